Source: an optimization exercise on an open RTL-to-GDS flow (aim: small area and a short achievable clock period). Production flows keep margins and buffers that such runs may drop. Where RTL was checked, it was by simulation tests only, not by an equivalence proof against the original. Runs are listed by start time; runs that overlapped did not see each other's results, and the first one shown may already differ from the original design. The series may have gaps, and a smaller design here may also do less where the tests do not look. Function not checked in runs 2 to 13, 15, 20, 22, 25, 32, 34, 35 and 40 to 42: the RTL went through the layout flow alone. Power and IR drop assume default switching activity.

==> design.v <==
module kernel_rom (
    input [1:0] kernel_size,
    input [5:0] addr,   
    output reg signed [7:0] kernel_val
);
    always @(*) begin
        case (kernel_size)
            2'b00: begin  
                case (addr)
                    0, 6: kernel_val = 1;
                    1, 7: kernel_val = 0;
                    2, 8: kernel_val = -1;
                    3, 5: kernel_val = 2;
                    4: kernel_val = 0;
                    default: kernel_val = -2;
                endcase
            end
            2'b01: begin  
                case (addr)
                    0, 4, 20, 24: kernel_val = 1;
                    1, 3, 21, 23: kernel_val = 2;
                    2, 22: kernel_val = 4;
                    5, 15: kernel_val = 3;
                    10, 14: kernel_val = 6;
                    6, 18: kernel_val = -1;
                    7, 17: kernel_val = -2;
                    8, 16: kernel_val = -4;
                    default: kernel_val = 0;
                endcase
            end
            2'b10: begin  
                kernel_val = (addr[0] == 1'b0) ? 1 : -1;
            end
            default: kernel_val = 0;
        endcase
    end
endmodule
module pe (
    input clk,
    input reset,
    input signed [7:0] pixel,
    input signed [7:0] weight,
    input signed [15:0] partial_sum_in,
    output reg signed [15:0] partial_sum_out
);
    always @(posedge clk or posedge reset) begin
        if (reset)
            partial_sum_out <= 0;
        else
            partial_sum_out <= partial_sum_in + (pixel * weight);
    end
endmodule
module systolic_array (
    input clk,
    input reset,
    input [1:0] kernel_size,
    input [7:0] pixel_in,
    output reg signed [15:0] conv_result
);
    reg [5:0] index;
    wire signed [7:0] kernel_val;
    reg signed [15:0] partial_sum;
    wire signed [15:0] pe_sum;
    kernel_rom kr (
        .kernel_size(kernel_size),
        .addr(index),
        .kernel_val(kernel_val)
    );
    pe pe_inst (
        .clk(clk),
        .reset(reset),
        .pixel(pixel_in),
        .weight(kernel_val),
        .partial_sum_in(partial_sum),
        .partial_sum_out(pe_sum)
    );
    always @(posedge clk or posedge reset) begin
        if (reset) begin
            index <= 0;
            partial_sum <= 0;
            conv_result <= 0;
        end else begin
            if ((kernel_size == 2'b00 && index < 9) ||
                (kernel_size == 2'b01 && index < 25) ||
                (kernel_size == 2'b10 && index < 49)) begin
                partial_sum <= pe_sum;
                index <= index + 1;
            end else begin
                conv_result <= partial_sum;
                index <= 0;
                partial_sum <= 0;
            end
        end
    end
endmodule
module cnn_accelerator (
    input clk,
    input reset,
    input [7:0] pixel_in,
    input [1:0] kernel_size,
    output reg detected
);
    wire signed [15:0] conv_result;
    systolic_array sa (
        .clk(clk),
        .reset(reset),
        .kernel_size(kernel_size),
        .pixel_in(pixel_in),
        .conv_result(conv_result)
    );
    always @(posedge clk or posedge reset) begin
        if (reset)
            detected <= 0;
        else begin
            case (kernel_size)
                2'b00: detected <= (conv_result > 16'sd200);
                2'b01: detected <= (conv_result > 16'sd500);
                2'b10: detected <= (conv_result > 16'sd1000);
                default: detected <= 0;
            endcase
        end
    end
endmodule
==> run.sh <==
#!/bin/bash
# synth_recipe.tcl (not shown) runs the flow's synth.tcl, then flattens the netlist and writes it again
# the make line also repeats each setting of config.mk as NAME=value (left out here)
make -C /OpenROAD-flow-scripts/flow DESIGN_CONFIG=/design/flow/config.mk WORK_HOME=/design/flow/orfs CLKGATE_MAP_FILE= SYNTH_SCRIPT=/design/flow/synth_recipe.tcl finish
==> config.mk <==
export PLATFORM = sky130hd
export DESIGN_NAME = cnn_accelerator
export DESIGN_NICKNAME = cnn_accelerator
export VERILOG_FILES = /design/flow/design.v
export SDC_FILE = /design/flow/constraint.sdc
export NUM_CORES = 4
export LEC_CHECK = 0
export CAP_MARGIN = 20
export CORE_MARGIN = 2
export CORE_UTILIZATION = 40
export SLEW_MARGIN = 20
==> constraint.sdc <==
create_clock -name core_clock -period 6.0 [get_ports {clk}]
set_input_delay 1.2000 -clock core_clock [delete_from_list [all_inputs] [get_ports {clk}]]
set_output_delay 1.2000 -clock core_clock [all_outputs]
set_load 0.01 [all_outputs]
==> notes.md, run 1 <==
CTS max path bufs 2; Overflow after GRT 0; Clock Sinks 55; Final ANT Viol Nets 0; synth warn 4; EDFF count, synth 0; Final Max Slew Viols 0; Synth cell types 55; Avg Cell Area, Syn 11.4 um^2; vias per inst 5.14; final worst path period need around 5.8 ns; Crit Path Class input pin to flip-flop; register area share after synthesis ~28%; CP Data Arrival Time between 6 and 7 ns; fmax around 170 MHz; Post-synth top flop dfrtp_1; CTS buffer count 5; total track usage 17.8%; asr flop ratio synth 100%; ant diodes 0; Starting Density 41.1%; clock latency (worst-skew pair) roughly 0.30 ns; #FFs+latches synth 55; slew margin rel. a little over half; HP Class flip-flop to flip-flop; Worst Skew 0.00494 ns; initial antenna violation count 0; # nets final 622; final setup vio count 0; Boundary Pins 13; vias in the first global route 3650; Port Buf Inserts 12; Area growth, synth to finish 23.2%; filler instances 1052; CTS tree done; Req. time, crit path 6.20 ns; area of the core approximately 0.012 mm^2; crit end category flip-flop; Chip Height around 120 um; Post-Syn Area approximately 0.005 mm^2; result of the run finished clean; final worst-path cycle share approximately 97%; worst-path fanout max 7; DRT Wirelength 10.5 mm; Die X-Extent 115 um; DP HPWL around 8.3 mm; Slew @ Worst Pin 0.710 ns; Post-Synthesis Cells around 430; DRT iter0 DRCs around 200; DR vias approximately 3.3k; layout cells sized above 1 between 20% and 30%; Finished Cell Area 0.00608 mm^2; DP Area 0.00563 mm^2; first-pass GRT wire length about 18 mm; RePlAce Congestion about 0.85; clk slew on worst S/H paths approximately 0.080 ns; clock root buffer clkbuf_16; Fin. Hold Viols 0; H-Tree Depth 2; Std-Cell Rows 40; critical path startpoint category input pin; Syn Nets between 500 and 600; Routed WL per cell around 16 um; die area between 0.01 and 0.015 mm^2; max-cap viol count 0; largest net degree at the start of global routing 56; flop2flop setup slack around 0.3 ns; DRC viols 0; drt pass-1 iters 5
[stage by stage]
stage	hold WS [ns]	instances	setup WS (ns)	util, %	TNS (ns)
detailed placement	0.419	626	-0.792	46.9	-3.72
floorplan	0.398	434	0.0211	-	0
global placement	0.408	626	-0.731	46.9	-3.23
CTS	0.429	641	-0.00127	49.2	-0.00127
finish	0.428	648	0.193	50.6	0
global route	0.460	648	-0.00454	50.6	-0.00454
[worst max-delay path: stages]
cell and delay [ns]:
buf_6 0.11, nor3b_2 0.16, a21boi_4 0.17, o31ai_4 0.35, clkinvlp_4 0.22, buf_4 0.16
and2_4 0.12, ha_1 0.26, inv_1 0.04, fa_1 0.50, inv_2 0.04, fa_1 0.53
fa_1 0.44, fa_1 0.55, ha_4 0.23, a21oi_4 0.13, o21bai_2 0.11, a2111oi_4 0.34
nor2_2 0.08, o311ai_1 0.26
[kinds of logic after synthesis]
logic type / share of synthesized area [%]
adder cells (fa/ha/maj): 37.9
multiplexers: 3.83
AO/OA/AOI/OAI: 8.29
XOR/XNOR: 3.73
flip-flops: 27.9
buffers and inverters: 5.20
AND/OR/NAND/NOR: 13.1
[layer usage]
layer  part of all wire (%)  up-vias  GRT usage [%]
met5                      0        -              0
met4                    2.5        0           5.70
met3                    2.9       21           3.16
met2                     50       49           30.2
met1                     45     1684           23.4
li1                       -     1574              -
[timing repair]
action / CTS / global route
cloned: 1 / 0
resized for setup: 31 / 21
buffers inserted: 6 / 6
pin swaps: 22 / 27
endpoints found under the setup margin: 6 / 5
hold buffers: 0 / 0
[cell usage in the layout, fill, tap and decap left out, drive strengths merged, types with 4 or more instances in the layout]
cell and instances:
nand2b 14, o21ai 5, a21oi 11, nor2b 4, nand2 20, fa 66, a21o 4, xnor2 15
and2 17, and3 20, xor2 6, inv 46, dfrtp 55, clkbuf 6, mux2 15, buf 64
nor2 24, nand3 4, ha 44, a31oi 5, clkdlybuf4s50 10
[state kept, by name (all words and copies together), names as in the netlist]
| name | flops |
|---|---|
| sa.pe_inst.partial_sum_out | 16 |
| sa.partial_sum | 16 |
| sa.index | 6 |
| sa.conv_result | 16 |
| detected | 1 |
[synthesized netlist by cell type, types with 3 or more instances]
cell type | number | share of area, %
xnor2_1 | 15 | 2.7
nor3_1 | 3 | 0.30
o21ai_0 | 5 | 0.51
a21o_1 | 4 | 0.61
and3_1 | 20 | 2.5
nor2_1 | 24 | 1.8
dfrtp_1 | 55 | 28
nand2_1 | 19 | 1.4
nor2b_1 | 4 | 0.51
and2_1 | 17 | 2.2
mux2_2 | 5 | 1.1
clkbuf_1 | 4 | 0.30
o31a_1 | 3 | 0.53
inv_2 | 4 | 0.30
inv_1 | 41 | 3.1
mux2_1 | 10 | 2.3
a211oi_1 | 3 | 0.46
a31oi_1 | 4 | 0.51
nand3_1 | 4 | 0.41
nand2b_1 | 13 | 1.6
fa_1 | 66 | 27
ha_1 | 44 | 11
xor2_1 | 6 | 1.1
buf_2 | 10 | 1.0
a21oi_1 | 11 | 1.1
[final cells by class]
class / instances / area (um^2) / area share (%)
Clock buffer: 6 / 139 / 2.28
Clock inverter: 2 / 20.0 / 0.329
Inverter: 45 / 169 / 2.78
Multi-Input combinational cell: 318 / 3570 / 58.8
Sequential cell: 55 / 1380 / 22.7
Tap cell: 147 / 184 / 3.03
Timing Repair Buffer: 74 / 608 / 10.0
Timing Repair inverter: 1 / 7.51 / 0.123
[path summary, 6_finish.rpt]
| kind | start | endpoint | cells past startpoint |
|---|---|---|---|
| min in group asynchronous | reset | sa.index[1] | 3 |
| hold / removal | sa.conv_result[15] | detected | 1 |
| setup reg to reg | sa.index[0] | sa.pe_inst.partial_sum_out[14] | 24 |
| max in group asynchronous | reset | sa.conv_result[7] | 3 |
| hold reg to reg | sa.conv_result[15] | detected | 1 |
| setup / recovery | kernel_size[0] | sa.pe_inst.partial_sum_out[14] | 20 |
Power of run 1 is not shown: default switching activity piles up to over one toggle a cycle in this logic, so the estimate is an artifact.
==> run 2: changes to the inputs <==
==> design.v (replaced) <==
module kernel_rom (
    input [1:0] kernel_size,
    input [5:0] addr,
    output reg [3:0] wcode
);
    localparam [3:0] W0  = 4'b0011,
                     WP1 = 4'b0000, WN1 = 4'b0100,
                     WP2 = 4'b0001, WN2 = 4'b0101,
                     WP4 = 4'b0010, WN4 = 4'b0110,
                     WP3 = 4'b1000, WP6 = 4'b1001;
    always @(*) begin
        case (kernel_size)
            2'b00: begin  
                case (addr)
                    0, 6: wcode = WP1;
                    1, 7: wcode = W0;
                    2, 8: wcode = WN1;
                    3, 5: wcode = WP2;
                    4: wcode = W0;
                    default: wcode = WN2;
                endcase
            end
            2'b01: begin  
                case (addr)
                    0, 4, 20, 24: wcode = WP1;
                    1, 3, 21, 23: wcode = WP2;
                    2, 22: wcode = WP4;
                    5, 15: wcode = WP3;
                    10, 14: wcode = WP6;
                    6, 18: wcode = WN1;
                    7, 17: wcode = WN2;
                    8, 16: wcode = WN4;
                    default: wcode = W0;
                endcase
            end
            2'b10: wcode = addr[0] ? WN1 : WP1;  
            default: wcode = W0;
        endcase
    end
endmodule
module pe (
    input signed [15:0] acc,
    input signed [10:0] term,
    input dbl,
    input neg,
    output signed [15:0] sum_out
);
    wire signed [15:0] t1 = term;
    wire signed [15:0] t2 = dbl ? (t1 <<< 1) : 16'sd0;
    assign sum_out = acc + t1 + t2 + {15'd0, neg};
endmodule
module systolic_array (
    input clk,
    input reset,
    input [1:0] kernel_size,
    input [7:0] pixel_in,
    output reg [2:0] cmp_q
);
    reg [5:0] index;
    reg wr_q;
    reg [9:0] term_q;
    reg neg_q, dbl_q;
    reg signed [15:0] ps_q, ps_d;
    wire [3:0] wcode;
    kernel_rom kr (.kernel_size(kernel_size), .addr(index), .wcode(wcode));
    wire run = (kernel_size == 2'b00 && index < 9) ||
               (kernel_size == 2'b01 && index < 25) ||
               (kernel_size == 2'b10 && index < 49);
    wire signed [9:0] px = {{2{pixel_in[7]}}, pixel_in};
    reg signed [9:0] sh;
    always @(*) begin
        case (wcode[1:0])
            2'd0: sh = px;
            2'd1: sh = px <<< 1;
            2'd2: sh = px <<< 2;
            default: sh = 10'sd0;
        endcase
    end
    wire [9:0] term_d = wcode[2] ? ~sh : sh;
    wire signed [15:0] partial_sum = wr_q ? 16'sd0 : ps_q;
    wire signed [15:0] pe_sum;
    pe pe_inst (.acc(ps_d), .term({term_q[9], term_q}), .dbl(dbl_q), .neg(neg_q),
                .sum_out(pe_sum));
    always @(posedge clk or posedge reset) begin
        if (reset) begin
            index <= 0;
            wr_q <= 0;
            term_q <= 0;
            neg_q <= 0;
            dbl_q <= 0;
            ps_q <= 0;
            ps_d <= 0;
            cmp_q <= 0;
        end else begin
            term_q <= term_d;
            neg_q <= wcode[2];
            dbl_q <= wcode[3];
            ps_q <= pe_sum;
            ps_d <= partial_sum;
            wr_q <= !run;
            if (run) begin
                index <= index + 1;
            end else begin
                index <= 0;
                cmp_q <= {partial_sum > 16'sd1000, partial_sum > 16'sd500,
                          partial_sum > 16'sd200};
            end
        end
    end
endmodule
module cnn_accelerator (
    input clk,
    input reset,
    input [7:0] pixel_in,
    input [1:0] kernel_size,
    output reg detected
);
    wire [2:0] cmp;
    systolic_array sa (
        .clk(clk),
        .reset(reset),
        .kernel_size(kernel_size),
        .pixel_in(pixel_in),
        .cmp_q(cmp)
    );
    always @(posedge clk or posedge reset) begin
        if (reset)
            detected <= 0;
        else begin
            case (kernel_size)
                2'b00: detected <= cmp[0];
                2'b01: detected <= cmp[1];
                2'b10: detected <= cmp[2];
                default: detected <= 0;
            endcase
        end
    end
endmodule
==> notes.md, run 2 <==
result of the run finished clean (unchanged); total track usage 15.5% (was 17.8%); Std-Cell Rows 35 (was 40); end of the worst register-to-register path sa.ps_q[13] (was sa.pe_inst.partial_sum_out[14]); max-cap viol count 0 (unchanged); top cells by count, synth 55 x dfrtp_1, 29 x inv_1, 23 x a21oi_1 (was 66 x fa_1, 55 x dfrtp_1, 44 x ha_1); vias per inst 5.38 (was 5.14); DR vias 2582 (was 3328); Overflow after GRT 0 (unchanged); Pwr Density approximately 520 mW/mm^2; Routed WL per cell 15.1 um (was 16.2 um); Area growth, synth to finish 6.40% (was 23.2%); area of the core 0.00915 mm^2 (was 0.0120 mm^2); Avg Cell Area, Syn 10.3 um^2 (was 11.4 um^2); asr flop ratio synth 100% (unchanged); clock latency (worst-skew pair) 0.30 ns (about the same); Port Buf Inserts 12 (unchanged); first-pass GRT wire length 12.7 mm (was 18.2 mm); met3 Resource Use GR 2.08% (was 3.16%); Final ANT Viol Nets 0 (unchanged); final worst-path cycle share 57.0% (was 96.8%); hold path cells 2 (was 1); worst-path fanout max 16 (was 7); Logic pwr share a little under three fifths; top flop regs sa.ps_d x16, sa.ps_q x16, sa.term_q x10 (was sa.conv_result x16, sa.partial_sum x16, sa.pe_inst.partial_sum_out x16); CTS tree done (unchanged); Max VDD drop 0.166 mV; cells taking the most area after synthesis dfrtp_1 37%, fa_1 8.6%, ha_1 6.7%, xnor2_1 4.5%, a21oi_1 3.1% (was dfrtp_1 28%, fa_1 27%, ha_1 11%, inv_1 3.1%, xnor2_1 2.7%); CTS buffer count 5 (unchanged); Worst Skew 0.0113 ns (was 0.00494 ns); peak per-stage delay on the critical path 0.61 ns (was 0.55 ns); Final WS setup 2.58 ns (was 0.193 ns); # nets final 417 (was 622); total negative slack 0 ns (unchanged); die area 0.0101 mm^2 (was 0.0132 mm^2); crit end category flip-flop (unchanged); Synth cell types 69 (was 55); initial antenna violation count 0 (unchanged); H-Tree Depth 2 (unchanged); P_sw 877 uW; CP Data Arrival Time 3.63 ns (was 6.01 ns); drt pass-1 iters 4 (was 5); final setup vio count 0 (unchanged); DRC viols 0 (unchanged); largest net degree at the start of global routing 56 (unchanged); filler instances 880 (was 1052); met2 Use GR 25.0% (was 30.2%); Final Max Slew Viols 0 (unchanged); reg2reg path depth 12 (was 24); RR Startpoint sa.dbl_q (was sa.index[0]); Seq pwr share roughly 34%; worst-path cell chain clkdlybuf4s50_1 -> or4_4 -> a21oi_1 -> o31a_2 -> o21ai_0 -> o221ai_1 (was buf_6 -> nor3b_2 -> a21boi_4 -> o31ai_4 -> clkinvlp_4 -> buf_4 -> and2_4 -> ha_1 -> inv_1 -> fa_1 -> inv_2 -> fa_1 -> fa_1 -> fa_1 -> ha_4 -> a21oi_4 -> o21bai_2 -> a2111oi_4 -> nor2_2 -> o311ai_1); DRT iter0 DRCs 99 (was 198); DP HPWL 5.49 mm (was 8.33 mm); unrepaired setup endpoints after global routing no; Multi-input gate area 0.00213 mm^2 (was 0.00357 mm^2); RePlAce Congestion 0.804 (was 0.851); flop2flop setup slack 2.71 ns (was 0.30 ns); fmax 292 MHz (was 172 MHz); Post-synth top flop dfrtp_1 (unchanged); DRT Wirelength 7.26 mm (was 10.5 mm); Slew @ Worst Pin 0.861 ns (was 0.710 ns); Yosys top cell area share 36.9% (was 27.9%); Static Leak 0.00173 uW; HP Class flip-flop to flip-flop (unchanged); Clock power frac between 10% and 20%; Fin. Hold Viols 0 (unchanged); register area share after synthesis 36.9% (was 27.9%); final worst path period need 3.42 ns (was 5.81 ns); GR peak layer met2 (unchanged); Synth area leader dfrtp_1 (unchanged); Hold Path Sink detected (unchanged); EDFF count, synth 0 (unchanged); PostCTS Resize Cnt 0 (was 31); most frequent cell after synthesis dfrtp_1 (was fa_1); pre-CTS WS 2.31 ns (was -0.792 ns); slowest CP cell or4_4 (was fa_1); buffers inserted by post-CTS timing repair 0 (was 6); clock root buffer clkbuf_8 (was clkbuf_16); Finished Core Util 43.4% (was 50.6%); Clock Sinks 55 (unchanged); commonest non-fill, non-tap cells in the layout 55 x dfrtp_1, 28 x inv_1, 23 x a21oi_1, 21 x nor2_1, 20 x ha_1 (was 64 x fa_1, 60 x buf_4, 53 x dfrtp_1, 39 x inv_1, 36 x ha_1); slew margin rel. 42.0% (was 52.7%); Req. time, crit path 6.21 ns (was 6.20 ns); layout cells sized above 1 11.1% (was 25.7%); internal power roughly 1200 uW; met1 Track Usage GR 22.4% (was 23.4%); Boundary Pins 13 (unchanged); Hold Crit Start sa.cmp_q[2] (was sa.conv_result[15]); Net Sw Frac 42.7%; Crit Path Class input pin to flip-flop (unchanged); #FFs+latches synth 55 (unchanged); synth warn 3 (was 4); ant diodes 0 (unchanged); clk slew on worst S/H paths 0.09 ns (was 0.08 ns); Reg area 0.00138 mm^2 (about the same); most common cell after layout, fill and taps aside dfrtp_1 (was fa_1); CTS max path bufs 2 (unchanged); CTS Hold Bufs 0 (unchanged); Syn Nets 411 (was 556); Chip Height 101 um (was 115 um); vias in the first global route 2603 (was 3650); critical path startpoint category input pin (unchanged); Die X-Extent 101 um (was 115 um); Starting Density 40.8% (was 41.1%); Post-Syn Area 0.00373 mm^2 (was 0.00493 mm^2); Post-Synthesis Cells 363 (was 434)
## run 2: changes by cell type after synthesis, sizes merged, moves of 5 or more
cell    previous run  this run
ha                44        20
and3              20         3
nand4              1         6
fa                66        16
a31o               0         6
inv               45        29
a21oi             11        23
nand2b            14         4
nand2             20        14
mux2              15         2
nor2b              4        17
o21ai              5        16
o221ai             0         6
nand3              4         9
## run 2: stage by stage
step / hold slack, ns / instances / power, uW / cell area, um^2
2_1_floorplan: 0.444 / 363 / 1640 / 3730
4_1_cts: 0.516 / 480 / 2080 / 3970
3_3_place_gp: 0.490 / 473 / 1830 / 3880
5_1_grt: 0.548 / 480 / 2270 / 3970
3_5_place_dp: 0.501 / 473 / 1860 / 3880
6_report: 0.513 / 480 / 2060 / 3970
## run 2: layout make-up
class | instances | area share, %
timing repair buffer | 13 | 3.21
inverter | 29 | 2.74
multi-input combinational | 265 | 53.7
clock buffer | 6 | 2.08
clock inverter | 1 | 0.126
tap | 111 | 3.50
sequential | 55 | 34.6
## run 2: routing by layer
layer  share of wire (%)  vias up
met5                   0        -
met4                 1.1        0
met3                 2.0        6
met2                  47       33
met1                  50     1268
li1                    -     1275
## run 2: worst max path at each step
stage / start / endpoint / cells past startpoint
finish: kernel_size[0] / sa.term_q[5] / 6
CTS: kernel_size[0] / sa.term_q[5] / 6
global placement: kernel_size[0] / sa.term_q[7] / 6
detailed placement: kernel_size[0] / sa.term_q[5] / 6
floorplan: kernel_size[0] / sa.term_q[6] / 9
global route: kernel_size[0] / sa.term_q[5] / 6
## run 2: logic make-up after synthesis
kind of cell	synth area share (%)
simple gates	17.8
fa+ha+maj	15.3
buf+inv	6.00
flops	36.9
mux	1.41
xor+xnor	5.40
compound gates	17.2
## run 2: power by group through the flow
stage               Sequential, uW  Clock, uW  Combinational [uW]
global placement               698          0                1130
detailed placement             701          0                1160
CTS                            693        217                1170
global route                   720        230                1320
floorplan                      634          0                1000
finish                         689        207                1160
## run 2: worst max-delay path: cells and delay by family
kind                   cells  cell delay [ns]
AND/OR/NAND/NOR            1             0.61
buffers and inverters      1             0.58
AO/OA/AOI/OAI              4             1.23
==> run 3: changes to the inputs <==
--- a/config.mk
+++ b/config.mk
@@ -7,2 +7,3 @@
 export LEC_CHECK = 0
+export ABC_CLOCK_PERIOD_IN_PS = 2500
 export CAP_MARGIN = 20
@@ -10,2 +11,3 @@
 export CORE_UTILIZATION = 40
+export SETUP_SLACK_MARGIN = 3.5
 export SLEW_MARGIN = 20
==> notes.md, run 3 <==
Post-Syn Area 0.00373 mm^2 (unchanged); Worst Skew 0.0122 ns (was 0.0113 ns); pre-CTS WS 2.48 ns (was 2.31 ns); #FFs+latches synth 55 (unchanged); Multi-input gate area 0.00238 mm^2 (was 0.00213 mm^2); Max VDD drop 0.155 mV (was 0.166 mV); result of the run finished clean (unchanged); # nets final 435 (was 417); CTS tree done (unchanged); CP Data Arrival Time 3.03 ns (was 3.63 ns); DRT iter0 DRCs 97 (was 99); largest net degree at the start of global routing 56 (unchanged); worst-path cell chain and2_1 -> fa_1 -> ha_4 -> nor2b_2 -> o211ai_1 -> a31oi_2 -> a221o_1 -> o41ai_2 -> xnor2_1 (was clkdlybuf4s50_1 -> or4_4 -> a21oi_1 -> o31a_2 -> o21ai_0 -> o221ai_1); most common cell after layout, fill and taps aside dfrtp_1 (unchanged); DRC viols 0 (unchanged); RePlAce Congestion 0.825 (was 0.804); Starting Density 40.8% (unchanged); worst-path fanout max 7 (was 16); Overflow after GRT 0 (unchanged); Reg area 0.00138 mm^2 (about the same); most frequent cell after synthesis dfrtp_1 (unchanged); Synth cell types 69 (unchanged); fmax 359 MHz (was 292 MHz); unrepaired setup endpoints after global routing yes (was no); Final Max Slew Viols 0 (unchanged); Avg Cell Area, Syn 10.3 um^2 (unchanged); slowest CP cell fa_1 (was or4_4); synth warn 3 (unchanged); Port Buf Inserts 12 (unchanged); Post-synth top flop dfrtp_1 (unchanged); Fin. Hold Viols 0 (unchanged); Std-Cell Rows 35 (unchanged); total negative slack 0 ns (unchanged); DRT Wirelength 7.76 mm (was 7.26 mm); vias in the first global route 2736 (was 2603); clk slew on worst S/H paths 0.10 ns (was 0.09 ns); filler instances 838 (was 880); Pwr Density 539 mW/mm^2 (was 518 mW/mm^2); initial antenna violation count 0 (unchanged); vias per inst 5.38 (about the same); final setup vio count 0 (unchanged); HP Class flip-flop to flip-flop (unchanged); drt pass-1 iters 5 (was 4); Syn Nets 411 (unchanged); die area 0.0101 mm^2 (unchanged); final worst path period need 2.79 ns (was 3.42 ns); Crit path max-delay family compound AO/OA/AOI/OAI gates (unchanged); Static Leak 0.00184 uW (was 0.00173 uW); clock latency (worst-skew pair) 0.32 ns (was 0.30 ns); clock root buffer clkbuf_8 (unchanged); Synth area leader dfrtp_1 (unchanged); Die X-Extent 101 um (unchanged); CTS max path bufs 2 (unchanged); crit end category flip-flop (unchanged); slew margin rel. 54.5% (was 42.0%); final worst-path cycle share 46.4% (was 57.0%); commonest non-fill, non-tap cells in the layout 50 x dfrtp_1, 26 x inv_1, 21 x a21oi_1, 20 x nor2_1, 19 x xnor2_1 (was 55 x dfrtp_1, 28 x inv_1, 23 x a21oi_1, 21 x nor2_1, 20 x ha_1); ant diodes 0 (unchanged); total track usage 16.1% (was 15.5%); Final ANT Viol Nets 0 (unchanged); Chip Height 101 um (unchanged); Boundary Pins 13 (unchanged); cells taking the most area after synthesis dfrtp_1 37%, fa_1 8.6%, ha_1 6.7%, xnor2_1 4.5%, a21oi_1 3.1% (unchanged); Yosys top cell area share 36.9% (unchanged); peak per-stage delay on the critical path 0.52 ns (was 0.61 ns); layout cells sized above 1 24.7% (was 11.1%); Crit Path Class flip-flop to flip-flop (was input pin to flip-flop); CTS Hold Bufs 0 (unchanged); DR vias 2685 (was 2582); H-Tree Depth 2 (unchanged); top flop regs sa.ps_d x16, sa.ps_q x16, sa.term_q x10 (unchanged); register area share after synthesis 36.9% (unchanged); max-cap viol count 0 (unchanged); EDFF count, synth 0 (unchanged); CTS buffer count 5 (unchanged); DP HPWL 5.44 mm (was 5.49 mm); Slew @ Worst Pin 0.683 ns (was 0.861 ns); top cells by count, synth 55 x dfrtp_1, 29 x inv_1, 23 x a21oi_1 (unchanged); Clock Sinks 55 (unchanged); Post-Synthesis Cells 363 (unchanged); Final WS setup 3.21 ns (was 2.58 ns); area of the core 0.00915 mm^2 (unchanged); Req. time, crit path 6.24 ns (was 6.21 ns); critical path startpoint category flip-flop (was input pin); Hold WS 0.504 ns (was 0.513 ns); WP buf/inv 0 (was 1); first-pass GRT wire length 13.1 mm (was 12.7 mm); Area growth, synth to finish 17.0% (was 6.40%); asr flop ratio synth 100% (unchanged); Routed WL per cell 15.5 um (was 15.1 um)
[run 3: cell count changes in the layout (fill, tap and decap cells not counted), moves of 4 or more]
cell and change:
ha_4 +6, buf_4 +12, o221ai_2 +4, ha_1 -7, dfrtp_2 +5, o221ai_1 -4
dfrtp_1 -5, buf_6 +6
[run 3: per-stage QoR]
step | cell area, um^2 | utilization, % | total power (uW) | std cells
6_report | 4370 | 47.7 | 2360 | 499
5_1_grt | 4370 | 47.7 | 2580 | 499
4_1_cts | 4200 | 45.9 | 2280 | 492
3_5_place_dp | 3940 | 43.0 | 1920 | 473
3_3_place_gp | 3940 | 43.0 | 1880 | 473
2_1_floorplan | 3800 | - | 1690 | 363
[run 3: kinds of logic (layout without fill, tap and decap cells)]
kind of cell / after synthesis / in the layout / share of synthesized area (%)
buffers and inverters: 43 / 66 / 6.00
xor gates and xnor gates: 23 / 23 / 5.40
DFF: 55 / 55 / 36.9
and+or+nand+nor: 114 / 116 / 17.8
adders and majority gates: 36 / 36 / 15.3
muxes: 5 / 5 / 1.41
AOI/OAI and AO/OA: 87 / 87 / 17.2
[run 3: repair_timing]
item,4_1_cts,5_1_grt
setup endpoints to repair,24,19
pin swaps,20,18
setup buffers,11,5
gates cloned,0,2
resized for setup,35,24
[run 3: worst paths after layout]
path                                  start      endpoint  slack [ns]  cells after the start
worst min-delay path            sa.cmp_q[2]      detected        0.50                      2
worst min register to register  sa.cmp_q[2]      detected        0.50                      2
max in group asynchronous             reset  sa.term_q[9]        4.08                      3
min in group asynchronous             reset    sa.ps_d[7]        1.44                      3
worst max-delay path               sa.dbl_q   sa.ps_q[15]        3.21                      9
worst max register to register     sa.dbl_q   sa.ps_q[15]        3.21                      9
[run 3: layout make-up]
cell class	count	area share, %
Timing Repair Buffer	29	6.07
Inverter	29	2.58
Multi-Input combinational cell	267	54.4
Tap cell	111	3.18
Clock buffer	5	1.58
Clock inverter	3	0.516
Sequential cell	55	31.7
[run 3: per-layer routing]
layer | track usage (%) | vias to the layer above | part of all wire [%]
met5 | 0 | - | 0
li1 | - | 1318 | -
met3 | 1.73 | 10 | 1.9
met2 | 26.4 | 38 | 49
met4 | 5.27 | 0 | 1.8
met1 | 22.4 | 1319 | 47
[run 3: where the power goes]
part / switching (uW) / leakage (uW) / internal [uW] / total, uW
clock network: 129 / 0.0000485 / 84.0 / 213
logic: 732 / 0.00112 / 718 / 1450
registers: 144 / 0.000664 / 548 / 692
[run 3: worst register-to-register path, stage by stage (launching register included)]
cell and delay [ns]:
dfrtp_2 0.48, and2_1 0.18, fa_1 0.52, ha_4 0.22, nor2b_2 0.15, o211ai_1 0.22, a31oi_2 0.18, a221o_1 0.34
o41ai_2 0.27, xnor2_1 0.16
==> run 4: changes to the inputs <==
--- a/config.mk
+++ b/config.mk
@@ -7,3 +7,3 @@
 export LEC_CHECK = 0
-export ABC_CLOCK_PERIOD_IN_PS = 2500
+export ABC_CLOCK_PERIOD_IN_PS = 2000
 export CAP_MARGIN = 20
@@ -11,3 +11,3 @@
 export CORE_UTILIZATION = 40
-export SETUP_SLACK_MARGIN = 3.5
+export SETUP_SLACK_MARGIN = 4.0
 export SLEW_MARGIN = 20
==> notes.md, run 4 <==
max-cap viol count 0 (unchanged); ant diodes 0 (unchanged); Syn Nets 411 (unchanged); Port Buf Inserts 12 (unchanged); Post-Synth Adder-Cell Area 15.3% (unchanged); Routed WL per cell 16.4 um (was 15.5 um); total negative slack 0 ns (unchanged); main combinational cell family by area after synthesis simple AND/OR/NAND/NOR gates (unchanged); Boundary Pins 13 (unchanged); synth warn 3 (unchanged); Final ANT Viol Nets 0 (unchanged); unrepaired setup endpoints after global routing yes (unchanged); crit end category flip-flop (unchanged); Seq pwr share 27.2% (was 29.4%); CP Data Arrival Time 3.03 ns (about the same); top flop regs sa.ps_d x16, sa.ps_q x16, sa.term_q x10 (unchanged); # nets final 458 (was 435); critical path startpoint category flip-flop (unchanged); Die X-Extent 101 um (unchanged); P_sw 1090 uW (was 1010 uW); Synth cell types 69 (unchanged); Max VDD drop 0.184 mV (was 0.155 mV); filler instances 783 (was 838); result of the run finished clean (unchanged); cells taking the most area after synthesis dfrtp_1 37%, fa_1 8.6%, ha_1 6.7%, xnor2_1 4.5%, a21oi_1 3.1% (unchanged); Yosys top cell area share 36.9% (unchanged); area of the core 0.00915 mm^2 (unchanged); Net Sw Frac 42.9% (was 42.7%); CTS buffer count 5 (unchanged); final worst path period need 2.80 ns (was 2.79 ns); DP HPWL 5.44 mm (about the same); Overflow after GRT 0 (unchanged); worst-path fanout max 6 (was 7); fmax 358 MHz (was 359 MHz); die area 0.0101 mm^2 (unchanged); Chip Height 101 um (unchanged); Finished Core Util 53.1% (was 47.7%); Worst Skew 0.00777 ns (was 0.0122 ns); Synth Area in Compound Gates 17.2% (unchanged); Area growth, synth to finish 30.1% (was 17.0%); first-pass GRT wire length 14.1 mm (was 13.1 mm); Req. time, crit path 6.24 ns (about the same); Pwr Density 526 mW/mm^2 (was 539 mW/mm^2); RePlAce Congestion 0.884 (was 0.825); CTS max path bufs 2 (unchanged); initial antenna violation count 0 (unchanged); Final Max Slew Viols 0 (unchanged); most common cell after layout, fill and taps aside dfrtp_1 (unchanged); final setup vio count 0 (unchanged); most frequent cell after synthesis dfrtp_1 (unchanged); Post-Synthesis Cells 363 (unchanged); register area share after synthesis 36.9% (unchanged); total track usage 17.6% (was 16.1%); asr flop ratio synth 100% (unchanged); Post-Syn Area 0.00373 mm^2 (unchanged); Synth Area in Simple Gates 17.8% (unchanged); DRT iter0 DRCs 78 (was 97); HP Class flip-flop to flip-flop (unchanged); Post-synth top flop dfrtp_1 (unchanged); CTS tree done (unchanged); final worst-path cycle share 46.6% (was 46.4%); EDFF count, synth 0 (unchanged); Crit Path Class flip-flop to flip-flop (unchanged); DRC viols 0 (unchanged); Finished Cell Area 0.00486 mm^2 (was 0.00437 mm^2); Starting Density 40.8% (unchanged); Logic pwr share 64.9% (was 61.6%); clock latency (worst-skew pair) 0.31 ns (was 0.32 ns); DP Area 0.00400 mm^2 (was 0.00394 mm^2); top cells by count, synth 55 x dfrtp_1, 29 x inv_1, 23 x a21oi_1 (unchanged); slew margin rel. 67.5% (was 54.5%); Reg area 0.00139 mm^2 (was 0.00138 mm^2); clk slew on worst S/H paths 0.10 ns (about the same); largest net degree at the start of global routing 56 (unchanged); Synth area leader dfrtp_1 (unchanged); commonest non-fill, non-tap cells in the layout 47 x dfrtp_1, 26 x inv_1, 25 x buf_4, 18 x xnor2_1, 16 x nor2b_1 (was 50 x dfrtp_1, 26 x inv_1, 21 x a21oi_1, 20 x nor2_1, 19 x xnor2_1); vias per inst 5.44 (was 5.38); mux contribution to synthesized area 1.41% (unchanged); Multi-input gate area 0.00264 mm^2 (was 0.00238 mm^2); layout cells sized above 1 40.4% (was 24.7%); internal power 1460 uW (was 1350 uW); DR vias 2841 (was 2685); clock root buffer clkbuf_8 (unchanged); DRT Wirelength 8.59 mm (was 7.76 mm); H-Tree Depth 2 (unchanged); Static Leak 0.00201 uW (was 0.00184 uW); drt pass-1 iters 4 (was 5); Clock power frac 8.0% (was 9.1%); xor-xnor portion of the synthesized cell area 5.40% (unchanged); vias in the first global route 2856 (was 2736); Fin. Hold Viols 0 (unchanged); Clock Sinks 55 (unchanged); Std-Cell Rows 35 (unchanged); #FFs+latches synth 55 (unchanged); Avg Cell Area, Syn 10.3 um^2 (unchanged); Slew @ Worst Pin 0.487 ns (was 0.683 ns)
[run 4: cell counts after synthesis]
Identical to the previous run, type by type.
[run 4: what timing repair did]
action / in CTS / in global routing
gates resized for setup: 75 / 54
pin swaps: 32 / 23
buffers inserted: 27 / 12
endpoints found under the setup margin: 39 / 36
cloned: 2 / 0
hold buffers: 0 / 0
[run 4: cells by family (layout without fill, tap and decap cells)]
| kind of cell | after synthesis | in the layout |
|---|---|---|
| and+or+nand+nor | 114 | 116 |
| AOI/OAI and AO/OA | 87 | 87 |
| DFF | 55 | 55 |
| buffers and inverters | 43 | 89 |
| adders and majority gates | 36 | 36 |
| xor gates and xnor gates | 23 | 23 |
| muxes | 5 | 5 |
[run 4: layout make-up]
| type | count | share of cell area, % |
|---|---|---|
| sequential | 55 | 28.5 |
| clock inverter | 3 | 0.412 |
| tap | 111 | 2.86 |
| multi-input combinational | 267 | 54.3 |
| timing repair buffer | 52 | 10.1 |
| inverter | 29 | 2.37 |
| clock buffer | 5 | 1.42 |
[run 4: critical path: stages (launching register included)]
cell	delay (ns)
dfrtp_2	0.47
buf_4	0.16
and2_4	0.16
fa_1	0.59
ha_4	0.23
and3_1	0.22
nor2b_1	0.17
a221o_1	0.34
o41ai_2	0.25
xnor2_1	0.16
[run 4: per-stage QoR]
step                total power [uW]  hold slack (ns)  std cells  worst slack, ns
floorplan                       1750            0.448        363             3.22
finish                          2550            0.511        522             3.20
detailed placement              1970            0.485        473             2.53
CTS                             2390            0.523        510             3.15
global placement                1950            0.474        473             2.59
global route                    2780            0.550        522             3.07
[run 4: path summary, 6_finish.rpt]
kind | endpoint | cells past startpoint | start | slack [ns]
min in group asynchronous | sa.ps_d[13] | 3 | reset | 1.36
setup / recovery | sa.ps_q[15] | 9 | sa.dbl_q | 3.20
max in group asynchronous | sa.dbl_q | 3 | reset | 4.27
setup reg to reg | sa.ps_q[15] | 9 | sa.dbl_q | 3.20
hold reg to reg | sa.ps_d[7] | 1 | sa.ps_q[7] | 0.51
hold / removal | sa.ps_d[7] | 1 | sa.ps_q[7] | 0.51
[run 4: power by group through the flow]
stage	clock (uW)	combinational, uW	sequential (uW)
final	204	1660	693
after global routing	224	1840	719
after CTS	213	1480	695
after detailed placement	0	1270	706
after global placement	0	1250	704
after floorplan	0	1120	636
[run 4: layer usage]
metal  share of wire [%]  GRT usage [%]  vias to the layer above
met1                  44           23.4                     1423
li1                    -              -                     1366
met3                 2.7           2.43                        9
met2                  52           30.4                       43
met4                 1.2           4.53                        0
met5                   0              0                        -
==> run 5: changes to the inputs <==
--- a/design.v
+++ b/design.v
@@ -41,11 +41,17 @@
 module pe (
-    input signed [15:0] acc,
-    input signed [10:0] term,
+    input [15:0] acc,
+    input [10:0] term,
     input dbl,
     input neg,
-    output signed [15:0] sum_out
+    output [7:0] sum_lo,
+    output [7:0] sum_hi,
+    output c8
 );
-    wire signed [15:0] t1 = term;
-    wire signed [15:0] t2 = dbl ? (t1 <<< 1) : 16'sd0;
-    assign sum_out = acc + t1 + t2 + {15'd0, neg};
+    wire [15:0] a = acc;
+    wire [15:0] b = {{5{term[10]}}, term};
+    wire [15:0] c = dbl ? {{4{term[10]}}, term, 1'b0} : 16'd0;
+    wire [15:0] s = a ^ b ^ c;
+    wire [15:0] k = (a & b) | (a & c) | (b & c);
+    assign {c8, sum_lo} = {1'b0, s[7:0]} + {1'b0, k[6:0], neg};
+    assign sum_hi = s[15:8] + k[14:7];
 endmodule
@@ -56,9 +62,12 @@
     input [7:0] pixel_in,
-    output reg [2:0] cmp_q
+    output [1:0] level
 );
     reg [5:0] index;
-    reg wr_q;
+    reg run_q, live_q, wrp_q;
+    reg [1:0] lvl_q;
     reg [9:0] term_q;
     reg neg_q, dbl_q;
-    reg signed [15:0] ps_q, ps_d;
+    reg [7:0] ps_hi, ps_lo;
+    reg ps_c8;
+    reg signed [15:0] ps_d;
     wire [3:0] wcode;
@@ -79,6 +88,21 @@
     wire [9:0] term_d = wcode[2] ? ~sh : sh;
-    wire signed [15:0] partial_sum = wr_q ? 16'sd0 : ps_q;
-    wire signed [15:0] pe_sum;
+    wire [15:0] ps_full = {ps_hi + {7'd0, ps_c8}, ps_lo};
+    wire [15:0] partial_sum = run_q ? ps_full : 16'd0;
+    wire [7:0] sum_lo, sum_hi;
+    wire c8;
     pe pe_inst (.acc(ps_d), .term({term_q[9], term_q}), .dbl(dbl_q), .neg(neg_q),
-                .sum_out(pe_sum));
+                .sum_lo(sum_lo), .sum_hi(sum_hi), .c8(c8));
+    wire gt200 = ps_d > 16'sd200;
+    wire gt500 = ps_d > 16'sd500;
+    wire gt1000 = ps_d > 16'sd1000;
+    assign level = wrp_q ? {gt500, gt1000 | (gt200 & ~gt500)} : lvl_q;
+    always @(posedge clk) begin
+        term_q <= term_d;
+        neg_q <= wcode[2];
+        dbl_q <= wcode[3];
+        ps_lo <= sum_lo;
+        ps_hi <= sum_hi;
+        ps_c8 <= c8;
+        ps_d <= partial_sum;
+    end
     always @(posedge clk or posedge reset) begin
@@ -86,23 +110,15 @@
             index <= 0;
-            wr_q <= 0;
-            term_q <= 0;
-            neg_q <= 0;
-            dbl_q <= 0;
-            ps_q <= 0;
-            ps_d <= 0;
-            cmp_q <= 0;
+            run_q <= 0;
+            live_q <= 0;
+            wrp_q <= 0;
+            lvl_q <= 0;
         end else begin
-            term_q <= term_d;
-            neg_q <= wcode[2];
-            dbl_q <= wcode[3];
-            ps_q <= pe_sum;
-            ps_d <= partial_sum;
-            wr_q <= !run;
-            if (run) begin
+            live_q <= 1'b1;
+            run_q <= run & live_q;
+            wrp_q <= !run;
+            lvl_q <= level;
+            if (run)
                 index <= index + 1;
-            end else begin
+            else
                 index <= 0;
-                cmp_q <= {partial_sum > 16'sd1000, partial_sum > 16'sd500,
-                          partial_sum > 16'sd200};
-            end
         end
@@ -117,3 +133,3 @@
 );
-    wire [2:0] cmp;
+    wire [1:0] lvl;
     systolic_array sa (
@@ -123,3 +139,3 @@
         .pixel_in(pixel_in),
-        .cmp_q(cmp)
+        .level(lvl)
     );
@@ -130,5 +146,5 @@
             case (kernel_size)
-                2'b00: detected <= cmp[0];
-                2'b01: detected <= cmp[1];
-                2'b10: detected <= cmp[2];
+                2'b00: detected <= |lvl;
+                2'b01: detected <= lvl[1];
+                2'b10: detected <= &lvl;
                 default: detected <= 0;
--- a/config.mk
+++ b/config.mk
@@ -7,3 +7,3 @@
 export LEC_CHECK = 0
-export ABC_CLOCK_PERIOD_IN_PS = 2000
+export ABC_CLOCK_PERIOD_IN_PS = 2500
 export CAP_MARGIN = 20
@@ -11,3 +11,3 @@
 export CORE_UTILIZATION = 40
-export SETUP_SLACK_MARGIN = 4.0
+export SETUP_SLACK_MARGIN = 3.5
 export SLEW_MARGIN = 20
==> notes.md, run 5 <==
result of the run finished clean (unchanged); DP HPWL 4.83 mm (was 5.44 mm); EDFF count, synth 0 (unchanged); commonest non-fill, non-tap cells in the layout 43 x dfxtp_1, 31 x xnor2_1, 27 x and2_1, 27 x ha_1, 26 x nor2_1 (was 47 x dfrtp_1, 26 x inv_1, 25 x buf_4, 18 x xnor2_1, 16 x nor2b_1); Area growth, synth to finish 14.1% (was 30.1%); final worst-path cycle share 40.9% (was 46.6%); Synth cell types 62 (was 69); asr flop ratio synth 21.1% (was 100%); Routed WL per cell 13.5 um (was 16.4 um); Yosys top cell area share 25.4% (was 36.9%); top cells by count, synth 45 x dfxtp_1, 31 x xnor2_1, 29 x ha_1 (was 55 x dfrtp_1, 29 x inv_1, 23 x a21oi_1); Clock Sinks 57 (was 55); Final ANT Viol Nets 0 (unchanged); critical path startpoint category input pin (was flip-flop); clock latency (worst-skew pair) 0.34 ns (was 0.31 ns); Crit Path Class input pin to flip-flop (was flip-flop to flip-flop); clock root buffer clkbuf_8 (unchanged); CTS tree done (unchanged); CTS Hold Bufs 0 (unchanged); Post-Syn Area 0.00355 mm^2 (was 0.00373 mm^2); DRT iter0 DRCs 52 (was 78); initial antenna violation count 0 (unchanged); DP Area 0.00371 mm^2 (was 0.00400 mm^2); DRC viols 0 (unchanged); Post-Synthesis Cells 355 (was 363); register area share after synthesis 33.8% (was 36.9%); HP Class flip-flop to flip-flop (unchanged); Final Max Slew Viols 0 (unchanged); Req. time, crit path 6.20 ns (was 6.24 ns); RR Startpoint sa.dbl_q (unchanged); Overflow after GRT 0 (unchanged); DR vias 2445 (was 2841); vias in the first global route 2404 (was 2856); number of flip-flops in the largest register 16; Fin. Hold Viols 0 (unchanged); DRT Wirelength 6.55 mm (was 8.59 mm); Hold Crit Start sa.ps_lo[4] (was sa.ps_q[7]); Avg Cell Area, Syn 10.0 um^2 (was 10.3 um^2); register with the most flip-flops sa.ps_d; CP Data Arrival Time 2.65 ns (was 3.03 ns); Hold WS 0.434 ns (was 0.511 ns); unrepaired setup endpoints after global routing yes (unchanged); Max VDD drop 0.194 mV (was 0.184 mV); final worst path period need 2.45 ns (was 2.80 ns); final setup vio count 0 (unchanged); most frequent cell after synthesis dfxtp_1 (was dfrtp_1); Syn Nets 407 (was 411); H-Tree Depth 3 (was 2); layout cells sized above 1 14.6% (was 40.4%); max-cap viol count 0 (unchanged); Synth area leader dfxtp_1 (was dfrtp_1); Pwr Density 485 mW/mm^2 (was 526 mW/mm^2); Final Total Pwr 1970 uW (was 2550 uW); worst-path fanout max 9 (was 6); Critical Path Source kernel_size[0] (was sa.dbl_q); #FFs+latches synth 57 (was 55); filler instances 828 (was 783); synth warn 3 (unchanged); most common cell after layout, fill and taps aside dfxtp_1 (was dfrtp_1); Static Leak 0.00178 uW (was 0.00201 uW); CTS buffer count 9 (was 5); crit end category flip-flop (unchanged); Slew @ Worst Pin 0.737 ns (was 0.487 ns); Starting Density 40.9% (was 40.8%); Worst Skew 0.00793 ns (was 0.00777 ns); vias per inst 5.04 (was 5.44); drt pass-1 iters 4 (unchanged); first-pass GRT wire length 11.4 mm (was 14.1 mm); area of the core 0.00868 mm^2 (was 0.00915 mm^2); total negative slack 0 ns (unchanged); slew margin rel. 50.9% (was 67.5%); Port Buf Inserts 12 (unchanged); top flop regs sa.ps_d x16, sa.term_q x10 (was sa.ps_d x16, sa.ps_q x16, sa.term_q x10); # nets final 424 (was 458); cells taking the most area after synthesis dfxtp_1 25%, ha_1 10%, dfrtp_1 8.5%, xnor2_1 7.6%, fa_1 6.2% (was dfrtp_1 37%, fa_1 8.6%, ha_1 6.7%, xnor2_1 4.5%, a21oi_1 3.1%); largest net degree at the start of global routing 22 (was 56); fmax 407 MHz (was 358 MHz); Std-Cell Rows 34 (was 35); Boundary Pins 13 (unchanged); Finished Cell Area 0.00405 mm^2 (was 0.00486 mm^2); ant diodes 0 (unchanged); total track usage 14.7% (was 17.6%); Die X-Extent 98.2 um (was 101 um); Finished Core Util 46.7% (was 53.1%); Chip Height 98.2 um (was 101 um); die area 0.00965 mm^2 (was 0.0101 mm^2); CTS max path bufs 2 (unchanged); RePlAce Congestion 0.812 (was 0.884); clk slew on worst S/H paths 0.06 ns (was 0.10 ns); Post-synth top flop dfxtp_1 (was dfrtp_1)
==> run 5: cell types whose count changed after synthesis, moves of 12 or more <==
cell,before,now
xnor2_1,19,31
nor2b_1,17,4
dfxtp_1,0,45
and2_1,13,28
inv_1,29,12
dfrtp_1,55,12
==> run 5: power by group <==
group / internal, uW / switching [uW] / total [uW]
Clock: 244 / 154 / 398
Combinational: 454 / 436 / 890
Sequential: 540 / 139 / 678
Total: 1240 / 729 / 1970
==> run 5: worst paths after layout <==
check	end	slack [ns]	cells after the start
worst max register to register	sa.ps_lo[7]	3.57	9
worst min-delay path	sa.ps_d[4]	0.43	1
worst min register to register	sa.ps_d[4]	0.43	1
worst max-delay path	sa.term_q[4]	3.55	7
max in group asynchronous	sa.index[1]	4.50	2
min in group asynchronous	detected	1.17	2
==> run 5: final cells by class <==
cell class / count / area, um^2 / area share (%)
clock inverters: 5 / 78.8 / 1.94
repair buffers: 18 / 175 / 4.32
multi-input cells: 273 / 2270 / 55.9
flip-flops and latches: 57 / 1210 / 29.8
inverters: 13 / 48.8 / 1.20
clock buffers: 11 / 141 / 3.49
well taps: 108 / 135 / 3.33
==> run 5: metrics by stage <==
stage	cells	worst slack (ns)
floorplan	355	3.34
global placement	463	2.63
detailed placement	463	2.55
CTS	482	3.47
global route	485	3.49
finish	485	3.55
==> run 5: critical path, cell delays in order <==
cell and delay [ns]:
buf_6 0.11, or3_4 0.35, o41a_1 0.45, nand2_1 0.14, o211ai_1 0.08, mux2i_1 0.20, xnor2_1 0.10
==> run 5: logic make-up (layout without fill, tap and decap cells) <==
family                     count (synthesis)  in the layout  share of synthesized area (%)
muxes                                     11             11                           3.17
other                                      1              1                          0.106
DFF                                       57             57                           33.8
xor gates and xnor gates                  38             38                           9.37
adders and majority gates                 41             41                           16.7
AOI/OAI and AO/OA                         61             61                           14.1
buffers and inverters                     25             47                           4.44
and+or+nand+nor                          121            121                           18.3
==> run 5: routing by layer <==
layer / track usage (%) / vias to the layer above / wire length, um
met2: 22.8 / 28 / 3010
met3: 4.37 / 11 / 181
met4: 5.06 / 0 / 113
met1: 19.8 / 1150 / 3240
li1: - / 1256 / -
met5: 0 / - / 0
==> run 5: repair_timing <==
item / in CTS / in global routing
setup endpoints to repair: 15 / 14
gates cloned: 0 / 0
gates resized for setup: 18 / 11
pin swaps: 10 / 8
buffers inserted: 3 / 3
==> run 6: changes to the inputs <==
--- a/config.mk
+++ b/config.mk
@@ -7,3 +7,3 @@
 export LEC_CHECK = 0
-export ABC_CLOCK_PERIOD_IN_PS = 2500
+export ABC_CLOCK_PERIOD_IN_PS = 2200
 export CAP_MARGIN = 20
@@ -11,3 +11,3 @@
 export CORE_UTILIZATION = 40
-export SETUP_SLACK_MARGIN = 3.5
+export SETUP_SLACK_MARGIN = 3.8
 export SLEW_MARGIN = 20
==> notes.md, run 6 <==
Req. time, crit path 6.22 ns (was 6.20 ns); Synth Area in Compound Gates 14.1% (unchanged); Static Leak 0.00184 uW (was 0.00178 uW); Cells after DPL 463 (unchanged); Synth cell types 62 (unchanged); Syn Nets 407 (unchanged); worst-path cell chain and2_4 -> fa_1 -> ha_1 -> a21o_1 -> a21oi_2 -> nor2b_1 -> o21a_1 -> o41a_1 -> xor2_1 (was buf_6 -> or3_4 -> o41a_1 -> nand2_1 -> o211ai_1 -> mux2i_1 -> xnor2_1); clock root buffer clkbuf_8 (unchanged); DRC viols 0 (unchanged); Crit Path Class flip-flop to flip-flop (was input pin to flip-flop); Boundary Pins 13 (unchanged); drt pass-1 iters 6 (was 4); die area 0.00965 mm^2 (unchanged); Finished Core Util 48.1% (was 46.7%); final setup vio count 0 (unchanged); unrepaired setup endpoints after global routing yes (unchanged); Area growth, synth to finish 17.5% (was 14.1%); Critical Path Source sa.dbl_q (was kernel_size[0]); max-cap viol count 0 (unchanged); RR Startpoint sa.dbl_q (unchanged); # nets final 435 (was 424); Post-Synthesis Cells 355 (unchanged); Post-Synth Adder-Cell Area 16.7% (unchanged); Final ANT Viol Nets 0 (unchanged); register area share after synthesis 33.8% (unchanged); Yosys top cell area share 25.4% (unchanged); flop2flop setup slack 3.56 ns (was 3.57 ns); Die X-Extent 98.2 um (unchanged); Final Max Slew Viols 0 (unchanged); Overflow after GRT 0 (unchanged); final worst-path cycle share 40.6% (was 40.9%); RePlAce Congestion 0.810 (was 0.812); Routed WL per cell 13.7 um (was 13.5 um); total negative slack 0 ns (unchanged); slowest CP cell fa_1 (was o41a_1); cells taking the most area after synthesis dfxtp_1 25%, ha_1 10%, dfrtp_1 8.5%, xnor2_1 7.6%, fa_1 6.2% (unchanged); Pwr Density 474 mW/mm^2 (was 485 mW/mm^2); Std-Cell Rows 34 (unchanged); first-pass GRT wire length 11.9 mm (was 11.4 mm); vias in the first global route 2575 (was 2404); Hold WS 0.432 ns (was 0.434 ns); xor-xnor portion of the synthesized cell area 9.37% (unchanged); Synth area leader dfxtp_1 (unchanged); Clock Sinks 57 (unchanged); Critical Path End sa.ps_lo[7] (was sa.term_q[4]); fmax 411 MHz (was 407 MHz); largest net degree at the start of global routing 22 (unchanged); Synth Area in Simple Gates 18.3% (unchanged); fin cells 496 (was 485); total track usage 15.3% (was 14.7%); HP Class flip-flop to flip-flop (unchanged); filler instances 809 (was 828); Starting Density 40.9% (unchanged); top cells by count, synth 45 x dfxtp_1, 31 x xnor2_1, 29 x ha_1 (unchanged); initial antenna violation count 0 (unchanged); result of the run finished clean (unchanged); number of flip-flops in the largest register 16 (unchanged); Chip Height 98.2 um (unchanged); reg2reg path depth 9 (unchanged); top flop regs sa.ps_d x16, sa.term_q x10 (unchanged); DR vias 2497 (was 2445); clk slew on worst S/H paths 0.07 ns (was 0.06 ns); area of the core 0.00868 mm^2 (unchanged); main combinational cell family by area after synthesis simple AND/OR/NAND/NOR gates (unchanged); worst-path fanout max 6 (was 9); EDFF count, synth 0 (unchanged); DRT Wirelength 6.78 mm (was 6.55 mm); Fin. Hold Viols 0 (unchanged); Post-synth top flop dfxtp_1 (unchanged); vias per inst 5.03 (was 5.04); Max VDD drop 0.179 mV (was 0.194 mV); layout cells sized above 1 20.9% (was 14.6%); register with the most flip-flops sa.ps_d (unchanged); crit end category flip-flop (unchanged); Reg area 0.00121 mm^2 (about the same); Worst Skew 0.0130 ns (was 0.00793 ns); H-Tree Depth 3 (unchanged); Post-Syn Area 0.00355 mm^2 (unchanged); CTS Hold Bufs 0 (unchanged); end of the worst register-to-register path sa.ps_lo[7] (unchanged); asr flop ratio synth 21.1% (unchanged); synth warn 3 (unchanged); Port Buf Inserts 12 (unchanged); CP Data Arrival Time 2.65 ns (about the same); most common cell after layout, fill and taps aside dfxtp_1 (unchanged); final worst path period need 2.44 ns (was 2.45 ns); DRT iter0 DRCs 58 (was 52); DP HPWL 5.00 mm (was 4.83 mm); ant diodes 0 (unchanged); Multi-input gate area 0.00231 mm^2 (was 0.00227 mm^2); mux contribution to synthesized area 3.17% (unchanged); critical path startpoint category flip-flop (was input pin); CTS tree done (unchanged); Avg Cell Area, Syn 10.0 um^2 (unchanged); peak per-stage delay on the critical path 0.48 ns (was 0.45 ns); clock latency (worst-skew pair) 0.33 ns (was 0.34 ns); #FFs+latches synth 57 (unchanged); CTS max path bufs 2 (unchanged); commonest non-fill, non-tap cells in the layout 43 x dfxtp_1, 31 x xnor2_1, 27 x ha_1, 25 x and2_1, 25 x nor2_1 (was 43 x dfxtp_1, 31 x xnor2_1, 27 x and2_1, 27 x ha_1, 26 x nor2_1); CTS buffer count 9 (unchanged); most frequent cell after synthesis dfxtp_1 (unchanged)
-- run 6: area by class of cell --
class	count	share of cell area (%)
Clock buffer	13	3.81
Clock inverter	3	0.959
Inverter	13	1.23
Multi-Input combinational cell	273	55.3
Sequential cell	57	29.0
Tap cell	108	3.24
Timing Repair Buffer	29	6.50
-- run 6: metal layers --
layer / wire [um] / share of wire (%) / global-route usage [%]
met1: 3140 / 46 / 19.6
met2: 3320 / 49 / 24.7
met3: 191 / 2.8 / 4.65
met4: 121 / 1.8 / 5.48
met5: 0 / 0 / 0
-- run 6: how the worst min path moves through the flow --
stage	from	end	slack [ns]	depth (start not counted)
finish	sa.ps_lo[0]	sa.ps_d[0]	0.43	1
global route	sa.ps_lo[4]	sa.ps_d[4]	0.45	1
CTS	sa.ps_lo[7]	sa.ps_d[7]	0.43	1
detailed placement	sa.ps_lo[3]	sa.ps_d[3]	0.42	1
global placement	sa.ps_lo[7]	sa.ps_d[7]	0.41	1
floorplan	sa.ps_lo[0]	sa.ps_d[0]	0.41	1
-- run 6: timing repair --
action                                  in CTS  in global routing
pin swaps                                   16                 19
buffers inserted                            14                  3
gates cloned                                 0                  0
gates resized for setup                     29                 18
endpoints found under the setup margin      26                 19
-- run 6: logic make-up after synthesis --
kind of cell               after synthesis
and+or+nand+nor                        121
AOI/OAI and AO/OA                       61
DFF                                     57
adders and majority gates               41
xor gates and xnor gates                38
buffers and inverters                   25
muxes                                   11
other                                    1
-- run 6: worst max-delay path, delay by kind of cell, from the launching register on --
family	cells	cell delay, ns
simple gates	2	0.21
xor+xnor	1	0.15
compound gates	4	0.82
flops	1	0.37
fa+ha+maj	2	0.77
-- run 6: power breakdown --
group / leakage, uW / switching [uW] / total [uW] / internal (uW)
logic: 0.00121 / 456 / 941 / 485
registers: 0.000523 / 142 / 683 / 541
clock network: 0.000103 / 143 / 357 / 213
-- run 6: through the flow --
stage | setup WS (ns) | power (uW) | area [um^2]
2_1_floorplan | 3.34 | 1380 | 3590
3_3_place_gp | 2.63 | 1520 | 3740
3_5_place_dp | 2.56 | 1540 | 3740
4_1_cts | 3.54 | 1960 | 4090
5_1_grt | 3.51 | 2150 | 4180
6_report | 3.56 | 1980 | 4180
==> run 7: changes to the inputs <==
--- a/design.v
+++ b/design.v
@@ -3,38 +3,35 @@
     input [5:0] addr,
-    output reg [3:0] wcode
-);
-    localparam [3:0] W0  = 4'b0011,
-                     WP1 = 4'b0000, WN1 = 4'b0100,
-                     WP2 = 4'b0001, WN2 = 4'b0101,
-                     WP4 = 4'b0010, WN4 = 4'b0110,
-                     WP3 = 4'b1000, WP6 = 4'b1001;
+    output [4:0] wcode
+);
+    localparam [4:0] W0  = 5'b00000,
+                     WP1 = 5'b00001, WN1 = 5'b01001,
+                     WP2 = 5'b00010, WN2 = 5'b01010,
+                     WP4 = 5'b00100, WN4 = 5'b01100,
+                     WP3 = 5'b10001, WP6 = 5'b10010;
+    reg [4:0] w0, w1;
     always @(*) begin
-        case (kernel_size)
-            2'b00: begin  
-                case (addr)
-                    0, 6: wcode = WP1;
-                    1, 7: wcode = W0;
-                    2, 8: wcode = WN1;
-                    3, 5: wcode = WP2;
-                    4: wcode = W0;
-                    default: wcode = WN2;
-                endcase
-            end
-            2'b01: begin  
-                case (addr)
-                    0, 4, 20, 24: wcode = WP1;
-                    1, 3, 21, 23: wcode = WP2;
-                    2, 22: wcode = WP4;
-                    5, 15: wcode = WP3;
-                    10, 14: wcode = WP6;
-                    6, 18: wcode = WN1;
-                    7, 17: wcode = WN2;
-                    8, 16: wcode = WN4;
-                    default: wcode = W0;
-                endcase
-            end
-            2'b10: wcode = addr[0] ? WN1 : WP1;  
-            default: wcode = W0;
+        case (addr)  
+            0, 6: w0 = WP1;
+            1, 7: w0 = W0;
+            2, 8: w0 = WN1;
+            3, 5: w0 = WP2;
+            4: w0 = W0;
+            default: w0 = WN2;
         endcase
-    end
+        case (addr)  
+            0, 4, 20, 24: w1 = WP1;
+            1, 3, 21, 23: w1 = WP2;
+            2, 22: w1 = WP4;
+            5, 15: w1 = WP3;
+            10, 14: w1 = WP6;
+            6, 18: w1 = WN1;
+            7, 17: w1 = WN2;
+            8, 16: w1 = WN4;
+            default: w1 = W0;
+        endcase
+    end
+    wire [4:0] w2 = addr[0] ? WN1 : WP1;  
+    assign wcode = kernel_size == 2'd0 ? w0 :
+                   kernel_size == 2'd1 ? w1 :
+                   kernel_size == 2'd2 ? w2 : W0;
 endmodule
@@ -54,4 +51,58 @@
     wire [15:0] k = (a & b) | (a & c) | (b & c);
-    assign {c8, sum_lo} = {1'b0, s[7:0]} + {1'b0, k[6:0], neg};
-    assign sum_hi = s[15:8] + k[14:7];
+    wire unused_c;
+    add8 lo (.x(s[7:0]), .y({k[6:0], neg}), .s(sum_lo), .co(c8));
+    add8 hi (.x(s[15:8]), .y(k[14:7]), .s(sum_hi), .co(unused_c));
+endmodule
+module add8 (
+    input [7:0] x,
+    input [7:0] y,
+    output [7:0] s,
+    output co
+);
+    wire [7:0] p0 = x ^ y;
+    wire [7:0] g0 = x & y;
+    wire [7:0] g1, p1;
+    wire [7:0] g2, p2;
+    wire [7:0] g3;
+    genvar i;
+    generate
+        for (i = 0; i < 8; i = i + 1) begin : pf
+            if (i % 2 == 1) begin : l1c
+                assign g1[i] = g0[i] | (p0[i] & g0[i-1]);
+                assign p1[i] = p0[i] & p0[i-1];
+            end else begin : l1p
+                assign g1[i] = g0[i];
+                assign p1[i] = p0[i];
+            end
+            if (i % 4 >= 2) begin : l2c
+                assign g2[i] = g1[i] | (p1[i] & g1[i - (i % 4) + 1]);
+                assign p2[i] = p1[i] & p1[i - (i % 4) + 1];
+            end else begin : l2p
+                assign g2[i] = g1[i];
+                assign p2[i] = p1[i];
+            end
+            if (i >= 4) begin : l3c
+                assign g3[i] = g2[i] | (p2[i] & g2[3]);
+            end else begin : l3p
+                assign g3[i] = g2[i];
+            end
+        end
+    endgenerate
+    assign s = p0 ^ {g3[6:0], 1'b0};
+    assign co = g3[7];
+endmodule
+module inc8 (
+    input [7:0] x,
+    input ci,
+    output [7:0] s
+);
+    wire [7:0] c;
+    assign c[0] = ci;
+    genvar i;
+    generate
+        for (i = 1; i < 8; i = i + 1) begin : cc
+            assign c[i] = ci & (&x[i-1:0]);
+        end
+    endgenerate
+    assign s = x ^ c;
 endmodule
@@ -72,3 +123,3 @@
     reg signed [15:0] ps_d;
-    wire [3:0] wcode;
+    wire [4:0] wcode;
     kernel_rom kr (.kernel_size(kernel_size), .addr(index), .wcode(wcode));
@@ -77,14 +128,9 @@
                (kernel_size == 2'b10 && index < 49);
-    wire signed [9:0] px = {{2{pixel_in[7]}}, pixel_in};
-    reg signed [9:0] sh;
-    always @(*) begin
-        case (wcode[1:0])
-            2'd0: sh = px;
-            2'd1: sh = px <<< 1;
-            2'd2: sh = px <<< 2;
-            default: sh = 10'sd0;
-        endcase
-    end
-    wire [9:0] term_d = wcode[2] ? ~sh : sh;
-    wire [15:0] ps_full = {ps_hi + {7'd0, ps_c8}, ps_lo};
+    wire [9:0] px = {{2{pixel_in[7]}}, pixel_in};
+    wire [9:0] sh = ({10{wcode[0]}} & px) | ({10{wcode[1]}} & {px[8:0], 1'b0}) |
+                    ({10{wcode[2]}} & {px[7:0], 2'b0});
+    wire [9:0] term_d = sh ^ {10{wcode[3]}};
+    wire [7:0] ps_hi_full;
+    inc8 resolve (.x(ps_hi), .ci(ps_c8), .s(ps_hi_full));
+    wire [15:0] ps_full = {ps_hi_full, ps_lo};
     wire [15:0] partial_sum = run_q ? ps_full : 16'd0;
@@ -100,4 +146,4 @@
         term_q <= term_d;
-        neg_q <= wcode[2];
-        dbl_q <= wcode[3];
+        neg_q <= wcode[3];
+        dbl_q <= wcode[4];
         ps_lo <= sum_lo;
--- a/config.mk
+++ b/config.mk
@@ -7,3 +7,3 @@
 export LEC_CHECK = 0
-export ABC_CLOCK_PERIOD_IN_PS = 2200
+export ABC_CLOCK_PERIOD_IN_PS = 2500
 export CAP_MARGIN = 20
@@ -11,3 +11,3 @@
 export CORE_UTILIZATION = 40
-export SETUP_SLACK_MARGIN = 3.8
+export SETUP_SLACK_MARGIN = 3.5
 export SLEW_MARGIN = 20
==> notes.md, run 7 <==
DRT Wirelength 5.74 mm (was 6.78 mm); Syn Nets 359 (was 407); vias per inst 4.99 (was 5.03); clock latency (worst-skew pair) 0.34 ns (was 0.33 ns); final worst-path cycle share 41.1% (was 40.6%); max-cap viol count 0 (unchanged); top cells by count, synth 45 x dfxtp_1, 26 x ha_1, 23 x and2_1 (was 45 x dfxtp_1, 31 x xnor2_1, 29 x ha_1); Starting Density 41.4% (was 40.9%); DRT iter0 DRCs 68 (was 58); DRC viols 0 (unchanged); slew margin rel. between 50 and 60%; Clock Sinks 57 (unchanged); critical path startpoint category flip-flop (unchanged); Req. time, crit path 6.22 ns (about the same); most frequent cell after synthesis dfxtp_1 (unchanged); initial antenna violation count 0 (unchanged); asr flop ratio synth 21.1% (unchanged); largest net degree at the start of global routing 21 (was 22); final worst path period need 2.47 ns (was 2.44 ns); Port Buf Inserts 12 (unchanged); Synth cell types 54 (was 62); # nets final 379 (was 435); Chip Height 93.5 um (was 98.2 um); HP Class flip-flop to flip-flop (unchanged); synth warn 3 (unchanged); Boundary Pins 13 (unchanged); Cells after DPL 410 (was 463); number of flip-flops in the largest register 16 (unchanged); flop2flop setup slack 3.53 ns (was 3.56 ns); vias in the first global route 2213 (was 2575); Max VDD drop 0.243 mV (was 0.179 mV); Synth area leader dfxtp_1 (unchanged); DP HPWL 4.26 mm (was 5.00 mm); CP Data Arrival Time 2.69 ns (was 2.65 ns); worst-path fanout max 6 (unchanged); unrepaired setup endpoints after global routing yes (unchanged); Hold Path Sink sa.ps_d[0] (unchanged); die area 0.00873 mm^2 (was 0.00965 mm^2); cells taking the most area after synthesis dfxtp_1 28%, ha_1 10%, dfrtp_1 9.4%, fa_1 9.4%, xor2_1 5.2% (was dfxtp_1 25%, ha_1 10%, dfrtp_1 8.5%, xnor2_1 7.6%, fa_1 6.2%); Area growth, synth to finish 15.8% (was 17.5%); most common cell after layout, fill and taps aside dfxtp_1 (unchanged); Final ANT Viol Nets 0 (unchanged); Die X-Extent 93.5 um (was 98.2 um); CTS max path bufs 2 (unchanged); Overflow after GRT 0 (unchanged); RePlAce Congestion 0.853 (was 0.810); Yosys top cell area share 28.1% (was 25.4%); Routed WL per cell 13.2 um (was 13.7 um); RR Startpoint sa.dbl_q (unchanged); crit end category flip-flop (unchanged); fmax 405 MHz (was 411 MHz); clock root buffer clkbuf_8 (unchanged); reg2reg path depth 9 (unchanged); final setup vio count 0 (unchanged); Std-Cell Rows 32 (was 34); Crit Path Class flip-flop to flip-flop (unchanged); top flop regs sa.ps_d x16, sa.term_q x10 (unchanged); #FFs+latches synth 57 (unchanged); first-pass GRT wire length 10.3 mm (was 11.9 mm); Final Max Slew Viols 0 (unchanged); layout cells sized above 1 13.9% (was 20.9%); hold path cells 1 (unchanged); Fin. Hold Viols 0 (unchanged); Post-Synthesis Cells 306 (was 355); Static Leak 0.00170 uW (was 0.00184 uW); Finished Core Util 47.9% (was 48.1%); EDFF count, synth 0 (unchanged); Hold Crit Start sa.ps_lo[0] (unchanged); Slew @ Worst Pin around 0.67 ns; drt pass-1 iters 4 (was 6); Avg Cell Area, Syn 10.5 um^2 (was 10.0 um^2); end of the worst register-to-register path sa.ps_c8 (was sa.ps_lo[7]); fin cells 433 (was 496); H-Tree Depth 3 (unchanged); Post-Syn Area 0.00320 mm^2 (was 0.00355 mm^2); Pwr Density 471 mW/mm^2 (was 474 mW/mm^2); Worst Skew 0.0106 ns (was 0.0130 ns); CTS Hold Bufs 0 (unchanged); register area share after synthesis 37.5% (was 33.8%); total track usage 15.2% (was 15.3%); result of the run finished clean (unchanged); commonest non-fill, non-tap cells in the layout 42 x dfxtp_1, 25 x ha_1, 23 x and2_1, 21 x inv_1, 19 x xor2_1 (was 43 x dfxtp_1, 31 x xnor2_1, 27 x ha_1, 25 x and2_1, 25 x nor2_1); Hold WS 0.433 ns (was 0.432 ns); CTS buffer count 9 (unchanged); DR vias 2159 (was 2497); filler instances 745 (was 809); clk slew on worst S/H paths 0.07 ns (about the same); Final WS setup 3.53 ns (was 3.56 ns); total negative slack 0 ns (unchanged); pre-CTS WS 2.56 ns (about the same); register with the most flip-flops sa.ps_d (unchanged); area of the core 0.00773 mm^2 (was 0.00868 mm^2); ant diodes 0 (unchanged); Post-synth top flop dfxtp_1 (unchanged); CTS tree done (unchanged)
==> run 7: cell types whose count changed after synthesis, moves of 8 or more <==
cell / delta
nor2_1: -11
nand2_1: -13
mux2i_1: -8
inv_1: +10
xnor2_1: -16
xor2_1: +12
==> run 7: power by group <==
group          internal, uW  switching [uW]  total [uW]  leakage, uW
combinational           361             339         699      0.00107
clock                   217             155         372     0.000107
sequential              537             135         672     0.000528
total                  1110             629        1740      0.00170
==> run 7: cell families (layout without fill, tap and decap cells) <==
| family | Yosys count | in the layout | synth area share (%) |
|---|---|---|---|
| simple gates | 88 | 88 | 15.9 |
| flops | 57 | 57 | 37.5 |
| compound gates | 51 | 51 | 12.5 |
| fa+ha+maj | 42 | 42 | 19.9 |
| xor+xnor | 34 | 34 | 9.30 |
| buf+inv | 32 | 57 | 4.42 |
| other cells | 1 | 1 | 0.117 |
| mux | 1 | 1 | 0.313 |
==> run 7: metrics by stage <==
| step | area (um^2) | total power (uW) |
|---|---|---|
| after global routing | 3700 | 1910 |
| after detailed placement | 3410 | 1340 |
| after CTS | 3690 | 1760 |
| after global placement | 3410 | 1330 |
| final | 3700 | 1740 |
| after floorplan | 3230 | 1200 |
==> run 7: worst max-delay path, cell delays in order (launching register included) <==
cell and delay (ns):
dfxtp_4 0.37, and2_1 0.15, fa_1 0.46, fa_2 0.37, a21o_1 0.17, a21o_1 0.19, a21o_1 0.19, a21oi_2 0.15
o21bai_1 0.11, a21o_1 0.19
==> run 7: timing repair <==
action	in CTS	in global routing
gates resized for setup	12	7
setup endpoints to repair	24	15
setup buffers	5	2
pin swaps	9	10
==> run 7: area by class of cell <==
cell class | count | area [um^2] | area share (%)
Clock buffer | 10 | 149 | 4.02
Inverter | 22 | 82.6 | 2.23
Clock inverter | 6 | 65.1 | 1.76
Sequential cell | 57 | 1210 | 32.6
Multi-Input combinational cell | 217 | 1890 | 51.1
Tap cell | 102 | 128 | 3.44
Timing Repair Buffer | 19 | 179 | 4.83
==> run 7: how the worst max path moves through the flow <==
stage                    from      endpoint
2_1_floorplan        sa.dbl_q   sa.ps_hi[7]
3_3_place_gp   kernel_size[0]  sa.term_q[8]
3_5_place_dp   kernel_size[0]  sa.term_q[8]
4_1_cts              sa.dbl_q   sa.ps_hi[7]
5_1_grt              sa.dbl_q      sa.ps_c8
6_report             sa.dbl_q      sa.ps_c8
==> run 7: routing by layer <==
layer  track usage, %  vias to the layer above  wire length (um)  part of all wire [%]
met5                0                        -                 0                     0
met4             5.51                        0                38                  0.66
met3             5.32                        2               222                   3.9
met2             24.2                       37              2800                    49
met1             19.2                     1032              2680                    47
li1                 -                     1088                 -                     -
==> run 8: changes to the inputs <==
--- a/config.mk
+++ b/config.mk
@@ -7,3 +7,3 @@
 export LEC_CHECK = 0
-export ABC_CLOCK_PERIOD_IN_PS = 2500
+export ABC_CLOCK_PERIOD_IN_PS = 2200
 export CAP_MARGIN = 20
@@ -11,3 +11,3 @@
 export CORE_UTILIZATION = 40
-export SETUP_SLACK_MARGIN = 3.5
+export SETUP_SLACK_MARGIN = 3.8
 export SLEW_MARGIN = 20
==> notes.md, run 8 <==
H-Tree Depth 3 (unchanged); DRT Wirelength 5.89 mm (was 5.74 mm); Avg Cell Area, Syn 10.5 um^2 (unchanged); filler instances 725 (was 745); top sig layer met4 (unchanged); #FFs+latches synth 57 (unchanged); Final ANT Viol Nets 0 (unchanged); Synth cell types 54 (unchanged); ant diodes 0 (unchanged); RePlAce Congestion 0.891 (was 0.853); synth warn 3 (unchanged); CTS buffer count 9 (unchanged); area of the core 0.00773 mm^2 (unchanged); Boundary Pins 13 (unchanged); clock root buffer clkbuf_8 (unchanged); # nets final 392 (was 379); Worst Skew 0.0118 ns (was 0.0106 ns); met2 wire length 2.92 mm (was 2.80 mm); CTS Hold Bufs 0 (unchanged); Port Buf Inserts 12 (unchanged); DRT iter0 DRCs 59 (was 68); total track usage 15.0% (was 15.2%); register with the most flip-flops sa.ps_d (unchanged); DRC viols 0 (unchanged); unrepaired setup endpoints after global routing yes (unchanged); Slew @ Worst Pin 0.591 ns (was 0.670 ns); fin cells 446 (was 433); clk slew on worst S/H paths 0.06 ns (was 0.07 ns); die area 0.00873 mm^2 (unchanged); number of flip-flops in the largest register 16 (unchanged); worst-path fanout max 2 (was 6); Post-Synthesis Cells 306 (unchanged); pre-CTS WS 2.68 ns (was 2.56 ns); total negative slack 0 ns (unchanged); final worst path period need 2.43 ns (was 2.47 ns); M1 WL 2.70 mm (was 2.68 mm); final worst-path cycle share 40.6% (was 41.1%); clock latency (worst-skew pair) 0.33 ns (was 0.34 ns); cells taking the most area after synthesis dfxtp_1 28%, ha_1 10%, dfrtp_1 9.4%, fa_1 9.4%, xor2_1 5.2% (unchanged); Overflow after GRT 0 (unchanged); Crit Path Class flip-flop to flip-flop (unchanged); Synth area leader dfxtp_1 (unchanged); Cells after DPL 410 (unchanged); critical path startpoint category flip-flop (unchanged); most frequent cell after synthesis dfxtp_1 (unchanged); crit end category flip-flop (unchanged); Area growth, synth to finish 19.3% (was 15.8%); Max VDD drop 0.248 mV (was 0.243 mV); met3 WL post-DR 173 um (was 222 um); Final Total Pwr 1740 uW (about the same); first-pass GRT wire length 10.1 mm (was 10.3 mm); top cells by count, synth 45 x dfxtp_1, 26 x ha_1, 23 x and2_1 (unchanged); initial antenna violation count 0 (unchanged); CTS tree done (unchanged); DR vias 2194 (was 2159); Starting Density 41.4% (unchanged); asr flop ratio synth 21.1% (unchanged); fmax 411 MHz (was 405 MHz); DP HPWL 4.15 mm (was 4.26 mm); top flop regs sa.ps_d x16, sa.term_q x10 (unchanged); HP Class flip-flop to flip-flop (unchanged); commonest non-fill, non-tap cells in the layout 42 x dfxtp_1, 25 x ha_1, 23 x and2_1, 21 x inv_1, 19 x xor2_1 (unchanged); vias per inst 4.92 (was 4.99); Die X-Extent 93.5 um (unchanged); Reg area 0.00121 mm^2 (about the same); Multi-input gate area 0.00193 mm^2 (was 0.00189 mm^2); Pwr Density 455 mW/mm^2 (was 471 mW/mm^2); final setup vio count 0 (unchanged); Post-synth top flop dfxtp_1 (unchanged); largest net degree at the start of global routing 21 (unchanged); max-cap viol count 0 (unchanged); Yosys top cell area share 28.1% (unchanged); Final Max Slew Viols 0 (unchanged); Post-Syn Area 0.00320 mm^2 (unchanged); Syn Nets 359 (unchanged); layout cells sized above 1 18.9% (was 13.9%); EDFF count, synth 0 (unchanged); Final WS setup 3.57 ns (was 3.53 ns); drt pass-1 iters 5 (was 4); slew margin rel. 60.6% (was 55.1%); Clock Sinks 57 (unchanged); Req. time, crit path 6.22 ns (about the same); Fin. Hold Viols 0 (unchanged); CP Data Arrival Time 2.65 ns (was 2.69 ns); Finished Core Util 49.4% (was 47.9%); vias in the first global route 2200 (was 2213); result of the run finished clean (unchanged); register area share after synthesis 37.5% (unchanged); Static Leak 0.00176 uW (was 0.00170 uW); Routed WL per cell 13.2 um (about the same); Chip Height 93.5 um (unchanged); Std-Cell Rows 32 (unchanged); most common cell after layout, fill and taps aside dfxtp_1 (unchanged); CTS max path bufs 2 (unchanged)
-- run 8: repair_timing --
action	in CTS	in global routing
pin swaps	15	13
endpoints found under the setup margin	30	21
buffers inserted	13	7
gates resized for setup	24	7
endpoints found under the hold margin	0	0
-- run 8: report_power, final --
group          leakage, uW  switching [uW]  internal (uW)
registers         0.000526             131            538
logic              0.00114             354            395
clock network    0.0000846             148            171
-- run 8: routing by layer --
layer	vias up	global-route usage (%)
li1	1108	-
met1	1036	18.2
met2	39	25.1
met3	11	5.32
met4	0	4.41
met5	-	0
-- run 8: path summary, 6_finish.rpt --
check,start,endpoint,slack [ns],depth (start not counted)
max,sa.ps_d[8],sa.ps_hi[7],3.57,11
min,sa.ps_lo[5],sa.ps_d[5],0.43,1
max reg2reg,sa.ps_d[8],sa.ps_hi[7],3.57,11
min reg2reg,sa.ps_lo[5],sa.ps_d[5],0.43,1
max in group asynchronous,reset,sa.index[4],4.48,2
min in group asynchronous,reset,sa.index[3],1.18,2
-- run 8: final cells by class --
type	instances	share of cell area, %
tap	102	3.34
multi-input combinational	217	50.6
clock inverter	4	0.721
clock buffer	12	4.06
inverter	22	2.16
timing repair buffer	32	7.41
sequential	57	31.7
-- run 8: stage by stage --
stage | cell area [um^2] | hold slack [ns]
finish | 3820 | 0.435
global route | 3820 | 0.457
CTS | 3730 | 0.441
detailed placement | 3430 | 0.422
global placement | 3430 | 0.414
floorplan | 3250 | 0.412
-- run 8: cell families after synthesis --
family / after synthesis / share of synthesized area [%]
AND/OR/NAND/NOR: 88 / 15.9
multiplexers: 1 / 0.313
buffers and inverters: 32 / 4.42
flip-flops: 57 / 37.5
XOR/XNOR: 34 / 9.30
adder cells (fa/ha/maj): 42 / 19.9
other: 1 / 0.117
AO/OA/AOI/OAI: 51 / 12.5
-- run 8: critical path, stage by stage (launching register included) --
cell	delay (ns)
dfxtp_2	0.34
inv_2	0.05
fa_1	0.52
inv_1	0.04
ha_2	0.16
fa_2	0.34
a21o_1	0.16
a21o_1	0.18
a21o_1	0.17
a21oi_2	0.14
o21bai_1	0.09
xnor2_1	0.12
==> run 9: changes to the inputs <==
--- a/design.v
+++ b/design.v
@@ -42,5 +42,5 @@
     input neg,
-    output [7:0] sum_lo,
-    output [7:0] sum_hi,
-    output c8
+    output [15:0] sum,
+    output c6,
+    output c11
 );
@@ -51,58 +51,43 @@
     wire [15:0] k = (a & b) | (a & c) | (b & c);
-    wire unused_c;
-    add8 lo (.x(s[7:0]), .y({k[6:0], neg}), .s(sum_lo), .co(c8));
-    add8 hi (.x(s[15:8]), .y(k[14:7]), .s(sum_hi), .co(unused_c));
+    wire [16:0] y = {k, neg};
+    assign {c6, sum[5:0]} = {1'b0, s[5:0]} + {1'b0, y[5:0]};
+    assign {c11, sum[10:6]} = {1'b0, s[10:6]} + {1'b0, y[10:6]};
+    assign sum[15:11] = s[15:11] + y[15:11];
 endmodule
-module add8 (
-    input [7:0] x,
-    input [7:0] y,
-    output [7:0] s,
-    output co
+module resolve (
+    input [15:0] x,
+    input c6,
+    input c11,
+    output [15:0] s
 );
-    wire [7:0] p0 = x ^ y;
-    wire [7:0] g0 = x & y;
-    wire [7:0] g1, p1;
-    wire [7:0] g2, p2;
-    wire [7:0] g3;
+    wire [4:0] m = x[10:6];
+    wire [4:0] cm;
+    assign cm[0] = c6;
     genvar i;
     generate
-        for (i = 0; i < 8; i = i + 1) begin : pf
-            if (i % 2 == 1) begin : l1c
-                assign g1[i] = g0[i] | (p0[i] & g0[i-1]);
-                assign p1[i] = p0[i] & p0[i-1];
-            end else begin : l1p
-                assign g1[i] = g0[i];
-                assign p1[i] = p0[i];
-            end
-            if (i % 4 >= 2) begin : l2c
-                assign g2[i] = g1[i] | (p1[i] & g1[i - (i % 4) + 1]);
-                assign p2[i] = p1[i] & p1[i - (i % 4) + 1];
-            end else begin : l2p
-                assign g2[i] = g1[i];
-                assign p2[i] = p1[i];
-            end
-            if (i >= 4) begin : l3c
-                assign g3[i] = g2[i] | (p2[i] & g2[3]);
-            end else begin : l3p
-                assign g3[i] = g2[i];
-            end
+        for (i = 1; i < 5; i = i + 1) begin : mc
+            assign cm[i] = c6 & (&m[i-1:0]);
         end
     endgenerate
-    assign s = p0 ^ {g3[6:0], 1'b0};
-    assign co = g3[7];
-endmodule
-module inc8 (
-    input [7:0] x,
-    input ci,
-    output [7:0] s
-);
-    wire [7:0] c;
-    assign c[0] = ci;
-    genvar i;
+    wire mo = c6 & (&m);
+    wire [4:0] h = x[15:11];
+    wire both = mo & c11;
+    wire one = mo ^ c11;
+    wire [4:0] t1;
+    assign t1[0] = one;
     generate
-        for (i = 1; i < 8; i = i + 1) begin : cc
-            assign c[i] = ci & (&x[i-1:0]);
+        for (i = 1; i < 5; i = i + 1) begin : hc
+            assign t1[i] = one & (&h[i-1:0]);
         end
     endgenerate
-    assign s = x ^ c;
+    wire [4:0] h1 = h ^ t1;
+    wire [4:0] t2;
+    assign t2[0] = 1'b0;
+    assign t2[1] = both;
+    generate
+        for (i = 2; i < 5; i = i + 1) begin : hd
+            assign t2[i] = both & (&h1[i-1:1]);
+        end
+    endgenerate
+    assign s = {h1 ^ t2, m ^ cm, x[5:0]};
 endmodule
@@ -120,4 +105,4 @@
     reg neg_q, dbl_q;
-    reg [7:0] ps_hi, ps_lo;
-    reg ps_c8;
+    reg [15:0] ps_q;
+    reg ps_c6, ps_c11;
     reg signed [15:0] ps_d;
@@ -132,10 +117,9 @@
     wire [9:0] term_d = sh ^ {10{wcode[3]}};
-    wire [7:0] ps_hi_full;
-    inc8 resolve (.x(ps_hi), .ci(ps_c8), .s(ps_hi_full));
-    wire [15:0] ps_full = {ps_hi_full, ps_lo};
+    wire [15:0] ps_full;
+    resolve rs (.x(ps_q), .c6(ps_c6), .c11(ps_c11), .s(ps_full));
     wire [15:0] partial_sum = run_q ? ps_full : 16'd0;
-    wire [7:0] sum_lo, sum_hi;
-    wire c8;
+    wire [15:0] pe_sum;
+    wire c6, c11;
     pe pe_inst (.acc(ps_d), .term({term_q[9], term_q}), .dbl(dbl_q), .neg(neg_q),
-                .sum_lo(sum_lo), .sum_hi(sum_hi), .c8(c8));
+                .sum(pe_sum), .c6(c6), .c11(c11));
     wire gt200 = ps_d > 16'sd200;
@@ -148,5 +132,5 @@
         dbl_q <= wcode[4];
-        ps_lo <= sum_lo;
-        ps_hi <= sum_hi;
-        ps_c8 <= c8;
+        ps_q <= pe_sum;
+        ps_c6 <= c6;
+        ps_c11 <= c11;
         ps_d <= partial_sum;
--- a/config.mk
+++ b/config.mk
@@ -7,3 +7,3 @@
 export LEC_CHECK = 0
-export ABC_CLOCK_PERIOD_IN_PS = 2200
+export ABC_CLOCK_PERIOD_IN_PS = 2400
 export CAP_MARGIN = 20
@@ -11,3 +11,3 @@
 export CORE_UTILIZATION = 40
-export SETUP_SLACK_MARGIN = 3.8
+export SETUP_SLACK_MARGIN = 3.6
 export SLEW_MARGIN = 20
==> notes.md, run 9 <==
Synth cell types 59 (was 54); Yosys top cell area share 27.4% (was 28.1%); layout cells sized above 1 9.71% (was 18.9%); initial antenna violation count 0 (unchanged); Hold Path Sink sa.ps_d[2] (was sa.ps_d[5]); RePlAce Congestion 0.893 (was 0.891); WP buf/inv 1 (was 2); Worst Skew 0.00644 ns (was 0.0118 ns); Syn Nets 388 (was 359); die area 0.00915 mm^2 (was 0.00873 mm^2); asr flop ratio synth 20.7% (was 21.1%); DP HPWL 4.66 mm (was 4.15 mm); Cells after DPL 440 (was 410); CTS tree done (unchanged); Port Buf Inserts 12 (unchanged); Final Max Slew Viols 0 (unchanged); vias in the first global route 2326 (was 2200); Post-Syn Area 0.00336 mm^2 (was 0.00320 mm^2); final worst path period need 2.36 ns (was 2.43 ns); slew margin rel. 58.4% (was 60.6%); cells taking the most area after synthesis dfxtp_1 27%, ha_1 12%, dfrtp_1 8.9%, xnor2_1 7.8%, fa_1 7.1% (was dfxtp_1 28%, ha_1 10%, dfrtp_1 9.4%, fa_1 9.4%, xor2_1 5.2%); Boundary Pins 13 (unchanged); Multi-input gate area 0.00205 mm^2 (was 0.00193 mm^2); EDFF count, synth 0 (unchanged); ant diodes 0 (unchanged); DRT Wirelength 6.18 mm (was 5.89 mm); peak per-stage delay on the critical path 0.52 ns (about the same); drt pass-1 iters 6 (was 5); Die X-Extent 95.7 um (was 93.5 um); Fin. Hold Viols 0 (unchanged); critical path startpoint category input pin (was flip-flop); Slew @ Worst Pin 0.620 ns (was 0.591 ns); Std-Cell Rows 33 (was 32); max-cap viol count 0 (unchanged); filler instances 770 (was 725); fmax 423 MHz (was 411 MHz); HP Class flip-flop to flip-flop (unchanged); fin cells 455 (was 446); first-pass GRT wire length 10.8 mm (was 10.1 mm); slowest CP cell or4b_4 (was fa_1); synth warn 3 (unchanged); Avg Cell Area, Syn 10.1 um^2 (was 10.5 um^2); CP Data Arrival Time 2.57 ns (was 2.65 ns); CTS max path bufs 2 (unchanged); RR Startpoint sa.dbl_q (was sa.ps_d[8]); Finished Core Util 46.8% (was 49.4%); area of the core 0.00818 mm^2 (was 0.00773 mm^2); Reg area 0.00122 mm^2 (was 0.00121 mm^2); Post-Synthesis Cells 333 (was 306); clk slew on worst S/H paths 0.07 ns (was 0.06 ns); most frequent cell after synthesis dfxtp_1 (unchanged); CTS Hold Bufs 0 (unchanged); commonest non-fill, non-tap cells in the layout 45 x dfxtp_1, 30 x xnor2_1, 30 x ha_1, 24 x inv_1, 24 x and2_1 (was 42 x dfxtp_1, 25 x ha_1, 23 x and2_1, 21 x inv_1, 19 x xor2_1); clock root buffer clkbuf_8 (unchanged); most common cell after layout, fill and taps aside dfxtp_1 (unchanged); Synth area leader dfxtp_1 (unchanged); #FFs+latches synth 58 (was 57); Hold Crit Start sa.ps_q[2] (was sa.ps_lo[5]); largest net degree at the start of global routing 20 (was 21); Post-synth top flop dfxtp_1 (unchanged); Starting Density 41.1% (was 41.4%); Crit path max-delay family simple AND/OR/NAND/NOR gates (was adder cells); unrepaired setup endpoints after global routing yes (unchanged); top cells by count, synth 46 x dfxtp_1, 31 x ha_1, 30 x xnor2_1 (was 45 x dfxtp_1, 26 x ha_1, 23 x and2_1); worst-path fanout max 8 (was 2); # nets final 401 (was 392); reg2reg path depth 8 (was 11); vias per inst 4.99 (was 4.92); Static Leak 0.00170 uW (was 0.00176 uW); total track usage 15.5% (was 15.0%); total negative slack 0 ns (unchanged); Req. time, crit path 6.21 ns (was 6.22 ns); Overflow after GRT 0 (unchanged); final setup vio count 0 (unchanged); Crit Path Class input pin to flip-flop (was flip-flop to flip-flop); result of the run finished clean (unchanged); Chip Height 95.7 um (was 93.5 um); top flop regs sa.ps_d x16, sa.ps_q x16, sa.term_q x10 (was sa.ps_d x16, sa.term_q x10); Clock Sinks 58 (was 57); clock latency (worst-skew pair) 0.33 ns (about the same); hold path cells 1 (unchanged); end of the worst register-to-register path sa.ps_c6 (was sa.ps_hi[7]); Routed WL per cell 13.6 um (was 13.2 um); CTS buffer count 9 (unchanged); Pwr Density 387 mW/mm^2 (was 455 mW/mm^2); Area growth, synth to finish 13.9% (was 19.3%); DR vias 2270 (was 2194); Final ANT Viol Nets 0 (unchanged); DRC viols 0 (unchanged); worst-path cell chain buf_4 -> or4b_4 -> a21oi_4 -> a211o_4 -> nand3b_1 -> o21ai_2 -> xnor2_1 (was inv_2 -> fa_1 -> inv_1 -> ha_2 -> fa_2 -> a21o_1 -> a21o_1 -> a21o_1 -> a21oi_2 -> o21bai_1 -> xnor2_1); register area share after synthesis 36.3% (was 37.5%); crit end category flip-flop (unchanged); flop2flop setup slack 3.74 ns (was 3.57 ns); Max VDD drop 0.158 mV (was 0.248 mV); H-Tree Depth 3 (unchanged); DRT iter0 DRCs 83 (was 59); final worst-path cycle share 39.4% (was 40.6%)
run 9: cell types whose count changed after synthesis, moves of 4 or more:
cell	delta
a21oi_1	+9
ha_1	+5
nor2_1	+4
xnor2_1	+15
xor2_1	-9
run 9: report_power, final:
group	switching (uW)	total, uW	internal, uW
sequential	102	613	511
clock	156	394	238
combinational	229	475	246
total	487	1480	995
run 9: logic make-up after synthesis:
| logic type | synth area share, % |
|---|---|
| fa+ha+maj | 19.0 |
| xor+xnor | 10.4 |
| flops | 36.3 |
| other cells | 0.112 |
| buf+inv | 4.99 |
| mux | 0.596 |
| compound gates | 12.7 |
| simple gates | 15.8 |
run 9: layout make-up:
cell class              count  share of cell area, %
clock buffers              12                   4.61
clock inverters             3                   1.14
inverters                  24                   2.35
multi-input cells         241                   53.5
flip-flops and latches     58                   32.0
well taps                 105                   3.43
repair buffers             12                   2.97
run 9: worst max path at each step:
stage / slack [ns] / startpoint / end / cells past startpoint
after floorplan: 3.51 / kernel_size[0] / sa.term_q[8] / 7
after global placement: 2.81 / kernel_size[0] / sa.term_q[9] / 7
after detailed placement: 2.79 / kernel_size[0] / sa.term_q[8] / 7
after CTS: 3.62 / sa.ps_q[7] / sa.ps_d[15] / 11
after global routing: 3.53 / sa.ps_q[7] / sa.ps_d[15] / 11
final: 3.64 / kernel_size[1] / sa.term_q[9] / 7
run 9: metal layers:
metal  GRT usage (%)  vias up  wire (um)
li1                -     1157          -
met5               0        -          0
met3            3.79        7        213
met4            7.26        0         70
met2            24.8       32       2960
met1            19.8     1074       2940
run 9: repair_timing:
action | in CTS | in global routing
buffers inserted | 0 | 0
setup endpoints to repair | 22 | 17
resized for setup | 15 | 14
pin swaps | 2 | 3
run 9: metrics by stage:
| step | hold slack (ns) | area, um^2 | power (uW) | setup slack, ns |
|---|---|---|---|---|
| CTS | 0.438 | 3780 | 1490 | 3.62 |
| global placement | 0.415 | 3550 | 1080 | 2.81 |
| finish | 0.433 | 3830 | 1480 | 3.64 |
| global route | 0.442 | 3830 | 1600 | 3.53 |
| detailed placement | 0.419 | 3550 | 1090 | 2.79 |
| floorplan | 0.412 | 3390 | 983 | 3.51 |
==> run 10: changes to the inputs <==
--- a/config.mk
+++ b/config.mk
@@ -7,3 +7,3 @@
 export LEC_CHECK = 0
-export ABC_CLOCK_PERIOD_IN_PS = 2400
+export ABC_CLOCK_PERIOD_IN_PS = 2100
 export CAP_MARGIN = 20
@@ -11,3 +11,3 @@
 export CORE_UTILIZATION = 40
-export SETUP_SLACK_MARGIN = 3.6
+export SETUP_SLACK_MARGIN = 3.9
 export SLEW_MARGIN = 20
==> notes.md, run 10 <==
Slew @ Worst Pin 0.528 ns (was 0.620 ns); register area share after synthesis 36.3% (unchanged); Syn Nets 388 (unchanged); Logic pwr share 35.5% (was 32.1%); layout cells sized above 1 23.6% (was 9.71%); Routed WL per cell 14.4 um (was 13.6 um); Finished Cell Area 0.00415 mm^2 (was 0.00383 mm^2); Synth area leader dfxtp_1 (unchanged); final setup vio count 0 (unchanged); Synth cell types 59 (unchanged); Max VDD drop 0.159 mV (was 0.158 mV); Worst Skew 0.0108 ns (was 0.00644 ns); Post-synth top flop dfxtp_1 (unchanged); worst-path cell chain buf_12 -> or4b_4 -> a21oi_2 -> a211o_4 -> nand3b_1 -> o21ai_2 -> xnor2_1 (was buf_4 -> or4b_4 -> a21oi_4 -> a211o_4 -> nand3b_1 -> o21ai_2 -> xnor2_1); Final ANT Viol Nets 0 (unchanged); Post-Synth Adder-Cell Area 19.0% (unchanged); clock latency (worst-skew pair) 0.34 ns (was 0.33 ns); final worst path period need 2.25 ns (was 2.36 ns); area of the core 0.00818 mm^2 (unchanged); #FFs+latches synth 58 (unchanged); P_sw 521 uW (was 487 uW); max-cap viol count 0 (unchanged); commonest non-fill, non-tap cells in the layout 40 x dfxtp_1, 28 x xnor2_1, 24 x ha_1, 22 x inv_1, 21 x and2_1 (was 45 x dfxtp_1, 30 x xnor2_1, 30 x ha_1, 24 x inv_1, 24 x and2_1); CTS buffer count 9 (unchanged); Post-Synthesis Cells 333 (unchanged); Crit Path Class input pin to flip-flop (unchanged); mux contribution to synthesized area 0.596% (unchanged); CP Data Arrival Time 2.48 ns (was 2.57 ns); most common cell after layout, fill and taps aside dfxtp_1 (unchanged); Yosys top cell area share 27.4% (unchanged); ant diodes 0 (unchanged); Hold WS 0.432 ns (was 0.433 ns); Avg Cell Area, Syn 10.1 um^2 (unchanged); result of the run finished clean (unchanged); unrepaired setup endpoints after global routing yes (unchanged); vias in the first global route 2371 (was 2326); first-pass GRT wire length 11.0 mm (was 10.8 mm); slowest CP cell or4b_4 (unchanged); synth warn 3 (unchanged); DRT Wirelength 6.82 mm (was 6.18 mm); Chip Height 95.7 um (unchanged); Std-Cell Rows 33 (unchanged); xor-xnor portion of the synthesized cell area 10.4% (unchanged); cells taking the most area after synthesis dfxtp_1 27%, ha_1 12%, dfrtp_1 8.9%, xnor2_1 7.8%, fa_1 7.1% (unchanged); DRC viols 0 (unchanged); asr flop ratio synth 20.7% (unchanged); Clock Sinks 58 (unchanged); main combinational cell family by area after synthesis adder cells (unchanged); CTS max path bufs 2 (unchanged); RePlAce Congestion 0.947 (was 0.893); HP Class flip-flop to flip-flop (unchanged); filler instances 752 (was 770); crit end category flip-flop (unchanged); Static Leak 0.00182 uW (was 0.00170 uW); Fin. Hold Viols 0 (unchanged); Seq pwr share 38.9% (was 41.4%); Area growth, synth to finish 23.5% (was 13.9%); total negative slack 0 ns (unchanged); worst-path fanout max 8 (unchanged); Die X-Extent 95.7 um (unchanged); largest net degree at the start of global routing 20 (unchanged); Starting Density 41.1% (unchanged); drt pass-1 iters 6 (unchanged); top flop regs sa.ps_d x16, sa.ps_q x16, sa.term_q x10 (unchanged); critical path startpoint category input pin (unchanged); Pwr Density 385 mW/mm^2 (was 387 mW/mm^2); internal power 1080 uW (was 995 uW); Net Sw Frac 32.6% (was 32.9%); total track usage 16.1% (was 15.5%); # nets final 419 (was 401); Synth Area in Simple Gates 15.8% (unchanged); clock root buffer clkbuf_8 (unchanged); clk slew on worst S/H paths 0.06 ns (was 0.07 ns); most frequent cell after synthesis dfxtp_1 (unchanged); peak per-stage delay on the critical path 0.48 ns (was 0.52 ns); Clock power frac 25.6% (was 26.6%); Post-Syn Area 0.00336 mm^2 (unchanged); CTS tree done (unchanged); fmax 444 MHz (was 423 MHz); DRT iter0 DRCs 107 (was 83); Port Buf Inserts 12 (unchanged); WP buf/inv 1 (unchanged); die area 0.00915 mm^2 (unchanged); initial antenna violation count 0 (unchanged); EDFF count, synth 0 (unchanged); Overflow after GRT 0 (unchanged); vias per inst 5.08 (was 4.99); Final Total Pwr 1600 uW (was 1480 uW); top cells by count, synth 46 x dfxtp_1, 31 x ha_1, 30 x xnor2_1 (unchanged); Synth Area in Compound Gates 12.7% (unchanged); Boundary Pins 13 (unchanged); Final Max Slew Viols 0 (unchanged); Crit path max-delay family simple AND/OR/NAND/NOR gates (unchanged); DR vias 2409 (was 2270); slew margin rel. 64.8% (was 58.4%); DP Area 0.00357 mm^2 (was 0.00355 mm^2); final worst-path cycle share 37.5% (was 39.4%); DP HPWL 4.77 mm (was 4.66 mm); H-Tree Depth 3 (unchanged); Req. time, crit path 6.23 ns (was 6.21 ns)
## run 10: timing repair
item / CTS / global route
setup endpoints to repair: 35 / 26
hold buffers: 0 / 0
pin swaps: 27 / 29
resized for setup: 45 / 25
buffers inserted: 9 / 9
## run 10: metrics by stage
step	worst slack [ns]	util, %	cells
2_1_floorplan	3.51	-	333
3_3_place_gp	2.82	43.6	440
3_5_place_dp	2.77	43.6	440
4_1_cts	3.74	48.7	465
5_1_grt	3.71	50.8	474
6_report	3.75	50.8	474
## run 10: kinds of logic after synthesis
| group | Yosys count |
|---|---|
| other | 1 |
| and+or+nand+nor | 95 |
| AOI/OAI and AO/OA | 59 |
| adders and majority gates | 44 |
| buffers and inverters | 34 |
| DFF | 58 |
| muxes | 2 |
| xor gates and xnor gates | 40 |
## run 10: area by class of cell
type                    instances  area (um^2)  area share [%]
multi-input cells             241         2180            52.4
flip-flops and latches         58         1240            29.8
repair buffers                 30          287            6.90
clock buffers                  12          155            3.74
well taps                     105          131            3.17
inverters                      24         90.1            2.17
clock inverters                 4         73.8            1.78
## run 10: routing by layer
layer	vias to the layer above	global-route usage [%]	part of all wire, %
li1	1202	-	-
met5	-	0	0
met4	0	6.19	1.2
met3	9	4.90	3.7
met2	40	26.3	49
met1	1158	20.0	46
## run 10: worst paths after layout
path                                     start            to  slack (ns)  depth (start not counted)
worst max-delay path            kernel_size[1]  sa.term_q[9]        3.75                          7
worst min-delay path                sa.ps_q[5]    sa.ps_d[5]        0.43                          1
worst max register to register        sa.dbl_q    sa.ps_q[5]        3.90                          8
worst min register to register      sa.ps_q[5]    sa.ps_d[5]        0.43                          1
max in group asynchronous                reset   sa.index[3]        4.52                          2
min in group asynchronous                reset      detected        1.15                          2
## run 10: power groups by stage
stage | sequential, uW | combinational, uW | clock (uW)
2_1_floorplan | 584 | 402 | 0
3_3_place_gp | 620 | 465 | 0
3_5_place_dp | 621 | 473 | 0
4_1_cts | 622 | 506 | 419
5_1_grt | 641 | 639 | 440
6_report | 622 | 567 | 409
==> run 11: changes to the inputs <==
--- a/config.mk
+++ b/config.mk
@@ -7,3 +7,3 @@
 export LEC_CHECK = 0
-export ABC_CLOCK_PERIOD_IN_PS = 2100
+export ABC_CLOCK_PERIOD_IN_PS = 2400
 export CAP_MARGIN = 20
@@ -11,3 +11,5 @@
 export CORE_UTILIZATION = 40
-export SETUP_SLACK_MARGIN = 3.9
+export CTS_CLUSTER_DIAMETER = 200
+export CTS_CLUSTER_SIZE = 30
+export SETUP_SLACK_MARGIN = 3.6
 export SLEW_MARGIN = 20
==> notes.md, run 11 <==
unrepaired setup endpoints after global routing yes (unchanged); Synth cell types 59 (unchanged); Max VDD drop 0.158 mV (was 0.159 mV); DRC viols 0 (unchanged); filler instances 770 (was 752); Hold WS 0.433 ns (was 0.432 ns); Synth area leader dfxtp_1 (unchanged); Syn Nets 388 (unchanged); vias per inst 4.99 (was 5.08); Worst Skew 0.00644 ns (was 0.0108 ns); Critical Path End sa.term_q[9] (unchanged); Final ANT Viol Nets 0 (unchanged); Crit Path Class input pin to flip-flop (unchanged); Fin. Hold Viols 0 (unchanged); CTS buffer count 9 (unchanged); Final Max Slew Viols 0 (unchanged); commonest non-fill, non-tap cells in the layout 45 x dfxtp_1, 30 x xnor2_1, 30 x ha_1, 24 x inv_1, 24 x and2_1 (was 40 x dfxtp_1, 28 x xnor2_1, 24 x ha_1, 22 x inv_1, 21 x and2_1); largest net degree at the start of global routing 20 (unchanged); clock latency (worst-skew pair) 0.33 ns (was 0.34 ns); drt pass-1 iters 6 (unchanged); DP HPWL 4.66 mm (was 4.77 mm); max-cap viol count 0 (unchanged); RePlAce Congestion 0.893 (was 0.947); final worst path period need 2.36 ns (was 2.25 ns); worst-path cell chain buf_4 -> or4b_4 -> a21oi_4 -> a211o_4 -> nand3b_1 -> o21ai_2 -> xnor2_1 (was buf_12 -> or4b_4 -> a21oi_2 -> a211o_4 -> nand3b_1 -> o21ai_2 -> xnor2_1); Die X-Extent 95.7 um (unchanged); cells taking the most area after synthesis dfxtp_1 27%, ha_1 12%, dfrtp_1 8.9%, xnor2_1 7.8%, fa_1 7.1% (unchanged); flop2flop setup slack 3.74 ns (was 3.90 ns); initial antenna violation count 0 (unchanged); slowest CP cell or4b_4 (unchanged); HP Class flip-flop to flip-flop (unchanged); Post-Syn Area 0.00336 mm^2 (unchanged); Std-Cell Rows 33 (unchanged); Hold Crit Start sa.ps_q[2] (was sa.ps_q[5]); register area share after synthesis 36.3% (unchanged); CTS tree done (unchanged); area of the core 0.00818 mm^2 (unchanged); Post-Synthesis Cells 333 (unchanged); CTS max path bufs 2 (unchanged); critical path startpoint category input pin (unchanged); Routed WL per cell 13.6 um (was 14.4 um); Starting Density 41.1% (unchanged); CP Data Arrival Time 2.57 ns (was 2.48 ns); peak per-stage delay on the critical path 0.52 ns (was 0.48 ns); crit end category flip-flop (unchanged); DRT Wirelength 6.18 mm (was 6.82 mm); Overflow after GRT 0 (unchanged); #FFs+latches synth 58 (unchanged); H-Tree Depth 3 (unchanged); DRT iter0 DRCs 83 (was 107); WP buf/inv 1 (unchanged); final worst-path cycle share 39.4% (was 37.5%); DR vias 2270 (was 2409); Levels on crit path 7 (unchanged); Multi-input gate area 0.00205 mm^2 (was 0.00218 mm^2); Reg area 0.00122 mm^2 (was 0.00124 mm^2); Avg Cell Area, Syn 10.1 um^2 (unchanged); first-pass GRT wire length 10.8 mm (was 11.0 mm); worst-path fanout max 8 (unchanged); layout cells sized above 1 9.71% (was 23.6%); Boundary Pins 13 (unchanged); Chip Height 95.7 um (unchanged); Pwr Density 387 mW/mm^2 (was 385 mW/mm^2); final setup vio count 0 (unchanged); die area 0.00915 mm^2 (unchanged); ant diodes 0 (unchanged); clk slew on worst S/H paths 0.07 ns (was 0.06 ns); Port Buf Inserts 12 (unchanged); Yosys top cell area share 27.4% (unchanged); asr flop ratio synth 20.7% (unchanged); EDFF count, synth 0 (unchanged); most common cell after layout, fill and taps aside dfxtp_1 (unchanged); Post-synth top flop dfxtp_1 (unchanged); slew margin rel. 58.4% (was 64.8%); Critical Path Source kernel_size[1] (unchanged); top flop regs sa.ps_d x16, sa.ps_q x16, sa.term_q x10 (unchanged); reg2reg path depth 8 (unchanged); synth warn 3 (unchanged); Crit path max-delay family simple AND/OR/NAND/NOR gates (unchanged); end of the worst register-to-register path sa.ps_c6 (was sa.ps_q[5]); RR Startpoint sa.dbl_q (unchanged); Slew @ Worst Pin 0.620 ns (was 0.528 ns); result of the run finished clean (unchanged); Req. time, crit path 6.21 ns (was 6.23 ns); most frequent cell after synthesis dfxtp_1 (unchanged); top cells by count, synth 46 x dfxtp_1, 31 x ha_1, 30 x xnor2_1 (unchanged); Static Leak 0.00170 uW (was 0.00182 uW); total negative slack 0 ns (unchanged); Area growth, synth to finish 13.9% (was 23.5%); vias in the first global route 2326 (was 2371); total track usage 15.5% (was 16.1%); clock root buffer clkbuf_8 (unchanged); # nets final 401 (was 419); Clock Sinks 58 (unchanged); fmax 423 MHz (was 444 MHz)
==> run 11: metal layers <==
metal	GRT usage, %	vias up	wire length, um
met5	0	-	0
met4	7.26	0	70
met3	3.79	7	213
met2	24.8	32	2960
met1	19.8	1074	2940
li1	-	1157	-
==> run 11: cell families (layout without fill, tap and decap cells) <==
| kind of cell | count (synthesis) | count (layout) | synth area share (%) |
|---|---|---|---|
| AND/OR/NAND/NOR | 95 | 95 | 15.8 |
| flip-flops | 58 | 58 | 36.3 |
| buffers and inverters | 34 | 51 | 4.99 |
| XOR/XNOR | 40 | 40 | 10.4 |
| AO/OA/AOI/OAI | 59 | 59 | 12.7 |
| multiplexers | 2 | 2 | 0.596 |
| other | 1 | 1 | 0.112 |
| adder cells (fa/ha/maj) | 44 | 44 | 19.0 |
==> run 11: through the flow <==
| step | util, % | power [uW] | setup WS [ns] | instance area (um^2) | instances |
|---|---|---|---|---|---|
| 2_1_floorplan | - | 983 | 3.51 | 3390 | 333 |
| 3_3_place_gp | 43.5 | 1080 | 2.81 | 3550 | 440 |
| 3_5_place_dp | 43.5 | 1090 | 2.79 | 3550 | 440 |
| 4_1_cts | 46.3 | 1490 | 3.62 | 3780 | 455 |
| 5_1_grt | 46.8 | 1600 | 3.53 | 3830 | 455 |
| 6_report | 46.8 | 1480 | 3.64 | 3830 | 455 |
==> run 11: layout make-up <==
type                    count  share of cell area [%]
repair buffers             12                    2.97
flip-flops and latches     58                    32.0
clock inverters             3                    1.14
inverters                  24                    2.35
well taps                 105                    3.43
multi-input cells         241                    53.5
clock buffers              12                    4.61
==> run 11: timing repair <==
action	in CTS	in global routing
resized for setup	15	14
pin swaps	2	3
buffers inserted	0	0
hold buffers	0	0
setup endpoints to repair	22	17
==> run 11: how the worst min path moves through the flow <==
| stage | slack (ns) | to | depth (start not counted) |
|---|---|---|---|
| after floorplan | 0.41 | sa.ps_d[0] | 1 |
| after global placement | 0.42 | sa.ps_d[1] | 1 |
| after detailed placement | 0.42 | sa.ps_d[5] | 1 |
| after CTS | 0.44 | sa.ps_d[2] | 1 |
| after global routing | 0.44 | sa.ps_d[2] | 1 |
| final | 0.43 | sa.ps_d[2] | 1 |
==> run 11: power breakdown <==
group	internal (uW)	switching (uW)	total (uW)
Sequential	511	102	613
Combinational	246	229	475
Clock	238	156	394
Total	995	487	1480
==> run 12: changes to the inputs <==
--- a/config.mk
+++ b/config.mk
@@ -10,3 +10,3 @@
 export CORE_MARGIN = 2
-export CORE_UTILIZATION = 40
+export CORE_UTILIZATION = 65
 export CTS_CLUSTER_DIAMETER = 200
==> notes.md, run 12 <==
result of the run finished clean (unchanged); Post-Synth Adder-Cell Area 19.0% (unchanged); register area share after synthesis 36.3% (unchanged); pre-CTS WS 2.76 ns (was 2.79 ns); Fin. Hold Viols 0 (unchanged); Final Max Slew Viols 0 (unchanged); Synth cell types 59 (unchanged); Post-Syn Area 0.00336 mm^2 (unchanged); Synth area leader dfxtp_1 (unchanged); clock root buffer clkbuf_8 (unchanged); Port Buf Inserts 12 (unchanged); crit end category flip-flop (unchanged); CTS tree done (unchanged); RePlAce Congestion 0.834 (was 0.893); Syn Nets 388 (unchanged); commonest non-fill, non-tap cells in the layout 45 x dfxtp_1, 30 x xnor2_1, 30 x ha_1, 24 x inv_1, 24 x and2_1 (unchanged); Boundary Pins 13 (unchanged); Clock Sinks 58 (unchanged); Std-Cell Rows 26 (was 33); Final ANT Viol Nets 0 (unchanged); Crit Path Class input pin to flip-flop (unchanged); Synth Area in Simple Gates 15.8% (unchanged); layout cells sized above 1 10.3% (was 9.71%); Overflow after GRT 0 (unchanged); final setup vio count 0 (unchanged); top cells by count, synth 46 x dfxtp_1, 31 x ha_1, 30 x xnor2_1 (unchanged); HP Class flip-flop to flip-flop (unchanged); Post-Synthesis Cells 333 (unchanged); top flop regs sa.ps_d x16, sa.ps_q x16, sa.term_q x10 (unchanged); total track usage 25.8% (was 15.5%); fmax 429 MHz (was 423 MHz); synth warn 3 (unchanged); drt pass-1 iters 4 (was 6); DRT Wirelength 6.35 mm (was 6.18 mm); critical path startpoint category input pin (unchanged); Yosys top cell area share 27.4% (unchanged); Chip Height 75.9 um (was 95.7 um); vias per inst 5.56 (was 4.99); xor-xnor portion of the synthesized cell area 10.4% (unchanged); max-cap viol count 0 (unchanged); Hold Crit Start sa.ps_q[5] (was sa.ps_q[2]); EDFF count, synth 0 (unchanged); Post-synth top flop dfxtp_1 (unchanged); mux contribution to synthesized area 0.596% (unchanged); # nets final 402 (was 401); DRT iter0 DRCs 124 (was 83); Worst Skew 0.0110 ns (was 0.00644 ns); clk slew on worst S/H paths 0.06 ns (was 0.07 ns); Slew @ Worst Pin 0.598 ns (was 0.620 ns); Routed WL per cell 15.1 um (was 13.6 um); cells taking the most area after synthesis dfxtp_1 27%, ha_1 12%, dfrtp_1 8.9%, xnor2_1 7.8%, fa_1 7.1% (unchanged); most frequent cell after synthesis dfxtp_1 (unchanged); Max VDD drop 0.213 mV (was 0.158 mV); Area growth, synth to finish 12.7% (was 13.9%); die area 0.00576 mm^2 (was 0.00915 mm^2); DP HPWL 4.41 mm (was 4.66 mm); asr flop ratio synth 20.7% (unchanged); RR Startpoint sa.dbl_q (unchanged); initial antenna violation count 0 (unchanged); first-pass GRT wire length 11.6 mm (was 10.8 mm); CTS Hold Bufs 0 (unchanged); DP Area 0.00351 mm^2 (was 0.00355 mm^2); Pwr Density 388 mW/mm^2 (was 387 mW/mm^2); worst-path fanout max 8 (unchanged); ant diodes 0 (unchanged); #FFs+latches synth 58 (unchanged); Synth Area in Compound Gates 12.7% (unchanged); CTS max path bufs 2 (unchanged); largest net degree at the start of global routing 20 (unchanged); unrepaired setup endpoints after global routing yes (unchanged); Starting Density 66.7% (was 41.1%); CTS buffer count 9 (unchanged); clock latency (worst-skew pair) 0.34 ns (was 0.33 ns); DR vias 2342 (was 2270); main combinational cell family by area after synthesis adder cells (unchanged); H-Tree Depth 3 (unchanged); area of the core 0.00504 mm^2 (was 0.00818 mm^2); slew margin rel. 60.1% (was 58.4%); Avg Cell Area, Syn 10.1 um^2 (unchanged); Die X-Extent 75.9 um (was 95.7 um); flop2flop setup slack 3.71 ns (was 3.74 ns); final worst-path cycle share 38.8% (was 39.4%); final worst path period need 2.33 ns (was 2.36 ns); CP Data Arrival Time 2.54 ns (was 2.57 ns); Final WS setup 3.67 ns (was 3.64 ns); vias in the first global route 2504 (was 2326); most common cell after layout, fill and taps aside dfxtp_1 (unchanged); Req. time, crit path 6.21 ns (about the same); total negative slack 0 ns (unchanged); DRC viols 0 (unchanged); Finished Cell Area 0.00379 mm^2 (was 0.00383 mm^2); Static Leak 0.00172 uW (was 0.00170 uW); Critical Path Source kernel_size[1] (unchanged)
[run 12: metal layers]
metal	vias up	GRT usage [%]	share of wire, %
met2	41	43.3	51
li1	1166	-	-
met1	1127	29.8	43
met3	8	9.40	4.3
met5	-	0	0
met4	0	10.9	1.7
[run 12: what timing repair did]
action,4_1_cts,5_1_grt
setup buffers,1,0
setup endpoints to repair,21,19
gates resized for setup,16,13
pin swaps,4,5
gates cloned,0,0
[run 12: cell type report]
type | instances | area (um^2)
clock inverters | 2 | 35.0
fillers | 372 | 1260
repair buffers | 13 | 125
clock buffers | 13 | 169
inverters | 24 | 90.1
multi-input cells | 241 | 2050
well taps | 70 | 87.6
flip-flops and latches | 58 | 1230
[run 12: where the power goes]
group	switching [uW]	internal [uW]
clock network	148	223
registers	104	512
logic	234	248
total	486	983
[run 12: kinds of logic (layout without fill, tap and decap cells)]
kind of cell / Yosys count / count (layout)
buffers and inverters: 34 / 52
flip-flops: 58 / 58
AO/OA/AOI/OAI: 59 / 59
XOR/XNOR: 40 / 40
multiplexers: 2 / 2
adder cells (fa/ha/maj): 44 / 44
other: 1 / 1
AND/OR/NAND/NOR: 95 / 95
[run 12: path summary, 6_finish.rpt]
| kind | endpoint | depth (start not counted) |
|---|---|---|
| max in group asynchronous | sa.index[0] | 2 |
| hold / removal | sa.ps_d[5] | 1 |
| min in group asynchronous | sa.index[1] | 2 |
| hold reg to reg | sa.ps_d[5] | 1 |
| setup / recovery | sa.term_q[9] | 7 |
| setup reg to reg | sa.ps_c6 | 8 |
[run 12: critical path, cell delays in order]
cell and delay, ns:
clkbuf_4 0.16, or4b_4 0.50, a21oi_2 0.14, a211o_4 0.19
nand3b_1 0.13, o21ai_1 0.09, xnor2_1 0.12
[run 12: stage by stage]
step,instances,hold WS [ns],util (%),power [uW]
after CTS,421,0.434,74.1,1470
after global placement,405,0.414,69.6,1070
after global routing,421,0.453,75.1,1590
after floorplan,333,0.412,-,983
after detailed placement,405,0.418,69.6,1080
final,421,0.435,75.1,1470
==> run 13: changes to the inputs <==
--- a/design.v
+++ b/design.v
@@ -46,11 +46,14 @@
 );
-    wire [15:0] a = acc;
-    wire [15:0] b = {{5{term[10]}}, term};
-    wire [15:0] c = dbl ? {{4{term[10]}}, term, 1'b0} : 16'd0;
-    wire [15:0] s = a ^ b ^ c;
-    wire [15:0] k = (a & b) | (a & c) | (b & c);
-    wire [16:0] y = {k, neg};
+    wire sgn = term[10];
+    wire [10:0] a = acc[10:0];
+    wire [10:0] b = term;
+    wire [10:0] c = dbl ? {term[9:0], 1'b0} : 11'd0;
+    wire [10:0] s = a ^ b ^ c;
+    wire [10:0] k = (a & b) | (a & c) | (b & c);
+    wire [11:0] y = {k, neg};
     assign {c6, sum[5:0]} = {1'b0, s[5:0]} + {1'b0, y[5:0]};
     assign {c11, sum[10:6]} = {1'b0, s[10:6]} + {1'b0, y[10:6]};
-    assign sum[15:11] = s[15:11] + y[15:11];
+    wire signed [2:0] d = $signed({2'b00, k[10]}) - $signed({2'b00, sgn}) -
+                          $signed({2'b00, dbl & sgn});
+    assign sum[15:11] = acc[15:11] + {{2{d[2]}}, d};
 endmodule
--- a/config.mk
+++ b/config.mk
@@ -11,4 +11,2 @@
 export CORE_UTILIZATION = 65
-export CTS_CLUSTER_DIAMETER = 200
-export CTS_CLUSTER_SIZE = 30
 export SETUP_SLACK_MARGIN = 3.6
==> notes.md, run 13 <==
clk slew on worst S/H paths 0.07 ns (was 0.06 ns); worst-path fanout max 15 (was 8); DRC viols 0 (unchanged); worst-path cell chain inv_1 -> ha_1 -> a311oi_1 -> o21ai_1 -> a32oi_4 -> buf_12 -> xor2_1 (was clkbuf_4 -> or4b_4 -> a21oi_2 -> a211o_4 -> nand3b_1 -> o21ai_1 -> xnor2_1); Fin. Hold Viols 0 (unchanged); CP Data Arrival Time 2.53 ns (was 2.54 ns); Pwr Density 386 mW/mm^2 (was 388 mW/mm^2); DP Area 0.00340 mm^2 (was 0.00351 mm^2); final worst path period need 2.27 ns (was 2.33 ns); Slew @ Worst Pin 0.627 ns (was 0.598 ns); Post-Synthesis Cells 321 (was 333); largest net degree at the start of global routing 19 (was 20); Die X-Extent 74.8 um (was 75.9 um); Logic pwr share 33.7% (was 32.8%); Yosys top cell area share 28.3% (was 27.4%); Synth Area in Simple Gates 14.1% (was 15.8%); most common cell after layout, fill and taps aside dfxtp_1 (unchanged); #FFs+latches synth 58 (unchanged); Critical Path Source sa.index[2] (was kernel_size[1]); clock root buffer clkbuf_8 (unchanged); EDFF count, synth 0 (unchanged); filler instances 333 (was 372); unrepaired setup endpoints after global routing no (was yes); top flop regs sa.ps_d x16, sa.ps_q x16, sa.term_q x10 (unchanged); slew margin rel. 58.2% (was 60.1%); vias per inst 5.58 (was 5.56); most frequent cell after synthesis dfxtp_1 (unchanged); asr flop ratio synth 20.7% (unchanged); initial antenna violation count 0 (unchanged); vias in the first global route 2294 (was 2504); fmax 441 MHz (was 429 MHz); Synth cell types 54 (was 59); Post-Synth Adder-Cell Area 18.8% (was 19.0%); Synth area leader dfxtp_1 (unchanged); total track usage 24.5% (was 25.8%); RePlAce Congestion 0.907 (was 0.834); Clock power frac 23.5% (was 25.2%); Req. time, crit path 6.26 ns (was 6.21 ns); result of the run finished clean (unchanged); Seq pwr share 42.8% (was 41.9%); P_sw 488 uW (was 486 uW); RR Startpoint sa.index[2] (was sa.dbl_q); cells taking the most area after synthesis dfxtp_1 28%, ha_1 11%, dfrtp_1 9.2%, fa_1 7.4%, and2_1 4.8% (was dfxtp_1 27%, ha_1 12%, dfrtp_1 8.9%, xnor2_1 7.8%, fa_1 7.1%); internal power 939 uW (was 983 uW); Area growth, synth to finish 13.5% (was 12.7%); Hold Crit Start sa.ps_q[5] (unchanged); clock latency (worst-skew pair) 0.34 ns (about the same); Crit Path Class flip-flop to flip-flop (was input pin to flip-flop); H-Tree Depth 3 (unchanged); Final ANT Viol Nets 0 (unchanged); Avg Cell Area, Syn 10.1 um^2 (about the same); Max VDD drop 0.261 mV (was 0.213 mV); Finished Cell Area 0.00369 mm^2 (was 0.00379 mm^2); Synth Area in Compound Gates 14.0% (was 12.7%); area of the core 0.00479 mm^2 (was 0.00504 mm^2); mux contribution to synthesized area 1.54% (was 0.596%); main combinational cell family by area after synthesis adder cells (unchanged); crit end category flip-flop (unchanged); Std-Cell Rows 25 (was 26); synth warn 3 (unchanged); flop2flop setup slack 3.73 ns (was 3.71 ns); Syn Nets 374 (was 388); # nets final 393 (was 402); drt pass-1 iters 5 (was 4); slowest CP cell dfrtp_1 (was or4b_4); DRT iter0 DRCs 103 (was 124); Clock Sinks 58 (unchanged); first-pass GRT wire length 10.0 mm (was 11.6 mm); DRT Wirelength 6.04 mm (was 6.35 mm); Net Sw Frac 34.2% (was 33.1%); ant diodes 0 (unchanged); top cells by count, synth 46 x dfxtp_1, 29 x ha_1, 26 x inv_1 (was 46 x dfxtp_1, 31 x ha_1, 30 x xnor2_1); max-cap viol count 0 (unchanged); die area 0.00559 mm^2 (was 0.00576 mm^2); xor-xnor portion of the synthesized cell area 9.15% (was 10.4%); critical path startpoint category flip-flop (was input pin); peak per-stage delay on the critical path 0.62 ns (was 0.50 ns); Static Leak 0.00163 uW (was 0.00172 uW); Post-Syn Area 0.00325 mm^2 (was 0.00336 mm^2); Chip Height 74.8 um (was 75.9 um); final setup vio count 0 (unchanged); Boundary Pins 13 (unchanged); DP HPWL 4.27 mm (was 4.41 mm); CTS buffer count 9 (unchanged); Port Buf Inserts 12 (unchanged); HP Class flip-flop to flip-flop (unchanged); Overflow after GRT 0 (unchanged); Routed WL per cell 14.7 um (was 15.1 um); total negative slack 0 ns (unchanged); register area share after synthesis 37.5% (was 36.3%); Worst Skew 0.00633 ns (was 0.0110 ns); Post-synth top flop dfxtp_1 (unchanged); Starting Density 68.0% (was 66.7%); DR vias 2297 (was 2342); CTS max path bufs 2 (unchanged); commonest non-fill, non-tap cells in the layout 44 x dfxtp_1, 27 x ha_1, 25 x inv_1, 25 x and2_1 (was 45 x dfxtp_1, 30 x xnor2_1, 30 x ha_1, 24 x inv_1, 24 x and2_1); Final Max Slew Viols 0 (unchanged); final worst-path cycle share 37.8% (was 38.8%); CTS tree done (unchanged); layout cells sized above 1 12.8% (was 10.3%)
==> run 13: what timing repair did <==
| action | CTS | global route |
|---|---|---|
| pin swaps | 7 | 6 |
| gates cloned | 0 | 1 |
| setup buffers | 1 | 2 |
| hold buffers | 0 | 0 |
| gates resized for setup | 11 | 21 |
| setup endpoints to repair | 22 | 15 |
==> run 13: worst paths after layout <==
check	to	cells after the start
max	sa.term_q[0]	7
min	sa.ps_d[5]	1
max reg2reg	sa.term_q[0]	7
min reg2reg	sa.ps_d[5]	1
max in group asynchronous	sa.index[3]	2
min in group asynchronous	detected	2
==> run 13: cells by family after synthesis <==
family	Yosys count
simple gates	85
buf+inv	34
compound gates	62
mux	5
other cells	1
xor+xnor	34
fa+ha+maj	42
flops	58
==> run 13: power by group through the flow <==
stage	Combinational, uW	Sequential (uW)	Clock [uW]
global placement	435	612	0
detailed placement	451	615	0
finish	481	610	336
CTS	466	607	342
global route	550	627	353
floorplan	374	584	0
==> run 13: metal layers <==
metal  vias to the layer above  global-route usage, %  part of all wire (%)
li1                       1140                      -                     -
met1                      1094                   30.3                    47
met2                        50                   39.6                    47
met3                        13                   6.02                   4.0
met4                         0                   13.1                   2.8
met5                         -                      0                     0
==> run 13: area by class of cell <==
class | count | area, um^2 | share of cell area, %
clock buffer | 14 | 173 | 4.67
clock inverter | 2 | 10.0 | 0.271
inverter | 26 | 97.6 | 2.64
multi-input combinational | 230 | 1960 | 53.0
sequential | 58 | 1230 | 33.3
tap | 67 | 83.8 | 2.27
timing repair buffer | 15 | 144 | 3.89
==> run 13: metrics by stage <==
stage	cells	power [uW]	hold WS, ns	setup WS [ns]	utilization, %
finish	412	1430	0.434	3.73	77.2
global route	412	1530	0.448	3.59	77.2
CTS	409	1420	0.433	3.61	75.8
detailed placement	392	1070	0.419	2.89	71.1
global placement	392	1050	0.413	2.94	71.1
floorplan	321	958	0.412	3.62	-
==> run 13: worst max-delay path, delay by kind of cell (launching register included) <==
kind,cells,cell delay (ns)
buffers and inverters,2,0.42
AO/OA/AOI/OAI,3,0.73
flip-flops,1,0.62
XOR/XNOR,1,0.17
adder cells (fa/ha/maj),1,0.26
==> run 14: changes to the inputs <==
--- a/design.v
+++ b/design.v
@@ -55,4 +55,3 @@
     assign {c11, sum[10:6]} = {1'b0, s[10:6]} + {1'b0, y[10:6]};
-    wire signed [2:0] d = $signed({2'b00, k[10]}) - $signed({2'b00, sgn}) -
-                          $signed({2'b00, dbl & sgn});
+    wire [2:0] d = {2'b00, k[10]} - {2'b00, sgn} - {2'b00, dbl & sgn};
     assign sum[15:11] = acc[15:11] + {{2{d[2]}}, d};
==> notes.md, run 14 <==
clock latency (worst-skew pair) 0.34 ns (about the same); largest net degree at the start of global routing 19 (unchanged); synth warn 3 (unchanged); CP Data Arrival Time 2.53 ns (about the same); Req. time, crit path 6.26 ns (about the same); Slew @ Worst Pin 0.627 ns (unchanged); first-pass GRT wire length 10.0 mm (unchanged); DRC viols 0 (unchanged); CTS max path bufs 2 (unchanged); commonest non-fill, non-tap cells in the layout 44 x dfxtp_1, 27 x ha_1, 25 x inv_1, 25 x and2_1 (unchanged); drt pass-1 iters 5 (unchanged); Chip Height 74.8 um (unchanged); Std-Cell Rows 25 (unchanged); RR Startpoint sa.index[2] (unchanged); CTS buffer count 9 (unchanged); asr flop ratio synth 20.7% (unchanged); reg2reg path depth 7 (unchanged); Synth cell types 54 (unchanged); Net Sw Frac 34.2% (unchanged); peak per-stage delay on the critical path 0.62 ns (about the same); layout cells sized above 1 12.8% (unchanged); result of the run finished clean (unchanged); Syn Nets 374 (unchanged); Clock power frac 23.5% (about the same); Reg area 0.00123 mm^2 (unchanged); final setup vio count 0 (unchanged); Post-Syn Area 0.00325 mm^2 (unchanged); initial antenna violation count 0 (unchanged); filler instances 333 (unchanged); worst-path cell chain inv_1 -> ha_1 -> a311oi_1 -> o21ai_1 -> a32oi_4 -> buf_12 -> xor2_1 (unchanged); die area 0.00559 mm^2 (unchanged); pre-CTS WS 2.89 ns (unchanged); Logic pwr share 33.7% (about the same); cells taking the most area after synthesis dfxtp_1 28%, ha_1 11%, dfrtp_1 9.2%, fa_1 7.4%, and2_1 4.8% (unchanged); WP buf/inv 2 (unchanged); crit end category flip-flop (unchanged); Port Buf Inserts 12 (unchanged); hold path cells 1 (unchanged); Synth area leader dfxtp_1 (unchanged); Pwr Density 386 mW/mm^2 (unchanged); Overflow after GRT 0 (unchanged); Post-synth top flop dfxtp_1 (unchanged); CTS Hold Bufs 0 (unchanged); most frequent cell after synthesis dfxtp_1 (unchanged); Area growth, synth to finish 13.5% (unchanged); register area share after synthesis 37.5% (unchanged); Crit path max-delay family compound AO/OA/AOI/OAI gates (unchanged); top flop regs sa.ps_d x16, sa.ps_q x16, sa.term_q x10 (unchanged); worst-path fanout max 15 (unchanged); ant diodes 0 (unchanged); HP Class flip-flop to flip-flop (unchanged); Clock Sinks 58 (unchanged); Avg Cell Area, Syn 10.1 um^2 (unchanged); # nets final 393 (unchanged); DP HPWL 4.27 mm (unchanged); area of the core 0.00479 mm^2 (unchanged); top cells by count, synth 46 x dfxtp_1, 29 x ha_1, 26 x inv_1 (unchanged); critical path startpoint category flip-flop (unchanged); Yosys top cell area share 28.3% (unchanged); Final WS setup 3.73 ns (unchanged); CTS tree done (unchanged); DR vias 2297 (unchanged); clk slew on worst S/H paths 0.07 ns (about the same); vias in the first global route 2294 (unchanged); max-cap viol count 0 (unchanged); Hold Crit Start sa.ps_q[5] (unchanged); H-Tree Depth 3 (unchanged); final worst path period need 2.27 ns (unchanged); #FFs+latches synth 58 (unchanged); internal power 939 uW (unchanged); Die X-Extent 74.8 um (unchanged); flop2flop setup slack 3.73 ns (about the same); slowest CP cell dfrtp_1 (unchanged); Boundary Pins 13 (unchanged); Post-Synthesis Cells 321 (unchanged); Worst Skew 0.00633 ns (unchanged); total negative slack 0 ns (unchanged); Fin. Hold Viols 0 (unchanged); Starting Density 68.0% (unchanged); final worst-path cycle share 37.8% (unchanged); Routed WL per cell 14.7 um (unchanged); RePlAce Congestion 0.907 (unchanged); vias per inst 5.58 (unchanged); DRT iter0 DRCs 103 (unchanged); Final ANT Viol Nets 0 (unchanged); fmax 441 MHz (unchanged); Max VDD drop 0.261 mV (unchanged); most common cell after layout, fill and taps aside dfxtp_1 (unchanged); Finished Core Util 77.2% (unchanged); Hold Path Sink sa.ps_d[5] (unchanged); slew margin rel. 58.2% (unchanged); Crit Path Class flip-flop to flip-flop (unchanged); Seq pwr share 42.8% (about the same); clock root buffer clkbuf_8 (unchanged); Multi-input gate area 0.00196 mm^2 (unchanged); Static Leak 0.00163 uW (unchanged); unrepaired setup endpoints after global routing no (unchanged); end of the worst register-to-register path sa.term_q[0] (unchanged); DRT Wirelength 6.04 mm (unchanged); EDFF count, synth 0 (unchanged); P_sw 488 uW (unchanged); Final Max Slew Viols 0 (unchanged); total track usage 24.5% (unchanged)
-- run 14: cell counts after synthesis --
No cell type changed its count.
-- run 14: timing repair --
action,in CTS,in global routing
gates resized for setup,11,21
setup endpoints to repair,22,15
pin swaps,7,6
cloned,0,1
setup buffers,1,2
-- run 14: worst max path at each step --
| stage | startpoint | end | slack, ns | depth (start not counted) |
|---|---|---|---|---|
| after floorplan | kernel_size[0] | sa.term_q[2] | 3.62 | 6 |
| after global placement | kernel_size[0] | sa.term_q[5] | 2.94 | 5 |
| after detailed placement | kernel_size[0] | sa.term_q[2] | 2.89 | 5 |
| after CTS | sa.ps_c6 | sa.ps_d[15] | 3.61 | 10 |
| after global routing | sa.index[2] | sa.term_q[3] | 3.59 | 7 |
| final | sa.index[2] | sa.term_q[0] | 3.73 | 7 |
-- run 14: cells by family (layout without fill, tap and decap cells) --
logic type,count (synthesis),after routing,share of synthesized area [%]
and+or+nand+nor,85,85,14.1
AOI/OAI and AO/OA,62,63,14.0
DFF,58,58,37.5
adders and majority gates,42,42,18.8
xor gates and xnor gates,34,34,9.15
buffers and inverters,34,57,4.69
muxes,5,5,1.54
other,1,1,0.115
-- run 14: area by class of cell --
type | instances | area share (%)
multi-input combinational | 230 | 53.0
sequential | 58 | 33.3
clock buffer | 14 | 4.67
timing repair buffer | 15 | 3.89
inverter | 26 | 2.64
tap | 67 | 2.27
clock inverter | 2 | 0.271
-- run 14: through the flow --
| step | hold WS, ns | cells | total power, uW | instance area [um^2] |
|---|---|---|---|---|
| 2_1_floorplan | 0.412 | 321 | 958 | 3250 |
| 3_3_place_gp | 0.413 | 392 | 1050 | 3400 |
| 3_5_place_dp | 0.419 | 392 | 1070 | 3400 |
| 4_1_cts | 0.433 | 409 | 1420 | 3630 |
| 5_1_grt | 0.448 | 412 | 1530 | 3690 |
| 6_report | 0.434 | 412 | 1430 | 3690 |
-- run 14: power by group through the flow --
stage | sequential (uW) | clock, uW | combinational [uW]
final | 610 | 336 | 481
after global routing | 627 | 353 | 550
after global placement | 612 | 0 | 435
after CTS | 607 | 342 | 466
after detailed placement | 615 | 0 | 451
after floorplan | 584 | 0 | 374
-- run 14: metal layers --
metal	vias up	part of all wire [%]	global-route usage [%]
li1	1140	-	-
met1	1094	47	30.3
met2	50	47	39.6
met3	13	4.0	6.02
met4	0	2.8	13.1
met5	-	0	0
==> run 15: changes to the inputs <==
==> design.v (replaced) <==
module kernel_rom (
    input [5:0] addr,
    output reg [2:0] w3,
    output reg [4:0] w5,
    output w7
);
    always @(*) begin
        case (addr)
            0, 6: w3 = 3'b001;
            1, 7: w3 = 3'b000;
            2, 8: w3 = 3'b101;
            3, 5: w3 = 3'b010;
            4: w3 = 3'b000;
            default: w3 = 3'b110;
        endcase
        case (addr)
            0, 4, 20, 24: w5 = 5'b00001;
            1, 3, 21, 23: w5 = 5'b00010;
            2, 22: w5 = 5'b00100;
            5, 15: w5 = 5'b10001;
            10, 14: w5 = 5'b10010;
            6, 18: w5 = 5'b01001;
            7, 17: w5 = 5'b01010;
            8, 16: w5 = 5'b01100;
            default: w5 = 5'b00000;
        endcase
    end
    assign w7 = addr[0];
endmodule
module pe (
    input [1:0] kernel_size,
    input [7:0] pixel,
    input [2:0] w3,
    input [4:0] w5,
    input w7,
    output [9:0] term,
    output neg,
    output dbl
);
    wire k3 = kernel_size == 2'd0;
    wire k5 = kernel_size == 2'd1;
    wire k7 = kernel_size == 2'd2;
    wire s0 = (k3 & w3[0]) | (k5 & w5[0]) | k7;
    wire s1 = (k3 & w3[1]) | (k5 & w5[1]);
    wire s2 = k5 & w5[2];
    assign neg = (k3 & w3[2]) | (k5 & w5[3]) | (k7 & w7);
    assign dbl = k5 & w5[4];
    wire [9:0] px = {{2{pixel[7]}}, pixel};
    wire [9:0] sh = ({10{s0}} & px) | ({10{s1}} & {px[8:0], 1'b0}) |
                    ({10{s2}} & {px[7:0], 2'b0});
    assign term = sh ^ {10{neg}};
endmodule
module systolic_array (
    input clk,
    input reset,
    input [1:0] kernel_size,
    input [7:0] pixel_in,
    output [1:0] level
);
    reg [5:0] index;
    reg run_q, live_q, wrp_q;
    reg [1:0] lvl_q;
    reg [9:0] term_q;
    reg neg_q, dbl_q;
    reg [15:0] ps_q;
    reg ps_c6, ps_c11;
    reg signed [15:0] ps_d;
    wire [2:0] w3;
    wire [4:0] w5;
    wire w7;
    kernel_rom kr (.addr(index), .w3(w3), .w5(w5), .w7(w7));
    wire [9:0] term_d;
    wire neg_d, dbl_d;
    pe pe_in (.kernel_size(kernel_size), .pixel(pixel_in), .w3(w3), .w5(w5), .w7(w7),
              .term(term_d), .neg(neg_d), .dbl(dbl_d));
    wire run = (kernel_size == 2'b00 && index < 9) ||
               (kernel_size == 2'b01 && index < 25) ||
               (kernel_size == 2'b10 && index < 49);
    wire [4:0] mid = ps_q[10:6];
    wire [4:0] cm;
    wire [4:0] hi = ps_q[15:11];
    wire [4:0] ch1, ch2;
    assign cm[0] = ps_c6;
    assign ch2[0] = 1'b0;
    genvar i;
    generate
        for (i = 1; i < 5; i = i + 1) begin : rc
            assign cm[i] = ps_c6 & (&mid[i-1:0]);
        end
    endgenerate
    wire mo = ps_c6 & (&mid);
    wire one = mo ^ ps_c11;
    wire both = mo & ps_c11;
    assign ch1[0] = one;
    generate
        for (i = 1; i < 5; i = i + 1) begin : rh
            assign ch1[i] = one & (&hi[i-1:0]);
        end
    endgenerate
    wire [4:0] hi1 = hi ^ ch1;
    assign ch2[1] = both;
    generate
        for (i = 2; i < 5; i = i + 1) begin : rh2
            assign ch2[i] = both & (&hi1[i-1:1]);
        end
    endgenerate
    wire [15:0] ps_full = {hi1 ^ ch2, mid ^ cm, ps_q[5:0]};
    wire [15:0] partial_sum = run_q ? ps_full : 16'd0;
    wire sgn = term_q[9];
    wire [10:0] a = ps_d[10:0];
    wire [10:0] b = {sgn, term_q};
    wire [10:0] c = dbl_q ? {term_q, 1'b0} : 11'd0;
    wire [10:0] s = a ^ b ^ c;
    wire [10:0] k = (a & b) | (a & c) | (b & c);
    wire [11:0] y = {k, neg_q};
    wire [15:0] pe_sum;
    wire c6, c11;
    assign {c6, pe_sum[5:0]} = {1'b0, s[5:0]} + {1'b0, y[5:0]};
    assign {c11, pe_sum[10:6]} = {1'b0, s[10:6]} + {1'b0, y[10:6]};
    wire [2:0] d = {2'b00, k[10]} - {2'b00, sgn} - {2'b00, dbl_q & sgn};
    assign pe_sum[15:11] = ps_d[15:11] + {{2{d[2]}}, d};
    wire gt200 = ps_d > 16'sd200;
    wire gt500 = ps_d > 16'sd500;
    wire gt1000 = ps_d > 16'sd1000;
    assign level = wrp_q ? {gt500, gt1000 | (gt200 & ~gt500)} : lvl_q;
    always @(posedge clk) begin
        term_q <= term_d;
        neg_q <= neg_d;
        dbl_q <= dbl_d;
        ps_q <= pe_sum;
        ps_c6 <= c6;
        ps_c11 <= c11;
        ps_d <= partial_sum;
    end
    always @(posedge clk or posedge reset) begin
        if (reset) begin
            index <= 0;
            run_q <= 0;
            live_q <= 0;
            wrp_q <= 0;
            lvl_q <= 0;
        end else begin
            live_q <= 1'b1;
            run_q <= run & live_q;
            wrp_q <= !run;
            lvl_q <= level;
            if (run)
                index <= index + 1;
            else
                index <= 0;
        end
    end
endmodule
module cnn_accelerator (
    input clk,
    input reset,
    input [7:0] pixel_in,
    input [1:0] kernel_size,
    output reg detected
);
    wire [1:0] lvl;
    systolic_array sa (
        .clk(clk),
        .reset(reset),
        .kernel_size(kernel_size),
        .pixel_in(pixel_in),
        .level(lvl)
    );
    always @(posedge clk or posedge reset) begin
        if (reset)
            detected <= 0;
        else begin
            case (kernel_size)
                2'b00: detected <= |lvl;
                2'b01: detected <= lvl[1];
                2'b10: detected <= &lvl;
                default: detected <= 0;
            endcase
        end
    end
endmodule
--- a/config.mk
+++ b/config.mk
@@ -13 +13,2 @@
 export SLEW_MARGIN = 20
+export SYNTH_HIERARCHICAL = 1
==> notes.md, run 15 <==
result of the run finished clean (unchanged); first-pass GRT wire length 11.0 mm (was 10.0 mm); Chip Height 76.6 um (was 74.8 um); largest net degree at the start of global routing 20 (was 19); max-cap viol count 0 (unchanged); Starting Density 67.1% (was 68.0%); Std-Cell Rows 26 (was 25); Area growth, synth to finish 9.78% (was 13.5%); hold path cells 1 (unchanged); register area share after synthesis 35.6% (was 37.5%); worst-path fanout max 17 (was 15); Routed WL per cell 14.0 um (was 14.7 um); flop2flop setup slack 3.76 ns (was 3.73 ns); Net Sw Frac 37.9% (was 34.2%); Post-Synthesis Cells 356 (was 321); RePlAce Congestion 0.842 (was 0.907); clock root buffer clkbuf_8 (unchanged); Post-synth top flop dfxtp_1 (unchanged); Avg Cell Area, Syn 9.63 um^2 (was 10.1 um^2); Worst Skew 0.00724 ns (was 0.00633 ns); final setup vio count 0 (unchanged); initial antenna violation count 0 (unchanged); CTS tree done (unchanged); H-Tree Depth 3 (unchanged); RR Startpoint sa.ps_d[10] (was sa.index[2]); DP HPWL 4.57 mm (was 4.27 mm); Crit Path Class input pin to flip-flop (was flip-flop to flip-flop); layout cells sized above 1 11.1% (was 12.8%); final worst path period need 2.29 ns (was 2.27 ns); Syn Nets 405 (was 374); Finished Core Util 73.7% (was 77.2%); DRT iter0 DRCs 49 (was 103); HP Class flip-flop to flip-flop (unchanged); Yosys top cell area share 26.9% (was 28.3%); DRT Wirelength 6.20 mm (was 6.04 mm); reg2reg path depth 9 (was 7); Post-Syn Area 0.00343 mm^2 (was 0.00325 mm^2); buffers inserted by post-CTS timing repair 0 (was 1); most common cell after layout, fill and taps aside inv_1 (was dfxtp_1); fmax 437 MHz (was 441 MHz); Overflow after GRT 0 (unchanged); Final ANT Viol Nets 0 (unchanged); Seq pwr share 40.0% (was 42.8%); Pwr Density 457 mW/mm^2 (was 386 mW/mm^2); Max VDD drop 0.217 mV (was 0.261 mV); final worst-path cycle share 38.1% (was 37.8%); CTS buffer count 9 (unchanged); # nets final 416 (was 393); Req. time, crit path 6.20 ns (was 6.26 ns); Die X-Extent 76.6 um (was 74.8 um); vias in the first global route 2429 (was 2294); asr flop ratio synth 20.7% (unchanged); ant diodes 0 (unchanged); total negative slack 0 ns (unchanged); Synth area leader dfxtp_1 (unchanged); clk slew on worst S/H paths 0.06 ns (was 0.07 ns); Fin. Hold Viols 0 (unchanged); Static Leak 0.00170 uW (was 0.00163 uW); CTS max path bufs 2 (unchanged); drt pass-1 iters 4 (was 5); cells taking the most area after synthesis dfxtp_1 27%, ha_1 9.1%, dfrtp_1 8.8%, fa_1 7.0%, xnor2_1 6.4% (was dfxtp_1 28%, ha_1 11%, dfrtp_1 9.2%, fa_1 7.4%, and2_1 4.8%); CTS Hold Bufs 0 (unchanged); clock latency (worst-skew pair) 0.33 ns (was 0.34 ns); total track usage 24.1% (was 24.5%); die area 0.00587 mm^2 (was 0.00559 mm^2); Clock power frac 17.8% (was 23.5%); Clock Sinks 58 (unchanged); filler instances 396 (was 333); internal power 1070 uW (was 939 uW); synth warn 9 (was 3); DR vias 2344 (was 2297); Synth cell types 58 (was 54); end of the worst register-to-register path sa.ps_q[15] (was sa.term_q[0]); P_sw 652 uW (was 488 uW); Port Buf Inserts 12 (unchanged); Logic pwr share 42.2% (was 33.7%); critical path startpoint category input pin (was flip-flop); EDFF count, synth 0 (unchanged); area of the core 0.00511 mm^2 (was 0.00479 mm^2); Hold Path Sink sa.ps_d[3] (was sa.ps_d[5]); CP Data Arrival Time 2.49 ns (was 2.53 ns); DRC viols 0 (unchanged); Final Max Slew Viols 0 (unchanged); vias per inst 5.32 (was 5.58); unrepaired setup endpoints after global routing no (unchanged); Boundary Pins 13 (unchanged); top cells by count, synth 46 x dfxtp_1, 46 x inv_1, 25 x ha_1, 25 x xnor2_1, 24 x nand2_1 (was 46 x dfxtp_1, 29 x ha_1, 26 x inv_1); #FFs+latches synth 58 (unchanged); Hold Crit Start sa.ps_q[3] (was sa.ps_q[5]); crit end category flip-flop (unchanged); top flop regs sa.ps_d x16, sa.ps_q x16, sa.term_q x10 (unchanged); commonest non-fill, non-tap cells in the layout 46 x inv_1, 44 x dfxtp_1, 25 x xnor2_1, 25 x ha_1, 24 x nand2_1 (was 44 x dfxtp_1, 27 x ha_1, 25 x inv_1, 25 x and2_1)
-- run 15: cell count changes in the layout (fill, tap and decap cells not counted), moves of 7 or more --
cell / delta
inv_1: +21
and2_1: -15
nand2_1: +13
a21oi_1: +10
xnor2_1: +8
xor2_1: -8
a221oi_2: +7
nor3b_1: +7
-- run 15: cell type report --
cell class                      count  area, um^2  share of cell area [%]
Clock inverter                      3        15.0                   0.399
Clock buffer                       12         155                    4.12
Sequential cell                    58        1230                    32.7
Tap cell                           70        87.6                    2.33
Timing Repair Buffer               12         125                    3.33
Multi-Input combinational cell    240        1980                    52.6
Inverter                           46         173                    4.59
-- run 15: power groups by stage --
stage | combinational, uW | sequential [uW] | clock [uW]
after floorplan | 630 | 626 | 0
after global placement | 689 | 683 | 0
after detailed placement | 717 | 690 | 0
after CTS | 733 | 684 | 317
after global routing | 829 | 713 | 332
final | 726 | 688 | 307
-- run 15: per-module statistics from Yosys, one instance, submodules excluded --
module	cell area (um^2)	cells inside	copies in the design	flops+latches
kernel_rom	285	48	1	0
systolic_array	2690	262	1	57
cnn_accelerator	57.6	5	1	1
pe	399	41	1	0
-- run 15: critical path, cell delays in order --
cell and delay [ns]:
clkdlybuf4s15_2 0.34, nand2b_1 0.26, a21oi_4 0.36, a22oi_1 0.17, xnor2_1 0.15
-- run 15: routing by layer --
metal  up-vias  track usage, %  part of all wire, %
li1       1212               -                    -
met4         0            12.5                  2.4
met2        27            40.0                   47
met3        14            5.33                  2.9
met1      1091            29.5                   48
met5         -               0                    0
-- run 15: through the flow --
step                hold slack (ns)  instances  instance area, um^2  setup slack [ns]  total power, uW
finish                        0.437        441                 3760              3.71             1720
global route                  0.452        441                 3760              3.62             1870
CTS                           0.435        441                 3750              3.61             1730
detailed placement            0.419        426                 3560              2.51             1410
global placement              0.413        426                 3560              2.66             1370
floorplan                     0.412        356                 3430              3.71             1260
-- run 15: worst max-delay path by stage --
stage	start	end	slack [ns]	depth (start not counted)
final	kernel_size[1]	sa.term_q[1]	3.71	5
after global routing	sa.term_q[9]	sa.ps_q[15]	3.62	9
after CTS	detected	detected	3.61	1
after detailed placement	kernel_size[0]	sa.term_q[5]	2.51	4
after global placement	kernel_size[0]	sa.term_q[8]	2.66	4
after floorplan	sa.dbl_q	sa.ps_q[10]	3.71	9
-- run 15: logic make-up after synthesis --
logic type	synth area share (%)
buffers and inverters	7.12
DFF	35.6
and+or+nand+nor	17.0
muxes	1.24
AOI/OAI and AO/OA	13.7
xor gates and xnor gates	8.69
adders and majority gates	16.5
other	0.109
-- run 15: timing repair --
item / CTS / global route
gates resized for setup: 8 / 9
setup endpoints to repair: 19 / 14
gates cloned: 0 / 0
==> run 16: changes to the inputs <==
==> design.v: back to that of run 14 <==
--- a/config.mk
+++ b/config.mk
@@ -7,3 +7,3 @@
 export LEC_CHECK = 0
-export ABC_CLOCK_PERIOD_IN_PS = 2400
+export ABC_CLOCK_PERIOD_IN_PS = 2700
 export CAP_MARGIN = 20
@@ -11,4 +11,3 @@
 export CORE_UTILIZATION = 65
-export SETUP_SLACK_MARGIN = 3.6
+export SETUP_SLACK_MARGIN = 3.3
 export SLEW_MARGIN = 20
-export SYNTH_HIERARCHICAL = 1
==> notes.md, run 16 <==
CP Data Arrival Time 2.79 ns (was 2.49 ns); flop2flop setup slack 3.48 ns (was 3.76 ns); Crit path max-delay family compound AO/OA/AOI/OAI gates (unchanged); Pwr Density 389 mW/mm^2 (was 457 mW/mm^2); Chip Height 74.8 um (was 76.6 um); final worst-path cycle share 42.0% (was 38.1%); most common cell after layout, fill and taps aside dfxtp_1 (was inv_1); Slew @ Worst Pin 0.583 ns; total track usage 24.1% (about the same); hold path cells 1 (unchanged); unrepaired setup endpoints after global routing yes (was no); final worst path period need 2.52 ns (was 2.29 ns); Finished Cell Area 0.00361 mm^2 (was 0.00376 mm^2); CTS max path bufs 2 (unchanged); Port Buf Inserts 12 (unchanged); RePlAce Congestion 0.907 (was 0.842); Starting Density 68.0% (was 67.1%); WP buf/inv 1 (unchanged); asr flop ratio synth 20.7% (unchanged); DP Area 0.00340 mm^2 (was 0.00356 mm^2); CTS tree done (unchanged); slew margin rel. 60.9%; Std-Cell Rows 25 (was 26); register area share after synthesis 37.5% (was 35.6%); Synth area leader dfxtp_1 (unchanged); first-pass GRT wire length 9.92 mm (was 11.0 mm); EDFF count, synth 0 (unchanged); largest net degree at the start of global routing 19 (was 20); total negative slack 0 ns (unchanged); Post-Syn Area 0.00325 mm^2 (was 0.00343 mm^2); end of the worst register-to-register path sa.term_q[0] (was sa.ps_q[15]); most frequent cell after synthesis dfxtp_1; RR Startpoint sa.index[0] (was sa.ps_d[10]); top cells by count, synth 46 x dfxtp_1, 29 x ha_1, 26 x inv_1 (was 46 x dfxtp_1, 46 x inv_1, 25 x ha_1, 25 x xnor2_1, 24 x nand2_1); crit end category flip-flop (unchanged); drt pass-1 iters 5 (was 4); Final Max Slew Viols 0 (unchanged); DRC viols 0 (unchanged); Area growth, synth to finish 10.8% (was 9.78%); initial antenna violation count 0 (unchanged); peak per-stage delay on the critical path 0.57 ns (was 0.36 ns); area of the core 0.00479 mm^2 (was 0.00511 mm^2); cells taking the most area after synthesis dfxtp_1 28%, ha_1 11%, dfrtp_1 9.2%, fa_1 7.4%, and2_1 4.8% (was dfxtp_1 27%, ha_1 9.1%, dfrtp_1 8.8%, fa_1 7.0%, xnor2_1 6.4%); clock latency (worst-skew pair) 0.34 ns (was 0.33 ns); reg2reg path depth 7 (was 9); #FFs+latches synth 58 (unchanged); HP Class flip-flop to flip-flop (unchanged); Clock Sinks 58 (unchanged); slowest CP cell dfrtp_1 (was a21oi_4); Routed WL per cell 14.3 um (was 14.0 um); clk slew on worst S/H paths 0.07 ns (was 0.06 ns); Synth cell types 54 (was 58); synth warn 3 (was 9); Boundary Pins 13 (unchanged); Post-Synthesis Cells 321 (was 356); result of the run finished clean (unchanged); Hold Path Sink sa.ps_d[1] (was sa.ps_d[3]); Req. time, crit path 6.27 ns (was 6.20 ns); commonest non-fill, non-tap cells in the layout 45 x dfxtp_1, 29 x ha_1, 25 x inv_1, 25 x and2_1, 19 x nor2_1 (was 46 x inv_1, 44 x dfxtp_1, 25 x xnor2_1, 25 x ha_1, 24 x nand2_1); # nets final 389 (was 416); worst-path cell chain ha_1 -> inv_1 -> ha_1 -> a311oi_1 -> o21ai_1 -> a32oi_4 -> xor2_1 (was clkdlybuf4s15_2 -> nand2b_1 -> a21oi_4 -> a22oi_1 -> xnor2_1); Worst Skew 0.00635 ns (was 0.00724 ns); fmax 397 MHz (was 437 MHz); vias in the first global route 2265 (was 2429); DR vias 2286 (was 2344); DRT Wirelength 5.84 mm (was 6.20 mm); H-Tree Depth 3 (unchanged); DP HPWL 4.27 mm (was 4.57 mm); max-cap viol count 0 (unchanged); Final ANT Viol Nets 0 (unchanged); CTS buffer count 9 (unchanged); Syn Nets 374 (was 405); clock root buffer clkbuf_8 (unchanged); layout cells sized above 1 7.04% (was 11.1%); critical path startpoint category flip-flop (was input pin); Fin. Hold Viols 0 (unchanged); Avg Cell Area, Syn 10.1 um^2 (was 9.63 um^2); filler instances 351 (was 396); Max VDD drop 0.251 mV (was 0.217 mV); ant diodes 0 (unchanged); die area 0.00559 mm^2 (was 0.00587 mm^2); Yosys top cell area share 28.3% (was 26.9%); vias per inst 5.60 (was 5.32); worst-path fanout max 11 (was 17); Post-synth top flop dfxtp_1 (unchanged); Hold Crit Start sa.ps_q[1] (was sa.ps_q[3]); Static Leak 0.00162 uW (was 0.00170 uW); Die X-Extent 74.8 um (was 76.6 um); top flop regs sa.ps_d x16, sa.ps_q x16, sa.term_q x10 (unchanged); final setup vio count 0 (unchanged); Crit path top cell by count ha_1; DRT iter0 DRCs 118 (was 49); Overflow after GRT 0 (unchanged); Crit Path Class flip-flop to flip-flop (was input pin to flip-flop)
==> run 16: final cells by class <==
| class | count | area (um^2) | share of cell area, % |
|---|---|---|---|
| repair buffers | 12 | 121 | 3.36 |
| multi-input cells | 229 | 1900 | 52.7 |
| clock inverters | 2 | 10.0 | 0.277 |
| flip-flops and latches | 58 | 1220 | 33.9 |
| well taps | 67 | 83.8 | 2.32 |
| inverters | 26 | 97.6 | 2.71 |
| clock buffers | 14 | 173 | 4.79 |
==> run 16: per-stage QoR <==
stage	instances	total power (uW)	setup slack (ns)	util, %	hold WS, ns
2_1_floorplan	321	958	3.62	-	0.412
3_3_place_gp	392	1050	2.94	71.1	0.413
3_5_place_dp	392	1070	2.89	71.1	0.419
4_1_cts	408	1410	3.35	75.1	0.433
5_1_grt	408	1500	3.30	75.4	0.448
6_report	408	1400	3.48	75.4	0.431
==> run 16: routing by layer <==
metal  track usage (%)  part of all wire (%)  vias to the layer above
met4              12.9                   2.6                        0
li1                  -                     -                     1134
met5                 0                     0                        -
met3              6.02                   4.3                       14
met2              38.8                    46                       47
met1              29.9                    47                     1091
==> run 16: worst max path at each step <==
stage | start | end | slack [ns] | cells after the start
2_1_floorplan | kernel_size[0] | sa.term_q[2] | 3.62 | 6
3_3_place_gp | kernel_size[0] | sa.term_q[5] | 2.94 | 5
3_5_place_dp | kernel_size[0] | sa.term_q[2] | 2.89 | 5
4_1_cts | kernel_size[1] | sa.term_q[2] | 3.35 | 7
5_1_grt | sa.index[0] | sa.term_q[3] | 3.30 | 8
6_report | sa.index[0] | sa.term_q[0] | 3.48 | 7
==> run 16: kinds of logic after synthesis <==
group | count (synthesis) | synth area share (%)
mux | 5 | 1.54
flops | 58 | 37.5
fa+ha+maj | 42 | 18.8
compound gates | 62 | 14.0
simple gates | 85 | 14.1
buf+inv | 34 | 4.69
xor+xnor | 34 | 9.15
other cells | 1 | 0.115
==> run 16: worst register-to-register path, stage by stage, from the launching register on <==
cell and delay, ns:
dfrtp_1 0.57, ha_1 0.35, inv_1 0.07, ha_1 0.18, a311oi_1 0.37, o21ai_1 0.15
a32oi_4 0.54, xor2_1 0.21
==> run 16: repair_timing <==
item                                    in CTS  in global routing
endpoints found under the setup margin      10                  7
setup buffers                                0                  0
pin swaps                                    0                  1
hold buffers                                 0                  0
gates resized for setup                      2                  4
==> run 16: report_power, final <==
group | internal, uW | total (uW) | switching, uW
Combinational | 232 | 459 | 227
Sequential | 513 | 607 | 93.8
Clock | 183 | 336 | 153
==> run 17: changes to the inputs <==
--- a/config.mk
+++ b/config.mk
@@ -7,3 +7,3 @@
 export LEC_CHECK = 0
-export ABC_CLOCK_PERIOD_IN_PS = 2700
+export ABC_CLOCK_PERIOD_IN_PS = 2200
 export CAP_MARGIN = 20
@@ -11,3 +11,3 @@
 export CORE_UTILIZATION = 65
-export SETUP_SLACK_MARGIN = 3.3
+export SETUP_SLACK_MARGIN = 3.8
 export SLEW_MARGIN = 20
==> notes.md, run 17 <==
result of the run finished clean (unchanged); DRT iter0 DRCs 83 (was 118); total track usage 24.2% (was 24.1%); unrepaired setup endpoints after global routing yes (unchanged); Pwr Density 370 mW/mm^2 (was 389 mW/mm^2); fmax 459 MHz (was 397 MHz); Overflow after GRT 0 (unchanged); flop2flop setup slack 3.86 ns (was 3.48 ns); filler instances 318 (was 351); Area growth, synth to finish 17.3% (was 10.8%); die area 0.00559 mm^2 (unchanged); Port Buf Inserts 12 (unchanged); Cells after DPL 392 (unchanged); Final Max Slew Viols 0 (unchanged); cells taking the most area after synthesis dfxtp_1 28%, ha_1 11%, dfrtp_1 9.2%, fa_1 7.4%, and2_1 4.8% (unchanged); H-Tree Depth 3 (unchanged); Avg Cell Area, Syn 10.1 um^2 (unchanged); Chip Height 74.8 um (unchanged); Yosys top cell area share 28.3% (unchanged); Starting Density 68.0% (unchanged); Final ANT Viol Nets 0 (unchanged); slowest CP cell a222oi_1 (was dfrtp_1); Critical Path End sa.term_q[5] (was sa.term_q[0]); final worst-path cycle share 36.3% (was 42.0%); reg2reg path depth 11 (was 7); DRT Wirelength 6.06 mm (was 5.84 mm); Worst Skew 0.00403 ns (was 0.00635 ns); clk slew on worst S/H paths 0.06 ns (was 0.07 ns); RR Startpoint sa.term_q[9] (was sa.index[0]); # nets final 401 (was 389); total negative slack 0 ns (unchanged); CP Data Arrival Time 2.45 ns (was 2.79 ns); Fin. Hold Viols 0 (unchanged); first-pass GRT wire length 9.92 mm (unchanged); Hold WS 0.434 ns (was 0.431 ns); DRC viols 0 (unchanged); CTS tree done (unchanged); Syn Nets 374 (unchanged); Post-Synthesis Cells 321 (unchanged); clock root buffer clkbuf_8 (unchanged); fin cells 418 (was 408); Routed WL per cell 14.5 um (was 14.3 um); DR vias 2339 (was 2286); Die X-Extent 74.8 um (unchanged); final worst path period need 2.18 ns (was 2.52 ns); Crit Path Class input pin to flip-flop (was flip-flop to flip-flop); layout cells sized above 1 19.4% (was 7.04%); top flop regs sa.ps_d x16, sa.ps_q x16, sa.term_q x10 (unchanged); vias per inst 5.60 (about the same); drt pass-1 iters 5 (unchanged); Crit path max-delay family compound AO/OA/AOI/OAI gates (unchanged); Req. time, crit path 6.27 ns (about the same); HP Class flip-flop to flip-flop (unchanged); peak per-stage delay on the critical path 0.38 ns (was 0.57 ns); asr flop ratio synth 20.7% (unchanged); Synth cell types 54 (unchanged); Multi-input gate area 0.00202 mm^2 (was 0.00190 mm^2); Max VDD drop 0.214 mV (was 0.251 mV); end of the worst register-to-register path sa.ps_q[15] (was sa.term_q[0]); top cells by count, synth 46 x dfxtp_1, 29 x ha_1, 26 x inv_1 (unchanged); largest net degree at the start of global routing 19 (unchanged); ant diodes 0 (unchanged); Std-Cell Rows 25 (unchanged); most common cell after layout, fill and taps aside dfxtp_1 (unchanged); Static Leak 0.00167 uW (was 0.00162 uW); initial antenna violation count 0 (unchanged); Post-Syn Area 0.00325 mm^2 (unchanged); area of the core 0.00479 mm^2 (unchanged); worst-path cell chain buf_12 -> nor3_4 -> o211ai_1 -> o211a_4 -> a222oi_1 -> xor2_1 (was ha_1 -> inv_1 -> ha_1 -> a311oi_1 -> o21ai_1 -> a32oi_4 -> xor2_1); clock latency (worst-skew pair) 0.34 ns (about the same); DP HPWL 4.30 mm (was 4.27 mm); Clock Sinks 58 (unchanged); CTS buffer count 9 (unchanged); final setup vio count 0 (unchanged); Levels on crit path 6 (was 7); Critical Path Source kernel_size[0] (was sa.index[0]); EDFF count, synth 0 (unchanged); vias in the first global route 2249 (was 2265); Boundary Pins 13 (unchanged); RePlAce Congestion 0.905 (was 0.907); critical path startpoint category input pin (was flip-flop); Post-synth top flop dfxtp_1 (unchanged); WP buf/inv 1 (unchanged); #FFs+latches synth 58 (unchanged); most frequent cell after synthesis dfxtp_1 (unchanged); worst-path fanout max 9 (was 11); Synth area leader dfxtp_1 (unchanged); Reg area 0.00124 mm^2 (was 0.00122 mm^2); max-cap viol count 0 (unchanged); register area share after synthesis 37.5% (unchanged); Finished Cell Area 0.00382 mm^2 (was 0.00361 mm^2); DP Area 0.00341 mm^2 (was 0.00340 mm^2); commonest non-fill, non-tap cells in the layout 41 x dfxtp_1, 25 x inv_1, 25 x and2_1, 25 x ha_1 (was 45 x dfxtp_1, 29 x ha_1, 25 x inv_1, 25 x and2_1, 19 x nor2_1); crit end category flip-flop (unchanged); CTS max path bufs 2 (unchanged); CTS Hold Bufs 0 (unchanged); synth warn 3 (unchanged)
## run 17: stage by stage
| stage | utilization [%] | total power (uW) | setup WS (ns) |
|---|---|---|---|
| floorplan | - | 960 | 3.69 |
| global placement | 71.3 | 1050 | 2.95 |
| detailed placement | 71.3 | 1070 | 2.87 |
| CTS | 77.6 | 1400 | 3.81 |
| global route | 79.8 | 1520 | 3.76 |
| finish | 79.8 | 1410 | 3.82 |
## run 17: final cells by class
cell class	count	area share, %
inverters	26	2.56
flip-flops and latches	58	32.4
clock buffers	10	3.61
clock inverters	4	0.524
multi-input cells	229	52.8
well taps	67	2.20
repair buffers	24	5.90
## run 17: worst min path at each step
stage	slack (ns)	depth (start not counted)	end	start
after floorplan	0.41	1	sa.ps_d[0]	sa.ps_q[0]
after global placement	0.41	1	sa.ps_d[0]	sa.ps_q[0]
after detailed placement	0.42	1	sa.ps_d[4]	sa.ps_q[4]
after CTS	0.44	1	sa.ps_d[2]	sa.ps_q[2]
after global routing	0.45	1	sa.ps_d[1]	sa.ps_q[1]
final	0.43	1	sa.ps_d[2]	sa.ps_q[2]
## run 17: metal layers
layer	vias to the layer above	share of wire [%]	global-route usage [%]
li1	1154	-	-
met1	1115	45	29.5
met2	55	49	39.4
met3	15	4.2	8.97
met4	0	2.3	8.73
met5	-	0	0
## run 17: what timing repair did
action	in CTS	in global routing
pin swaps	9	13
endpoints found under the setup margin	28	26
resized for setup	34	25
buffers inserted	6	6
## run 17: cell families (layout without fill, tap and decap cells)
group                      after synthesis  in the layout  share of synthesized area (%)
AOI/OAI and AO/OA                       62             62                           14.0
DFF                                     58             58                           37.5
buffers and inverters                   34             64                           4.69
adders and majority gates               42             42                           18.8
xor gates and xnor gates                34             34                           9.15
muxes                                    5              5                           1.54
and+or+nand+nor                         85             85                           14.1
other                                    1              1                          0.115
## run 17: power by group
part / switching, uW / total, uW / internal, uW
clock network: 145 / 298 / 153
logic: 242 / 499 / 257
registers: 98.6 / 615 / 516
total: 486 / 1410 / 926
## run 17: worst register-to-register path, delay by kind of cell, from the launching register on
family          cells  cell delay [ns]
compound gates      3             0.29
xor+xnor            2             0.30
fa+ha+maj           4             0.98
buf+inv             2             0.11
flops               1             0.35
==> run 18: changes to the inputs <==
==> flow/run.sh (new file) <==
#!/bin/bash
# The standard layout, with yosys's full/half-adder extraction turned off
# (ADDER_MAP_FILE empty) so that ABC maps the adders along with the rest.
set -euo pipefail
bash standard.sh ADDER_MAP_FILE= finish > standard_flow.log 2>&1
==> standard.sh (new file) <==
#!/bin/bash
# synth_recipe.tcl (not shown) runs the flow's synth.tcl, then flattens the netlist and writes it again
# the make line also repeats each setting of config.mk as NAME=value (left out here)
make -C /OpenROAD-flow-scripts/flow DESIGN_CONFIG=/design/flow/config.mk WORK_HOME=/design/flow/orfs CLKGATE_MAP_FILE= SYNTH_SCRIPT=/design/flow/synth_recipe.tcl "${@:-finish}"
--- a/config.mk
+++ b/config.mk
@@ -7,3 +7,3 @@
 export LEC_CHECK = 0
-export ABC_CLOCK_PERIOD_IN_PS = 2200
+export ABC_CLOCK_PERIOD_IN_PS = 2400
 export CAP_MARGIN = 20
@@ -11,3 +11,3 @@
 export CORE_UTILIZATION = 65
-export SETUP_SLACK_MARGIN = 3.8
+export SETUP_SLACK_MARGIN = 3.6
 export SLEW_MARGIN = 20
removed: run.sh
==> notes.md, run 18 <==
Synth area leader dfxtp_1 (unchanged); Port Buf Inserts 12 (unchanged); DRT iter0 DRCs 225 (was 83); unrepaired setup endpoints after global routing yes (unchanged); met1 Track Usage GR 35.2% (was 29.5%); HP Class flip-flop to flip-flop (unchanged); Chip Height 78.5 um (was 74.8 um); total track usage 26.5% (was 24.2%); clock latency (worst-skew pair) 0.34 ns (about the same); clock root buffer clkbuf_8 (unchanged); most common cell after layout, fill and taps aside xnor2_1 (was dfxtp_1); cells taking the most area after synthesis dfxtp_1 26%, xnor2_1 11%, dfrtp_1 8.3%, nand2_1 4.3%, nor2_1 4.1% (was dfxtp_1 28%, ha_1 11%, dfrtp_1 9.2%, fa_1 7.4%, and2_1 4.8%); Hold Path Sink sa.ps_d[3] (was sa.ps_d[2]); Overflow after GRT 0 (unchanged); die area 0.00616 mm^2 (was 0.00559 mm^2); top flop regs sa.ps_d x16, sa.ps_q x16, sa.term_q x10 (unchanged); Max VDD drop 0.317 mV (was 0.214 mV); CTS buffer count 9 (unchanged); Starting Density 66.3% (was 68.0%); met3 Resource Use GR 7.13% (was 8.97%); P_sw 841 uW (was 486 uW); DR vias 3206 (was 2339); Logic pwr share 43.5% (was 35.3%); most frequent cell after synthesis xnor2_1 (was dfxtp_1); Clock Sinks 58 (unchanged); area of the core 0.00544 mm^2 (was 0.00479 mm^2); max-cap viol count 0 (unchanged); met2 Use GR 42.1% (was 39.4%); final worst path period need 2.83 ns (was 2.18 ns); first-pass GRT wire length 13.0 mm (was 9.92 mm); CTS max path bufs 2 (unchanged); commonest non-fill, non-tap cells in the layout 46 x xnor2_1, 39 x nand2_1, 37 x nor2_1, 33 x dfxtp_1, 28 x o21ai_0 (was 41 x dfxtp_1, 25 x inv_1, 25 x and2_1, 25 x ha_1); EDFF count, synth 0 (unchanged); drt pass-1 iters 5 (unchanged); Cells after DPL 491 (was 392); Area growth, synth to finish 20.8% (was 17.3%); CTS tree done (unchanged); worst-path fanout max 7 (was 9); vias per inst 5.99 (was 5.60); end of the worst register-to-register path sa.ps_q[5] (was sa.ps_q[15]); Std-Cell Rows 27 (was 25); GR peak layer met2 (unchanged); Post-synth top flop dfxtp_1 (unchanged); Crit Path Class flip-flop to flip-flop (was input pin to flip-flop); Static Leak 0.00163 uW (was 0.00167 uW); Routed WL per cell 15.3 um (was 14.5 um); #FFs+latches synth 58 (unchanged); # nets final 470 (was 401); synth warn 3 (unchanged); initial antenna violation count 0 (unchanged); result of the run finished clean (unchanged); Worst Skew 0.00675 ns (was 0.00403 ns); Post-Synthesis Cells 441 (was 321); register area share after synthesis 33.9% (was 37.5%); final setup vio count 0 (unchanged); critical path startpoint category flip-flop (was input pin); asr flop ratio synth 20.7% (unchanged); Die X-Extent 78.5 um (was 74.8 um); DP HPWL 4.78 mm (was 4.30 mm); Syn Nets 453 (was 374); ant diodes 0 (unchanged); internal power 1290 uW (was 926 uW); reg2reg path depth 11 (unchanged); Net Sw Frac 39.4% (was 34.4%); RePlAce Congestion 0.882 (was 0.905); CP Data Arrival Time 3.10 ns (was 2.45 ns); Finished Core Util 80.0% (was 79.8%); Boundary Pins 13 (unchanged); slew margin rel. 27.9%; Final WS setup 3.17 ns (was 3.82 ns); H-Tree Depth 3 (unchanged); fmax 353 MHz (was 459 MHz); Final Max Slew Viols 0 (unchanged); top cells by count, synth 47 x xnor2_1, 46 x dfxtp_1, 41 x nand2_1 (was 46 x dfxtp_1, 29 x ha_1, 26 x inv_1); total negative slack 0 ns (unchanged); layout cells sized above 1 21.2% (was 19.4%); Req. time, crit path 6.27 ns (about the same); Pwr Density 490 mW/mm^2 (was 370 mW/mm^2); Synth cell types 67 (was 54); Seq pwr share 37.1% (was 43.6%); final worst-path cycle share 47.2% (was 36.3%); flop2flop setup slack 3.17 ns (was 3.86 ns); Avg Cell Area, Syn 8.17 um^2 (was 10.1 um^2); Final ANT Viol Nets 0 (unchanged); pre-CTS WS 2.60 ns (was 2.87 ns); hold path cells 1 (unchanged); Fin. Hold Viols 0 (unchanged); vias in the first global route 2761 (was 2249); Hold Crit Start sa.ps_q[3] (was sa.ps_q[2]); clk slew on worst S/H paths 0.07 ns (was 0.06 ns); DRT Wirelength 8.18 mm (was 6.06 mm); Yosys top cell area share 25.5% (was 28.3%); filler instances 385 (was 318); largest net degree at the start of global routing 23 (was 19); Slew @ Worst Pin between 1 and 1.5 ns; Clock power frac 19.4% (was 21.1%); DRC viols 0 (unchanged); Post-Syn Area 0.00360 mm^2 (was 0.00325 mm^2); CTS Hold Bufs 0 (unchanged); RR Startpoint sa.ps_d[0] (was sa.term_q[9]); crit end category flip-flop (unchanged); fin cells 535 (was 418)
-- run 18: power by group through the flow --
| stage | clock (uW) | sequential (uW) | combinational (uW) |
|---|---|---|---|
| 2_1_floorplan | 0 | 616 | 805 |
| 3_3_place_gp | 0 | 777 | 737 |
| 3_5_place_dp | 0 | 782 | 754 |
| 4_1_cts | 419 | 779 | 785 |
| 5_1_grt | 438 | 815 | 1020 |
| 6_report | 414 | 791 | 927 |
-- run 18: routing by layer --
| metal | share of wire, % | routed length, um | up-vias |
|---|---|---|---|
| li1 | - | - | 1599 |
| met1 | 45 | 3710 | 1514 |
| met2 | 48 | 3900 | 74 |
| met3 | 4.4 | 360 | 19 |
| met4 | 2.6 | 209 | 0 |
| met5 | 0 | 0 | - |
-- run 18: what timing repair did --
action,4_1_cts,5_1_grt
pin swaps,10,17
buffers inserted,8,19
endpoints found under the setup margin,26,16
gates cloned,0,1
resized for setup,22,34
-- run 18: cell type report --
class	instances	area, um^2	share of cell area, %
multi-input cells	339	2410	55.5
flip-flops and latches	58	1260	28.9
repair buffers	39	318	7.30
clock buffers	12	156	3.59
well taps	72	90.1	2.07
clock inverters	4	72.6	1.67
inverters	11	43.8	1.01
-- run 18: metrics by stage --
| stage | hold slack [ns] | area [um^2] | power, uW |
|---|---|---|---|
| final | 0.433 | 4350 | 2130 |
| after global routing | 0.449 | 4350 | 2270 |
| after global placement | 0.412 | 3740 | 1510 |
| after detailed placement | 0.422 | 3740 | 1540 |
| after floorplan | 0.412 | 3710 | 1420 |
| after CTS | 0.437 | 4090 | 1980 |
-- run 18: cells by family after synthesis --
group,after synthesis,share of synthesized area (%)
flops,58,33.9
other cells,1,0.104
buf+inv,45,5.52
compound gates,118,22.6
mux,2,0.625
xor+xnor,62,15.5
fa+ha+maj,3,0.833
simple gates,152,21.0
-- run 18: worst max path at each step --
| stage | end | startpoint | slack, ns |
|---|---|---|---|
| finish | sa.ps_q[5] | sa.ps_d[0] | 3.17 |
| global route | sa.ps_c11 | sa.dbl_q | 2.95 |
| CTS | sa.ps_c11 | sa.dbl_q | 3.15 |
| detailed placement | sa.ps_q[5] | sa.dbl_q | 2.60 |
| global placement | sa.ps_q[5] | sa.dbl_q | 2.68 |
| floorplan | sa.ps_q[5] | sa.dbl_q | 3.30 |
-- run 18: critical path: stages (launching register included) --
cell and delay, ns:
dfxtp_2 0.36, o21ai_0 0.16, a21oi_1 0.12, o211a_1 0.22, maj3_1 0.36, a221o_1 0.31, a21oi_2 0.13, o21ai_1 0.08
a222oi_1 0.40, nand3_1 0.22, a32oi_1 0.25, xnor2_1 0.14
==> run 19: changes to the inputs <==
==> run.sh (new file) <==
#!/bin/bash
# synth_recipe.tcl (not shown) runs the flow's synth.tcl, then flattens the netlist and writes it again
# the make line also repeats each setting of config.mk as NAME=value (left out here)
make -C /OpenROAD-flow-scripts/flow DESIGN_CONFIG=/design/flow/config.mk WORK_HOME=/design/flow/orfs CLKGATE_MAP_FILE= SYNTH_SCRIPT=/design/flow/synth_recipe.tcl finish
--- a/config.mk
+++ b/config.mk
@@ -7,3 +7,3 @@
 export LEC_CHECK = 0
-export ABC_CLOCK_PERIOD_IN_PS = 2400
+export ABC_CLOCK_PERIOD_IN_PS = 2050
 export CAP_MARGIN = 20
@@ -11,3 +11,3 @@
 export CORE_UTILIZATION = 65
-export SETUP_SLACK_MARGIN = 3.6
+export SETUP_SLACK_MARGIN = 3.95
 export SLEW_MARGIN = 20
removed: flow/run.sh
removed: standard.sh
==> notes.md, run 19 <==
DRT Wirelength 6.81 mm (was 8.18 mm); Hold Crit Start sa.ps_q[2] (was sa.ps_q[3]); Synth area leader dfxtp_1 (unchanged); initial antenna violation count 0 (unchanged); vias in the first global route 2353 (was 2761); Clock Sinks 58 (unchanged); Post-Synthesis Cells 321 (was 441); CTS Hold Bufs 0 (unchanged); first-pass GRT wire length 10.4 mm (was 13.0 mm); Final Max Slew Viols 0 (unchanged); RePlAce Congestion 0.830 (was 0.882); Avg Cell Area, Syn 10.1 um^2 (was 8.17 um^2); Final ANT Viol Nets 0 (unchanged); commonest non-fill, non-tap cells in the layout 40 x dfxtp_1, 23 x and2_1, 21 x buf_4, 19 x inv_1, 18 x ha_1 (was 46 x xnor2_1, 39 x nand2_1, 37 x nor2_1, 33 x dfxtp_1, 28 x o21ai_0); DP HPWL 4.06 mm (was 4.78 mm); # nets final 416 (was 470); top flop regs sa.ps_d x16, sa.ps_q x16, sa.term_q x10 (unchanged); Post-synth top flop dfxtp_1 (unchanged); slowest CP cell fa_2 (was a222oi_1); Chip Height 74.8 um (was 78.5 um); die area 0.00559 mm^2 (was 0.00616 mm^2); H-Tree Depth 3 (unchanged); final worst-path cycle share 35.3% (was 47.2%); Max VDD drop 0.260 mV (was 0.317 mV); DP Area 0.00344 mm^2 (was 0.00374 mm^2); worst-path cell chain and2_4 -> fa_2 -> ha_1 -> a21o_1 -> a21oi_2 -> o21bai_1 -> a21oi_2 -> xnor2_1 (was o21ai_0 -> a21oi_1 -> o211a_1 -> maj3_1 -> a221o_1 -> a21oi_2 -> o21ai_1 -> a222oi_1 -> nand3_1 -> a32oi_1 -> xnor2_1); synth warn 3 (unchanged); DRC viols 0 (unchanged); DR vias 2420 (was 3206); vias per inst 5.56 (was 5.99); Port Buf Inserts 12 (unchanged); Pwr Density 379 mW/mm^2 (was 490 mW/mm^2); unrepaired setup endpoints after global routing yes (unchanged); EDFF count, synth 0 (unchanged); asr flop ratio synth 20.7% (unchanged); RR Startpoint sa.dbl_q (was sa.ps_d[0]); Area growth, synth to finish 27.0% (was 20.8%); CTS tree done (unchanged); largest net degree at the start of global routing 19 (was 23); Req. time, crit path 6.27 ns (about the same); most common cell after layout, fill and taps aside dfxtp_1 (was xnor2_1); result of the run finished clean (unchanged); Die X-Extent 74.8 um (was 78.5 um); CTS buffer count 9 (unchanged); hold path cells 1 (unchanged); Static Leak 0.00176 uW (was 0.00163 uW); Fin. Hold Viols 0 (unchanged); most frequent cell after synthesis dfxtp_1 (was xnor2_1); Synth cell types 54 (was 67); Yosys top cell area share 28.3% (was 25.5%); total negative slack 0 ns (unchanged); end of the worst register-to-register path sa.ps_q[5] (unchanged); HP Class flip-flop to flip-flop (unchanged); area of the core 0.00479 mm^2 (was 0.00544 mm^2); top cells by count, synth 46 x dfxtp_1, 29 x ha_1, 26 x inv_1 (was 47 x xnor2_1, 46 x dfxtp_1, 41 x nand2_1); fmax 472 MHz (was 353 MHz); clock latency (worst-skew pair) 0.34 ns (about the same); Std-Cell Rows 25 (was 27); crit end category flip-flop (unchanged); reg2reg path depth 8 (was 11); CTS max path bufs 2 (unchanged); cells taking the most area after synthesis dfxtp_1 28%, ha_1 11%, dfrtp_1 9.2%, fa_1 7.4%, and2_1 4.8% (was dfxtp_1 26%, xnor2_1 11%, dfrtp_1 8.3%, nand2_1 4.3%, nor2_1 4.1%); final worst path period need 2.12 ns (was 2.83 ns); peak per-stage delay on the critical path 0.55 ns (was 0.40 ns); drt pass-1 iters 5 (unchanged); total track usage 25.5% (was 26.5%); clk slew on worst S/H paths 0.07 ns (about the same); ant diodes 0 (unchanged); Crit Path Class flip-flop to flip-flop (unchanged); CP Data Arrival Time 2.40 ns (was 3.10 ns); register area share after synthesis 37.5% (was 33.9%); Routed WL per cell 15.7 um (was 15.3 um); Post-Syn Area 0.00325 mm^2 (was 0.00360 mm^2); clock root buffer clkbuf_8 (unchanged); filler instances 261 (was 385); worst-path fanout max 7 (unchanged); Starting Density 68.0% (was 66.3%); DRT iter0 DRCs 111 (was 225); Finished Cell Area 0.00413 mm^2 (was 0.00435 mm^2); Overflow after GRT 0 (unchanged); Hold WS 0.433 ns (about the same); Boundary Pins 13 (unchanged); Hold Path Sink sa.ps_d[2] (was sa.ps_d[3]); flop2flop setup slack 3.88 ns (was 3.17 ns); Crit path top cell by count a21oi_2; #FFs+latches synth 58 (unchanged); Syn Nets 374 (was 453); Worst Skew 0.00451 ns (was 0.00675 ns); max-cap viol count 0 (unchanged); critical path startpoint category flip-flop (unchanged); layout cells sized above 1 31.0% (was 21.2%); final setup vio count 0 (unchanged)
## run 19: per-layer routing
| layer | part of all wire [%] | global-route usage, % | vias up |
|---|---|---|---|
| met3 | 3.2 | 8.43 | 15 |
| met5 | 0 | 0 | - |
| met2 | 50 | 42.0 | 46 |
| met1 | 44 | 30.7 | 1170 |
| li1 | - | - | 1189 |
| met4 | 2.1 | 10.9 | 0 |
## run 19: timing repair
item                                    4_1_cts  5_1_grt
setup buffers                                16       11
gates resized for setup                      58       26
pin swaps                                    28       29
cloned                                        0        0
endpoints found under the setup margin       31       31
## run 19: logic make-up (layout without fill, tap and decap cells)
| family | count (synthesis) | in the layout | share of synthesized area [%] |
|---|---|---|---|
| AO/OA/AOI/OAI | 62 | 62 | 14.0 |
| XOR/XNOR | 34 | 34 | 9.15 |
| adder cells (fa/ha/maj) | 42 | 42 | 18.8 |
| buffers and inverters | 34 | 81 | 4.69 |
| flip-flops | 58 | 58 | 37.5 |
| multiplexers | 5 | 5 | 1.54 |
| other | 1 | 1 | 0.115 |
| AND/OR/NAND/NOR | 85 | 85 | 14.1 |
## run 19: worst max path at each step
stage,startpoint,to,slack (ns),cells past startpoint
after global placement,kernel_size[0],sa.term_q[4],2.96,5
final,sa.dbl_q,sa.ps_q[5],3.88,8
after CTS,kernel_size[0],sa.term_q[7],3.82,6
after global routing,kernel_size[0],sa.term_q[7],3.75,6
after floorplan,kernel_size[0],sa.term_q[3],3.69,6
after detailed placement,kernel_size[0],sa.term_q[7],2.87,6
## run 19: through the flow
step	setup WS (ns)	util, %	total power, uW	cells
after floorplan	3.69	-	970	321
after global placement	2.96	72.0	1060	392
after detailed placement	2.87	72.0	1070	392
after CTS	3.82	82.4	1490	424
after global routing	3.75	86.4	1670	435
final	3.88	86.4	1570	435
## run 19: final cells by class
| cell class | instances | area [um^2] | share of cell area, % |
|---|---|---|---|
| well taps | 67 | 83.8 | 2.03 |
| multi-input cells | 229 | 2160 | 52.2 |
| clock buffers | 12 | 176 | 4.27 |
| repair buffers | 39 | 350 | 8.48 |
| clock inverters | 4 | 22.5 | 0.545 |
| flip-flops and latches | 58 | 1240 | 30.1 |
| inverters | 26 | 100 | 2.42 |
## run 19: worst max-delay path: cells and delay by family (launching register included)
kind	cells	cell delay, ns
AOI/OAI and AO/OA	4	0.62
xor gates and xnor gates	1	0.12
adders and majority gates	2	0.78
DFF	1	0.37
and+or+nand+nor	1	0.14
## run 19: power by group
part | internal [uW] | switching (uW) | total, uW
sequential | 517 | 103 | 620
combinational | 311 | 285 | 596
clock | 195 | 154 | 350
==> run 20: changes to the inputs <==
==> design.v: back to that of run 7 <==
--- a/config.mk
+++ b/config.mk
@@ -7,3 +7,3 @@
 export LEC_CHECK = 0
-export ABC_CLOCK_PERIOD_IN_PS = 2050
+export ABC_CLOCK_PERIOD_IN_PS = 2200
 export CAP_MARGIN = 20
@@ -11,3 +11,3 @@
 export CORE_UTILIZATION = 65
-export SETUP_SLACK_MARGIN = 3.95
+export SETUP_SLACK_MARGIN = 3.8
 export SLEW_MARGIN = 20
==> notes.md, run 20 <==
Final ANT Viol Nets 0 (unchanged); H-Tree Depth 3 (unchanged); slew margin rel. between 50% and 60%; Post-synth top flop dfxtp_1 (unchanged); number of flip-flops in the largest register 16; final worst path period need 2.53 ns (was 2.12 ns); Clock Sinks 57 (was 58); CTS buffer count 9 (unchanged); RePlAce Congestion 0.854 (was 0.830); filler instances 285 (was 261); clock latency (worst-skew pair) 0.33 ns (was 0.34 ns); clock root buffer clkbuf_8 (unchanged); clk slew on worst S/H paths 0.06 ns (was 0.07 ns); Overflow after GRT 0 (unchanged); Max VDD drop 0.337 mV (was 0.260 mV); area of the core 0.00472 mm^2 (was 0.00479 mm^2); slowest CP cell fa_1 (was fa_2); most frequent cell after synthesis dfxtp_1 (unchanged); Final Max Slew Viols 0 (unchanged); synth warn 3 (unchanged); largest net degree at the start of global routing 21 (was 19); HP Class flip-flop to flip-flop (unchanged); Routed WL per cell 14.9 um (was 15.7 um); initial antenna violation count 0 (unchanged); CTS max path bufs 2 (unchanged); Static Leak 0.00178 uW (was 0.00176 uW); Port Buf Inserts 12 (unchanged); commonest non-fill, non-tap cells in the layout 42 x dfxtp_1, 25 x ha_1, 23 x and2_1, 21 x inv_1, 19 x xor2_1 (was 40 x dfxtp_1, 23 x and2_1, 21 x buf_4, 19 x inv_1, 18 x ha_1); reg2reg path depth 11 (was 8); CP Data Arrival Time 2.74 ns (was 2.40 ns); DRC viols 0 (unchanged); Pwr Density 470 mW/mm^2 (was 379 mW/mm^2); Avg Cell Area, Syn 10.5 um^2 (was 10.1 um^2); CTS Hold Bufs 0 (unchanged); critical path startpoint category flip-flop (unchanged); register area share after synthesis 37.5% (about the same); final setup vio count 0 (unchanged); Post-Synthesis Cells 306 (was 321); DRT Wirelength 6.11 mm (was 6.81 mm); most common cell after layout, fill and taps aside dfxtp_1 (unchanged); result of the run finished clean (unchanged); Slew @ Worst Pin between 0.6 and 0.7 ns; Area growth, synth to finish 19.0% (was 27.0%); Worst Skew 0.00618 ns (was 0.00451 ns); worst-path cell chain nand2_2 -> fa_1 -> inv_1 -> ha_2 -> fa_2 -> a21o_1 -> a21o_1 -> a21o_1 -> a21oi_2 -> o21bai_1 -> xnor2_1 (was and2_4 -> fa_2 -> ha_1 -> a21o_1 -> a21oi_2 -> o21bai_1 -> a21oi_2 -> xnor2_1); top flop regs sa.ps_d x16, sa.term_q x10 (was sa.ps_d x16, sa.ps_q x16, sa.term_q x10); Chip Height 74.2 um (was 74.8 um); # nets final 392 (was 416); #FFs+latches synth 57 (was 58); layout cells sized above 1 19.2% (was 31.0%); unrepaired setup endpoints after global routing yes (unchanged); DR vias 2239 (was 2420); Crit path top cell by count a21o_1 (was a21oi_2); Final WS setup 3.47 ns (was 3.88 ns); hold path cells 1 (unchanged); cells taking the most area after synthesis dfxtp_1 28%, ha_1 10%, dfrtp_1 9.4%, fa_1 9.4%, xor2_1 5.2% (was dfxtp_1 28%, ha_1 11%, dfrtp_1 9.2%, fa_1 7.4%, and2_1 4.8%); max-cap viol count 0 (unchanged); Crit path max-delay family adder cells (unchanged); Starting Density 67.8% (was 68.0%); Yosys top cell area share 28.1% (was 28.3%); pre-CTS WS 2.70 ns (was 2.87 ns); RR Startpoint sa.dbl_q (unchanged); vias in the first global route 2164 (was 2353); Post-Syn Area 0.00320 mm^2 (was 0.00325 mm^2); register with the most flip-flops sa.ps_d; Boundary Pins 13 (unchanged); total track usage 24.7% (was 25.5%); vias per inst 5.45 (was 5.56); EDFF count, synth 0 (unchanged); Synth area leader dfxtp_1 (unchanged); flop2flop setup slack 3.47 ns (was 3.88 ns); Synth cell types 54 (unchanged); DP HPWL 4.17 mm (was 4.06 mm); crit end category flip-flop (unchanged); Hold Crit Start sa.ps_lo[3] (was sa.ps_q[2]); drt pass-1 iters 5 (unchanged); Std-Cell Rows 25 (unchanged); ant diodes 0 (unchanged); Syn Nets 359 (was 374); Crit Path Class flip-flop to flip-flop (unchanged); WP buf/inv 1 (was 0); peak per-stage delay on the critical path 0.48 ns (was 0.55 ns); CTS tree done (unchanged); Req. time, crit path 6.22 ns (was 6.27 ns); Die X-Extent 74.2 um (was 74.8 um); DRT iter0 DRCs 133 (was 111); fmax 396 MHz (was 472 MHz); total negative slack 0 ns (unchanged); asr flop ratio synth 21.1% (was 20.7%); final worst-path cycle share 42.1% (was 35.3%); Hold Path Sink sa.ps_d[3] (was sa.ps_d[2]); top cells by count, synth 45 x dfxtp_1, 26 x ha_1, 23 x and2_1 (was 46 x dfxtp_1, 29 x ha_1, 26 x inv_1); Fin. Hold Viols 0 (unchanged); die area 0.00550 mm^2 (was 0.00559 mm^2); worst-path fanout max 6 (was 7); Cells after DPL 375 (was 392); end of the worst register-to-register path sa.ps_hi[7] (was sa.ps_q[5]); first-pass GRT wire length 9.90 mm (was 10.4 mm); fin cells 411 (was 435)
-- run 20: cell count changes in the layout (fill, tap and decap cells not counted), sizes merged, moves of 4 or more --
| cell | previous run | this run |
|---|---|---|
| a21oi | 13 | 6 |
| buf | 29 | 22 |
| nand2b | 3 | 10 |
| o211ai | 10 | 3 |
| nor2 | 20 | 15 |
| inv | 26 | 22 |
| mux2i | 5 | 1 |
| nand3 | 5 | 9 |
| nand4 | 0 | 4 |
| o21ai | 9 | 5 |
-- run 20: layout make-up --
type,instances,area [um^2],area share [%]
Multi-Input combinational cell,217,1950,51.1
Clock inverter,2,10.0,0.263
Timing Repair Buffer,32,297,7.78
Clock buffer,14,183,4.79
Inverter,22,82.6,2.17
Sequential cell,57,1210,31.7
Tap cell,67,83.8,2.20
-- run 20: what timing repair did --
| item | in CTS | in global routing |
|---|---|---|
| endpoints found under the hold margin | 0 | 0 |
| setup buffers | 13 | 7 |
| setup endpoints to repair | 31 | 20 |
| pin swaps | 15 | 16 |
| resized for setup | 23 | 9 |
-- run 20: worst register-to-register path: stages (launching register included) --
cell and delay [ns]:
dfxtp_4 0.38, nand2_2 0.06, fa_1 0.48, inv_1 0.05
ha_2 0.18, fa_2 0.37, a21o_1 0.17, a21o_1 0.18
a21o_1 0.19, a21oi_2 0.14, o21bai_1 0.09, xnor2_1 0.13
-- run 20: routing by layer --
metal / track usage [%] / wire (um) / vias to the layer above
met5: 0 / 0 / -
met4: 8.69 / 100 / 0
met3: 8.81 / 182 / 11
met2: 40.7 / 3010 / 37
met1: 30.0 / 2820 / 1081
li1: - / - / 1110
-- run 20: logic make-up (layout without fill, tap and decap cells) --
family	after synthesis	in the layout	synth area share, %
and+or+nand+nor	88	88	15.9
DFF	57	57	37.5
AOI/OAI and AO/OA	51	51	12.5
adders and majority gates	42	42	19.9
xor gates and xnor gates	34	34	9.30
buffers and inverters	32	70	4.42
other	1	1	0.117
muxes	1	1	0.313
-- run 20: stage by stage --
step	total power, uW	area (um^2)	hold WS (ns)	util, %
2_1_floorplan	1210	3250	0.412	-
3_3_place_gp	1320	3380	0.412	71.7
3_5_place_dp	1350	3380	0.420	71.7
4_1_cts	1760	3720	0.437	78.8
5_1_grt	1930	3810	0.448	80.7
6_report	1790	3810	0.436	80.7
-- run 20: how the worst max path moves through the flow --
stage | endpoint | depth (start not counted) | slack [ns] | from
after floorplan | sa.ps_hi[7] | 12 | 3.49 | sa.dbl_q
after global placement | sa.term_q[8] | 7 | 2.75 | kernel_size[0]
after detailed placement | sa.term_q[8] | 7 | 2.70 | kernel_size[0]
after CTS | sa.ps_hi[7] | 11 | 3.44 | sa.dbl_q
after global routing | sa.ps_hi[7] | 11 | 3.36 | sa.dbl_q
final | sa.ps_hi[7] | 11 | 3.47 | sa.dbl_q
-- run 20: power by group --
part	switching (uW)	leakage (uW)	internal [uW]
Combinational	373	0.00115	404
Clock	142	0.000102	194
Sequential	139	0.000528	538
Total	653	0.00178	1140
==> run 21: changes to the inputs <==
==> design.v: back to that of run 14 <==
--- a/config.mk
+++ b/config.mk
@@ -11,2 +11,3 @@
 export CORE_UTILIZATION = 65
+export CTS_BUF_LIST = sky130_fd_sc_hd__clkbuf_4
 export SETUP_SLACK_MARGIN = 3.8
==> notes.md, run 21 <==
RePlAce Congestion 0.905 (was 0.854); top flop regs sa.ps_d x16, sa.ps_q x16, sa.term_q x10 (was sa.ps_d x16, sa.term_q x10); CTS buffer count 9 (unchanged); P_sw 486 uW (was 653 uW); Crit Path Class input pin to flip-flop (was flip-flop to flip-flop); Starting Density 68.0% (was 67.8%); Synth cell types 54 (unchanged); unrepaired setup endpoints after global routing no (was yes); Synth area leader dfxtp_1 (unchanged); Net Sw Frac 36.1% (was 36.5%); vias in the first global route 2219 (was 2164); max-cap viol count 0 (unchanged); Post-Synthesis Cells 321 (was 306); Overflow after GRT 0 (unchanged); clock latency (worst-skew pair) 0.40 ns (was 0.33 ns); DRT Wirelength 6.13 mm (was 6.11 mm); cells taking the most area after synthesis dfxtp_1 28%, ha_1 11%, dfrtp_1 9.2%, fa_1 7.4%, and2_1 4.8% (was dfxtp_1 28%, ha_1 10%, dfrtp_1 9.4%, fa_1 9.4%, xor2_1 5.2%); critical path startpoint category input pin (was flip-flop); Std-Cell Rows 25 (unchanged); Post-synth top flop dfxtp_1 (unchanged); clock root buffer clkbuf_4 (was clkbuf_8); CTS tree done (unchanged); Seq pwr share 45.9% (was 37.8%); worst-path fanout max 9 (was 6); internal power 859 uW (was 1140 uW); total track usage 23.6% (was 24.7%); Cells after DPL 392 (was 375); layout cells sized above 1 21.9% (was 19.2%); asr flop ratio synth 20.7% (was 21.1%); Die X-Extent 74.8 um (was 74.2 um); Fin. Hold Viols 0 (unchanged); fin cells 419 (was 411); Final Max Slew Viols 0 (unchanged); vias per inst 5.65 (was 5.45); DR vias 2367 (was 2239); Chip Height 74.8 um (was 74.2 um); most common cell after layout, fill and taps aside dfxtp_1 (unchanged); CP Data Arrival Time 2.49 ns (was 2.74 ns); crit end category flip-flop (unchanged); Clock power frac 15.7% (was 18.7%); # nets final 402 (was 392); most frequent cell after synthesis dfxtp_1 (unchanged); fmax 464 MHz (was 396 MHz); Area growth, synth to finish 16.4% (was 19.0%); Finished Core Util 79.2% (was 80.7%); largest net degree at the start of global routing 19 (was 21); pre-CTS WS 2.87 ns (was 2.70 ns); final worst-path cycle share 35.9% (was 42.1%); Logic pwr share 38.5% (was 43.4%); Final ANT Viol Nets 0 (unchanged); area of the core 0.00479 mm^2 (was 0.00472 mm^2); total negative slack 0 ns (unchanged); Static Leak 0.00164 uW (was 0.00178 uW); Avg Cell Area, Syn 10.1 um^2 (was 10.5 um^2); H-Tree Depth 3 (unchanged); synth warn 3 (unchanged); Syn Nets 374 (was 359); die area 0.00559 mm^2 (was 0.00550 mm^2); Clock Sinks 58 (was 57); DP HPWL 4.30 mm (was 4.17 mm); CTS max path bufs 2 (unchanged); Pwr Density 355 mW/mm^2 (was 470 mW/mm^2); Hold WS 0.441 ns (was 0.436 ns); Final WS setup 3.84 ns (was 3.47 ns); ant diodes 0 (unchanged); register area share after synthesis 37.5% (about the same); final worst path period need 2.16 ns (was 2.53 ns); DRT iter0 DRCs 149 (was 133); DRC viols 0 (unchanged); Max VDD drop 0.222 mV (was 0.337 mV); Routed WL per cell 14.6 um (was 14.9 um); Req. time, crit path 6.33 ns (was 6.22 ns); clk slew on worst S/H paths 0.09 ns (was 0.06 ns); #FFs+latches synth 58 (was 57); result of the run finished clean (unchanged); initial antenna violation count 0 (unchanged); Worst Skew 0.00619 ns (was 0.00618 ns); final setup vio count 0 (unchanged); Port Buf Inserts 12 (unchanged); Post-Syn Area 0.00325 mm^2 (was 0.00320 mm^2); Boundary Pins 13 (unchanged); Yosys top cell area share 28.3% (was 28.1%); drt pass-1 iters 6 (was 5); first-pass GRT wire length 9.67 mm (was 9.90 mm); commonest non-fill, non-tap cells in the layout 40 x dfxtp_1, 24 x and2_1, 23 x inv_1, 23 x ha_1 (was 42 x dfxtp_1, 25 x ha_1, 23 x and2_1, 21 x inv_1, 19 x xor2_1); top cells by count, synth 46 x dfxtp_1, 29 x ha_1, 26 x inv_1 (was 45 x dfxtp_1, 26 x ha_1, 23 x and2_1); HP Class flip-flop to flip-flop (unchanged); EDFF count, synth 0 (unchanged)
[run 21: cell count changes after synthesis, moves of 4 or more]
cell      delta
inv_1        +4
a21oi_1      +7
nand2b_1     -7
nand4_1      -4
o211ai_1     +7
nor2_1       +4
mux2i_1      +4
[run 21: cell families after synthesis]
| family | Yosys count | synth area share (%) |
|---|---|---|
| AND/OR/NAND/NOR | 85 | 14.1 |
| AO/OA/AOI/OAI | 62 | 14.0 |
| multiplexers | 5 | 1.54 |
| other | 1 | 0.115 |
| adder cells (fa/ha/maj) | 42 | 18.8 |
| XOR/XNOR | 34 | 9.15 |
| flip-flops | 58 | 37.5 |
| buffers and inverters | 34 | 4.69 |
[run 21: worst paths after layout]
check | from | to | slack [ns] | cells after the start
max | kernel_size[0] | sa.term_q[5] | 3.84 | 6
min | sa.ps_q[2] | sa.ps_d[2] | 0.44 | 1
max reg2reg | sa.term_q[9] | sa.ps_q[15] | 3.86 | 11
min reg2reg | sa.ps_q[2] | sa.ps_d[2] | 0.44 | 1
max in group asynchronous | reset | sa.index[3] | 4.56 | 2
min in group asynchronous | reset | sa.index[1] | 1.10 | 2
[run 21: worst max-delay path, stage by stage]
cell      delay, ns
buf_6          0.12
nor3_4         0.24
o211ai_1       0.18
o211a_4        0.21
a222oi_1       0.36
xor2_1         0.18
[run 21: per-layer routing]
layer,up-vias,part of all wire (%),GRT usage (%)
met5,-,0,0
met4,0,2.1,9.72
met3,16,4.1,7.76
met2,59,49,38.7
met1,1131,45,28.6
li1,1161,-,-
[run 21: repair_timing]
action	CTS	global route
hold buffers	0	0
buffers inserted	6	7
resized for setup	35	34
pin swaps	10	21
setup endpoints to repair	28	27
[run 21: power by group through the flow]
stage / Sequential (uW) / Combinational, uW / Clock, uW
global placement: 613 / 434 / 0
floorplan: 584 / 376 / 0
finish: 617 / 517 / 211
CTS: 611 / 476 / 219
global route: 633 / 583 / 233
detailed placement: 615 / 451 / 0
[run 21: area by class of cell]
class | count | area [um^2]
Timing Repair Buffer | 25 | 216
Fill cell | 328 | 997
Inverter | 26 | 97.6
Tap cell | 67 | 83.8
Sequential cell | 58 | 1240
Clock buffer | 9 | 67.6
Multi-Input combinational cell | 229 | 2060
Clock inverter | 5 | 23.8
[run 21: through the flow]
| step | area, um^2 | total power (uW) |
|---|---|---|
| after global placement | 3410 | 1050 |
| final | 3790 | 1350 |
| after floorplan | 3270 | 960 |
| after CTS | 3610 | 1310 |
| after detailed placement | 3410 | 1070 |
| after global routing | 3790 | 1450 |
==> run 22: changes to the inputs <==
--- a/design.v
+++ b/design.v
@@ -103,3 +103,3 @@
     reg [5:0] index;
-    reg run_q, live_q, wrp_q;
+    reg run_q, live_q;
     reg [1:0] lvl_q;
@@ -129,3 +129,3 @@
     wire gt1000 = ps_d > 16'sd1000;
-    assign level = wrp_q ? {gt500, gt1000 | (gt200 & ~gt500)} : lvl_q;
+    assign level = (live_q & ~run_q) ? {gt500, gt1000 | (gt200 & ~gt500)} : lvl_q;
     always @(posedge clk) begin
@@ -144,3 +144,2 @@
             live_q <= 0;
-            wrp_q <= 0;
             lvl_q <= 0;
@@ -149,3 +148,2 @@
             run_q <= run & live_q;
-            wrp_q <= !run;
             lvl_q <= level;
==> notes.md, run 22 <==
# nets final 415 (was 402); Starting Density 66.6% (was 68.0%); Overflow after GRT 0 (unchanged); slowest CP cell or3b_4 (was a222oi_1); slew margin rel. approximately 64%; DR vias 2340 (was 2367); result of the run finished clean (unchanged); top cells by count, synth 46 x dfxtp_1, 30 x and2_1, 29 x ha_1 (was 46 x dfxtp_1, 29 x ha_1, 26 x inv_1); hold path cells 1 (unchanged); Area growth, synth to finish 15.2% (was 16.4%); Clock Sinks 57 (was 58); DP HPWL 4.39 mm (was 4.30 mm); #FFs+latches synth 57 (was 58); clk slew on worst S/H paths 0.09 ns (about the same); max-cap viol count 0 (unchanged); Clock power frac 19.5% (was 15.7%); die area 0.00576 mm^2 (was 0.00559 mm^2); flop2flop setup slack 3.86 ns (about the same); clock latency (worst-skew pair) 0.40 ns (about the same); Yosys top cell area share 27.4% (was 28.3%); Final Max Slew Viols 0 (unchanged); final worst path period need 2.24 ns (was 2.16 ns); crit end category flip-flop (unchanged); Hold Path Sink sa.ps_d[0] (was sa.ps_d[2]); internal power 918 uW (was 859 uW); commonest non-fill, non-tap cells in the layout 39 x dfxtp_1, 30 x and2_1, 27 x xnor2_1, 23 x inv_1, 23 x ha_1 (was 40 x dfxtp_1, 24 x and2_1, 23 x inv_1, 23 x ha_1); HP Class flip-flop to flip-flop (unchanged); clock root buffer clkbuf_4 (unchanged); Final WS setup 3.76 ns (was 3.84 ns); Seq pwr share 43.8% (was 45.9%); worst-path cell chain buf_8 -> or3b_4 -> nor4b_4 -> a211o_2 -> nand4b_1 -> o21ai_2 -> xnor2_1 (was buf_6 -> nor3_4 -> o211ai_1 -> o211a_4 -> a222oi_1 -> xor2_1); ant diodes 0 (unchanged); top flop regs sa.ps_d x16, sa.ps_q x16, sa.term_q x10 (unchanged); Post-Syn Area 0.00336 mm^2 (was 0.00325 mm^2); Crit path max-delay family simple AND/OR/NAND/NOR gates (was compound AO/OA/AOI/OAI gates); Worst Skew 0.0210 ns (was 0.00619 ns); CP Data Arrival Time 2.52 ns (was 2.49 ns); final setup vio count 0 (unchanged); RePlAce Congestion 0.837 (was 0.905); critical path startpoint category input pin (unchanged); initial antenna violation count 0 (unchanged); Die X-Extent 75.9 um (was 74.8 um); most common cell after layout, fill and taps aside dfxtp_1 (unchanged); DRC viols 0 (unchanged); Routed WL per cell 14.2 um (was 14.6 um); Port Buf Inserts 12 (unchanged); register area share after synthesis 35.6% (was 37.5%); Synth area leader dfxtp_1 (unchanged); Chip Height 75.9 um (was 74.8 um); DP Area 0.00350 mm^2 (was 0.00341 mm^2); Fin. Hold Viols 0 (unchanged); CTS max path bufs 2 (unchanged); unrepaired setup endpoints after global routing yes (was no); vias per inst 5.35 (was 5.65); CTS tree done (unchanged); Static Leak 0.00172 uW (was 0.00164 uW); end of the worst register-to-register path sa.ps_q[15] (unchanged); Final ANT Viol Nets 0 (unchanged); synth warn 3 (unchanged); Net Sw Frac 34.3% (was 36.1%); DRT iter0 DRCs 67 (was 149); Crit Path Class input pin to flip-flop (unchanged); most frequent cell after synthesis dfxtp_1 (unchanged); Boundary Pins 13 (unchanged); cells taking the most area after synthesis dfxtp_1 27%, ha_1 11%, dfrtp_1 8.2%, xnor2_1 7.3%, fa_1 7.2% (was dfxtp_1 28%, ha_1 11%, dfrtp_1 9.2%, fa_1 7.4%, and2_1 4.8%); fmax 447 MHz (was 464 MHz); worst-path fanout max 6 (was 9); Hold WS 0.425 ns (was 0.441 ns); pre-CTS WS 2.68 ns (was 2.87 ns); Pwr Density 361 mW/mm^2 (was 355 mW/mm^2); Post-synth top flop dfxtp_1 (unchanged); drt pass-1 iters 4 (was 6); Final Total Pwr 1400 uW (was 1350 uW); reg2reg path depth 11 (unchanged); H-Tree Depth 3 (unchanged); area of the core 0.00504 mm^2 (was 0.00479 mm^2); largest net degree at the start of global routing 22 (was 19); total track usage 24.2% (was 23.6%); DRT Wirelength 6.21 mm (was 6.13 mm); Synth cell types 59 (was 54); RR Startpoint sa.term_q[9] (unchanged); Std-Cell Rows 26 (was 25); CTS buffer count 9 (unchanged); asr flop ratio synth 19.3% (was 20.7%); Syn Nets 388 (was 374); Slew @ Worst Pin about 0.54 ns; Max VDD drop 0.192 mV (was 0.222 mV); Levels on crit path 7 (was 6); peak per-stage delay on the critical path 0.40 ns (was 0.36 ns); Finished Cell Area 0.00387 mm^2 (was 0.00379 mm^2); P_sw 480 uW (was 486 uW); Hold Crit Start sa.ps_q[0] (was sa.ps_q[2]); Post-Synthesis Cells 335 (was 321); EDFF count, synth 0 (unchanged); Logic pwr share 36.7% (was 38.5%); first-pass GRT wire length 10.2 mm (was 9.67 mm); final worst-path cycle share 37.3% (was 35.9%); Avg Cell Area, Syn 10.0 um^2 (was 10.1 um^2); total negative slack 0 ns (unchanged); Req. time, crit path 6.28 ns (was 6.33 ns); vias in the first global route 2269 (was 2219); layout cells sized above 1 22.9% (was 21.9%); WP buf/inv 1 (unchanged)
## run 22: cell types whose count changed in the layout (fill, tap and decap cells not counted), moves of 6 or more
cell / change
a222oi_1: -6
xnor2_1: +10
o211ai_1: -8
a221oi_2: +7
nand2b_1: +6
xor2_1: -8
and2_1: +6
## run 22: layer usage
layer,GRT usage (%),routed length (um)
met1,29.3,2880
met2,40.7,3140
met3,7.94,155
met4,7.60,36
met5,0,0
## run 22: how the worst max path moves through the flow
stage	start	endpoint
2_1_floorplan	kernel_size[1]	sa.term_q[9]
3_3_place_gp	kernel_size[0]	sa.term_q[9]
3_5_place_dp	kernel_size[0]	sa.term_q[9]
4_1_cts	sa.dbl_q	sa.ps_c6
5_1_grt	kernel_size[1]	sa.term_q[9]
6_report	kernel_size[1]	sa.term_q[9]
## run 22: kinds of logic after synthesis
kind of cell,count (synthesis),share of synthesized area [%]
AND/OR/NAND/NOR,103,17.8
flip-flops,57,35.6
AO/OA/AOI/OAI,55,12.1
adder cells (fa/ha/maj),42,18.3
XOR/XNOR,37,9.65
buffers and inverters,35,4.96
multiplexers,5,1.53
other,1,0.112
## run 22: final cells by class
type,count,area (um^2)
clock buffer,12,90.1
clock inverter,4,43.8
fill,375,1170
inverter,25,93.8
multi-input combinational,243,2100
sequential,57,1210
tap,70,87.6
timing repair buffer,26,235
## run 22: per-stage QoR
stage / cells / util [%]
after floorplan: 335 / -
after global placement: 407 / 69.5
after detailed placement: 407 / 69.5
after CTS: 426 / 73.2
after global routing: 437 / 76.7
final: 437 / 76.7
## run 22: timing repair
| action | CTS | global route |
|---|---|---|
| buffers inserted | 3 | 11 |
| pin swaps | 7 | 14 |
| gates resized for setup | 28 | 34 |
| setup endpoints to repair | 27 | 24 |
| hold buffers | 0 | 0 |
| hold endpoints to repair | 0 | 0 |
## run 22: power groups by stage
stage | logic [uW] | clock network, uW | registers, uW
2_1_floorplan | 399 | 0 | 576
3_3_place_gp | 445 | 0 | 612
3_5_place_dp | 465 | 0 | 615
4_1_cts | 484 | 278 | 607
5_1_grt | 582 | 297 | 631
6_report | 513 | 272 | 612
==> run 23: changes to the inputs <==
--- a/design.v
+++ b/design.v
@@ -103,3 +103,3 @@
     reg [5:0] index;
-    reg run_q, live_q;
+    reg run_q, live_q, wrp_q;
     reg [1:0] lvl_q;
@@ -129,3 +129,3 @@
     wire gt1000 = ps_d > 16'sd1000;
-    assign level = (live_q & ~run_q) ? {gt500, gt1000 | (gt200 & ~gt500)} : lvl_q;
+    assign level = wrp_q ? {gt500, gt1000 | (gt200 & ~gt500)} : lvl_q;
     always @(posedge clk) begin
@@ -144,2 +144,3 @@
             live_q <= 0;
+            wrp_q <= 0;
             lvl_q <= 0;
@@ -148,2 +149,3 @@
             run_q <= run & live_q;
+            wrp_q <= !run;
             lvl_q <= level;
--- a/config.mk
+++ b/config.mk
@@ -7,3 +7,3 @@
 export LEC_CHECK = 0
-export ABC_CLOCK_PERIOD_IN_PS = 2200
+export ABC_CLOCK_PERIOD_IN_PS = 2300
 export CAP_MARGIN = 20
@@ -12,3 +12,3 @@
 export CTS_BUF_LIST = sky130_fd_sc_hd__clkbuf_4
-export SETUP_SLACK_MARGIN = 3.8
+export SETUP_SLACK_MARGIN = 3.7
 export SLEW_MARGIN = 20
==> notes.md, run 23 <==
clock latency (worst-skew pair) 0.41 ns (was 0.40 ns); register area share after synthesis 37.5% (was 35.6%); Seq pwr share 44.0% (was 43.8%); peak per-stage delay on the critical path 0.42 ns (was 0.40 ns); internal power 895 uW (was 918 uW); layout cells sized above 1 15.3% (was 22.9%); Port Buf Inserts 12 (unchanged); fmax 445 MHz (was 447 MHz); Crit Path Class input pin to flip-flop (unchanged); Req. time, crit path 6.34 ns (was 6.28 ns); Area growth, synth to finish 13.8% (was 15.2%); DRT Wirelength 5.78 mm (was 6.21 mm); Crit path max-delay family compound AO/OA/AOI/OAI gates (was simple AND/OR/NAND/NOR gates); worst-path fanout max 8 (was 6); Net Sw Frac 35.5% (was 34.3%); DR vias 2274 (was 2340); Hold WS 0.446 ns (was 0.425 ns); met2 wire length 2.87 mm (was 3.14 mm); Max VDD drop 0.238 mV (was 0.192 mV); H-Tree Depth 3 (unchanged); drt pass-1 iters 4 (unchanged); Clock Sinks 58 (was 57); Syn Nets 374 (was 388); area of the core 0.00479 mm^2 (was 0.00504 mm^2); max-cap viol count 0 (unchanged); top cells by count, synth 46 x dfxtp_1, 29 x ha_1, 26 x inv_1 (was 46 x dfxtp_1, 30 x and2_1, 29 x ha_1); initial antenna violation count 0 (unchanged); most frequent cell after synthesis dfxtp_1 (unchanged); DP HPWL 4.24 mm (was 4.39 mm); slew margin rel. 57.9% (was 64.1%); Post-synth top flop dfxtp_1 (unchanged); Logic pwr share 35.3% (was 36.7%); #FFs+latches synth 58 (was 57); Post-Synthesis Cells 321 (was 335); Fin. Hold Viols 0 (unchanged); Reg area 0.00123 mm^2 (was 0.00121 mm^2); Final ANT Viol Nets 0 (unchanged); Starting Density 68.0% (was 66.6%); Pwr Density 374 mW/mm^2 (was 361 mW/mm^2); Post-Syn Area 0.00325 mm^2 (was 0.00336 mm^2); Yosys top cell area share 28.3% (was 27.4%); most common cell after layout, fill and taps aside dfxtp_1 (unchanged); final setup vio count 0 (unchanged); asr flop ratio synth 20.7% (was 19.3%); final worst-path cycle share 37.4% (was 37.3%); CTS Hold Bufs 0 (unchanged); largest net degree at the start of global routing 19 (was 22); HP Class flip-flop to flip-flop (unchanged); Slew @ Worst Pin 0.632 ns (was 0.538 ns); ant diodes 0 (unchanged); Routed WL per cell 14.0 um (was 14.2 um); EDFF count, synth 0 (unchanged); top flop regs sa.ps_d x16, sa.ps_q x16, sa.term_q x10 (unchanged); DRC viols 0 (unchanged); RePlAce Congestion 0.963 (was 0.837); Overflow after GRT 0 (unchanged); Synth cell types 54 (was 59); CTS tree done (unchanged); met3 WL post-DR 183 um (was 155 um); first-pass GRT wire length 9.56 mm (was 10.2 mm); synth warn 3 (unchanged); Avg Cell Area, Syn 10.1 um^2 (was 10.0 um^2); Boundary Pins 13 (unchanged); crit end category flip-flop (unchanged); M1 WL 2.67 mm (was 2.88 mm); Std-Cell Rows 25 (was 26); CTS buffer count 9 (unchanged); CTS max path bufs 2 (unchanged); Die X-Extent 74.8 um (was 75.9 um); result of the run finished clean (unchanged); Clock power frac 20.7% (was 19.5%); critical path startpoint category input pin (unchanged); top sig layer met4 (unchanged); commonest non-fill, non-tap cells in the layout 41 x dfxtp_1, 25 x inv_1, 25 x and2_1, 24 x ha_1 (was 39 x dfxtp_1, 30 x and2_1, 27 x xnor2_1, 23 x inv_1, 23 x ha_1); total track usage 23.0% (was 24.2%); die area 0.00559 mm^2 (was 0.00576 mm^2); worst-path cell chain dlygate4sd2_1 -> inv_2 -> nor2_2 -> a31oi_2 -> o21ai_4 -> a222oi_1 -> xor2_1 (was buf_8 -> or3b_4 -> nor4b_4 -> a211o_2 -> nand4b_1 -> o21ai_2 -> xnor2_1); total negative slack 0 ns (unchanged); Chip Height 74.8 um (was 75.9 um); clk slew on worst S/H paths 0.11 ns (was 0.09 ns); DRT iter0 DRCs 123 (was 67); # nets final 395 (was 415); Multi-input gate area 0.00197 mm^2 (was 0.00210 mm^2); Worst Skew 0.0140 ns (was 0.0210 ns); slowest CP cell a222oi_1 (was or3b_4); cells taking the most area after synthesis dfxtp_1 28%, ha_1 11%, dfrtp_1 9.2%, fa_1 7.4%, and2_1 4.8% (was dfxtp_1 27%, ha_1 11%, dfrtp_1 8.2%, xnor2_1 7.3%, fa_1 7.2%); unrepaired setup endpoints after global routing yes (unchanged); Synth area leader dfxtp_1 (unchanged); clock root buffer clkbuf_4 (unchanged); WP buf/inv 2 (was 1); Static Leak 0.00162 uW (was 0.00172 uW); P_sw 492 uW (was 480 uW); vias in the first global route 2248 (was 2269); filler instances 330 (was 375); Final Max Slew Viols 0 (unchanged); final worst path period need 2.25 ns (was 2.24 ns); CP Data Arrival Time 2.59 ns (was 2.52 ns); vias per inst 5.49 (was 5.35)
[run 23: cell count changes in the layout (fill, tap and decap cells not counted), moves of 5 or more]
cell,delta
a221oi_2,-7
a222oi_1,+6
and2_1,-5
buf_4,-9
nand2b_1,-6
o211ai_1,+8
xnor2_1,-10
xor2_1,+8
[run 23: kinds of logic after synthesis]
family,Yosys count,share of synthesized area (%)
AO/OA/AOI/OAI,62,14.0
XOR/XNOR,34,9.15
adder cells (fa/ha/maj),42,18.8
buffers and inverters,34,4.69
flip-flops,58,37.5
multiplexers,5,1.54
other,1,0.115
AND/OR/NAND/NOR,85,14.1
[run 23: final timing paths]
| kind | startpoint | endpoint | slack (ns) | cells after the start |
|---|---|---|---|---|
| max in group asynchronous | reset | sa.index[0] | 4.53 | 2 |
| setup reg to reg | sa.dbl_q | sa.ps_c6 | 3.77 | 9 |
| hold reg to reg | sa.ps_q[0] | sa.ps_d[0] | 0.45 | 1 |
| setup / recovery | kernel_size[1] | sa.term_q[5] | 3.75 | 7 |
| hold / removal | sa.ps_q[0] | sa.ps_d[0] | 0.45 | 1 |
| min in group asynchronous | reset | sa.index[5] | 1.11 | 2 |
[run 23: per-layer routing]
layer | global-route usage, % | vias to the layer above
li1 | - | 1151
met5 | 0 | -
met1 | 27.7 | 1078
met2 | 37.5 | 39
met3 | 8.84 | 6
met4 | 8.93 | 0
[run 23: worst register-to-register path, stage by stage, from the launching register on]
cell      delay, ns
dfxtp_4        0.39
and2_1         0.15
fa_1           0.49
fa_1           0.49
a21oi_2        0.17
nor2_1         0.07
nor2_2         0.11
nor2b_1        0.05
o21ai_0        0.15
nand2b_1       0.07
[run 23: cell type report]
type	instances	share of cell area, %
sequential	58	33.3
inverter	26	2.64
clock inverter	7	2.09
tap	67	2.26
clock buffer	9	1.82
timing repair buffer	18	4.63
multi-input combinational	229	53.2
[run 23: through the flow]
| stage | setup slack (ns) | util, % | cell area (um^2) | total power [uW] | std cells |
|---|---|---|---|---|---|
| after CTS | 3.71 | 75.6 | 3620 | 1370 | 411 |
| after global placement | 2.96 | 71.2 | 3410 | 1050 | 392 |
| after floorplan | 3.69 | - | 3270 | 959 | 321 |
| after global routing | 3.62 | 77.4 | 3700 | 1500 | 414 |
| after detailed placement | 2.90 | 71.2 | 3410 | 1060 | 392 |
| final | 3.75 | 77.4 | 3700 | 1390 | 414 |
[run 23: repair_timing]
| action | 4_1_cts | 5_1_grt |
|---|---|---|
| setup endpoints to repair | 24 | 23 |
| resized for setup | 14 | 23 |
| setup buffers | 3 | 3 |
| pin swaps | 4 | 5 |
[run 23: power by group through the flow]
stage	Clock [uW]	Sequential [uW]	Combinational, uW
global placement	0	612	437
finish	287	610	489
global route	313	627	560
detailed placement	0	616	448
CTS	295	607	467
floorplan	0	584	375
==> run 24: changes to the inputs <==
--- a/config.mk
+++ b/config.mk
@@ -7,3 +7,3 @@
 export LEC_CHECK = 0
-export ABC_CLOCK_PERIOD_IN_PS = 2300
+export ABC_CLOCK_PERIOD_IN_PS = 2100
 export CAP_MARGIN = 20
@@ -12,3 +12,3 @@
 export CTS_BUF_LIST = sky130_fd_sc_hd__clkbuf_4
-export SETUP_SLACK_MARGIN = 3.7
+export SETUP_SLACK_MARGIN = 3.9
 export SLEW_MARGIN = 20
==> notes.md, run 24 <==
result of the run finished clean (unchanged); Worst Skew 0.00866 ns (was 0.0140 ns); area of the core 0.00479 mm^2 (unchanged); Synth cell types 54 (unchanged); DRT Wirelength 6.84 mm (was 5.78 mm); Chip Height 74.8 um (unchanged); Std-Cell Rows 25 (unchanged); DR vias 2461 (was 2274); Die X-Extent 74.8 um (unchanged); EDFF count, synth 0 (unchanged); H-Tree Depth 3 (unchanged); Post-synth top flop dfxtp_1 (unchanged); most common cell after layout, fill and taps aside dfxtp_1 (unchanged); Synth area leader dfxtp_1 (unchanged); ant diodes 0 (unchanged); unrepaired setup endpoints after global routing yes (unchanged); worst-path fanout max 8 (unchanged); initial antenna violation count 0 (unchanged); Boundary Pins 13 (unchanged); CTS tree done (unchanged); top cells by count, synth 46 x dfxtp_1, 29 x ha_1, 26 x inv_1 (unchanged); total negative slack 0 ns (unchanged); Hold WS 0.440 ns (was 0.446 ns); cells taking the most area after synthesis dfxtp_1 28%, ha_1 11%, dfrtp_1 9.2%, fa_1 7.4%, and2_1 4.8% (unchanged); Avg Cell Area, Syn 10.1 um^2 (unchanged); Area growth, synth to finish 22.9% (was 13.8%); Multi-input gate area 0.00214 mm^2 (was 0.00197 mm^2); Fin. Hold Viols 0 (unchanged); Post-Synthesis Cells 321 (unchanged); Final Total Pwr 1430 uW (was 1390 uW); DRC viols 0 (unchanged); max-cap viol count 0 (unchanged); final worst-path cycle share 35.1% (was 37.4%); #FFs+latches synth 58 (unchanged); DRT iter0 DRCs 82 (was 123); M1 WL 2.86 mm (was 2.67 mm); Reg area 0.00124 mm^2 (was 0.00123 mm^2); Clock Sinks 58 (unchanged); critical path startpoint category input pin (unchanged); top flop regs sa.ps_d x16, sa.ps_q x16, sa.term_q x10 (unchanged); Req. time, crit path 6.31 ns (was 6.34 ns); synth warn 3 (unchanged); CTS buffer count 9 (unchanged); HP Class flip-flop to flip-flop (unchanged); # nets final 416 (was 395); Starting Density 68.0% (unchanged); met2 wire length 3.53 mm (was 2.87 mm); Syn Nets 374 (unchanged); final worst path period need 2.10 ns (was 2.25 ns); register area share after synthesis 37.5% (unchanged); largest net degree at the start of global routing 19 (unchanged); vias in the first global route 2440 (was 2248); Final Max Slew Viols 0 (unchanged); met3 WL post-DR 288 um (was 183 um); CTS max path bufs 2 (unchanged); vias per inst 5.66 (was 5.49); asr flop ratio synth 20.7% (unchanged); Yosys top cell area share 28.3% (unchanged); first-pass GRT wire length 10.6 mm (was 9.56 mm); most frequent cell after synthesis dfxtp_1 (unchanged); Overflow after GRT 0 (unchanged); DP HPWL 4.21 mm (was 4.24 mm); layout cells sized above 1 27.4% (was 15.3%); final setup vio count 0 (unchanged); Routed WL per cell 15.7 um (was 14.0 um); CP Data Arrival Time 2.42 ns (was 2.59 ns); crit end category flip-flop (unchanged); Port Buf Inserts 12 (unchanged); RePlAce Congestion 0.892 (was 0.963); top sig layer met4 (unchanged); clock root buffer clkbuf_4 (unchanged); Max VDD drop 0.229 mV (was 0.238 mV); Static Leak 0.00171 uW (was 0.00162 uW); clock latency (worst-skew pair) 0.39 ns (was 0.41 ns); total track usage 25.3% (was 23.0%); commonest non-fill, non-tap cells in the layout 40 x dfxtp_1, 24 x and2_1, 22 x buf_4, 21 x inv_1, 18 x ha_1 (was 41 x dfxtp_1, 25 x inv_1, 25 x and2_1, 24 x ha_1); filler instances 277 (was 330); Post-Syn Area 0.00325 mm^2 (unchanged); fmax 475 MHz (was 445 MHz); die area 0.00559 mm^2 (unchanged); Final ANT Viol Nets 0 (unchanged); drt pass-1 iters 5 (was 4); Pwr Density 357 mW/mm^2 (was 374 mW/mm^2); Crit Path Class input pin to flip-flop (unchanged); CTS Hold Bufs 0 (unchanged); clk slew on worst S/H paths 0.09 ns (was 0.11 ns)
[run 24: worst max-delay path: stages]
cell	delay (ns)
buf_12	0.11
nor3_4	0.15
o211ai_1	0.19
o211a_4	0.21
a222oi_1	0.35
xor2_1	0.21
[run 24: kinds of logic (layout without fill, tap and decap cells)]
group	Yosys count	count (layout)	share of synthesized area (%)
other	1	1	0.115
and+or+nand+nor	85	85	14.1
DFF	58	58	37.5
muxes	5	5	1.54
buffers and inverters	34	80	4.69
xor gates and xnor gates	34	34	9.15
adders and majority gates	42	42	18.8
AOI/OAI and AO/OA	62	63	14.0
[run 24: timing repair]
item | in CTS | in global routing
cloned | 1 | 0
setup buffers | 14 | 12
setup endpoints to repair | 29 | 29
pin swaps | 21 | 22
resized for setup | 57 | 26
[run 24: per-stage QoR]
stage	instances	worst slack (ns)	utilization (%)	area [um^2]
floorplan	321	3.69	-	3290
global placement	392	2.97	71.6	3430
detailed placement	392	2.90	71.6	3430
CTS	423	3.89	79.6	3810
global route	435	3.82	83.6	4000
finish	435	3.90	83.6	4000
[run 24: worst paths after layout]
path                                start           end  slack, ns  cells after the start
max                        kernel_size[0]  sa.term_q[6]       3.90                      6
min                            sa.ps_q[2]    sa.ps_d[2]       0.44                      1
max in group asynchronous           reset   sa.index[3]       4.54                      2
max reg2reg                      sa.dbl_q    sa.ps_q[5]       3.91                      8
min in group asynchronous           reset   sa.index[1]       1.12                      2
min reg2reg                    sa.ps_q[2]    sa.ps_d[2]       0.44                      1
[run 24: power breakdown]
part | total (uW) | internal (uW) | leakage, uW | switching, uW
clock | 224 | 89.2 | 0.0000631 | 135
sequential | 617 | 517 | 0.000531 | 101
combinational | 587 | 303 | 0.00112 | 284
total | 1430 | 909 | 0.00171 | 520
[run 24: layer usage]
metal  up-vias  global-route usage (%)
met5         -                       0
met2        54                    44.3
li1       1199                       -
met1      1192                    29.3
met3        16                    5.89
met4         0                    11.9
[run 24: cell type report]
class | count | area share [%]
Timing Repair Buffer | 38 | 8.32
Multi-Input combinational cell | 230 | 53.5
Clock inverter | 5 | 0.532
Tap cell | 67 | 2.10
Inverter | 26 | 2.44
Clock buffer | 11 | 2.07
Sequential cell | 58 | 31.0
==> run 25: changes to the inputs <==
--- a/design.v
+++ b/design.v
@@ -43,3 +43,2 @@
     output [15:0] sum,
-    output c6,
     output c11
@@ -53,4 +52,3 @@
     wire [11:0] y = {k, neg};
-    assign {c6, sum[5:0]} = {1'b0, s[5:0]} + {1'b0, y[5:0]};
-    assign {c11, sum[10:6]} = {1'b0, s[10:6]} + {1'b0, y[10:6]};
+    assign {c11, sum[10:0]} = {1'b0, s} + {1'b0, y[10:0]};
     wire [2:0] d = {2'b00, k[10]} - {2'b00, sgn} - {2'b00, dbl & sgn};
@@ -60,3 +58,2 @@
     input [15:0] x,
-    input c6,
     input c11,
@@ -64,32 +61,12 @@
 );
-    wire [4:0] m = x[10:6];
-    wire [4:0] cm;
-    assign cm[0] = c6;
+    wire [4:0] h = x[15:11];
+    wire [4:0] ch;
+    assign ch[0] = c11;
     genvar i;
     generate
-        for (i = 1; i < 5; i = i + 1) begin : mc
-            assign cm[i] = c6 & (&m[i-1:0]);
+        for (i = 1; i < 5; i = i + 1) begin : hc
+            assign ch[i] = c11 & (&h[i-1:0]);
         end
     endgenerate
-    wire mo = c6 & (&m);
-    wire [4:0] h = x[15:11];
-    wire both = mo & c11;
-    wire one = mo ^ c11;
-    wire [4:0] t1;
-    assign t1[0] = one;
-    generate
-        for (i = 1; i < 5; i = i + 1) begin : hc
-            assign t1[i] = one & (&h[i-1:0]);
-        end
-    endgenerate
-    wire [4:0] h1 = h ^ t1;
-    wire [4:0] t2;
-    assign t2[0] = 1'b0;
-    assign t2[1] = both;
-    generate
-        for (i = 2; i < 5; i = i + 1) begin : hd
-            assign t2[i] = both & (&h1[i-1:1]);
-        end
-    endgenerate
-    assign s = {h1 ^ t2, m ^ cm, x[5:0]};
+    assign s = {h ^ ch, x[10:0]};
 endmodule
@@ -108,3 +85,3 @@
     reg [15:0] ps_q;
-    reg ps_c6, ps_c11;
+    reg ps_c11;
     reg signed [15:0] ps_d;
@@ -120,8 +97,8 @@
     wire [15:0] ps_full;
-    resolve rs (.x(ps_q), .c6(ps_c6), .c11(ps_c11), .s(ps_full));
+    resolve rs (.x(ps_q), .c11(ps_c11), .s(ps_full));
     wire [15:0] partial_sum = run_q ? ps_full : 16'd0;
     wire [15:0] pe_sum;
-    wire c6, c11;
+    wire c11;
     pe pe_inst (.acc(ps_d), .term({term_q[9], term_q}), .dbl(dbl_q), .neg(neg_q),
-                .sum(pe_sum), .c6(c6), .c11(c11));
+                .sum(pe_sum), .c11(c11));
     wire gt200 = ps_d > 16'sd200;
@@ -135,3 +112,2 @@
         ps_q <= pe_sum;
-        ps_c6 <= c6;
         ps_c11 <= c11;
--- a/config.mk
+++ b/config.mk
@@ -7,3 +7,3 @@
 export LEC_CHECK = 0
-export ABC_CLOCK_PERIOD_IN_PS = 2100
+export ABC_CLOCK_PERIOD_IN_PS = 2200
 export CAP_MARGIN = 20
@@ -12,3 +12,3 @@
 export CTS_BUF_LIST = sky130_fd_sc_hd__clkbuf_4
-export SETUP_SLACK_MARGIN = 3.9
+export SETUP_SLACK_MARGIN = 3.8
 export SLEW_MARGIN = 20
==> notes.md, run 25 <==
Post-Synthesis Cells 341 (was 321); Crit Path Class flip-flop to flip-flop (was input pin to flip-flop); Syn Nets 390 (was 374); Area growth, synth to finish 26.1% (was 22.9%); result of the run finished clean (unchanged); Synth Area in Simple Gates 15.8% (was 14.1%); Std-Cell Rows 25 (unchanged); #FFs+latches synth 57 (was 58); DR vias 2579 (was 2461); Pwr Density 463 mW/mm^2 (was 357 mW/mm^2); die area 0.00558 mm^2 (was 0.00559 mm^2); drt pass-1 iters 4 (was 5); vias per inst 5.50 (was 5.66); clock latency (worst-skew pair) 0.40 ns (was 0.39 ns); DRT iter0 DRCs 138 (was 82); Req. time, crit path 6.28 ns (was 6.31 ns); register area share after synthesis 37.0% (was 37.5%); ant diodes 0 (unchanged); most frequent cell after synthesis dfxtp_1 (unchanged); DRC viols 0 (unchanged); vias in the first global route 2366 (was 2440); worst-path fanout max 4 (was 8); CTS buffer count 9 (unchanged); final worst path period need 2.59 ns (was 2.10 ns); layout cells sized above 1 30.1% (was 27.4%); hold path cells 1 (unchanged); CTS Hold Bufs 0 (unchanged); largest net degree at the start of global routing 20 (was 19); Final ANT Viol Nets 0 (unchanged); Hold WS 0.437 ns (was 0.440 ns); Chip Height 74.7 um (was 74.8 um); EDFF count, synth 0 (unchanged); worst-path cell chain nand2_2 -> fa_1 -> inv_2 -> ha_4 -> a21o_1 -> a21oi_4 -> o21ai_2 -> a211o_1 -> a2111oi_4 -> nor3_1 (was buf_12 -> nor3_4 -> o211ai_1 -> o211a_4 -> a222oi_1 -> xor2_1); peak per-stage delay on the critical path 0.52 ns (was 0.35 ns); RePlAce Congestion 0.868 (was 0.892); synth warn 3 (unchanged); Yosys top cell area share 27.7% (was 28.3%); clock root buffer clkbuf_4 (unchanged); Post-synth top flop dfxtp_1 (unchanged); Clock Sinks 57 (was 58); fmax 387 MHz (was 475 MHz); Boundary Pins 13 (unchanged); mux contribution to synthesized area 1.58% (was 1.54%); filler instances 272 (was 277); max-cap viol count 0 (unchanged); Overflow after GRT 0 (unchanged); slowest CP cell fa_1 (was a222oi_1); final setup vio count 0 (unchanged); Final Max Slew Viols 0 (unchanged); cells taking the most area after synthesis dfxtp_1 28%, ha_1 10%, dfrtp_1 9.2%, xnor2_1 7.0%, fa_1 6.8% (was dfxtp_1 28%, ha_1 11%, dfrtp_1 9.2%, fa_1 7.4%, and2_1 4.8%); Synth Area in Compound Gates 12.9% (was 14.0%); # nets final 446 (was 416); Slew @ Worst Pin 0.632 ns; flop2flop setup slack 3.41 ns (was 3.91 ns); Synth cell types 56 (was 54); CTS tree done (unchanged); Hold Path Sink sa.ps_d[3] (was sa.ps_d[2]); Synth area leader dfxtp_1 (unchanged); Port Buf Inserts 12 (unchanged); unrepaired setup endpoints after global routing yes (unchanged); DRT Wirelength 7.37 mm (was 6.84 mm); Worst Skew 0.0127 ns (was 0.00866 ns); CP Data Arrival Time 2.86 ns (was 2.42 ns); first-pass GRT wire length 10.5 mm (was 10.6 mm); top flop regs sa.ps_d x16, sa.ps_q x16, sa.term_q x10 (unchanged); Post-Synth Adder-Cell Area 17.1% (was 18.8%); reg2reg path depth 10 (was 8); Static Leak 0.00184 uW (was 0.00171 uW); crit end category flip-flop (unchanged); DP HPWL 4.36 mm (was 4.21 mm); Routed WL per cell 15.7 um (about the same); slew margin rel. 57.7%; Max VDD drop 0.307 mV (was 0.229 mV); critical path startpoint category flip-flop (was input pin); RR Startpoint sa.dbl_q (unchanged); total negative slack 0 ns (unchanged); main combinational cell family by area after synthesis adder cells (unchanged); area of the core 0.00479 mm^2 (unchanged); Hold Crit Start sa.ps_q[3] (was sa.ps_q[2]); commonest non-fill, non-tap cells in the layout 38 x inv_1, 38 x buf_4, 38 x dfxtp_1, 26 x xnor2_1, 22 x nor2_1 (was 40 x dfxtp_1, 24 x and2_1, 22 x buf_4, 21 x inv_1, 18 x ha_1); CTS max path bufs 2 (unchanged); Post-Syn Area 0.00325 mm^2 (about the same); total track usage 25.1% (was 25.3%); xor-xnor portion of the synthesized cell area 8.90% (was 9.15%); final worst-path cycle share 43.1% (was 35.1%); Fin. Hold Viols 0 (unchanged); asr flop ratio synth 21.1% (was 20.7%); clk slew on worst S/H paths 0.10 ns (was 0.09 ns); initial antenna violation count 0 (unchanged); Avg Cell Area, Syn 9.53 um^2 (was 10.1 um^2); Starting Density 67.9% (was 68.0%); HP Class flip-flop to flip-flop (unchanged); end of the worst register-to-register path sa.ps_c11 (was sa.ps_q[5]); top cells by count, synth 45 x dfxtp_1, 42 x inv_1, 26 x ha_1, 26 x xnor2_1, 25 x nor2_1 (was 46 x dfxtp_1, 29 x ha_1, 26 x inv_1); Die X-Extent 74.7 um (was 74.8 um); H-Tree Depth 3 (unchanged)
## run 25: changes by cell type after synthesis, sizes merged, moves of 3 or more
cell / change
nand2: +10
nand3: -3
inv: +17
and2: -4
xnor2: +9
nor3: +4
o211ai: -7
ha: -3
nor2: +5
xor2: -10
## run 25: routing by layer
metal	GRT usage, %	up-vias	wire (um)
met2	39.6	48	3740
met3	7.10	12	232
met1	32.9	1253	3270
li1	-	1266	-
met4	9.72	0	125
met5	0	-	0
## run 25: cells by family (layout without fill, tap and decap cells)
| family | count (synthesis) | count (layout) |
|---|---|---|
| AOI/OAI and AO/OA | 55 | 57 |
| xor gates and xnor gates | 33 | 33 |
| adders and majority gates | 38 | 38 |
| buffers and inverters | 52 | 111 |
| DFF | 57 | 57 |
| muxes | 5 | 5 |
| other | 1 | 1 |
| and+or+nand+nor | 100 | 100 |
## run 25: final cells by class
cell class                 instances  area [um^2]  share of cell area (%)
clock buffer                      11         82.6                    2.02
multi-input combinational        234         2100                    51.2
inverter                          43          161                    3.94
timing repair buffer              52          428                    10.4
clock inverter                     5         22.5                   0.550
sequential                        57         1220                    29.8
tap                               67         83.8                    2.05
## run 25: what timing repair did
action,in CTS,in global routing
setup buffers,12,26
gates resized for setup,27,44
pin swaps,12,16
cloned,0,3
setup endpoints to repair,27,26
## run 25: how the worst max path moves through the flow
stage / from / end / slack [ns]
2_1_floorplan: sa.dbl_q / sa.ps_c11 / 3.49
3_3_place_gp: kernel_size[0] / sa.term_q[4] / 2.59
3_5_place_dp: kernel_size[0] / sa.term_q[8] / 2.53
4_1_cts: sa.dbl_q / sa.ps_c11 / 3.50
5_1_grt: sa.ps_d[1] / sa.ps_c11 / 3.32
6_report: sa.dbl_q / sa.ps_c11 / 3.41
## run 25: critical path: cells and delay by family (launching register included)
family	cells	cell delay, ns
simple gates	2	0.17
fa+ha+maj	2	0.73
buf+inv	1	0.06
flops	1	0.38
compound gates	5	1.12
## run 25: metrics by stage
| step | total power, uW | std cells | utilization [%] | area [um^2] | worst slack [ns] |
|---|---|---|---|---|---|
| 6_report | 1900 | 469 | 85.6 | 4100 | 3.41 |
| 5_1_grt | 2040 | 469 | 85.6 | 4100 | 3.32 |
| 2_1_floorplan | 1270 | 341 | - | 3340 | 3.49 |
| 4_1_cts | 1710 | 440 | 78.0 | 3730 | 3.50 |
| 3_3_place_gp | 1390 | 412 | 72.8 | 3490 | 2.59 |
| 3_5_place_dp | 1420 | 412 | 72.8 | 3490 | 2.53 |
## run 25: report_power, final
| part | leakage (uW) | total [uW] | internal [uW] | switching [uW] |
|---|---|---|---|---|
| Combinational | 0.00126 | 1020 | 508 | 508 |
| Clock | 0.0000655 | 231 | 89.9 | 141 |
| Sequential | 0.000521 | 648 | 537 | 111 |
==> run 26: changes to the inputs <==
--- a/design.v
+++ b/design.v
@@ -43,2 +43,3 @@
     output [15:0] sum,
+    output c6,
     output c11
@@ -52,3 +53,4 @@
     wire [11:0] y = {k, neg};
-    assign {c11, sum[10:0]} = {1'b0, s} + {1'b0, y[10:0]};
+    assign {c6, sum[5:0]} = {1'b0, s[5:0]} + {1'b0, y[5:0]};
+    assign {c11, sum[10:6]} = {1'b0, s[10:6]} + {1'b0, y[10:6]};
     wire [2:0] d = {2'b00, k[10]} - {2'b00, sgn} - {2'b00, dbl & sgn};
@@ -58,2 +60,3 @@
     input [15:0] x,
+    input c6,
     input c11,
@@ -61,12 +64,32 @@
 );
-    wire [4:0] h = x[15:11];
-    wire [4:0] ch;
-    assign ch[0] = c11;
+    wire [4:0] m = x[10:6];
+    wire [4:0] cm;
+    assign cm[0] = c6;
     genvar i;
     generate
-        for (i = 1; i < 5; i = i + 1) begin : hc
-            assign ch[i] = c11 & (&h[i-1:0]);
+        for (i = 1; i < 5; i = i + 1) begin : mc
+            assign cm[i] = c6 & (&m[i-1:0]);
         end
     endgenerate
-    assign s = {h ^ ch, x[10:0]};
+    wire mo = c6 & (&m);
+    wire [4:0] h = x[15:11];
+    wire both = mo & c11;
+    wire one = mo ^ c11;
+    wire [4:0] t1;
+    assign t1[0] = one;
+    generate
+        for (i = 1; i < 5; i = i + 1) begin : hc
+            assign t1[i] = one & (&h[i-1:0]);
+        end
+    endgenerate
+    wire [4:0] h1 = h ^ t1;
+    wire [4:0] t2;
+    assign t2[0] = 1'b0;
+    assign t2[1] = both;
+    generate
+        for (i = 2; i < 5; i = i + 1) begin : hd
+            assign t2[i] = both & (&h1[i-1:1]);
+        end
+    endgenerate
+    assign s = {h1 ^ t2, m ^ cm, x[5:0]};
 endmodule
@@ -85,3 +108,3 @@
     reg [15:0] ps_q;
-    reg ps_c11;
+    reg ps_c6, ps_c11;
     reg signed [15:0] ps_d;
@@ -97,8 +120,8 @@
     wire [15:0] ps_full;
-    resolve rs (.x(ps_q), .c11(ps_c11), .s(ps_full));
+    resolve rs (.x(ps_q), .c6(ps_c6), .c11(ps_c11), .s(ps_full));
     wire [15:0] partial_sum = run_q ? ps_full : 16'd0;
     wire [15:0] pe_sum;
-    wire c11;
+    wire c6, c11;
     pe pe_inst (.acc(ps_d), .term({term_q[9], term_q}), .dbl(dbl_q), .neg(neg_q),
-                .sum(pe_sum), .c11(c11));
+                .sum(pe_sum), .c6(c6), .c11(c11));
     wire gt200 = ps_d > 16'sd200;
@@ -112,2 +135,3 @@
         ps_q <= pe_sum;
+        ps_c6 <= c6;
         ps_c11 <= c11;
--- a/config.mk
+++ b/config.mk
@@ -8,3 +8,3 @@
 export ABC_CLOCK_PERIOD_IN_PS = 2200
-export CAP_MARGIN = 20
+export CAP_MARGIN = 0
 export CORE_MARGIN = 2
@@ -13,2 +13,2 @@
 export SETUP_SLACK_MARGIN = 3.8
-export SLEW_MARGIN = 20
+export SLEW_MARGIN = 0
==> notes.md, run 26 <==
result of the run finished clean (unchanged); ant diodes 0 (unchanged); EDFF count, synth 0 (unchanged); DR vias 2367 (was 2579); Avg Cell Area, Syn 10.1 um^2 (was 9.53 um^2); Hold WS 0.441 ns (was 0.437 ns); Req. time, crit path 6.33 ns (was 6.28 ns); DP HPWL 4.30 mm (was 4.36 mm); DRT Wirelength 6.13 mm (was 7.37 mm); critical path startpoint category input pin (was flip-flop); vias in the first global route 2219 (was 2366); RePlAce Congestion 0.905 (was 0.868); clock root buffer clkbuf_4 (unchanged); DRT iter0 DRCs 149 (was 138); Final ANT Viol Nets 0 (unchanged); Finished Core Util 79.2% (was 85.6%); Crit Path Class input pin to flip-flop (was flip-flop to flip-flop); Hold Path Sink sa.ps_d[2] (was sa.ps_d[3]); clk slew on worst S/H paths 0.09 ns (was 0.10 ns); Final Max Slew Viols 0 (unchanged); largest net degree at the start of global routing 19 (was 20); Hold Crit Start sa.ps_q[2] (was sa.ps_q[3]); CTS tree done (unchanged); Clock Sinks 58 (was 57); top flop regs sa.ps_d x16, sa.ps_q x16, sa.term_q x10 (unchanged); Routed WL per cell 14.6 um (was 15.7 um); layout cells sized above 1 21.9% (was 30.1%); initial antenna violation count 0 (unchanged); CTS max path bufs 2 (unchanged); # nets final 402 (was 446); DP Area 0.00341 mm^2 (was 0.00349 mm^2); Synth area leader dfxtp_1 (unchanged); final worst path period need 2.16 ns (was 2.59 ns); vias per inst 5.65 (was 5.50); crit end category flip-flop (unchanged); die area 0.00559 mm^2 (was 0.00558 mm^2); commonest non-fill, non-tap cells in the layout 40 x dfxtp_1, 24 x and2_1, 23 x inv_1, 23 x ha_1 (was 38 x inv_1, 38 x buf_4, 38 x dfxtp_1, 26 x xnor2_1, 22 x nor2_1); #FFs+latches synth 58 (was 57); flop2flop setup slack 3.86 ns (was 3.41 ns); Static Leak 0.00164 uW (was 0.00184 uW); asr flop ratio synth 20.7% (was 21.1%); synth warn 3 (unchanged); first-pass GRT wire length 9.67 mm (was 10.5 mm); Synth cell types 54 (was 56); total track usage 23.6% (was 25.1%); unrepaired setup endpoints after global routing no (was yes); Finished Cell Area 0.00379 mm^2 (was 0.00410 mm^2); Overflow after GRT 0 (unchanged); end of the worst register-to-register path sa.ps_q[15] (was sa.ps_c11); most frequent cell after synthesis dfxtp_1 (unchanged); Area growth, synth to finish 16.4% (was 26.1%); top cells by count, synth 46 x dfxtp_1, 29 x ha_1, 26 x inv_1 (was 45 x dfxtp_1, 42 x inv_1, 26 x ha_1, 26 x xnor2_1, 25 x nor2_1); Boundary Pins 13 (unchanged); Chip Height 74.8 um (was 74.7 um); final worst-path cycle share 35.9% (was 43.1%); area of the core 0.00479 mm^2 (unchanged); Std-Cell Rows 25 (unchanged); reg2reg path depth 11 (was 10); Yosys top cell area share 28.3% (was 27.7%); drt pass-1 iters 6 (was 4); Pwr Density 355 mW/mm^2 (was 463 mW/mm^2); HP Class flip-flop to flip-flop (unchanged); worst-path fanout max 9 (was 4); H-Tree Depth 3 (unchanged); Post-Syn Area 0.00325 mm^2 (about the same); hold path cells 1 (unchanged); DRC viols 0 (unchanged); Max VDD drop 0.222 mV (was 0.307 mV); Starting Density 68.0% (was 67.9%); most common cell after layout, fill and taps aside dfxtp_1; CP Data Arrival Time 2.49 ns (was 2.86 ns); cells taking the most area after synthesis dfxtp_1 28%, ha_1 11%, dfrtp_1 9.2%, fa_1 7.4%, and2_1 4.8% (was dfxtp_1 28%, ha_1 10%, dfrtp_1 9.2%, xnor2_1 7.0%, fa_1 6.8%); RR Startpoint sa.term_q[9] (was sa.dbl_q); final setup vio count 0 (unchanged); Die X-Extent 74.8 um (was 74.7 um); max-cap viol count 0 (unchanged); Fin. Hold Viols 0 (unchanged); Port Buf Inserts 12 (unchanged); Final Total Pwr 1350 uW (was 1900 uW); register area share after synthesis 37.5% (was 37.0%); Post-synth top flop dfxtp_1 (unchanged); Post-Synthesis Cells 321 (was 341); fmax 464 MHz (was 387 MHz); total negative slack 0 ns (unchanged); Worst Skew 0.00619 ns (was 0.0127 ns); clock latency (worst-skew pair) 0.40 ns (about the same); CTS buffer count 9 (unchanged); Syn Nets 374 (was 390)
-- run 26: cell count changes after synthesis, sizes merged, moves of 3 or more --
cell	before	now
and2	21	25
xnor2	26	17
nand3	2	5
ha	26	29
xor2	7	17
nor3	9	5
nand2	21	11
o211ai	3	10
inv	43	26
nor2	25	20
-- run 26: critical path: stages --
cell	delay, ns
buf_6	0.12
nor3_4	0.24
o211ai_1	0.18
o211a_4	0.21
a222oi_1	0.36
xor2_1	0.18
-- run 26: cell families after synthesis --
group                      share of synthesized area (%)
xor gates and xnor gates                            9.15
buffers and inverters                               4.69
and+or+nand+nor                                     14.1
AOI/OAI and AO/OA                                   14.0
adders and majority gates                           18.8
other                                              0.115
DFF                                                 37.5
muxes                                               1.54
-- run 26: cell type report --
| type | count | area, um^2 |
|---|---|---|
| Clock buffer | 9 | 67.6 |
| Clock inverter | 5 | 23.8 |
| Fill cell | 328 | 997 |
| Inverter | 26 | 97.6 |
| Multi-Input combinational cell | 229 | 2060 |
| Sequential cell | 58 | 1240 |
| Tap cell | 67 | 83.8 |
| Timing Repair Buffer | 25 | 216 |
-- run 26: per-layer routing --
| layer | part of all wire (%) | GRT usage (%) |
|---|---|---|
| met5 | 0 | 0 |
| met4 | 2.1 | 9.72 |
| met3 | 4.1 | 7.76 |
| met2 | 49 | 38.7 |
| met1 | 45 | 28.6 |
-- run 26: worst max-delay path by stage --
stage	cells past startpoint	end	startpoint	slack, ns
finish	6	sa.term_q[5]	kernel_size[0]	3.84
detailed placement	5	sa.term_q[8]	kernel_size[0]	2.87
global route	6	sa.term_q[6]	kernel_size[0]	3.75
CTS	9	sa.ps_c6	sa.dbl_q	3.80
floorplan	6	sa.term_q[3]	kernel_size[0]	3.69
global placement	5	sa.term_q[5]	kernel_size[0]	2.95
-- run 26: report_power, final --
part / total (uW) / switching (uW) / internal [uW]
Clock: 211 / 134 / 76.3
Sequential: 617 / 101 / 516
Combinational: 517 / 251 / 266
-- run 26: per-stage QoR --
step	std cells	setup WS [ns]
finish	419	3.84
global route	419	3.75
CTS	412	3.80
detailed placement	392	2.87
global placement	392	2.95
floorplan	321	3.69
-- run 26: repair_timing --
| item | 4_1_cts | 5_1_grt |
|---|---|---|
| hold buffers | 0 | 0 |
| buffers inserted | 6 | 7 |
| pin swaps | 10 | 21 |
| gates cloned | 0 | 0 |
| gates resized for setup | 35 | 34 |
| endpoints found under the setup margin | 28 | 27 |
==> run 27: changes to the inputs <==
--- a/config.mk
+++ b/config.mk
@@ -8,3 +8,3 @@
 export ABC_CLOCK_PERIOD_IN_PS = 2200
-export CAP_MARGIN = 0
+export CAP_MARGIN = 20
 export CORE_MARGIN = 2
@@ -12,3 +12,5 @@
 export CTS_BUF_LIST = sky130_fd_sc_hd__clkbuf_4
+export GPL_ROUTABILITY_DRIVEN = 0
+export GPL_TIMING_DRIVEN = 0
 export SETUP_SLACK_MARGIN = 3.8
-export SLEW_MARGIN = 0
+export SLEW_MARGIN = 20
==> notes.md, run 27 <==
Die X-Extent 74.8 um (unchanged); Logic pwr share 35.4% (was 38.5%); Overflow after GRT 0 (unchanged); largest net degree at the start of global routing 13 (was 19); DRT iter0 DRCs 148 (was 149); Synth Area in Compound Gates 14.0% (unchanged); Crit Path Class flip-flop to flip-flop (was input pin to flip-flop); DP Area 0.00347 mm^2 (was 0.00341 mm^2); Avg Cell Area, Syn 10.1 um^2 (unchanged); DR vias 2391 (was 2367); cells taking the most area after synthesis dfxtp_1 28%, ha_1 11%, dfrtp_1 9.2%, fa_1 7.4%, and2_1 4.8% (unchanged); unrepaired setup endpoints after global routing yes (was no); CTS max path bufs 2 (unchanged); Routed WL per cell 14.6 um (about the same); EDFF count, synth 0 (unchanged); Synth cell types 54 (unchanged); Synth area leader dfxtp_1 (unchanged); Post-Synthesis Cells 321 (unchanged); reg2reg path depth 10 (was 11); Seq pwr share 40.7% (was 45.9%); initial antenna violation count 0 (unchanged); commonest non-fill, non-tap cells in the layout 41 x dfxtp_1, 24 x and2_1, 22 x inv_1, 21 x ha_1 (was 40 x dfxtp_1, 24 x and2_1, 23 x inv_1, 23 x ha_1); Cells after DPL 399 (was 392); Port Buf Inserts 11 (was 12); top cells by count, synth 46 x dfxtp_1, 29 x ha_1, 26 x inv_1 (unchanged); CP Data Arrival Time 2.51 ns (was 2.49 ns); clock latency (worst-skew pair) 0.41 ns (was 0.40 ns); HP Class flip-flop to flip-flop (unchanged); CTS buffer count 9 (unchanged); Final ANT Viol Nets 0 (unchanged); final setup vio count 0 (unchanged); clock root buffer clkbuf_4 (unchanged); synth warn 3 (unchanged); Fin. Hold Viols 0 (unchanged); critical path startpoint category flip-flop (was input pin); Starting Density 68.0% (unchanged); vias in the first global route 2339 (was 2219); fin cells 427 (was 419); CTS Hold Bufs 0 (unchanged); #FFs+latches synth 58 (unchanged); DRC viols 0 (unchanged); drt pass-1 iters 7 (was 6); Pwr Density 386 mW/mm^2 (was 355 mW/mm^2); Net Sw Frac 33.7% (was 36.1%); DRT Wirelength 6.23 mm (was 6.13 mm); Static Leak 0.00170 uW (was 0.00164 uW); final worst path period need 2.21 ns (was 2.16 ns); Clock power frac 24.0% (was 15.7%); Chip Height 74.8 um (unchanged); mux contribution to synthesized area 1.54% (unchanged); area of the core 0.00479 mm^2 (unchanged); vias per inst 5.60 (was 5.65); internal power 996 uW (was 859 uW); Clock Sinks 58 (unchanged); Synth Area in Simple Gates 14.1% (unchanged); # nets final 408 (was 402); register area share after synthesis 37.5% (unchanged); ant diodes 0 (unchanged); Yosys top cell area share 28.3% (unchanged); main combinational cell family by area after synthesis adder cells (unchanged); P_sw 506 uW (was 486 uW); fmax 452 MHz (was 464 MHz); worst-path fanout max 5 (was 9); CTS tree done (unchanged); Req. time, crit path 6.29 ns (was 6.33 ns); Area growth, synth to finish 19.6% (was 16.4%); max-cap viol count 0 (unchanged); Boundary Pins 13 (unchanged); die area 0.00559 mm^2 (unchanged); DP HPWL 4.28 mm (was 4.30 mm); Final Max Slew Viols 0 (unchanged); Finished Cell Area 0.00389 mm^2 (was 0.00379 mm^2); Std-Cell Rows 25 (unchanged); top flop regs sa.ps_d x16, sa.ps_q x16, sa.term_q x10 (unchanged); clk slew on worst S/H paths 0.11 ns (was 0.09 ns); filler instances 298 (was 328); total track usage 25.0% (was 23.6%); most common cell after layout, fill and taps aside dfxtp_1 (unchanged); Worst Skew 0.0129 ns (was 0.00619 ns); result of the run finished clean (unchanged); asr flop ratio synth 20.7% (unchanged); Post-synth top flop dfxtp_1 (unchanged); H-Tree Depth 3 (unchanged); total negative slack 0 ns (unchanged); crit end category flip-flop (unchanged); final worst-path cycle share 36.9% (was 35.9%); first-pass GRT wire length 10.3 mm (was 9.67 mm); Syn Nets 374 (unchanged); Post-Synth Adder-Cell Area 18.8% (unchanged); Post-Syn Area 0.00325 mm^2 (unchanged); layout cells sized above 1 23.3% (was 21.9%); most frequent cell after synthesis dfxtp_1 (unchanged); hold path cells 1 (unchanged); Max VDD drop 0.246 mV (was 0.222 mV); Hold WS 0.443 ns (was 0.441 ns); xor-xnor portion of the synthesized cell area 9.15% (unchanged)
[run 27: cell counts after synthesis]
Identical to the previous run, type by type.
[run 27: stage by stage]
stage	utilization (%)	total power (uW)	setup slack, ns
floorplan	-	960	3.69
global placement	72.5	1050	3.06
detailed placement	72.5	1070	3.06
CTS	79.0	1470	3.73
global route	81.4	1620	3.69
finish	81.4	1500	3.79
[run 27: path summary, 6_finish.rpt]
check,start,end,slack [ns]
max in group asynchronous,reset,sa.index[1],4.56
max,sa.dbl_q,sa.ps_c6,3.79
max reg2reg,sa.dbl_q,sa.ps_c6,3.79
min reg2reg,sa.ps_q[1],sa.ps_d[1],0.44
min,sa.ps_q[1],sa.ps_d[1],0.44
min in group asynchronous,reset,sa.live_q,1.09
[run 27: area by class of cell]
| type | instances | area, um^2 | area share (%) |
|---|---|---|---|
| flip-flops and latches | 58 | 1230 | 31.7 |
| clock buffers | 9 | 67.6 | 1.74 |
| inverters | 26 | 97.6 | 2.51 |
| plain buffers | 8 | 76.3 | 1.96 |
| repair buffers | 23 | 190 | 4.88 |
| multi-input cells | 229 | 2030 | 52.1 |
| well taps | 67 | 83.8 | 2.15 |
| clock inverters | 7 | 118 | 3.02 |
[run 27: power groups by stage]
| stage | clock network (uW) | logic, uW | registers [uW] |
|---|---|---|---|
| 6_report | 360 | 532 | 611 |
| 5_1_grt | 389 | 600 | 626 |
| 4_1_cts | 370 | 496 | 606 |
| 3_5_place_dp | 0 | 466 | 605 |
| 3_3_place_gp | 0 | 450 | 603 |
| 2_1_floorplan | 0 | 376 | 584 |
[run 27: logic make-up (layout without fill, tap and decap cells)]
kind of cell    count (synthesis)  count (layout)
fa+ha+maj                      42              42
compound gates                 62              62
buf+inv                        34              73
other cells                     1               1
simple gates                   85              85
xor+xnor                       34              34
flops                          58              58
mux                             5               5
[run 27: repair_timing]
action	4_1_cts	5_1_grt
setup buffers	5	6
setup endpoints to repair	28	28
pin swaps	14	25
cloned	1	0
gates resized for setup	31	27
[run 27: critical path: stages (launching register included)]
cell      delay [ns]
dfxtp_2         0.36
buf_8           0.11
and2_4          0.13
fa_2            0.46
fa_2            0.40
a21oi_2         0.17
nor2_1          0.05
nor2_1          0.15
nor2b_1         0.07
o21ai_1         0.13
nand2b_1        0.07
[run 27: metal layers]
metal	GRT usage (%)	wire, um
met3	7.23	309
met1	29.8	2710
met2	41.9	3110
met4	11.3	108
met5	0	0
==> run 28: changes to the inputs <==
--- a/config.mk
+++ b/config.mk
@@ -10,6 +10,4 @@
 export CORE_MARGIN = 2
-export CORE_UTILIZATION = 65
+export CORE_UTILIZATION = 80
 export CTS_BUF_LIST = sky130_fd_sc_hd__clkbuf_4
-export GPL_ROUTABILITY_DRIVEN = 0
-export GPL_TIMING_DRIVEN = 0
 export SETUP_SLACK_MARGIN = 3.8
==> notes.md, run 28 <==
DP Area 0.00339 mm^2 (was 0.00347 mm^2); Port Buf Inserts 12 (was 11); flop2flop setup slack 3.51 ns (was 3.79 ns); slew margin rel. 58.1%; Area growth, synth to finish 19.1% (was 19.6%); total negative slack 0 ns (unchanged); Synth area leader dfxtp_1 (unchanged); Crit Path Class flip-flop to flip-flop (unchanged); DR vias 3048 (was 2391); Clock power frac 14.9% (was 24.0%); CTS max path bufs 2 (unchanged); Static Leak 0.00167 uW (was 0.00170 uW); layout cells sized above 1 24.9% (was 23.3%); final worst path period need 2.49 ns (was 2.21 ns); synth warn 3 (unchanged); Chip Height 67.8 um (was 74.8 um); Syn Nets 374 (unchanged); vias per inst 7.42 (was 5.60); Net Sw Frac 41.8% (was 33.7%); DRC viols 0 (unchanged); Finished Cell Area 0.00388 mm^2 (was 0.00389 mm^2); area of the core 0.00397 mm^2 (was 0.00479 mm^2); Finished Core Util 97.6% (was 81.4%); Clock Sinks 58 (unchanged); drt pass-1 iters 14 (was 7); Std-Cell Rows 23 (was 25); Avg Cell Area, Syn 10.1 um^2 (unchanged); clk slew on worst S/H paths 0.11 ns (about the same); Pwr Density 402 mW/mm^2 (was 386 mW/mm^2); cells taking the most area after synthesis dfxtp_1 28%, ha_1 11%, dfrtp_1 9.2%, fa_1 7.4%, and2_1 4.8% (unchanged); HP Class flip-flop to flip-flop (unchanged); register area share after synthesis 37.5% (unchanged); top flop regs sa.ps_d x16, sa.ps_q x16, sa.term_q x10 (unchanged); Post-Syn Area 0.00325 mm^2 (unchanged); Starting Density 81.9% (was 68.0%); commonest non-fill, non-tap cells in the layout 39 x dfxtp_1, 25 x and2_1, 22 x inv_1, 20 x ha_1, 19 x buf_4 (was 41 x dfxtp_1, 24 x and2_1, 22 x inv_1, 21 x ha_1); CTS buffer count 9 (unchanged); DP HPWL 4.54 mm (was 4.28 mm); worst-path fanout max 11 (was 5); Hold WS 0.450 ns (was 0.443 ns); Post-Synthesis Cells 321 (unchanged); final setup vio count 0 (unchanged); Die X-Extent 67.8 um (was 74.8 um); DRT Wirelength 11.0 mm (was 6.23 mm); largest net degree at the start of global routing 19 (was 13); Logic pwr share 43.6% (was 35.4%); Routed WL per cell 26.8 um (was 14.6 um); Max VDD drop 0.351 mV (was 0.246 mV); Boundary Pins 13 (unchanged); unrepaired setup endpoints after global routing yes (unchanged); clock latency (worst-skew pair) 0.43 ns (was 0.41 ns); internal power 908 uW (was 996 uW); first-pass GRT wire length 11.5 mm (was 10.3 mm); Final ANT Viol Nets 0 (unchanged); P_sw 652 uW (was 506 uW); H-Tree Depth 3 (unchanged); Req. time, crit path 6.30 ns (was 6.29 ns); #FFs+latches synth 58 (unchanged); Yosys top cell area share 28.3% (unchanged); Worst Skew 0.0170 ns (was 0.0129 ns); Slew @ Worst Pin 0.624 ns; asr flop ratio synth 20.7% (unchanged); Fin. Hold Viols 0 (unchanged); critical path startpoint category flip-flop (unchanged); RePlAce Congestion around 0.85; Synth cell types 54 (unchanged); Final Total Pwr 1560 uW (was 1500 uW); ant diodes 0 (unchanged); clock root buffer clkbuf_4 (unchanged); Post-synth top flop dfxtp_1 (unchanged); Seq pwr share 41.5% (was 40.7%); most frequent cell after synthesis dfxtp_1 (unchanged); CTS tree done (unchanged); final worst-path cycle share 41.5% (was 36.9%); total track usage 34.9% (was 25.0%); die area 0.00459 mm^2 (was 0.00559 mm^2); vias in the first global route 2509 (was 2339); Overflow after GRT 0 (unchanged); Final Max Slew Viols 0 (unchanged); CP Data Arrival Time 2.79 ns (was 2.51 ns); most common cell after layout, fill and taps aside dfxtp_1 (unchanged); EDFF count, synth 0 (unchanged); top cells by count, synth 46 x dfxtp_1, 29 x ha_1, 26 x inv_1 (unchanged); crit end category flip-flop (unchanged); # nets final 410 (was 408); max-cap viol count 0 (unchanged); fmax 402 MHz (was 452 MHz); initial antenna violation count 1 (was 0); DRT iter0 DRCs 421 (was 148); result of the run finished clean (unchanged)
[run 28: kinds of logic (layout without fill, tap and decap cells)]
group	after synthesis	count (layout)	share of synthesized area (%)
flip-flops	58	58	37.5
multiplexers	5	5	1.54
buffers and inverters	34	73	4.69
AND/OR/NAND/NOR	85	85	14.1
adder cells (fa/ha/maj)	42	42	18.8
other	1	1	0.115
XOR/XNOR	34	34	9.15
AO/OA/AOI/OAI	62	63	14.0
[run 28: path summary, 6_finish.rpt]
kind                             from     endpoint  cells after the start
setup / recovery             sa.dbl_q     sa.ps_c6                      9
hold / removal             sa.ps_q[3]   sa.ps_d[3]                      1
setup reg to reg             sa.dbl_q     sa.ps_c6                      9
hold reg to reg            sa.ps_q[3]   sa.ps_d[3]                      1
max in group asynchronous       reset  sa.index[1]                      2
min in group asynchronous       reset    sa.live_q                      2
[run 28: power groups by stage]
stage / combinational [uW] / clock, uW / sequential [uW]
floorplan: 376 / 0 / 584
CTS: 505 / 223 / 615
global route: 725 / 243 / 649
finish: 681 / 232 / 647
detailed placement: 460 / 0 / 617
global placement: 436 / 0 / 609
[run 28: worst max-delay path: stages (launching register included)]
cell and delay [ns]:
dfxtp_4 0.42, and2_1 0.19, fa_1 0.47, ha_2 0.36
a21oi_1 0.22, nor2_1 0.09, nor2_1 0.22, nor2b_1 0.11
o21ai_1 0.18, nand2b_1 0.10
[run 28: metrics by stage]
step                      setup slack, ns  instances
final                                3.51        411
after global routing                 3.34        411
after CTS                            3.80        398
after detailed placement             2.91        375
after global placement               2.96        375
after floorplan                      3.69        321
[run 28: routing by layer]
| metal | up-vias | part of all wire [%] | GRT usage (%) |
|---|---|---|---|
| li1 | 1177 | - | - |
| met1 | 1363 | 31 | 38.4 |
| met2 | 343 | 45 | 59.7 |
| met3 | 165 | 12 | 11.7 |
| met4 | 0 | 11 | 17.8 |
| met5 | - | 0 | 0 |
[run 28: repair_timing]
| item | CTS | global route |
|---|---|---|
| gates cloned | 1 | 0 |
| hold buffers | 0 | 0 |
| gates resized for setup | 38 | 42 |
| setup buffers | 7 | 13 |
| setup endpoints to repair | 29 | 29 |
| pin swaps | 13 | 27 |
[run 28: final cells by class]
type                    instances  area (um^2)
inverters                      26         97.6
clock buffers                  10         75.1
fillers                        57         93.8
repair buffers                 32          265
clock inverters                 5         22.5
flip-flops and latches         58         1240
well taps                      50         62.6
multi-input cells             230         2110
==> run 29: changes to the inputs <==
--- a/config.mk
+++ b/config.mk
@@ -7,8 +7,8 @@
 export LEC_CHECK = 0
-export ABC_CLOCK_PERIOD_IN_PS = 2200
+export ABC_CLOCK_PERIOD_IN_PS = 2150
 export CAP_MARGIN = 20
 export CORE_MARGIN = 2
-export CORE_UTILIZATION = 80
+export CORE_UTILIZATION = 65
 export CTS_BUF_LIST = sky130_fd_sc_hd__clkbuf_4
-export SETUP_SLACK_MARGIN = 3.8
+export SETUP_SLACK_MARGIN = 3.85
 export SLEW_MARGIN = 20
==> notes.md, run 29 <==
Overflow after GRT 0 (unchanged); HP Class flip-flop to flip-flop (unchanged); Req. time, crit path 6.29 ns (was 6.30 ns); Final ANT Viol Nets 0 (unchanged); vias in the first global route 2340 (was 2509); GR peak layer met2 (unchanged); CTS buffer count 9 (unchanged); DRT Wirelength 6.74 mm (was 11.0 mm); most frequent cell after synthesis dfxtp_1 (unchanged); Post-Synth Adder-Cell Area 18.8% (unchanged); Post-Syn Area 0.00325 mm^2 (unchanged); final worst path period need 2.16 ns (was 2.49 ns); Die X-Extent 74.8 um (was 67.8 um); Net Sw Frac 34.8% (was 41.8%); total track usage 25.7% (was 34.9%); critical path startpoint category flip-flop (unchanged); Syn Nets 374 (unchanged); drt pass-1 iters 4 (was 14); CP Data Arrival Time 2.45 ns (was 2.79 ns); Starting Density 68.0% (was 81.9%); total negative slack 0 ns (unchanged); vias per inst 5.56 (was 7.42); met2 Use GR 43.4% (was 59.7%); area of the core 0.00479 mm^2 (was 0.00397 mm^2); CTS tree done (unchanged); max-cap viol count 0 (unchanged); largest net degree at the start of global routing 19 (unchanged); RePlAce Congestion 0.917 (was 0.851); commonest non-fill, non-tap cells in the layout 41 x dfxtp_1, 24 x inv_1, 24 x and2_1, 21 x ha_1, 18 x buf_4 (was 39 x dfxtp_1, 25 x and2_1, 22 x inv_1, 20 x ha_1, 19 x buf_4); worst-path cell chain nand3_4 -> nor2_4 -> and3_4 -> ha_4 -> ha_4 -> nor2b_1 -> o211ai_1 -> a21boi_2 -> or3_1 -> and3_1 (was and2_1 -> fa_1 -> ha_2 -> a21oi_1 -> nor2_1 -> nor2_1 -> nor2b_1 -> o21ai_1 -> nand2b_1); initial antenna violation count 0 (was 1); Yosys top cell area share 28.3% (unchanged); most common cell after layout, fill and taps aside dfxtp_1 (unchanged); Seq pwr share 41.5% (about the same); main combinational cell family by area after synthesis adder cells (unchanged); crit end category flip-flop (unchanged); clock root buffer clkbuf_4 (unchanged); Area growth, synth to finish 20.7% (was 19.1%); mux contribution to synthesized area 1.54% (unchanged); cells taking the most area after synthesis dfxtp_1 28%, ha_1 11%, dfrtp_1 9.2%, fa_1 7.4%, and2_1 4.8% (unchanged); worst-path fanout max 4 (was 11); asr flop ratio synth 20.7% (unchanged); top cells by count, synth 46 x dfxtp_1, 29 x ha_1, 26 x inv_1 (unchanged); P_sw 518 uW (was 652 uW); register area share after synthesis 37.5% (unchanged); Finished Core Util 82.1% (was 97.6%); DRT iter0 DRCs 83 (was 421); peak per-stage delay on the critical path 0.39 ns (was 0.47 ns); clk slew on worst S/H paths 0.10 ns (was 0.11 ns); filler instances 305 (was 57); Routed WL per cell 15.7 um (was 26.8 um); internal power 969 uW (was 908 uW); Final Max Slew Viols 0 (unchanged); ant diodes 0 (unchanged); Port Buf Inserts 12 (unchanged); Crit Path Class flip-flop to flip-flop (unchanged); # nets final 409 (was 410); Crit path top cell by count ha_4 (was nor2_1); Synth Area in Simple Gates 14.1% (unchanged); DRC viols 0 (unchanged); Chip Height 74.8 um (was 67.8 um); Post-synth top flop dfxtp_1 (unchanged); DP HPWL 4.21 mm (was 4.54 mm); Max VDD drop 0.297 mV (was 0.351 mV); CTS max path bufs 2 (unchanged); Boundary Pins 13 (unchanged); #FFs+latches synth 58 (unchanged); final setup vio count 0 (unchanged); EDFF count, synth 0 (unchanged); Avg Cell Area, Syn 10.1 um^2 (unchanged); DR vias 2378 (was 3048); Std-Cell Rows 25 (was 23); Synth area leader dfxtp_1 (unchanged); xor-xnor portion of the synthesized cell area 9.15% (unchanged); Fin. Hold Viols 0 (unchanged); die area 0.00559 mm^2 (was 0.00459 mm^2); Logic pwr share 37.5% (was 43.6%); Post-Synthesis Cells 321 (unchanged); Static Leak 0.00170 uW (was 0.00167 uW); Pwr Density 379 mW/mm^2 (was 402 mW/mm^2); Clock power frac 21.0% (was 14.9%); H-Tree Depth 3 (unchanged); clock latency (worst-skew pair) 0.40 ns (was 0.43 ns); Synth cell types 54 (unchanged); Clock Sinks 58 (unchanged); layout cells sized above 1 24.4% (was 24.9%); top flop regs sa.ps_d x16, sa.ps_q x16, sa.term_q x10 (unchanged); result of the run finished clean (unchanged); Worst Skew 0.0108 ns (was 0.0170 ns); fmax 462 MHz (was 402 MHz); met3 Resource Use GR 7.36% (was 11.7%); Final Total Pwr 1490 uW (was 1560 uW); final worst-path cycle share 36.0% (was 41.5%); Synth Area in Compound Gates 14.0% (unchanged); unrepaired setup endpoints after global routing yes (unchanged); first-pass GRT wire length 10.5 mm (was 11.5 mm); met1 Track Usage GR 30.4% (was 38.4%); synth warn 3 (unchanged); slowest CP cell or3_1 (was fa_1)
-- run 29: cell counts after synthesis --
No cell type changed its count.
-- run 29: per-layer routing --
layer	share of wire (%)	vias to the layer above
li1	-	1174
met1	43	1144
met2	51	44
met3	3.6	16
met4	2.4	0
met5	0	-
-- run 29: path summary, 6_finish.rpt --
kind	startpoint	to	slack (ns)	cells after the start
setup / recovery	sa.ps_q[6]	sa.ps_d[14]	3.84	10
hold / removal	sa.ps_q[4]	sa.ps_d[4]	0.43	1
setup reg to reg	sa.ps_q[6]	sa.ps_d[14]	3.84	10
hold reg to reg	sa.ps_q[4]	sa.ps_d[4]	0.43	1
max in group asynchronous	reset	sa.index[3]	4.56	2
min in group asynchronous	reset	detected	1.10	2
-- run 29: cell type report --
class                   count  area [um^2]  area share [%]
repair buffers             32          272            6.91
well taps                  67         83.8            2.13
clock inverters             6         80.1            2.04
inverters                  26         97.6            2.48
multi-input cells         229         2080            52.9
flip-flops and latches     58         1240            31.6
clock buffers              10         75.1            1.91
-- run 29: per-stage QoR --
| stage | cells | hold WS (ns) | instance area [um^2] | worst slack [ns] |
|---|---|---|---|---|
| after global placement | 392 | 0.414 | 3410 | 2.95 |
| final | 428 | 0.434 | 3930 | 3.84 |
| after detailed placement | 392 | 0.418 | 3410 | 2.90 |
| after CTS | 414 | 0.438 | 3720 | 3.85 |
| after global routing | 428 | 0.475 | 3930 | 3.78 |
| after floorplan | 321 | 0.412 | 3280 | 3.69 |
-- run 29: timing repair --
action,in CTS,in global routing
setup endpoints to repair,29,28
cloned,0,0
pin swaps,13,16
resized for setup,39,34
buffers inserted,6,14
hold buffers,0,0
hold endpoints to repair,0,0
-- run 29: cell families (layout without fill, tap and decap cells) --
logic type,after synthesis,count (layout)
other,1,1
muxes,5,5
DFF,58,58
AOI/OAI and AO/OA,62,62
adders and majority gates,42,42
xor gates and xnor gates,34,34
and+or+nand+nor,85,85
buffers and inverters,34,74
-- run 29: power by group through the flow --
| stage | logic [uW] | registers (uW) | clock network, uW |
|---|---|---|---|
| after floorplan | 377 | 584 | 0 |
| after global placement | 438 | 612 | 0 |
| after detailed placement | 455 | 613 | 0 |
| after CTS | 485 | 615 | 320 |
| after global routing | 628 | 632 | 335 |
| final | 558 | 616 | 313 |
-- run 29: worst max-delay path: cells and delay by family (launching register included) --
family	cells	cell delay [ns]
flops	1	0.37
fa+ha+maj	2	0.43
simple gates	6	0.91
compound gates	2	0.34
==> run 30: changes to the inputs <==
--- a/config.mk
+++ b/config.mk
@@ -7,3 +7,3 @@
 export LEC_CHECK = 0
-export ABC_CLOCK_PERIOD_IN_PS = 2150
+export ABC_CLOCK_PERIOD_IN_PS = 2200
 export CAP_MARGIN = 20
@@ -12,3 +12,4 @@
 export CTS_BUF_LIST = sky130_fd_sc_hd__clkbuf_4
-export SETUP_SLACK_MARGIN = 3.85
+export PLACE_DENSITY = 0.45
+export SETUP_SLACK_MARGIN = 3.8
 export SLEW_MARGIN = 20
==> notes.md, run 30 <==
RePlAce Congestion 0.905 (was 0.917); met3 WL post-DR 253 um (was 241 um); result of the run finished clean (unchanged); Die X-Extent 74.8 um (unchanged); Finished Core Util 79.2% (was 82.1%); total track usage 23.6% (was 25.7%); final worst-path cycle share 35.9% (was 36.0%); Routed WL per cell 14.6 um (was 15.7 um); Logic pwr share 38.5% (was 37.5%); Final WS setup 3.84 ns (about the same); #FFs+latches synth 58 (unchanged); Yosys top cell area share 28.3% (unchanged); DR vias 2367 (was 2378); CTS Hold Bufs 0 (unchanged); CTS buffer count 9 (unchanged); internal power 859 uW (was 969 uW); final worst path period need 2.16 ns (about the same); Req. time, crit path 6.33 ns (was 6.29 ns); Final ANT Viol Nets 0 (unchanged); clock latency (worst-skew pair) 0.40 ns (about the same); # nets final 402 (was 409); flop2flop setup slack 3.86 ns (was 3.84 ns); Post-Synth Adder-Cell Area 18.8% (unchanged); M1 WL 2.73 mm (was 2.88 mm); CP Data Arrival Time 2.49 ns (was 2.45 ns); die area 0.00559 mm^2 (unchanged); Post-Synthesis Cells 321 (unchanged); Final Total Pwr 1350 uW (was 1490 uW); ant diodes 0 (unchanged); reg2reg path depth 11 (was 10); filler instances 328 (was 305); HP Class flip-flop to flip-flop (unchanged); max-cap viol count 0 (unchanged); Max VDD drop 0.222 mV (was 0.297 mV); fin cells 419 (was 428); Net Sw Frac 36.1% (was 34.8%); asr flop ratio synth 20.7% (unchanged); Clock Sinks 58 (unchanged); layout cells sized above 1 21.9% (was 24.4%); Pwr Density 355 mW/mm^2 (was 379 mW/mm^2); Avg Cell Area, Syn 10.1 um^2 (unchanged); commonest non-fill, non-tap cells in the layout 40 x dfxtp_1, 24 x and2_1, 23 x inv_1, 23 x ha_1 (was 41 x dfxtp_1, 24 x inv_1, 24 x and2_1, 21 x ha_1, 18 x buf_4); total negative slack 0 ns (unchanged); Crit Path Class input pin to flip-flop (was flip-flop to flip-flop); Synth Area in Simple Gates 14.1% (unchanged); top cells by count, synth 46 x dfxtp_1, 29 x ha_1, 26 x inv_1 (unchanged); vias per inst 5.65 (was 5.56); DRC viols 0 (unchanged); met2 wire length 3.02 mm (was 3.46 mm); Synth cell types 54 (unchanged); Overflow after GRT 0 (unchanged); Final Max Slew Viols 0 (unchanged); clk slew on worst S/H paths 0.09 ns (was 0.10 ns); hold path cells 1 (unchanged); critical path startpoint category input pin (was flip-flop); Starting Density 68.0% (unchanged); clock root buffer clkbuf_4 (unchanged); Clock power frac 15.7% (was 21.0%); main combinational cell family by area after synthesis adder cells (unchanged); top flop regs sa.ps_d x16, sa.ps_q x16, sa.term_q x10 (unchanged); Area growth, synth to finish 16.4% (was 20.7%); pre-CTS WS 2.87 ns (was 2.90 ns); xor-xnor portion of the synthesized cell area 9.15% (unchanged); Fin. Hold Viols 0 (unchanged); first-pass GRT wire length 9.67 mm (was 10.5 mm); H-Tree Depth 3 (unchanged); area of the core 0.00479 mm^2 (unchanged); initial antenna violation count 0 (unchanged); Boundary Pins 13 (unchanged); DRT Wirelength 6.13 mm (was 6.74 mm); final setup vio count 0 (unchanged); Syn Nets 374 (unchanged); Synth Area in Compound Gates 14.0% (unchanged); Post-Syn Area 0.00325 mm^2 (unchanged); Post-synth top flop dfxtp_1 (unchanged); Seq pwr share 45.9% (was 41.5%); top sig layer met4 (unchanged); DP HPWL 4.30 mm (was 4.21 mm); most common cell after layout, fill and taps aside dfxtp_1 (unchanged); cells taking the most area after synthesis dfxtp_1 28%, ha_1 11%, dfrtp_1 9.2%, fa_1 7.4%, and2_1 4.8% (unchanged); largest net degree at the start of global routing 19 (unchanged); Cells after DPL 392 (unchanged); worst-path fanout max 9 (was 4); P_sw 486 uW (was 518 uW); CTS tree done (unchanged); unrepaired setup endpoints after global routing no (was yes); register area share after synthesis 37.5% (unchanged); fmax 464 MHz (was 462 MHz); Port Buf Inserts 12 (unchanged); DRT iter0 DRCs 149 (was 83); Std-Cell Rows 25 (unchanged); Static Leak 0.00164 uW (was 0.00170 uW); most frequent cell after synthesis dfxtp_1 (unchanged); crit end category flip-flop (unchanged); mux contribution to synthesized area 1.54% (unchanged); Worst Skew 0.00619 ns (was 0.0108 ns); vias in the first global route 2219 (was 2340); EDFF count, synth 0 (unchanged); synth warn 3 (unchanged); Chip Height 74.8 um (unchanged); drt pass-1 iters 6 (was 4); Synth area leader dfxtp_1 (unchanged); CTS max path bufs 2 (unchanged)
==> run 30: logic make-up after synthesis <==
group / after synthesis
xor gates and xnor gates: 34
adders and majority gates: 42
AOI/OAI and AO/OA: 62
buffers and inverters: 34
and+or+nand+nor: 85
DFF: 58
other: 1
muxes: 5
==> run 30: layout make-up <==
class / instances / area (um^2) / share of cell area, %
multi-input combinational: 229 / 2060 / 54.4
sequential: 58 / 1240 / 32.7
timing repair buffer: 25 / 216 / 5.71
inverter: 26 / 97.6 / 2.58
tap: 67 / 83.8 / 2.21
clock buffer: 9 / 67.6 / 1.78
clock inverter: 5 / 23.8 / 0.627
==> run 30: worst paths after layout <==
check / from / end
max: kernel_size[0] / sa.term_q[5]
min: sa.ps_q[2] / sa.ps_d[2]
max reg2reg: sa.term_q[9] / sa.ps_q[15]
min reg2reg: sa.ps_q[2] / sa.ps_d[2]
max in group asynchronous: reset / sa.index[3]
min in group asynchronous: reset / sa.index[1]
==> run 30: routing by layer <==
metal	up-vias	GRT usage, %
met5	-	0
met1	1131	28.6
li1	1161	-
met3	16	7.76
met4	0	9.72
met2	59	38.7
==> run 30: repair_timing <==
action                     4_1_cts  5_1_grt
gates cloned                     0        0
resized for setup               35       34
hold endpoints to repair         0        0
setup buffers                    6        7
pin swaps                       10       21
setup endpoints to repair       28       27
==> run 30: through the flow <==
step	cell area, um^2	hold WS [ns]
finish	3790	0.441
global route	3790	0.457
CTS	3610	0.444
detailed placement	3410	0.420
global placement	3410	0.414
floorplan	3270	0.412
==> run 30: power by group through the flow <==
| stage | Sequential (uW) | Combinational, uW | Clock (uW) |
|---|---|---|---|
| CTS | 611 | 476 | 219 |
| global placement | 613 | 434 | 0 |
| finish | 617 | 517 | 211 |
| global route | 633 | 583 | 233 |
| floorplan | 584 | 376 | 0 |
| detailed placement | 615 | 451 | 0 |
==> run 30: worst max-delay path, stage by stage <==
cell,delay (ns)
buf_6,0.12
nor3_4,0.24
o211ai_1,0.18
o211a_4,0.21
a222oi_1,0.36
xor2_1,0.18
==> run 31: changes to the inputs <==
--- a/config.mk
+++ b/config.mk
@@ -12,3 +12,3 @@
 export CTS_BUF_LIST = sky130_fd_sc_hd__clkbuf_4
-export PLACE_DENSITY = 0.45
+export PLACE_DENSITY = 0.8
 export SETUP_SLACK_MARGIN = 3.8
==> notes.md, run 31 <==
cells taking the most area after synthesis dfxtp_1 28%, ha_1 11%, dfrtp_1 9.2%, fa_1 7.4%, and2_1 4.8% (unchanged); CTS tree done (unchanged); met3 WL post-DR 248 um (was 253 um); CTS Hold Bufs 0 (unchanged); critical path startpoint category input pin (unchanged); Clock Sinks 58 (unchanged); RePlAce Congestion 0.893 (was 0.905); DRT Wirelength 6.28 mm (was 6.13 mm); DRT iter0 DRCs 109 (was 149); Fin. Hold Viols 0 (unchanged); RR Startpoint sa.dbl_q (was sa.term_q[9]); clock latency (worst-skew pair) 0.41 ns (was 0.40 ns); clock root buffer clkbuf_4 (unchanged); final worst-path cycle share 35.6% (was 35.9%); H-Tree Depth 3 (unchanged); die area 0.00559 mm^2 (unchanged); Max VDD drop 0.235 mV (was 0.222 mV); Final ANT Viol Nets 0 (unchanged); ant diodes 0 (unchanged); EDFF count, synth 0 (unchanged); CTS buffer count 9 (unchanged); Critical Path Source kernel_size[0] (unchanged); Routed WL per cell 14.8 um (was 14.6 um); synth warn 3 (unchanged); Std-Cell Rows 25 (unchanged); Avg Cell Area, Syn 10.1 um^2 (unchanged); crit end category flip-flop (unchanged); Post-synth top flop dfxtp_1 (unchanged); result of the run finished clean (unchanged); drt pass-1 iters 4 (was 6); Starting Density 68.0% (unchanged); final worst path period need 2.13 ns (was 2.16 ns); #FFs+latches synth 58 (unchanged); Finished Core Util 80.1% (was 79.2%); largest net degree at the start of global routing 19 (unchanged); Boundary Pins 13 (unchanged); area of the core 0.00479 mm^2 (unchanged); final setup vio count 0 (unchanged); Synth area leader dfxtp_1 (unchanged); fmax 469 MHz (was 464 MHz); unrepaired setup endpoints after global routing yes (was no); Static Leak 0.00166 uW (was 0.00164 uW); Overflow after GRT 0 (unchanged); Syn Nets 374 (unchanged); DP Area 0.00341 mm^2 (unchanged); Hold Crit Start sa.ps_q[5] (was sa.ps_q[2]); DR vias 2346 (was 2367); vias per inst 5.53 (was 5.65); Area growth, synth to finish 17.8% (was 16.4%); Final Max Slew Viols 0 (unchanged); Port Buf Inserts 12 (unchanged); total track usage 23.8% (was 23.6%); asr flop ratio synth 20.7% (unchanged); commonest non-fill, non-tap cells in the layout 40 x dfxtp_1, 25 x and2_1, 23 x inv_1, 22 x ha_1 (was 40 x dfxtp_1, 24 x and2_1, 23 x inv_1, 23 x ha_1); Crit Path Class input pin to flip-flop (unchanged); Finished Cell Area 0.00383 mm^2 (was 0.00379 mm^2); CP Data Arrival Time 2.48 ns (was 2.49 ns); Chip Height 74.8 um (unchanged); Post-Syn Area 0.00325 mm^2 (unchanged); M1 WL 2.75 mm (was 2.73 mm); most frequent cell after synthesis dfxtp_1 (unchanged); max-cap viol count 0 (unchanged); DP HPWL 4.32 mm (was 4.30 mm); Req. time, crit path 6.35 ns (was 6.33 ns); worst-path fanout max 9 (unchanged); top cells by count, synth 46 x dfxtp_1, 29 x ha_1, 26 x inv_1 (unchanged); HP Class flip-flop to flip-flop (unchanged); Post-Synthesis Cells 321 (unchanged); Hold WS 0.439 ns (was 0.441 ns); most common cell after layout, fill and taps aside dfxtp_1 (unchanged); initial antenna violation count 0 (unchanged); Yosys top cell area share 28.3% (unchanged); first-pass GRT wire length 9.85 mm (was 9.67 mm); Synth cell types 54 (unchanged); clk slew on worst S/H paths 0.10 ns (was 0.09 ns); DRC viols 0 (unchanged); CTS max path bufs 2 (unchanged); register area share after synthesis 37.5% (unchanged); Worst Skew 0.0132 ns (was 0.00619 ns); met2 wire length 3.19 mm (was 3.02 mm); vias in the first global route 2279 (was 2219); layout cells sized above 1 22.4% (was 21.9%); Die X-Extent 74.8 um (unchanged); top sig layer met4 (unchanged); # nets final 406 (was 402); Pwr Density 367 mW/mm^2 (was 355 mW/mm^2); total negative slack 0 ns (unchanged); top flop regs sa.ps_d x16, sa.ps_q x16, sa.term_q x10 (unchanged)
## run 31: worst paths after layout
kind | end | slack, ns | cells after the start
worst max register to register | sa.ps_q[5] | 3.87 | 8
worst max-delay path | sa.term_q[5] | 3.87 | 7
max in group asynchronous | sa.index[3] | 4.58 | 2
min in group asynchronous | sa.index[1] | 1.08 | 2
worst min-delay path | sa.ps_d[5] | 0.44 | 1
worst min register to register | sa.ps_d[5] | 0.44 | 1
## run 31: worst max-delay path: stages
cell and delay (ns):
clkbuf_4 0.17, nor3_4 0.06, buf_4 0.15, a31oi_4 0.20, o21ai_4 0.11, a222oi_1 0.41
xor2_1 0.17
## run 31: layout make-up
class	instances	area (um^2)
fillers	312	953
inverters	26	97.6
clock inverters	6	58.8
well taps	67	83.8
flip-flops and latches	58	1240
clock buffers	9	67.6
multi-input cells	230	2040
repair buffers	28	241
## run 31: repair_timing
| item | CTS | global route |
|---|---|---|
| pin swaps | 8 | 18 |
| gates cloned | 1 | 0 |
| buffers inserted | 5 | 11 |
| endpoints found under the hold margin | 0 | 0 |
| resized for setup | 33 | 30 |
| endpoints found under the setup margin | 28 | 27 |
## run 31: kinds of logic after synthesis
kind of cell / after synthesis / share of synthesized area [%]
XOR/XNOR: 34 / 9.15
other: 1 / 0.115
multiplexers: 5 / 1.54
AND/OR/NAND/NOR: 85 / 14.1
buffers and inverters: 34 / 4.69
AO/OA/AOI/OAI: 62 / 14.0
flip-flops: 58 / 37.5
adder cells (fa/ha/maj): 42 / 18.8
## run 31: power by group
| part | internal [uW] | switching (uW) | leakage (uW) |
|---|---|---|---|
| logic | 271 | 256 | 0.00106 |
| clock network | 122 | 142 | 0.0000652 |
| registers | 516 | 101 | 0.000532 |
| total | 909 | 499 | 0.00166 |
## run 31: stage by stage
stage | setup slack, ns | instances | total power (uW)
floorplan | 3.69 | 321 | 960
finish | 3.87 | 424 | 1410
global route | 3.72 | 424 | 1510
global placement | 2.95 | 392 | 1040
detailed placement | 2.90 | 392 | 1070
CTS | 3.78 | 413 | 1360
## run 31: routing by layer
metal	track usage, %	vias up
met5	0	-
met3	8.17	9
met1	28.4	1113
met2	40.1	51
li1	-	1173
met4	8.73	0
==> run 32: changes to the inputs <==
==> design.v: back to that of run 15 <==
--- a/config.mk
+++ b/config.mk
@@ -12,4 +12,4 @@
 export CTS_BUF_LIST = sky130_fd_sc_hd__clkbuf_4
-export PLACE_DENSITY = 0.8
 export SETUP_SLACK_MARGIN = 3.8
 export SLEW_MARGIN = 20
+export SYNTH_HIERARCHICAL = 1
==> notes.md, run 32 <==
result of the run finished clean (unchanged); max-cap viol count 0 (unchanged); final worst-path cycle share 35.1% (was 35.6%); H-Tree Depth 3 (unchanged); slowest CP cell a221oi_2 (was a222oi_1); register area share after synthesis 35.6% (was 37.5%); Die X-Extent 76.6 um (was 74.8 um); HP Class flip-flop to flip-flop (unchanged); Avg Cell Area, Syn 9.63 um^2 (was 10.1 um^2); Final ANT Viol Nets 0 (unchanged); Crit path max-delay family compound AO/OA/AOI/OAI gates (unchanged); CTS tree done (unchanged); Area growth, synth to finish 13.0% (was 17.8%); worst-path cell chain buf_2 -> and3b_1 -> a221oi_2 -> xnor2_1 (was clkbuf_4 -> nor3_4 -> buf_4 -> a31oi_4 -> o21ai_4 -> a222oi_1 -> xor2_1); total track usage 23.3% (was 23.8%); synth warn 9 (was 3); CTS buffer count 9 (unchanged); CP Data Arrival Time 2.43 ns (was 2.48 ns); DRT iter0 DRCs 71 (was 109); worst-path fanout max 17 (was 9); fmax 475 MHz (was 469 MHz); Overflow after GRT 0 (unchanged); Std-Cell Rows 26 (was 25); clk slew on worst S/H paths 0.09 ns (was 0.10 ns); # nets final 430 (was 406); Post-synth top flop dfxtp_1 (unchanged); most common cell after layout, fill and taps aside inv_1 (was dfxtp_1); Syn Nets 405 (was 374); Final Max Slew Viols 0 (unchanged); drt pass-1 iters 4 (unchanged); RePlAce Congestion 0.846 (was 0.893); DRC viols 0 (unchanged); Yosys top cell area share 26.9% (was 28.3%); vias per inst 5.31 (was 5.53); Clock Sinks 58 (unchanged); top flop regs sa.ps_d x16, sa.ps_q x16, sa.term_q x10 (unchanged); Req. time, crit path 6.33 ns (was 6.35 ns); Final WS setup 3.90 ns (was 3.87 ns); initial antenna violation count 0 (unchanged); CTS max path bufs 2 (unchanged); EDFF count, synth 0 (unchanged); Routed WL per cell 13.8 um (was 14.8 um); filler instances 371 (was 312); die area 0.00587 mm^2 (was 0.00559 mm^2); critical path startpoint category input pin (unchanged); Worst Skew 0.0117 ns (was 0.0132 ns); clock latency (worst-skew pair) 0.39 ns (was 0.41 ns); total negative slack 0 ns (unchanged); Reg area 0.00124 mm^2 (unchanged); Static Leak 0.00173 uW (was 0.00166 uW); ant diodes 0 (unchanged); Post-Syn Area 0.00343 mm^2 (was 0.00325 mm^2); layout cells sized above 1 18.4% (was 22.4%); largest net degree at the start of global routing 20 (was 19); cells taking the most area after synthesis dfxtp_1 27%, ha_1 9.1%, dfrtp_1 8.8%, fa_1 7.0%, xnor2_1 6.4% (was dfxtp_1 28%, ha_1 11%, dfrtp_1 9.2%, fa_1 7.4%, and2_1 4.8%); top cells by count, synth 46 x dfxtp_1, 46 x inv_1, 25 x ha_1, 25 x xnor2_1, 24 x nand2_1 (was 46 x dfxtp_1, 29 x ha_1, 26 x inv_1); Boundary Pins 13 (unchanged); Post-Synthesis Cells 356 (was 321); final worst path period need 2.10 ns (was 2.13 ns); Starting Density 67.1% (was 68.0%); vias in the first global route 2254 (was 2279); final setup vio count 0 (unchanged); first-pass GRT wire length 10.5 mm (was 9.85 mm); Fin. Hold Viols 0 (unchanged); Chip Height 76.6 um (was 74.8 um); DRT Wirelength 6.31 mm (was 6.28 mm); DP HPWL 4.40 mm (was 4.32 mm); CTS Hold Bufs 0 (unchanged); Pwr Density 441 mW/mm^2 (was 367 mW/mm^2); Hold WS 0.439 ns (about the same); unrepaired setup endpoints after global routing yes (unchanged); Max VDD drop 0.219 mV (was 0.235 mV); Synth area leader dfxtp_1 (unchanged); asr flop ratio synth 20.7% (unchanged); clock root buffer clkbuf_4 (unchanged); Synth cell types 58 (was 54); area of the core 0.00511 mm^2 (was 0.00479 mm^2); Port Buf Inserts 12 (unchanged); crit end category flip-flop (unchanged); Multi-input gate area 0.00205 mm^2 (was 0.00204 mm^2); DR vias 2420 (was 2346); pre-CTS WS 2.62 ns (was 2.90 ns); WP buf/inv 1 (was 2); Crit Path Class input pin to flip-flop (unchanged); commonest non-fill, non-tap cells in the layout 46 x inv_1, 40 x dfxtp_1, 25 x xnor2_1, 24 x nand2_1, 21 x ha_1 (was 40 x dfxtp_1, 25 x and2_1, 23 x inv_1, 22 x ha_1); #FFs+latches synth 58 (unchanged); peak per-stage delay on the critical path 0.39 ns (was 0.41 ns)
[run 32: cell count changes after synthesis, moves of 8 or more]
cell / change
xnor2_1: +8
a21oi_1: +8
inv_1: +20
xor2_1: -8
nand2_1: +13
and2_1: -15
[run 32: routing by layer]
metal / vias to the layer above / track usage (%) / share of wire (%)
met5: - / 0 / 0
met4: 0 / 10.4 / 2.0
met3: 12 / 6.04 / 2.8
met2: 31 / 37.0 / 48
met1: 1132 / 29.9 / 47
li1: 1245 / - / -
[run 32: cells by family (layout without fill, tap and decap cells)]
family / Yosys count / after routing / synth area share (%)
AO/OA/AOI/OAI: 61 / 61 / 13.7
XOR/XNOR: 34 / 34 / 8.69
adder cells (fa/ha/maj): 38 / 38 / 16.5
buffers and inverters: 58 / 88 / 7.12
flip-flops: 58 / 58 / 35.6
multiplexers: 3 / 3 / 1.24
other: 1 / 1 / 0.109
AND/OR/NAND/NOR: 103 / 103 / 17.0
[run 32: cell type report]
class / count / area share [%]
Multi-Input combinational cell: 240 / 52.9
Sequential cell: 58 / 32.0
Timing Repair Buffer: 26 / 5.75
Inverter: 46 / 4.46
Tap cell: 70 / 2.26
Clock buffer: 11 / 2.13
Clock inverter: 5 / 0.549
[run 32: worst paths after layout]
kind,from,endpoint,slack [ns],depth (start not counted)
max,kernel_size[1],sa.term_q[5],3.90,4
min,sa.ps_q[0],sa.ps_d[0],0.44,1
max reg2reg,sa.ps_d[6],sa.ps_q[10],3.90,8
min reg2reg,sa.ps_q[0],sa.ps_d[0],0.44,1
max in group asynchronous,reset,sa.index[4],4.59,2
min in group asynchronous,reset,detected,0.97,2
[run 32: what timing repair did]
item	CTS	global route
setup endpoints to repair	26	17
gates cloned	0	0
setup buffers	3	11
resized for setup	21	22
pin swaps	0	9
[run 32: metrics by stage]
step                std cells  cell area [um^2]  util, %  total power, uW
floorplan                 356              3430        -             1260
finish                    456              3870     75.8             1710
global route              456              3870     75.8             1860
CTS                       445              3730     73.0             1640
detailed placement        426              3560     69.8             1400
global placement          426              3560     69.8             1370
[run 32: where the power goes]
part	internal, uW	switching (uW)	leakage (uW)
logic	402	402	0.00113
clock network	89.1	129	0.0000631
registers	549	136	0.000532
total	1040	667	0.00173
[run 32: modules after synthesis (local to each module, per instance)]
module	times used	area, um^2	flops+latches	cells
kernel_rom	1	285	0	48
cnn_accelerator	1	57.6	1	5
systolic_array	1	2690	57	262
pe	1	399	0	41
==> run 33: changes to the inputs <==
==> design.v: back to that of run 14 <==
==> flow/run.sh (new file) <==
#!/bin/bash
# The standard layout (standard.sh), with one change: Yosys's ABC mapping
# uses flow/abc_speed.script, which ends with an extra choice-based
# (&dch -f) mapping pass with more area recovery (&nf -R 1000).
# Everything else, including the synthesis script and the registers it
# makes, is ORFS's own.
set -euo pipefail
S="$PWD/orfs_scripts"
rm -rf "$S"
cp -r "$FLOW_HOME/scripts" "$S"
cp flow/abc_speed.script "$S/abc_speed.script"
bash standard.sh SCRIPTS_DIR="$S" finish > standard_flow.log 2>&1
==> flow/abc_speed.script (new file) <==
&get -n
&st
&dch
&nf
&st
&syn2
&if -g -K 6
&synch2
&nf
&st
&syn2
&if -g -K 6
&synch2
&nf
&st
&dch -f
&nf -R 1000
&put
buffer -c
topo
stime -c
upsize -c
dnsize -c
==> standard.sh (new file) <==
#!/bin/bash
# synth_recipe.tcl (not shown) runs the flow's synth.tcl, then flattens the netlist and writes it again
# the make line also repeats each setting of config.mk as NAME=value (left out here)
make -C /OpenROAD-flow-scripts/flow DESIGN_CONFIG=/design/flow/config.mk WORK_HOME=/design/flow/orfs CLKGATE_MAP_FILE= SYNTH_SCRIPT=/design/flow/synth_recipe.tcl "${@:-finish}"
--- a/config.mk
+++ b/config.mk
@@ -14,2 +14 @@
 export SLEW_MARGIN = 20
-export SYNTH_HIERARCHICAL = 1
removed: run.sh
==> notes.md, run 33 <==
Net Sw Frac 34.0% (was 39.0%); Slew @ Worst Pin around 0.59 ns; # nets final 403 (was 430); DP HPWL 4.24 mm (was 4.40 mm); Synth area leader dfxtp_1 (unchanged); Critical Path Source sa.index[1] (was kernel_size[1]); Die X-Extent 73.5 um (was 76.6 um); Worst Skew 0.00832 ns (was 0.0117 ns); Pwr Density 375 mW/mm^2 (was 441 mW/mm^2); fmax 453 MHz (was 475 MHz); peak per-stage delay on the critical path 0.46 ns (was 0.39 ns); worst-path fanout max 4 (was 17); EDFF count, synth 0 (unchanged); final setup vio count 0 (unchanged); Post-Synthesis Cells 317 (was 356); Clock power frac 21.5% (was 12.8%); drt pass-1 iters 9 (was 4); DRT Wirelength 6.63 mm (was 6.31 mm); critical path startpoint category flip-flop (was input pin); Routed WL per cell 16.2 um (was 13.8 um); P_sw 489 uW (was 667 uW); final worst-path cycle share 36.8% (was 35.1%); Synth cell types 46 (was 58); register area share after synthesis 38.9% (was 35.6%); Chip Height 73.5 um (was 76.6 um); Starting Density 67.0% (was 67.1%); DR vias 2410 (was 2420); Boundary Pins 13 (unchanged); slowest CP cell dfrtp_2 (was a221oi_2); final worst path period need 2.21 ns (was 2.10 ns); Static Leak 0.00167 uW (was 0.00173 uW); largest net degree at the start of global routing 18 (was 20); total negative slack 0 ns (unchanged); Std-Cell Rows 25 (was 26); initial antenna violation count 0 (unchanged); Post-synth top flop dfxtp_1 (unchanged); max-cap viol count 0 (unchanged); Crit path max-delay family compound AO/OA/AOI/OAI gates (unchanged); slew margin rel. between 60 and 70%; RR Startpoint sa.index[1] (was sa.ps_d[6]); unrepaired setup endpoints after global routing yes (unchanged); Syn Nets 370 (was 405); Finished Core Util 81.8% (was 75.8%); filler instances 282 (was 371); cells taking the most area after synthesis dfxtp_1 29%, ha_1 12%, dfrtp_1 9.6%, fa_1 7.6%, xnor2_1 6.4% (was dfxtp_1 27%, ha_1 9.1%, dfrtp_1 8.8%, fa_1 7.0%, xnor2_1 6.4%); Crit Path Class flip-flop to flip-flop (was input pin to flip-flop); WP buf/inv 2 (was 1); Clock Sinks 58 (unchanged); total track usage 24.2% (was 23.3%); Reg area 0.00123 mm^2 (was 0.00124 mm^2); most frequent cell after synthesis dfxtp_1; #FFs+latches synth 58 (unchanged); layout cells sized above 1 26.2% (was 18.4%); ant diodes 0 (unchanged); clk slew on worst S/H paths 0.10 ns (was 0.09 ns); Area growth, synth to finish 22.1% (was 13.0%); CP Data Arrival Time 2.48 ns (was 2.43 ns); CTS tree done (unchanged); synth warn 3 (was 9); vias in the first global route 2132 (was 2254); Fin. Hold Viols 0 (unchanged); worst-path cell chain buf_4 -> ha_2 -> nand2b_4 -> a21oi_2 -> nor4_2 -> nor2_1 -> buf_4 -> o21ai_2 -> a222oi_1 -> xnor2_1 (was buf_2 -> and3b_1 -> a221oi_2 -> xnor2_1); commonest non-fill, non-tap cells in the layout 43 x dfxtp_1, 22 x xnor2_1, 21 x ha_1, 20 x and2_1, 19 x inv_1 (was 46 x inv_1, 40 x dfxtp_1, 25 x xnor2_1, 24 x nand2_1, 21 x ha_1); Final ANT Viol Nets 0 (unchanged); top flop regs sa.ps_d x16, sa.ps_q x16, sa.term_q x10 (unchanged); vias per inst 5.89 (was 5.31); CTS Hold Bufs 0 (unchanged); first-pass GRT wire length 9.62 mm (was 10.5 mm); Overflow after GRT 0 (unchanged); RePlAce Congestion 0.910 (was 0.846); die area 0.00541 mm^2 (was 0.00587 mm^2); clock latency (worst-skew pair) 0.39 ns (about the same); crit end category flip-flop (unchanged); asr flop ratio synth 20.7% (unchanged); Seq pwr share 42.1% (was 40.1%); Port Buf Inserts 12 (unchanged); Multi-input gate area 0.00202 mm^2 (was 0.00205 mm^2); DRT iter0 DRCs 159 (was 71); result of the run finished clean (unchanged); Post-Syn Area 0.00314 mm^2 (was 0.00343 mm^2); H-Tree Depth 3 (unchanged); HP Class flip-flop to flip-flop (unchanged); clock root buffer clkbuf_4 (unchanged); most common cell after layout, fill and taps aside dfxtp_1 (was inv_1); Avg Cell Area, Syn 9.91 um^2 (was 9.63 um^2); Crit path top cell by count buf_4; CTS max path bufs 2 (unchanged); Hold Crit Start sa.ps_q[2] (was sa.ps_q[0]); internal power 948 uW (was 1040 uW); CTS buffer count 9 (unchanged); DRC viols 0 (unchanged); Final Max Slew Viols 0 (unchanged); area of the core 0.00469 mm^2 (was 0.00511 mm^2); Yosys top cell area share 29.3% (was 26.9%); Logic pwr share 36.3% (was 47.1%); Req. time, crit path 6.27 ns (was 6.33 ns); top cells by count, synth 46 x dfxtp_1, 29 x a21oi_1, 29 x ha_1 (was 46 x dfxtp_1, 46 x inv_1, 25 x ha_1, 25 x xnor2_1, 24 x nand2_1); Max VDD drop 0.219 mV (about the same)
run 33: cell count changes after synthesis, moves of 5 or more:
cell	delta
o21ai_0	+11
a222oi_1	+6
and2_1	+11
a21oi_1	+8
nand2_1	-12
nand2b_1	-5
inv_1	-22
a221oi_2	-7
run 33: worst paths after layout:
path / endpoint / slack (ns) / depth (start not counted)
worst max-delay path: sa.term_q[3] / 3.79 / 10
worst min-delay path: sa.ps_d[2] / 0.44 / 1
worst max register to register: sa.term_q[3] / 3.79 / 10
worst min register to register: sa.ps_d[2] / 0.44 / 1
max in group asynchronous: sa.index[3] / 4.56 / 2
min in group asynchronous: sa.run_q / 1.12 / 2
run 33: timing repair:
action | in CTS | in global routing
cloned | 0 | 1
resized for setup | 31 | 41
buffers inserted | 7 | 11
pin swaps | 10 | 21
endpoints found under the setup margin | 29 | 25
run 33: cell families after synthesis:
group                    count (synthesis)  synth area share (%)
AO/OA/AOI/OAI                           72                  14.8
buffers and inverters                   34                  4.22
AND/OR/NAND/NOR                         81                  14.3
other                                    1                 0.119
multiplexers                             1                 0.358
adder cells (fa/ha/maj)                 41                  19.2
flip-flops                              58                  38.9
XOR/XNOR                                29                  8.08
run 33: layer usage:
metal  vias up  routed length, um  track usage [%]
li1       1163                  -                -
met1      1147               2820             30.6
met2        85               3220             38.6
met3        15                411             7.27
met4         0                178             10.1
met5         -                  0                0
run 33: layout make-up:
class,instances,area share (%)
Multi-Input combinational cell,226,52.7
Sequential cell,58,32.2
Timing Repair Buffer,30,6.62
Inverter,25,2.71
Clock inverter,6,2.09
Clock buffer,10,1.96
Tap cell,54,1.76
run 33: stage by stage:
step                      area [um^2]  worst slack, ns  power (uW)  hold slack, ns  std cells
after floorplan                  3190             3.73         927           0.412        317
after CTS                        3590             3.80        1370           0.446        397
after global routing             3840             3.69        1540           0.452        409
final                            3840             3.79        1440           0.442        409
after global placement           3310             2.97        1010           0.414        374
after detailed placement         3310             2.96        1030           0.423        374
run 33: power by group through the flow:
| stage | sequential, uW | clock (uW) | combinational [uW] |
|---|---|---|---|
| floorplan | 576 | 0 | 351 |
| global placement | 605 | 0 | 408 |
| detailed placement | 608 | 0 | 420 |
| CTS | 603 | 317 | 450 |
| global route | 621 | 336 | 586 |
| finish | 605 | 310 | 522 |
==> run 34: changes to the inputs <==
==> design.v: back to that of run 15 <==
==> run.sh (new file) <==
#!/bin/bash
# synth_recipe.tcl (not shown) runs the flow's synth.tcl, then flattens the netlist and writes it again
# the make line also repeats each setting of config.mk as NAME=value (left out here)
make -C /OpenROAD-flow-scripts/flow DESIGN_CONFIG=/design/flow/config.mk WORK_HOME=/design/flow/orfs CLKGATE_MAP_FILE= SYNTH_SCRIPT=/design/flow/synth_recipe.tcl finish
--- a/config.mk
+++ b/config.mk
@@ -7,3 +7,3 @@
 export LEC_CHECK = 0
-export ABC_CLOCK_PERIOD_IN_PS = 2200
+export ABC_CLOCK_PERIOD_IN_PS = 2300
 export CAP_MARGIN = 20
@@ -12,3 +12,4 @@
 export CTS_BUF_LIST = sky130_fd_sc_hd__clkbuf_4
-export SETUP_SLACK_MARGIN = 3.8
+export SETUP_SLACK_MARGIN = 3.7
 export SLEW_MARGIN = 20
+export SYNTH_HIERARCHICAL = 1
removed: flow/run.sh
removed: flow/abc_speed.script
removed: standard.sh
==> notes.md, run 34 <==
result of the run finished clean (unchanged); Max VDD drop 0.227 mV (was 0.219 mV); clock root buffer clkbuf_4 (unchanged); Final Max Slew Viols 0 (unchanged); register area share after synthesis 35.6% (was 38.9%); unrepaired setup endpoints after global routing no (was yes); Net Sw Frac 39.4% (was 34.0%); total track usage 23.9% (was 24.2%); CP Data Arrival Time 1.02 ns (was 2.48 ns); top flop regs sa.ps_d x16, sa.ps_q x16, sa.term_q x10 (unchanged); Boundary Pins 13 (unchanged); CTS max path bufs 2 (unchanged); final worst path period need 2.22 ns (was 2.21 ns); Seq pwr share 41.2% (was 42.1%); HP Class flip-flop to flip-flop (unchanged); CTS tree done (unchanged); Reg area 0.00123 mm^2 (about the same); Worst Skew 0.00701 ns (was 0.00832 ns); Static Leak 0.00169 uW (was 0.00167 uW); WP buf/inv 1 (was 2); commonest non-fill, non-tap cells in the layout 46 x inv_1, 44 x dfxtp_1, 25 x xnor2_1, 24 x nand2_1, 24 x ha_1 (was 43 x dfxtp_1, 22 x xnor2_1, 21 x ha_1, 20 x and2_1, 19 x inv_1); Starting Density 67.1% (was 67.0%); internal power 1010 uW (was 948 uW); Fin. Hold Viols 0 (unchanged); Chip Height 76.6 um (was 73.5 um); Crit Path Class flip-flop to primary output (was flip-flop to flip-flop); Area growth, synth to finish 10.1% (was 22.1%); CTS Hold Bufs 0 (unchanged); critical path startpoint category flip-flop (unchanged); #FFs+latches synth 58 (unchanged); ant diodes 0 (unchanged); worst-path cell chain dlygate4sd2_1 (was buf_4 -> ha_2 -> nand2b_4 -> a21oi_2 -> nor4_2 -> nor2_1 -> buf_4 -> o21ai_2 -> a222oi_1 -> xnor2_1); clk slew on worst S/H paths 0.09 ns (was 0.10 ns); most common cell after layout, fill and taps aside inv_1 (was dfxtp_1); RePlAce Congestion 0.842 (was 0.910); DP Area 0.00356 mm^2 (was 0.00331 mm^2); Logic pwr share 46.1% (was 36.3%); Die X-Extent 76.6 um (was 73.5 um); asr flop ratio synth 20.7% (unchanged); P_sw 656 uW (was 489 uW); Avg Cell Area, Syn 9.63 um^2 (was 9.91 um^2); vias in the first global route 2423 (was 2132); Synth cell types 58 (was 46); DP HPWL 4.57 mm (was 4.24 mm); Post-synth top flop dfxtp_1 (unchanged); Std-Cell Rows 26 (was 25); final worst-path cycle share 37.0% (was 36.8%); Clock Sinks 58 (unchanged); total negative slack 0 ns (unchanged); Final ANT Viol Nets 0 (unchanged); vias per inst 5.38 (was 5.89); CTS buffer count 9 (unchanged); EDFF count, synth 0 (unchanged); Post-Syn Area 0.00343 mm^2 (was 0.00314 mm^2); largest net degree at the start of global routing 20 (was 18); clock latency (worst-skew pair) 0.39 ns (about the same); worst-path fanout max 1 (was 4); DRC viols 0 (unchanged); fmax 451 MHz (was 453 MHz); Synth area leader dfxtp_1 (unchanged); drt pass-1 iters 4 (was 9); peak per-stage delay on the critical path 0.36 ns (was 0.46 ns); initial antenna violation count 0 (unchanged); Overflow after GRT 0 (unchanged); Crit path max-delay family flip-flops (was compound AO/OA/AOI/OAI gates); Port Buf Inserts 12 (unchanged); layout cells sized above 1 13.8% (was 26.2%); Yosys top cell area share 26.9% (was 29.3%); # nets final 422 (was 403); max-cap viol count 0 (unchanged); Multi-input gate area 0.00200 mm^2 (was 0.00202 mm^2); H-Tree Depth 3 (unchanged); Pwr Density 441 mW/mm^2 (was 375 mW/mm^2); filler instances 403 (was 282); DRT iter0 DRCs 51 (was 159); Clock power frac 12.7% (was 21.5%); synth warn 9 (was 3); DR vias 2406 (was 2410); Syn Nets 405 (was 370); DRT Wirelength 6.33 mm (was 6.63 mm); area of the core 0.00511 mm^2 (was 0.00469 mm^2); top cells by count, synth 46 x dfxtp_1, 46 x inv_1, 25 x ha_1, 25 x xnor2_1, 24 x nand2_1 (was 46 x dfxtp_1, 29 x a21oi_1, 29 x ha_1); die area 0.00587 mm^2 (was 0.00541 mm^2); slowest CP cell dfrtp_1 (was dfrtp_2); Req. time, crit path 4.80 ns (was 6.27 ns); first-pass GRT wire length 10.9 mm (was 9.62 mm); Routed WL per cell 14.2 um (was 16.2 um); Finished Cell Area 0.00377 mm^2 (was 0.00384 mm^2); crit end category primary output (was flip-flop); Post-Synthesis Cells 356 (was 317); final setup vio count 0 (unchanged); cells taking the most area after synthesis dfxtp_1 27%, ha_1 9.1%, dfrtp_1 8.8%, fa_1 7.0%, xnor2_1 6.4% (was dfxtp_1 29%, ha_1 12%, dfrtp_1 9.6%, fa_1 7.6%, xnor2_1 6.4%)
[run 34: cell count changes after synthesis, moves of 5 or more]
cell,before,now
o21ai_0,14,3
nand2_1,12,24
a21oi_1,29,21
inv_1,24,46
a222oi_1,6,0
nand2b_1,3,8
and2_1,21,10
a221oi_2,0,7
[run 34: through the flow]
stage               setup WS, ns  power [uW]  utilization (%)  std cells  hold WS, ns
floorplan                   3.71        1260                -        356        0.412
global placement            2.66        1370             69.8        426        0.413
detailed placement          2.51        1410             69.8        426        0.419
CTS                         3.72        1640             72.1        441        0.443
global route                3.68        1820             73.9        447        0.465
finish                      3.78        1670             73.9        447        0.443
[run 34: Yosys stat by module, one instance, submodules excluded]
| module | copies in the design | cells | flops+latches | cell area [um^2] |
|---|---|---|---|---|
| cnn_accelerator | 1 | 5 | 1 | 57.6 |
| kernel_rom | 1 | 48 | 0 | 285 |
| pe | 1 | 41 | 0 | 399 |
| systolic_array | 1 | 262 | 57 | 2690 |
[run 34: area by class of cell]
cell class                 count  area share [%]
multi-input combinational    240            53.1
sequential                    58            32.7
clock buffer                  10            1.99
inverter                      46            4.57
tap                           70            2.32
clock inverter                 5           0.597
timing repair buffer          18            4.74
[run 34: logic make-up (layout without fill, tap and decap cells)]
group / count (synthesis) / in the layout / share of synthesized area, %
AND/OR/NAND/NOR: 103 / 103 / 17.0
AO/OA/AOI/OAI: 61 / 61 / 13.7
flip-flops: 58 / 58 / 35.6
buffers and inverters: 58 / 79 / 7.12
adder cells (fa/ha/maj): 38 / 38 / 16.5
XOR/XNOR: 34 / 34 / 8.69
multiplexers: 3 / 3 / 1.24
other: 1 / 1 / 0.109
[run 34: per-layer routing]
layer	share of wire, %	track usage (%)
met1	47	29.5
met2	48	39.3
met3	3.4	6.04
met4	2.0	10.9
met5	0	0
[run 34: power by group through the flow]
stage          clock [uW]  sequential (uW)  combinational (uW)
3_3_place_gp            0              683                 689
5_1_grt               237              710                 870
6_report              212              686                 767
3_5_place_dp            0              690                 717
4_1_cts               221              685                 730
2_1_floorplan           0              626                 630
[run 34: timing repair]
item                       4_1_cts  5_1_grt
setup endpoints to repair       22       13
setup buffers                    0        6
gates resized for setup         15       10
pin swaps                        0        3
[run 34: path summary, 6_finish.rpt]
kind                            start          end  slack (ns)  cells past startpoint
setup / recovery             detected     detected        3.78                      1
hold / removal             sa.ps_q[0]   sa.ps_d[0]        0.44                      1
setup reg to reg             sa.ps_c6  sa.ps_d[15]        3.80                      7
hold reg to reg            sa.ps_q[0]   sa.ps_d[0]        0.44                      1
max in group asynchronous       reset  sa.index[1]        4.55                      2
min in group asynchronous       reset     detected        0.97                      2
==> run 35: changes to the inputs <==
--- a/config.mk
+++ b/config.mk
@@ -7,3 +7,3 @@
 export LEC_CHECK = 0
-export ABC_CLOCK_PERIOD_IN_PS = 2300
+export ABC_CLOCK_PERIOD_IN_PS = 2100
 export CAP_MARGIN = 20
@@ -12,3 +12,3 @@
 export CTS_BUF_LIST = sky130_fd_sc_hd__clkbuf_4
-export SETUP_SLACK_MARGIN = 3.7
+export SETUP_SLACK_MARGIN = 3.9
 export SLEW_MARGIN = 20
==> notes.md, run 35 <==
final worst-path cycle share 35.3% (was 37.0%); DP HPWL 4.55 mm (was 4.57 mm); DRT iter0 DRCs 120 (was 51); top cells by count, synth 46 x dfxtp_1, 46 x inv_1, 25 x ha_1, 25 x xnor2_1, 24 x nand2_1 (unchanged); EDFF count, synth 0 (unchanged); first-pass GRT wire length 11.4 mm (was 10.9 mm); Fin. Hold Viols 0 (unchanged); reg2reg path depth 8 (was 7); Chip Height 76.6 um (unchanged); most common cell after layout, fill and taps aside inv_1 (unchanged); Final Max Slew Viols 0 (unchanged); Max VDD drop 0.321 mV (was 0.227 mV); slowest CP cell fa_1 (was dfrtp_1); GR peak layer met2 (unchanged); Post-synth top flop dfxtp_1 (unchanged); CP Data Arrival Time 2.43 ns (was 1.02 ns); Routed WL per cell 15.2 um (was 14.2 um); Hold Path Sink sa.ps_d[1] (was sa.ps_d[0]); Hold WS 0.433 ns (was 0.443 ns); H-Tree Depth 3 (unchanged); critical path startpoint category flip-flop (unchanged); Post-Synthesis Cells 356 (unchanged); Syn Nets 405 (unchanged); Crit Path Class flip-flop to flip-flop (was flip-flop to primary output); synth warn 9 (unchanged); Req. time, crit path 6.31 ns (was 4.80 ns); peak per-stage delay on the critical path 0.56 ns (was 0.36 ns); unrepaired setup endpoints after global routing yes (was no); Yosys top cell area share 26.9% (unchanged); max-cap viol count 0 (unchanged); met1 Track Usage GR 30.4% (was 29.5%); final worst path period need 2.12 ns (was 2.22 ns); CTS max path bufs 2 (unchanged); Final ANT Viol Nets 0 (unchanged); RePlAce Congestion 0.848 (was 0.842); area of the core 0.00511 mm^2 (unchanged); DRC viols 0 (unchanged); clock root buffer clkbuf_4 (unchanged); die area 0.00587 mm^2 (unchanged); Synth area leader dfxtp_1 (unchanged); Static Leak 0.00182 uW (was 0.00169 uW); Post-Syn Area 0.00343 mm^2 (unchanged); Worst Skew 0.0139 ns (was 0.00701 ns); fmax 473 MHz (was 451 MHz); Pwr Density 455 mW/mm^2 (was 441 mW/mm^2); register area share after synthesis 35.6% (unchanged); Boundary Pins 13 (unchanged); vias per inst 5.60 (was 5.38); clock latency (worst-skew pair) 0.40 ns (was 0.39 ns); # nets final 444 (was 422); HP Class flip-flop to flip-flop (unchanged); Area growth, synth to finish 20.2% (was 10.1%); commonest non-fill, non-tap cells in the layout 45 x inv_1, 37 x dfxtp_1, 24 x xnor2_1, 23 x nand2_1, 19 x buf_4 (was 46 x inv_1, 44 x dfxtp_1, 25 x xnor2_1, 24 x nand2_1, 24 x ha_1); clk slew on worst S/H paths 0.10 ns (was 0.09 ns); crit end category flip-flop (was primary output); Overflow after GRT 0 (unchanged); Std-Cell Rows 26 (unchanged); Synth cell types 58 (unchanged); Avg Cell Area, Syn 9.63 um^2 (unchanged); result of the run finished clean (unchanged); drt pass-1 iters 5 (was 4); met2 Use GR 42.6% (was 39.3%); RR Startpoint sa.ps_d[6] (was sa.ps_c6); CTS tree done (unchanged); DR vias 2634 (was 2406); final setup vio count 0 (unchanged); worst-path fanout max 2 (was 1); #FFs+latches synth 58 (unchanged); asr flop ratio synth 20.7% (unchanged); Starting Density 67.1% (unchanged); total negative slack 0 ns (unchanged); met3 Resource Use GR 6.04% (unchanged); top flop regs sa.ps_d x16, sa.ps_q x16, sa.term_q x10 (unchanged); worst-path cell chain inv_1 -> fa_1 -> inv_2 -> ha_4 -> fa_2 -> a21o_1 -> a21oi_2 -> xnor2_1 (was dlygate4sd2_1); cells taking the most area after synthesis dfxtp_1 27%, ha_1 9.1%, dfrtp_1 8.8%, fa_1 7.0%, xnor2_1 6.4% (unchanged); initial antenna violation count 0 (unchanged); DRT Wirelength 7.13 mm (was 6.33 mm); layout cells sized above 1 26.8% (was 13.8%); largest net degree at the start of global routing 20 (unchanged); Die X-Extent 76.6 um (unchanged); CTS buffer count 9 (unchanged); Port Buf Inserts 12 (unchanged); Hold Crit Start sa.ps_q[1] (was sa.ps_q[0]); vias in the first global route 2537 (was 2423); Clock Sinks 58 (unchanged); hold path cells 1 (unchanged); end of the worst register-to-register path sa.ps_q[10] (was sa.ps_d[15]); flop2flop setup slack 3.88 ns (was 3.80 ns); total track usage 25.0% (was 23.9%); ant diodes 0 (unchanged)
==> run 35: cell counts after synthesis <==
Identical to the previous run, type by type.
==> run 35: worst max-delay path by stage <==
stage | startpoint | to | slack (ns)
floorplan | sa.dbl_q | sa.ps_q[10] | 3.89
global placement | kernel_size[0] | sa.term_q[1] | 2.66
detailed placement | kernel_size[0] | sa.term_q[7] | 2.61
CTS | sa.term_q[9] | sa.ps_q[15] | 3.88
global route | sa.term_q[9] | sa.ps_q[15] | 3.76
finish | sa.ps_d[6] | sa.ps_q[10] | 3.88
==> run 35: report_power, final <==
part / internal [uW] / total (uW) / switching, uW
clock network: 89.2 / 222 / 133
registers: 552 / 678 / 127
logic: 486 / 974 / 488
==> run 35: logic make-up (layout without fill, tap and decap cells) <==
group / after synthesis / count (layout) / synth area share [%]
simple gates: 103 / 103 / 17.0
mux: 3 / 3 / 1.24
other cells: 1 / 1 / 0.109
fa+ha+maj: 38 / 38 / 16.5
buf+inv: 58 / 102 / 7.12
flops: 58 / 58 / 35.6
xor+xnor: 34 / 34 / 8.69
compound gates: 61 / 61 / 13.7
==> run 35: layout make-up <==
class | instances | area (um^2)
flip-flops and latches | 58 | 1240
repair buffers | 40 | 359
fillers | 330 | 988
clock buffers | 11 | 82.6
well taps | 70 | 87.6
clock inverters | 5 | 21.3
multi-input cells | 240 | 2150
inverters | 46 | 173
==> run 35: modules after synthesis (local to each module, per instance) <==
module / flops+latches / cell area (um^2)
kernel_rom: 0 / 285
systolic_array: 57 / 2690
pe: 0 / 399
cnn_accelerator: 1 / 57.6
==> run 35: critical path: cells and delay by family, from the launching register on <==
kind                       cells  cell delay (ns)
AOI/OAI and AO/OA              2             0.34
buffers and inverters          2             0.11
DFF                            1             0.36
xor gates and xnor gates       1             0.15
adders and majority gates      3             1.08
==> run 35: per-stage QoR <==
step / utilization [%] / instance area [um^2] / instances / setup slack [ns] / total power, uW
floorplan: - / 3440 / 356 / 3.89 / 1260
global placement: 69.9 / 3570 / 426 / 2.66 / 1380
detailed placement: 69.9 / 3570 / 426 / 2.61 / 1420
CTS: 75.7 / 3870 / 454 / 3.88 / 1730
global route: 80.6 / 4120 / 470 / 3.76 / 2030
finish: 80.6 / 4120 / 470 / 3.88 / 1870
==> run 35: repair_timing <==
action                     CTS  global route
pin swaps                    9            16
buffers inserted            12            16
gates cloned                 0             0
gates resized for setup     39            30
hold buffers                 0             0
setup endpoints to repair   31            21
==> run 35: per-layer routing <==
| layer | share of wire [%] | routed length (um) | up-vias |
|---|---|---|---|
| met4 | 1.9 | 133 | 0 |
| li1 | - | - | 1269 |
| met5 | 0 | 0 | - |
| met1 | 44 | 3130 | 1286 |
| met2 | 50 | 3600 | 63 |
| met3 | 3.8 | 268 | 16 |
==> run 36: changes to the inputs <==
==> design.v: back to that of run 14 <==
--- a/config.mk
+++ b/config.mk
@@ -7,9 +7,8 @@
 export LEC_CHECK = 0
-export ABC_CLOCK_PERIOD_IN_PS = 2100
+export ABC_CLOCK_PERIOD_IN_PS = 2200
 export CAP_MARGIN = 20
 export CORE_MARGIN = 2
-export CORE_UTILIZATION = 65
+export CORE_UTILIZATION = 55
 export CTS_BUF_LIST = sky130_fd_sc_hd__clkbuf_4
-export SETUP_SLACK_MARGIN = 3.9
+export SETUP_SLACK_MARGIN = 3.8
 export SLEW_MARGIN = 20
-export SYNTH_HIERARCHICAL = 1
==> notes.md, run 36 <==
result of the run finished clean (unchanged); Worst Skew 0.0165 ns (was 0.0139 ns); flop2flop setup slack 3.87 ns (was 3.88 ns); worst-path fanout max 2 (unchanged); CTS tree done (unchanged); clock root buffer clkbuf_4 (unchanged); largest net degree at the start of global routing 19 (was 20); reg2reg path depth 11 (was 8); Hold Crit Start sa.ps_q[1] (unchanged); Die X-Extent 80.9 um (was 76.6 um); ant diodes 0 (unchanged); final worst-path cycle share 35.5% (was 35.3%); EDFF count, synth 0 (unchanged); #FFs+latches synth 58 (unchanged); slew margin rel. 63.3%; Fin. Hold Viols 0 (unchanged); first-pass GRT wire length 10.0 mm (was 11.4 mm); vias per inst 5.37 (was 5.60); filler instances 481 (was 330); register area share after synthesis 37.5% (was 35.6%); DP Area 0.00342 mm^2 (was 0.00357 mm^2); clk slew on worst S/H paths 0.09 ns (was 0.10 ns); Synth cell types 54 (was 58); Max VDD drop 0.207 mV (was 0.321 mV); Avg Cell Area, Syn 10.1 um^2 (was 9.63 um^2); hold path cells 1 (unchanged); Post-Synthesis Cells 321 (was 356); Chip Height 80.9 um (was 76.6 um); clock latency (worst-skew pair) 0.41 ns (was 0.40 ns); commonest non-fill, non-tap cells in the layout 40 x dfxtp_1, 25 x and2_1, 23 x inv_1, 22 x ha_1 (was 45 x inv_1, 37 x dfxtp_1, 24 x xnor2_1, 23 x nand2_1, 19 x buf_4); fmax 470 MHz (was 473 MHz); Final Total Pwr 1430 uW (was 1870 uW); DR vias 2334 (was 2634); final setup vio count 0 (unchanged); asr flop ratio synth 20.7% (unchanged); DRC viols 0 (unchanged); CTS Hold Bufs 0 (unchanged); Routed WL per cell 14.4 um (was 15.2 um); CTS max path bufs 2 (unchanged); H-Tree Depth 3 (unchanged); layout cells sized above 1 22.2% (was 26.8%); die area 0.00655 mm^2 (was 0.00587 mm^2); vias in the first global route 2244 (was 2537); final worst path period need 2.13 ns (was 2.12 ns); Finished Core Util 67.2% (was 80.6%); initial antenna violation count 0 (unchanged); DRT iter0 DRCs 66 (was 120); total negative slack 0 ns (unchanged); crit end category flip-flop (unchanged); CTS buffer count 9 (unchanged); Static Leak 0.00169 uW (was 0.00182 uW); Post-synth top flop dfxtp_1 (unchanged); Req. time, crit path 6.30 ns (was 6.31 ns); top flop regs sa.ps_d x16, sa.ps_q x16, sa.term_q x10 (unchanged); CP Data Arrival Time 2.43 ns (about the same); Synth area leader dfxtp_1 (unchanged); Final Max Slew Viols 0 (unchanged); cells taking the most area after synthesis dfxtp_1 28%, ha_1 11%, dfrtp_1 9.2%, fa_1 7.4%, and2_1 4.8% (was dfxtp_1 27%, ha_1 9.1%, dfrtp_1 8.8%, fa_1 7.0%, xnor2_1 6.4%); area of the core 0.00582 mm^2 (was 0.00511 mm^2); Slew @ Worst Pin 0.537 ns; end of the worst register-to-register path sa.ps_q[15] (was sa.ps_q[10]); DP HPWL 4.43 mm (was 4.55 mm); # nets final 408 (was 444); Boundary Pins 13 (unchanged); Hold WS 0.439 ns (was 0.433 ns); Port Buf Inserts 12 (unchanged); total track usage 20.4% (was 25.0%); unrepaired setup endpoints after global routing yes (unchanged); critical path startpoint category flip-flop (unchanged); Crit Path Class flip-flop to flip-flop (unchanged); synth warn 3 (was 9); Post-Syn Area 0.00325 mm^2 (was 0.00343 mm^2); Std-Cell Rows 28 (was 26); RR Startpoint sa.ps_d[10] (was sa.ps_d[6]); Starting Density 56.0% (was 67.1%); Finished Cell Area 0.00391 mm^2 (was 0.00412 mm^2); Hold Path Sink sa.ps_d[1] (unchanged); HP Class flip-flop to flip-flop (unchanged); Yosys top cell area share 28.3% (was 26.9%); drt pass-1 iters 6 (was 5); most common cell after layout, fill and taps aside dfxtp_1 (was inv_1); top cells by count, synth 46 x dfxtp_1, 29 x ha_1, 26 x inv_1 (was 46 x dfxtp_1, 46 x inv_1, 25 x ha_1, 25 x xnor2_1, 24 x nand2_1); Overflow after GRT 0 (unchanged); Syn Nets 374 (was 405); Area growth, synth to finish 20.1% (was 20.2%); RePlAce Congestion 0.842 (was 0.848); max-cap viol count 0 (unchanged); Clock Sinks 58 (unchanged); DRT Wirelength 6.26 mm (was 7.13 mm); Pwr Density 366 mW/mm^2 (was 455 mW/mm^2); Final ANT Viol Nets 0 (unchanged); most frequent cell after synthesis dfxtp_1
run 36: cell count changes after synthesis, sizes merged, moves of 4 or more:
cell / delta
a21oi: -9
o211ai: +5
a222oi: +6
a221oi: -7
nand2: -13
inv: -20
o21ai: +4
xnor2: -8
xor2: +8
ha: +4
and2: +15
nor3b: -7
buf: -4
nand2b: -5
run 36: timing repair:
action                                  in CTS  in global routing
pin swaps                                   16                 14
setup buffers                               10                  9
resized for setup                           38                 28
endpoints found under the setup margin      28                 25
run 36: cell families (layout without fill, tap and decap cells):
kind of cell             count (synthesis)  in the layout  share of synthesized area [%]
AO/OA/AOI/OAI                           62             62                           14.0
other                                    1              1                          0.115
flip-flops                              58             58                           37.5
adder cells (fa/ha/maj)                 42             42                           18.8
XOR/XNOR                                34             34                           9.15
AND/OR/NAND/NOR                         85             85                           14.1
multiplexers                             5              5                           1.54
buffers and inverters                   34             73                           4.69
run 36: critical path, cell delays in order (launching register included):
cell	delay (ns)
dfxtp_2	0.37
ha_2	0.19
a21oi_2	0.03
ha_1	0.30
xor2_1	0.17
ha_2	0.20
inv_1	0.05
fa_2	0.37
inv_2	0.06
a21o_1	0.10
a21oi_1	0.07
xnor2_1	0.12
run 36: area by class of cell:
type,instances,area (um^2),area share [%]
timing repair buffer,31,289,7.40
clock buffer,12,90.1,2.31
inverter,26,97.6,2.50
multi-input combinational,229,2050,52.6
clock inverter,4,42.5,1.09
sequential,58,1240,31.7
tap,75,93.8,2.40
run 36: how the worst max path moves through the flow:
| stage | from | endpoint | depth (start not counted) |
|---|---|---|---|
| floorplan | kernel_size[0] | sa.term_q[3] | 6 |
| global placement | kernel_size[0] | sa.term_q[4] | 5 |
| detailed placement | kernel_size[0] | sa.term_q[8] | 5 |
| CTS | kernel_size[1] | sa.term_q[8] | 6 |
| global route | sa.ps_d[10] | sa.ps_q[15] | 11 |
| finish | sa.ps_d[10] | sa.ps_q[15] | 11 |
run 36: routing by layer:
layer	part of all wire (%)	GRT usage [%]	vias to the layer above
met4	2.2	10.7	0
met5	0	0	-
met2	49	33.1	33
li1	-	-	1183
met3	2.5	4.67	11
met1	46	25.2	1107
run 36: metrics by stage:
stage,setup WS [ns],cells
finish,3.87,435
global route,3.75,435
CTS,3.80,426
detailed placement,2.86,400
global placement,2.93,400
floorplan,3.69,321
run 36: power by group:
part | internal (uW) | switching (uW)
Clock | 138 | 139
Sequential | 516 | 98.5
Combinational | 282 | 255
Total | 936 | 493
==> run 37: changes to the inputs <==
--- a/config.mk
+++ b/config.mk
@@ -10,3 +10,3 @@
 export CORE_MARGIN = 2
-export CORE_UTILIZATION = 55
+export CORE_UTILIZATION = 72
 export CTS_BUF_LIST = sky130_fd_sc_hd__clkbuf_4
==> notes.md, run 37 <==
DRT Wirelength 6.91 mm (was 6.26 mm); max-cap viol count 0 (unchanged); Yosys top cell area share 28.3% (unchanged); xor-xnor portion of the synthesized cell area 9.15% (unchanged); Routed WL per cell 16.7 um (was 14.4 um); end of the worst register-to-register path sa.ps_q[10] (was sa.ps_q[15]); EDFF count, synth 0 (unchanged); CTS tree done (unchanged); hold path cells 1 (unchanged); vias in the first global route 2357 (was 2244); Post-Syn Area 0.00325 mm^2 (unchanged); RR Startpoint sa.dbl_q (was sa.ps_d[10]); Final ANT Viol Nets 0 (unchanged); ant diodes 0 (unchanged); Fin. Hold Viols 0 (unchanged); critical path startpoint category flip-flop (unchanged); HP Class flip-flop to flip-flop (unchanged); main combinational cell family by area after synthesis adder cells (unchanged); drt pass-1 iters 5 (was 6); Std-Cell Rows 24 (was 28); CP Data Arrival Time 2.50 ns (was 2.43 ns); register area share after synthesis 37.5% (unchanged); Crit Path Class flip-flop to flip-flop (unchanged); area of the core 0.00435 mm^2 (was 0.00582 mm^2); reg2reg path depth 10 (was 11); Overflow after GRT 0 (unchanged); Syn Nets 374 (unchanged); CTS buffer count 9 (unchanged); clock root buffer clkbuf_4 (unchanged); Hold Crit Start sa.ps_q[3] (was sa.ps_q[1]); DRT iter0 DRCs 98 (was 66); Avg Cell Area, Syn 10.1 um^2 (unchanged); Chip Height 71.2 um (was 80.9 um); # nets final 410 (was 408); Max VDD drop 0.271 mV (was 0.207 mV); Boundary Pins 13 (unchanged); clk slew on worst S/H paths 0.10 ns (was 0.09 ns); unrepaired setup endpoints after global routing yes (unchanged); internal power 892 uW (was 936 uW); final setup vio count 0 (unchanged); initial antenna violation count 0 (unchanged); DP Area 0.00339 mm^2 (was 0.00342 mm^2); #FFs+latches synth 58 (unchanged); Pwr Density 364 mW/mm^2 (was 366 mW/mm^2); Worst Skew 0.0126 ns (was 0.0165 ns); most common cell after layout, fill and taps aside dfxtp_1 (unchanged); Starting Density 74.7% (was 56.0%); Hold Path Sink sa.ps_d[3] (was sa.ps_d[1]); Clock Sinks 58 (unchanged); Die X-Extent 71.2 um (was 80.9 um); slew margin rel. 61.7% (was 63.3%); first-pass GRT wire length 10.7 mm (was 10.0 mm); Port Buf Inserts 12 (unchanged); total track usage 27.7% (was 20.4%); CTS max path bufs 2 (unchanged); die area 0.00507 mm^2 (was 0.00655 mm^2); Synth Area in Simple Gates 14.1% (unchanged); commonest non-fill, non-tap cells in the layout 40 x dfxtp_1, 24 x and2_1, 22 x inv_1, 21 x ha_1, 19 x buf_4 (was 40 x dfxtp_1, 25 x and2_1, 23 x inv_1, 22 x ha_1); Final Max Slew Viols 0 (unchanged); filler instances 209 (was 481); DP HPWL 4.42 mm (was 4.43 mm); Clock power frac 15.5% (was 19.4%); clock latency (worst-skew pair) 0.40 ns (was 0.41 ns); synth warn 3 (unchanged); Synth cell types 54 (unchanged); Post-synth top flop dfxtp_1 (unchanged); RePlAce Congestion 0.899 (was 0.842); DR vias 2455 (was 2334); fmax 457 MHz (was 470 MHz); final worst-path cycle share 36.4% (was 35.5%); total negative slack 0 ns (unchanged); Synth area leader dfxtp_1 (unchanged); cells taking the most area after synthesis dfxtp_1 28%, ha_1 11%, dfrtp_1 9.2%, fa_1 7.4%, and2_1 4.8% (unchanged); Multi-input gate area 0.00209 mm^2 (was 0.00205 mm^2); Req. time, crit path 6.32 ns (was 6.30 ns); Critical Path Source sa.dbl_q (was sa.ps_d[10]); DRC viols 0 (unchanged); Logic pwr share 40.3% (was 37.6%); Post-Synth Adder-Cell Area 18.8% (unchanged); Slew @ Worst Pin 0.575 ns (was 0.537 ns); Reg area 0.00124 mm^2 (unchanged); worst-path fanout max 7 (was 2); final worst path period need 2.19 ns (was 2.13 ns); vias per inst 5.94 (was 5.37); CTS Hold Bufs 0 (unchanged); mux contribution to synthesized area 1.54% (unchanged); crit end category flip-flop (unchanged); top flop regs sa.ps_d x16, sa.ps_q x16, sa.term_q x10 (unchanged); Seq pwr share 44.3% (was 43.0%); Post-Synthesis Cells 321 (unchanged); H-Tree Depth 3 (unchanged); top cells by count, synth 46 x dfxtp_1, 29 x ha_1, 26 x inv_1 (unchanged); asr flop ratio synth 20.7% (unchanged); layout cells sized above 1 24.9% (was 22.2%); Net Sw Frac 36.7% (was 34.5%); Finished Cell Area 0.00386 mm^2 (was 0.00391 mm^2); most frequent cell after synthesis dfxtp_1 (unchanged); Synth Area in Compound Gates 14.0% (unchanged); Static Leak 0.00168 uW (was 0.00169 uW); result of the run finished clean (unchanged); Area growth, synth to finish 18.8% (was 20.1%); P_sw 517 uW (was 493 uW); flop2flop setup slack 3.81 ns (was 3.87 ns); largest net degree at the start of global routing 19 (unchanged)
==> run 37: worst max path at each step <==
stage	end	slack (ns)
floorplan	sa.term_q[3]	3.69
global placement	sa.term_q[4]	2.96
detailed placement	sa.term_q[2]	2.86
CTS	sa.ps_d[15]	3.80
global route	sa.ps_q[10]	3.72
finish	sa.ps_q[10]	3.81
==> run 37: what timing repair did <==
item | 4_1_cts | 5_1_grt
endpoints found under the setup margin | 28 | 26
resized for setup | 35 | 40
pin swaps | 10 | 21
setup buffers | 5 | 16
==> run 37: logic make-up (layout without fill, tap and decap cells) <==
group           Yosys count  in the layout
simple gates             85             85
compound gates           62             62
flops                    58             58
fa+ha+maj                42             42
xor+xnor                 34             34
buf+inv                  34             74
mux                       5              5
other cells               1              1
==> run 37: layout make-up <==
class,instances,share of cell area [%]
Timing Repair Buffer,33,7.22
Tap cell,52,1.68
Sequential cell,58,32.1
Clock inverter,5,0.583
Clock buffer,10,1.94
Inverter,26,2.53
Multi-Input combinational cell,229,54.0
==> run 37: metrics by stage <==
step                total power [uW]  instances  hold WS (ns)  utilization, %  setup slack (ns)
global route                    1510        413         0.452            88.8              3.72
floorplan                        960        321         0.412               -              3.69
detailed placement              1070        377         0.419            77.9              2.86
CTS                             1320        397         0.445            82.7              3.80
finish                          1410        413         0.435            88.8              3.81
global placement                1040        377         0.413            77.9              2.96
==> run 37: power by group through the flow <==
stage          clock, uW  combinational, uW  sequential [uW]
2_1_floorplan          0                376              584
3_3_place_gp           0                434              611
3_5_place_dp           0                455              617
4_1_cts              224                478              615
5_1_grt              236                633              638
6_report             218                567              624
==> run 37: worst max-delay path: stages (launching register included) <==
cell and delay, ns:
dfxtp_4 0.38, clkbuf_2 0.15, and2_1 0.16, fa_1 0.39, ha_1 0.21, inv_1 0.07, fa_1 0.22, inv_1 0.06
a21o_1 0.16, a21oi_2 0.17, xnor2_1 0.16
==> run 37: metal layers <==
| metal | wire, um | vias up | global-route usage [%] |
|---|---|---|---|
| li1 | - | 1177 | - |
| met1 | 2820 | 1200 | 33.2 |
| met2 | 3660 | 61 | 46.3 |
| met3 | 282 | 17 | 9.14 |
| met4 | 146 | 0 | 10.9 |
| met5 | 0 | - | 0 |
==> run 38: changes to the inputs <==
--- a/config.mk
+++ b/config.mk
@@ -10,3 +10,3 @@
 export CORE_MARGIN = 2
-export CORE_UTILIZATION = 72
+export CORE_UTILIZATION = 65
 export CTS_BUF_LIST = sky130_fd_sc_hd__clkbuf_4
@@ -14 +14,2 @@
 export SLEW_MARGIN = 20
+export TNS_END_PERCENT = 5
==> notes.md, run 38 <==
Chip Height 74.8 um (was 71.2 um); unrepaired setup endpoints after global routing yes (unchanged); H-Tree Depth 3 (unchanged); DRT Wirelength 6.32 mm (was 6.91 mm); slew margin rel. 56.2% (was 61.7%); RePlAce Congestion 0.905 (was 0.899); layout cells sized above 1 19.5% (was 24.9%); asr flop ratio synth 20.7% (unchanged); vias per inst 5.53 (was 5.94); Finished Core Util 79.7% (was 88.8%); Area growth, synth to finish 17.2% (was 18.8%); Req. time, crit path 6.33 ns (was 6.32 ns); Fin. Hold Viols 0 (unchanged); drt pass-1 iters 5 (unchanged); most common cell after layout, fill and taps aside dfxtp_1 (unchanged); clock root buffer clkbuf_4 (unchanged); Syn Nets 374 (unchanged); Crit Path Class flip-flop to flip-flop (unchanged); most frequent cell after synthesis dfxtp_1 (unchanged); worst-path fanout max 15 (was 7); top cells by count, synth 46 x dfxtp_1, 29 x ha_1, 26 x inv_1 (unchanged); result of the run finished clean (unchanged); register area share after synthesis 37.5% (unchanged); DP HPWL 4.19 mm (was 4.42 mm); filler instances 326 (was 209); #FFs+latches synth 58 (unchanged); vias in the first global route 2251 (was 2357); max-cap viol count 0 (unchanged); CP Data Arrival Time 2.54 ns (was 2.50 ns); Die X-Extent 74.8 um (was 71.2 um); HP Class flip-flop to flip-flop (unchanged); final worst-path cycle share 36.8% (was 36.4%); Synth cell types 54 (unchanged); Post-synth top flop dfxtp_1 (unchanged); Final Max Slew Viols 0 (unchanged); critical path startpoint category flip-flop (unchanged); Worst Skew 0.0116 ns (was 0.0126 ns); clock latency (worst-skew pair) 0.41 ns (was 0.40 ns); Yosys top cell area share 28.3% (unchanged); Post-Synthesis Cells 321 (unchanged); area of the core 0.00479 mm^2 (was 0.00435 mm^2); Pwr Density 380 mW/mm^2 (was 364 mW/mm^2); cells taking the most area after synthesis dfxtp_1 28%, ha_1 11%, dfrtp_1 9.2%, fa_1 7.4%, and2_1 4.8% (unchanged); Overflow after GRT 0 (unchanged); EDFF count, synth 0 (unchanged); CTS buffer count 9 (unchanged); DRC viols 0 (unchanged); Boundary Pins 13 (unchanged); commonest non-fill, non-tap cells in the layout 40 x dfxtp_1, 25 x and2_1, 23 x inv_1, 23 x ha_1 (was 40 x dfxtp_1, 24 x and2_1, 22 x inv_1, 21 x ha_1, 19 x buf_4); top flop regs sa.ps_d x16, sa.ps_q x16, sa.term_q x10 (unchanged); Std-Cell Rows 25 (was 24); Synth area leader dfxtp_1 (unchanged); crit end category flip-flop (unchanged); Avg Cell Area, Syn 10.1 um^2 (unchanged); largest net degree at the start of global routing 19 (unchanged); CTS max path bufs 2 (unchanged); Starting Density 68.0% (was 74.7%); Port Buf Inserts 12 (unchanged); clk slew on worst S/H paths 0.10 ns (about the same); Max VDD drop 0.222 mV (was 0.271 mV); final setup vio count 0 (unchanged); total track usage 24.2% (was 27.7%); CTS tree done (unchanged); initial antenna violation count 0 (unchanged); first-pass GRT wire length 9.86 mm (was 10.7 mm); final worst path period need 2.21 ns (was 2.19 ns); # nets final 401 (was 410); Final ANT Viol Nets 0 (unchanged); die area 0.00559 mm^2 (was 0.00507 mm^2); DRT iter0 DRCs 88 (was 98); Clock Sinks 58 (unchanged); fmax 453 MHz (was 457 MHz); CTS Hold Bufs 0 (unchanged); Post-Syn Area 0.00325 mm^2 (unchanged); Static Leak 0.00165 uW (was 0.00168 uW); synth warn 3 (unchanged); ant diodes 0 (unchanged); Routed WL per cell 15.0 um (was 16.7 um); DR vias 2322 (was 2455); Hold WS 0.445 ns (was 0.435 ns); total negative slack 0 ns (unchanged); Slew @ Worst Pin 0.657 ns (was 0.575 ns)
## run 38: what timing repair did
| action | CTS | global route |
|---|---|---|
| gates resized for setup | 22 | 33 |
| buffers inserted | 4 | 8 |
| cloned | 0 | 0 |
| endpoints found under the setup margin | 28 | 27 |
| pin swaps | 5 | 16 |
## run 38: routing by layer
layer  vias up  track usage (%)  wire length (um)  share of wire (%)
met5         -                0                 0                  0
met4         0             10.5                93                1.5
met3         8             7.76               258                4.1
met2        47             40.0              3200                 51
met1      1106             29.0              2760                 44
li1       1161                -                 -                  -
## run 38: logic make-up after synthesis
logic type                 synth area share (%)
adders and majority gates                  18.8
and+or+nand+nor                            14.1
AOI/OAI and AO/OA                          14.0
xor gates and xnor gates                   9.15
buffers and inverters                      4.69
muxes                                      1.54
other                                     0.115
DFF                                        37.5
## run 38: power breakdown
part / switching, uW / leakage, uW / internal [uW] / total [uW]
combinational: 253 / 0.00103 / 264 / 517
sequential: 99.4 / 0.000533 / 516 / 616
clock: 147 / 0.0000838 / 171 / 318
## run 38: worst max-delay path, cell delays in order, from the launching register on
cell and delay (ns):
dfrtp_1 0.78, nor2_2 0.10, and3_1 0.21, a311oi_1 0.33, o21ai_1 0.17, a32oi_4 0.22
buf_12 0.17, xor2_1 0.16
## run 38: area by class of cell
class                      count  area [um^2]  area share, %
multi-input combinational    229         2020           53.0
sequential                    58         1240           32.5
timing repair buffer          24          218           5.71
inverter                      26         97.6           2.56
tap                           67         83.8           2.20
clock inverter                 6         81.3           2.13
clock buffer                  10         75.1           1.97
## run 38: final timing paths
check | startpoint | to | slack [ns] | depth (start not counted)
worst max-delay path | sa.index[4] | sa.term_q[9] | 3.79 | 7
worst min-delay path | sa.ps_q[3] | sa.ps_d[3] | 0.44 | 1
worst max register to register | sa.index[4] | sa.term_q[9] | 3.79 | 7
worst min register to register | sa.ps_q[3] | sa.ps_d[3] | 0.44 | 1
max in group asynchronous | reset | sa.index[3] | 4.58 | 2
min in group asynchronous | reset | sa.index[1] | 1.09 | 2
## run 38: per-stage QoR
| stage | setup WS, ns | instance area (um^2) | std cells | total power (uW) |
|---|---|---|---|---|
| floorplan | 3.65 | 3260 | 321 | 959 |
| global placement | 2.94 | 3410 | 392 | 1050 |
| detailed placement | 2.90 | 3410 | 392 | 1070 |
| CTS | 3.76 | 3660 | 412 | 1410 |
| global route | 3.73 | 3810 | 420 | 1560 |
| finish | 3.79 | 3810 | 420 | 1450 |
==> run 39: changes to the inputs <==
--- a/config.mk
+++ b/config.mk
@@ -14,2 +14,2 @@
 export SLEW_MARGIN = 20
-export TNS_END_PERCENT = 5
+export TNS_END_PERCENT = 40
==> notes.md, run 39 <==
unrepaired setup endpoints after global routing yes (unchanged); die area 0.00559 mm^2 (unchanged); top flop regs sa.ps_d x16, sa.ps_q x16, sa.term_q x10 (unchanged); cells taking the most area after synthesis dfxtp_1 28%, ha_1 11%, dfrtp_1 9.2%, fa_1 7.4%, and2_1 4.8% (unchanged); DP HPWL 4.22 mm (was 4.19 mm); layout cells sized above 1 19.8% (was 19.5%); CTS buffer count 9 (unchanged); Req. time, crit path 6.33 ns (about the same); drt pass-1 iters 4 (was 5); flop2flop setup slack 3.85 ns (was 3.79 ns); Fin. Hold Viols 0 (unchanged); first-pass GRT wire length 9.54 mm (was 9.86 mm); register area share after synthesis 37.5% (unchanged); CTS max path bufs 2 (unchanged); EDFF count, synth 0 (unchanged); fmax 466 MHz (was 453 MHz); Critical Path Source sa.index[0] (was sa.index[4]); Avg Cell Area, Syn 10.1 um^2 (unchanged); largest net degree at the start of global routing 19 (unchanged); Hold Crit Start sa.ps_q[0] (was sa.ps_q[3]); peak per-stage delay on the critical path 0.44 ns (was 0.78 ns); asr flop ratio synth 20.7% (unchanged); Clock Sinks 58 (unchanged); Hold WS 0.446 ns (was 0.445 ns); slowest CP cell dfrtp_2 (was dfrtp_1); ant diodes 0 (unchanged); vias in the first global route 2261 (was 2251); Worst Skew 0.0116 ns (about the same); Starting Density 68.0% (unchanged); initial antenna violation count 0 (unchanged); clock root buffer clkbuf_4 (unchanged); Boundary Pins 13 (unchanged); area of the core 0.00479 mm^2 (unchanged); filler instances 324 (was 326); Static Leak 0.00165 uW (about the same); Synth cell types 54 (unchanged); max-cap viol count 0 (unchanged); Synth area leader dfxtp_1 (unchanged); internal power 909 uW (was 951 uW); most frequent cell after synthesis dfxtp_1 (unchanged); DRT Wirelength 5.95 mm (was 6.32 mm); RePlAce Congestion 0.963 (was 0.905); DRT iter0 DRCs 121 (was 88); end of the worst register-to-register path sa.term_q[9] (unchanged); H-Tree Depth 3 (unchanged); total negative slack 0 ns (unchanged); clk slew on worst S/H paths 0.11 ns (was 0.10 ns); total track usage 23.0% (was 24.2%); reg2reg path depth 8 (was 7); hold path cells 1 (unchanged); P_sw 505 uW (was 499 uW); worst-path cell chain ha_1 -> inv_1 -> ha_1 -> a311oi_1 -> o21ai_1 -> a32oi_4 -> buf_12 -> xor2_1 (was nor2_2 -> and3_1 -> a311oi_1 -> o21ai_1 -> a32oi_4 -> buf_12 -> xor2_1); final setup vio count 0 (unchanged); DR vias 2336 (was 2322); # nets final 402 (was 401); commonest non-fill, non-tap cells in the layout 41 x dfxtp_1, 25 x and2_1, 24 x inv_1, 24 x ha_1 (was 40 x dfxtp_1, 25 x and2_1, 23 x inv_1, 23 x ha_1); Logic pwr share 36.1% (was 35.6%); top cells by count, synth 46 x dfxtp_1, 29 x ha_1, 26 x inv_1 (unchanged); Overflow after GRT 0 (unchanged); CTS Hold Bufs 0 (unchanged); Yosys top cell area share 28.3% (unchanged); Hold Path Sink sa.ps_d[0] (was sa.ps_d[3]); Routed WL per cell 14.1 um (was 15.0 um); Area growth, synth to finish 17.5% (was 17.2%); DRC viols 0 (unchanged); Std-Cell Rows 25 (unchanged); Seq pwr share 43.6% (was 42.5%); CTS tree done (unchanged); Post-synth top flop dfxtp_1 (unchanged); synth warn 3 (unchanged); Net Sw Frac 35.7% (was 34.4%); Pwr Density 370 mW/mm^2 (was 380 mW/mm^2); fin cells 421 (was 420); crit end category flip-flop (unchanged); Post-Synthesis Cells 321 (unchanged); RR Startpoint sa.index[0] (was sa.index[4]); DP Area 0.00341 mm^2 (unchanged); Finished Core Util 79.9% (was 79.7%); final worst path period need 2.15 ns (was 2.21 ns); result of the run finished clean (unchanged); Clock power frac 20.2% (was 21.9%); Finished Cell Area 0.00382 mm^2 (was 0.00381 mm^2); final worst-path cycle share 35.8% (was 36.8%); Port Buf Inserts 12 (unchanged); critical path startpoint category flip-flop (unchanged); Final Max Slew Viols 0 (unchanged); Crit path top cell by count ha_1; Post-Syn Area 0.00325 mm^2 (unchanged); Die X-Extent 74.8 um (unchanged); Crit Path Class flip-flop to flip-flop (unchanged); Max VDD drop 0.264 mV (was 0.222 mV); #FFs+latches synth 58 (unchanged); CP Data Arrival Time 2.48 ns (was 2.54 ns); worst-path fanout max 11 (was 15); most common cell after layout, fill and taps aside dfxtp_1 (unchanged); HP Class flip-flop to flip-flop (unchanged); Cells after DPL 392 (unchanged); Final ANT Viol Nets 0 (unchanged); clock latency (worst-skew pair) 0.41 ns (about the same); Chip Height 74.8 um (unchanged); vias per inst 5.55 (was 5.53); Syn Nets 374 (unchanged)
## run 39: worst max path at each step
| stage | to | slack [ns] | cells past startpoint |
|---|---|---|---|
| global route | sa.term_q[9] | 3.72 | 8 |
| finish | sa.term_q[9] | 3.85 | 8 |
| global placement | sa.term_q[5] | 2.96 | 5 |
| CTS | sa.ps_q[5] | 3.75 | 8 |
| detailed placement | sa.term_q[9] | 2.91 | 5 |
| floorplan | sa.term_q[3] | 3.69 | 6 |
## run 39: logic make-up after synthesis
logic type               count (synthesis)  synth area share [%]
multiplexers                             5                  1.54
buffers and inverters                   34                  4.69
AO/OA/AOI/OAI                           62                  14.0
flip-flops                              58                  37.5
adder cells (fa/ha/maj)                 42                  18.8
AND/OR/NAND/NOR                         85                  14.1
XOR/XNOR                                34                  9.15
other                                    1                 0.115
## run 39: through the flow
stage	worst slack (ns)	total power, uW
after floorplan	3.69	959
after global placement	2.96	1050
after detailed placement	2.91	1060
after CTS	3.75	1380
after global routing	3.72	1530
final	3.85	1410
## run 39: area by class of cell
class | count | area, um^2 | share of cell area [%]
well taps | 67 | 83.8 | 2.19
flip-flops and latches | 58 | 1240 | 32.3
repair buffers | 25 | 215 | 5.63
clock inverters | 7 | 77.6 | 2.03
clock buffers | 9 | 67.6 | 1.77
inverters | 26 | 97.6 | 2.55
multi-input cells | 229 | 2050 | 53.5
## run 39: metal layers
layer / share of wire, % / track usage, % / vias up / wire length (um)
met2: 51 / 38.4 / 58 / 3030
met5: 0 / 0 / - / 0
met4: 1.6 / 9.52 / 0 / 96
met3: 4.3 / 7.90 / 13 / 258
met1: 43 / 27.2 / 1104 / 2560
li1: - / - / 1161 / -
## run 39: what timing repair did
action,in CTS,in global routing
setup endpoints to repair,29,29
pin swaps,6,13
buffers inserted,5,8
gates resized for setup,23,34
## run 39: power groups by stage
stage / sequential [uW] / clock, uW / combinational, uW
final: 618 / 286 / 511
after global routing: 634 / 313 / 581
after CTS: 611 / 295 / 475
after detailed placement: 615 / 0 / 448
after global placement: 612 / 0 / 437
after floorplan: 584 / 0 / 375
## run 39: worst max-delay path, delay by kind of cell, from the launching register on
family / cells / cell delay, ns
xor+xnor: 1 / 0.14
compound gates: 3 / 0.72
flops: 1 / 0.44
fa+ha+maj: 2 / 0.50
buf+inv: 2 / 0.27
==> run 40: changes to the inputs <==
--- a/design.v
+++ b/design.v
@@ -55,4 +55,5 @@
     assign {c11, sum[10:6]} = {1'b0, s[10:6]} + {1'b0, y[10:6]};
-    wire [2:0] d = {2'b00, k[10]} - {2'b00, sgn} - {2'b00, dbl & sgn};
-    assign sum[15:11] = acc[15:11] + {{2{d[2]}}, d};
+    wire [4:0] hi0 = acc[15:11] - {3'b000, dbl & sgn, sgn & ~dbl};
+    wire [4:0] hi1 = acc[15:11] + {{4{sgn & dbl}}, ~sgn | dbl};
+    assign sum[15:11] = k[10] ? hi1 : hi0;
 endmodule
--- a/config.mk
+++ b/config.mk
@@ -14,2 +14 @@
 export SLEW_MARGIN = 20
-export TNS_END_PERCENT = 40
==> notes.md, run 40 <==
# nets final 404 (was 402); slew margin rel. around two thirds; top flop regs sa.ps_d x16, sa.ps_q x16, sa.term_q x10 (unchanged); Final Max Slew Viols 0 (unchanged); die area 0.00570 mm^2 (was 0.00559 mm^2); Final WS setup 3.82 ns (was 3.85 ns); critical path startpoint category input pin (was flip-flop); Slew @ Worst Pin between 0.5 and 0.6 ns; Crit path max-delay family compound AO/OA/AOI/OAI gates (unchanged); EDFF count, synth 0 (unchanged); CTS tree done (unchanged); Post-synth top flop dfxtp_1 (unchanged); worst-path fanout max 5 (was 11); Net Sw Frac 34.5% (was 35.7%); unrepaired setup endpoints after global routing yes (unchanged); Pwr Density 374 mW/mm^2 (was 370 mW/mm^2); Routed WL per cell 15.1 um (was 14.1 um); layout cells sized above 1 24.4% (was 19.8%); total negative slack 0 ns (unchanged); first-pass GRT wire length 9.73 mm (was 9.54 mm); internal power 972 uW (was 909 uW); ant diodes 0 (unchanged); cells taking the most area after synthesis dfxtp_1 28%, ha_1 11%, dfrtp_1 9.0%, fa_1 7.2%, xnor2_1 6.6% (was dfxtp_1 28%, ha_1 11%, dfrtp_1 9.2%, fa_1 7.4%, and2_1 4.8%); Syn Nets 376 (was 374); clock latency (worst-skew pair) 0.40 ns (was 0.41 ns); CTS buffer count 9 (unchanged); vias per inst 5.65 (was 5.55); Synth area leader dfxtp_1 (unchanged); CTS max path bufs 2 (unchanged); Chip Height 75.5 um (was 74.8 um); Worst Skew 0.0102 ns (was 0.0116 ns); Area growth, synth to finish 19.3% (was 17.5%); total track usage 23.3% (was 23.0%); Req. time, crit path 6.33 ns (about the same); Post-Synthesis Cells 324 (was 321); DP HPWL 4.49 mm (was 4.22 mm); most frequent cell after synthesis dfxtp_1 (unchanged); max-cap viol count 0 (unchanged); HP Class flip-flop to flip-flop (unchanged); final setup vio count 0 (unchanged); Final ANT Viol Nets 0 (unchanged); most common cell after layout, fill and taps aside dfxtp_1 (unchanged); Fin. Hold Viols 0 (unchanged); register area share after synthesis 36.7% (was 37.5%); slowest CP cell o32ai_4 (was dfrtp_2); final worst path period need 2.18 ns (was 2.15 ns); top cells by count, synth 46 x dfxtp_1, 31 x and2_1, 28 x ha_1 (was 46 x dfxtp_1, 29 x ha_1, 26 x inv_1); crit end category flip-flop (unchanged); clk slew on worst S/H paths 0.10 ns (was 0.11 ns); Die X-Extent 75.5 um (was 74.8 um); Synth cell types 58 (was 54); RePlAce Congestion 0.961 (was 0.963); pre-CTS WS 2.74 ns (was 2.91 ns); #FFs+latches synth 58 (unchanged); Clock power frac 21.4% (was 20.2%); Cells after DPL 397 (was 392); Logic pwr share 36.7% (was 36.1%); Std-Cell Rows 26 (was 25); DRC viols 0 (unchanged); area of the core 0.00501 mm^2 (was 0.00479 mm^2); clock root buffer clkbuf_4 (unchanged); Port Buf Inserts 12 (unchanged); worst-path cell chain buf_8 -> or3_4 -> o32ai_4 -> buf_12 -> a22oi_2 -> xnor2_1 (was ha_1 -> inv_1 -> ha_1 -> a311oi_1 -> o21ai_1 -> a32oi_4 -> buf_12 -> xor2_1); peak per-stage delay on the critical path 0.40 ns (was 0.44 ns); fmax 458 MHz (was 466 MHz); CP Data Arrival Time 2.51 ns (was 2.48 ns); synth warn 3 (unchanged); initial antenna violation count 0 (unchanged); Static Leak 0.00171 uW (was 0.00165 uW); vias in the first global route 2168 (was 2261); asr flop ratio synth 20.7% (unchanged); commonest non-fill, non-tap cells in the layout 40 x dfxtp_1, 31 x and2_1, 25 x xnor2_1, 22 x inv_1, 21 x ha_1 (was 41 x dfxtp_1, 25 x and2_1, 24 x inv_1, 24 x ha_1); Yosys top cell area share 27.7% (was 28.3%); Overflow after GRT 0 (unchanged); Crit Path Class input pin to flip-flop (was flip-flop to flip-flop); largest net degree at the start of global routing 18 (was 19); Finished Core Util 79.2% (was 79.9%); Boundary Pins 13 (unchanged); Clock Sinks 58 (unchanged); DR vias 2413 (was 2336); H-Tree Depth 3 (unchanged); fin cells 427 (was 421); WP buf/inv 2 (unchanged); drt pass-1 iters 4 (unchanged); Seq pwr share 42.0% (was 43.6%); DRT iter0 DRCs 67 (was 121); final worst-path cycle share 36.4% (was 35.8%); result of the run finished clean (unchanged); Avg Cell Area, Syn 10.3 um^2 (was 10.1 um^2); DRT Wirelength 6.44 mm (was 5.95 mm); Max VDD drop 0.240 mV (was 0.264 mV); P_sw 512 uW (was 505 uW); Starting Density 66.4% (was 68.0%); Post-Syn Area 0.00333 mm^2 (was 0.00325 mm^2); Final Total Pwr 1480 uW (was 1410 uW)
## run 40: path summary, 6_finish.rpt
check / to / slack (ns) / start / depth (start not counted)
setup / recovery: sa.term_q[1] / 3.82 / kernel_size[1] / 6
hold / removal: sa.ps_d[5] / 0.44 / sa.ps_q[5] / 1
setup reg to reg: sa.ps_q[10] / 3.88 / sa.dbl_q / 9
hold reg to reg: sa.ps_d[5] / 0.44 / sa.ps_q[5] / 1
max in group asynchronous: sa.index[3] / 4.57 / reset / 2
min in group asynchronous: sa.lvl_q[1] / 1.10 / reset / 2
## run 40: layout make-up
cell class	count	area, um^2
inverters	23	88.8
repair buffers	26	268
clock inverters	6	81.3
flip-flops and latches	58	1240
multi-input cells	234	2130
fillers	353	1040
clock buffers	10	75.1
well taps	70	87.6
## run 40: logic make-up after synthesis
kind of cell,synth area share (%)
simple gates,15.4
compound gates,14.7
flops,36.7
fa+ha+maj,18.1
xor+xnor,9.22
buf+inv,4.89
mux,0.978
other cells,0.113
## run 40: through the flow
step / cell area (um^2) / hold slack, ns
after detailed placement: 3470 / 0.424
final: 3970 / 0.445
after floorplan: 3360 / 0.412
after CTS: 3760 / 0.439
after global placement: 3470 / 0.413
after global routing: 3970 / 0.468
## run 40: worst register-to-register path, cell delays in order, from the launching register on
cell and delay (ns):
dfxtp_4 0.38, and2_1 0.15, fa_1 0.48, ha_1 0.17, inv_1 0.05, fa_1 0.39
inv_1 0.07, a21o_1 0.12, a21oi_2 0.07, xnor2_1 0.12
## run 40: power by group through the flow
| stage | clock (uW) | sequential (uW) | combinational [uW] |
|---|---|---|---|
| 6_report | 317 | 623 | 544 |
| 2_1_floorplan | 0 | 587 | 393 |
| 3_3_place_gp | 0 | 617 | 447 |
| 4_1_cts | 318 | 617 | 501 |
| 5_1_grt | 340 | 639 | 611 |
| 3_5_place_dp | 0 | 619 | 470 |
## run 40: routing by layer
| layer | wire length (um) | GRT usage [%] | part of all wire [%] | up-vias |
|---|---|---|---|---|
| met5 | 0 | 0 | 0 | - |
| met3 | 222 | 7.14 | 3.4 | 12 |
| li1 | - | - | - | 1171 |
| met1 | 2820 | 27.9 | 44 | 1187 |
| met4 | 88 | 8.19 | 1.4 | 0 |
| met2 | 3310 | 39.9 | 51 | 43 |
## run 40: repair_timing
| action | in CTS | in global routing |
|---|---|---|
| hold buffers | 0 | 0 |
| gates resized for setup | 34 | 34 |
| setup buffers | 4 | 9 |
| pin swaps | 6 | 14 |
| setup endpoints to repair | 31 | 26 |
| cloned | 1 | 0 |
==> run 41: changes to the inputs <==
--- a/design.v
+++ b/design.v
@@ -46,14 +46,11 @@
 );
-    wire sgn = term[10];
-    wire [10:0] a = acc[10:0];
-    wire [10:0] b = term;
-    wire [10:0] c = dbl ? {term[9:0], 1'b0} : 11'd0;
-    wire [10:0] s = a ^ b ^ c;
-    wire [10:0] k = (a & b) | (a & c) | (b & c);
-    wire [11:0] y = {k, neg};
+    wire [15:0] a = acc;
+    wire [15:0] b = {{5{term[10]}}, term};
+    wire [15:0] c = dbl ? {{4{term[10]}}, term, 1'b0} : 16'd0;
+    wire [15:0] s = a ^ b ^ c;
+    wire [15:0] k = (a & b) | (a & c) | (b & c);
+    wire [16:0] y = {k, neg};
     assign {c6, sum[5:0]} = {1'b0, s[5:0]} + {1'b0, y[5:0]};
     assign {c11, sum[10:6]} = {1'b0, s[10:6]} + {1'b0, y[10:6]};
-    wire [4:0] hi0 = acc[15:11] - {3'b000, dbl & sgn, sgn & ~dbl};
-    wire [4:0] hi1 = acc[15:11] + {{4{sgn & dbl}}, ~sgn | dbl};
-    assign sum[15:11] = k[10] ? hi1 : hi0;
+    assign sum[15:11] = s[15:11] + y[15:11];
 endmodule
==> notes.md, run 41 <==
Yosys top cell area share 27.4% (was 27.7%); Chip Height 75.9 um (was 75.5 um); DP Area 0.00351 mm^2 (was 0.00347 mm^2); slew margin rel. 65.1% (was 66.1%); peak per-stage delay on the critical path 0.48 ns (was 0.40 ns); most common cell after layout, fill and taps aside dfxtp_1 (unchanged); Synth cell types 59 (was 58); Hold Crit Start sa.ps_q[3] (was sa.ps_q[5]); #FFs+latches synth 58 (unchanged); Critical Path Source kernel_size[1] (unchanged); vias per inst 5.48 (was 5.65); critical path startpoint category input pin (unchanged); Syn Nets 388 (was 376); Overflow after GRT 0 (unchanged); Boundary Pins 13 (unchanged); Seq pwr share 41.5% (was 42.0%); CTS tree done (unchanged); ant diodes 0 (unchanged); total negative slack 0 ns (unchanged); # nets final 418 (was 404); vias in the first global route 2365 (was 2168); max-cap viol count 0 (unchanged); worst-path cell chain buf_12 -> or4b_4 -> a21oi_2 -> a211o_4 -> nand3b_1 -> a22oi_2 -> xnor2_1 (was buf_8 -> or3_4 -> o32ai_4 -> buf_12 -> a22oi_2 -> xnor2_1); Routed WL per cell 14.6 um (was 15.1 um); CTS max path bufs 2 (unchanged); synth warn 3 (unchanged); most frequent cell after synthesis dfxtp_1 (unchanged); Clock power frac 23.4% (was 21.4%); Clock Sinks 58 (unchanged); Final Max Slew Viols 0 (unchanged); Worst Skew 0.00959 ns (was 0.0102 ns); asr flop ratio synth 20.7% (unchanged); Post-Synthesis Cells 333 (was 324); cells taking the most area after synthesis dfxtp_1 27%, ha_1 12%, dfrtp_1 8.9%, xnor2_1 7.8%, fa_1 7.1% (was dfxtp_1 28%, ha_1 11%, dfrtp_1 9.0%, fa_1 7.2%, xnor2_1 6.6%); final setup vio count 0 (unchanged); area of the core 0.00504 mm^2 (was 0.00501 mm^2); CP Data Arrival Time 2.53 ns (was 2.51 ns); Die X-Extent 75.9 um (was 75.5 um); final worst-path cycle share 36.8% (was 36.4%); worst-path fanout max 8 (was 5); drt pass-1 iters 5 (was 4); Pwr Density 378 mW/mm^2 (was 374 mW/mm^2); Std-Cell Rows 26 (unchanged); top flop regs sa.ps_d x16, sa.ps_q x16, sa.term_q x10 (unchanged); die area 0.00576 mm^2 (was 0.00570 mm^2); Post-synth top flop dfxtp_1 (unchanged); Post-Syn Area 0.00336 mm^2 (was 0.00333 mm^2); DRT iter0 DRCs 102 (was 67); unrepaired setup endpoints after global routing yes (unchanged); internal power 1000 uW (was 972 uW); clock root buffer clkbuf_4 (unchanged); final worst path period need 2.21 ns (was 2.18 ns); clock latency (worst-skew pair) 0.40 ns (about the same); RR Startpoint sa.dbl_q (unchanged); Slew @ Worst Pin 0.523 ns (was 0.508 ns); crit end category flip-flop (unchanged); slowest CP cell or4b_4 (was o32ai_4); Starting Density 66.7% (was 66.4%); largest net degree at the start of global routing 20 (was 18); result of the run finished clean (unchanged); Max VDD drop 0.219 mV (was 0.240 mV); DRC viols 0 (unchanged); layout cells sized above 1 20.4% (was 24.4%); Area growth, synth to finish 18.4% (was 19.3%); Crit Path Class input pin to flip-flop (unchanged); fmax 452 MHz (was 458 MHz); HP Class flip-flop to flip-flop (unchanged); DRT Wirelength 6.39 mm (was 6.44 mm); H-Tree Depth 3 (unchanged); Avg Cell Area, Syn 10.1 um^2 (was 10.3 um^2); register area share after synthesis 36.3% (was 36.7%); first-pass GRT wire length 11.0 mm (was 9.73 mm); Logic pwr share 35.1% (was 36.7%); Final ANT Viol Nets 0 (unchanged); Finished Cell Area 0.00398 mm^2 (was 0.00397 mm^2); clk slew on worst S/H paths 0.09 ns (was 0.10 ns); Fin. Hold Viols 0 (unchanged); Net Sw Frac 33.3% (was 34.5%); EDFF count, synth 0 (unchanged); RePlAce Congestion 0.824 (was 0.961); initial antenna violation count 0 (unchanged); Static Leak 0.00177 uW (was 0.00171 uW); Synth area leader dfxtp_1 (unchanged); Port Buf Inserts 12 (unchanged); Req. time, crit path 6.32 ns (was 6.33 ns); DR vias 2400 (was 2413); Crit path max-delay family simple AND/OR/NAND/NOR gates (was compound AO/OA/AOI/OAI gates); top cells by count, synth 46 x dfxtp_1, 31 x ha_1, 30 x xnor2_1 (was 46 x dfxtp_1, 31 x and2_1, 28 x ha_1); CTS buffer count 9 (unchanged); P_sw 500 uW (was 512 uW); Hold WS 0.440 ns (was 0.445 ns); commonest non-fill, non-tap cells in the layout 40 x dfxtp_1, 30 x xnor2_1, 26 x ha_1, 24 x and2_1, 23 x inv_1 (was 40 x dfxtp_1, 31 x and2_1, 25 x xnor2_1, 22 x inv_1, 21 x ha_1); total track usage 24.2% (was 23.3%); WP buf/inv 1 (was 2); DP HPWL 4.42 mm (was 4.49 mm)
## run 41: area by class of cell
cell class | count | area, um^2
Timing Repair Buffer | 29 | 264
Clock buffer | 9 | 67.6
Fill cell | 330 | 1060
Inverter | 24 | 90.1
Clock inverter | 7 | 108
Tap cell | 70 | 87.6
Multi-Input combinational cell | 241 | 2120
Sequential cell | 58 | 1240
## run 41: final timing paths
kind | to | slack [ns] | cells past startpoint
worst min-delay path | sa.ps_d[3] | 0.44 | 1
min in group asynchronous | sa.index[1] | 1.10 | 2
max in group asynchronous | sa.index[2] | 4.56 | 2
worst min register to register | sa.ps_d[3] | 0.44 | 1
worst max-delay path | sa.term_q[8] | 3.79 | 7
worst max register to register | sa.ps_q[5] | 3.88 | 8
## run 41: layer usage
layer / part of all wire [%] / vias up / global-route usage, %
met5: 0 / - / 0
met4: 1.0 / 0 / 7.64
met3: 3.2 / 8 / 7.74
met2: 51 / 40 / 39.3
met1: 45 / 1153 / 30.9
li1: - / 1199 / -
## run 41: per-stage QoR
step | utilization, % | power, uW | cells | worst slack, ns
after floorplan | - | 984 | 333 | 3.51
after global placement | 69.7 | 1070 | 405 | 2.82
after detailed placement | 69.7 | 1090 | 405 | 2.76
after CTS | 74.7 | 1460 | 425 | 3.77
after global routing | 78.9 | 1620 | 438 | 3.76
final | 78.9 | 1500 | 438 | 3.79
## run 41: cells by family (layout without fill, tap and decap cells)
family | Yosys count | after routing | share of synthesized area (%)
DFF | 58 | 58 | 36.3
muxes | 2 | 2 | 0.596
other | 1 | 1 | 0.112
xor gates and xnor gates | 40 | 40 | 10.4
and+or+nand+nor | 95 | 95 | 15.8
buffers and inverters | 34 | 69 | 4.99
AOI/OAI and AO/OA | 59 | 59 | 12.7
adders and majority gates | 44 | 44 | 19.0
## run 41: worst register-to-register path: stages (launching register included)
cell and delay, ns:
dfxtp_4 0.37, and2_1 0.15, fa_2 0.55, ha_1 0.23, a21o_1 0.19, a21oi_2 0.16
o21bai_1 0.10, a21oi_1 0.16, xnor2_1 0.14
## run 41: power groups by stage
| stage | combinational, uW | sequential (uW) | clock, uW |
|---|---|---|---|
| final | 527 | 623 | 351 |
| after global routing | 597 | 643 | 376 |
| after floorplan | 400 | 584 | 0 |
| after CTS | 488 | 613 | 360 |
| after global placement | 451 | 618 | 0 |
| after detailed placement | 466 | 621 | 0 |
## run 41: timing repair
item	in CTS	in global routing
resized for setup	32	29
setup endpoints to repair	28	27
buffers inserted	4	13
pin swaps	9	16
hold buffers	0	0
hold endpoints to repair	0	0
==> run 42: changes to the inputs <==
--- a/design.v
+++ b/design.v
@@ -46,11 +46,13 @@
 );
-    wire [15:0] a = acc;
-    wire [15:0] b = {{5{term[10]}}, term};
-    wire [15:0] c = dbl ? {{4{term[10]}}, term, 1'b0} : 16'd0;
-    wire [15:0] s = a ^ b ^ c;
-    wire [15:0] k = (a & b) | (a & c) | (b & c);
-    wire [16:0] y = {k, neg};
+    wire sgn = term[10];
+    wire [10:0] a = acc[10:0];
+    wire [10:0] b = term;
+    wire [10:0] c = dbl ? {term[9:0], 1'b0} : 11'd0;
+    wire [10:0] s = a ^ b ^ c;
+    wire [10:0] k = (a & b) | (a & c) | (b & c);
+    wire [11:0] y = {k, neg};
     assign {c6, sum[5:0]} = {1'b0, s[5:0]} + {1'b0, y[5:0]};
     assign {c11, sum[10:6]} = {1'b0, s[10:6]} + {1'b0, y[10:6]};
-    assign sum[15:11] = s[15:11] + y[15:11];
+    wire [2:0] d = {2'b00, k[10]} - {2'b00, sgn} - {2'b00, dbl & sgn};
+    assign sum[15:11] = acc[15:11] + {{2{d[2]}}, d};
 endmodule
@@ -98,3 +100,3 @@
     input [7:0] pixel_in,
-    output [1:0] level
+    output [2:0] level
 );
@@ -102,3 +104,3 @@
     reg run_q, live_q, wrp_q;
-    reg [1:0] lvl_q;
+    reg [2:0] cmp_q;
     reg [9:0] term_q;
@@ -127,3 +129,3 @@
     wire gt1000 = ps_d > 16'sd1000;
-    assign level = wrp_q ? {gt500, gt1000 | (gt200 & ~gt500)} : lvl_q;
+    assign level = wrp_q ? {gt1000, gt500, gt200} : cmp_q;
     always @(posedge clk) begin
@@ -143,3 +145,3 @@
             wrp_q <= 0;
-            lvl_q <= 0;
+            cmp_q <= 0;
         end else begin
@@ -148,3 +150,3 @@
             wrp_q <= !run;
-            lvl_q <= level;
+            cmp_q <= level;
             if (run)
@@ -163,3 +165,3 @@
 );
-    wire [1:0] lvl;
+    wire [2:0] lvl;
     systolic_array sa (
@@ -176,5 +178,5 @@
             case (kernel_size)
-                2'b00: detected <= |lvl;
+                2'b00: detected <= lvl[0];
                 2'b01: detected <= lvl[1];
-                2'b10: detected <= &lvl;
+                2'b10: detected <= lvl[2];
                 default: detected <= 0;
==> notes.md, run 42 <==
result of the run finished clean (unchanged); Post-synth top flop dfxtp_1 (unchanged); DRT Wirelength 6.90 mm (was 6.39 mm); Final ANT Viol Nets 0 (unchanged); Synth area leader dfxtp_1 (unchanged); RePlAce Congestion 0.827 (was 0.824); vias per inst 5.45 (was 5.48); final worst-path cycle share 38.2% (was 36.8%); EDFF count, synth 0 (unchanged); Overflow after GRT 0 (unchanged); critical path startpoint category input pin (unchanged); Avg Cell Area, Syn 9.49 um^2 (was 10.1 um^2); CTS tree done (unchanged); most frequent cell after synthesis inv_1 (was dfxtp_1); total negative slack 0 ns (unchanged); Pwr Density 462 mW/mm^2 (was 378 mW/mm^2); worst-path fanout max 8 (unchanged); Synth cell types 54 (was 59); HP Class flip-flop to flip-flop (unchanged); crit end category flip-flop (unchanged); Die X-Extent 75.9 um (unchanged); Final Max Slew Viols 0 (unchanged); Fin. Hold Viols 0 (unchanged); clock root buffer clkbuf_4 (unchanged); clk slew on worst S/H paths 0.10 ns (was 0.09 ns); CTS max path bufs 2 (unchanged); Syn Nets 407 (was 388); Port Buf Inserts 12 (unchanged); Area growth, synth to finish 21.9% (was 18.4%); Net Sw Frac 38.1% (was 33.3%); slew margin rel. 67.3% (was 65.1%); top cells by count, synth 52 x inv_1, 46 x dfxtp_1, 29 x ha_1 (was 46 x dfxtp_1, 31 x ha_1, 30 x xnor2_1); # nets final 444 (was 418); fmax 437 MHz (was 452 MHz); Chip Height 75.9 um (unchanged); CTS Hold Bufs 0 (unchanged); most common cell after layout, fill and taps aside inv_1 (was dfxtp_1); Post-Syn Area 0.00336 mm^2 (unchanged); layout cells sized above 1 24.0% (was 20.4%); Yosys top cell area share 27.4% (unchanged); Static Leak 0.00188 uW (was 0.00177 uW); drt pass-1 iters 6 (was 5); Hold WS 0.446 ns (was 0.440 ns); internal power 1170 uW (was 1000 uW); Routed WL per cell 14.8 um (was 14.6 um); main combinational cell family by area after synthesis adder cells (unchanged); Post-Synth Adder-Cell Area 17.9% (was 19.0%); Boundary Pins 13 (unchanged); Synth Area in Compound Gates 13.3% (was 12.7%); clock latency (worst-skew pair) 0.41 ns (was 0.40 ns); cells taking the most area after synthesis dfxtp_1 27%, ha_1 11%, dfrtp_1 9.7%, fa_1 7.1%, xnor2_1 6.8% (was dfxtp_1 27%, ha_1 12%, dfrtp_1 8.9%, xnor2_1 7.8%, fa_1 7.1%); DRC viols 0 (unchanged); Clock Sinks 59 (was 58); mux contribution to synthesized area 0.894% (was 0.596%); total track usage 24.8% (was 24.2%); xor-xnor portion of the synthesized cell area 9.38% (was 10.4%); initial antenna violation count 0 (unchanged); Final Total Pwr 1890 uW (was 1500 uW); Req. time, crit path 6.28 ns (was 6.32 ns); #FFs+latches synth 59 (was 58); max-cap viol count 0 (unchanged); Slew @ Worst Pin 0.484 ns (was 0.523 ns); synth warn 3 (unchanged); register area share after synthesis 37.1% (was 36.3%); filler instances 322 (was 330); unrepaired setup endpoints after global routing yes (unchanged); vias in the first global route 2535 (was 2365); Cells after DPL 426 (was 405); DR vias 2540 (was 2400); DP HPWL 4.39 mm (was 4.42 mm); final worst path period need 2.29 ns (was 2.21 ns); CP Data Arrival Time 2.57 ns (was 2.53 ns); Crit Path Class input pin to flip-flop (unchanged); largest net degree at the start of global routing 17 (was 20); fin cells 466 (was 438); Std-Cell Rows 26 (unchanged); DRT iter0 DRCs 97 (was 102); Starting Density 66.7% (unchanged); asr flop ratio synth 22.0% (was 20.7%); Worst Skew 0.0149 ns (was 0.00959 ns); Logic pwr share 47.3% (was 35.1%); ant diodes 0 (unchanged); Max VDD drop 0.294 mV (was 0.219 mV); commonest non-fill, non-tap cells in the layout 51 x inv_1, 38 x dfxtp_1, 25 x xnor2_1, 23 x buf_4, 22 x nand2_1 (was 40 x dfxtp_1, 30 x xnor2_1, 26 x ha_1, 24 x and2_1, 23 x inv_1); first-pass GRT wire length 11.2 mm (was 11.0 mm); Post-Synthesis Cells 354 (was 333); top flop regs sa.ps_d x16, sa.ps_q x16, sa.term_q x10 (unchanged); Synth Area in Simple Gates 13.7% (was 15.8%); Seq pwr share 36.5% (was 41.5%); P_sw 722 uW (was 500 uW); die area 0.00576 mm^2 (unchanged); area of the core 0.00504 mm^2 (unchanged); final setup vio count 0 (unchanged); Clock power frac 16.2% (was 23.4%); H-Tree Depth 3 (unchanged); CTS buffer count 9 (unchanged)
==> run 42: cell count changes after synthesis, sizes merged, moves of 3 or more <==
cell,previous run,this run
and2,24,15
inv,24,54
nand2,12,23
nor3b,3,0
nand3,5,8
o21ai,8,11
or2,3,0
nand2b,11,7
xnor2,30,26
nand3b,3,0
==> run 42: repair_timing <==
item                                    CTS  global route
setup buffers                            13            10
gates cloned                              0             1
gates resized for setup                  42            36
endpoints found under the setup margin   30            17
pin swaps                                 9            21
==> run 42: worst max-delay path, stage by stage <==
cell,delay (ns)
buf_12,0.11
or4b_4,0.52
a31oi_2,0.23
o21ai_2,0.09
nand2_2,0.15
a222oi_1,0.13
xnor2_1,0.14
==> run 42: cells by family (layout without fill, tap and decap cells) <==
| family | after synthesis | after routing |
|---|---|---|
| other | 1 | 1 |
| AND/OR/NAND/NOR | 89 | 89 |
| adder cells (fa/ha/maj) | 41 | 41 |
| multiplexers | 3 | 3 |
| flip-flops | 59 | 59 |
| buffers and inverters | 64 | 105 |
| AO/OA/AOI/OAI | 61 | 62 |
| XOR/XNOR | 36 | 36 |
==> run 42: cell type report <==
| type | instances | area (um^2) | area share [%] |
|---|---|---|---|
| inverters | 54 | 203 | 4.95 |
| clock inverters | 7 | 82.6 | 2.02 |
| repair buffers | 35 | 303 | 7.39 |
| flip-flops and latches | 59 | 1260 | 30.9 |
| well taps | 70 | 87.6 | 2.14 |
| multi-input cells | 232 | 2090 | 51.0 |
| clock buffers | 9 | 67.6 | 1.65 |
==> run 42: through the flow <==
step	util (%)	instance area [um^2]	setup WS, ns
after floorplan	-	3410	3.51
after global placement	69.9	3520	2.76
after detailed placement	69.9	3520	2.72
after CTS	76.2	3840	3.74
after global routing	81.2	4100	3.69
final	81.2	4100	3.71
==> run 42: power groups by stage <==
| stage | combinational (uW) | clock, uW | sequential [uW] |
|---|---|---|---|
| after floorplan | 625 | 0 | 635 |
| after global placement | 701 | 0 | 680 |
| after detailed placement | 722 | 0 | 683 |
| after CTS | 777 | 315 | 675 |
| after global routing | 1010 | 332 | 709 |
| final | 895 | 306 | 691 |
==> run 42: worst paths after layout <==
kind	start	slack (ns)	endpoint	depth (start not counted)
min	sa.ps_q[2]	0.45	sa.ps_d[2]	1
min in group asynchronous	reset	1.10	sa.index[5]	2
min reg2reg	sa.ps_q[2]	0.45	sa.ps_d[2]	1
max reg2reg	sa.index[0]	3.83	sa.term_q[8]	9
max	kernel_size[1]	3.71	sa.term_q[3]	7
max in group asynchronous	reset	4.55	sa.index[0]	2
==> run 42: routing by layer <==
layer / global-route usage (%) / up-vias / routed length (um)
met5: 0 / - / 0
met4: 8.91 / 0 / 169
met1: 29.6 / 1211 / 2930
met2: 42.9 / 55 / 3450
met3: 6.79 / 18 / 347
li1: - / 1256 / -
==> run 43: changes to the inputs <==
--- a/design.v
+++ b/design.v
@@ -100,3 +100,3 @@
     input [7:0] pixel_in,
-    output [2:0] level
+    output [1:0] level
 );
@@ -104,3 +104,3 @@
     reg run_q, live_q, wrp_q;
-    reg [2:0] cmp_q;
+    reg [1:0] lvl_q;
     reg [9:0] term_q;
@@ -129,3 +129,3 @@
     wire gt1000 = ps_d > 16'sd1000;
-    assign level = wrp_q ? {gt1000, gt500, gt200} : cmp_q;
+    assign level = wrp_q ? {gt500, gt1000 | (gt200 & ~gt500)} : lvl_q;
     always @(posedge clk) begin
@@ -145,3 +145,3 @@
             wrp_q <= 0;
-            cmp_q <= 0;
+            lvl_q <= 0;
         end else begin
@@ -150,3 +150,3 @@
             wrp_q <= !run;
-            cmp_q <= level;
+            lvl_q <= level;
             if (run)
@@ -165,3 +165,3 @@
 );
-    wire [2:0] lvl;
+    wire [1:0] lvl;
     systolic_array sa (
@@ -178,5 +178,5 @@
             case (kernel_size)
-                2'b00: detected <= lvl[0];
+                2'b00: detected <= |lvl;
                 2'b01: detected <= lvl[1];
-                2'b10: detected <= lvl[2];
+                2'b10: detected <= &lvl;
                 default: detected <= 0;
--- a/config.mk
+++ b/config.mk
@@ -9,2 +9,4 @@
 export CAP_MARGIN = 20
+export CELL_PAD_IN_SITES_DETAIL_PLACEMENT = 0
+export CELL_PAD_IN_SITES_GLOBAL_PLACEMENT = 0
 export CORE_MARGIN = 2
==> notes.md, run 43 <==
top flop regs sa.ps_d x16, sa.ps_q x16, sa.term_q x10 (unchanged); total negative slack 0 ns (unchanged); flop2flop setup slack 3.86 ns (was 3.83 ns); Finished Cell Area 0.00379 mm^2 (was 0.00410 mm^2); DP Area 0.00341 mm^2 (was 0.00352 mm^2); DRC viols 0 (unchanged); Critical Path Source kernel_size[0] (was kernel_size[1]); die area 0.00559 mm^2 (was 0.00576 mm^2); CTS Hold Bufs 0 (unchanged); Req. time, crit path 6.33 ns (was 6.28 ns); Hold Crit Start sa.ps_q[2] (unchanged); most common cell after layout, fill and taps aside dfxtp_1 (was inv_1); final setup vio count 0 (unchanged); final worst-path cycle share 35.9% (was 38.2%); fin cells 419 (was 466); register area share after synthesis 37.5% (was 37.1%); total track usage 23.6% (was 24.8%); HP Class flip-flop to flip-flop (unchanged); worst-path fanout max 9 (was 8); most frequent cell after synthesis dfxtp_1 (was inv_1); CTS buffer count 9 (unchanged); worst-path cell chain buf_6 -> nor3_4 -> o211ai_1 -> o211a_4 -> a222oi_1 -> xor2_1 (was buf_12 -> or4b_4 -> a31oi_2 -> o21ai_2 -> nand2_2 -> a222oi_1 -> xnor2_1); vias in the first global route 2219 (was 2535); Post-Syn Area 0.00325 mm^2 (was 0.00336 mm^2); first-pass GRT wire length 9.67 mm (was 11.2 mm); clock latency (worst-skew pair) 0.40 ns (was 0.41 ns); DR vias 2367 (was 2540); EDFF count, synth 0 (unchanged); commonest non-fill, non-tap cells in the layout 40 x dfxtp_1, 24 x and2_1, 23 x inv_1, 23 x ha_1 (was 51 x inv_1, 38 x dfxtp_1, 25 x xnor2_1, 23 x buf_4, 22 x nand2_1); Port Buf Inserts 12 (unchanged); Syn Nets 374 (was 407); largest net degree at the start of global routing 19 (was 17); Starting Density 68.0% (was 66.7%); Crit Path Class input pin to flip-flop (unchanged); final worst path period need 2.16 ns (was 2.29 ns); Boundary Pins 13 (unchanged); clock root buffer clkbuf_4 (unchanged); Pwr Density 355 mW/mm^2 (was 462 mW/mm^2); Die X-Extent 74.8 um (was 75.9 um); Clock Sinks 58 (was 59); Final Max Slew Viols 0 (unchanged); CTS tree done (unchanged); area of the core 0.00479 mm^2 (was 0.00504 mm^2); Routed WL per cell 14.6 um (was 14.8 um); cells taking the most area after synthesis dfxtp_1 28%, ha_1 11%, dfrtp_1 9.2%, fa_1 7.4%, and2_1 4.8% (was dfxtp_1 27%, ha_1 11%, dfrtp_1 9.7%, fa_1 7.1%, xnor2_1 6.8%); Chip Height 74.8 um (was 75.9 um); Final Total Pwr 1350 uW (was 1890 uW); DRT Wirelength 6.13 mm (was 6.90 mm); # nets final 402 (was 444); unrepaired setup endpoints after global routing no (was yes); Final ANT Viol Nets 0 (unchanged); RR Startpoint sa.term_q[9] (was sa.index[0]); Avg Cell Area, Syn 10.1 um^2 (was 9.49 um^2); DP HPWL 4.30 mm (was 4.39 mm); Synth cell types 54 (unchanged); Fin. Hold Viols 0 (unchanged); RePlAce Congestion 0.905 (was 0.827); CTS max path bufs 2 (unchanged); clk slew on worst S/H paths 0.09 ns (was 0.10 ns); max-cap viol count 0 (unchanged); CP Data Arrival Time 2.49 ns (was 2.57 ns); H-Tree Depth 3 (unchanged); Yosys top cell area share 28.3% (was 27.4%); synth warn 3 (unchanged); Overflow after GRT 0 (unchanged); ant diodes 0 (unchanged); Synth area leader dfxtp_1 (unchanged); Std-Cell Rows 25 (was 26); asr flop ratio synth 20.7% (was 22.0%); result of the run finished clean (unchanged); vias per inst 5.65 (was 5.45); peak per-stage delay on the critical path 0.36 ns (was 0.52 ns); Cells after DPL 392 (was 426); Worst Skew 0.00619 ns (was 0.0149 ns); crit end category flip-flop (unchanged); Post-Synthesis Cells 321 (was 354); DRT iter0 DRCs 149 (was 97); initial antenna violation count 0 (unchanged); top cells by count, synth 46 x dfxtp_1, 29 x ha_1, 26 x inv_1 (was 52 x inv_1, 46 x dfxtp_1, 29 x ha_1); fmax 464 MHz (was 437 MHz); Static Leak 0.00164 uW (was 0.00188 uW); Max VDD drop 0.222 mV (was 0.294 mV); #FFs+latches synth 58 (was 59); layout cells sized above 1 21.9% (was 24.0%); critical path startpoint category input pin (unchanged); slowest CP cell a222oi_1 (was or4b_4); drt pass-1 iters 6 (unchanged); Area growth, synth to finish 16.4% (was 21.9%); Post-synth top flop dfxtp_1 (unchanged)
run 43: cell types whose count changed after synthesis, moves of 4 or more:
cell and delta:
and2_1 +10, inv_1 -26, nand2_1 -11, nand2b_1 -4, o211ai_1 +10, xnor2_1 -9
xor2_1 +7
run 43: worst paths after layout:
kind	to	depth (start not counted)
max	sa.term_q[5]	6
min	sa.ps_d[2]	1
max reg2reg	sa.ps_q[15]	11
min reg2reg	sa.ps_d[2]	1
max in group asynchronous	sa.index[3]	2
min in group asynchronous	sa.index[1]	2
run 43: metrics by stage:
stage | setup WS (ns) | hold WS [ns] | util (%)
floorplan | 3.69 | 0.412 | -
global placement | 2.95 | 0.414 | 71.3
detailed placement | 2.87 | 0.420 | 71.3
CTS | 3.80 | 0.444 | 75.5
global route | 3.75 | 0.457 | 79.2
finish | 3.84 | 0.441 | 79.2
run 43: worst max-delay path: cells and delay by family:
| kind | cells | cell delay (ns) |
|---|---|---|
| and+or+nand+nor | 1 | 0.24 |
| buffers and inverters | 1 | 0.12 |
| xor gates and xnor gates | 1 | 0.18 |
| AOI/OAI and AO/OA | 3 | 0.75 |
run 43: power by group:
part           switching [uW]  internal (uW)
clock network             134           76.3
registers                 101            516
logic                     251            266
run 43: layer usage:
metal	up-vias	wire length, um	GRT usage, %
li1	1161	-	-
met1	1131	2730	28.6
met2	59	3020	38.7
met3	16	253	7.76
met4	0	127	9.72
met5	-	0	0
run 43: repair_timing:
action / CTS / global route
pin swaps: 10 / 21
cloned: 0 / 0
buffers inserted: 6 / 7
setup endpoints to repair: 28 / 27
resized for setup: 35 / 34
run 43: area by class of cell:
cell class / count / area [um^2]
repair buffers: 25 / 216
inverters: 26 / 97.6
well taps: 67 / 83.8
multi-input cells: 229 / 2060
flip-flops and latches: 58 / 1240
fillers: 328 / 997
clock buffers: 9 / 67.6
clock inverters: 5 / 23.8
run 43: kinds of logic (layout without fill, tap and decap cells):
family | count (synthesis) | count (layout) | share of synthesized area [%]
muxes | 5 | 5 | 1.54
adders and majority gates | 42 | 42 | 18.8
other | 1 | 1 | 0.115
AOI/OAI and AO/OA | 62 | 62 | 14.0
DFF | 58 | 58 | 37.5
buffers and inverters | 34 | 65 | 4.69
and+or+nand+nor | 85 | 85 | 14.1
xor gates and xnor gates | 34 | 34 | 9.15
==> run 44: changes to the inputs <==
--- a/config.mk
+++ b/config.mk
@@ -9,4 +9,4 @@
 export CAP_MARGIN = 20
-export CELL_PAD_IN_SITES_DETAIL_PLACEMENT = 0
-export CELL_PAD_IN_SITES_GLOBAL_PLACEMENT = 0
+export CELL_PAD_IN_SITES_DETAIL_PLACEMENT = 1
+export CELL_PAD_IN_SITES_GLOBAL_PLACEMENT = 4
 export CORE_MARGIN = 2
==> notes.md, run 44 <==
Post-Syn Area 0.00325 mm^2 (unchanged); Yosys top cell area share 28.3% (unchanged); top cells by count, synth 46 x dfxtp_1, 29 x ha_1, 26 x inv_1 (unchanged); most frequent cell after synthesis dfxtp_1 (unchanged); Syn Nets 374 (unchanged); register area share after synthesis 37.5% (unchanged); EDFF count, synth 0 (unchanged); tool error [ERROR GPL-0301] Utilization 148.114 % exceeds 100%.; Synth cell types 54 (unchanged); Die X-Extent 74.8 um (unchanged); synth warn 3 (unchanged); Post-synth top flop dfxtp_1 (unchanged); Post-Synthesis Cells 321 (unchanged); Chip Height 74.8 um (unchanged); asr flop ratio synth 20.7% (unchanged); Starting Density 68.0% (unchanged); Synth area leader dfxtp_1 (unchanged); cells taking the most area after synthesis dfxtp_1 28%, ha_1 11%, dfrtp_1 9.2%, fa_1 7.4%, and2_1 4.8% (unchanged); #FFs+latches synth 58 (unchanged); result of the run did not finish (was finished clean); Std-Cell Rows 25 (unchanged); failing step global placement without I/O; Avg Cell Area, Syn 10.1 um^2 (unchanged)
-- run 44: cell counts after synthesis --
Identical to the previous run, type by type.
-- run 44: cell families after synthesis --
| logic type | Yosys count | share of synthesized area, % |
|---|---|---|
| AOI/OAI and AO/OA | 62 | 14.0 |
| xor gates and xnor gates | 34 | 9.15 |
| adders and majority gates | 42 | 18.8 |
| buffers and inverters | 34 | 4.69 |
| DFF | 58 | 37.5 |
| muxes | 5 | 1.54 |
| other | 1 | 0.115 |
| and+or+nand+nor | 85 | 14.1 |

## separate check: timing with driven ports
In the flow no input, the clock included, has a driving cell. The finished layouts below were timed again as built, in two steps. Step 1 sets driving cells, clkbuf_16 on the clock port and buf_2 on the other inputs (assumed; they add their load-dependent delay and slew). Step 2 moves the port delays by t, midway between the first and last clock arrival at a register: inputs arrive t later, outputs are due t later. That takes back most of the time a late clock gives input paths. Slacks: ideal / step 1 / step 2; pairs: ideal / step 1.
| run | shift t [ns] | slack for setup (ns) | hold slack, ns | latest minus earliest clock arrival (ns) | worst slew at a driven data input, ns |
|---|---|---|---|---|---|
| run 1 | 0.336 | 0.193 / 0.200 / -0.136 | 0.428 / 0.428 / 0.428 | 0.006 / 0.007 | 0.05 |
| run 2 | 0.331 | 2.578 / 2.590 / 2.259 | 0.513 / 0.513 / 0.513 | 0.011 / 0.012 | 0.03 |
| run 3 | 0.344 | 3.214 / 3.214 / 3.204 | 0.504 / 0.504 / 0.504 | 0.013 / 0.012 | 0.04 |
| run 4 | 0.332 | 3.205 / 3.205 / 3.205 | 0.511 / 0.511 / 0.511 | 0.007 / 0.008 | 0.06 |
| run 5 | 0.368 | 3.546 / 3.546 / 3.178 | 0.434 / 0.434 / 0.434 | 0.009 / 0.008 | 0.04 |
| run 6 | 0.357 | 3.564 / 3.561 / 3.203 | 0.432 / 0.432 / 0.432 | 0.013 / 0.013 | 0.05 |
| run 7 | 0.361 | 3.532 / 3.532 / 3.272 | 0.433 / 0.433 / 0.433 | 0.010 / 0.011 | 0.04 |
| run 8 | 0.356 | 3.567 / 3.567 / 3.355 | 0.435 / 0.435 / 0.435 | 0.012 / 0.012 | 0.06 |
| run 9 | 0.357 | 3.636 / 3.640 / 3.283 | 0.433 / 0.433 / 0.433 | 0.006 / 0.007 | 0.03 |
| run 10 | 0.366 | 3.749 / 3.732 / 3.366 | 0.432 / 0.432 / 0.432 | 0.010 / 0.011 | 0.06 |
| run 11 | 0.357 | 3.636 / 3.640 / 3.283 | 0.433 / 0.433 / 0.433 | 0.006 / 0.007 | 0.03 |
| run 12 | 0.369 | 3.671 / 3.678 / 3.309 | 0.435 / 0.435 / 0.435 | 0.011 / 0.012 | 0.03 |
| run 13 | 0.368 | 3.733 / 3.733 / 3.404 | 0.434 / 0.434 / 0.434 | 0.006 / 0.007 | 0.04 |
| run 14 | 0.368 | 3.733 / 3.733 / 3.404 | 0.434 / 0.434 / 0.434 | 0.006 / 0.007 | 0.04 |
| run 15 | 0.358 | 3.713 / 3.722 / 3.364 | 0.437 / 0.437 / 0.437 | 0.008 / 0.007 | 0.05 |
| run 16 | 0.368 | 3.480 / 3.480 / 3.181 | 0.431 / 0.431 / 0.431 | 0.007 / 0.006 | 0.04 |
| run 17 | 0.363 | 3.820 / 3.798 / 3.435 | 0.434 / 0.434 / 0.434 | 0.004 / 0.004 | 0.07 |
| run 18 | 0.368 | 3.167 / 3.167 / 3.167 | 0.433 / 0.433 / 0.433 | 0.007 / 0.007 | 0.03 |
| run 19 | 0.368 | 3.879 / 3.855 / 3.487 | 0.433 / 0.433 / 0.433 | 0.006 / 0.006 | 0.06 |
| run 20 | 0.356 | 3.474 / 3.474 / 3.313 | 0.436 / 0.436 / 0.436 | 0.006 / 0.006 | 0.06 |
| run 21 | 0.423 | 3.844 / 3.840 / 3.417 | 0.441 / 0.441 / 0.441 | 0.007 / 0.007 | 0.04 |
| run 22 | 0.410 | 3.765 / 3.730 / 3.319 | 0.425 / 0.425 / 0.425 | 0.021 / 0.021 | 0.06 |
| run 23 | 0.426 | 3.754 / 3.759 / 3.333 | 0.446 / 0.446 / 0.446 | 0.014 / 0.014 | 0.03 |
| run 24 | 0.411 | 3.895 / 3.850 / 3.438 | 0.440 / 0.440 / 0.440 | 0.009 / 0.009 | 0.07 |
| run 25 | 0.421 | 3.414 / 3.414 / 3.348 | 0.437 / 0.437 / 0.437 | 0.013 / 0.013 | 0.06 |
| run 26 | 0.423 | 3.844 / 3.840 / 3.417 | 0.441 / 0.441 / 0.441 | 0.007 / 0.007 | 0.04 |
| run 27 | 0.430 | 3.787 / 3.787 / 3.452 | 0.443 / 0.443 / 0.443 | 0.014 / 0.013 | 0.05 |
| run 28 | 0.451 | 3.512 / 3.512 / 3.283 | 0.450 / 0.450 / 0.450 | 0.017 / 0.017 | 0.04 |
| run 29 | 0.419 | 3.838 / 3.838 / 3.470 | 0.434 / 0.434 / 0.434 | 0.011 / 0.010 | 0.04 |
| run 30 | 0.423 | 3.844 / 3.840 / 3.417 | 0.441 / 0.441 / 0.441 | 0.007 / 0.007 | 0.04 |
| run 31 | 0.428 | 3.866 / 3.860 / 3.439 | 0.439 / 0.439 / 0.439 | 0.013 / 0.013 | 0.04 |
| run 32 | 0.414 | 3.896 / 3.904 / 3.492 | 0.439 / 0.439 / 0.439 | 0.011 / 0.012 | 0.05 |
| run 33 | 0.415 | 3.793 / 3.793 / 3.468 | 0.442 / 0.442 / 0.442 | 0.009 / 0.009 | 0.04 |
| run 34 | 0.408 | 3.781 / 3.758 / 3.406 | 0.443 / 0.443 / 0.443 | 0.007 / 0.007 | 0.05 |
| run 35 | 0.417 | 3.885 / 3.885 / 3.539 | 0.433 / 0.433 / 0.433 | 0.014 / 0.014 | 0.03 |
| run 36 | 0.433 | 3.870 / 3.870 / 3.446 | 0.439 / 0.439 / 0.439 | 0.016 / 0.017 | 0.04 |
| run 37 | 0.419 | 3.814 / 3.814 / 3.435 | 0.435 / 0.435 / 0.435 | 0.013 / 0.013 | 0.04 |
| run 38 | 0.428 | 3.792 / 3.789 / 3.393 | 0.445 / 0.445 / 0.445 | 0.012 / 0.012 | 0.04 |
| run 39 | 0.430 | 3.854 / 3.854 / 3.459 | 0.446 / 0.446 / 0.446 | 0.012 / 0.012 | 0.03 |
| run 40 | 0.423 | 3.818 / 3.807 / 3.384 | 0.445 / 0.445 / 0.445 | 0.011 / 0.010 | 0.06 |
| run 41 | 0.423 | 3.789 / 3.767 / 3.344 | 0.440 / 0.440 / 0.440 | 0.009 / 0.010 | 0.06 |
| run 42 | 0.426 | 3.711 / 3.681 / 3.254 | 0.446 / 0.446 / 0.446 | 0.015 / 0.015 | 0.08 |
| run 43 | 0.423 | 3.844 / 3.840 / 3.417 | 0.441 / 0.441 / 0.441 | 0.007 / 0.007 | 0.04 |
Met with ideal ports but missed after step 2: setup timing in run 1.
